Context: an optimization exercise on an open-source flow, tuned for small area, a short achievable clock period and few clock cycles. The choices shown serve that exercise and are no tape-out recipe.
At most, simulation tests tie the RTL to the original design; equivalence was not proved.
Order is by start time. A run may have started before the one above it ended, and the first run may already hold edits.
Some runs may be left out. An edit can pass the tests and still lose a function that they never use.
Only the layout flow was run in runs 3 to 10, 12, 19, 23 to 26, 32 and 34; the RTL was not checked for function there.

## flow/design.v

```verilog
`timescale 1ns / 1ps
module KAG #(parameter m=3)(
    input clk,rstn,
    input [3:0]addr,  
    input [(m*m)-1:0] kernel,  
    output out
    );
    reg [(m*m)-1:0] k_mem;  
    always @(posedge clk)
     begin
        if(!rstn)
            k_mem <= 0;  
        else
            k_mem <= kernel;
     end
     assign out = k_mem[addr];  
endmodule
`timescale 1ns / 1ps
module IAG #(parameter w=220, h=220, m=3)(
    input clk,rstn,start,fetch,slide,
    input [3:0]pixel_count,
    output wire [15:0]img_addr,
    output reg [15:0]res_addr,
    output wire conv_complete
    );
    wire [15:0]base_addr;
    reg [15:0]offset;
    reg [9:0]col_offset, row_offset;
    reg [3:0]col_addr;
    assign base_addr = (w*row_offset)+col_offset;
    assign img_addr = base_addr+offset;
    assign conv_complete = (col_offset==w-m) && (row_offset==h-m);
    always @(posedge clk)
    begin
        if(!rstn || start)
         begin
            offset <= 0;
            col_offset <= 0;
            row_offset <= 0;
            col_addr <= 1;
          end
        else if(fetch)
            begin
            if(col_addr<m)
                 begin
                   offset <= offset+1;
                   col_addr <= col_addr+1;
                 end
            else
                 begin
                    offset <= offset+(w-m+1);
                    col_addr <= 1;
                 end
            if(pixel_count==(((m*m)-1)/2))res_addr <= img_addr;
            end
        else if(slide)
            begin
            offset <= 0;
            col_addr <= 1;
            if(col_offset<w-m)
                col_offset <= col_offset+1;
            else if(row_offset<h-m)
                begin
                col_offset <= 0;
                row_offset <= row_offset+1;
                end
            end
    end
endmodule
`timescale 1ns / 1ps
module Compute(
        input clk,rstn,
        input ker_val,res_rst,  
        input acc_en,           
        input [7:0]img_val,  
        output reg [15:0] temp_res
    );
    wire [15:0]product;
    assign product = ker_val*img_val;
    always @(posedge clk)
        begin
        if(!rstn || res_rst)temp_res <= 0;
        else if(acc_en)
        temp_res <= temp_res+product;
        end
endmodule
`timescale 1ns / 1ps
module control#(parameter m=3, w=220, h=220)(
    input rstn,clk,ready,
    input [(m*m)-1:0] kernel,
    output wire [15:0] img_addr,
    output wire img_rd,
    input [7:0] img_data,
    output wire res_valid,
    output wire [15:0] res_addr,
    output wire [7:0] out,
    output reg finish
    );
    reg [3:0]pixel_count;
    reg [3:0]ker_addr;
    reg acc_en;
    wire fetch,slide,start,res_rst;
    wire [15:0] res;
    wire [15:0] ker_res;
    wire ker_val;
    wire conv_complete;
    reg [2:0] state;
    parameter S0 = 3'b000, S1 = 3'b001, S2 = 3'b010, S3 = 3'b011;
    assign start = (state==S0) && ready;
    assign fetch = (state==S1);
    assign slide = (state==S3);
    assign res_rst = (state==S3);
    KAG #(m) ker(clk,rstn,ker_addr,kernel,ker_val);
    IAG #(w,h,m) img(clk,rstn,start,fetch,slide,pixel_count,img_addr,res_addr,conv_complete);
    Compute cmp(clk,rstn,ker_val,res_rst,acc_en,img_data,res);
    assign img_rd = fetch;
    assign ker_res = res/(m*m);
    assign out = ker_res[7:0];
    assign res_valid = (state==S3);
    always @ (posedge clk)
    begin
       if(!rstn)
         begin
           state <= S0;
           pixel_count <= 0;
           ker_addr <= 0;
           acc_en <= 0;
           finish <= 0;
         end
       else
         begin
           finish <= 0;
           acc_en <= fetch;
           ker_addr <= pixel_count;
           case(state)
             S0: if(ready)
                   begin
                     state <= S1;
                     pixel_count <= 0;
                   end
             S1: if(pixel_count>=(m*m-1))state <= S2;
                 else pixel_count <= pixel_count+1;
             S2: state <= S3;
             S3: begin
                   pixel_count <= 0;
                   if(conv_complete)
                     begin
                       state <= S0;
                       finish <= 1;
                     end
                   else state <= S1;
                 end
             default: state <= S0;
           endcase
         end
    end
endmodule
```

## flow/config.mk

```make
export PLATFORM = sky130hd
export DESIGN_NAME = control
export DESIGN_NICKNAME = control
export VERILOG_FILES = /design/flow/design.v
export SDC_FILE = /design/flow/constraint.sdc
export NUM_CORES = 4
export LEC_CHECK = 0
export CAP_MARGIN = 20
export CORE_MARGIN = 2
export CORE_UTILIZATION = 40
export SLEW_MARGIN = 20
```

## flow/run.sh

```bash
#!/bin/bash
# synth_recipe.tcl (not shown) runs the flow's synth.tcl, then flattens the netlist and writes it again
# the make line also repeats each setting of config.mk as NAME=value (left out here)
make -C /OpenROAD-flow-scripts/flow DESIGN_CONFIG=/design/flow/config.mk WORK_HOME=/design/flow/orfs CLKGATE_MAP_FILE= SYNTH_SCRIPT=/design/flow/synth_recipe.tcl finish
```

## flow/constraint.sdc

```tcl
create_clock -name core_clock -period 13.0 [get_ports {clk}]
set_input_delay 2.6000 -clock core_clock [delete_from_list [all_inputs] [get_ports {clk}]]
set_output_delay 2.6000 -clock core_clock [all_outputs]
set_load 0.01 [all_outputs]
```

==> flow_summary_export.csv, run 1 <==
group,metric,value,unit
outcome,status,"timing/DRC/antenna clean",
final_layout,multi_input_area,0.008243,mm^2
final_layout,drive_above_1_share,0.1203,
timing,fmax,79.97,MHz
cts,insertion_delay,0.35,ns
die,die_h,167.3,um
cts,htreeDepth,3,
global_routing,grt_pass1_wl,46060,um
critical_path,worst_path_largest_cell_delay,0.48,ns
cts,cts-root-buf,"clkbuf_16",
final_layout,diodes,0,
yosys,async_reset_ff_frac,0,
critical_path,r2r_slack,7.86,ns
route,routed_wl,28540,um
critical_path,r2r_end,"img.res_addr[15]",
placed_design,placed_cell_area,0.01174,mm^2
final_layout,layout_common_cells,"nor2_1, inv_1, nand2_1, ha_1, dfxtp_1",
min_path,worstHoldStart,"img.col_addr[2]",
final_layout,register_area,0.002022,mm^2
final_layout,fillers,2626,
placed_design,port_buffers,62,
critical_path,r2r_cells,22,
yosys,synth_seq_cells,93,
yosys,synth-warning-count,4,
yosys,synth_area_per_cell,7.866,um^2
global_routing,grt_max_degree,33,
critical_path,reg2reg_from,"img.row_offset[3]",
final_layout,fin_area,0.01244,mm^2
placed_design,dpl.hpwl,21940,um
final_layout,final_common_cell,"nor2_1",
min_path,hold_path_class,"register to register",
timing,finalMaxSlewViolations,0,
final_layout,area.growth.synth_to_final,16.60,%
yosys,synth_cell_types,107,
yosys,syn_inst,1356,
route,wl_per_cell,16.09,um
timing,min_period,12.50,ns
cts,cts_tree,"yes",
route,viasPerCell,5.680,
min_path,hold_end,"img.col_addr[2]",
route,route.antenna.remaining_nets,0,
critical_path,cp.arrival,9.90,ns
route,drc,0,
route,firstDrtPassIters,18,
global_routing,antenna_found_initial,0,
cts,cts_num_sinks,93,
yosys,syn_nets,1485,
yosys,yosys.area.top_type,"dfxtp_1",
yosys,synth_ff_type,"dfxtp_1",
yosys,seq_area_frac_synth,0.1896,
die,io_pins,63,
final_layout,nets,1563,
flow_run,max-cap-violations,0,
critical_path,crit_top_cell,"buf_4",
die,rows,59,
min_path,hold_depth,1,
die,core-area,0.02613,mm^2
yosys,synth_edf_count,16,
route,vias,10070,
yosys,netlist.area_leader.share,0.1445,
die,die_w,167.3,um
critical_path,start_kind,"register",
timing,max-slew-margin-rel,0.3507,
die,die-area,0.02799,mm^2
timing,fin_crit_sh,0.9619,
yosys,netlist_area,0.01067,mm^2
global_routing,grt_pass1_vias,9249,
critical_path,required,10.40,ns
timing,fin_skew,0.01174,ns
timing,hold_viol,0,
timing,worst_pin_slew,0.9728,ns
timing,final-setup-viol-count,0,
global_routing,globalRouteOverflowTotal,0,
critical_path,critPathKind,"register to primary output",
critical_path,worstSetupEndpointType,"primary output",
placed_design,place_congestion,0.8897,
route,initialDrtViolationCount,720,
critical_path,crit_slowest_cell,"clkdlybuf4s50_1",
die,initial_utilization,0.4082,
cts,numCtsBuffers,9,
critical_path,critPathMaxFanout,8,
critical_path,setup.worst_path.start,"cmp.temp_res[12]",
global_routing,grt_usage,0.1969,
yosys,synthTopCellsByArea,"dfxtp_1, ha_1, fa_1, xnor2_1, nor2_1",
cts,clk_path_buf_depth,2,
cts,clk_pin_slew,0.06,ns
==> per-layer routing <==
layer  vias to the layer above  wire length [um]  GRT usage  share of wire
li1                       5052                 -          -              -
met1                      4761             14080     0.2834           0.49
met2                       227             12810     0.3092           0.45
met3                        30              1204    0.03167          0.042
met4                         0               440    0.04575          0.015
met5                         -                 0          0              0
==> cell families (layout without fill, tap and decap cells) <==
| group | after synthesis | after routing | share of synthesized area |
|---|---|---|---|
| DFF | 93 | 93 | 0.1896 |
| xor gates and xnor gates | 79 | 79 | 0.06487 |
| muxes | 28 | 28 | 0.03015 |
| and+or+nand+nor | 491 | 491 | 0.2385 |
| adders and majority gates | 114 | 114 | 0.1551 |
| AOI/OAI and AO/OA | 381 | 382 | 0.2576 |
| buffers and inverters | 170 | 251 | 0.06428 |
==> what timing repair did <==
item,4_1_cts,5_1_grt
buffers inserted,2,14
gates resized for setup,3,49
setup endpoints to repair,1,2
hold buffers,0,0
pin swaps,1,9
gates cloned,0,1
==> cell type report <==
cell class	count	share of cell area
multi-input cells	1094	0.6628
flip-flops and latches	93	0.1626
repair buffers	110	0.07988
inverters	126	0.03803
well taps	335	0.03370
clock buffers	13	0.02173
clock inverters	2	0.001308
==> registers in the layout (all words and copies together), names as in the netlist <==
name and flops:
img.res_addr 16, finish 1, img.offset 16, state 2, pixel_count 4, img.col_offset 10
img.col_addr 4, cmp.temp_res 16, ker.k_mem 9, ker_addr 4, acc_en 1, img.row_offset 10
==> synth_stat cells, types with 9 or more instances <==
library cell	n
a211oi_1	23
xnor2_1	66
inv_1	119
o31ai_1	13
clkbuf_1	28
mux2i_1	17
o21ai_0	59
nand3_1	55
ha_1	77
a31oi_1	13
edfxtp_1	16
or3_1	9
o2111ai_1	9
o21a_1	13
a21o_1	23
nand2_1	92
and2_1	41
dfxtp_1	77
nand2b_1	13
o21bai_1	18
nand4_1	10
fa_1	32
nor2b_1	15
nor3_1	33
a21oi_1	79
xor2_1	13
or2_2	12
and3_1	27
o211a_1	10
o211ai_1	14
nor2_1	131
==> worst max-delay path by stage <==
stage,to,slack [ns],cells after the start
2_1_floorplan,out[0],1.48,42
3_3_place_gp,out[0],0.44,39
3_5_place_dp,out[0],0.27,41
4_1_cts,out[0],0.03,37
5_1_grt,out[0],-0.05,42
6_report,out[0],0.50,40
==> stage by stage <==
| stage | TNS (ns) | hold slack, ns | worst slack [ns] | utilization | std cells |
|---|---|---|---|---|---|
| 2_1_floorplan | 0 | 0.4692 | 1.483 | - | 1356 |
| 3_3_place_gp | 0 | 0.4794 | 0.4388 | 0.4491 | 1741 |
| 3_5_place_dp | 0 | 0.4865 | 0.2727 | 0.4491 | 1741 |
| 4_1_cts | 0 | 0.4957 | 0.02788 | 0.4614 | 1758 |
| 5_1_grt | -0.04905 | 0.5339 | -0.04905 | 0.4759 | 1773 |
| 6_report | 0 | 0.5051 | 0.4956 | 0.4759 | 1773 |
==> critical path, delay by kind of cell, from the launching register on <==
family	cells	cell delay, ns
mux	2	0.54
flops	1	0.32
simple gates	14	2.78
xor+xnor	1	0.15
buf+inv	6	1.19
fa+ha+maj	2	0.49
compound gates	15	4.07
Testbench counts, summed over its fixed seeds: cycles 3,136,596.
Power of run 1 is not shown: the default activity estimate is doubtful for this run.
==> run 2: changes to the inputs <==
==> flow/design.v (replaced) <==
`timescale 1ns / 1ps
module control#(parameter m=3, w=220, h=220)(
    input rstn,clk,ready,
    input [(m*m)-1:0] kernel,
    output wire [15:0] img_addr,
    output wire img_rd,
    input [7:0] img_data,
    output wire res_valid,
    output wire [15:0] res_addr,
    output wire [7:0] out,
    output wire finish
    );
    localparam K     = 6;
    localparam L     = K + 2;
    localparam NFULL = (h - 2) / K;
    localparam REM   = (h - 2) % K;
    localparam KL    = (REM == 0) ? K : REM;       
    localparam SKIP  = K - KL;                     
    localparam [15:0] ST_ROW   = w;
    localparam [15:0] ST_COL   = 16'd1 - w*(L-1);
    localparam [15:0] ST_STRIP = 16'd1 - 2*w;
    localparam [15:0] ST_LAST  = 16'd1 - 2*w - w*SKIP;
    localparam [15:0] A_PRELAST = w*((NFULL-1)*K + L - 1) + w - 1;
    localparam [15:0] RS_ROW   = w;
    localparam [15:0] RS_COL   = 16'd1 - w*(K-1);
    localparam [15:0] RS_COLL  = 16'd1 - w*(KL-1);
    localparam [15:0] RS_STRIP = 16'd3;
    reg        run;
    reg [15:0] ra;
    reg [2:0]  rc;           
    reg [7:0]  cc;           
    reg        last_strip;
    wire start   = ready & ~run;
    wire rc_end  = (rc == L-1);
    wire cc_end  = (cc == w-1);
    wire prelast = (ra == A_PRELAST) & (REM != 0);
    assign img_rd   = run;
    assign img_addr = ra;
    always @(posedge clk) begin
        if (!rstn) run <= 1'b0;
        else if (start) run <= 1'b1;
        else if (rc_end & cc_end & (last_strip | (REM == 0 & ra == w*h-1))) run <= 1'b0;
    end
    always @(posedge clk) begin
        if (start) begin
            ra <= 16'd0;
            rc <= 3'd0;
            cc <= 8'd0;
            last_strip <= 1'b0;
        end else begin
            rc <= rc + 3'd1;
            if (!rc_end) ra <= ra + ST_ROW;
            else if (!cc_end) ra <= ra + ST_COL;
            else if (prelast) ra <= ra + ST_LAST;
            else ra <= ra + ST_STRIP;
            if (rc_end) cc <= cc_end ? 8'd0 : cc + 8'd1;
            if (rc_end & cc_end & prelast) last_strip <= 1'b1;
        end
    end
    wire rv = run & (cc >= 2) & (last_strip ? (rc >= 2 + SKIP) : (rc >= 2));
    wire re = cc_end;
    reg [8:0] kr;
    always @(posedge clk) kr <= kernel;
    reg [7:0] sr [0:2*L+2];
    integer i;
    always @(posedge clk) begin
        sr[0] <= img_data;
        for (i = 1; i <= 2*L+2; i = i + 1) sr[i] <= sr[i-1];
    end
    function [7:0] tap(input integer r, input integer c);
        tap = sr[(2-c)*L + (2-r)] & {8{kr[3*r+c]}};
    endfunction
    wire [11:0] sum = tap(0,0) + tap(0,1) + tap(0,2)
                    + tap(1,0) + tap(1,1) + tap(1,2)
                    + tap(2,0) + tap(2,1) + tap(2,2);
    reg [11:0] s_r;
    always @(posedge clk) s_r <= sum;
    wire [19:0] prod = s_r * 20'd455 + 20'd256;
    reg [7:0] q_r;
    always @(posedge clk) q_r <= prod[19:12];
    assign out = q_r;
    localparam D = 4;
    reg [D-1:0] vp;
    reg [D-1:0] ep;
    reg [D-1:0] fp;
    wire rf = run & rc_end & cc_end & last_strip;
    always @(posedge clk) begin
        if (!rstn) begin vp <= 0; fp <= 0; end
        else begin vp <= {vp[D-2:0], rv}; fp <= {fp[D-2:0], rf}; end
        ep <= {ep[D-2:0], re};
    end
    assign res_valid = vp[D-1];
    wire col_last = vp[D-1] & ~vp[D-2];
    assign finish = fp[D-1];
    reg [15:0] rs;
    always @(posedge clk) begin
        if (start) rs <= w + 1;
        else if (res_valid) begin
            if (!col_last) rs <= rs + RS_ROW;
            else if (!ep[D-1]) rs <= rs + (last_strip ? RS_COLL : RS_COL);
            else rs <= rs + RS_STRIP;
        end
    end
    assign res_addr = rs;
endmodule
==> run 2 against run 1 <==
- still clean on timing, DRC and antenna
- core utilization grew 0.082 points
- global-route usage shrank 5.3 points
- critical path depth shrank 27
- fmax grew to 2.8 times the previous value
- flip-flop and latch count grew 145
- sequential share of layout area grew 21 points
- die area grew 2.8%
- non-clock buffer count shrank 45
- synthesized cell count shrank 24%
- clock-buffer cell count grew 18
- setup slack gained 8.1 ns
- critical path type is now register to register
- largest cell class unchanged
==> flow_summary_export.csv, run 2 <==
group,metric,value,unit
yosys,synthTopCellsByCount,"dfxtp_1, inv_1, ha_1",
cts,post-cts-setup-buffers,0,
timing,fin_crit_sh,0.3421,
timing,finalMaxSlewViolations,0,
cts,insertion_delay,0.52,ns
critical_path,crit_chain,"nand2_1 > fa_1 > inv_1 > fa_1 > fa_1 > fa_1 > ha_1 > fa_1 > a21o_1 > a21oi_1 > o21ai_0 > o41ai_1 > xnor2_1",
placed_design,port_buffers,62,
critical_path,required,13.45,ns
yosys,synth_edf_count,0,
final_layout,largest_reg_flops,152,
yosys,synthTopCellsByArea,"dfxtp_1, fa_1, ha_1, inv_1, nand2_1",
critical_path,path_delay_family,"adder cells",
global_routing,globalRouteOverflowTotal,0,
critical_path,critPathBufInv,1,
cts,htreeDepth,1,
timing,fmax,224.8,MHz
timing,rsz0062_at_grt,"no",
route,wl_per_cell,13.87,um
timing,fin_skew,0.01683,ns
min_path,hold_path_class,"register to register",
die,die_w,169.6,um
route,route.antenna.remaining_nets,0,
cts,cts-root-buf,"clkbuf_16",
flow_run,max-cap-violations,0,
route,drc,0,
route,viasPerCell,4.721,
critical_path,worst_path_largest_cell_delay,0.54,ns
cts,clk_path_buf_depth,3,
route,routed_wl,20270,um
route,firstDrtPassIters,5,
yosys,seq_area_frac_synth,0.4344,
yosys,synth_seq_cells,238,
timing,max-slew-margin-rel,0.3038,
die,die-area,0.02876,mm^2
yosys,async_reset_ff_frac,0,
die,core-area,0.02695,mm^2
global_routing,antenna_found_initial,0,
final_layout,reg_top3,"sr x152, ra x16, rs x16",
outcome,status,"timing/DRC/antenna clean",
yosys,synth_cell_types,64,
global_routing,grt_usage,0.1437,
final_layout,area.growth.synth_to_final,17.13,%
placed_design,dpl.hpwl,15390,um
global_routing,grt_max_degree,33,
timing,fin_setup_tns,0,ns
final_layout,layout_common_cells,"dfxtp_1, inv_1, ha_1, nand2_1, fa_1",
yosys,netlist.area_leader.share,0.4344,
final_layout,drive_above_1_share,0.04906,
yosys,syn_inst,1026,
route,vias,6902,
cts,numCtsBuffers,26,
cts,clk_pin_slew,0.06,ns
critical_path,start_kind,"register",
die,io_pins,63,
critical_path,critPathMaxFanout,8,
final_layout,fillers,2440,
yosys,syn_nets,1229,
final_layout,final_common_cell,"dfxtp_1",
global_routing,grt_pass1_vias,6886,
final_layout,largest-register,"sr",
route,initialDrtViolationCount,330,
final_layout,diodes,0,
timing,final-setup-viol-count,0,
final_layout,nets,1304,
critical_path,critPathKind,"register to register",
critical_path,cp.arrival,4.90,ns
critical_path,crit_slowest_cell,"fa_1",
die,initial_utilization,0.4070,
cts,cts_tree,"yes",
critical_path,crit_top_cell,"fa_1",
die,rows,60,
global_routing,grt_pass1_wl,33820,um
yosys,synth_area_per_cell,10.69,um^2
yosys,synth_ff_type,"dfxtp_1",
cts,cts_num_sinks,238,
die,die_h,169.6,um
cts,ctsHoldBuffers,0,
yosys,synth-warning-count,2,
yosys,netlist_area,0.01097,mm^2
yosys,yosys.area.top_type,"dfxtp_1",
timing,hold_viol,0,
cts,postCtsResizedCells,0,
critical_path,worstSetupEndpointType,"register",
yosys,synth.most_common_cell,"dfxtp_1",
timing,min_period,4.448,ns
timing,worst_pin_slew,1.042,ns
placed_design,place_congestion,0.8707,
run 2: final timing paths:
check | end | slack, ns | start | cells after the start
worst max-delay path | s_r[10] | 8.55 | kr[6] | 13
worst min-delay path | sr[16][6] | 0.31 | sr[15][6] | 0
worst max register to register | s_r[10] | 8.55 | kr[6] | 13
worst min register to register | sr[16][6] | 0.31 | sr[15][6] | 0
run 2: layout make-up:
cell class,count,area (um^2),area share
Clock buffer,31,689.4,0.05366
Clock inverter,17,187.7,0.01461
Inverter,131,491.7,0.03827
Multi-Input combinational cell,639,5645,0.4394
Sequential cell,238,4765,0.3708
Tap cell,341,426.7,0.03321
Timing Repair Buffer,65,643.1,0.05005
run 2: cells by family (layout without fill, tap and decap cells):
group,after synthesis,count (layout),synth area share
flip-flops,238,238,0.4344
XOR/XNOR,49,49,0.03912
AND/OR/NAND/NOR,263,263,0.1170
adder cells (fa/ha/maj),183,183,0.2642
AO/OA/AOI/OAI,141,141,0.09137
buffers and inverters,149,244,0.05121
multiplexers,3,3,0.002738
run 2: worst register-to-register path, delay by kind of cell, from the launching register on:
kind            cells  cell delay, ns
fa+ha+maj           6            2.66
compound gates      4            0.92
xor+xnor            1            0.16
buf+inv             1            0.05
flops               1            0.46
simple gates        1            0.13
run 2: layer usage:
| metal | GRT usage | wire [um] | up-vias |
|---|---|---|---|
| met5 | 0 | 0 | - |
| met4 | 0.03530 | 329 | 0 |
| met3 | 0.02705 | 904 | 28 |
| met2 | 0.2181 | 8575 | 109 |
| met1 | 0.2111 | 10460 | 3219 |
| li1 | - | - | 3546 |
run 2: through the flow:
| step | hold WS, ns | worst slack, ns | cell area (um^2) | util | instances |
|---|---|---|---|---|---|
| 2_1_floorplan | 0.3096 | 8.763 | 10970 | - | 1026 |
| 3_3_place_gp | 0.3096 | 8.643 | 11970 | 0.4442 | 1414 |
| 3_5_place_dp | 0.3121 | 8.594 | 11970 | 0.4442 | 1414 |
| 4_1_cts | 0.3198 | 8.550 | 12850 | 0.4767 | 1462 |
| 5_1_grt | 0.3266 | 8.274 | 12850 | 0.4767 | 1462 |
| 6_report | 0.3131 | 8.552 | 12850 | 0.4767 | 1462 |
Testbench counts for the RTL of run 2, summed over its fixed seeds: cycles 390,750.
Power of run 2 is not shown: the default activity estimate is doubtful for this run.
==> run 3: changes to the inputs <==
==> flow/design.v (replaced) <==
`timescale 1ns / 1ps
module control#(parameter m=3, w=220, h=220)(
    input rstn,clk,ready,
    input [(m*m)-1:0] kernel,
    output wire [15:0] img_addr,
    output wire img_rd,
    input [7:0] img_data,
    output wire res_valid,
    output wire [15:0] res_addr,
    output wire [7:0] out,
    output wire finish
    );
    localparam K     = 6;
    localparam L     = K + 2;                      
    localparam NFULL = (h - 2) / K;
    localparam REM   = (h - 2) % K;                
    localparam SKIP  = K - REM;                    
    localparam [15:0] ST_ROW   = w;
    localparam [15:0] ST_COL   = 16'd1 - w*(L-1);
    localparam [15:0] ST_STRIP = 16'd1 - 2*w;
    localparam [15:0] ST_LAST  = 16'd1 - 2*w - w*SKIP;
    localparam [15:0] A_PRELAST = w*((NFULL-1)*K + L - 1) + w - 1;
    localparam [15:0] RS_SAME  = -(3*w) - (w+1);           
    localparam [15:0] RS_PREV  = w*(L-3) - 1 - (w+1);      
    localparam [15:0] RS_STRIP = w*(L-3) - 1 - w*K + w - (w+1);        
    localparam [15:0] RS_LAST  = w*(L-3) - 1 - w*(K-SKIP) + w - (w+1);  
    reg        ready_r;
    reg        run;
    reg [15:0] ra;
    reg [2:0]  rc;           
    reg [7:0]  cc;           
    reg        c0;           
    reg        lsf;          
    reg        last_strip;
    wire start   = ready_r & ~run;
    wire rc_end  = (rc == L-1);
    wire cc_end  = (cc == w-1);
    wire prelast = (ra == A_PRELAST);
    assign img_rd   = run;
    assign img_addr = ra;
    always @(posedge clk) ready_r <= ready;
    always @(posedge clk) begin
        if (!rstn) run <= 1'b0;
        else if (start) run <= 1'b1;
        else if (rc_end & cc_end & last_strip) run <= 1'b0;
    end
    always @(posedge clk) begin
        if (start) begin
            ra <= 16'd0;
            rc <= 3'd0;
            cc <= 8'd0;
            c0 <= 1'b1;
            lsf <= 1'b0;
            last_strip <= 1'b0;
        end else begin
            rc <= rc + 3'd1;
            if (!rc_end) ra <= ra + ST_ROW;
            else if (!cc_end) ra <= ra + ST_COL;
            else if (prelast) ra <= ra + ST_LAST;
            else ra <= ra + ST_STRIP;
            if (rc_end) begin
                cc <= cc_end ? 8'd0 : cc + 8'd1;
                c0 <= cc_end;
                lsf <= cc_end & prelast;
            end
            if (rc_end & cc_end & prelast) last_strip <= 1'b1;
        end
    end
    reg [15:0] rs;
    wire same_col = rc[2] | (rc[1] & rc[0]);           
    always @(posedge clk) begin
        if (same_col) rs <= ra + RS_SAME;
        else if (!c0) rs <= ra + RS_PREV;
        else if (lsf) rs <= ra + RS_LAST;
        else rs <= ra + RS_STRIP;
    end
    assign res_addr = rs;
    wire rv = run & (cc >= 2) & (last_strip ? (rc >= 2 + SKIP) : (rc >= 2));
    wire rf = run & rc_end & cc_end & last_strip;
    reg [8:0] kr;
    always @(posedge clk) kr <= kernel;
    reg [7:0] sr [0:2*L];
    integer i;
    always @(posedge clk) begin
        sr[0] <= img_data;
        for (i = 1; i <= 2*L; i = i + 1) sr[i] <= sr[i-1];
    end
    wire [7:0] p2 = sr[0];
    wire [7:0] p1 = sr[L];
    wire [7:0] p0 = sr[2*L];
    wire [9:0] r0 = (p0 & {8{kr[0]}}) + (p1 & {8{kr[1]}}) + (p2 & {8{kr[2]}});
    wire [9:0] r1 = (p0 & {8{kr[3]}}) + (p1 & {8{kr[4]}}) + (p2 & {8{kr[5]}});
    wire [9:0] r2 = (p0 & {8{kr[6]}}) + (p1 & {8{kr[7]}}) + (p2 & {8{kr[8]}});
    reg [9:0]  a0;
    reg [10:0] a1;
    reg [11:0] ws;
    always @(posedge clk) begin
        a0 <= r0;
        a1 <= a0 + r1;
        ws <= a1 + r2;
    end
    wire [5:0] dh = ws[11:6];
    wire [6:0] hl = dh + ws[5:0];
    reg  [3:0] f;
    always @* begin
        case (hl)
            7'd0: f = 4'd0;
            7'd1: f = 4'd0;
            7'd2: f = 4'd0;
            7'd3: f = 4'd0;
            7'd4: f = 4'd0;
            7'd5: f = 4'd0;
            7'd6: f = 4'd0;
            7'd7: f = 4'd0;
            7'd8: f = 4'd0;
            7'd9: f = 4'd1;
            7'd10: f = 4'd1;
            7'd11: f = 4'd1;
            7'd12: f = 4'd1;
            7'd13: f = 4'd1;
            7'd14: f = 4'd1;
            7'd15: f = 4'd1;
            7'd16: f = 4'd1;
            7'd17: f = 4'd1;
            7'd18: f = 4'd2;
            7'd19: f = 4'd2;
            7'd20: f = 4'd2;
            7'd21: f = 4'd2;
            7'd22: f = 4'd2;
            7'd23: f = 4'd2;
            7'd24: f = 4'd2;
            7'd25: f = 4'd2;
            7'd26: f = 4'd2;
            7'd27: f = 4'd3;
            7'd28: f = 4'd3;
            7'd29: f = 4'd3;
            7'd30: f = 4'd3;
            7'd31: f = 4'd3;
            7'd32: f = 4'd3;
            7'd33: f = 4'd3;
            7'd34: f = 4'd3;
            7'd35: f = 4'd3;
            7'd36: f = 4'd4;
            7'd37: f = 4'd4;
            7'd38: f = 4'd4;
            7'd39: f = 4'd4;
            7'd40: f = 4'd4;
            7'd41: f = 4'd4;
            7'd42: f = 4'd4;
            7'd43: f = 4'd4;
            7'd44: f = 4'd4;
            7'd45: f = 4'd5;
            7'd46: f = 4'd5;
            7'd47: f = 4'd5;
            7'd48: f = 4'd5;
            7'd49: f = 4'd5;
            7'd50: f = 4'd5;
            7'd51: f = 4'd5;
            7'd52: f = 4'd5;
            7'd53: f = 4'd5;
            7'd54: f = 4'd6;
            7'd55: f = 4'd6;
            7'd56: f = 4'd6;
            7'd57: f = 4'd6;
            7'd58: f = 4'd6;
            7'd59: f = 4'd6;
            7'd60: f = 4'd6;
            7'd61: f = 4'd6;
            7'd62: f = 4'd6;
            7'd63: f = 4'd7;
            7'd64: f = 4'd7;
            7'd65: f = 4'd7;
            7'd66: f = 4'd7;
            7'd67: f = 4'd7;
            7'd68: f = 4'd7;
            7'd69: f = 4'd7;
            7'd70: f = 4'd7;
            7'd71: f = 4'd7;
            7'd72: f = 4'd8;
            7'd73: f = 4'd8;
            7'd74: f = 4'd8;
            7'd75: f = 4'd8;
            7'd76: f = 4'd8;
            7'd77: f = 4'd8;
            7'd78: f = 4'd8;
            7'd79: f = 4'd8;
            7'd80: f = 4'd8;
            7'd81: f = 4'd9;
            7'd82: f = 4'd9;
            7'd83: f = 4'd9;
            7'd84: f = 4'd9;
            7'd85: f = 4'd9;
            7'd86: f = 4'd9;
            7'd87: f = 4'd9;
            7'd88: f = 4'd9;
            7'd89: f = 4'd9;
            7'd90: f = 4'd10;
            7'd91: f = 4'd10;
            7'd92: f = 4'd10;
            7'd93: f = 4'd10;
            7'd94: f = 4'd10;
            7'd95: f = 4'd10;
            7'd96: f = 4'd10;
            7'd97: f = 4'd10;
            7'd98: f = 4'd10;
            7'd99: f = 4'd11;
            7'd100: f = 4'd11;
            7'd101: f = 4'd11;
            7'd102: f = 4'd11;
            7'd103: f = 4'd11;
            7'd104: f = 4'd11;
            7'd105: f = 4'd11;
            7'd106: f = 4'd11;
            7'd107: f = 4'd11;
            7'd108: f = 4'd12;
            7'd109: f = 4'd12;
            7'd110: f = 4'd12;
            7'd111: f = 4'd12;
            7'd112: f = 4'd12;
            7'd113: f = 4'd12;
            7'd114: f = 4'd12;
            7'd115: f = 4'd12;
            7'd116: f = 4'd12;
            7'd117: f = 4'd13;
            7'd118: f = 4'd13;
            7'd119: f = 4'd13;
            7'd120: f = 4'd13;
            7'd121: f = 4'd13;
            7'd122: f = 4'd13;
            7'd123: f = 4'd13;
            7'd124: f = 4'd13;
            7'd125: f = 4'd13;
            7'd126: f = 4'd14;
            7'd127: f = 4'd14;
            default: f = 4'd0;
        endcase
    end
    reg [7:0] q_r;
    always @(posedge clk) q_r <= {dh, 3'b0} - dh + f;
    assign out = q_r;
    localparam D = 4;
    reg [D-1:0] vp;
    reg [D-1:0] fp;
    always @(posedge clk) begin
        if (!rstn) begin vp <= 0; fp <= 0; end
        else begin vp <= {vp[D-2:0], rv}; fp <= {fp[D-2:0], rf}; end
    end
    assign res_valid = vp[D-1];
    assign finish = fp[D-1];
endmodule
==> run 3 against run 2 <==
- worst hold slack gained 0.0027 ns
- flip-flop and latch count grew 4
- non-clock buffer count shrank 1
- sequential share of layout area grew 2.8 points
- die area shrank 6.1%
- final area shrank 5.4%
- largest cell class unchanged
- setup slack gained 0.037 ns
- register-to-register slack gained 0.50 ns
- clock skew shrank 0.0014 ns
- synthesized area shrank 6.3%
- cell count shrank 4.7%
==> flow_summary_export.csv, run 3 <==
group,metric,value,unit
flow_run,max-cap-violations,0,
final_layout,drive_above_1_share,0.07432,
timing,fmax,226.7,MHz
cts,ctsHoldBuffers,0,
yosys,synth.most_common_cell,"dfxtp_1",
yosys,netlist.area_leader.share,0.4713,
die,rows,58,
route,drc,0,
route,routed_wl,18290,um
final_layout,final_common_cell,"dfxtp_1",
min_path,hold_path_class,"register to register",
critical_path,start_kind,"register",
cts,clk_pin_slew,0.06,ns
global_routing,grt_max_degree,32,
critical_path,path_delay_family,"flip-flops",
yosys,synth_cell_types,75,
final_layout,largest_reg_flops,136,
final_layout,register_area,0.004845,mm^2
yosys,synth-warning-count,2,
route,wl_per_cell,13.13,um
global_routing,grt_pass1_wl,30630,um
cts,cts-root-buf,"clkbuf_16",
critical_path,critPathMaxFanout,11,
die,initial_utilization,0.4082,
cts,numCtsBuffers,26,
timing,fin_setup_tns,0,ns
yosys,syn_nets,1114,
route,route.antenna.remaining_nets,0,
cts,htreeDepth,1,
global_routing,antenna_found_initial,0,
cts,postCtsResizedCells,0,
global_routing,grt_pass1_vias,6309,
yosys,seq_area_frac_synth,0.4713,
outcome,status,"timing/DRC/antenna clean",
placed_design,dpl.hpwl,13820,um
timing,max-slew-margin-rel,0.5738,
placed_design,place_congestion,0.8123,
cts,cts_num_sinks,242,
global_routing,grt_usage,0.1397,
final_layout,nets,1187,
route,initialDrtViolationCount,267,
timing,final-setup-viol-count,0,
timing,worst_pin_slew,0.6340,ns
timing,finalMaxSlewViolations,0,
yosys,synth_seq_cells,242,
final_layout,reg_top3,"sr x136, ra x16, rs x16",
critical_path,cp.arrival,1.81,ns
critical_path,crit_chain,"clkdlybuf4s50_1",
timing,fin_skew,0.01540,ns
die,die_h,164.3,um
yosys,syn_inst,975,
route,firstDrtPassIters,4,
final_layout,diodes,0,
placed_design,port_buffers,62,
final_layout,area.growth.synth_to_final,18.23,%
cts,clk_path_buf_depth,3,
timing,min_period,4.411,ns
critical_path,crit_slowest_cell,"dfxtp_1",
timing,fin_crit_sh,0.3393,
critical_path,required,10.40,ns
yosys,synth_edf_count,0,
timing,rsz0062_at_grt,"no",
route,vias,6635,
critical_path,worstSetupEndpointType,"primary output",
cts,cts_tree,"yes",
die,core-area,0.02518,mm^2
yosys,async_reset_ff_frac,0,
yosys,netlist_area,0.01028,mm^2
cts,post-cts-setup-buffers,0,
critical_path,worst_path_largest_cell_delay,0.64,ns
yosys,synthTopCellsByArea,"dfxtp_1, ha_1, fa_1, xnor2_1, a21oi_1",
timing,hold_viol,0,
yosys,synth_ff_type,"dfxtp_1",
route,viasPerCell,4.763,
final_layout,layout_common_cells,"dfxtp_1, nand2_1, inv_1, ha_1, a21oi_1",
yosys,yosys.area.top_type,"dfxtp_1",
critical_path,critPathBufInv,1,
yosys,synth_area_per_cell,10.54,um^2
die,die-area,0.02700,mm^2
final_layout,multi_input_area,0.005032,mm^2
yosys,synthTopCellsByCount,"dfxtp_1, nand2_1, inv_1",
global_routing,globalRouteOverflowTotal,0,
critical_path,critPathKind,"register to primary output",
die,io_pins,63,
final_layout,largest-register,"sr",
cts,insertion_delay,0.53,ns
final_layout,fillers,2329,
die,die_w,164.3,um
[run 3: changes by cell type after synthesis, moves of 6 or more]
cell,previous run,this run
inv_1,131,81
a21oi_1,28,64
fa_1,81,45
ha_1,102,74
xnor2_1,27,44
xor2_1,22,31
o21bai_1,2,10
nand2_1,92,85
a21oi_2,0,6
nor2_1,50,56
o211ai_1,9,3
[run 3: cells by family after synthesis]
logic type	synth area share
and+or+nand+nor	0.1357
AOI/OAI and AO/OA	0.1039
muxes	0.004869
adders and majority gates	0.1777
buffers and inverters	0.03943
DFF	0.4713
xor gates and xnor gates	0.06706
[run 3: per-layer routing]
layer,vias up,part of all wire,track usage,wire [um]
li1,3375,-,-,-
met1,3105,0.50,0.1957,9089
met2,127,0.44,0.2208,7995
met3,28,0.049,0.02677,892
met4,0,0.017,0.03748,309
met5,-,0,0,0
[run 3: path summary, 6_finish.rpt]
path	from	to	slack [ns]	depth (start not counted)
max reg2reg	ws[6]	q_r[7]	9.05	20
min	sr[13][2]	sr[14][2]	0.32	0
max	ra[10]	img_addr[10]	8.59	1
min reg2reg	sr[13][2]	sr[14][2]	0.32	0
[run 3: layout make-up]
class / count / share of cell area
clock buffer: 29 / 0.05693
multi-input combinational: 632 / 0.4140
sequential: 242 / 0.3986
tap: 330 / 0.03397
clock inverter: 14 / 0.01884
timing repair buffer: 64 / 0.05230
inverter: 82 / 0.02532
[run 3: stage by stage]
step	hold WS (ns)	setup WS, ns	area, um^2	instances	util
after global placement	0.3098	9.146	11230	1350	0.4460
after floorplan	0.3096	9.422	10280	975	-
after CTS	0.3158	8.564	12150	1393	0.4826
after global routing	0.3235	8.506	12150	1393	0.4827
after detailed placement	0.3121	9.074	11230	1350	0.4460
final	0.3158	8.589	12150	1393	0.4827
Power of run 3 is not shown: the default activity estimate is doubtful for this run.
==> run 4: changes to the inputs <==
--- a/flow/config.mk
+++ b/flow/config.mk
@@ -10,2 +10,5 @@
 export CORE_UTILIZATION = 40
+export CTS_BUF_LIST = sky130_fd_sc_hd__clkbuf_8
+export CTS_CLUSTER_DIAMETER = 50
+export CTS_CLUSTER_SIZE = 25
 export SLEW_MARGIN = 20
==> run 4 against run 3 <==
- wire length decreased by 0.36%
- largest cell class unchanged
- setup slack improved by 0.0044 ns
- clock skew increased by 0.033 ns
- highest routed layer unchanged
- die area unchanged
- via count decreased by 1.0%
- final area decreased by 1.9%
- global-route usage decreased by 0.066 points
- critical path type unchanged
- non-clock buffer count unchanged
- fmax about the same
- still clean on timing, DRC and antenna
- worst hold slack got worse by 0.016 ns
==> flow_summary_export.csv, run 4 <==
group,metric,value,unit
outcome,status,"timing/DRC/antenna clean",
cts,numCtsBuffers,27,
critical_path,crit_chain,"clkdlybuf4s50_1",
yosys,synth-warning-count,2,
timing,min_period,4.407,ns
route,routed_wl,18220,um
critical_path,start_kind,"register",
yosys,yosys.area.top_type,"dfxtp_1",
min_path,hold_path_class,"register to register",
yosys,syn_inst,975,
final_layout,area.growth.synth_to_final,15.97,%
critical_path,path_delay_family,"buffers and inverters",
critical_path,worst_path_largest_cell_delay,0.64,ns
yosys,synth_edf_count,0,
final_layout,final_common_cell,"dfxtp_1",
yosys,syn_nets,1114,
final_layout,drive_above_1_share,0.07764,
die,io_pins,63,
route,drc,0,
cts,cts-root-buf,"clkbuf_8",
yosys,netlist.area_leader.share,0.4713,
yosys,async_reset_ff_frac,0,
cts,postCtsResizedCells,0,
yosys,synth.most_common_cell,"dfxtp_1",
yosys,synth_seq_cells,242,
yosys,synth_cell_types,75,
cts,cts_num_sinks,242,
cts,ctsHoldBuffers,0,
critical_path,crit_slowest_cell,"clkdlybuf4s50_1",
cts,insertion_delay,0.58,ns
die,core-area,0.02518,mm^2
critical_path,cp.arrival,1.81,ns
timing,final-setup-viol-count,0,
die,initial_utilization,0.4082,
die,die-area,0.02700,mm^2
timing,worst_pin_slew,0.6310,ns
placed_design,place_congestion,0.8123,
critical_path,required,10.40,ns
route,vias,6568,
final_layout,reg_top3,"sr x136, ra x16, rs x16",
critical_path,critPathBufInv,1,
die,rows,58,
cts,post-cts-setup-buffers,0,
timing,hold_viol,0,
timing,finalMaxSlewViolations,0,
die,die_h,164.3,um
cts,clk_pin_slew,0.12,ns
timing,fmax,226.9,MHz
final_layout,diodes,0,
cts,clk_path_buf_depth,3,
critical_path,r2r_slack,9.03,ns
cts,htreeDepth,1,
yosys,seq_area_frac_synth,0.4713,
route,wl_per_cell,13.02,um
yosys,synthTopCellsByCount,"dfxtp_1, nand2_1, inv_1",
placed_design,port_buffers,62,
yosys,synthTopCellsByArea,"dfxtp_1, ha_1, fa_1, xnor2_1, a21oi_1",
route,route.antenna.remaining_nets,0,
global_routing,grt_max_degree,32,
route,viasPerCell,4.695,
final_layout,layout_common_cells,"dfxtp_1, nand2_1, inv_1, ha_1, a21oi_1",
global_routing,grt_pass1_wl,30600,um
flow_run,max-cap-violations,0,
yosys,synth_ff_type,"dfxtp_1",
timing,max-slew-margin-rel,0.5758,
die,die_w,164.3,um
global_routing,globalRouteOverflowTotal,0,
global_routing,antenna_found_initial,0,
timing,fin_setup_tns,0,ns
timing,fin_crit_sh,0.3390,
yosys,netlist_area,0.01028,mm^2
cts,cts_tree,"yes",
timing,rsz0062_at_grt,"no",
global_routing,grt_pass1_vias,6289,
timing,fin_skew,0.04884,ns
route,firstDrtPassIters,5,
yosys,synth_area_per_cell,10.54,um^2
final_layout,largest-register,"sr",
critical_path,critPathKind,"register to primary output",
critical_path,worstSetupEndpointType,"primary output",
placed_design,dpl.hpwl,13820,um
final_layout,largest_reg_flops,136,
final_layout,nets,1188,
critical_path,critPathMaxFanout,11,
route,initialDrtViolationCount,240,
global_routing,grt_usage,0.1391,
## run 4: cell types whose count changed in the layout (fill, tap and decap cells not counted)
cell,change
clkinv_2,-2
inv_8,+7
bufinv_16,-4
clkbuf_16,-26
clkbuf_8,+24
clkinv_8,+2
inv_6,-1
inv_12,+2
inv_16,+3
clkinv_16,+1
inv_1,+2
clkinvlp_4,-2
## run 4: through the flow
step	hold slack, ns	instance area (um^2)	util	cells	setup WS [ns]
detailed placement	0.3121	11230	0.4460	1350	9.074
global route	0.3093	11920	0.4734	1399	8.469
CTS	0.3083	11920	0.4733	1399	8.530
global placement	0.3098	11230	0.4460	1350	9.146
finish	0.2995	11920	0.4734	1399	8.593
floorplan	0.3096	10280	-	975	9.422
## run 4: cells by family after synthesis
group | after synthesis | synth area share
buffers and inverters | 101 | 0.03943
multiplexers | 5 | 0.004869
adder cells (fa/ha/maj) | 119 | 0.1777
AND/OR/NAND/NOR | 267 | 0.1357
AO/OA/AOI/OAI | 164 | 0.1039
XOR/XNOR | 77 | 0.06706
flip-flops | 242 | 0.4713
## run 4: area by class of cell
type,count,area (um^2)
sequential,242,4845
inverter,82,307.8
clock buffer,27,371.6
tap,330,412.9
timing repair buffer,64,635.6
clock inverter,22,316.6
multi-input combinational,632,5032
fill,2357,13260
## run 4: path summary, 6_finish.rpt
check,cells past startpoint,endpoint,from
min,0,sr[14][5],sr[13][5]
max reg2reg,20,q_r[7],ws[6]
max,1,img_addr[10],ra[10]
min reg2reg,0,sr[14][5],sr[13][5]
## run 4: per-layer routing
layer / wire [um] / global-route usage
met1: 9154 / 0.1963
met2: 7914 / 0.2189
met4: 306 / 0.03748
met3: 845 / 0.02525
met5: 0 / 0
Power of run 4 is not shown: the default activity estimate is doubtful for this run.
==> run 5: changes to the inputs <==
--- a/flow/config.mk
+++ b/flow/config.mk
@@ -10,5 +10,4 @@
 export CORE_UTILIZATION = 40
-export CTS_BUF_LIST = sky130_fd_sc_hd__clkbuf_8
-export CTS_CLUSTER_DIAMETER = 50
-export CTS_CLUSTER_SIZE = 25
+export CTS_BUF_LIST = sky130_fd_sc_hd__clkbuf_4 sky130_fd_sc_hd__clkbuf_8 sky130_fd_sc_hd__clkbuf_16
+export CTS_CLUSTER_SIZE = 20
 export SLEW_MARGIN = 20
==> run 5 against run 4 <==
- critical path type unchanged
- synthesized area unchanged
- non-clock buffer count unchanged
- synthesized cell count unchanged
- largest cell class unchanged
- clock skew down 0.033 ns
==> flow_summary_export.csv, run 5 <==
group,metric,value,unit
outcome,status,"timing/DRC/antenna clean",
yosys,synth_ff_type,"dfxtp_1",
critical_path,start_kind,"register",
cts,clk_path_buf_depth,3,
die,die_w,164.3,um
global_routing,grt_max_degree,32,
min_path,hold_path_class,"register to register",
cts,postCtsResizedCells,0,
final_layout,area.growth.synth_to_final,18.23,%
route,initialDrtViolationCount,267,
yosys,synth_seq_cells,242,
timing,hold_viol,0,
yosys,synth_edf_count,0,
yosys,synthTopCellsByArea,"dfxtp_1, ha_1, fa_1, xnor2_1, a21oi_1",
global_routing,grt_pass1_wl,30630,um
yosys,async_reset_ff_frac,0,
final_layout,fillers,2329,
timing,final-setup-viol-count,0,
placed_design,dpl.hpwl,13820,um
route,vias,6635,
yosys,netlist_area,0.01028,mm^2
critical_path,crit_slowest_cell,"dfxtp_1",
yosys,synth_cell_types,75,
timing,rsz0062_at_grt,"no",
cts,ctsHoldBuffers,0,
critical_path,critPathMaxFanout,11,
global_routing,grt_usage,0.1397,
cts,post-cts-setup-buffers,0,
yosys,yosys.area.top_type,"dfxtp_1",
cts,cts-root-buf,"clkbuf_16",
global_routing,grt_pass1_vias,6309,
final_layout,final_common_cell,"dfxtp_1",
timing,min_period,4.411,ns
timing,fin_crit_sh,0.3393,
yosys,synth.most_common_cell,"dfxtp_1",
critical_path,worstSetupEndpointType,"primary output",
global_routing,grt_use_met3,0.02677,
placed_design,port_buffers,62,
timing,max-slew-margin-rel,0.5738,
yosys,synth_area_per_cell,10.54,um^2
timing,fin_setup_tns,0,ns
yosys,netlist.area_leader.share,0.4713,
die,rows,58,
final_layout,largest_reg_flops,136,
route,wl_per_cell,13.13,um
timing,fmax,226.7,MHz
final_layout,nets,1187,
cts,clk_pin_slew,0.06,ns
critical_path,cp.arrival,1.81,ns
cts,cts_tree,"yes",
yosys,syn_nets,1114,
route,route.antenna.remaining_nets,0,
yosys,syn_inst,975,
timing,holdWs,0.3158,ns
timing,fin_skew,0.01540,ns
global_routing,met1_usage,0.1957,
route,viasPerCell,4.763,
route,routed_wl,18290,um
critical_path,worst_path_largest_cell_delay,0.64,ns
final_layout,diodes,0,
timing,worst_pin_slew,0.6340,ns
global_routing,antenna_found_initial,0,
global_routing,met2_usage,0.2208,
critical_path,crit_chain,"clkdlybuf4s50_1",
flow_run,max-cap-violations,0,
yosys,seq_area_frac_synth,0.4713,
global_routing,globalRouteOverflowTotal,0,
cts,htreeDepth,1,
cts,cts_num_sinks,242,
die,core-area,0.02518,mm^2
critical_path,path_delay_family,"flip-flops",
die,die-area,0.02700,mm^2
final_layout,drive_above_1_share,0.07432,
route,drc,0,
final_layout,largest-register,"sr",
cts,numCtsBuffers,26,
die,io_pins,63,
die,die_h,164.3,um
final_layout,layout_common_cells,"dfxtp_1, nand2_1, inv_1, ha_1, a21oi_1",
yosys,synthTopCellsByCount,"dfxtp_1, nand2_1, inv_1",
critical_path,critPathKind,"register to primary output",
critical_path,required,10.40,ns
cts,insertion_delay,0.53,ns
yosys,synth-warning-count,2,
critical_path,critPathBufInv,1,
final_layout,reg_top3,"sr x136, ra x16, rs x16",
die,initial_utilization,0.4082,
route,firstDrtPassIters,4,
timing,finalMaxSlewViolations,0,
global_routing,busiest_layer,"met2",
placed_design,place_congestion,0.8123,
-- run 5: final timing paths --
check | from | end | slack, ns | depth (start not counted)
setup / recovery | ra[10] | img_addr[10] | 8.59 | 1
hold / removal | sr[13][2] | sr[14][2] | 0.32 | 0
setup reg to reg | ws[6] | q_r[7] | 9.05 | 20
hold reg to reg | sr[13][2] | sr[14][2] | 0.32 | 0
-- run 5: layer usage --
layer / part of all wire / vias to the layer above
li1: - / 3375
met1: 0.50 / 3105
met2: 0.44 / 127
met3: 0.049 / 28
met4: 0.017 / 0
met5: 0 / -
-- run 5: layout make-up --
type | instances | area [um^2] | share of cell area
well taps | 330 | 412.9 | 0.03397
flip-flops and latches | 242 | 4845 | 0.3986
inverters | 82 | 307.8 | 0.02532
multi-input cells | 632 | 5032 | 0.4140
clock inverters | 14 | 229.0 | 0.01884
clock buffers | 29 | 691.9 | 0.05693
repair buffers | 64 | 635.6 | 0.05230
-- run 5: worst reg2reg max path: cells and delay by family, from the launching register on --
family	cells	cell delay [ns]
compound gates	8	1.00
xor+xnor	2	0.51
fa+ha+maj	5	1.39
buf+inv	3	0.18
flops	1	0.35
simple gates	2	0.42
-- run 5: cell families (layout without fill, tap and decap cells) --
group / Yosys count / count (layout) / share of synthesized area
buffers and inverters: 101 / 189 / 0.03943
xor gates and xnor gates: 77 / 77 / 0.06706
DFF: 242 / 242 / 0.4713
muxes: 5 / 5 / 0.004869
AOI/OAI and AO/OA: 164 / 164 / 0.1039
adders and majority gates: 119 / 119 / 0.1777
and+or+nand+nor: 267 / 267 / 0.1357
-- run 5: through the flow --
stage	instance area, um^2	utilization	instances	setup WS (ns)
global route	12150	0.4827	1393	8.506
detailed placement	11230	0.4460	1350	9.074
finish	12150	0.4827	1393	8.589
floorplan	10280	-	975	9.422
global placement	11230	0.4460	1350	9.146
CTS	12150	0.4826	1393	8.564
Power of run 5 is not shown: the default activity estimate is doubtful for this run.
==> run 6: changes to the inputs <==
--- a/flow/design.v
+++ b/flow/design.v
@@ -12,18 +12,10 @@
     );
-    localparam K     = 6;
-    localparam L     = K + 2;                      
-    localparam NFULL = (h - 2) / K;
-    localparam REM   = (h - 2) % K;                
-    localparam SKIP  = K - REM;                    
-    localparam [15:0] ST_ROW   = w;
-    localparam [15:0] ST_COL   = 16'd1 - w*(L-1);
-    localparam [15:0] ST_STRIP = 16'd1 - 2*w;
-    localparam [15:0] ST_LAST  = 16'd1 - 2*w - w*SKIP;
-    localparam [15:0] A_PRELAST = w*((NFULL-1)*K + L - 1) + w - 1;
-    localparam [15:0] RS_SAME  = -(3*w) - (w+1);           
-    localparam [15:0] RS_PREV  = w*(L-3) - 1 - (w+1);      
-    localparam [15:0] RS_STRIP = w*(L-3) - 1 - w*K + w - (w+1);        
-    localparam [15:0] RS_LAST  = w*(L-3) - 1 - w*(K-SKIP) + w - (w+1);  
+    localparam [15:0] ST_ROW   = 16'd220;               
+    localparam [15:0] ST_COL   = 16'd1 - 16'd1540;      
+    localparam [15:0] ST_STRIP = -16'd440;              
+    localparam [15:0] RS_SAME  = -16'd660 - 16'd221;    
+    localparam [15:0] RS_PREV  = 16'd1099 - 16'd221;    
     reg        ready_r;
     reg        run;
+    reg        rd;
     reg [15:0] ra;
@@ -31,10 +23,12 @@
     reg [7:0]  cc;           
-    reg        c0;           
-    reg        lsf;          
     reg        last_strip;
-    wire start   = ready_r & ~run;
-    wire rc_end  = (rc == L-1);
-    wire cc_end  = (cc == w-1);
-    wire prelast = (ra == A_PRELAST);
-    assign img_rd   = run;
+    wire start    = ready_r & ~run;
+    wire rc_end   = (rc == 3'd7);
+    wire cc_end   = (cc == 8'd220);
+    wire strip_end = rc_end & cc_end;
+    wire prelast  = ra[15] & ra[11] & ~ra[5];
+    wire run_end  = last_strip & (cc == 8'd219) & (rc == 3'd3);
+    wire [2:0] rc_nx = rc + 3'd1;
+    wire last_nx  = last_strip | (strip_end & prelast);
+    assign img_rd   = rd;
     assign img_addr = ra;
@@ -42,5 +36,12 @@
     always @(posedge clk) begin
-        if (!rstn) run <= 1'b0;
-        else if (start) run <= 1'b1;
-        else if (rc_end & cc_end & last_strip) run <= 1'b0;
+        if (!rstn) begin
+            run <= 1'b0;
+            rd  <= 1'b0;
+        end else if (start) begin
+            run <= 1'b1;
+            rd  <= 1'b1;
+        end else begin
+            if (run_end) run <= 1'b0;
+            rd <= run & ~run_end & ~(last_nx & rc_nx[2]);
+        end
     end
@@ -51,17 +52,8 @@
             cc <= 8'd0;
-            c0 <= 1'b1;
-            lsf <= 1'b0;
             last_strip <= 1'b0;
         end else begin
-            rc <= rc + 3'd1;
-            if (!rc_end) ra <= ra + ST_ROW;
-            else if (!cc_end) ra <= ra + ST_COL;
-            else if (prelast) ra <= ra + ST_LAST;
-            else ra <= ra + ST_STRIP;
-            if (rc_end) begin
-                cc <= cc_end ? 8'd0 : cc + 8'd1;
-                c0 <= cc_end;
-                lsf <= cc_end & prelast;
-            end
-            if (rc_end & cc_end & prelast) last_strip <= 1'b1;
+            rc <= rc_nx;
+            ra <= ra + (!rc_end ? ST_ROW : !cc_end ? ST_COL : ST_STRIP);
+            if (rc_end) cc <= cc_end ? 8'd0 : cc + 8'd1;
+            last_strip <= last_nx;
         end
@@ -70,14 +62,8 @@
     wire same_col = rc[2] | (rc[1] & rc[0]);           
-    always @(posedge clk) begin
-        if (same_col) rs <= ra + RS_SAME;
-        else if (!c0) rs <= ra + RS_PREV;
-        else if (lsf) rs <= ra + RS_LAST;
-        else rs <= ra + RS_STRIP;
-    end
+    always @(posedge clk) rs <= ra + (same_col ? RS_SAME : RS_PREV);
     assign res_addr = rs;
-    wire rv = run & (cc >= 2) & (last_strip ? (rc >= 2 + SKIP) : (rc >= 2));
-    wire rf = run & rc_end & cc_end & last_strip;
+    wire rv = run & (rc >= 3'd2) & (cc >= 8'd2) & ~cc_end & ~(last_strip & rc[2]);
     reg [8:0] kr;
     always @(posedge clk) kr <= kernel;
-    reg [7:0] sr [0:2*L];
+    reg [7:0] sr [0:16];
     integer i;
@@ -85,7 +71,7 @@
         sr[0] <= img_data;
-        for (i = 1; i <= 2*L; i = i + 1) sr[i] <= sr[i-1];
+        for (i = 1; i <= 16; i = i + 1) sr[i] <= sr[i-1];
     end
     wire [7:0] p2 = sr[0];
-    wire [7:0] p1 = sr[L];
-    wire [7:0] p0 = sr[2*L];
+    wire [7:0] p1 = sr[8];
+    wire [7:0] p0 = sr[16];
     wire [9:0] r0 = (p0 & {8{kr[0]}}) + (p1 & {8{kr[1]}}) + (p2 & {8{kr[2]}});
@@ -205,31 +191,2 @@
             7'd98: f = 4'd10;
-            7'd99: f = 4'd11;
-            7'd100: f = 4'd11;
-            7'd101: f = 4'd11;
-            7'd102: f = 4'd11;
-            7'd103: f = 4'd11;
-            7'd104: f = 4'd11;
-            7'd105: f = 4'd11;
-            7'd106: f = 4'd11;
-            7'd107: f = 4'd11;
-            7'd108: f = 4'd12;
-            7'd109: f = 4'd12;
-            7'd110: f = 4'd12;
-            7'd111: f = 4'd12;
-            7'd112: f = 4'd12;
-            7'd113: f = 4'd12;
-            7'd114: f = 4'd12;
-            7'd115: f = 4'd12;
-            7'd116: f = 4'd12;
-            7'd117: f = 4'd13;
-            7'd118: f = 4'd13;
-            7'd119: f = 4'd13;
-            7'd120: f = 4'd13;
-            7'd121: f = 4'd13;
-            7'd122: f = 4'd13;
-            7'd123: f = 4'd13;
-            7'd124: f = 4'd13;
-            7'd125: f = 4'd13;
-            7'd126: f = 4'd14;
-            7'd127: f = 4'd14;
             default: f = 4'd0;
@@ -240,11 +197,10 @@
     assign out = q_r;
-    localparam D = 4;
-    reg [D-1:0] vp;
-    reg [D-1:0] fp;
+    reg [3:0] vp;
+    reg [3:0] fp;
     always @(posedge clk) begin
         if (!rstn) begin vp <= 0; fp <= 0; end
-        else begin vp <= {vp[D-2:0], rv}; fp <= {fp[D-2:0], rf}; end
-    end
-    assign res_valid = vp[D-1];
-    assign finish = fp[D-1];
+        else begin vp <= {vp[2:0], rv}; fp <= {fp[2:0], run_end}; end
+    end
+    assign res_valid = vp[3];
+    assign finish = fp[3];
 endmodule
--- a/flow/config.mk
+++ b/flow/config.mk
@@ -10,4 +10,2 @@
 export CORE_UTILIZATION = 40
-export CTS_BUF_LIST = sky130_fd_sc_hd__clkbuf_4 sky130_fd_sc_hd__clkbuf_8 sky130_fd_sc_hd__clkbuf_16
-export CTS_CLUSTER_SIZE = 20
 export SLEW_MARGIN = 20
==> run 6 against run 5 <==
- still clean
- synthesized area is 7.7% lower
- fmax rose by 5.4%
- non-clock buffer count fell by 1
- via count shrank 12%
==> flow_summary_export.csv, run 6 <==
group,metric,value,unit
outcome,status,"timing/DRC/antenna clean",
placed_design,place_congestion,0.8058,
timing,fin_setup_tns,0,ns
die,die-area,0.02497,mm^2
route,top_layer_used,"met4",
final_layout,area.growth.synth_to_final,19.76,%
yosys,synthTopCellsByCount,"dfxtp_1, ha_1, inv_1",
yosys,syn_nets,984,
timing,finalMaxSlewViolations,0,
final_layout,reg_top3,"sr x136, ra x16, rs x16",
die,rows,56,
timing,fmax,238.8,MHz
timing,worst_pin_slew,0.6836,ns
timing,rsz0062_at_grt,"no",
route,initialDrtViolationCount,207,
final_layout,drive_above_1_share,0.06667,
min_path,hold_path_class,"register to register",
route,route.met2.wl,7065,um
critical_path,r2r_slack,9.07,ns
die,initial_utilization,0.4055,
global_routing,antenna_found_initial,0,
critical_path,crit_slowest_cell,"clkdlybuf4s50_1",
critical_path,worstSetupEndpointType,"primary output",
yosys,synth_area_per_cell,11.28,um^2
yosys,synth_cell_types,59,
final_layout,nets,1071,
route,met1_length,8415,um
yosys,synth.most_common_cell,"dfxtp_1",
final_layout,fin_area,0.01136,mm^2
timing,min_period,4.187,ns
route,viasPerCell,4.617,
cts,post-cts-setup-buffers,0,
cts,htreeDepth,1,
cts,clk_path_buf_depth,3,
global_routing,grt_pass1_vias,5575,
final_layout,layout_common_cells,"dfxtp_1, ha_1, inv_1, nand2_1, clkdlybuf4s50_1",
critical_path,critPathKind,"register to primary output",
yosys,synth-warning-count,2,
final_layout,diodes,0,
yosys,async_reset_ff_frac,0,
yosys,yosys.area.top_type,"dfxtp_1",
timing,fin_crit_sh,0.3221,
cts,postCtsResizedCells,0,
yosys,synth_ff_type,"dfxtp_1",
critical_path,start_kind,"register",
route,routed_wl,16420,um
timing,hold_viol,0,
timing,holdWs,0.3194,ns
global_routing,grt_usage,0.1330,
yosys,synth_seq_cells,241,
placed_design,port_buffers,62,
flow_run,max-cap-violations,0,
cts,insertion_delay,0.52,ns
route,vias,5836,
yosys,syn_inst,841,
critical_path,crit_chain,"clkdlybuf4s50_1",
critical_path,critPathMaxFanout,7,
final_layout,largest_reg_flops,136,
critical_path,path_delay_family,"buffers and inverters",
die,core-area,0.02340,mm^2
timing,final-setup-viol-count,0,
global_routing,globalRouteOverflowTotal,0,
cts,cts-root-buf,"clkbuf_16",
cts,cts_num_sinks,241,
cts,cts_tree,"yes",
cts,ctsHoldBuffers,0,
route,route.antenna.remaining_nets,0,
die,io_pins,63,
global_routing,grt_max_degree,18,
route,drc,0,
placed_design,placed_cell_area,0.01051,mm^2
route,wl_met3,654,um
yosys,netlist.area_leader.share,0.5084,
yosys,netlist_area,0.009489,mm^2
yosys,synth_edf_count,0,
critical_path,worst_path_largest_cell_delay,0.60,ns
cts,numCtsBuffers,25,
die,die_w,158.0,um
yosys,seq_area_frac_synth,0.5084,
timing,fin_skew,0.01806,ns
yosys,synthTopCellsByArea,"dfxtp_1, ha_1, fa_1, xnor2_1, and2_1",
placed_design,dpl.hpwl,12190,um
die,die_h,158.0,um
global_routing,grt_pass1_wl,26610,um
critical_path,critPathBufInv,1,
critical_path,cp.arrival,1.59,ns
timing,max-slew-margin-rel,0.5427,
final_layout,final_common_cell,"dfxtp_1",
route,wl_per_cell,12.99,um
final_layout,largest-register,"sr",
critical_path,required,10.40,ns
cts,clk_pin_slew,0.06,ns
route,firstDrtPassIters,4,
run 6: changes by cell type in the layout (fill, tap and decap cells not counted), moves of 8 or more:
cell     delta
a21oi_1    -29
nand2_1    -18
nor2_1     -17
o21ai_0    -12
inv_1      -10
nand3_1     -8
xnor2_1     -8
xor2_1      -8
run 6: cell type report:
cell class                 instances  area, um^2
timing repair buffer              63       628.1
clock inverter                    13       181.4
tap                              319       399.1
fill                            2161       12040
clock buffer                      31       678.2
inverter                          71       266.5
multi-input combinational        526        4387
sequential                       241        4825
run 6: worst paths after layout:
kind | startpoint | endpoint | cells past startpoint
worst max-delay path | ra[6] | img_addr[6] | 1
worst min-delay path | sr[6][4] | sr[7][4] | 0
worst max register to register | ws[6] | q_r[7] | 16
worst min register to register | sr[6][4] | sr[7][4] | 0
run 6: kinds of logic after synthesis:
| family | after synthesis | share of synthesized area |
|---|---|---|
| AO/OA/AOI/OAI | 120 | 0.08597 |
| XOR/XNOR | 60 | 0.05736 |
| flip-flops | 241 | 0.5084 |
| multiplexers | 1 | 0.001055 |
| adder cells (fa/ha/maj) | 125 | 0.1994 |
| AND/OR/NAND/NOR | 220 | 0.1185 |
| buffers and inverters | 74 | 0.02927 |
run 6: stage by stage:
| step | worst slack, ns | cells | util |
|---|---|---|---|
| floorplan | 9.350 | 841 | - |
| global placement | 9.162 | 1220 | 0.4489 |
| detailed placement | 9.079 | 1220 | 0.4489 |
| CTS | 8.794 | 1264 | 0.4856 |
| global route | 8.767 | 1264 | 0.4856 |
| finish | 8.813 | 1264 | 0.4856 |
run 6: metal layers:
layer,track usage,vias up
met5,0,-
met1,0.1871,2752
met2,0.2075,83
met3,0.02655,27
met4,0.03861,0
li1,-,2974
Power of run 6 is not shown: the default activity estimate is doubtful for this run.
==> run 7: changes to the inputs <==
==> flow/flow/run.sh (new file) <==
#!/bin/bash
# Standard ORFS layout (standard.sh, unchanged synthesis), with the
# port buffers made from buf_2 cells instead of the default buffer cell.
set -euo pipefail
export BUFFER_PORTS_ARGS="-buffer_cell sky130_fd_sc_hd__buf_2"
bash standard.sh > standard.log 2>&1
==> flow/standard.sh (new file) <==
#!/bin/bash
# synth_recipe.tcl (not shown) runs the flow's synth.tcl, then flattens the netlist and writes it again
# the make line also repeats each setting of config.mk as NAME=value (left out here)
make -C /OpenROAD-flow-scripts/flow DESIGN_CONFIG=/design/flow/config.mk WORK_HOME=/design/flow/orfs CLKGATE_MAP_FILE= SYNTH_SCRIPT=/design/flow/synth_recipe.tcl "${@:-finish}"
removed: flow/run.sh
==> run 7 against run 6 <==
- register-to-register slack lost 0.04 ns
- global-route usage rose by 0.34 points
- non-clock buffer count is the same
- clock-buffer cell count grew 6
- fmax grew 5.6%
- sequential share of layout area is 1.2 points higher
- clock skew down 0.0057 ns
- die area unchanged
- via count up 0.81%
- cell count barely moved
- flip-flop and latch count is the same
==> flow_summary_export.csv, run 7 <==
group,metric,value,unit
yosys,synthTopCellsByCount,"dfxtp_1, ha_1, inv_1",
yosys,synth.most_common_cell,"dfxtp_1",
final_layout,fin_area,0.01106,mm^2
timing,hold_viol,0,
critical_path,worstSetupEndpointType,"register",
yosys,seq_area_frac_synth,0.5084,
yosys,synth_edf_count,0,
outcome,status,"timing/DRC/antenna clean",
route,vias,5883,
final_layout,largest_reg_flops,136,
cts,clk_pin_slew,0.06,ns
final_layout,layout_common_cells,"dfxtp_1, ha_1, inv_1, nand2_1, buf_2",
route,route.antenna.remaining_nets,0,
cts,post-cts-setup-buffers,0,
timing,fin_crit_sh,0.3050,
final_layout,nets,1071,
min_path,hold_path_class,"register to register",
die,io_pins,63,
yosys,synth-warning-count,2,
route,routed_wl,16250,um
route,firstDrtPassIters,4,
yosys,syn_nets,984,
global_routing,grt_pass1_vias,5664,
yosys,synth_cell_types,59,
global_routing,grt_pass1_wl,27600,um
critical_path,cp.arrival,4.40,ns
critical_path,r2r_slack,9.03,ns
die,die-area,0.02497,mm^2
yosys,synth_ff_type,"dfxtp_1",
critical_path,required,13.43,ns
yosys,synth_seq_cells,241,
yosys,netlist.area_leader.share,0.5084,
timing,worst_slack,9.035,ns
timing,worst_pin_slew,0.6732,ns
final_layout,final_common_cell,"dfxtp_1",
placed_design,dpl.hpwl,12160,um
cts,cts-root-buf,"clkbuf_16",
timing,fin_skew,0.01237,ns
cts,postCtsResizedCells,0,
route,drc,0,
critical_path,critPathKind,"register to register",
cts,cts_num_sinks,241,
final_layout,largest-register,"sr",
die,core-area,0.02340,mm^2
die,initial_utilization,0.4055,
die,die_w,158.0,um
yosys,yosys.area.top_type,"dfxtp_1",
final_layout,diodes,0,
global_routing,grt_max_degree,17,
timing,rsz0062_at_grt,"no",
placed_design,port_buffers,62,
critical_path,start_kind,"register",
yosys,async_reset_ff_frac,0,
route,wl_per_cell,12.85,um
yosys,netlist_area,0.009489,mm^2
global_routing,antenna_found_initial,0,
final_layout,reg_top3,"sr x136, ra x16, rs x16",
route,viasPerCell,4.651,
timing,max-slew-margin-rel,0.5497,
placed_design,place_congestion,0.8230,
placed_design,dpl_worst_slack,9.082,ns
placed_design,placed_cell_area,0.01019,mm^2
yosys,syn_inst,841,
timing,fin_setup_tns,0,ns
cts,cts_tree,"yes",
cts,htreeDepth,1,
timing,final-setup-viol-count,0,
global_routing,globalRouteOverflowTotal,0,
die,die_h,158.0,um
final_layout,drive_above_1_share,0.1279,
cts,clk_path_buf_depth,3,
flow_run,max-cap-violations,0,
timing,finalMaxSlewViolations,0,
global_routing,grt_usage,0.1364,
timing,min_period,3.965,ns
cts,ctsHoldBuffers,0,
cts,numCtsBuffers,25,
yosys,synthTopCellsByArea,"dfxtp_1, ha_1, fa_1, xnor2_1, and2_1",
yosys,synth_area_per_cell,11.28,um^2
final_layout,area.growth.synth_to_final,16.53,%
route,initialDrtViolationCount,239,
critical_path,critPathMaxFanout,4,
cts,insertion_delay,0.51,ns
die,rows,56,
timing,fmax,252.2,MHz
[run 7: cell counts after synthesis]
No cell type changed its count.
[run 7: cells by family (layout without fill, tap and decap cells)]
family | Yosys count | after routing | synth area share
DFF | 241 | 241 | 0.5084
muxes | 1 | 1 | 0.001055
and+or+nand+nor | 220 | 220 | 0.1185
buffers and inverters | 74 | 179 | 0.02927
xor gates and xnor gates | 60 | 60 | 0.05736
adders and majority gates | 125 | 125 | 0.1994
AOI/OAI and AO/OA | 120 | 120 | 0.08597
[run 7: layout make-up]
cell class,instances,area [um^2]
inverter,71,266.5
multi-input combinational,526,4387
sequential,241,4825
timing repair buffer,63,317.8
clock buffer,37,710.7
clock inverter,8,152.6
fill,2190,12340
tap,319,399.1
[run 7: metal layers]
metal | GRT usage | vias to the layer above | share of wire | wire length [um]
li1 | - | 2987 | - | -
met1 | 0.1974 | 2763 | 0.49 | 8027
met2 | 0.2093 | 109 | 0.44 | 7082
met3 | 0.02683 | 24 | 0.054 | 882
met4 | 0.03432 | 0 | 0.016 | 261
met5 | 0 | - | 0 | 0
[run 7: stage by stage]
stage                     cells  utilization  hold WS, ns
after global routing       1265       0.4725       0.3291
after CTS                  1265       0.4725       0.3229
after global placement     1220       0.4356       0.3098
after floorplan             841            -       0.3096
final                      1265       0.4725       0.3227
after detailed placement   1220       0.4356       0.3121
[run 7: critical path: stages, from the launching register on]
cell and delay, ns:
dfxtp_1 0.44, ha_1 0.29, a21o_2 0.19, a21oi_1 0.23, xor2_1 0.37, nand2_1 0.18
a211oi_1 0.37, o32a_1 0.22, ha_1 0.23, ha_1 0.23, fa_1 0.41, a21oi_1 0.14
nor2_1 0.05, nor2_1 0.15, o21bai_1 0.08, a21oi_1 0.17, xnor2_1 0.14
[run 7: worst paths after layout]
check	startpoint	endpoint	cells after the start
hold reg to reg	sr[11][6]	sr[12][6]	0
hold / removal	sr[11][6]	sr[12][6]	0
setup reg to reg	ws[7]	q_r[7]	16
setup / recovery	ws[7]	q_r[7]	16
Power of run 7 is not shown: the default activity estimate is doubtful for this run.
==> run 8: changes to the inputs <==
--- a/flow/config.mk
+++ b/flow/config.mk
@@ -7,2 +7,3 @@
 export LEC_CHECK = 0
+export ABC_CLOCK_PERIOD_IN_PS = 3600
 export CAP_MARGIN = 20
==> run 8 against run 7 <==
- register-to-register slack about the same
- flip-flop and latch count did not move
- sequential share of layout area stayed put
- critical path type unchanged
- largest cell class unchanged
- highest routed layer unchanged
==> flow_summary_export.csv, run 8 <==
group,metric,value,unit
final_layout,register_area,0.004825,mm^2
route,initialDrtViolationCount,239,
yosys,synth_cell_types,59,
final_layout,area.growth.synth_to_final,16.53,%
cts,htreeDepth,1,
critical_path,start_kind,"register",
final_layout,largest-register,"sr",
cts,ctsHoldBuffers,0,
final_layout,fillers,2190,
flow_run,max-cap-violations,0,
die,io_pins,63,
timing,hold_viol,0,
timing,rsz0062_at_grt,"no",
min_path,hold_path_class,"register to register",
min_path,worstHoldStart,"sr[11][6]",
final_layout,largest_reg_flops,136,
cts,clk_pin_slew,0.06,ns
route,route.antenna.remaining_nets,0,
yosys,synthTopCellsByArea,"dfxtp_1, ha_1, fa_1, xnor2_1, and2_1",
yosys,synth_seq_cells,241,
yosys,syn_nets,984,
final_layout,final_common_cell,"dfxtp_1",
placed_design,place_inst,1220,
yosys,netlist_area,0.009489,mm^2
die,core-area,0.02340,mm^2
route,drc,0,
die,initial_utilization,0.4055,
timing,max-slew-margin-rel,0.5497,
critical_path,worstSetupEndpointType,"register",
global_routing,antenna_found_initial,0,
final_layout,reg_top3,"sr x136, ra x16, rs x16",
route,routed_wl,16250,um
yosys,synthTopCellsByCount,"dfxtp_1, ha_1, inv_1",
outcome,status,"timing/DRC/antenna clean",
min_path,hold_end,"sr[12][6]",
final_layout,fin_util,0.4725,
final_layout,multi_input_area,0.004387,mm^2
cts,numCtsBuffers,25,
yosys,async_reset_ff_frac,0,
die,rows,56,
final_layout,layout_common_cells,"dfxtp_1, ha_1, inv_1, nand2_1, buf_2",
timing,fin_skew,0.01237,ns
timing,worst_slack,9.035,ns
critical_path,critPathMaxFanout,4,
route,firstDrtPassIters,4,
die,die_h,158.0,um
placed_design,dpl.hpwl,12160,um
route,vias,5883,
timing,finalMaxSlewViolations,0,
die,die_w,158.0,um
timing,min_period,3.965,ns
yosys,yosys.area.top_type,"dfxtp_1",
critical_path,setup.worst_path.start,"ws[7]",
timing,fmax,252.2,MHz
yosys,synth_edf_count,0,
yosys,seq_area_frac_synth,0.5084,
route,viasPerCell,4.651,
global_routing,grt_usage,0.1364,
final_layout,drive_above_1_share,0.1279,
global_routing,grt_pass1_wl,27600,um
yosys,synth_ff_type,"dfxtp_1",
cts,postCtsResizedCells,0,
global_routing,globalRouteOverflowTotal,0,
placed_design,place_congestion,0.8230,
timing,worst_pin_slew,0.6732,ns
timing,fin_setup_tns,0,ns
final_layout,nets,1071,
yosys,synth_area_per_cell,11.28,um^2
min_path,hold_depth,0,
cts,insertion_delay,0.51,ns
critical_path,cp.arrival,4.40,ns
cts,cts_num_sinks,241,
cts,clk_path_buf_depth,3,
die,die-area,0.02497,mm^2
final_layout,diodes,0,
critical_path,r2r_end,"q_r[7]",
critical_path,r2r_slack,9.03,ns
placed_design,port_buffers,62,
cts,cts-root-buf,"clkbuf_16",
yosys,netlist.area_leader.share,0.5084,
critical_path,required,13.43,ns
global_routing,grt_max_degree,17,
yosys,syn_inst,841,
timing,fin_crit_sh,0.3050,
critical_path,reg2reg_from,"ws[7]",
global_routing,grt_pass1_vias,5664,
placed_design,dpl_worst_slack,9.082,ns
critical_path,r2r_cells,16,
yosys,synth.most_common_cell,"dfxtp_1",
cts,cts_tree,"yes",
yosys,synth-warning-count,2,
cts,post-cts-setup-buffers,0,
critical_path,critPathKind,"register to register",
route,wl_per_cell,12.85,um
final_layout,fin_cells,1265,
timing,final-setup-viol-count,0,
run 8: cell counts after synthesis:
Identical to the previous run, type by type.
run 8: cell type report:
class | instances | share of cell area
inverter | 71 | 0.02410
multi-input combinational | 526 | 0.3967
timing repair buffer | 63 | 0.02874
clock buffer | 37 | 0.06427
tap | 319 | 0.03609
clock inverter | 8 | 0.01380
sequential | 241 | 0.4363
run 8: layer usage:
metal | wire [um] | track usage | up-vias | share of wire
li1 | - | - | 2987 | -
met1 | 8027 | 0.1974 | 2763 | 0.49
met2 | 7082 | 0.2093 | 109 | 0.44
met3 | 882 | 0.02683 | 24 | 0.054
met4 | 261 | 0.03432 | 0 | 0.016
met5 | 0 | 0 | - | 0
run 8: metrics by stage:
stage	hold WS (ns)	instance area, um^2
finish	0.3227	11060
detailed placement	0.3121	10190
global route	0.3291	11060
global placement	0.3098	10190
CTS	0.3229	11060
floorplan	0.3096	9489
run 8: worst max path at each step:
| stage | endpoint | slack [ns] | depth (start not counted) |
|---|---|---|---|
| 6_report | q_r[7] | 9.03 | 16 |
| 5_1_grt | q_r[7] | 8.68 | 16 |
| 4_1_cts | q_r[7] | 9.07 | 18 |
| 3_5_place_dp | q_r[7] | 9.08 | 16 |
| 3_3_place_gp | q_r[7] | 9.16 | 18 |
| 2_1_floorplan | q_r[7] | 9.35 | 18 |
run 8: critical path: stages, from the launching register on:
cell      delay, ns
dfxtp_1        0.44
ha_1           0.29
a21o_2         0.19
a21oi_1        0.23
xor2_1         0.37
nand2_1        0.18
a211oi_1       0.37
o32a_1         0.22
ha_1           0.23
ha_1           0.23
fa_1           0.41
a21oi_1        0.14
nor2_1         0.05
nor2_1         0.15
o21bai_1       0.08
a21oi_1        0.17
xnor2_1        0.14
run 8: cell families after synthesis:
group / share of synthesized area
fa+ha+maj: 0.1994
compound gates: 0.08597
xor+xnor: 0.05736
mux: 0.001055
simple gates: 0.1185
flops: 0.5084
buf+inv: 0.02927
Power of run 8 is not shown: the default activity estimate is doubtful for this run.
==> run 9: changes to the inputs <==
--- a/flow/config.mk
+++ b/flow/config.mk
@@ -7,3 +7,3 @@
 export LEC_CHECK = 0
-export ABC_CLOCK_PERIOD_IN_PS = 3600
+export ABC_CLOCK_PERIOD_IN_PS = 3000
 export CAP_MARGIN = 20
==> run 9 against run 8 <==
- sequential share of layout area did not move
- non-clock buffer count did not move
- final area did not move
- still clean on timing, DRC and antenna
==> flow_summary_export.csv, run 9 <==
group,metric,value,unit
die,core-area,0.02340,mm^2
critical_path,r2r_cells,16,
route,routed_wl,16250,um
final_layout,largest-register,"sr",
die,die_h,158.0,um
die,die_w,158.0,um
timing,fin_crit_sh,0.3050,
route,viasPerCell,4.651,
cts,clk_pin_slew,0.06,ns
final_layout,diodes,0,
critical_path,worst_path_largest_cell_delay,0.44,ns
yosys,synth-warning-count,2,
route,drc,0,
placed_design,port_buffers,62,
critical_path,crit_chain,"ha_1 > a21o_2 > a21oi_1 > xor2_1 > nand2_1 > a211oi_1 > o32a_1 > ha_1 > ha_1 > fa_1 > a21oi_1 > nor2_1 > nor2_1 > o21bai_1 > a21oi_1 > xnor2_1",
cts,post-cts-setup-buffers,0,
cts,numCtsBuffers,25,
final_layout,reg_top3,"sr x136, ra x16, rs x16",
global_routing,grt_pass1_wl,27600,um
route,wl_per_cell,12.85,um
yosys,netlist_area,0.009489,mm^2
min_path,worstHoldStart,"sr[11][6]",
cts,ctsHoldBuffers,0,
timing,hold_viol,0,
yosys,async_reset_ff_frac,0,
critical_path,critPathBufInv,0,
timing,fin_skew,0.01237,ns
min_path,hold_path_class,"register to register",
cts,clk_path_buf_depth,3,
yosys,synth_seq_cells,241,
outcome,status,"timing/DRC/antenna clean",
cts,htreeDepth,1,
timing,min_period,3.965,ns
die,initial_utilization,0.4055,
timing,max-slew-margin-rel,0.5497,
global_routing,grt_usage,0.1364,
global_routing,antenna_found_initial,0,
critical_path,required,13.43,ns
critical_path,worstSetupEndpointType,"register",
yosys,syn_nets,984,
final_layout,layout_common_cells,"dfxtp_1, ha_1, inv_1, nand2_1, buf_2",
yosys,synth_cell_types,59,
cts,cts_tree,"yes",
critical_path,critPathMaxFanout,4,
critical_path,critPathKind,"register to register",
yosys,synth_edf_count,0,
critical_path,crit_slowest_cell,"dfxtp_1",
route,route.antenna.remaining_nets,0,
die,io_pins,63,
timing,final-setup-viol-count,0,
critical_path,r2r_end,"q_r[7]",
yosys,seq_area_frac_synth,0.5084,
timing,finalMaxSlewViolations,0,
critical_path,start_kind,"register",
placed_design,place_congestion,0.8230,
yosys,synthTopCellsByCount,"dfxtp_1, ha_1, inv_1",
die,die-area,0.02497,mm^2
global_routing,grt_pass1_vias,5664,
yosys,synth.most_common_cell,"dfxtp_1",
yosys,syn_inst,841,
die,rows,56,
critical_path,r2r_slack,9.03,ns
route,firstDrtPassIters,4,
final_layout,nets,1071,
yosys,synthTopCellsByArea,"dfxtp_1, ha_1, fa_1, xnor2_1, and2_1",
flow_run,max-cap-violations,0,
cts,cts_num_sinks,241,
critical_path,path_depth,16,
yosys,netlist.area_leader.share,0.5084,
timing,fin_setup_tns,0,ns
critical_path,reg2reg_from,"ws[7]",
critical_path,path_delay_family,"compound AO/OA/AOI/OAI gates",
min_path,hold_depth,0,
min_path,hold_end,"sr[12][6]",
timing,rsz0062_at_grt,"no",
global_routing,globalRouteOverflowTotal,0,
placed_design,dpl.hpwl,12160,um
cts,cts-root-buf,"clkbuf_16",
final_layout,area.growth.synth_to_final,16.53,%
yosys,synth_area_per_cell,11.28,um^2
critical_path,cp.arrival,4.40,ns
cts,postCtsResizedCells,0,
yosys,synth_ff_type,"dfxtp_1",
yosys,yosys.area.top_type,"dfxtp_1",
timing,fmax,252.2,MHz
cts,insertion_delay,0.51,ns
final_layout,final_common_cell,"dfxtp_1",
global_routing,grt_max_degree,17,
timing,worst_pin_slew,0.6732,ns
route,initialDrtViolationCount,239,
final_layout,drive_above_1_share,0.1279,
final_layout,fillers,2190,
final_layout,largest_reg_flops,136,
route,vias,5883,
[run 9: metal layers]
metal	part of all wire	global-route usage	vias up
met1	0.49	0.1974	2763
met5	0	0	-
met3	0.054	0.02683	24
li1	-	-	2987
met2	0.44	0.2093	109
met4	0.016	0.03432	0
[run 9: worst register-to-register path: cells and delay by family (launching register included)]
| family | cells | cell delay (ns) |
|---|---|---|
| and+or+nand+nor | 3 | 0.38 |
| DFF | 1 | 0.44 |
| AOI/OAI and AO/OA | 7 | 1.40 |
| adders and majority gates | 4 | 1.16 |
| xor gates and xnor gates | 2 | 0.51 |
[run 9: cell type report]
| cell class | instances | area [um^2] | share of cell area |
|---|---|---|---|
| flip-flops and latches | 241 | 4825 | 0.4363 |
| multi-input cells | 526 | 4387 | 0.3967 |
| clock buffers | 37 | 710.7 | 0.06427 |
| well taps | 319 | 399.1 | 0.03609 |
| repair buffers | 63 | 317.8 | 0.02874 |
| inverters | 71 | 266.5 | 0.02410 |
| clock inverters | 8 | 152.6 | 0.01380 |
[run 9: logic make-up (layout without fill, tap and decap cells)]
family	after synthesis	in the layout	share of synthesized area
flip-flops	241	241	0.5084
multiplexers	1	1	0.001055
buffers and inverters	74	179	0.02927
XOR/XNOR	60	60	0.05736
AND/OR/NAND/NOR	220	220	0.1185
adder cells (fa/ha/maj)	125	125	0.1994
AO/OA/AOI/OAI	120	120	0.08597
[run 9: worst max-delay path by stage]
stage	startpoint	slack [ns]	to
3_3_place_gp	ws[6]	9.16	q_r[7]
3_5_place_dp	ws[7]	9.08	q_r[7]
5_1_grt	ws[7]	8.68	q_r[7]
4_1_cts	ws[6]	9.07	q_r[7]
2_1_floorplan	ws[6]	9.35	q_r[7]
6_report	ws[7]	9.03	q_r[7]
[run 9: through the flow]
stage	instance area, um^2	utilization	std cells	hold WS, ns	setup WS, ns
after floorplan	9489	-	841	0.3096	9.350
after CTS	11060	0.4725	1265	0.3229	9.072
after global placement	10190	0.4356	1220	0.3098	9.157
after detailed placement	10190	0.4356	1220	0.3121	9.082
final	11060	0.4725	1265	0.3227	9.035
after global routing	11060	0.4725	1265	0.3291	8.676
Power of run 9 is not shown: the default activity estimate is doubtful for this run.
==> run 10: changes to the inputs <==
==> flow/flow/run.sh (replaced) <==
#!/bin/bash
# Standard ORFS layout (standard.sh, unchanged synthesis), with
# buf_2 port buffers and a smaller clock tree.
set -euo pipefail
export BUFFER_PORTS_ARGS="-buffer_cell sky130_fd_sc_hd__buf_2"
export CTS_ARGS="-sink_clustering_enable -repair_clock_nets -buf_list {sky130_fd_sc_hd__clkbuf_4 sky130_fd_sc_hd__clkbuf_8} -sink_clustering_size 20 -sink_clustering_max_diameter 50 -dont_use_dummy_load"
bash standard.sh > standard.log 2>&1
--- a/flow/config.mk
+++ b/flow/config.mk
@@ -7,3 +7,2 @@
 export LEC_CHECK = 0
-export ABC_CLOCK_PERIOD_IN_PS = 3000
 export CAP_MARGIN = 20
==> run 10 against run 9 <==
- synthesized area unchanged
- core utilization decreased by 2.3 points
- global-route usage decreased by 0.26 points
- register-to-register slack about the same
- critical endpoint unchanged
- highest routed layer unchanged
==> flow_summary_export.csv, run 10 <==
group,metric,value,unit
flow_run,max-cap-violations,0,
route,route.antenna.remaining_nets,0,
yosys,synth_seq_cells,241,
timing,fin_skew,0.06137,ns
timing,rsz0062_at_grt,"no",
final_layout,final_common_cell,"dfxtp_1",
global_routing,globalRouteOverflowTotal,0,
cts,cts_num_sinks,241,
yosys,synth_edf_count,0,
timing,hold_viol,0,
die,io_pins,63,
yosys,async_reset_ff_frac,0,
yosys,yosys.area.top_type,"dfxtp_1",
cts,post-cts-setup-buffers,0,
critical_path,worstSetupEndpointType,"register",
yosys,synth.most_common_cell,"dfxtp_1",
cts,ctsHoldBuffers,0,
cts,htreeDepth,1,
cts,clk_pin_slew,0.10,ns
timing,worst_slack,9.020,ns
die,die_w,158.0,um
timing,final-setup-viol-count,0,
die,die-area,0.02497,mm^2
yosys,synthTopCellsByArea,"dfxtp_1, ha_1, fa_1, xnor2_1, and2_1",
placed_design,place_congestion,0.8230,
final_layout,nets,1069,
final_layout,drive_above_1_share,0.1158,
outcome,status,"timing/DRC/antenna clean",
yosys,synth-warning-count,2,
yosys,netlist.area_leader.share,0.5084,
cts,insertion_delay,0.54,ns
cts,postCtsResizedCells,0,
final_layout,largest_reg_flops,136,
final_layout,reg_top3,"sr x136, ra x16, rs x16",
timing,worst_pin_slew,0.6821,ns
die,core-area,0.02340,mm^2
yosys,synth_cell_types,59,
global_routing,antenna_found_initial,0,
final_layout,layout_common_cells,"dfxtp_1, ha_1, inv_1, nand2_1, buf_2",
critical_path,cp.arrival,4.42,ns
placed_design,dpl.hpwl,12160,um
global_routing,grt_max_degree,21,
min_path,hold_path_class,"register to register",
yosys,synth_area_per_cell,11.28,um^2
yosys,syn_inst,841,
timing,fmax,251.3,MHz
global_routing,grt_usage,0.1338,
final_layout,diodes,0,
route,viasPerCell,4.652,
timing,fin_setup_tns,0,ns
yosys,synth_ff_type,"dfxtp_1",
die,rows,56,
final_layout,area.growth.synth_to_final,10.77,%
placed_design,dpl_worst_slack,9.082,ns
global_routing,grt_pass1_wl,27000,um
placed_design,port_buffers,62,
die,die_h,158.0,um
final_layout,largest-register,"sr",
critical_path,required,13.44,ns
yosys,syn_nets,984,
die,initial_utilization,0.4055,
yosys,seq_area_frac_synth,0.5084,
global_routing,grt_pass1_vias,5591,
cts,cts_tree,"yes",
final_layout,fillers,2232,
timing,min_period,3.980,ns
timing,finalMaxSlewViolations,0,
cts,clk_path_buf_depth,3,
critical_path,critPathKind,"register to register",
route,wl_per_cell,12.90,um
route,firstDrtPassIters,4,
yosys,synthTopCellsByCount,"dfxtp_1, ha_1, inv_1",
timing,holdWs,0.2821,ns
route,vias,5783,
critical_path,r2r_slack,9.02,ns
critical_path,start_kind,"register",
critical_path,critPathMaxFanout,10,
timing,fin_crit_sh,0.3061,
cts,numCtsBuffers,23,
timing,max-slew-margin-rel,0.5437,
route,initialDrtViolationCount,244,
cts,cts-root-buf,"clkbuf_8",
route,drc,0,
yosys,netlist_area,0.009489,mm^2
route,routed_wl,16040,um
-- run 10: area by class of cell --
cell class	instances	area, um^2	share of cell area
sequential	241	4825	0.4590
tap	319	399.1	0.03797
clock buffer	23	316.6	0.03012
multi-input combinational	526	4387	0.4173
timing repair buffer	63	317.8	0.03023
inverter	71	266.5	0.02535
-- run 10: path summary, 6_finish.rpt --
check             cells past startpoint        end       from
hold reg to reg                       0  sr[15][6]  sr[14][6]
setup reg to reg                     16     q_r[7]      ws[6]
hold / removal                        0  sr[15][6]  sr[14][6]
setup / recovery                     16     q_r[7]      ws[6]
-- run 10: kinds of logic (layout without fill, tap and decap cells) --
group                    after synthesis  after routing  synth area share
AND/OR/NAND/NOR                      220            220            0.1185
AO/OA/AOI/OAI                        120            120           0.08597
buffers and inverters                 74            157           0.02927
flip-flops                           241            241            0.5084
adder cells (fa/ha/maj)              125            125            0.1994
XOR/XNOR                              60             60           0.05736
multiplexers                           1              1          0.001055
-- run 10: metal layers --
metal / track usage / wire length, um / vias up
met5: 0 / 0 / -
met4: 0.03990 / 340 / 0
met3: 0.02245 / 532 / 26
met2: 0.2041 / 6848 / 83
met1: 0.1946 / 8318 / 2717
li1: - / - / 2957
-- run 10: critical path, cell delays in order, from the launching register on --
cell      delay, ns
dfxtp_1        0.36
ha_1           0.23
fa_1           0.40
xor2_1         0.57
nor2_1         0.06
or3_1          0.33
a21oi_1        0.17
o32a_1         0.16
ha_1           0.23
ha_1           0.23
fa_1           0.41
a21oi_1        0.14
nor2_1         0.05
nor2_1         0.15
o21bai_1       0.08
a21oi_1        0.17
xnor2_1        0.14
-- run 10: metrics by stage --
| stage | cells | utilization | area, um^2 |
|---|---|---|---|
| floorplan | 841 | - | 9489 |
| global placement | 1220 | 0.4356 | 10190 |
| detailed placement | 1220 | 0.4356 | 10190 |
| CTS | 1243 | 0.4492 | 10510 |
| global route | 1243 | 0.4492 | 10510 |
| finish | 1243 | 0.4492 | 10510 |
Power of run 10 is not shown: the default activity estimate is doubtful for this run.
==> run 11: changes to the inputs <==
--- a/flow/design.v
+++ b/flow/design.v
@@ -15,4 +15,4 @@
     localparam [15:0] ST_STRIP = -16'd440;              
-    localparam [15:0] RS_SAME  = -16'd660 - 16'd221;    
-    localparam [15:0] RS_PREV  = 16'd1099 - 16'd221;    
+    localparam [15:0] RS_SAME  = -16'd880 - 16'd221;    
+    localparam [15:0] RS_PREV  = 16'd879 - 16'd221;     
     reg        ready_r;
@@ -61,4 +61,3 @@
     reg [15:0] rs;
-    wire same_col = rc[2] | (rc[1] & rc[0]);           
-    always @(posedge clk) rs <= ra + (same_col ? RS_SAME : RS_PREV);
+    always @(posedge clk) rs <= ra + (rc[2] ? RS_SAME : RS_PREV);
     assign res_addr = rs;
@@ -87,4 +86,8 @@
     end
-    wire [5:0] dh = ws[11:6];
-    wire [6:0] hl = dh + ws[5:0];
+    reg  [6:0] hl;
+    reg  [8:0] h7;
+    always @(posedge clk) begin
+        hl <= ws[11:6] + ws[5:0];
+        h7 <= {ws[11:6], 3'b0} - ws[11:6];
+    end
     reg  [3:0] f;
@@ -195,12 +198,12 @@
     reg [7:0] q_r;
-    always @(posedge clk) q_r <= {dh, 3'b0} - dh + f;
+    always @(posedge clk) q_r <= h7 + f;
     assign out = q_r;
-    reg [3:0] vp;
-    reg [3:0] fp;
+    reg [4:0] vp;
+    reg [4:0] fp;
     always @(posedge clk) begin
         if (!rstn) begin vp <= 0; fp <= 0; end
-        else begin vp <= {vp[2:0], rv}; fp <= {fp[2:0], run_end}; end
-    end
-    assign res_valid = vp[3];
-    assign finish = fp[3];
+        else begin vp <= {vp[3:0], rv}; fp <= {fp[3:0], run_end}; end
+    end
+    assign res_valid = vp[4];
+    assign finish = fp[4];
 endmodule
==> run 11 against run 10 <==
- worst hold slack worse by 0.023 ns
- cell count up 3.5%
- clock-buffer cell count up 3
- core utilization down 0.11 points
- still clean
- non-clock buffer count unchanged
- largest cell class unchanged
- sequential share of layout area up 1.4 points
- setup slack better by 0.17 ns
==> flow_summary_export.csv, run 11 <==
group,metric,value,unit
yosys,seq_area_frac_synth,0.5236,
global_routing,grt_pass1_wl,26540,um
cts,htreeDepth,1,
yosys,synth_area_per_cell,11.07,um^2
final_layout,multi_input_area,0.004292,mm^2
critical_path,cp.arrival,1.21,ns
flow_run,max-cap-violations,0,
final_layout,fin_util,0.4480,
die,initial_utilization,0.4044,
critical_path,crit_chain,"buf_2",
critical_path,required,10.40,ns
critical_path,critPathMaxFanout,9,
cts,ctsHoldBuffers,0,
timing,fin_crit_sh,0.2927,
yosys,yosys.area.top_type,"dfxtp_1",
route,drc,0,
critical_path,worstSetupEndpointType,"primary output",
final_layout,register_area,0.005105,mm^2
yosys,netlist.area_leader.share,0.5236,
critical_path,start_kind,"register",
min_path,hold_depth,0,
critical_path,path_depth,1,
timing,worst_slack,9.194,ns
yosys,synthTopCellsByArea,"dfxtp_1, ha_1, fa_1, xnor2_1, inv_1",
timing,finalMaxSlewViolations,0,
yosys,synthTopCellsByCount,"dfxtp_1, inv_1, ha_1, nand2_1, nor2_1",
cts,postCtsResizedCells,0,
global_routing,grt_max_degree,21,
final_layout,drive_above_1_share,0.1029,
critical_path,crit_slowest_cell,"dfxtp_1",
timing,fin_setup_tns,0,ns
final_layout,reg_top3,"sr x136, ra x16, rs x16",
cts,clk_path_buf_depth,3,
global_routing,antenna_found_initial,0,
outcome,status,"timing/DRC/antenna clean",
cts,post-cts-setup-buffers,0,
timing,final-setup-viol-count,0,
cts,cts-root-buf,"clkbuf_8",
final_layout,area.growth.synth_to_final,10.78,%
critical_path,r2r_end,"a1[9]",
yosys,synth.most_common_cell,"dfxtp_1",
global_routing,globalRouteOverflowTotal,0,
min_path,hold_end,"sr[5][6]",
placed_design,dpl_worst_slack,9.445,ns
timing,rsz0062_at_grt,"no",
die,rows,57,
global_routing,grt_usage,0.1238,
placed_design,place_congestion,0.8249,
yosys,synth_seq_cells,255,
yosys,syn_nets,1014,
critical_path,critPathBufInv,1,
critical_path,r2r_cells,12,
cts,numCtsBuffers,26,
placed_design,port_buffers,62,
global_routing,grt_pass1_vias,5799,
final_layout,fillers,2315,
critical_path,path_delay_family,"flip-flops",
critical_path,r2r_slack,9.52,ns
route,vias,5907,
critical_path,critPathKind,"register to primary output",
die,die_w,160.1,um
final_layout,final_common_cell,"dfxtp_1",
timing,max-slew-margin-rel,0.6180,
yosys,netlist_area,0.009749,mm^2
min_path,hold_path_class,"register to register",
critical_path,reg2reg_from,"kr[3]",
yosys,syn_inst,881,
route,initialDrtViolationCount,229,
final_layout,largest-register,"sr",
final_layout,diodes,0,
timing,min_period,3.806,ns
die,io_pins,63,
cts,insertion_delay,0.58,ns
cts,cts_num_sinks,255,
critical_path,worst_path_largest_cell_delay,0.50,ns
min_path,worstHoldStart,"sr[4][6]",
final_layout,layout_common_cells,"dfxtp_1, inv_1, nand2_1, ha_1, buf_2",
route,routed_wl,15620,um
yosys,async_reset_ff_frac,0,
route,firstDrtPassIters,4,
final_layout,largest_reg_flops,136,
yosys,synth_ff_type,"dfxtp_1",
route,viasPerCell,4.593,
route,route.antenna.remaining_nets,0,
timing,fin_skew,0.08911,ns
die,core-area,0.02411,mm^2
timing,hold_viol,0,
placed_design,dpl.hpwl,11820,um
final_layout,nets,1097,
cts,cts_tree,"yes",
die,die-area,0.02564,mm^2
die,die_h,160.1,um
cts,clk_pin_slew,0.10,ns
yosys,synth_edf_count,0,
yosys,synth-warning-count,2,
timing,worst_pin_slew,0.5731,ns
yosys,synth_cell_types,58,
route,wl_per_cell,12.15,um
timing,fmax,262.8,MHz
[run 11: cell families after synthesis]
group                      share of synthesized area
DFF                                           0.5236
and+or+nand+nor                               0.1159
AOI/OAI and AO/OA                            0.08663
adders and majority gates                     0.1793
buffers and inverters                        0.03619
xor gates and xnor gates                     0.05737
muxes                                       0.001027
[run 11: final cells by class]
| class | instances | share of cell area |
|---|---|---|
| Inverter | 86 | 0.02989 |
| Clock buffer | 26 | 0.03313 |
| Sequential cell | 255 | 0.4727 |
| Multi-Input combinational cell | 532 | 0.3974 |
| Timing Repair Buffer | 63 | 0.02943 |
| Tap cell | 324 | 0.03753 |
[run 11: how the worst max path moves through the flow]
stage | end | slack (ns) | from
2_1_floorplan | a1[9] | 9.57 | kr[3]
3_3_place_gp | a1[9] | 9.51 | kr[3]
3_5_place_dp | a1[9] | 9.45 | kr[3]
4_1_cts | img_addr[10] | 9.16 | ra[10]
5_1_grt | img_addr[6] | 9.14 | ra[6]
6_report | img_addr[6] | 9.19 | ra[6]
[run 11: per-stage QoR]
stage               std cells  cell area, um^2  hold WS [ns]
finish                   1286            10800        0.2589
global route             1286            10800        0.2619
CTS                      1286            10800        0.2576
detailed placement       1260            10440        0.3121
global placement         1260            10440        0.3096
floorplan                 881             9749        0.3096
[run 11: metal layers]
layer	track usage	wire length, um	vias up
met3	0.02416	708	27
met2	0.2050	6987	102
li1	-	-	3063
met5	0	0	-
met4	0.03890	399	0
met1	0.1639	7527	2715
Testbench counts for the RTL of run 11, summed over its fixed seeds: cycles 392,466.
Power of run 11 is not shown: the default activity estimate is doubtful for this run.
==> run 12: changes to the inputs <==
--- a/flow/design.v
+++ b/flow/design.v
@@ -15,4 +15,4 @@
     localparam [15:0] ST_STRIP = -16'd440;              
-    localparam [15:0] RS_SAME  = -16'd880 - 16'd221;    
-    localparam [15:0] RS_PREV  = 16'd879 - 16'd221;     
+    localparam [15:0] RS_SAME  = -16'd660 - 16'd221;    
+    localparam [15:0] RS_PREV  = 16'd1099 - 16'd221;    
     reg        ready_r;
@@ -61,3 +61,4 @@
     reg [15:0] rs;
-    always @(posedge clk) rs <= ra + (rc[2] ? RS_SAME : RS_PREV);
+    wire same_col = rc[2] | (rc[1] & rc[0]);           
+    always @(posedge clk) rs <= ra + (same_col ? RS_SAME : RS_PREV);
     assign res_addr = rs;
@@ -86,8 +87,4 @@
     end
-    reg  [6:0] hl;
-    reg  [8:0] h7;
-    always @(posedge clk) begin
-        hl <= ws[11:6] + ws[5:0];
-        h7 <= {ws[11:6], 3'b0} - ws[11:6];
-    end
+    wire [5:0] dh = ws[11:6];
+    wire [6:0] hl = dh + ws[5:0];
     reg  [3:0] f;
@@ -198,12 +195,12 @@
     reg [7:0] q_r;
-    always @(posedge clk) q_r <= h7 + f;
+    always @(posedge clk) q_r <= {dh, 3'b0} - dh + f;
     assign out = q_r;
-    reg [4:0] vp;
-    reg [4:0] fp;
+    reg [3:0] vp;
+    reg [3:0] fp;
     always @(posedge clk) begin
         if (!rstn) begin vp <= 0; fp <= 0; end
-        else begin vp <= {vp[3:0], rv}; fp <= {fp[3:0], run_end}; end
-    end
-    assign res_valid = vp[4];
-    assign finish = fp[4];
+        else begin vp <= {vp[2:0], rv}; fp <= {fp[2:0], run_end}; end
+    end
+    assign res_valid = vp[3];
+    assign finish = fp[3];
 endmodule
==> flow/flow/run.sh (replaced) <==
#!/bin/bash
# Standard ORFS layout (standard.sh, unchanged synthesis), with
# buf_2 port buffers and a smaller clock tree.
set -euo pipefail
export BUFFER_PORTS_ARGS="-buffer_cell sky130_fd_sc_hd__buf_2"
export CTS_ARGS="-sink_clustering_enable -repair_clock_nets -buf_list sky130_fd_sc_hd__clkbuf_16 -sink_clustering_size 30 -sink_clustering_max_diameter 60 -dont_use_dummy_load"
bash standard.sh > standard.log 2>&1
==> run 12 against run 11 <==
- wire length is 3.2% higher
- final area is 1.2% lower
- critical path type is now register to register
- first-iteration DRC count is 9.6% lower
- critical endpoint is now q_r[7]
- still clean on timing, DRC and antenna
- fmax is 4.1% lower
==> flow_summary_export.csv, run 12 <==
group,metric,value,unit
route,wl_per_cell,13.02,um
cts,ctsHoldBuffers,0,
route,routed_wl,16130,um
die,initial_utilization,0.4055,
yosys,netlist.area_leader.share,0.5084,
timing,fin_setup_tns,0,ns
yosys,seq_area_frac_synth,0.5084,
global_routing,grt_usage,0.1347,
route,route.met2.wl,6953,um
yosys,syn_nets,984,
flow_run,max-cap-violations,0,
timing,rsz0062_at_grt,"no",
route,vias,5774,
cts,postCtsResizedCells,0,
route,initialDrtViolationCount,207,
critical_path,worstSetupEndpointType,"register",
route,viasPerCell,4.660,
timing,fmax,252.1,MHz
global_routing,globalRouteOverflowTotal,0,
die,die_w,158.0,um
route,met1_length,8263,um
cts,clk_pin_slew,0.10,ns
yosys,synth_cell_types,59,
yosys,synth_seq_cells,241,
die,die_h,158.0,um
cts,clk_path_buf_depth,3,
yosys,synthTopCellsByCount,"dfxtp_1, ha_1, inv_1",
critical_path,required,13.39,ns
cts,post-cts-setup-buffers,0,
placed_design,port_buffers,62,
yosys,async_reset_ff_frac,0,
timing,min_period,3.967,ns
critical_path,start_kind,"register",
critical_path,cp.arrival,4.36,ns
global_routing,grt_pass1_wl,27060,um
final_layout,drive_above_1_share,0.1120,
final_layout,reg_top3,"sr x136, ra x16, rs x16",
final_layout,final_common_cell,"dfxtp_1",
critical_path,critPathKind,"register to register",
die,rows,56,
critical_path,r2r_slack,9.03,ns
timing,max-slew-margin-rel,0.5470,
min_path,hold_path_class,"register to register",
yosys,yosys.area.top_type,"dfxtp_1",
outcome,status,"timing/DRC/antenna clean",
cts,cts_tree,"yes",
timing,finalMaxSlewViolations,0,
timing,fin_crit_sh,0.3052,
yosys,synth_ff_type,"dfxtp_1",
route,firstDrtPassIters,4,
route,wl_met3,673,um
final_layout,largest_reg_flops,136,
yosys,synth_edf_count,0,
placed_design,place_congestion,0.8230,
yosys,synth-warning-count,2,
placed_design,dpl.hpwl,12160,um
yosys,synth_area_per_cell,11.28,um^2
final_layout,fillers,2225,
route,drc,0,
die,core-area,0.02340,mm^2
die,die-area,0.02497,mm^2
timing,hold_viol,0,
final_layout,layout_common_cells,"dfxtp_1, ha_1, inv_1, nand2_1, buf_2",
global_routing,antenna_found_initial,0,
final_layout,diodes,0,
critical_path,critPathMaxFanout,10,
route,top_layer_used,"met4",
cts,htreeDepth,1,
final_layout,nets,1065,
global_routing,grt_max_degree,31,
yosys,syn_inst,841,
yosys,netlist_area,0.009489,mm^2
cts,cts_num_sinks,241,
final_layout,area.growth.synth_to_final,12.45,%
final_layout,largest-register,"sr",
cts,cts-root-buf,"clkbuf_16",
cts,insertion_delay,0.51,ns
global_routing,grt_pass1_vias,5556,
yosys,synthTopCellsByArea,"dfxtp_1, ha_1, fa_1, xnor2_1, and2_1",
timing,final-setup-viol-count,0,
yosys,synth.most_common_cell,"dfxtp_1",
die,io_pins,63,
route,route.antenna.remaining_nets,0,
timing,fin_skew,0.04269,ns
cts,numCtsBuffers,19,
timing,worst_pin_slew,0.6772,ns
-- run 12: changes by cell type after synthesis, moves of 4 or more --
cell / change
a21oi_1: +4
xnor2_1: -6
dfxtp_1: -14
o21ai_0: -6
clkbuf_1: -4
nor2_1: -6
inv_1: -15
or2_2: +4
and2_1: +8
ha_1: +9
-- run 12: final timing paths --
kind / cells past startpoint / startpoint / end
setup / recovery: 16 / ws[6] / q_r[7]
hold reg to reg: 0 / sr[6][3] / sr[7][3]
hold / removal: 0 / sr[6][3] / sr[7][3]
setup reg to reg: 16 / ws[6] / q_r[7]
-- run 12: cells by family (layout without fill, tap and decap cells) --
| logic type | count (synthesis) | after routing | synth area share |
|---|---|---|---|
| fa+ha+maj | 125 | 125 | 0.1994 |
| simple gates | 220 | 220 | 0.1185 |
| buf+inv | 74 | 153 | 0.02927 |
| flops | 241 | 241 | 0.5084 |
| xor+xnor | 60 | 60 | 0.05736 |
| mux | 1 | 1 | 0.001055 |
| compound gates | 120 | 120 | 0.08597 |
-- run 12: metrics by stage --
| stage | hold WS [ns] | cells | utilization | setup WS (ns) | area, um^2 |
|---|---|---|---|---|---|
| after CTS | 0.3027 | 1239 | 0.4559 | 9.043 | 10670 |
| after detailed placement | 0.3121 | 1220 | 0.4356 | 9.082 | 10190 |
| after global routing | 0.3055 | 1239 | 0.4559 | 8.672 | 10670 |
| final | 0.3009 | 1239 | 0.4559 | 9.033 | 10670 |
| after floorplan | 0.3096 | 841 | - | 9.350 | 9489 |
| after global placement | 0.3098 | 1220 | 0.4356 | 9.157 | 10190 |
-- run 12: final cells by class --
cell class	instances	area, um^2	share of cell area
Sequential cell	241	4825	0.4522
Multi-Input combinational cell	526	4387	0.4111
Clock buffer	19	475.5	0.04456
Tap cell	319	399.1	0.03741
Timing Repair Buffer	63	317.8	0.02978
Inverter	71	266.5	0.02498
-- run 12: critical path, cell delays in order (launching register included) --
cell and delay (ns):
dfxtp_1 0.35, ha_1 0.23, fa_1 0.40, xor2_1 0.56
nor2_1 0.06, or3_1 0.33, a21oi_1 0.17, o32a_1 0.16
ha_1 0.23, ha_1 0.23, fa_1 0.41, a21oi_1 0.14
nor2_1 0.05, nor2_1 0.15, o21bai_1 0.08, a21oi_1 0.17
xnor2_1 0.14
-- run 12: metal layers --
metal,vias to the layer above,track usage
li1,2950,-
met1,2722,0.1969
met2,83,0.2041
met3,19,0.02628
met4,0,0.03518
met5,-,0
Power of run 12 is not shown: the default activity estimate is doubtful for this run.
==> run 13: changes to the inputs <==
--- a/flow/design.v
+++ b/flow/design.v
@@ -15,4 +15,4 @@
     localparam [15:0] ST_STRIP = -16'd440;              
-    localparam [15:0] RS_SAME  = -16'd660 - 16'd221;    
-    localparam [15:0] RS_PREV  = 16'd1099 - 16'd221;    
+    localparam [15:0] RS_SAME  = -16'd880 - 16'd221;    
+    localparam [15:0] RS_PREV  = 16'd879 - 16'd221;     
     reg        ready_r;
@@ -61,4 +61,3 @@
     reg [15:0] rs;
-    wire same_col = rc[2] | (rc[1] & rc[0]);           
-    always @(posedge clk) rs <= ra + (same_col ? RS_SAME : RS_PREV);
+    always @(posedge clk) rs <= ra + (rc[2] ? RS_SAME : RS_PREV);
     assign res_addr = rs;
@@ -87,4 +86,8 @@
     end
-    wire [5:0] dh = ws[11:6];
-    wire [6:0] hl = dh + ws[5:0];
+    reg  [6:0] hl;
+    reg  [8:0] h7;
+    always @(posedge clk) begin
+        hl <= ws[11:6] + ws[5:0];
+        h7 <= {ws[11:6], 3'b0} - ws[11:6];
+    end
     reg  [3:0] f;
@@ -195,12 +198,12 @@
     reg [7:0] q_r;
-    always @(posedge clk) q_r <= {dh, 3'b0} - dh + f;
+    always @(posedge clk) q_r <= h7 + f;
     assign out = q_r;
-    reg [3:0] vp;
-    reg [3:0] fp;
+    reg [4:0] vp;
+    reg [4:0] fp;
     always @(posedge clk) begin
         if (!rstn) begin vp <= 0; fp <= 0; end
-        else begin vp <= {vp[2:0], rv}; fp <= {fp[2:0], run_end}; end
-    end
-    assign res_valid = vp[3];
-    assign finish = fp[3];
+        else begin vp <= {vp[3:0], rv}; fp <= {fp[3:0], run_end}; end
+    end
+    assign res_valid = vp[4];
+    assign finish = fp[4];
 endmodule
==> flow/flow/run.sh (replaced) <==
#!/bin/bash
# Standard ORFS layout (standard.sh, unchanged synthesis), with
# buf_2 port buffers and a smaller clock tree.
set -euo pipefail
export BUFFER_PORTS_ARGS="-buffer_cell sky130_fd_sc_hd__buf_2"
export CTS_ARGS="-sink_clustering_enable -repair_clock_nets -buf_list {sky130_fd_sc_hd__clkbuf_4 sky130_fd_sc_hd__clkbuf_8} -sink_clustering_size 20 -sink_clustering_max_diameter 50 -dont_use_dummy_load"
export SETUP_SLACK_MARGIN=9.6
bash standard.sh > standard.log 2>&1
==> run 13 against run 12 <==
- first-iteration DRC count increased by 20%
- largest cell class unchanged
- worst hold slack got worse by 0.040 ns
- critical path type is now register to primary output
- register-to-register slack gained 0.71 ns
- synthesized cell count is 4.8% higher
==> flow_summary_export.csv, run 13 <==
group,metric,value,unit
yosys,async_reset_ff_frac,0,
critical_path,r2r_slack,9.74,ns
route,routed_wl,16120,um
placed_design,place_congestion,0.8243,
yosys,synthTopCellsByArea,"dfxtp_1, ha_1, fa_1, xnor2_1, inv_1",
cts,numCtsBuffers,25,
critical_path,worst_path_largest_cell_delay,0.36,ns
critical_path,crit_chain,"buf_6",
die,initial_utilization,0.4044,
route,top_layer_used,"met4",
placed_design,port_buffers,62,
yosys,syn_nets,1014,
final_layout,largest-register,"sr",
global_routing,grt_pass1_wl,27410,um
min_path,hold_path_class,"register to register",
critical_path,critPathBufInv,1,
timing,fin_setup_tns,0,ns
yosys,synth_area_per_cell,11.07,um^2
final_layout,largest_reg_flops,136,
die,rows,57,
critical_path,start_kind,"register",
die,die_h,160.1,um
die,die_w,160.1,um
final_layout,nets,1118,
timing,min_period,3.602,ns
route,firstDrtPassIters,4,
placed_design,dpl.hpwl,11830,um
timing,hold_viol,0,
route,met1_length,7769,um
critical_path,path_delay_family,"flip-flops",
yosys,synth_ff_type,"dfxtp_1",
timing,fmax,277.6,MHz
die,io_pins,63,
die,core-area,0.02411,mm^2
cts,clk_path_buf_depth,3,
yosys,netlist.area_leader.share,0.5236,
route,route.met2.wl,7332,um
route,viasPerCell,4.604,
route,initialDrtViolationCount,248,
yosys,synth_cell_types,58,
route,wl_per_cell,12.34,um
critical_path,crit_slowest_cell,"dfxtp_4",
final_layout,layout_common_cells,"dfxtp_1, inv_1, nand2_1, ha_1, nor2_1",
global_routing,grt_max_degree,21,
critical_path,cp.arrival,1.00,ns
die,die-area,0.02564,mm^2
flow_run,max-cap-violations,0,
timing,fin_skew,0.05932,ns
yosys,synth-warning-count,2,
route,route.antenna.remaining_nets,0,
yosys,yosys.area.top_type,"dfxtp_1",
cts,htreeDepth,1,
yosys,synth_edf_count,0,
final_layout,register_area,0.005177,mm^2
critical_path,critPathMaxFanout,2,
final_layout,area.growth.synth_to_final,14.84,%
cts,cts-root-buf,"clkbuf_8",
timing,finalMaxSlewViolations,0,
critical_path,critPathKind,"register to primary output",
final_layout,final_common_cell,"dfxtp_1",
global_routing,grt_pass1_vias,5937,
final_layout,drive_above_1_share,0.1607,
yosys,syn_inst,881,
global_routing,grt_usage,0.1280,
critical_path,worstSetupEndpointType,"primary output",
timing,max-slew-margin-rel,0.5867,
timing,worst_pin_slew,0.6200,ns
timing,holdWs,0.2609,ns
final_layout,fillers,2306,
route,wl_met3,713,um
cts,clk_pin_slew,0.11,ns
critical_path,required,10.40,ns
yosys,synth_seq_cells,255,
final_layout,diodes,0,
final_layout,reg_top3,"sr x136, ra x16, rs x16",
yosys,synth.most_common_cell,"dfxtp_1",
timing,fin_crit_sh,0.2771,
global_routing,antenna_found_initial,0,
timing,rsz0062_at_grt,"yes",
timing,final-setup-viol-count,0,
outcome,status,"timing/DRC/antenna clean",
yosys,seq_area_frac_synth,0.5236,
global_routing,globalRouteOverflowTotal,0,
yosys,synthTopCellsByCount,"dfxtp_1, inv_1, ha_1, nand2_1, nor2_1",
route,vias,6018,
route,drc,0,
final_layout,multi_input_area,0.004325,mm^2
cts,cts_tree,"yes",
yosys,netlist_area,0.009749,mm^2
cts,insertion_delay,0.57,ns
cts,cts_num_sinks,255,
run 13: cell types whose count changed after synthesis, sizes merged, moves of 6 or more:
cell / previous run / this run
xnor2: 37 / 43
inv: 71 / 86
nor2: 39 / 45
o21ai: 20 / 26
and2: 45 / 36
dfxtp: 241 / 255
ha: 79 / 70
run 13: path summary, 6_finish.rpt:
path	startpoint	endpoint	depth (start not counted)
max reg2reg	kr[3]	a1[9]	12
max	ra[11]	img_addr[11]	1
min reg2reg	sr[6][2]	sr[7][2]	0
min	sr[6][2]	sr[7][2]	0
run 13: cell type report:
cell class,count,area share
clock buffers,25,0.03073
well taps,324,0.03621
multi-input cells,532,0.3863
flip-flops and latches,255,0.4625
repair buffers,85,0.05543
inverters,86,0.02883
run 13: worst reg2reg max path: cells and delay by family (launching register included):
family          cells  cell delay (ns)
buf+inv             2             0.18
compound gates      4             0.84
xor+xnor            1             0.15
simple gates        2             0.12
fa+ha+maj           3             1.41
flops               1             0.37
run 13: per-layer routing:
layer  global-route usage  vias up
met2               0.2190       94
li1                     -     3117
met4              0.03604        0
met3              0.02234       29
met1               0.1671     2778
met5                    0        -
run 13: what timing repair did:
action                     CTS  global route
setup endpoints to repair   47            56
setup buffers               22             0
hold buffers                 0             0
pin swaps                    0             3
gates resized for setup     52            23
gates cloned                 0             0
run 13: stage by stage:
step	cells	utilization	cell area, um^2	setup WS, ns
floorplan	881	-	9751	9.603
global placement	1260	0.4332	10440	9.517
detailed placement	1260	0.4332	10440	9.455
CTS	1307	0.4611	11110	9.355
global route	1307	0.4644	11200	9.355
finish	1307	0.4644	11200	9.398
run 13: logic make-up (layout without fill, tap and decap cells):
group | after synthesis | after routing | share of synthesized area
mux | 1 | 1 | 0.001027
compound gates | 126 | 126 | 0.08663
flops | 255 | 255 | 0.5236
buf+inv | 94 | 196 | 0.03619
xor+xnor | 63 | 63 | 0.05737
fa+ha+maj | 114 | 114 | 0.1793
simple gates | 228 | 228 | 0.1159
Testbench counts for the RTL of run 13, summed over its fixed seeds: cycles 392,466.
Power of run 13 is not shown: the default activity estimate is doubtful for this run.
==> run 14: changes to the inputs <==
--- a/flow/flow/run.sh
+++ b/flow/flow/run.sh
@@ -6,3 +6,3 @@
 export CTS_ARGS="-sink_clustering_enable -repair_clock_nets -buf_list {sky130_fd_sc_hd__clkbuf_4 sky130_fd_sc_hd__clkbuf_8} -sink_clustering_size 20 -sink_clustering_max_diameter 50 -dont_use_dummy_load"
-export SETUP_SLACK_MARGIN=9.6
+export SETUP_SLACK_MARGIN=9.3
 bash standard.sh > standard.log 2>&1
==> run 14 against run 13 <==
- still clean on timing, DRC and antenna
- clock-buffer cell count grew 1
- core utilization shrank 1.4 points
- first-iteration DRC count shrank 13%
- via count shrank 1.7%
- non-clock buffer count shrank 18
- fmax shrank 1.3%
- synthesized area is the same
- setup slack lost 0.048 ns
- cell count shrank 1.3%
- clock skew grew 0.029 ns
- critical endpoint is now img_addr[7]
==> flow_summary_export.csv, run 14 <==
group,metric,value,unit
outcome,status,"timing/DRC/antenna clean",
cts,clk_path_buf_depth,3,
die,die-area,0.02564,mm^2
critical_path,crit_slowest_cell,"dfxtp_2",
route,vias,5913,
critical_path,worstSetupEndpointType,"primary output",
final_layout,reg_top3,"sr x136, ra x16, rs x16",
global_routing,grt_pass1_vias,5804,
yosys,synth.most_common_cell,"dfxtp_1",
route,drc,0,
cts,insertion_delay,0.58,ns
final_layout,largest-register,"sr",
yosys,synthTopCellsByArea,"dfxtp_1, ha_1, fa_1, xnor2_1, inv_1",
flow_run,max-cap-violations,0,
yosys,netlist_area,0.009749,mm^2
min_path,hold_path_class,"register to register",
yosys,synth_cell_types,58,
die,io_pins,63,
placed_design,port_buffers,62,
timing,worst_slack,9.350,ns
yosys,yosys.area.top_type,"dfxtp_1",
global_routing,antenna_found_initial,0,
cts,cts_num_sinks,255,
yosys,synth_ff_type,"dfxtp_1",
cts,clk_pin_slew,0.10,ns
die,rows,57,
timing,hold_viol,0,
critical_path,required,10.40,ns
critical_path,critPathBufInv,1,
critical_path,start_kind,"register",
critical_path,crit_chain,"buf_2",
global_routing,grt_max_degree,21,
timing,max-slew-margin-rel,0.6180,
die,core-area,0.02411,mm^2
placed_design,place_congestion,0.8249,
global_routing,grt_pass1_wl,26570,um
yosys,netlist.area_leader.share,0.5236,
placed_design,dpl.hpwl,11820,um
final_layout,layout_common_cells,"dfxtp_1, inv_1, nand2_1, ha_1, buf_2",
timing,final-setup-viol-count,0,
route,firstDrtPassIters,4,
critical_path,critPathKind,"register to primary output",
die,die_h,160.1,um
yosys,synth_edf_count,0,
timing,finalMaxSlewViolations,0,
route,route.antenna.remaining_nets,0,
yosys,syn_nets,1014,
cts,cts-root-buf,"clkbuf_8",
final_layout,drive_above_1_share,0.1211,
global_routing,globalRouteOverflowTotal,0,
critical_path,r2r_slack,9.52,ns
timing,worst_pin_slew,0.5731,ns
timing,fmax,274.0,MHz
final_layout,register_area,0.005139,mm^2
critical_path,cp.arrival,1.05,ns
timing,rsz0062_at_grt,"no",
die,die_w,160.1,um
yosys,synth_area_per_cell,11.07,um^2
yosys,syn_inst,881,
final_layout,largest_reg_flops,136,
final_layout,area.growth.synth_to_final,11.46,%
final_layout,fillers,2308,
die,initial_utilization,0.4044,
cts,htreeDepth,1,
yosys,seq_area_frac_synth,0.5236,
critical_path,critPathMaxFanout,5,
timing,min_period,3.650,ns
route,initialDrtViolationCount,215,
cts,cts_tree,"yes",
critical_path,path_delay_family,"flip-flops",
yosys,synth-warning-count,2,
cts,numCtsBuffers,26,
final_layout,final_common_cell,"dfxtp_1",
critical_path,worst_path_largest_cell_delay,0.39,ns
final_layout,diodes,0,
final_layout,nets,1101,
timing,fin_skew,0.08880,ns
route,routed_wl,15660,um
placed_design,dpl_worst_slack,9.445,ns
yosys,synth_seq_cells,255,
route,wl_per_cell,12.14,um
timing,holdWs,0.2589,ns
yosys,async_reset_ff_frac,0,
final_layout,multi_input_area,0.004294,mm^2
yosys,synthTopCellsByCount,"dfxtp_1, inv_1, ha_1, nand2_1, nor2_1",
route,viasPerCell,4.584,
timing,fin_crit_sh,0.2808,
timing,fin_setup_tns,0,ns
global_routing,grt_usage,0.1239,
==> run 14: layer usage <==
metal / share of wire / global-route usage / wire, um / vias up
met3: 0.042 / 0.02416 / 657 / 27
li1: - / - / - / 3073
met5: 0 / 0 / 0 / -
met2: 0.45 / 0.2054 / 7038 / 95
met4: 0.025 / 0.03890 / 399 / 0
met1: 0.48 / 0.1639 / 7566 / 2718
==> run 14: logic make-up after synthesis <==
family	count (synthesis)	synth area share
muxes	1	0.001027
and+or+nand+nor	228	0.1159
AOI/OAI and AO/OA	126	0.08663
xor gates and xnor gates	63	0.05737
adders and majority gates	114	0.1793
buffers and inverters	94	0.03619
DFF	255	0.5236
==> run 14: final timing paths <==
path / cells past startpoint / endpoint / startpoint
worst max-delay path: 1 / img_addr[7] / ra[7]
worst min-delay path: 0 / sr[5][6] / sr[4][6]
worst max register to register: 12 / a1[9] / kr[3]
worst min register to register: 0 / sr[5][6] / sr[4][6]
==> run 14: final cells by class <==
class	instances	share of cell area
Sequential cell	255	0.4729
Multi-Input combinational cell	532	0.3952
Tap cell	324	0.03731
Clock buffer	26	0.03293
Timing Repair Buffer	67	0.03201
Inverter	86	0.02971
==> run 14: repair_timing <==
| item | CTS | global route |
|---|---|---|
| hold buffers | 0 | 0 |
| endpoints found under the setup margin | 13 | 7 |
| hold endpoints to repair | 0 | 0 |
| setup buffers | 0 | 4 |
| gates resized for setup | 19 | 2 |
==> run 14: stage by stage <==
stage | utilization | area [um^2] | cells
4_1_cts | 0.4493 | 10830 | 1286
5_1_grt | 0.4508 | 10870 | 1290
3_5_place_dp | 0.4332 | 10440 | 1260
3_3_place_gp | 0.4332 | 10440 | 1260
2_1_floorplan | - | 9749 | 881
6_report | 0.4508 | 10870 | 1290
Power of run 14 is not shown: the default activity estimate is doubtful for this run.
==> run 15: changes to the inputs <==
==> flow/flow/run.sh (replaced) <==
#!/bin/bash
# Standard ORFS layout (standard.sh, unchanged synthesis), with
# buf_2 port buffers and a smaller clock tree.
set -euo pipefail
export BUFFER_PORTS_ARGS="-buffer_cell sky130_fd_sc_hd__buf_2"
export CTS_ARGS="-sink_clustering_enable -repair_clock_nets -root_buf sky130_fd_sc_hd__clkbuf_16 -buf_list {sky130_fd_sc_hd__clkbuf_4 sky130_fd_sc_hd__clkbuf_8} -sink_clustering_size 20 -sink_clustering_max_diameter 50 -sink_clustering_levels 1 -dont_use_dummy_load"
export SETUP_SLACK_MARGIN=9.3
bash standard.sh > standard.log 2>&1
==> run 15 against run 14 <==
- highest routed layer unchanged
- clock-buffer cell count unchanged
- still clean on timing, DRC and antenna
- wire length decreased by 0.23%
- worst hold slack about the same
- critical path type unchanged
- register-to-register slack about the same
- critical path depth unchanged
- first-iteration DRC count decreased by 2.3%
==> flow_summary_export.csv, run 15 <==
group,metric,value,unit
die,core-area,0.02411,mm^2
yosys,yosys.area.top_type,"dfxtp_1",
critical_path,worst_path_largest_cell_delay,0.42,ns
route,drc,0,
critical_path,worstSetupEndpointType,"primary output",
critical_path,critPathMaxFanout,9,
yosys,synth_area_per_cell,11.07,um^2
critical_path,crit_slowest_cell,"dfxtp_2",
flow_run,max-cap-violations,0,
critical_path,r2r_cells,12,
yosys,synthTopCellsByArea,"dfxtp_1, ha_1, fa_1, xnor2_1, inv_1",
timing,min_period,3.637,ns
route,wl_per_cell,12.15,um
critical_path,path_delay_family,"flip-flops",
yosys,synthTopCellsByCount,"dfxtp_1, inv_1, ha_1, nand2_1, nor2_1",
final_layout,fillers,2311,
route,route.antenna.remaining_nets,0,
timing,finalMaxSlewViolations,0,
die,die-area,0.02564,mm^2
final_layout,largest-register,"sr",
global_routing,grt_pass1_vias,5790,
final_layout,drive_above_1_share,0.1133,
final_layout,largest_reg_flops,136,
die,die_h,160.1,um
final_layout,final_common_cell,"dfxtp_1",
critical_path,path_depth,1,
yosys,syn_inst,881,
cts,cts_num_sinks,255,
route,vias,5896,
cts,clk_pin_slew,0.10,ns
cts,numCtsBuffers,26,
yosys,synth-warning-count,2,
placed_design,port_buffers,62,
final_layout,diodes,0,
critical_path,start_kind,"register",
timing,fin_crit_sh,0.2797,
route,initialDrtViolationCount,210,
timing,hold_viol,0,
min_path,hold_depth,0,
timing,final-setup-viol-count,0,
timing,worst_pin_slew,0.5731,ns
yosys,synth.most_common_cell,"dfxtp_1",
cts,clk_path_buf_depth,3,
min_path,hold_path_class,"register to register",
yosys,syn_nets,1014,
cts,cts_tree,"yes",
critical_path,crit_chain,"buf_2",
placed_design,dpl.hpwl,11820,um
global_routing,antenna_found_initial,0,
global_routing,grt_max_degree,21,
global_routing,grt_usage,0.1243,
critical_path,cp.arrival,1.04,ns
cts,insertion_delay,0.52,ns
route,firstDrtPassIters,4,
critical_path,critPathKind,"register to primary output",
yosys,netlist.area_leader.share,0.5236,
die,die_w,160.1,um
outcome,status,"timing/DRC/antenna clean",
yosys,synth_seq_cells,255,
yosys,netlist_area,0.009749,mm^2
yosys,synth_ff_type,"dfxtp_1",
critical_path,critPathBufInv,1,
cts,htreeDepth,1,
yosys,synth_edf_count,0,
final_layout,area.growth.synth_to_final,11.27,%
timing,fin_skew,0.07954,ns
critical_path,required,10.40,ns
die,rows,57,
global_routing,globalRouteOverflowTotal,0,
placed_design,place_congestion,0.8249,
die,io_pins,63,
timing,fmax,275.0,MHz
timing,fin_setup_tns,0,ns
route,viasPerCell,4.585,
die,initial_utilization,0.4044,
yosys,async_reset_ff_frac,0,
route,routed_wl,15630,um
timing,max-slew-margin-rel,0.6180,
final_layout,reg_top3,"sr x136, ra x16, rs x16",
final_layout,nets,1097,
timing,rsz0062_at_grt,"no",
final_layout,layout_common_cells,"dfxtp_1, inv_1, nand2_1, ha_1, buf_2",
global_routing,grt_pass1_wl,26520,um
yosys,seq_area_frac_synth,0.5236,
cts,cts-root-buf,"clkbuf_16",
yosys,synth_cell_types,58,
==> run 15: repair_timing <==
action,4_1_cts,5_1_grt
setup endpoints to repair,8,4
gates resized for setup,8,2
hold buffers,0,0
setup buffers,0,0
endpoints found under the hold margin,0,0
==> run 15: worst paths after layout <==
kind                  to  startpoint  slack, ns
max          img_addr[6]       ra[6]       9.36
min reg2reg     sr[5][6]    sr[4][6]       0.26
max reg2reg        a1[9]       kr[3]       9.52
min             sr[5][6]    sr[4][6]       0.26
==> run 15: layer usage <==
layer | GRT usage | vias up | part of all wire | wire length (um)
met5 | 0 | - | 0 | 0
met4 | 0.04300 | 0 | 0.027 | 427
li1 | - | 3063 | - | -
met3 | 0.02416 | 31 | 0.047 | 734
met1 | 0.1636 | 2707 | 0.48 | 7516
met2 | 0.2052 | 95 | 0.44 | 6946
==> run 15: cell families after synthesis <==
family	after synthesis	share of synthesized area
flops	255	0.5236
simple gates	228	0.1159
compound gates	126	0.08663
fa+ha+maj	114	0.1793
buf+inv	94	0.03619
xor+xnor	63	0.05737
mux	1	0.001027
==> run 15: area by class of cell <==
type	instances	area (um^2)	share of cell area
flip-flops and latches	255	5116	0.4716
multi-input cells	532	4294	0.3958
well taps	324	405.4	0.03737
clock buffers	26	391.6	0.03610
inverters	86	322.8	0.02976
repair buffers	63	317.8	0.02930
==> run 15: through the flow <==
stage	cells	worst slack [ns]	utilization	cell area (um^2)	hold WS (ns)
after floorplan	881	9.569	-	9749	0.3096
after global placement	1260	9.511	0.4332	10440	0.3096
after detailed placement	1260	9.445	0.4332	10440	0.3121
after CTS	1286	9.319	0.4499	10840	0.2576
after global routing	1286	9.307	0.4500	10850	0.2618
final	1286	9.363	0.4500	10850	0.2588
Power of run 15 is not shown: the default activity estimate is doubtful for this run.
==> run 16: changes to the inputs <==
==> flow/flow/run.sh (replaced) <==
#!/bin/bash
# Standard ORFS layout (standard.sh, unchanged synthesis), with
# buf_2 port buffers and a smaller clock tree.
set -euo pipefail
export BUFFER_PORTS_ARGS="-buffer_cell sky130_fd_sc_hd__buf_2"
export CTS_ARGS="-sink_clustering_enable -repair_clock_nets -root_buf sky130_fd_sc_hd__clkbuf_16 -buf_list {sky130_fd_sc_hd__clkbuf_8 sky130_fd_sc_hd__clkbuf_16} -sink_clustering_size 30 -sink_clustering_max_diameter 100 -dont_use_dummy_load"
export SETUP_SLACK_MARGIN=9.3
bash standard.sh > standard.log 2>&1
==> run 16 against run 15 <==
- still clean on timing, DRC and antenna
- worst hold slack improved by 0.041 ns
- critical path depth unchanged
- non-clock buffer count unchanged
- critical endpoint is now img_addr[7]
- highest routed layer unchanged
==> flow_summary_export.csv, run 16 <==
group,metric,value,unit
placed_design,dpl_worst_slack,9.445,ns
critical_path,crit_chain,"buf_2",
yosys,async_reset_ff_frac,0,
final_layout,largest_reg_flops,136,
final_layout,nets,1084,
global_routing,grt_pass1_vias,5705,
critical_path,cp.arrival,1.04,ns
yosys,synth_cell_types,58,
yosys,seq_area_frac_synth,0.5236,
yosys,synth_ff_type,"dfxtp_1",
cts,clk_path_buf_depth,3,
yosys,synth.most_common_cell,"dfxtp_1",
timing,final-setup-viol-count,0,
global_routing,grt_max_degree,31,
min_path,hold_path_class,"register to register",
critical_path,path_delay_family,"flip-flops",
final_layout,largest-register,"sr",
critical_path,required,10.40,ns
critical_path,worstSetupEndpointType,"primary output",
critical_path,r2r_cells,12,
die,rows,57,
yosys,netlist.area_leader.share,0.5236,
global_routing,globalRouteOverflowTotal,0,
yosys,synth_area_per_cell,11.07,um^2
timing,fin_setup_tns,0,ns
critical_path,worst_path_largest_cell_delay,0.41,ns
cts,cts_tree,"yes",
yosys,synthTopCellsByCount,"dfxtp_1, inv_1, ha_1, nand2_1, nor2_1",
timing,fin_crit_sh,0.2802,
critical_path,critPathKind,"register to primary output",
cts,clk_pin_slew,0.11,ns
cts,insertion_delay,0.49,ns
global_routing,grt_pass1_wl,26190,um
placed_design,port_buffers,62,
die,die_h,160.1,um
yosys,synthTopCellsByArea,"dfxtp_1, ha_1, fa_1, xnor2_1, inv_1",
cts,ctsHoldBuffers,0,
timing,max-slew-margin-rel,0.6075,
placed_design,dpl.hpwl,11820,um
placed_design,place_congestion,0.8249,
final_layout,reg_top3,"sr x136, ra x16, rs x16",
timing,rsz0062_at_grt,"no",
final_layout,final_common_cell,"dfxtp_1",
die,die-area,0.02564,mm^2
cts,numCtsBuffers,13,
timing,min_period,3.643,ns
critical_path,start_kind,"register",
final_layout,area.growth.synth_to_final,10.69,%
yosys,synth-warning-count,2,
critical_path,crit_slowest_cell,"dfxtp_2",
final_layout,layout_common_cells,"dfxtp_1, inv_1, nand2_1, ha_1, buf_2",
route,firstDrtPassIters,4,
timing,worst_slack,9.358,ns
final_layout,diodes,0,
timing,holdWs,0.2993,ns
route,initialDrtViolationCount,247,
global_routing,grt_usage,0.1221,
yosys,yosys.area.top_type,"dfxtp_1",
timing,finalMaxSlewViolations,0,
timing,hold_viol,0,
route,wl_per_cell,12.15,um
die,die_w,160.1,um
final_layout,fillers,2314,
critical_path,path_depth,1,
route,vias,5837,
global_routing,antenna_found_initial,0,
timing,fmax,274.5,MHz
yosys,synth_seq_cells,255,
route,routed_wl,15470,um
cts,cts-root-buf,"clkbuf_16",
die,core-area,0.02411,mm^2
route,route.antenna.remaining_nets,0,
outcome,status,"timing/DRC/antenna clean",
die,io_pins,63,
yosys,synth_edf_count,0,
yosys,netlist_area,0.009749,mm^2
route,drc,0,
critical_path,critPathBufInv,1,
die,initial_utilization,0.4044,
timing,worst_pin_slew,0.5887,ns
yosys,syn_nets,1014,
critical_path,critPathMaxFanout,5,
timing,fin_skew,0.04550,ns
final_layout,drive_above_1_share,0.1033,
cts,cts_num_sinks,255,
flow_run,max-cap-violations,0,
yosys,syn_inst,881,
min_path,hold_depth,0,
route,viasPerCell,4.585,
cts,htreeDepth,1,
-- run 16: cell counts after synthesis --
Identical to the previous run, type by type.
-- run 16: what timing repair did --
item / 4_1_cts / 5_1_grt
buffers inserted: 0 / 0
setup endpoints to repair: 8 / 9
resized for setup: 8 / 7
-- run 16: path summary, 6_finish.rpt --
path | from | end | slack [ns]
max | ra[7] | img_addr[7] | 9.36
max reg2reg | kr[3] | a1[9] | 9.50
min | sr[10][6] | sr[11][6] | 0.30
min reg2reg | sr[10][6] | sr[11][6] | 0.30
-- run 16: cell families after synthesis --
logic type | Yosys count | share of synthesized area
AOI/OAI and AO/OA | 126 | 0.08663
xor gates and xnor gates | 63 | 0.05737
adders and majority gates | 114 | 0.1793
buffers and inverters | 94 | 0.03619
DFF | 255 | 0.5236
muxes | 1 | 0.001027
and+or+nand+nor | 228 | 0.1159
-- run 16: metrics by stage --
step / instance area (um^2) / util / std cells
detailed placement: 10440 / 0.4332 / 1260
floorplan: 9749 / - / 881
finish: 10790 / 0.4477 / 1273
global placement: 10440 / 0.4332 / 1260
CTS: 10780 / 0.4471 / 1273
global route: 10790 / 0.4477 / 1273
-- run 16: final cells by class --
class / count / area [um^2] / area share
multi-input cells: 532 / 4294 / 0.3979
well taps: 324 / 405.4 / 0.03757
clock buffers: 13 / 325.3 / 0.03014
flip-flops and latches: 255 / 5126 / 0.4750
inverters: 86 / 322.8 / 0.02991
repair buffers: 63 / 317.8 / 0.02945
-- run 16: layer usage --
layer	GRT usage	vias up	wire (um)
li1	-	3035	-
met1	0.1647	2707	7642
met2	0.2041	78	6955
met3	0.02104	17	625
met4	0.03153	0	246
met5	0	-	0
Power of run 16 is not shown: the default activity estimate is doubtful for this run.
==> run 17: changes to the inputs <==
--- a/flow/design.v
+++ b/flow/design.v
@@ -86,8 +86,3 @@
     end
-    reg  [6:0] hl;
-    reg  [8:0] h7;
-    always @(posedge clk) begin
-        hl <= ws[11:6] + ws[5:0];
-        h7 <= {ws[11:6], 3'b0} - ws[11:6];
-    end
+    wire [6:0] hl = ws[11:6] + ws[5:0];
     reg  [3:0] f;
@@ -197,13 +192,19 @@
     end
+    reg  [3:0] f_r;
+    reg  [5:0] h_r;
+    always @(posedge clk) begin
+        f_r <= f;
+        h_r <= ws[11:6];
+    end
     reg [7:0] q_r;
-    always @(posedge clk) q_r <= h7 + f;
+    always @(posedge clk) q_r <= {h_r, 3'b0} - h_r + f_r;
     assign out = q_r;
     reg [4:0] vp;
-    reg [4:0] fp;
-    always @(posedge clk) begin
-        if (!rstn) begin vp <= 0; fp <= 0; end
-        else begin vp <= {vp[3:0], rv}; fp <= {fp[3:0], run_end}; end
+    reg       fin;
+    always @(posedge clk) begin
+        if (!rstn) begin vp <= 0; fin <= 1'b0; end
+        else begin vp <= {vp[3:0], rv}; fin <= vp[3] & ~vp[2] & ~run; end
     end
     assign res_valid = vp[4];
-    assign finish = fp[4];
+    assign finish = fin;
 endmodule
==> flow/flow/run.sh (replaced) <==
#!/bin/bash
# Standard ORFS layout (standard.sh, unchanged synthesis), with
# buf_2 port buffers and a smaller clock tree.
set -euo pipefail
export BUFFER_PORTS_ARGS="-buffer_cell sky130_fd_sc_hd__buf_2"
export CTS_ARGS="-repair_clock_nets -root_buf sky130_fd_sc_hd__clkbuf_16 -buf_list {sky130_fd_sc_hd__clkbuf_8 sky130_fd_sc_hd__clkbuf_16} -dont_use_dummy_load"
export SETUP_SLACK_MARGIN=9.3
bash standard.sh > standard.log 2>&1
==> run 17 against run 16 <==
- still clean
- non-clock buffer count increased by 3
- register-to-register slack improved by 0.07 ns
- cell count up 2.4%
- die area decreased by 1.1%
- final area grew 7.5%
- flip-flop and latch count is 6 lower
- first-iteration DRC count shrank 4.9%
- synthesized cell count decreased by 0.23%
- via count grew 3.5%
- clock skew down 0.019 ns
- highest routed layer unchanged
==> flow_summary_export.csv, run 17 <==
group,metric,value,unit
route,initialDrtViolationCount,235,
yosys,synth_area_per_cell,10.96,um^2
cts,htreeDepth,5,
timing,fin_skew,0.02626,ns
die,die_w,159.2,um
global_routing,globalRouteOverflowTotal,0,
critical_path,path_delay_family,"flip-flops",
die,die-area,0.02535,mm^2
critical_path,path_depth,1,
yosys,synth.most_common_cell,"dfxtp_1",
timing,min_period,3.648,ns
critical_path,reg2reg_from,"kr[6]",
cts,clk_path_buf_depth,3,
critical_path,critPathBufInv,1,
route,wl_per_cell,12.66,um
critical_path,cp.arrival,1.05,ns
cts,clk_pin_slew,0.05,ns
yosys,synthTopCellsByCount,"dfxtp_1, inv_1, ha_1",
timing,max-slew-margin-rel,0.6826,
final_layout,fin_cells,1304,
die,rows,56,
cts,cts_tree,"yes",
placed_design,dpl.hpwl,11860,um
timing,finalMaxSlewViolations,0,
critical_path,required,10.40,ns
timing,fin_crit_sh,0.2806,
critical_path,crit_chain,"buf_2",
critical_path,start_kind,"register",
cts,cts-root-buf,"clkbuf_16",
timing,hold_viol,0,
yosys,netlist.area_leader.share,0.5173,
critical_path,worst_path_largest_cell_delay,0.39,ns
timing,worst_pin_slew,0.4640,ns
critical_path,critPathMaxFanout,9,
yosys,synth-warning-count,2,
global_routing,grt_pass1_wl,27920,um
final_layout,largest_reg_flops,136,
timing,final-setup-viol-count,0,
yosys,netlist_area,0.009637,mm^2
final_layout,layout_common_cells,"dfxtp_1, inv_1, nand2_1, ha_1, buf_2",
critical_path,crit_slowest_cell,"dfxtp_4",
final_layout,fin_util,0.4928,
final_layout,largest-register,"sr",
placed_design,place_congestion,0.8255,
critical_path,worstSetupEndpointType,"primary output",
yosys,synthTopCellsByArea,"dfxtp_1, ha_1, fa_1, inv_1, xnor2_1",
yosys,async_reset_ff_frac,0,
placed_design,place_inst,1252,
die,initial_utilization,0.4093,
cts,insertion_delay,0.54,ns
critical_path,r2r_end,"ws[10]",
die,io_pins,63,
die,core-area,0.02354,mm^2
yosys,seq_area_frac_synth,0.5173,
global_routing,antenna_found_initial,0,
route,viasPerCell,4.633,
yosys,synth_seq_cells,249,
critical_path,endpoint,"img_addr[6]",
critical_path,r2r_cells,11,
global_routing,grt_usage,0.1358,
yosys,syn_inst,879,
outcome,status,"timing/DRC/antenna clean",
placed_design,port_buffers,62,
timing,fin_setup_tns,0,ns
final_layout,reg_top3,"sr x136, ra x16, rs x16",
cts,numCtsBuffers,49,
min_path,hold_path_class,"register to register",
final_layout,diodes,0,
route,drc,0,
critical_path,critPathKind,"register to primary output",
route,vias,6041,
yosys,yosys.area.top_type,"dfxtp_1",
yosys,synth_ff_type,"dfxtp_1",
flow_run,max-cap-violations,0,
yosys,syn_nets,1016,
route,routed_wl,16510,um
die,die_h,159.2,um
global_routing,grt_pass1_vias,6101,
critical_path,r2r_slack,9.57,ns
route,route.antenna.remaining_nets,0,
final_layout,nets,1124,
yosys,synth_edf_count,0,
timing,fmax,274.2,MHz
timing,rsz0062_at_grt,"yes",
global_routing,grt_max_degree,24,
final_layout,area.growth.synth_to_final,20.40,%
final_layout,final_common_cell,"dfxtp_1",
cts,cts_num_sinks,249,
yosys,synth_cell_types,59,
route,firstDrtPassIters,4,
final_layout,drive_above_1_share,0.1472,
critical_path,setup.worst_path.start,"ra[6]",
[run 17: how the worst min path moves through the flow]
| stage | depth (start not counted) | to | slack, ns | from |
|---|---|---|---|---|
| final | 0 | sr[12][0] | 0.31 | sr[11][0] |
| after global routing | 0 | sr[12][0] | 0.31 | sr[11][0] |
| after CTS | 0 | sr[12][3] | 0.31 | sr[11][3] |
| after detailed placement | 0 | sr[11][2] | 0.31 | sr[10][2] |
| after global placement | 0 | sr[13][5] | 0.31 | sr[12][5] |
| after floorplan | 0 | sr[10][0] | 0.31 | sr[9][0] |
[run 17: layout make-up]
class	instances	area [um^2]
Clock buffer	49	1226
Timing Repair Buffer	66	340.3
Multi-Input combinational cell	527	4268
Tap cell	319	399.1
Inverter	94	352.8
Fill cell	2135	11940
Sequential cell	249	5016
[run 17: logic make-up (layout without fill, tap and decap cells)]
group,after synthesis,after routing,share of synthesized area
AOI/OAI and AO/OA,119,119,0.08154
xor gates and xnor gates,57,57,0.05258
adders and majority gates,118,118,0.1872
buffers and inverters,103,209,0.04012
and+or+nand+nor,232,232,0.1202
muxes,1,1,0.001039
DFF,249,249,0.5173
[run 17: stage by stage]
step / setup WS (ns) / cell area (um^2) / hold slack [ns]
3_5_place_dp: 9.553 / 10320 / 0.3121
2_1_floorplan: 9.813 / 9637 / 0.3096
3_3_place_gp: 9.630 / 10320 / 0.3098
4_1_cts: 9.282 / 11560 / 0.3130
5_1_grt: 9.297 / 11600 / 0.3108
6_report: 9.352 / 11600 / 0.3083
[run 17: worst register-to-register path: cells and delay by family (launching register included)]
family / cells / cell delay (ns)
AND/OR/NAND/NOR: 3 / 0.64
adder cells (fa/ha/maj): 3 / 1.39
flip-flops: 1 / 0.45
buffers and inverters: 1 / 0.06
AO/OA/AOI/OAI: 4 / 0.82
[run 17: what timing repair did]
item                                    CTS  global route
resized for setup                        12            10
endpoints found under the setup margin   10            11
hold buffers                              0             0
buffers inserted                          0             3
[run 17: layer usage]
layer / global-route usage / wire length [um] / vias up
li1: - / - / 3103
met1: 0.1735 / 7839 / 2794
met2: 0.2150 / 7669 / 112
met3: 0.03985 / 652 / 32
met4: 0.05785 / 346 / 0
met5: 0 / 0 / -
Testbench counts for the RTL of run 17, summed over its fixed seeds: cycles 392,466.
Power of run 17 is not shown: the default activity estimate is doubtful for this run.
==> run 18: changes to the inputs <==
==> flow/flow/run.sh (replaced) <==
#!/bin/bash
# Standard ORFS layout (standard.sh, unchanged synthesis), with
# buf_2 port buffers and a smaller clock tree.
set -euo pipefail
export BUFFER_PORTS_ARGS="-buffer_cell sky130_fd_sc_hd__buf_2"
export CTS_ARGS="-sink_clustering_enable -repair_clock_nets -root_buf sky130_fd_sc_hd__clkbuf_16 -buf_list {sky130_fd_sc_hd__clkbuf_8 sky130_fd_sc_hd__clkbuf_16} -sink_clustering_size 30 -sink_clustering_max_diameter 100 -dont_use_dummy_load"
export SETUP_SLACK_MARGIN=9.3
bash standard.sh > standard.log 2>&1
==> run 18 against run 17 <==
- synthesized cell count unchanged
- final area decreased by 8.3%
- first-iteration DRC count shrank 16%
- wire length fell by 5.6%
- global-route usage fell by 1.2 points
- synthesized area stayed put
- clock-buffer cell count down 37
- non-clock buffer count shrank 3
- fmax rose by 0.17%
- die area unchanged
- largest cell class unchanged
- highest routed layer unchanged
==> flow_summary_export.csv, run 18 <==
group,metric,value,unit
timing,fin_skew,0.04186,ns
timing,max-slew-margin-rel,0.6825,
die,initial_utilization,0.4093,
yosys,seq_area_frac_synth,0.5173,
final_layout,nets,1084,
yosys,synth_area_per_cell,10.96,um^2
die,die_h,159.2,um
cts,post-cts-setup-buffers,0,
final_layout,reg_top3,"sr x136, ra x16, rs x16",
timing,finalMaxSlewViolations,0,
critical_path,worstSetupEndpointType,"primary output",
timing,worst_slack,9.359,ns
timing,fin_setup_tns,0,ns
yosys,netlist.area_leader.share,0.5173,
min_path,hold_path_class,"register to register",
route,routed_wl,15580,um
cts,htreeDepth,1,
timing,fin_crit_sh,0.2801,
route,initialDrtViolationCount,197,
placed_design,dpl.hpwl,11860,um
route,wl_per_cell,12.33,um
critical_path,critPathKind,"register to primary output",
yosys,synth_cell_types,59,
critical_path,worst_path_largest_cell_delay,0.41,ns
placed_design,dpl_worst_slack,9.553,ns
global_routing,grt_pass1_wl,26340,um
die,die-area,0.02535,mm^2
cts,numCtsBuffers,12,
route,vias,5823,
timing,final-setup-viol-count,0,
flow_run,max-cap-violations,0,
placed_design,port_buffers,62,
cts,cts-root-buf,"clkbuf_16",
route,route.antenna.remaining_nets,0,
yosys,syn_inst,879,
timing,min_period,3.641,ns
yosys,synth_edf_count,0,
cts,clk_path_buf_depth,3,
global_routing,grt_pass1_vias,5652,
timing,worst_pin_slew,0.4762,ns
yosys,synth.most_common_cell,"dfxtp_1",
critical_path,cp.arrival,1.04,ns
route,drc,0,
final_layout,fillers,2240,
yosys,synth_seq_cells,249,
placed_design,place_congestion,0.8255,
yosys,synthTopCellsByCount,"dfxtp_1, inv_1, ha_1",
final_layout,drive_above_1_share,0.1069,
die,io_pins,63,
global_routing,antenna_found_initial,0,
cts,clk_pin_slew,0.11,ns
yosys,synthTopCellsByArea,"dfxtp_1, ha_1, fa_1, inv_1, xnor2_1",
die,die_w,159.2,um
timing,fmax,274.6,MHz
yosys,synth_ff_type,"dfxtp_1",
yosys,syn_nets,1016,
timing,holdWs,0.3222,ns
final_layout,largest_reg_flops,136,
critical_path,path_delay_family,"flip-flops",
critical_path,required,10.40,ns
critical_path,crit_chain,"buf_2",
timing,rsz0062_at_grt,"no",
route,firstDrtPassIters,4,
timing,hold_viol,0,
cts,cts_tree,"yes",
cts,cts_num_sinks,249,
die,core-area,0.02354,mm^2
cts,ctsHoldBuffers,0,
final_layout,area.growth.synth_to_final,10.45,%
die,rows,56,
cts,postCtsResizedCells,8,
global_routing,globalRouteOverflowTotal,0,
final_layout,layout_common_cells,"dfxtp_1, inv_1, nand2_1, ha_1, buf_2",
critical_path,start_kind,"register",
final_layout,final_common_cell,"dfxtp_1",
yosys,yosys.area.top_type,"dfxtp_1",
global_routing,grt_usage,0.1242,
cts,insertion_delay,0.48,ns
final_layout,largest-register,"sr",
outcome,status,"timing/DRC/antenna clean",
critical_path,critPathMaxFanout,7,
global_routing,grt_max_degree,31,
yosys,async_reset_ff_frac,0,
yosys,netlist_area,0.009637,mm^2
critical_path,critPathBufInv,1,
final_layout,diodes,0,
yosys,synth-warning-count,2,
route,viasPerCell,4.607,
critical_path,crit_slowest_cell,"dfxtp_2",
[run 18: cell counts after synthesis]
No cell type changed its count.
[run 18: metrics by stage]
step           area, um^2  cells  utilization
3_3_place_gp        10320   1252       0.4384
6_report            10640   1264       0.4521
3_5_place_dp        10320   1252       0.4384
5_1_grt             10640   1264       0.4521
4_1_cts             10630   1264       0.4515
2_1_floorplan        9637    879            -
[run 18: cells by family after synthesis]
family | count (synthesis) | synth area share
AND/OR/NAND/NOR | 232 | 0.1202
buffers and inverters | 103 | 0.04012
adder cells (fa/ha/maj) | 118 | 0.1872
multiplexers | 1 | 0.001039
flip-flops | 249 | 0.5173
AO/OA/AOI/OAI | 119 | 0.08154
XOR/XNOR | 57 | 0.05258
[run 18: path summary, 6_finish.rpt]
path | depth (start not counted) | startpoint | slack (ns) | endpoint
setup / recovery | 1 | ra[1] | 9.36 | img_addr[1]
setup reg to reg | 13 | sr[8][1] | 9.60 | ws[11]
hold reg to reg | 0 | sr[7][2] | 0.32 | sr[8][2]
hold / removal | 0 | sr[7][2] | 0.32 | sr[8][2]
[run 18: layout make-up]
| cell class | count | area [um^2] | area share |
|---|---|---|---|
| Inverter | 94 | 352.8 | 0.03315 |
| Timing Repair Buffer | 63 | 317.8 | 0.02986 |
| Sequential cell | 249 | 5006 | 0.4703 |
| Tap cell | 319 | 399.1 | 0.03750 |
| Clock buffer | 12 | 300.3 | 0.02821 |
| Multi-Input combinational cell | 527 | 4268 | 0.4010 |
[run 18: metal layers]
metal  GRT usage  routed length (um)
met5           0                   0
met3     0.02006                 557
met4     0.02810                 295
met2      0.2061                7019
met1      0.1712                7707
Power of run 18 is not shown: the default activity estimate is doubtful for this run.
==> run 19: changes to the inputs <==
--- a/flow/design.v
+++ b/flow/design.v
@@ -21,2 +21,3 @@
     reg [15:0] ra;
+    reg [15:0] ra_o;         
     reg [2:0]  rc;           
@@ -31,6 +32,11 @@
     wire [2:0] rc_nx = rc + 3'd1;
+    wire [15:0] ra_nx = ra + (!rc_end ? ST_ROW : !cc_end ? ST_COL : ST_STRIP);
     wire last_nx  = last_strip | (strip_end & prelast);
     assign img_rd   = rd;
-    assign img_addr = ra;
+    assign img_addr = ra_o;
     always @(posedge clk) ready_r <= ready;
+    always @(posedge clk) begin
+        if (!rstn || start) ra_o <= 16'd0;
+        else ra_o <= ra_nx;
+    end
     always @(posedge clk) begin
@@ -55,3 +61,3 @@
             rc <= rc_nx;
-            ra <= ra + (!rc_end ? ST_ROW : !cc_end ? ST_COL : ST_STRIP);
+            ra <= ra_nx;
             if (rc_end) cc <= cc_end ? 8'd0 : cc + 8'd1;
==> run 19 against run 18 <==
- critical path type unchanged
- critical endpoint is now img_addr[14]
- global-route usage is 0.18 points higher
- register-to-register slack worse by 0.13 ns
- synthesized cell count is 5.3% higher
- setup slack better by 0.016 ns
- clock skew is 0.0061 ns higher
- critical path depth stayed put
==> flow_summary_export.csv, run 19 <==
group,metric,value,unit
cts,cts_tree,"yes",
yosys,synth.most_common_cell,"dfxtp_1",
timing,fin_setup_tns,0,ns
yosys,synth_seq_cells,265,
min_path,hold_path_class,"register to register",
final_layout,final_common_cell,"dfxtp_1",
cts,cts_num_sinks,265,
global_routing,globalRouteOverflowTotal,0,
yosys,async_reset_ff_frac,0,
yosys,syn_inst,926,
die,io_pins,63,
min_path,hold_depth,0,
global_routing,grt_pass1_wl,27430,um
timing,final-setup-viol-count,0,
critical_path,worstSetupEndpointType,"primary output",
die,initial_utilization,0.4057,
final_layout,nets,1131,
final_layout,largest_reg_flops,136,
final_layout,area.growth.synth_to_final,10.06,%
yosys,synth_cell_types,66,
route,wl_per_cell,12.33,um
cts,cts-root-buf,"clkbuf_16",
final_layout,layout_common_cells,"dfxtp_1, nand2_1, inv_1, ha_1, nor2_1",
timing,finalMaxSlewViolations,0,
critical_path,critPathBufInv,1,
timing,max-slew-margin-rel,0.5863,
final_layout,diodes,0,
yosys,synth_edf_count,0,
yosys,synth_area_per_cell,10.97,um^2
critical_path,critPathMaxFanout,1,
critical_path,r2r_cells,11,
placed_design,dpl.hpwl,12420,um
global_routing,antenna_found_initial,0,
timing,rsz0062_at_grt,"no",
yosys,yosys.area.top_type,"dfxtp_1",
timing,worst_pin_slew,0.6205,ns
cts,clk_pin_slew,0.10,ns
final_layout,fin_area,0.01118,mm^2
route,viasPerCell,4.594,
cts,insertion_delay,0.50,ns
route,vias,6073,
die,core-area,0.02504,mm^2
global_routing,grt_max_degree,31,
cts,htreeDepth,1,
route,drc,0,
cts,clk_path_buf_depth,3,
final_layout,largest-register,"sr",
die,die-area,0.02669,mm^2
global_routing,grt_pass1_vias,5783,
yosys,netlist_area,0.01016,mm^2
placed_design,place_congestion,0.7933,
global_routing,grt_usage,0.1260,
critical_path,crit_chain,"buf_2",
placed_design,placed_cell_area,0.01085,mm^2
critical_path,required,10.40,ns
die,rows,58,
route,route.antenna.remaining_nets,0,
critical_path,path_depth,1,
critical_path,cp.arrival,1.03,ns
placed_design,port_buffers,62,
die,die_w,163.4,um
yosys,seq_area_frac_synth,0.5222,
critical_path,start_kind,"register",
yosys,syn_nets,1063,
timing,hold_viol,0,
yosys,netlist.area_leader.share,0.5222,
yosys,synth-warning-count,2,
timing,fin_skew,0.04795,ns
yosys,synth_ff_type,"dfxtp_1",
timing,fmax,275.9,MHz
route,firstDrtPassIters,4,
outcome,status,"timing/DRC/antenna clean",
final_layout,register_area,0.005309,mm^2
yosys,synthTopCellsByCount,"dfxtp_1, nand2_1, inv_1",
yosys,synthTopCellsByArea,"dfxtp_1, ha_1, fa_1, nand2_1, inv_1",
timing,fin_crit_sh,0.2788,
critical_path,worst_path_largest_cell_delay,0.38,ns
critical_path,path_delay_family,"flip-flops",
die,die_h,163.4,um
route,initialDrtViolationCount,234,
final_layout,drive_above_1_share,0.09677,
critical_path,critPathKind,"register to primary output",
final_layout,multi_input_area,0.004478,mm^2
final_layout,fillers,2412,
route,routed_wl,16300,um
flow_run,max-cap-violations,0,
critical_path,crit_slowest_cell,"dfxtp_1",
timing,min_period,3.625,ns
cts,numCtsBuffers,13,
==> run 19: timing repair <==
item                                    CTS  global route
hold buffers                              0             0
endpoints found under the hold margin     0             0
buffers inserted                          0             0
gates resized for setup                   1             3
endpoints found under the setup margin    1             2
==> run 19: cells by family (layout without fill, tap and decap cells) <==
logic type,count (synthesis),count (layout),share of synthesized area
AOI/OAI and AO/OA,115,115,0.08216
adders and majority gates,118,118,0.1776
DFF,265,265,0.5222
buffers and inverters,100,166,0.03720
muxes,3,3,0.003079
xor gates and xnor gates,58,58,0.05075
and+or+nand+nor,267,267,0.1270
==> run 19: path summary, 6_finish.rpt <==
path / startpoint / end / slack, ns
worst min-delay path: sr[2][0] / sr[3][0] / 0.28
worst max register to register: sr[8][2] / ws[10] / 9.47
worst min register to register: sr[2][0] / sr[3][0] / 0.28
worst max-delay path: ra_o[14] / img_addr[14] / 9.37
==> run 19: area by class of cell <==
cell class / instances / area share
flip-flops and latches: 265 / 0.4748
multi-input cells: 561 / 0.4005
well taps: 330 / 0.03693
inverters: 90 / 0.03021
clock buffers: 13 / 0.02910
repair buffers: 63 / 0.02842
==> run 19: layer usage <==
| layer | vias to the layer above | track usage | share of wire |
|---|---|---|---|
| li1 | 3141 | - | - |
| met1 | 2842 | 0.1801 | 0.51 |
| met2 | 70 | 0.1968 | 0.43 |
| met3 | 20 | 0.02158 | 0.042 |
| met4 | 0 | 0.03459 | 0.017 |
| met5 | - | 0 | 0 |
==> run 19: through the flow <==
step / setup slack (ns) / std cells / util / hold WS [ns]
final: 9.375 / 1322 / 0.4466 / 0.2826
after global routing: 9.317 / 1322 / 0.4466 / 0.2763
after floorplan: 9.617 / 926 / - / 0.3096
after global placement: 9.165 / 1309 / 0.4333 / 0.3098
after detailed placement: 9.135 / 1309 / 0.4333 / 0.3121
after CTS: 9.346 / 1322 / 0.4464 / 0.2810
Power of run 19 is not shown: the default activity estimate is doubtful for this run.
==> run 20: changes to the inputs <==
--- a/flow/design.v
+++ b/flow/design.v
@@ -17,2 +17,53 @@
     localparam [15:0] RS_PREV  = 16'd879 - 16'd221;     
+    function [15:0] bk16(input [15:0] x, input [15:0] y);
+        reg [15:0] g, p, G, P; integer i, d;
+        begin
+            g = x & y; p = x ^ y; G = g; P = p;
+            for (d = 1; d < 16; d = d * 2)
+                for (i = 2*d - 1; i < 16; i = i + 2*d) begin
+                    G[i] = G[i] | (P[i] & G[i-d]); P[i] = P[i] & P[i-d];
+                end
+            for (d = 4; d >= 1; d = d / 2)
+                for (i = 3*d - 1; i < 16; i = i + 2*d) begin
+                    G[i] = G[i] | (P[i] & G[i-d]); P[i] = P[i] & P[i-d];
+                end
+            bk16 = p ^ {G[14:0], 1'b0};
+        end
+    endfunction
+    function [11:0] bk12(input [11:0] x, input [11:0] y);
+        reg [11:0] g, p, G, P; integer i, d;
+        begin
+            g = x & y; p = x ^ y; G = g; P = p;
+            for (d = 1; d < 12; d = d * 2)
+                for (i = 2*d - 1; i < 12; i = i + 2*d) begin
+                    G[i] = G[i] | (P[i] & G[i-d]); P[i] = P[i] & P[i-d];
+                end
+            for (d = 4; d >= 1; d = d / 2)
+                for (i = 3*d - 1; i < 12; i = i + 2*d) begin
+                    G[i] = G[i] | (P[i] & G[i-d]); P[i] = P[i] & P[i-d];
+                end
+            bk12 = p ^ {G[10:0], 1'b0};
+        end
+    endfunction
+    function [23:0] csa(input [11:0] x, input [11:0] y, input [11:0] z);
+        begin
+            csa[11:0]  = x ^ y ^ z;
+            csa[23:12] = ((x & y) | (x & z) | (y & z)) << 1;
+        end
+    endfunction
+    function [11:0] add3(input [11:0] x, input [11:0] y, input [11:0] z);
+        reg [23:0] c;
+        begin
+            c = csa(x, y, z);
+            add3 = bk12(c[11:0], c[23:12]);
+        end
+    endfunction
+    function [11:0] add4(input [11:0] w, input [11:0] x, input [11:0] y, input [11:0] z);
+        reg [23:0] c, d;
+        begin
+            c = csa(w, x, y);
+            d = csa(c[11:0], c[23:12], z);
+            add4 = bk12(d[11:0], d[23:12]);
+        end
+    endfunction
     reg        ready_r;
@@ -21,3 +72,2 @@
     reg [15:0] ra;
-    reg [15:0] ra_o;         
     reg [2:0]  rc;           
@@ -26,4 +76,4 @@
     wire start    = ready_r & ~run;
-    wire rc_end   = (rc == 3'd7);
-    wire cc_end   = (cc == 8'd220);
+    reg        rc_end;       
+    reg        cc_end;       
     wire strip_end = rc_end & cc_end;
@@ -32,11 +82,6 @@
     wire [2:0] rc_nx = rc + 3'd1;
-    wire [15:0] ra_nx = ra + (!rc_end ? ST_ROW : !cc_end ? ST_COL : ST_STRIP);
     wire last_nx  = last_strip | (strip_end & prelast);
     assign img_rd   = rd;
-    assign img_addr = ra_o;
+    assign img_addr = ra;
     always @(posedge clk) ready_r <= ready;
-    always @(posedge clk) begin
-        if (!rstn || start) ra_o <= 16'd0;
-        else ra_o <= ra_nx;
-    end
     always @(posedge clk) begin
@@ -58,2 +103,4 @@
             cc <= 8'd0;
+            rc_end <= 1'b0;
+            cc_end <= 1'b0;
             last_strip <= 1'b0;
@@ -61,3 +108,5 @@
             rc <= rc_nx;
-            ra <= ra_nx;
+            rc_end <= (rc == 3'd6);
+            if (rc_end) cc_end <= (cc == 8'd219);
+            ra <= bk16(ra, !rc_end ? ST_ROW : !cc_end ? ST_COL : ST_STRIP);
             if (rc_end) cc <= cc_end ? 8'd0 : cc + 8'd1;
@@ -67,3 +116,3 @@
     reg [15:0] rs;
-    always @(posedge clk) rs <= ra + (rc[2] ? RS_SAME : RS_PREV);
+    always @(posedge clk) rs <= bk16(ra, rc[2] ? RS_SAME : RS_PREV);
     assign res_addr = rs;
@@ -81,5 +130,8 @@
     wire [7:0] p0 = sr[16];
-    wire [9:0] r0 = (p0 & {8{kr[0]}}) + (p1 & {8{kr[1]}}) + (p2 & {8{kr[2]}});
-    wire [9:0] r1 = (p0 & {8{kr[3]}}) + (p1 & {8{kr[4]}}) + (p2 & {8{kr[5]}});
-    wire [9:0] r2 = (p0 & {8{kr[6]}}) + (p1 & {8{kr[7]}}) + (p2 & {8{kr[8]}});
+    wire [7:0] m0 = p0 & {8{kr[0]}}, m1 = p1 & {8{kr[1]}}, m2 = p2 & {8{kr[2]}};
+    wire [7:0] m3 = p0 & {8{kr[3]}}, m4 = p1 & {8{kr[4]}}, m5 = p2 & {8{kr[5]}};
+    wire [7:0] m6 = p0 & {8{kr[6]}}, m7 = p1 & {8{kr[7]}}, m8 = p2 & {8{kr[8]}};
+    wire [11:0] s0 = add3(m0, m1, m2);
+    wire [11:0] s1 = add4(a0, m3, m4, m5);
+    wire [11:0] s2 = add4(a1, m6, m7, m8);
     reg [9:0]  a0;
@@ -88,5 +140,5 @@
     always @(posedge clk) begin
-        a0 <= r0;
-        a1 <= a0 + r1;
-        ws <= a1 + r2;
+        a0 <= s0[9:0];
+        a1 <= s1[10:0];
+        ws <= s2;
     end
--- a/flow/config.mk
+++ b/flow/config.mk
@@ -9,3 +9,3 @@
 export CORE_MARGIN = 2
-export CORE_UTILIZATION = 40
+export CORE_UTILIZATION = 60
 export SLEW_MARGIN = 20
==> run 20 against run 19 <==
- fmax is 1.2% lower
- sequential share of layout area increased by 1.8 points
- setup slack worse by 0.045 ns
- final area down 8.3%
- critical path type unchanged
- largest cell class unchanged
- cell count down 21%
==> flow_summary_export.csv, run 20 <==
group,metric,value,unit
outcome,status,"timing/DRC/antenna clean",
yosys,synthTopCellsByArea,"dfxtp_1, fa_1, ha_1, inv_1, and2_1",
yosys,synthTopCellsByCount,"dfxtp_1, inv_1, ha_1",
critical_path,path_delay_family,"flip-flops",
critical_path,cp.arrival,1.07,ns
yosys,async_reset_ff_frac,0,
timing,fin_setup_tns,0,ns
timing,worst_pin_slew,0.6004,ns
min_path,worstHoldStart,"sr[9][2]",
placed_design,placed_cell_area,0.009899,mm^2
cts,insertion_delay,0.49,ns
final_layout,largest-register,"sr",
yosys,synth_top_family_by_area,"adder cells",
timing,rsz0062_at_grt,"yes",
critical_path,critPathBufInv,1,
placed_design,place_congestion,0.8650,
timing,max-slew-margin-rel,0.5992,
placed_design,port_buffers,62,
final_layout,fillers,1143,
critical_path,r2r_end,"ws[9]",
critical_path,reg2reg_from,"kr[7]",
yosys,synth-warning-count,2,
critical_path,r2r_slack,9.51,ns
cts,numCtsBuffers,12,
final_layout,largest_reg_flops,136,
yosys,synth-xor-area-share,0.03741,
final_layout,reg_top3,"sr x136, ra x16, rs x16",
timing,fmax,272.5,MHz
route,drc,0,
yosys,yosys.area.top_type,"dfxtp_1",
final_layout,final_common_cell,"dfxtp_1",
cts,cts-root-buf,"clkbuf_16",
global_routing,grt_usage,0.1884,
yosys,synth.most_common_cell,"dfxtp_1",
die,rows,45,
yosys,netlist.area_leader.share,0.5365,
global_routing,grt_pass1_vias,5530,
flow_run,max-cap-violations,0,
global_routing,grt_max_degree,31,
critical_path,r2r_cells,12,
global_routing,grt_pass1_wl,25430,um
global_routing,antenna_found_initial,0,
min_path,hold_depth,0,
cts,clk_pin_slew,0.10,ns
route,firstDrtPassIters,5,
yosys,synth_seq_cells,251,
global_routing,globalRouteOverflowTotal,0,
timing,finalMaxSlewViolations,0,
critical_path,crit_slowest_cell,"dfxtp_2",
yosys,synth_ff_type,"dfxtp_1",
timing,fin_crit_sh,0.2823,
cts,clk_path_buf_depth,3,
cts,cts_tree,"yes",
timing,hold_viol,0,
yosys,syn_inst,781,
critical_path,worstSetupEndpointType,"primary output",
die,initial_utilization,0.6160,
yosys,synth_compound_area_frac,0.05972,
yosys,syn_nets,939,
critical_path,critPathKind,"register to primary output",
critical_path,start_kind,"register",
min_path,hold_path_class,"register to register",
cts,htreeDepth,1,
critical_path,worst_path_largest_cell_delay,0.43,ns
placed_design,dpl.hpwl,11190,um
yosys,synth_cell_types,48,
die,die_w,128.9,um
route,initialDrtViolationCount,189,
critical_path,path_depth,1,
route,route.antenna.remaining_nets,0,
yosys,synth-simple-area-share,0.08671,
final_layout,fin_area,0.01025,mm^2
die,die-area,0.01662,mm^2
placed_design,place_inst,1027,
die,die_h,128.9,um
timing,min_period,3.670,ns
final_layout,drive_above_1_share,0.1234,
final_layout,diodes,0,
critical_path,required,10.40,ns
die,io_pins,63,
timing,fin_skew,0.05244,ns
final_layout,area.growth.synth_to_final,9.419,%
yosys,synthAdderAreaFrac,0.2354,
route,viasPerCell,5.075,
final_layout,fin_cells,1039,
route,wl_per_cell,14.13,um
timing,holdWs,0.2910,ns
yosys,seq_area_frac_synth,0.5365,
die,core-area,0.01520,mm^2
min_path,hold_end,"sr[10][2]",
critical_path,critPathMaxFanout,5,
final_layout,layout_common_cells,"dfxtp_1, inv_1, ha_1, buf_2, fa_1",
route,vias,5273,
yosys,netlist_area,0.009365,mm^2
yosys,synth_edf_count,0,
route,routed_wl,14680,um
cts,cts_num_sinks,251,
final_layout,nets,1011,
yosys,synth_area_per_cell,11.99,um^2
critical_path,crit_chain,"buf_2",
yosys,muxShareOfSynthArea,0.002138,
timing,final-setup-viol-count,0,
cts,post-cts-setup-buffers,0,
-- run 20: changes by cell type after synthesis, sizes merged, moves of 9 or more --
cell and delta:
nand2 -37, dfxtp -14, nor2 -27, nor3 -9
inv +10, fa +17, o21ai -12, xnor2 -15
-- run 20: routing by layer --
layer,track usage,share of wire,vias to the layer above
li1,-,-,2617
met1,0.2476,0.46,2564
met2,0.3374,0.50,78
met3,0.02287,0.030,14
met4,0.04028,0.012,0
met5,0,0,-
-- run 20: cell type report --
cell class,count,area (um^2),area share
multi-input cells,425,3966,0.3871
well taps,188,235.2,0.02295
repair buffers,63,317.8,0.03101
flip-flops and latches,251,5052,0.4930
inverters,100,375.4,0.03663
clock buffers,12,300.3,0.02930
-- run 20: stage by stage --
| step | worst slack [ns] | utilization |
|---|---|---|
| 2_1_floorplan | 9.485 | - |
| 3_3_place_gp | 9.376 | 0.6512 |
| 3_5_place_dp | 9.182 | 0.6512 |
| 4_1_cts | 9.303 | 0.6717 |
| 5_1_grt | 9.240 | 0.6741 |
| 6_report | 9.330 | 0.6741 |
-- run 20: logic make-up (layout without fill, tap and decap cells) --
| logic type | count (synthesis) | in the layout |
|---|---|---|
| AOI/OAI and AO/OA | 77 | 77 |
| muxes | 2 | 2 |
| xor gates and xnor gates | 40 | 40 |
| and+or+nand+nor | 166 | 166 |
| DFF | 251 | 251 |
| adders and majority gates | 140 | 140 |
| buffers and inverters | 105 | 175 |
-- run 20: how the worst max path moves through the flow --
stage	start	endpoint
after detailed placement	rc_end	ra[15]
after global routing	cc_end	ra[15]
final	ra[3]	img_addr[3]
after global placement	rc_end	ra[15]
after CTS	rc_end	ra[15]
after floorplan	rc_end	ra[15]
-- run 20: timing repair --
item	CTS	global route
pin swaps	0	1
hold buffers	0	0
setup endpoints to repair	9	11
gates resized for setup	9	14
Testbench counts for the RTL of run 20, summed over its fixed seeds: cycles 392,466.
Power of run 20 is not shown: the default activity estimate is doubtful for this run.
==> run 21: changes to the inputs <==
--- a/flow/config.mk
+++ b/flow/config.mk
@@ -9,3 +9,3 @@
 export CORE_MARGIN = 2
-export CORE_UTILIZATION = 60
+export CORE_UTILIZATION = 25
 export SLEW_MARGIN = 20
==> run 21 against run 20 <==
- global-route usage decreased by 11 points
- still clean on timing, DRC and antenna
- first-iteration DRC count fell by 8.5%
- setup slack better by 0.029 ns
- fmax grew 0.79%
- clock skew is 0.0098 ns higher
- core utilization shrank 38 points
- critical path depth stayed put
- synthesized cell count is the same
- register-to-register slack gained 0.02 ns
- synthesized area did not move
- final area grew 3.9%
- cell count grew 27%
==> flow_summary_export.csv, run 21 <==
group,metric,value,unit
yosys,synth-simple-area-share,0.08671,
timing,final-setup-viol-count,0,
route,routed_wl,15150,um
global_routing,globalRouteOverflowTotal,0,
final_layout,fillers,3805,
final_layout,fin_cells,1321,
yosys,synth-warning-count,2,
die,io_pins,63,
yosys,synth_edf_count,0,
yosys,syn_inst,781,
global_routing,grt_pass1_wl,25570,um
cts,clk_path_buf_depth,3,
yosys,synth_ff_type,"dfxtp_1",
route,firstDrtPassIters,4,
yosys,synth_cell_types,48,
timing,hold_viol,0,
flow_run,max-cap-violations,0,
die,rows,70,
global_routing,grt_pass1_vias,5205,
route,initialDrtViolationCount,173,
critical_path,worst_path_largest_cell_delay,0.40,ns
die,die_w,197.6,um
final_layout,layout_common_cells,"dfxtp_1, inv_1, ha_1, buf_2, fa_1",
timing,finalMaxSlewViolations,0,
yosys,synthTopCellsByCount,"dfxtp_1, inv_1, ha_1",
yosys,netlist_area,0.009365,mm^2
cts,cts-root-buf,"clkbuf_16",
timing,rsz0062_at_grt,"yes",
timing,max-slew-margin-rel,0.6087,
final_layout,reg_top3,"sr x136, ra x16, rs x16",
placed_design,place_congestion,0.7755,
critical_path,critPathMaxFanout,5,
placed_design,place_inst,1307,
critical_path,path_delay_family,"flip-flops",
final_layout,drive_above_1_share,0.1266,
cts,clk_pin_slew,0.11,ns
route,wl_per_cell,11.47,um
yosys,netlist.area_leader.share,0.5365,
cts,insertion_delay,0.49,ns
yosys,synth_seq_cells,251,
timing,worst_pin_slew,0.5862,ns
yosys,synth-xor-area-share,0.03741,
final_layout,multi_input_area,0.003954,mm^2
yosys,syn_nets,939,
global_routing,grt_max_degree,31,
route,vias,5265,
yosys,seq_area_frac_synth,0.5365,
route,drc,0,
placed_design,dpl.hpwl,11710,um
placed_design,port_buffers,62,
timing,fin_setup_tns,0,ns
die,die_h,197.6,um
critical_path,cp.arrival,1.04,ns
critical_path,worstSetupEndpointType,"primary output",
outcome,status,"timing/DRC/antenna clean",
critical_path,crit_chain,"buf_2",
global_routing,antenna_found_initial,0,
timing,fin_crit_sh,0.2801,
timing,fmax,274.6,MHz
min_path,hold_path_class,"register to register",
final_layout,largest-register,"sr",
final_layout,area.growth.synth_to_final,13.69,%
die,core-area,0.03679,mm^2
die,die-area,0.03903,mm^2
critical_path,start_kind,"register",
yosys,synthTopCellsByArea,"dfxtp_1, fa_1, ha_1, inv_1, and2_1",
critical_path,critPathBufInv,1,
yosys,yosys.area.top_type,"dfxtp_1",
final_layout,nets,1013,
yosys,async_reset_ff_frac,0,
route,viasPerCell,3.986,
yosys,synth.most_common_cell,"dfxtp_1",
yosys,synthAdderAreaFrac,0.2354,
final_layout,register_area,0.005065,mm^2
die,initial_utilization,0.2546,
timing,fin_skew,0.06227,ns
final_layout,largest_reg_flops,136,
critical_path,crit_slowest_cell,"dfxtp_2",
timing,min_period,3.641,ns
final_layout,final_common_cell,"dfxtp_1",
final_layout,diodes,0,
yosys,synth_top_family_by_area,"adder cells",
global_routing,grt_usage,0.08059,
yosys,muxShareOfSynthArea,0.002138,
critical_path,required,10.40,ns
critical_path,critPathKind,"register to primary output",
route,route.antenna.remaining_nets,0,
yosys,synth_area_per_cell,11.99,um^2
yosys,synth_compound_area_frac,0.05972,
cts,cts_num_sinks,251,
cts,numCtsBuffers,14,
cts,cts_tree,"yes",
cts,htreeDepth,1,
==> run 21: through the flow <==
stage	worst slack (ns)	util	instance area (um^2)	hold WS [ns]
after floorplan	9.485	-	9365	0.3096
after global placement	9.296	0.2786	10250	0.3099
after detailed placement	9.209	0.2786	10250	0.3121
after CTS	9.300	0.2888	10620	0.2833
after global routing	9.267	0.2895	10650	0.2908
final	9.359	0.2895	10650	0.2838
==> run 21: repair_timing <==
item,4_1_cts,5_1_grt
setup buffers,0,0
pin swaps,0,0
hold buffers,0,0
endpoints found under the setup margin,13,16
gates resized for setup,16,13
==> run 21: per-layer routing <==
layer	routed length, um	share of wire	vias to the layer above	global-route usage
met5	0	0	-	0
met4	355	0.023	0	0.02896
met3	511	0.034	21	0.01366
met2	7028	0.46	57	0.1329
met1	7250	0.48	2564	0.1063
li1	-	-	2623	-
==> run 21: path summary, 6_finish.rpt <==
kind / start / endpoint / slack [ns] / depth (start not counted)
setup / recovery: ra[9] / img_addr[9] / 9.36 / 1
setup reg to reg: cc_end / ra[15] / 9.53 / 14
hold / removal: sr[11][7] / sr[12][7] / 0.28 / 0
hold reg to reg: sr[11][7] / sr[12][7] / 0.28 / 0
==> run 21: kinds of logic (layout without fill, tap and decap cells) <==
| logic type | count (synthesis) | count (layout) |
|---|---|---|
| and+or+nand+nor | 166 | 166 |
| buffers and inverters | 105 | 177 |
| muxes | 2 | 2 |
| xor gates and xnor gates | 40 | 40 |
| DFF | 251 | 251 |
| adders and majority gates | 140 | 140 |
| AOI/OAI and AO/OA | 77 | 77 |
==> run 21: cell type report <==
cell class	instances	share of cell area
clock buffers	14	0.03290
flip-flops and latches	251	0.4757
multi-input cells	425	0.3713
repair buffers	63	0.02985
well taps	468	0.05499
inverters	100	0.03525
Power of run 21 is not shown: the default activity estimate is doubtful for this run.
==> run 22: changes to the inputs <==
--- a/flow/config.mk
+++ b/flow/config.mk
@@ -9,3 +9,3 @@
 export CORE_MARGIN = 2
-export CORE_UTILIZATION = 25
+export CORE_UTILIZATION = 40
 export SLEW_MARGIN = 20
==> run 22 against run 21 <==
- flip-flop and latch count unchanged
- synthesized cell count unchanged
- wire length decreased by 4.4%
- sequential share of layout area increased by 1.0 points
- non-clock buffer count unchanged
- global-route usage increased by 4.4 points
- die area decreased by 37%
- worst hold slack improved by 0.014 ns
==> flow_summary_export.csv, run 22 <==
group,metric,value,unit
critical_path,critPathKind,"register to primary output",
die,core-area,0.02278,mm^2
timing,finalMaxSlewViolations,0,
yosys,synth_cell_types,48,
cts,numCtsBuffers,12,
final_layout,register_area,0.005049,mm^2
die,die_w,157.0,um
route,route.antenna.remaining_nets,0,
yosys,synth_edf_count,0,
yosys,synth-simple-area-share,0.08671,
critical_path,worstSetupEndpointType,"primary output",
yosys,netlist_area,0.009365,mm^2
yosys,synth_compound_area_frac,0.05972,
final_layout,multi_input_area,0.003954,mm^2
timing,rsz0062_at_grt,"yes",
critical_path,critPathBufInv,1,
timing,final-setup-viol-count,0,
yosys,syn_nets,939,
min_path,hold_path_class,"register to register",
final_layout,area.growth.synth_to_final,10.92,%
global_routing,globalRouteOverflowTotal,0,
placed_design,port_buffers,62,
flow_run,max-cap-violations,0,
die,io_pins,63,
final_layout,largest_reg_flops,136,
critical_path,cp.arrival,1.03,ns
timing,min_period,3.630,ns
yosys,synth_area_per_cell,11.99,um^2
yosys,seq_area_frac_synth,0.5365,
yosys,synth_ff_type,"dfxtp_1",
route,firstDrtPassIters,4,
timing,fin_crit_sh,0.2792,
yosys,yosys.area.top_type,"dfxtp_1",
die,die-area,0.02465,mm^2
route,initialDrtViolationCount,136,
global_routing,grt_pass1_vias,5138,
cts,clk_pin_slew,0.11,ns
global_routing,grt_max_degree,31,
timing,fmax,275.5,MHz
yosys,synthAdderAreaFrac,0.2354,
timing,hold_viol,0,
cts,post-cts-setup-buffers,0,
yosys,async_reset_ff_frac,0,
yosys,synth_seq_cells,251,
critical_path,crit_slowest_cell,"dfxtp_2",
route,drc,0,
die,die_h,157.0,um
cts,insertion_delay,0.49,ns
cts,htreeDepth,1,
die,initial_utilization,0.4112,
yosys,muxShareOfSynthArea,0.002138,
timing,fin_skew,0.04060,ns
final_layout,nets,1011,
final_layout,fin_util,0.4560,
final_layout,layout_common_cells,"dfxtp_1, inv_1, ha_1, buf_2, fa_1",
yosys,synth.most_common_cell,"dfxtp_1",
final_layout,diodes,0,
global_routing,grt_pass1_wl,24880,um
timing,holdWs,0.2982,ns
yosys,synth_top_family_by_area,"adder cells",
route,routed_wl,14480,um
route,vias,5093,
final_layout,fillers,2137,
yosys,netlist.area_leader.share,0.5365,
yosys,synth-xor-area-share,0.03741,
final_layout,drive_above_1_share,0.1234,
cts,cts-root-buf,"clkbuf_16",
final_layout,reg_top3,"sr x136, ra x16, rs x16",
outcome,status,"timing/DRC/antenna clean",
yosys,synth-warning-count,2,
cts,cts_tree,"yes",
critical_path,path_delay_family,"flip-flops",
yosys,syn_inst,781,
cts,clk_path_buf_depth,3,
critical_path,crit_chain,"buf_2",
critical_path,required,10.40,ns
cts,ctsHoldBuffers,0,
yosys,synthTopCellsByCount,"dfxtp_1, inv_1, ha_1",
route,viasPerCell,4.375,
global_routing,antenna_found_initial,0,
timing,fin_setup_tns,0,ns
placed_design,dpl.hpwl,10850,um
final_layout,final_common_cell,"dfxtp_1",
yosys,synthTopCellsByArea,"dfxtp_1, fa_1, ha_1, inv_1, and2_1",
die,rows,55,
cts,cts_num_sinks,251,
global_routing,grt_usage,0.1245,
timing,max-slew-margin-rel,0.5810,
route,wl_per_cell,12.44,um
final_layout,largest-register,"sr",
critical_path,critPathMaxFanout,5,
timing,worst_pin_slew,0.6277,ns
placed_design,place_congestion,0.7635,
critical_path,start_kind,"register",
critical_path,worst_path_largest_cell_delay,0.41,ns
[run 22: cell families (layout without fill, tap and decap cells)]
family	count (synthesis)	count (layout)
multiplexers	2	2
adder cells (fa/ha/maj)	140	140
AO/OA/AOI/OAI	77	77
buffers and inverters	105	175
flip-flops	251	251
XOR/XNOR	40	40
AND/OR/NAND/NOR	166	166
[run 22: worst paths after layout]
kind	from	endpoint	slack, ns	cells past startpoint
max reg2reg	cc_end	ra[15]	9.51	14
max	ra[8]	img_addr[8]	9.37	1
min reg2reg	sr[12][4]	sr[13][4]	0.30	0
min	sr[12][4]	sr[13][4]	0.30	0
[run 22: timing repair]
action                     CTS  global route
resized for setup            6            15
pin swaps                    0             1
setup endpoints to repair    6            17
[run 22: area by class of cell]
class / instances / area share
timing repair buffer: 63 / 0.03059
inverter: 100 / 0.03614
tap: 313 / 0.03770
sequential: 251 / 0.4860
multi-input combinational: 425 / 0.3806
clock buffer: 12 / 0.02891
[run 22: per-stage QoR]
| step | worst slack [ns] | cells | cell area, um^2 |
|---|---|---|---|
| 2_1_floorplan | 9.485 | 781 | 9365 |
| 3_3_place_gp | 9.362 | 1152 | 10060 |
| 3_5_place_dp | 9.251 | 1152 | 10060 |
| 4_1_cts | 9.301 | 1164 | 10360 |
| 5_1_grt | 9.231 | 1164 | 10390 |
| 6_report | 9.370 | 1164 | 10390 |
[run 22: routing by layer]
layer	share of wire	track usage
met2	0.44	0.2057
met5	0	0
met1	0.50	0.1714
met3	0.035	0.01872
met4	0.023	0.03290
Power of run 22 is not shown: the default activity estimate is doubtful for this run.
==> run 23: changes to the inputs <==
--- a/flow/design.v
+++ b/flow/design.v
@@ -14,3 +14,2 @@
     localparam [15:0] ST_COL   = 16'd1 - 16'd1540;      
-    localparam [15:0] ST_STRIP = -16'd440;              
     localparam [15:0] RS_SAME  = -16'd880 - 16'd221;    
@@ -74,11 +73,11 @@
     reg [7:0]  cc;           
+    reg        re;           
+    reg        dum;          
     reg        last_strip;
-    wire start    = ready_r & ~run;
-    reg        rc_end;       
-    reg        cc_end;       
-    wire strip_end = rc_end & cc_end;
-    wire prelast  = ra[15] & ra[11] & ~ra[5];
-    wire run_end  = last_strip & (cc == 8'd219) & (rc == 3'd3);
-    wire [2:0] rc_nx = rc + 3'd1;
-    wire last_nx  = last_strip | (strip_end & prelast);
+    wire start     = ready_r & ~run;
+    wire strip_end = dum & (rc == 3'd4);
+    wire prelast   = ra[15] & ra[6] & ~ra[4] & ~ra[3];
+    wire run_end   = last_strip & (cc == 8'd219) & (rc == 3'd3);
+    wire [2:0] rc_nx = strip_end ? 3'd0 : rc + 3'd1;
+    wire last_nx   = last_strip | (strip_end & prelast);
     assign img_rd   = rd;
@@ -103,4 +102,4 @@
             cc <= 8'd0;
-            rc_end <= 1'b0;
-            cc_end <= 1'b0;
+            re <= 1'b0;
+            dum <= 1'b0;
             last_strip <= 1'b0;
@@ -108,6 +107,11 @@
             rc <= rc_nx;
-            rc_end <= (rc == 3'd6);
-            if (rc_end) cc_end <= (cc == 8'd219);
-            ra <= bk16(ra, !rc_end ? ST_ROW : !cc_end ? ST_COL : ST_STRIP);
-            if (rc_end) cc <= cc_end ? 8'd0 : cc + 8'd1;
+            re <= (rc == 3'd6);
+            ra <= bk16(ra, re ? ST_COL : ST_ROW);
+            if (re) begin
+                cc <= cc + 8'd1;
+                dum <= (cc == 8'd219);
+            end else if (strip_end) begin
+                cc <= 8'd0;
+                dum <= 1'b0;
+            end
             last_strip <= last_nx;
@@ -118,3 +122,3 @@
     assign res_addr = rs;
-    wire rv = run & (rc >= 3'd2) & (cc >= 8'd2) & ~cc_end & ~(last_strip & rc[2]);
+    wire rv = run & (rc >= 3'd2) & (cc >= 8'd2) & ~dum & ~(last_strip & rc[2]);
     reg [8:0] kr;
==> run 23 against run 22 <==
- still clean
- flip-flop and latch count unchanged
- synthesized area down 0.63%
- wire length fell by 2.1%
- via count increased by 0.29%
- critical path depth unchanged
- sequential share of layout area is 0.45 points higher
- fmax shrank 0.29%
- die area decreased by 0.62%
- cell count is 2.7% lower
- critical path type unchanged
- critical endpoint is now img_addr[3]
- largest cell class unchanged
- highest routed layer unchanged
==> flow_summary_export.csv, run 23 <==
group,metric,value,unit
outcome,status,"timing/DRC/antenna clean",
timing,rsz0062_at_grt,"yes",
cts,clk_path_buf_depth,3,
min_path,hold_path_class,"register to register",
route,firstDrtPassIters,5,
die,die_w,156.5,um
yosys,synth-xor-area-share,0.03388,
timing,max-slew-margin-rel,0.6413,
global_routing,globalRouteOverflowTotal,0,
yosys,synthTopCellsByCount,"dfxtp_1, inv_1, ha_1",
die,initial_utilization,0.4098,
global_routing,grt_usage,0.1242,
global_routing,antenna_found_initial,0,
route,route.antenna.remaining_nets,0,
critical_path,path_delay_family,"flip-flops",
critical_path,r2r_slack,9.53,ns
timing,fmax,274.7,MHz
timing,fin_crit_sh,0.2801,
die,core-area,0.02271,mm^2
yosys,synthAdderAreaFrac,0.2291,
yosys,syn_inst,778,
timing,fin_skew,0.06576,ns
yosys,synth-simple-area-share,0.08887,
cts,cts_tree,"yes",
route,vias,5108,
critical_path,cp.arrival,1.04,ns
yosys,synth_compound_area_frac,0.06211,
critical_path,crit_slowest_cell,"dfxtp_4",
critical_path,start_kind,"register",
yosys,synth_cell_types,51,
placed_design,port_buffers,62,
final_layout,area.growth.synth_to_final,10.46,%
cts,cts_num_sinks,251,
yosys,synth_top_family_by_area,"adder cells",
global_routing,grt_max_degree,31,
critical_path,worstSetupEndpointType,"primary output",
cts,insertion_delay,0.50,ns
timing,final-setup-viol-count,0,
critical_path,critPathKind,"register to primary output",
final_layout,drive_above_1_share,0.1216,
critical_path,worst_path_largest_cell_delay,0.41,ns
route,drc,0,
final_layout,largest_reg_flops,136,
final_layout,nets,1003,
yosys,muxShareOfSynthArea,0.003361,
yosys,syn_nets,932,
yosys,netlist_area,0.009306,mm^2
timing,worst_pin_slew,0.5381,ns
final_layout,layout_common_cells,"dfxtp_1, inv_1, ha_1, buf_2, fa_1",
critical_path,critPathMaxFanout,7,
yosys,synth.most_common_cell,"dfxtp_1",
yosys,synthTopCellsByArea,"dfxtp_1, fa_1, ha_1, inv_1, and2_1",
route,viasPerCell,4.512,
cts,post-cts-setup-buffers,0,
route,routed_wl,14170,um
cts,ctsHoldBuffers,0,
global_routing,grt_pass1_vias,5056,
route,initialDrtViolationCount,219,
final_layout,largest-register,"sr",
die,die_h,156.5,um
placed_design,dpl.hpwl,10550,um
final_layout,diodes,0,
yosys,synth_ff_type,"dfxtp_1",
yosys,seq_area_frac_synth,0.5399,
cts,numCtsBuffers,12,
global_routing,grt_pass1_wl,24540,um
timing,min_period,3.641,ns
timing,finalMaxSlewViolations,0,
critical_path,required,10.40,ns
yosys,synth-warning-count,2,
yosys,yosys.area.top_type,"dfxtp_1",
yosys,synth_edf_count,0,
yosys,synth_seq_cells,251,
die,rows,55,
critical_path,crit_chain,"buf_2",
final_layout,reg_top3,"sr x136, ra x16, rs x16",
route,wl_per_cell,12.52,um
yosys,synth_area_per_cell,11.96,um^2
die,die-area,0.02450,mm^2
yosys,async_reset_ff_frac,0,
placed_design,place_congestion,0.7591,
cts,clk_pin_slew,0.10,ns
die,io_pins,63,
flow_run,max-cap-violations,0,
cts,htreeDepth,1,
yosys,netlist.area_leader.share,0.5399,
timing,hold_viol,0,
final_layout,final_common_cell,"dfxtp_1",
cts,postCtsResizedCells,6,
timing,fin_setup_tns,0,ns
cts,cts-root-buf,"clkbuf_16",
critical_path,critPathBufInv,1,
==> run 23: changes by cell type after synthesis, sizes merged, moves of 3 or more <==
cell / delta
a21oi: +6
fa: -3
nor2: -8
o21ai: -3
or2: +3
xor2: -5
==> run 23: cells by family after synthesis <==
group,Yosys count
buffers and inverters,106
and+or+nand+nor,165
AOI/OAI and AO/OA,81
xor gates and xnor gates,36
adders and majority gates,136
muxes,3
DFF,251
==> run 23: area by class of cell <==
cell class | count | area (um^2)
Fill cell | 2150 | 12430
Sequential cell | 251 | 5042
Multi-Input combinational cell | 421 | 3884
Inverter | 99 | 371.6
Tap cell | 285 | 356.6
Timing Repair Buffer | 64 | 325.3
Clock buffer | 12 | 300.3
==> run 23: final timing paths <==
check	startpoint	endpoint	cells past startpoint
setup reg to reg	kr[6]	ws[10]	12
setup / recovery	ra[3]	img_addr[3]	1
hold / removal	sr[12][2]	sr[13][2]	0
hold reg to reg	sr[12][2]	sr[13][2]	0
==> run 23: through the flow <==
step	instances	hold slack (ns)	setup slack [ns]	cell area, um^2	util
2_1_floorplan	778	0.3096	9.799	9306	-
3_3_place_gp	1120	0.3097	9.589	9962	0.4387
3_5_place_dp	1120	0.3121	9.478	9962	0.4387
4_1_cts	1132	0.2978	9.290	10270	0.4522
5_1_grt	1132	0.3146	9.244	10280	0.4527
6_report	1132	0.2990	9.359	10280	0.4527
==> run 23: per-layer routing <==
layer  GRT usage  share of wire
met1      0.1751           0.50
met2      0.2018           0.45
met3     0.01772          0.030
met4     0.03102          0.022
met5           0              0
Power of run 23 is not shown: the default activity estimate is doubtful for this run.
==> run 24: changes to the inputs <==
--- a/flow/flow/run.sh
+++ b/flow/flow/run.sh
@@ -6,3 +6,3 @@
 export CTS_ARGS="-sink_clustering_enable -repair_clock_nets -root_buf sky130_fd_sc_hd__clkbuf_16 -buf_list {sky130_fd_sc_hd__clkbuf_8 sky130_fd_sc_hd__clkbuf_16} -sink_clustering_size 30 -sink_clustering_max_diameter 100 -dont_use_dummy_load"
-export SETUP_SLACK_MARGIN=9.3
+export SETUP_SLACK_MARGIN=9.45
 bash standard.sh > standard.log 2>&1
==> run 24 against run 23 <==
- final area rose by 2.6%
- fmax increased by 2.3%
- clock-buffer cell count did not move
- cell count increased by 1.4%
- sequential share of layout area down 0.88 points
- register-to-register slack improved by 0.19 ns
- die area stayed put
- first-iteration DRC count decreased by 4.6%
- flip-flop and latch count did not move
- worst hold slack improved by 0.0081 ns
- global-route usage up 0.30 points
- core utilization rose by 1.2 points
==> flow_summary_export.csv, run 24 <==
group,metric,value,unit
final_layout,diodes,0,
yosys,synth_edf_count,0,
final_layout,final_common_cell,"dfxtp_1",
cts,clk_pin_slew,0.10,ns
die,die_w,156.5,um
flow_run,max-cap-violations,0,
cts,cts-root-buf,"clkbuf_16",
final_layout,largest-register,"sr",
cts,ctsHoldBuffers,0,
outcome,status,"timing/DRC/antenna clean",
yosys,async_reset_ff_frac,0,
yosys,synthTopCellsByArea,"dfxtp_1, fa_1, ha_1, inv_1, and2_1",
yosys,seq_area_frac_synth,0.5399,
route,viasPerCell,4.517,
cts,insertion_delay,0.50,ns
timing,hold_viol,0,
yosys,syn_nets,932,
final_layout,area.growth.synth_to_final,13.35,%
yosys,synth_cell_types,51,
die,io_pins,63,
final_layout,drive_above_1_share,0.1541,
critical_path,critPathMaxFanout,2,
timing,fmax,281.1,MHz
timing,worst_slack,9.443,ns
timing,fin_setup_tns,0,ns
route,drc,0,
critical_path,cp.arrival,0.96,ns
timing,max-slew-margin-rel,0.6413,
yosys,netlist.area_leader.share,0.5399,
final_layout,largest_reg_flops,136,
critical_path,critPathBufInv,1,
global_routing,grt_usage,0.1271,
yosys,synth_area_per_cell,11.96,um^2
global_routing,antenna_found_initial,0,
critical_path,start_kind,"register",
placed_design,dpl.hpwl,10550,um
cts,clk_path_buf_depth,3,
critical_path,required,10.40,ns
cts,cts_num_sinks,251,
timing,fin_crit_sh,0.2736,
die,rows,55,
route,wl_per_cell,12.73,um
yosys,synth_ff_type,"dfxtp_1",
timing,worst_pin_slew,0.5381,ns
timing,rsz0062_at_grt,"yes",
global_routing,grt_pass1_wl,25040,um
route,routed_wl,14610,um
yosys,yosys.area.top_type,"dfxtp_1",
timing,min_period,3.557,ns
final_layout,layout_common_cells,"dfxtp_1, inv_1, ha_1, fa_1, nand2_1",
die,core-area,0.02271,mm^2
placed_design,dpl_worst_slack,9.478,ns
die,initial_utilization,0.4098,
cts,numCtsBuffers,12,
timing,holdWs,0.3070,ns
yosys,synth-warning-count,2,
critical_path,crit_slowest_cell,"dfxtp_4",
die,die_h,156.5,um
critical_path,worstSetupEndpointType,"primary output",
die,die-area,0.02450,mm^2
yosys,synthTopCellsByCount,"dfxtp_1, inv_1, ha_1",
critical_path,path_delay_family,"flip-flops",
yosys,syn_inst,778,
final_layout,reg_top3,"sr x136, ra x16, rs x16",
route,firstDrtPassIters,5,
final_layout,nets,1019,
critical_path,worst_path_largest_cell_delay,0.36,ns
yosys,netlist_area,0.009306,mm^2
placed_design,place_congestion,0.7591,
yosys,synth.most_common_cell,"dfxtp_1",
route,initialDrtViolationCount,209,
yosys,synth_seq_cells,251,
min_path,hold_path_class,"register to register",
timing,finalMaxSlewViolations,0,
cts,cts_tree,"yes",
critical_path,critPathKind,"register to primary output",
timing,fin_skew,0.06162,ns
placed_design,port_buffers,62,
global_routing,globalRouteOverflowTotal,0,
route,route.antenna.remaining_nets,0,
critical_path,crit_chain,"buf_6",
cts,htreeDepth,1,
route,vias,5185,
timing,final-setup-viol-count,0,
global_routing,grt_pass1_vias,5124,
global_routing,grt_max_degree,31,
==> run 24: cell counts after synthesis <==
Identical to the previous run, type by type.
==> run 24: what timing repair did <==
action | in CTS | in global routing
pin swaps | 0 | 1
setup endpoints to repair | 18 | 27
buffers inserted | 15 | 1
resized for setup | 37 | 18
==> run 24: cell type report <==
| cell class | count | area [um^2] |
|---|---|---|
| clock buffer | 12 | 300.3 |
| fill | 2110 | 12160 |
| inverter | 99 | 371.6 |
| multi-input combinational | 421 | 3887 |
| sequential | 251 | 5081 |
| tap | 285 | 356.6 |
| timing repair buffer | 80 | 551.8 |
==> run 24: final timing paths <==
| check | start | slack (ns) | cells after the start | endpoint |
|---|---|---|---|---|
| hold / removal | sr[12][2] | 0.31 | 0 | sr[13][2] |
| setup / recovery | ra[3] | 9.44 | 1 | img_addr[3] |
| hold reg to reg | sr[12][2] | 0.31 | 0 | sr[13][2] |
| setup reg to reg | kr[3] | 9.72 | 12 | a1[9] |
==> run 24: logic make-up after synthesis <==
family          share of synthesized area
compound gates                    0.06211
flops                              0.5399
buf+inv                           0.04275
xor+xnor                          0.03388
mux                              0.003361
simple gates                      0.08887
fa+ha+maj                          0.2291
==> run 24: per-stage QoR <==
stage | area, um^2 | util | instances
after global placement | 9962 | 0.4387 | 1120
after floorplan | 9306 | - | 778
after global routing | 10550 | 0.4645 | 1148
after detailed placement | 9962 | 0.4387 | 1120
final | 10550 | 0.4645 | 1148
after CTS | 10470 | 0.4612 | 1147
==> run 24: per-layer routing <==
| metal | share of wire | vias up | track usage |
|---|---|---|---|
| met2 | 0.46 | 56 | 0.2098 |
| met1 | 0.50 | 2465 | 0.1771 |
| li1 | - | 2647 | - |
| met3 | 0.025 | 17 | 0.01772 |
| met4 | 0.021 | 0 | 0.03102 |
| met5 | 0 | - | 0 |
Power of run 24 is not shown: the default activity estimate is doubtful for this run.
==> run 25: changes to the inputs <==
--- a/flow/flow/run.sh
+++ b/flow/flow/run.sh
@@ -6,3 +6,3 @@
 export CTS_ARGS="-sink_clustering_enable -repair_clock_nets -root_buf sky130_fd_sc_hd__clkbuf_16 -buf_list {sky130_fd_sc_hd__clkbuf_8 sky130_fd_sc_hd__clkbuf_16} -sink_clustering_size 30 -sink_clustering_max_diameter 100 -dont_use_dummy_load"
-export SETUP_SLACK_MARGIN=9.45
+export SETUP_SLACK_MARGIN=9.0
 bash standard.sh > standard.log 2>&1
==> run 25 against run 24 <==
- cell count is 1.4% lower
- final area fell by 2.7%
- sequential share of layout area up 0.80 points
- synthesized cell count stayed put
- largest cell class unchanged
==> flow_summary_export.csv, run 25 <==
group,metric,value,unit
outcome,status,"timing/DRC/antenna clean",
global_routing,antenna_found_initial,0,
die,die_w,156.5,um
cts,numCtsBuffers,12,
final_layout,nets,1003,
die,io_pins,63,
final_layout,largest_reg_flops,136,
critical_path,path_delay_family,"flip-flops",
final_layout,diodes,0,
placed_design,dpl.hpwl,10550,um
yosys,synth_seq_cells,251,
critical_path,crit_chain,"buf_2",
cts,ctsHoldBuffers,0,
final_layout,reg_top3,"sr x136, ra x16, rs x16",
min_path,hold_path_class,"register to register",
placed_design,port_buffers,62,
timing,fin_skew,0.06607,ns
cts,insertion_delay,0.50,ns
cts,cts_tree,"yes",
global_routing,grt_pass1_wl,24540,um
timing,hold_viol,0,
route,firstDrtPassIters,5,
timing,fmax,262.4,MHz
die,die_h,156.5,um
route,route.antenna.remaining_nets,0,
yosys,synth_cell_types,51,
route,initialDrtViolationCount,203,
global_routing,grt_usage,0.1242,
yosys,synthTopCellsByArea,"dfxtp_1, fa_1, ha_1, inv_1, and2_1",
cts,postCtsResizedCells,0,
critical_path,start_kind,"register",
route,drc,0,
yosys,synth.most_common_cell,"dfxtp_1",
yosys,async_reset_ff_frac,0,
cts,cts-root-buf,"clkbuf_16",
min_path,worstHoldStart,"sr[12][2]",
critical_path,worst_path_largest_cell_delay,0.52,ns
critical_path,critPathMaxFanout,7,
critical_path,critPathKind,"register to primary output",
yosys,yosys.area.top_type,"dfxtp_1",
die,core-area,0.02271,mm^2
yosys,netlist_area,0.009306,mm^2
global_routing,grt_max_degree,31,
yosys,synth_area_per_cell,11.96,um^2
critical_path,required,10.40,ns
critical_path,critPathBufInv,1,
critical_path,cp.arrival,1.21,ns
yosys,synthTopCellsByCount,"dfxtp_1, inv_1, ha_1",
final_layout,layout_common_cells,"dfxtp_1, inv_1, ha_1, buf_2, fa_1",
cts,cts_num_sinks,251,
yosys,synth_edf_count,0,
timing,rsz0062_at_grt,"no",
timing,fin_setup_tns,0,ns
die,die-area,0.02450,mm^2
yosys,syn_nets,932,
die,initial_utilization,0.4098,
yosys,syn_inst,778,
cts,htreeDepth,1,
final_layout,fillers,2149,
global_routing,globalRouteOverflowTotal,0,
placed_design,placed_cell_area,0.009962,mm^2
timing,min_period,3.812,ns
final_layout,drive_above_1_share,0.1074,
route,viasPerCell,4.508,
placed_design,place_congestion,0.7591,
timing,finalMaxSlewViolations,0,
final_layout,fin_area,0.01026,mm^2
global_routing,grt_pass1_vias,5053,
route,vias,5103,
cts,post-cts-setup-buffers,0,
timing,fin_crit_sh,0.2932,
timing,worst_pin_slew,0.9324,ns
final_layout,final_common_cell,"dfxtp_1",
route,routed_wl,14180,um
route,wl_per_cell,12.53,um
cts,clk_pin_slew,0.10,ns
final_layout,largest-register,"sr",
die,rows,55,
critical_path,worstSetupEndpointType,"primary output",
critical_path,crit_slowest_cell,"dfxtp_1",
critical_path,setup.worst_path.start,"ra[3]",
yosys,synth_ff_type,"dfxtp_1",
timing,final-setup-viol-count,0,
critical_path,reg2reg_from,"kr[6]",
yosys,synth-warning-count,2,
final_layout,area.growth.synth_to_final,10.27,%
yosys,netlist.area_leader.share,0.5399,
flow_run,max-cap-violations,0,
yosys,seq_area_frac_synth,0.5399,
timing,max-slew-margin-rel,0.3775,
cts,clk_path_buf_depth,3,
[run 25: cell types whose count changed in the layout (fill, tap and decap cells not counted), sizes merged]
cell  before  now
buf       80   64
[run 25: logic make-up after synthesis]
| family | synth area share |
|---|---|
| xor+xnor | 0.03388 |
| compound gates | 0.06211 |
| buf+inv | 0.04275 |
| flops | 0.5399 |
| simple gates | 0.08887 |
| mux | 0.003361 |
| fa+ha+maj | 0.2291 |
[run 25: metrics by stage]
| stage | setup WS [ns] | util | cells | hold slack (ns) |
|---|---|---|---|---|
| floorplan | 9.799 | - | 778 | 0.3096 |
| global placement | 9.589 | 0.4387 | 1120 | 0.3097 |
| detailed placement | 9.478 | 0.4387 | 1120 | 0.3121 |
| CTS | 9.170 | 0.4519 | 1132 | 0.2978 |
| global route | 9.135 | 0.4519 | 1132 | 0.3146 |
| finish | 9.188 | 0.4519 | 1132 | 0.2995 |
[run 25: worst paths after layout]
kind	end	slack, ns	cells after the start
worst min register to register	sr[13][2]	0.30	0
worst min-delay path	sr[13][2]	0.30	0
worst max register to register	ws[10]	9.44	12
worst max-delay path	img_addr[3]	9.19	1
[run 25: cell type report]
class	instances	area, um^2	share of cell area
Sequential cell	251	5025	0.4896
Multi-Input combinational cell	421	3884	0.3784
Inverter	99	371.6	0.03621
Tap cell	285	356.6	0.03475
Timing Repair Buffer	64	325.3	0.03170
Clock buffer	12	300.3	0.02926
[run 25: per-layer routing]
layer	wire length, um	track usage	up-vias	share of wire
met5	0	0	-	0
met1	7135	0.1752	2415	0.50
li1	-	-	2615	-
met3	400	0.01772	17	0.028
met2	6339	0.2016	56	0.45
met4	308	0.03102	0	0.022
Power of run 25 is not shown: the default activity estimate is doubtful for this run.
==> run 26: changes to the inputs <==
--- a/flow/design.v
+++ b/flow/design.v
@@ -14,4 +14,4 @@
     localparam [15:0] ST_COL   = 16'd1 - 16'd1540;      
-    localparam [15:0] RS_SAME  = -16'd880 - 16'd221;    
-    localparam [15:0] RS_PREV  = 16'd879 - 16'd221;     
+    localparam [15:0] RS_SAME  = -16'd660 - 16'd221;    
+    localparam [15:0] RS_PREV  = 16'd1099 - 16'd221;    
     function [15:0] bk16(input [15:0] x, input [15:0] y);
@@ -120,3 +120,3 @@
     reg [15:0] rs;
-    always @(posedge clk) rs <= bk16(ra, rc[2] ? RS_SAME : RS_PREV);
+    always @(posedge clk) rs <= bk16(ra, (rc[2] | (rc[1] & rc[0])) ? RS_SAME : RS_PREV);
     assign res_addr = rs;
@@ -254,12 +254,6 @@
     end
-    reg  [3:0] f_r;
-    reg  [5:0] h_r;
-    always @(posedge clk) begin
-        f_r <= f;
-        h_r <= ws[11:6];
-    end
     reg [7:0] q_r;
-    always @(posedge clk) q_r <= {h_r, 3'b0} - h_r + f_r;
+    always @(posedge clk) q_r <= {ws[11:6], 3'b0} - ws[11:6] + f;
     assign out = q_r;
-    reg [4:0] vp;
+    reg [3:0] vp;
     reg       fin;
@@ -267,5 +261,5 @@
         if (!rstn) begin vp <= 0; fin <= 1'b0; end
-        else begin vp <= {vp[3:0], rv}; fin <= vp[3] & ~vp[2] & ~run; end
-    end
-    assign res_valid = vp[4];
+        else begin vp <= {vp[2:0], rv}; fin <= vp[2] & ~vp[1] & ~run; end
+    end
+    assign res_valid = vp[3];
     assign finish = fin;
--- a/flow/flow/run.sh
+++ b/flow/flow/run.sh
@@ -6,3 +6,3 @@
 export CTS_ARGS="-sink_clustering_enable -repair_clock_nets -root_buf sky130_fd_sc_hd__clkbuf_16 -buf_list {sky130_fd_sc_hd__clkbuf_8 sky130_fd_sc_hd__clkbuf_16} -sink_clustering_size 30 -sink_clustering_max_diameter 100 -dont_use_dummy_load"
-export SETUP_SLACK_MARGIN=9.0
+export SETUP_SLACK_MARGIN=9.3
 bash standard.sh > standard.log 2>&1
==> run 26 against run 25 <==
- still clean on timing, DRC and antenna
- largest cell class unchanged
- synthesized area is 1.5% lower
- core utilization rose by 1.1 points
- critical endpoint is now q_r[7]
- setup slack improved by 0.12 ns
- highest routed layer unchanged
- global-route usage grew 0.36 points
==> flow_summary_export.csv, run 26 <==
group,metric,value,unit
global_routing,grt_pass1_vias,5103,
global_routing,antenna_found_initial,0,
timing,finalMaxSlewViolations,0,
timing,rsz0062_at_grt,"yes",
yosys,yosys.area.top_type,"dfxtp_1",
cts,numCtsBuffers,12,
timing,fin_crit_sh,0.2839,
final_layout,largest_reg_flops,136,
yosys,synth-warning-count,2,
cts,clk_path_buf_depth,3,
timing,fmax,271.0,MHz
route,drc,0,
global_routing,globalRouteOverflowTotal,0,
die,core-area,0.02257,mm^2
timing,fin_setup_tns,0,ns
route,routed_wl,15220,um
route,route.antenna.remaining_nets,0,
route,initialDrtViolationCount,186,
yosys,synth_ff_type,"dfxtp_1",
final_layout,largest-register,"sr",
die,die_h,155.4,um
yosys,syn_nets,930,
timing,final-setup-viol-count,0,
die,initial_utilization,0.4063,
flow_run,max-cap-violations,0,
die,io_pins,63,
route,vias,5239,
die,die-area,0.02416,mm^2
final_layout,area.growth.synth_to_final,14.00,%
cts,htreeDepth,1,
critical_path,critPathMaxFanout,7,
timing,worst_pin_slew,0.9335,ns
final_layout,nets,1018,
global_routing,grt_pass1_wl,25120,um
yosys,syn_inst,771,
cts,clk_pin_slew,0.11,ns
yosys,synthTopCellsByArea,"dfxtp_1, fa_1, ha_1, inv_1, and2_1",
yosys,seq_area_frac_synth,0.5239,
final_layout,register_area,0.004836,mm^2
final_layout,diodes,0,
route,wl_per_cell,13.33,um
yosys,synth_edf_count,0,
final_layout,final_common_cell,"dfxtp_1",
critical_path,critPathKind,"register to register",
yosys,synthTopCellsByCount,"dfxtp_1, inv_1, ha_1",
critical_path,required,13.41,ns
global_routing,grt_usage,0.1277,
cts,insertion_delay,0.49,ns
yosys,synth_area_per_cell,11.90,um^2
yosys,async_reset_ff_frac,0,
critical_path,worstSetupEndpointType,"register",
min_path,hold_path_class,"register to register",
critical_path,cp.arrival,4.10,ns
outcome,status,"timing/DRC/antenna clean",
die,die_w,155.4,um
final_layout,layout_common_cells,"dfxtp_1, inv_1, ha_1, buf_2, fa_1",
route,viasPerCell,4.588,
final_layout,reg_top3,"sr x136, ra x16, rs x16",
cts,cts-root-buf,"clkbuf_16",
critical_path,r2r_slack,9.31,ns
final_layout,fillers,2038,
yosys,netlist.area_leader.share,0.5239,
critical_path,start_kind,"register",
cts,cts_num_sinks,240,
timing,max-slew-margin-rel,0.3749,
yosys,synth_seq_cells,240,
final_layout,multi_input_area,0.004172,mm^2
final_layout,fin_util,0.4632,
placed_design,place_congestion,0.7984,
placed_design,dpl.hpwl,11300,um
cts,cts_tree,"yes",
placed_design,port_buffers,62,
yosys,synth.most_common_cell,"dfxtp_1",
global_routing,grt_max_degree,31,
die,rows,55,
yosys,synth_cell_types,56,
timing,min_period,3.690,ns
timing,hold_viol,0,
timing,fin_skew,0.07217,ns
final_layout,drive_above_1_share,0.1657,
yosys,netlist_area,0.009171,mm^2
route,firstDrtPassIters,4,
## run 26: changes by cell type in the layout (fill, tap and decap cells not counted), sizes merged, moves of 3 or more
cell	delta
nand2	-15
buf	+14
dfxtp	-11
and2	+8
a21o	-5
inv	-5
nand3	+5
nor3	+4
a211o	-3
and3	+3
ha	+3
## run 26: timing repair
item | in CTS | in global routing
pin swaps | 4 | 1
endpoints found under the setup margin | 17 | 14
setup buffers | 1 | 14
hold endpoints to repair | 0 | 0
hold buffers | 0 | 0
resized for setup | 27 | 15
## run 26: cell families (layout without fill, tap and decap cells)
kind of cell,count (synthesis),in the layout,synth area share
AOI/OAI and AO/OA,77,77,0.05716
buffers and inverters,99,185,0.04065
xor gates and xnor gates,38,38,0.03629
DFF,240,240,0.5239
adders and majority gates,140,140,0.2398
muxes,1,1,0.001228
and+or+nand+nor,176,176,0.1010
## run 26: final timing paths
kind / startpoint / to / cells past startpoint
setup reg to reg: ws[6] / q_r[7] / 17
hold / removal: sr[13][4] / sr[14][4] / 0
hold reg to reg: sr[13][4] / sr[14][4] / 0
setup / recovery: ws[6] / q_r[7] / 17
## run 26: worst max-delay path, cell delays in order, from the launching register on
cell and delay (ns):
dfxtp_4 0.38, ha_4 0.13, inv_1 0.04, fa_2 0.38, nand2b_4 0.17, a21oi_4 0.20
xor2_4 0.24, or2_4 0.19, nor3_1 0.06, o32a_1 0.34, ha_1 0.28, ha_2 0.20
fa_2 0.34, a21o_1 0.19, a21oi_2 0.15, o21bai_1 0.07, a21oi_1 0.15, xnor2_1 0.12
## run 26: routing by layer
metal	track usage	part of all wire	up-vias
li1	-	-	2640
met1	0.1728	0.48	2523
met2	0.2139	0.46	57
met3	0.01894	0.026	19
met4	0.03626	0.025	0
met5	0	0	-
## run 26: area by class of cell
cell class,instances,share of cell area
inverter,95,0.03447
timing repair buffer,78,0.04117
clock buffer,12,0.02872
multi-input combinational,432,0.3990
tap,285,0.03411
sequential,240,0.4625
## run 26: per-stage QoR
stage / hold WS [ns] / setup WS [ns] / cells / instance area [um^2]
2_1_floorplan: 0.3096 / 9.303 / 771 / 9223
3_3_place_gp: 0.3100 / 9.171 / 1115 / 9883
3_5_place_dp: 0.3121 / 9.077 / 1115 / 9883
4_1_cts: 0.3275 / 9.308 / 1128 / 10300
5_1_grt: 0.3352 / 9.106 / 1142 / 10460
6_report: 0.3303 / 9.310 / 1142 / 10460
Power of run 26 is not shown: the default activity estimate is doubtful for this run.
==> run 27: changes to the inputs <==
--- a/flow/design.v
+++ b/flow/design.v
@@ -14,4 +14,4 @@
     localparam [15:0] ST_COL   = 16'd1 - 16'd1540;      
-    localparam [15:0] RS_SAME  = -16'd660 - 16'd221;    
-    localparam [15:0] RS_PREV  = 16'd1099 - 16'd221;    
+    localparam [15:0] RS_SAME  = -16'd880 - 16'd221;    
+    localparam [15:0] RS_PREV  = 16'd879 - 16'd221;     
     function [15:0] bk16(input [15:0] x, input [15:0] y);
@@ -67,3 +67,2 @@
     endfunction
-    reg        ready_r;
     reg        run;
@@ -76,3 +75,3 @@
     reg        last_strip;
-    wire start     = ready_r & ~run;
+    wire start     = ready & ~run;
     wire strip_end = dum & (rc == 3'd4);
@@ -84,3 +83,2 @@
     assign img_addr = ra;
-    always @(posedge clk) ready_r <= ready;
     always @(posedge clk) begin
@@ -120,3 +118,3 @@
     reg [15:0] rs;
-    always @(posedge clk) rs <= bk16(ra, (rc[2] | (rc[1] & rc[0])) ? RS_SAME : RS_PREV);
+    always @(posedge clk) rs <= bk16(ra, rc[2] ? RS_SAME : RS_PREV);
     assign res_addr = rs;
@@ -254,6 +252,12 @@
     end
+    reg  [3:0] f_r;
+    reg  [5:0] h_r;
+    always @(posedge clk) begin
+        f_r <= f;
+        h_r <= ws[11:6];
+    end
     reg [7:0] q_r;
-    always @(posedge clk) q_r <= {ws[11:6], 3'b0} - ws[11:6] + f;
+    always @(posedge clk) q_r <= {h_r, 3'b0} - h_r + f_r;
     assign out = q_r;
-    reg [3:0] vp;
+    reg [4:0] vp;
     reg       fin;
@@ -261,5 +265,5 @@
         if (!rstn) begin vp <= 0; fin <= 1'b0; end
-        else begin vp <= {vp[2:0], rv}; fin <= vp[2] & ~vp[1] & ~run; end
-    end
-    assign res_valid = vp[3];
+        else begin vp <= {vp[3:0], rv}; fin <= vp[3] & ~vp[2] & ~run; end
+    end
+    assign res_valid = vp[4];
     assign finish = fin;
==> run 27 against run 26 <==
- setup slack better by 0.066 ns
- critical endpoint is now img_addr[2]
- critical path type is now register to primary output
- clock skew decreased by 0.026 ns
- still clean
- global-route usage decreased by 0.57 points
- highest routed layer unchanged
- non-clock buffer count fell by 13
- final area shrank 1.8%
- synthesized cell count grew 0.78%
- worst hold slack got worse by 0.052 ns
- register-to-register slack better by 0.26 ns
- clock-buffer cell count unchanged
- largest cell class unchanged
==> flow_summary_export.csv, run 27 <==
group,metric,value,unit
cts,post-cts-setup-buffers,0,
critical_path,required,10.40,ns
route,viasPerCell,4.460,
timing,worst_pin_slew,0.5405,ns
yosys,netlist_area,0.009286,mm^2
timing,hold_viol,0,
global_routing,grt_max_degree,31,
timing,min_period,3.624,ns
yosys,synth_top_family_by_area,"adder cells",
critical_path,worst_path_largest_cell_delay,0.39,ns
yosys,async_reset_ff_frac,0,
placed_design,place_inst,1120,
critical_path,r2r_slack,9.57,ns
final_layout,register_area,0.005026,mm^2
critical_path,path_depth,1,
final_layout,layout_common_cells,"dfxtp_1, inv_1, ha_1, buf_2, fa_1",
route,route.antenna.remaining_nets,0,
yosys,synth.most_common_cell,"dfxtp_1",
global_routing,globalRouteOverflowTotal,0,
final_layout,diodes,0,
yosys,synth_area_per_cell,11.95,um^2
critical_path,crit_slowest_cell,"dfxtp_2",
final_layout,largest_reg_flops,136,
yosys,muxShareOfSynthArea,0.003368,
yosys,synth_seq_cells,250,
die,core-area,0.02271,mm^2
timing,rsz0062_at_grt,"no",
yosys,syn_nets,931,
die,io_pins,63,
timing,fmax,275.9,MHz
timing,final-setup-viol-count,0,
route,vias,5049,
critical_path,setup.worst_path.start,"ra[2]",
critical_path,r2r_end,"ws[10]",
placed_design,place_congestion,0.7924,
timing,max-slew-margin-rel,0.6397,
timing,worst_slack,9.376,ns
route,routed_wl,13860,um
cts,insertion_delay,0.49,ns
critical_path,path_delay_family,"flip-flops",
final_layout,area.growth.synth_to_final,10.60,%
die,rows,55,
yosys,yosys.area.top_type,"dfxtp_1",
yosys,synthTopCellsByCount,"dfxtp_1, inv_1, ha_1",
route,drc,0,
yosys,synthTopCellsByArea,"dfxtp_1, fa_1, ha_1, inv_1, and2_1",
die,die_w,156.4,um
yosys,synthAdderAreaFrac,0.2296,
critical_path,crit_chain,"buf_2",
cts,cts-root-buf,"clkbuf_16",
placed_design,port_buffers,62,
placed_design,dpl_worst_slack,9.489,ns
outcome,status,"timing/DRC/antenna clean",
route,wl_per_cell,12.24,um
cts,cts_tree,"yes",
flow_run,max-cap-violations,0,
global_routing,grt_usage,0.1220,
critical_path,critPathMaxFanout,6,
cts,clk_path_buf_depth,3,
yosys,seq_area_frac_synth,0.5389,
final_layout,fillers,2118,
timing,finalMaxSlewViolations,0,
die,die_h,156.4,um
final_layout,largest-register,"sr",
critical_path,critPathBufInv,1,
timing,holdWs,0.2783,ns
yosys,synth_ff_type,"dfxtp_1",
yosys,synth_edf_count,0,
critical_path,critPathKind,"register to primary output",
cts,clk_pin_slew,0.11,ns
global_routing,grt_pass1_vias,5170,
final_layout,final_common_cell,"dfxtp_1",
final_layout,nets,1003,
final_layout,drive_above_1_share,0.1263,
timing,fin_skew,0.04582,ns
yosys,syn_inst,777,
yosys,synth-simple-area-share,0.08906,
critical_path,endpoint,"img_addr[2]",
yosys,netlist.area_leader.share,0.5389,
cts,cts_num_sinks,250,
route,initialDrtViolationCount,148,
min_path,hold_path_class,"register to register",
placed_design,dpl.hpwl,10510,um
global_routing,antenna_found_initial,0,
yosys,synth-warning-count,2,
critical_path,start_kind,"register",
critical_path,reg2reg_from,"sr[8][2]",
critical_path,worstSetupEndpointType,"primary output",
critical_path,cp.arrival,1.02,ns
timing,fin_setup_tns,0,ns
yosys,synth_compound_area_frac,0.06225,
route,firstDrtPassIters,4,
cts,htreeDepth,1,
die,initial_utilization,0.4089,
yosys,synth_cell_types,51,
final_layout,multi_input_area,0.003884,mm^2
yosys,synth-xor-area-share,0.03395,
critical_path,r2r_cells,12,
die,die-area,0.02445,mm^2
cts,numCtsBuffers,12,
final_layout,fin_cells,1132,
timing,fin_crit_sh,0.2788,
global_routing,grt_pass1_wl,24180,um
final_layout,reg_top3,"sr x136, ra x16, rs x16",
-- run 27: repair_timing --
item                                    in CTS  in global routing
endpoints found under the setup margin       8                  8
hold buffers                                 0                  0
gates resized for setup                      8                  8
gates cloned                                 0                  0
pin swaps                                    0                  0
-- run 27: area by class of cell --
cell class	count	share of cell area
Tap cell	285	0.03472
Multi-Input combinational cell	421	0.3781
Timing Repair Buffer	65	0.03240
Inverter	99	0.03618
Clock buffer	12	0.02924
Sequential cell	250	0.4893
-- run 27: metal layers --
layer	up-vias	GRT usage	routed length, um
li1	2613	-	-
met3	17	0.01966	450
met2	58	0.1984	6105
met5	-	0	0
met1	2361	0.1695	7036
met4	0	0.03277	266
-- run 27: kinds of logic (layout without fill, tap and decap cells) --
logic type                 count (synthesis)  in the layout
DFF                                      250            250
muxes                                      3              3
xor gates and xnor gates                  36             36
AOI/OAI and AO/OA                         81             81
and+or+nand+nor                          165            165
buffers and inverters                    106            176
adders and majority gates                136            136
-- run 27: how the worst min path moves through the flow --
stage / startpoint / endpoint / slack, ns / cells after the start
finish: sr[7][2] / sr[8][2] / 0.28 / 0
CTS: sr[15][3] / sr[16][3] / 0.28 / 0
detailed placement: sr[2][7] / sr[3][7] / 0.31 / 0
floorplan: sr[9][0] / sr[10][0] / 0.31 / 0
global placement: sr[10][6] / sr[11][6] / 0.31 / 0
global route: sr[15][3] / sr[16][3] / 0.28 / 0
-- run 27: metrics by stage --
step,utilization,instance area [um^2]
2_1_floorplan,-,9286
4_1_cts,0.4518,10260
3_5_place_dp,0.4381,9950
5_1_grt,0.4523,10270
3_3_place_gp,0.4381,9950
6_report,0.4523,10270
Testbench counts for the RTL of run 27, summed over its fixed seeds: cycles 391,812.
Power of run 27 is not shown: the default activity estimate is doubtful for this run.
==> run 28: changes to the inputs <==
--- a/flow/flow/run.sh
+++ b/flow/flow/run.sh
@@ -6,3 +6,3 @@
 export CTS_ARGS="-sink_clustering_enable -repair_clock_nets -root_buf sky130_fd_sc_hd__clkbuf_16 -buf_list {sky130_fd_sc_hd__clkbuf_8 sky130_fd_sc_hd__clkbuf_16} -sink_clustering_size 30 -sink_clustering_max_diameter 100 -dont_use_dummy_load"
-export SETUP_SLACK_MARGIN=9.3
+export SETUP_SLACK_MARGIN=9.38
 bash standard.sh > standard.log 2>&1
==> run 28 against run 27 <==
- still clean on timing, DRC and antenna
- synthesized area did not move
- core utilization is 0.54 points higher
- register-to-register slack improved by 0.08 ns
- wire length rose by 1.1%
- die area unchanged
- sequential share of layout area shrank 0.30 points
- flip-flop and latch count unchanged
- clock skew about the same
- critical path type unchanged
==> flow_summary_export.csv, run 28 <==
group,metric,value,unit
final_layout,nets,1013,
yosys,synthTopCellsByCount,"dfxtp_1, inv_1, ha_1",
critical_path,worst_path_largest_cell_delay,0.39,ns
critical_path,crit_slowest_cell,"dfxtp_4",
global_routing,globalRouteOverflowTotal,0,
die,io_pins,63,
min_path,hold_depth,0,
timing,fin_crit_sh,0.2753,
final_layout,final_common_cell,"dfxtp_1",
yosys,synth_ff_type,"dfxtp_1",
cts,clk_pin_slew,0.11,ns
route,viasPerCell,4.447,
timing,fin_skew,0.04551,ns
final_layout,area.growth.synth_to_final,11.92,%
final_layout,diodes,0,
timing,worst_pin_slew,0.5405,ns
final_layout,fillers,2111,
yosys,netlist.area_leader.share,0.5389,
critical_path,required,10.40,ns
timing,max-slew-margin-rel,0.6397,
cts,numCtsBuffers,12,
route,drc,0,
final_layout,drive_above_1_share,0.1424,
timing,finalMaxSlewViolations,0,
yosys,synth_seq_cells,250,
critical_path,start_kind,"register",
timing,final-setup-viol-count,0,
die,initial_utilization,0.4089,
yosys,synthTopCellsByArea,"dfxtp_1, fa_1, ha_1, inv_1, and2_1",
cts,htreeDepth,1,
timing,hold_viol,0,
die,die-area,0.02445,mm^2
global_routing,antenna_found_initial,0,
route,vias,5079,
yosys,synth-warning-count,2,
min_path,hold_path_class,"register to register",
flow_run,max-cap-violations,0,
critical_path,crit_chain,"buf_2",
cts,insertion_delay,0.49,ns
timing,rsz0062_at_grt,"no",
critical_path,cp.arrival,0.98,ns
final_layout,layout_common_cells,"dfxtp_1, inv_1, ha_1, buf_2, fa_1",
global_routing,grt_usage,0.1231,
placed_design,dpl.hpwl,10510,um
route,route.antenna.remaining_nets,0,
cts,cts_tree,"yes",
cts,clk_path_buf_depth,3,
yosys,seq_area_frac_synth,0.5389,
die,die_w,156.4,um
critical_path,critPathBufInv,1,
global_routing,grt_pass1_vias,5215,
route,firstDrtPassIters,4,
final_layout,largest-register,"sr",
timing,fmax,279.4,MHz
yosys,syn_inst,777,
yosys,async_reset_ff_frac,0,
yosys,synth_cell_types,51,
critical_path,r2r_cells,12,
global_routing,grt_max_degree,31,
critical_path,path_depth,1,
yosys,synth_area_per_cell,11.95,um^2
critical_path,critPathKind,"register to primary output",
route,routed_wl,14010,um
critical_path,critPathMaxFanout,5,
placed_design,place_congestion,0.7924,
cts,cts-root-buf,"clkbuf_16",
yosys,yosys.area.top_type,"dfxtp_1",
die,core-area,0.02271,mm^2
final_layout,reg_top3,"sr x136, ra x16, rs x16",
outcome,status,"timing/DRC/antenna clean",
yosys,synth_edf_count,0,
global_routing,grt_pass1_wl,24360,um
yosys,synth.most_common_cell,"dfxtp_1",
yosys,syn_nets,931,
cts,cts_num_sinks,250,
route,wl_per_cell,12.26,um
timing,fin_setup_tns,0,ns
critical_path,worstSetupEndpointType,"primary output",
placed_design,port_buffers,62,
route,initialDrtViolationCount,190,
die,die_h,156.4,um
yosys,netlist_area,0.009286,mm^2
final_layout,largest_reg_flops,136,
die,rows,55,
critical_path,path_delay_family,"flip-flops",
timing,min_period,3.579,ns
==> run 28: changes by cell type in the layout (fill, tap and decap cells not counted) <==
cell	before	now
buf_4	3	13
dfxtp_4	1	10
dfxtp_1	235	230
dfxtp_2	14	10
buf_2	62	59
buf_6	0	3
o21ai_0	7	5
o21ai_1	0	2
==> run 28: repair_timing <==
action	in CTS	in global routing
setup endpoints to repair	13	18
setup buffers	3	7
gates resized for setup	20	15
hold buffers	0	0
==> run 28: cells by family after synthesis <==
family	synth area share
and+or+nand+nor	0.08906
xor gates and xnor gates	0.03395
AOI/OAI and AO/OA	0.06225
adders and majority gates	0.2296
DFF	0.5389
muxes	0.003368
buffers and inverters	0.04285
==> run 28: area by class of cell <==
cell class	instances	area, um^2	share of cell area
multi-input combinational	421	3884	0.3737
clock buffer	12	300.3	0.02889
timing repair buffer	75	426.7	0.04105
sequential	250	5055	0.4863
tap	285	356.6	0.03431
inverter	99	371.6	0.03575
==> run 28: worst paths after layout <==
path | endpoint | startpoint | slack [ns]
min | sr[8][2] | sr[7][2] | 0.28
max reg2reg | ws[10] | sr[8][2] | 9.65
max | img_addr[7] | ra[7] | 9.42
min reg2reg | sr[8][2] | sr[7][2] | 0.28
==> run 28: stage by stage <==
stage | worst slack (ns) | utilization | instance area, um^2 | hold WS [ns] | cells
after floorplan | 9.540 | - | 9286 | 0.3096 | 777
after global placement | 9.564 | 0.4381 | 9950 | 0.3102 | 1120
after detailed placement | 9.489 | 0.4381 | 9950 | 0.3121 | 1120
after CTS | 9.322 | 0.4538 | 10310 | 0.2777 | 1135
after global routing | 9.377 | 0.4577 | 10390 | 0.2835 | 1142
final | 9.421 | 0.4577 | 10390 | 0.2789 | 1142
==> run 28: metal layers <==
metal / track usage / wire [um]
met5: 0 / 0
met4: 0.03277 / 266
met3: 0.01966 / 404
met2: 0.2010 / 6194
met1: 0.1705 / 7139
Power of run 28 is not shown: the default activity estimate is doubtful for this run.
==> run 29: changes to the inputs <==
--- a/flow/design.v
+++ b/flow/design.v
@@ -50,2 +50,12 @@
             csa[23:12] = ((x & y) | (x & z) | (y & z)) << 1;
+        end
+    endfunction
+    function [11:0] rca(input [11:0] x, input [11:0] y, input cin);
+        integer i; reg c;
+        begin
+            c = cin;
+            for (i = 0; i < 12; i = i + 1) begin
+                rca[i] = x[i] ^ y[i] ^ c;
+                c = (x[i] & y[i]) | (x[i] & c) | (y[i] & c);
+            end
         end
@@ -146,3 +156,4 @@
     end
-    wire [6:0] hl = ws[11:6] + ws[5:0];
+    wire [11:0] hl12 = rca({6'd0, ws[11:6]}, {6'd0, ws[5:0]}, 1'b0);
+    wire [6:0] hl = hl12[6:0];
     reg  [3:0] f;
@@ -259,3 +270,5 @@
     reg [7:0] q_r;
-    always @(posedge clk) q_r <= {h_r, 3'b0} - h_r + f_r;
+    wire [11:0] h7 = rca({1'b0, h_r, 3'b0}, {2'b11, ~h_r}, 1'b1);
+    wire [11:0] q  = rca(h7, {8'd0, f_r}, 1'b0);
+    always @(posedge clk) q_r <= q[7:0];
     assign out = q_r;
--- a/flow/flow/run.sh
+++ b/flow/flow/run.sh
@@ -6,3 +6,3 @@
 export CTS_ARGS="-sink_clustering_enable -repair_clock_nets -root_buf sky130_fd_sc_hd__clkbuf_16 -buf_list {sky130_fd_sc_hd__clkbuf_8 sky130_fd_sc_hd__clkbuf_16} -sink_clustering_size 30 -sink_clustering_max_diameter 100 -dont_use_dummy_load"
-export SETUP_SLACK_MARGIN=9.38
+export SETUP_SLACK_MARGIN=9.3
 bash standard.sh > standard.log 2>&1
==> run 29 against run 28 <==
- critical endpoint is now img_addr[4]
- critical path type unchanged
- die area down 1.5%
- synthesized area down 1.5%
- wire length down 2.3%
- still clean on timing, DRC and antenna
==> flow_summary_export.csv, run 29 <==
group,metric,value,unit
route,route.antenna.remaining_nets,0,
timing,final-setup-viol-count,0,
die,die_h,155.2,um
final_layout,largest_reg_flops,136,
global_routing,grt_pass1_wl,23050,um
critical_path,critPathMaxFanout,5,
yosys,syn_nets,911,
placed_design,place_congestion,0.7389,
placed_design,port_buffers,62,
yosys,synth_top_family_by_area,"adder cells",
critical_path,r2r_slack,9.48,ns
critical_path,critPathKind,"register to primary output",
critical_path,setup.worst_path.start,"ra[4]",
yosys,synthAdderAreaFrac,0.2361,
route,drc,0,
yosys,synth_seq_cells,250,
critical_path,required,10.40,ns
die,rows,55,
route,firstDrtPassIters,4,
timing,max-slew-margin-rel,0.7241,
cts,clk_path_buf_depth,3,
timing,rsz0062_at_grt,"yes",
timing,worst_pin_slew,0.4138,ns
critical_path,crit_chain,"buf_2",
timing,fin_setup_tns,0,ns
final_layout,fin_area,0.01016,mm^2
cts,post-cts-setup-buffers,0,
yosys,synth_compound_area_frac,0.04870,
critical_path,worst_path_largest_cell_delay,0.41,ns
cts,cts-root-buf,"clkbuf_16",
yosys,yosys.area.top_type,"dfxtp_1",
critical_path,start_kind,"register",
final_layout,reg_top3,"sr x136, ra x16, rs x16",
route,routed_wl,13690,um
die,io_pins,63,
timing,fin_crit_sh,0.2799,
min_path,worstHoldStart,"sr[5][2]",
cts,numCtsBuffers,13,
critical_path,worstSetupEndpointType,"primary output",
yosys,async_reset_ff_frac,0,
yosys,netlist_area,0.009146,mm^2
yosys,netlist.area_leader.share,0.5472,
min_path,hold_path_class,"register to register",
yosys,muxShareOfSynthArea,0.002326,
global_routing,antenna_found_initial,0,
timing,fmax,274.8,MHz
final_layout,largest-register,"sr",
timing,finalMaxSlewViolations,0,
yosys,synth.most_common_cell,"dfxtp_1",
final_layout,diodes,0,
outcome,status,"timing/DRC/antenna clean",
yosys,synthTopCellsByArea,"dfxtp_1, fa_1, ha_1, inv_1, and2_1",
die,die_w,155.2,um
placed_design,placed_cell_area,0.009813,mm^2
critical_path,cp.arrival,1.04,ns
placed_design,dpl.hpwl,10190,um
timing,holdWs,0.3051,ns
route,initialDrtViolationCount,212,
final_layout,nets,985,
yosys,synth_edf_count,0,
yosys,syn_inst,758,
timing,fin_skew,0.02680,ns
flow_run,max-cap-violations,0,
die,die-area,0.02409,mm^2
yosys,synth_area_per_cell,12.07,um^2
cts,cts_num_sinks,250,
yosys,synth_cell_types,44,
yosys,synth-simple-area-share,0.08769,
die,initial_utilization,0.4052,
yosys,synth_ff_type,"dfxtp_1",
timing,min_period,3.639,ns
critical_path,critPathBufInv,1,
cts,htreeDepth,1,
final_layout,area.growth.synth_to_final,11.04,%
timing,hold_viol,0,
route,vias,4897,
cts,ctsHoldBuffers,0,
yosys,synth-warning-count,2,
yosys,synth-xor-area-share,0.02873,
route,wl_per_cell,12.28,um
route,viasPerCell,4.392,
critical_path,crit_slowest_cell,"dfxtp_1",
global_routing,grt_pass1_vias,4804,
cts,insertion_delay,0.48,ns
cts,cts_tree,"yes",
final_layout,final_common_cell,"dfxtp_1",
critical_path,reg2reg_from,"kr[3]",
cts,postCtsResizedCells,6,
critical_path,path_delay_family,"flip-flops",
final_layout,drive_above_1_share,0.1169,
global_routing,grt_usage,0.1181,
global_routing,grt_max_degree,31,
die,core-area,0.02257,mm^2
global_routing,globalRouteOverflowTotal,0,
yosys,synthTopCellsByCount,"dfxtp_1, inv_1, ha_1",
final_layout,layout_common_cells,"dfxtp_1, inv_1, ha_1, fa_1, buf_2",
cts,clk_pin_slew,0.11,ns
yosys,seq_area_frac_synth,0.5472,
## run 29: kinds of logic (layout without fill, tap and decap cells)
group	after synthesis	after routing
AOI/OAI and AO/OA	66	66
xor gates and xnor gates	30	30
adders and majority gates	133	133
buffers and inverters	120	192
DFF	250	250
muxes	2	2
and+or+nand+nor	157	157
## run 29: final cells by class
cell class | instances | area (um^2)
inverter | 114 | 427.9
sequential | 250 | 5020
fill | 2111 | 12420
clock buffer | 13 | 325.3
tap | 285 | 356.6
timing repair buffer | 65 | 332.8
multi-input combinational | 388 | 3694
## run 29: routing by layer
metal | wire length, um | GRT usage
met1 | 6952 | 0.1642
met3 | 474 | 0.01894
met2 | 6036 | 0.1932
met4 | 224 | 0.03145
met5 | 0 | 0
## run 29: path summary, 6_finish.rpt
check | to | depth (start not counted)
worst min-delay path | sr[6][2] | 0
worst max-delay path | img_addr[4] | 1
worst min register to register | sr[6][2] | 0
worst max register to register | a1[9] | 12
## run 29: per-stage QoR
step | util | std cells | setup slack (ns)
final | 0.4499 | 1115 | 9.361
after detailed placement | 0.4348 | 1102 | 9.448
after floorplan | - | 758 | 9.540
after global placement | 0.4348 | 1102 | 9.507
after global routing | 0.4499 | 1115 | 9.286
after CTS | 0.4495 | 1115 | 9.300
Testbench counts for the RTL of run 29, summed over its fixed seeds: cycles 391,812.
Power of run 29 is not shown: the default activity estimate is doubtful for this run.
==> run 30: changes to the inputs <==
--- a/flow/config.mk
+++ b/flow/config.mk
@@ -10,2 +10,3 @@
 export CORE_UTILIZATION = 40
+export PLACE_DENSITY = 0.75
 export SLEW_MARGIN = 20
==> run 30 against run 29 <==
- via count rose by 0.67%
- non-clock buffer count fell by 2
- first-iteration DRC count rose by 0.94%
- clock skew rose by 0.055 ns
- sequential share of layout area barely moved
- global-route usage fell by 0.12 points
- synthesized cell count did not move
- synthesized area did not move
- highest routed layer unchanged
- core utilization barely moved
- register-to-register slack got worse by 0.05 ns
- setup slack got worse by 0.0071 ns
- worst hold slack got worse by 0.064 ns
==> flow_summary_export.csv, run 30 <==
group,metric,value,unit
outcome,status,"timing/DRC/antenna clean",
yosys,yosys.area.top_type,"dfxtp_1",
route,routed_wl,13680,um
placed_design,placed_cell_area,0.009798,mm^2
final_layout,fin_area,0.01015,mm^2
die,die_h,155.2,um
timing,fin_crit_sh,0.2805,
placed_design,place_congestion,0.7856,
critical_path,critPathMaxFanout,5,
yosys,syn_nets,911,
critical_path,crit_chain,"buf_2",
critical_path,worst_path_largest_cell_delay,0.43,ns
die,rows,55,
cts,cts-root-buf,"clkbuf_16",
yosys,synthTopCellsByCount,"dfxtp_1, inv_1, ha_1",
global_routing,grt_pass1_wl,22940,um
timing,fin_skew,0.08182,ns
timing,min_period,3.646,ns
min_path,hold_path_class,"register to register",
yosys,synth_seq_cells,250,
final_layout,nets,983,
final_layout,area.growth.synth_to_final,10.97,%
timing,hold_viol,0,
yosys,synth_area_per_cell,12.07,um^2
route,route.antenna.remaining_nets,0,
placed_design,port_buffers,62,
yosys,netlist.area_leader.share,0.5472,
cts,clk_path_buf_depth,3,
die,die-area,0.02409,mm^2
cts,cts_tree,"yes",
yosys,seq_area_frac_synth,0.5472,
final_layout,reg_top3,"sr x136, ra x16, rs x16",
final_layout,multi_input_area,0.003704,mm^2
final_layout,drive_above_1_share,0.1196,
cts,numCtsBuffers,13,
route,vias,4930,
cts,ctsHoldBuffers,0,
critical_path,required,10.40,ns
yosys,synth_cell_types,44,
timing,final-setup-viol-count,0,
global_routing,globalRouteOverflowTotal,0,
yosys,async_reset_ff_frac,0,
timing,finalMaxSlewViolations,0,
critical_path,worstSetupEndpointType,"primary output",
final_layout,largest_reg_flops,136,
flow_run,max-cap-violations,0,
final_layout,final_common_cell,"dfxtp_1",
route,initialDrtViolationCount,214,
cts,htreeDepth,1,
timing,max-slew-margin-rel,0.5066,
die,die_w,155.2,um
cts,cts_num_sinks,250,
yosys,synth-warning-count,2,
global_routing,grt_usage,0.1170,
route,wl_per_cell,12.29,um
final_layout,register_area,0.005019,mm^2
cts,clk_pin_slew,0.11,ns
cts,postCtsResizedCells,9,
yosys,netlist_area,0.009146,mm^2
yosys,synth.most_common_cell,"dfxtp_1",
die,initial_utilization,0.4052,
placed_design,dpl.hpwl,10350,um
final_layout,largest-register,"sr",
timing,fmax,274.3,MHz
yosys,synth_ff_type,"dfxtp_1",
final_layout,fin_util,0.4497,
die,core-area,0.02257,mm^2
yosys,synth_edf_count,0,
global_routing,antenna_found_initial,0,
timing,rsz0062_at_grt,"yes",
route,firstDrtPassIters,4,
yosys,synthTopCellsByArea,"dfxtp_1, fa_1, ha_1, inv_1, and2_1",
critical_path,start_kind,"register",
timing,worst_pin_slew,0.7391,ns
critical_path,r2r_slack,9.43,ns
cts,post-cts-setup-buffers,0,
critical_path,crit_slowest_cell,"dfxtp_2",
global_routing,grt_max_degree,31,
critical_path,critPathBufInv,1,
die,io_pins,63,
route,drc,0,
final_layout,layout_common_cells,"dfxtp_1, inv_1, ha_1, fa_1, buf_2",
critical_path,critPathKind,"register to primary output",
timing,fin_setup_tns,0,ns
yosys,syn_inst,758,
critical_path,cp.arrival,1.05,ns
final_layout,diodes,0,
cts,insertion_delay,0.49,ns
critical_path,path_delay_family,"flip-flops",
route,viasPerCell,4.429,
global_routing,grt_pass1_vias,4939,
final_layout,fillers,2077,
[run 30: through the flow]
step | setup slack (ns) | hold slack, ns | std cells
4_1_cts | 9.312 | 0.2459 | 1113
6_report | 9.354 | 0.2408 | 1113
3_3_place_gp | 9.453 | 0.3099 | 1100
5_1_grt | 9.224 | 0.2377 | 1113
2_1_floorplan | 9.540 | 0.3096 | 758
3_5_place_dp | 9.378 | 0.3121 | 1100
[run 30: final timing paths]
path / from / end / depth (start not counted)
max: ra[8] / img_addr[8] / 1
min: sr[2][6] / sr[3][6] / 0
max reg2reg: kr[3] / a1[9] / 12
min reg2reg: sr[2][6] / sr[3][6] / 0
[run 30: kinds of logic after synthesis]
kind of cell | share of synthesized area
AOI/OAI and AO/OA | 0.04870
xor gates and xnor gates | 0.02873
adders and majority gates | 0.2361
buffers and inverters | 0.04925
DFF | 0.5472
muxes | 0.002326
and+or+nand+nor | 0.08769
[run 30: per-layer routing]
layer / global-route usage / part of all wire / vias up
met5: 0 / 0 / -
met4: 0.03582 / 0.017 / 0
met3: 0.01838 / 0.031 / 18
met2: 0.1941 / 0.46 / 62
met1: 0.1586 / 0.49 / 2346
li1: - / - / 2504
[run 30: area by class of cell]
class | instances | area share
Clock buffer | 13 | 0.03205
Inverter | 114 | 0.04216
Multi-Input combinational cell | 388 | 0.3649
Sequential cell | 250 | 0.4945
Tap cell | 285 | 0.03513
Timing Repair Buffer | 63 | 0.03131
Power of run 30 is not shown: the default activity estimate is doubtful for this run.
==> run 31: changes to the inputs <==
--- a/flow/config.mk
+++ b/flow/config.mk
@@ -10,3 +10,3 @@
 export CORE_UTILIZATION = 40
-export PLACE_DENSITY = 0.75
+export GPL_TIMING_DRIVEN = 1
 export SLEW_MARGIN = 20
==> run 31 against run 30 <==
- wire length hardly changed
- core utilization hardly changed
- synthesized cell count stayed put
- first-iteration DRC count is 0.93% lower
- critical path depth stayed put
- flip-flop and latch count stayed put
- clock-buffer cell count stayed put
- sequential share of layout area hardly changed
- clock skew is 0.055 ns lower
- register-to-register slack better by 0.05 ns
- setup slack better by 0.0071 ns
- critical endpoint is now img_addr[4]
==> flow_summary_export.csv, run 31 <==
group,metric,value,unit
global_routing,grt_pass1_wl,23050,um
global_routing,grt_max_degree,31,
route,firstDrtPassIters,4,
yosys,synth_seq_cells,250,
final_layout,nets,985,
critical_path,path_delay_family,"flip-flops",
final_layout,fin_cells,1115,
route,vias,4897,
critical_path,start_kind,"register",
placed_design,dpl.hpwl,10190,um
final_layout,largest_reg_flops,136,
global_routing,antenna_found_initial,0,
route,viasPerCell,4.392,
critical_path,cp.arrival,1.04,ns
yosys,seq_area_frac_synth,0.5472,
yosys,synthTopCellsByCount,"dfxtp_1, inv_1, ha_1",
die,die_w,155.2,um
final_layout,fin_area,0.01016,mm^2
die,core-area,0.02257,mm^2
yosys,synth_ff_type,"dfxtp_1",
die,die-area,0.02409,mm^2
final_layout,fillers,2111,
yosys,netlist_area,0.009146,mm^2
timing,hold_viol,0,
global_routing,globalRouteOverflowTotal,0,
final_layout,fin_util,0.4499,
cts,clk_pin_slew,0.11,ns
global_routing,grt_usage,0.1181,
timing,fin_skew,0.02680,ns
cts,htreeDepth,1,
timing,final-setup-viol-count,0,
timing,rsz0062_at_grt,"yes",
critical_path,worst_path_largest_cell_delay,0.41,ns
yosys,async_reset_ff_frac,0,
yosys,yosys.area.top_type,"dfxtp_1",
timing,finalMaxSlewViolations,0,
final_layout,diodes,0,
yosys,synthTopCellsByArea,"dfxtp_1, fa_1, ha_1, inv_1, and2_1",
yosys,syn_nets,911,
placed_design,port_buffers,62,
critical_path,critPathKind,"register to primary output",
global_routing,grt_pass1_vias,4804,
global_routing,busiest_layer,"met2",
timing,fin_crit_sh,0.2799,
cts,cts_num_sinks,250,
die,rows,55,
route,route.antenna.remaining_nets,0,
route,wl_per_cell,12.28,um
route,drc,0,
global_routing,met1_usage,0.1642,
yosys,synth_area_per_cell,12.07,um^2
cts,insertion_delay,0.48,ns
critical_path,required,10.40,ns
yosys,syn_inst,758,
final_layout,largest-register,"sr",
flow_run,max-cap-violations,0,
route,routed_wl,13690,um
yosys,synth-warning-count,2,
critical_path,worstSetupEndpointType,"primary output",
die,io_pins,63,
yosys,synth_cell_types,44,
route,initialDrtViolationCount,212,
global_routing,grt_use_met3,0.01894,
cts,cts-root-buf,"clkbuf_16",
timing,fin_setup_tns,0,ns
timing,worst_pin_slew,0.4138,ns
cts,clk_path_buf_depth,3,
min_path,hold_path_class,"register to register",
cts,numCtsBuffers,13,
final_layout,area.growth.synth_to_final,11.04,%
final_layout,drive_above_1_share,0.1169,
yosys,netlist.area_leader.share,0.5472,
cts,cts_tree,"yes",
critical_path,critPathMaxFanout,5,
global_routing,met2_usage,0.1932,
final_layout,final_common_cell,"dfxtp_1",
cts,post-cts-setup-buffers,0,
timing,fmax,274.8,MHz
timing,max-slew-margin-rel,0.7241,
yosys,synth.most_common_cell,"dfxtp_1",
critical_path,crit_slowest_cell,"dfxtp_1",
final_layout,reg_top3,"sr x136, ra x16, rs x16",
placed_design,place_inst,1102,
critical_path,crit_chain,"buf_2",
critical_path,critPathBufInv,1,
timing,min_period,3.639,ns
yosys,synth_edf_count,0,
final_layout,layout_common_cells,"dfxtp_1, inv_1, ha_1, fa_1, buf_2",
placed_design,placed_cell_area,0.009813,mm^2
die,die_h,155.2,um
die,initial_utilization,0.4052,
outcome,status,"timing/DRC/antenna clean",
placed_design,place_congestion,0.7389,
[run 31: worst reg2reg max path, delay by kind of cell, from the launching register on]
kind            cells  cell delay [ns]
buf+inv             2             0.11
compound gates      4             0.75
xor+xnor            1             0.17
fa+ha+maj           4             1.81
flops               1             0.39
simple gates        1             0.18
[run 31: metal layers]
layer  up-vias  wire, um
met5         -         0
met4         0       224
met3        19       474
met2        56      6036
met1      2312      6952
li1       2510         -
[run 31: final cells by class]
type	count	area (um^2)	area share
sequential	250	5020	0.4943
timing repair buffer	65	332.8	0.03277
multi-input combinational	388	3694	0.3637
inverter	114	427.9	0.04213
tap	285	356.6	0.03511
clock buffer	13	325.3	0.03203
[run 31: kinds of logic (layout without fill, tap and decap cells)]
| group | count (synthesis) | count (layout) | synth area share |
|---|---|---|---|
| DFF | 250 | 250 | 0.5472 |
| AOI/OAI and AO/OA | 66 | 66 | 0.04870 |
| muxes | 2 | 2 | 0.002326 |
| adders and majority gates | 133 | 133 | 0.2361 |
| xor gates and xnor gates | 30 | 30 | 0.02873 |
| and+or+nand+nor | 157 | 157 | 0.08769 |
| buffers and inverters | 120 | 192 | 0.04925 |
[run 31: final timing paths]
path,startpoint,end,slack (ns),cells after the start
max,ra[4],img_addr[4],9.36,1
min reg2reg,sr[5][2],sr[6][2],0.31,0
max reg2reg,kr[3],a1[9],9.48,12
min,sr[5][2],sr[6][2],0.31,0
[run 31: repair_timing]
item / in CTS / in global routing
setup endpoints to repair: 6 / 7
hold buffers: 0 / 0
resized for setup: 6 / 7
[run 31: metrics by stage]
stage,setup slack [ns],hold slack [ns]
floorplan,9.540,0.3096
global placement,9.507,0.3101
detailed placement,9.448,0.3121
CTS,9.300,0.2997
global route,9.286,0.3102
finish,9.361,0.3051
Power of run 31 is not shown: the default activity estimate is doubtful for this run.
==> run 32: changes to the inputs <==
--- a/flow/design.v
+++ b/flow/design.v
@@ -47,5 +47,10 @@
     function [23:0] csa(input [11:0] x, input [11:0] y, input [11:0] z);
-        begin
-            csa[11:0]  = x ^ y ^ z;
-            csa[23:12] = ((x & y) | (x & z) | (y & z)) << 1;
+        integer i; reg [1:0] t;
+        begin
+            csa[23:12] = 12'd0;
+            for (i = 0; i < 12; i = i + 1) begin
+                t = x[i] + y[i] + z[i];
+                csa[i] = t[0];
+                if (i < 11) csa[13+i] = t[1];
+            end
         end
--- a/flow/config.mk
+++ b/flow/config.mk
@@ -10,3 +10,2 @@
 export CORE_UTILIZATION = 40
-export GPL_TIMING_DRIVEN = 1
 export SLEW_MARGIN = 20
==> run 32 against run 31 <==
- clock-buffer cell count shrank 1
- via count down 1.7%
- non-clock buffer count shrank 1
- still clean
- critical path type unchanged
- final area decreased by 0.81%
- fmax up 0.15%
- wire length shrank 2.5%
- worst hold slack got worse by 0.023 ns
- cell count shrank 2.2%
- critical endpoint is now img_addr[3]
- first-iteration DRC count down 31%
- synthesized area decreased by 0.57%
- core utilization is 0.23 points lower
- sequential share of layout area grew 0.42 points
==> flow_summary_export.csv, run 32 <==
group,metric,value,unit
outcome,status,"timing/DRC/antenna clean",
yosys,synth_area_per_cell,12.37,um^2
placed_design,place_congestion,0.7600,
timing,max-slew-margin-rel,0.4714,
cts,insertion_delay,0.47,ns
critical_path,crit_chain,"buf_2",
final_layout,largest-register,"sr",
yosys,seq_area_frac_synth,0.5504,
die,die-area,0.02396,mm^2
min_path,hold_end,"sr[16][7]",
yosys,synth_cell_types,46,
timing,fmax,275.2,MHz
global_routing,antenna_found_initial,0,
timing,fin_crit_sh,0.2795,
route,wl_per_cell,12.23,um
global_routing,grt_max_degree,31,
yosys,synth.most_common_cell,"dfxtp_1",
global_routing,grt_pass1_wl,22570,um
yosys,syn_nets,888,
route,initialDrtViolationCount,146,
global_routing,globalRouteOverflowTotal,0,
critical_path,cp.arrival,1.03,ns
flow_run,max-cap-violations,0,
min_path,hold_depth,0,
route,routed_wl,13340,um
timing,holdWs,0.2826,ns
cts,post-cts-setup-buffers,0,
cts,clk_pin_slew,0.11,ns
die,die_w,154.8,um
route,viasPerCell,4.414,
timing,fin_skew,0.04201,ns
critical_path,path_delay_family,"flip-flops",
final_layout,diodes,0,
cts,htreeDepth,1,
critical_path,worstSetupEndpointType,"primary output",
yosys,synth_ff_type,"dfxtp_1",
route,firstDrtPassIters,4,
yosys,synth_edf_count,0,
yosys,synth-warning-count,2,
timing,finalMaxSlewViolations,0,
final_layout,area.growth.synth_to_final,10.77,%
final_layout,layout_common_cells,"dfxtp_1, inv_1, ha_1, fa_1, and2_1",
placed_design,port_buffers,62,
yosys,syn_inst,735,
min_path,hold_path_class,"register to register",
cts,cts_tree,"yes",
final_layout,nets,961,
timing,min_period,3.634,ns
critical_path,reg2reg_from,"ws[6]",
die,io_pins,63,
critical_path,critPathKind,"register to primary output",
final_layout,reg_top3,"sr x136, ra x16, rs x16",
timing,rsz0062_at_grt,"no",
critical_path,required,10.40,ns
timing,fin_setup_tns,0,ns
yosys,yosys.area.top_type,"dfxtp_1",
yosys,synth_seq_cells,250,
route,route.antenna.remaining_nets,0,
yosys,netlist.area_leader.share,0.5504,
timing,hold_viol,0,
die,die_h,154.8,um
cts,cts-root-buf,"clkbuf_16",
final_layout,drive_above_1_share,0.1166,
yosys,synthTopCellsByCount,"dfxtp_1, inv_1, ha_1",
die,rows,55,
route,vias,4816,
cts,clk_path_buf_depth,3,
cts,cts_num_sinks,250,
global_routing,grt_pass1_vias,4631,
yosys,async_reset_ff_frac,0,
timing,worst_pin_slew,0.7919,ns
critical_path,r2r_slack,9.50,ns
placed_design,dpl.hpwl,10080,um
die,initial_utilization,0.4041,
cts,numCtsBuffers,12,
final_layout,largest_reg_flops,136,
critical_path,critPathMaxFanout,7,
critical_path,r2r_end,"f_r[1]",
timing,final-setup-viol-count,0,
critical_path,worst_path_largest_cell_delay,0.41,ns
min_path,worstHoldStart,"sr[15][7]",
critical_path,crit_slowest_cell,"dfxtp_2",
yosys,synthTopCellsByArea,"dfxtp_1, fa_1, ha_1, and2_1, inv_1",
die,core-area,0.02250,mm^2
critical_path,r2r_cells,12,
timing,worst_slack,9.366,ns
final_layout,final_common_cell,"dfxtp_1",
yosys,netlist_area,0.009094,mm^2
placed_design,dpl_worst_slack,9.503,ns
route,drc,0,
global_routing,grt_usage,0.1154,
critical_path,critPathBufInv,1,
cts,ctsHoldBuffers,0,
critical_path,start_kind,"register",
==> run 32: cell types whose count changed after synthesis, moves of 3 or more <==
cell | previous run | this run
inv_1 | 114 | 91
and2_1 | 54 | 65
nand2_1 | 44 | 35
nor2_1 | 27 | 23
a21oi_1 | 19 | 22
nand3_1 | 8 | 5
o21ai_0 | 9 | 6
==> run 32: worst max path at each step <==
stage          startpoint  depth (start not counted)           to  slack, ns
2_1_floorplan       ready                          4        cc[0]       9.54
3_5_place_dp        kr[4]                         13        a1[9]       9.50
6_report            ra[3]                          1  img_addr[3]       9.37
3_3_place_gp        kr[4]                         13        a1[9]       9.53
4_1_cts             ra[2]                          1  img_addr[2]       9.30
5_1_grt             ra[3]                          1  img_addr[3]       9.30
==> run 32: cell type report <==
cell class	count	area [um^2]
Clock buffer	12	300.3
Inverter	91	341.6
Multi-Input combinational cell	389	3729
Tap cell	285	356.6
Sequential cell	250	5021
Fill cell	2058	12430
Timing Repair Buffer	64	325.3
==> run 32: layer usage <==
layer	track usage	part of all wire	vias to the layer above
met1	0.1705	0.52	2275
met3	0.01961	0.035	17
met4	0.03175	0.022	0
met5	0	0	-
li1	-	-	2466
met2	0.1752	0.43	58
==> run 32: timing repair <==
action,in CTS,in global routing
endpoints found under the setup margin,9,4
gates resized for setup,9,4
pin swaps,0,0
hold endpoints to repair,0,0
==> run 32: logic make-up after synthesis <==
family / count (synthesis) / share of synthesized area
AO/OA/AOI/OAI: 65 / 0.04733
flip-flops: 250 / 0.5504
XOR/XNOR: 30 / 0.02889
adder cells (fa/ha/maj): 133 / 0.2375
AND/OR/NAND/NOR: 159 / 0.09397
buffers and inverters: 96 / 0.03963
multiplexers: 2 / 0.002339
==> run 32: per-stage QoR <==
step | util | cells | instance area [um^2]
after CTS | 0.4474 | 1091 | 10070
after detailed placement | 0.4336 | 1079 | 9757
final | 0.4477 | 1091 | 10070
after floorplan | - | 735 | 9094
after global placement | 0.4336 | 1079 | 9757
after global routing | 0.4477 | 1091 | 10070
Power of run 32 is not shown: the default activity estimate is doubtful for this run.
==> run 33: changes to the inputs <==
--- a/flow/design.v
+++ b/flow/design.v
@@ -58,8 +58,8 @@
     function [11:0] rca(input [11:0] x, input [11:0] y, input cin);
-        integer i; reg c;
-        begin
-            c = cin;
+        integer i; reg [1:0] t;
+        begin
+            t[1] = cin;
             for (i = 0; i < 12; i = i + 1) begin
-                rca[i] = x[i] ^ y[i] ^ c;
-                c = (x[i] & y[i]) | (x[i] & c) | (y[i] & c);
+                t = x[i] + y[i] + t[1];
+                rca[i] = t[0];
             end
==> run 33 against run 32 <==
- still clean on timing, DRC and antenna
- via count is 0.12% lower
- first-iteration DRC count increased by 15%
- clock skew increased by 0.0011 ns
- synthesized area is 0.15% lower
- global-route usage about the same
- clock-buffer cell count unchanged
- largest cell class unchanged
==> flow_summary_export.csv, run 33 <==
group,metric,value,unit
outcome,status,"timing/DRC/antenna clean",
cts,insertion_delay,0.48,ns
timing,fin_crit_sh,0.2790,
final_layout,fin_area,0.01005,mm^2
route,route.antenna.remaining_nets,0,
placed_design,dpl.hpwl,9903,um
final_layout,fillers,2091,
global_routing,grt_pass1_wl,22510,um
placed_design,place_congestion,0.7436,
yosys,synthTopCellsByCount,"dfxtp_1, inv_1, ha_1",
yosys,synth_cell_types,47,
cts,cts_tree,"yes",
final_layout,diodes,0,
die,rows,55,
yosys,synth_edf_count,0,
global_routing,grt_pass1_vias,4712,
final_layout,final_common_cell,"dfxtp_1",
route,met1_length,6724,um
placed_design,placed_cell_area,0.009736,mm^2
yosys,synthTopCellsByArea,"dfxtp_1, fa_1, ha_1, and2_1, inv_1",
cts,clk_path_buf_depth,3,
route,firstDrtPassIters,4,
die,io_pins,63,
cts,htreeDepth,1,
route,top_layer_used,"met4",
route,wl_met3,480,um
final_layout,largest_reg_flops,136,
yosys,synth-warning-count,2,
final_layout,reg_top3,"sr x136, ra x16, rs x16",
final_layout,nets,955,
route,wl_per_cell,12.03,um
route,vias,4810,
cts,numCtsBuffers,12,
cts,ctsHoldBuffers,0,
timing,max-slew-margin-rel,0.4882,
critical_path,critPathMaxFanout,7,
timing,min_period,3.627,ns
global_routing,antenna_found_initial,0,
route,routed_wl,13050,um
critical_path,path_delay_family,"flip-flops",
die,initial_utilization,0.4047,
critical_path,start_kind,"register",
critical_path,critPathBufInv,1,
route,initialDrtViolationCount,168,
timing,finalMaxSlewViolations,0,
timing,final-setup-viol-count,0,
die,die_h,154.7,um
cts,cts-root-buf,"clkbuf_16",
placed_design,place_inst,1073,
final_layout,largest-register,"sr",
route,drc,0,
die,core-area,0.02243,mm^2
cts,cts_num_sinks,250,
yosys,synth.most_common_cell,"dfxtp_1",
global_routing,grt_max_degree,31,
critical_path,cp.arrival,1.03,ns
yosys,syn_inst,731,
critical_path,worstSetupEndpointType,"primary output",
timing,fmax,275.7,MHz
critical_path,required,10.40,ns
min_path,hold_path_class,"register to register",
final_layout,fin_cells,1085,
final_layout,layout_common_cells,"dfxtp_1, inv_1, ha_1, fa_1, and2_1",
placed_design,port_buffers,62,
global_routing,globalRouteOverflowTotal,0,
global_routing,grt_usage,0.1155,
yosys,seq_area_frac_synth,0.5512,
timing,hold_viol,0,
yosys,netlist_area,0.009080,mm^2
yosys,netlist.area_leader.share,0.5512,
route,route.met2.wl,5587,um
cts,post-cts-setup-buffers,0,
timing,fin_setup_tns,0,ns
yosys,async_reset_ff_frac,0,
final_layout,multi_input_area,0.003734,mm^2
yosys,synth_area_per_cell,12.42,um^2
timing,fin_skew,0.04314,ns
yosys,synth_seq_cells,250,
cts,clk_pin_slew,0.11,ns
flow_run,max-cap-violations,0,
critical_path,crit_slowest_cell,"dfxtp_2",
yosys,syn_nets,884,
final_layout,drive_above_1_share,0.1188,
die,die_w,154.7,um
final_layout,register_area,0.005024,mm^2
timing,rsz0062_at_grt,"no",
timing,worst_pin_slew,0.7666,ns
yosys,synth_ff_type,"dfxtp_1",
critical_path,crit_chain,"buf_2",
final_layout,area.growth.synth_to_final,10.73,%
die,die-area,0.02392,mm^2
critical_path,worst_path_largest_cell_delay,0.41,ns
yosys,yosys.area.top_type,"dfxtp_1",
route,viasPerCell,4.433,
critical_path,critPathKind,"register to primary output",
run 33: worst paths after layout:
check	slack [ns]	start	end	cells past startpoint
hold / removal	0.28	sr[4][7]	sr[5][7]	0
setup reg to reg	9.53	kr[4]	a1[9]	13
setup / recovery	9.37	ra[9]	img_addr[9]	1
hold reg to reg	0.28	sr[4][7]	sr[5][7]	0
run 33: kinds of logic after synthesis:
family,synth area share
compound gates,0.04975
xor+xnor,0.02797
fa+ha+maj,0.2378
buf+inv,0.03762
flops,0.5512
mux,0.003583
simple gates,0.09205
run 33: final cells by class:
cell class | count | share of cell area
sequential | 250 | 0.4996
multi-input combinational | 390 | 0.3713
tap | 285 | 0.03547
timing repair buffer | 64 | 0.03235
inverter | 84 | 0.03136
clock buffer | 12 | 0.02987
run 33: metrics by stage:
step / setup slack [ns] / hold WS (ns) / util
finish: 9.373 / 0.2823 / 0.4482
detailed placement: 9.462 / 0.3121 / 0.4340
global route: 9.313 / 0.2934 / 0.4482
floorplan: 9.564 / 0.3096 / -
global placement: 9.518 / 0.3098 / 0.4340
CTS: 9.304 / 0.2877 / 0.4479
run 33: timing repair:
| item | in CTS | in global routing |
|---|---|---|
| pin swaps | 0 | 1 |
| endpoints found under the hold margin | 0 | 0 |
| resized for setup | 9 | 5 |
| endpoints found under the setup margin | 9 | 6 |
run 33: metal layers:
layer	track usage	vias to the layer above
met5	0	-
met4	0.02778	0
met3	0.02017	17
met2	0.1798	75
met1	0.1682	2264
li1	-	2454
Testbench counts for the RTL of run 33, summed over its fixed seeds: cycles 391,812.
Power of run 33 is not shown: the default activity estimate is doubtful for this run.
==> run 34: changes to the inputs <==
--- a/flow/design.v
+++ b/flow/design.v
@@ -17,5 +17,9 @@
     function [15:0] bk16(input [15:0] x, input [15:0] y);
-        reg [15:0] g, p, G, P; integer i, d;
-        begin
-            g = x & y; p = x ^ y; G = g; P = p;
+        reg [15:0] g, p, G, P; integer i, d; reg [1:0] t;
+        begin
+            for (i = 0; i < 16; i = i + 1) begin
+                t = x[i] + y[i];
+                g[i] = t[1]; p[i] = t[0];
+            end
+            G = g; P = p;
             for (d = 1; d < 16; d = d * 2)
@@ -32,5 +36,9 @@
     function [11:0] bk12(input [11:0] x, input [11:0] y);
-        reg [11:0] g, p, G, P; integer i, d;
-        begin
-            g = x & y; p = x ^ y; G = g; P = p;
+        reg [11:0] g, p, G, P; integer i, d; reg [1:0] t;
+        begin
+            for (i = 0; i < 12; i = i + 1) begin
+                t = x[i] + y[i];
+                g[i] = t[1]; p[i] = t[0];
+            end
+            G = g; P = p;
             for (d = 1; d < 12; d = d * 2)
==> run 34 against run 33 <==
- still clean
- fmax hardly changed
- highest routed layer unchanged
- clock-buffer cell count stayed put
- core utilization is 0.13 points higher
- largest cell class unchanged
- critical endpoint is now img_addr[3]
==> flow_summary_export.csv, run 34 <==
group,metric,value,unit
cts,numCtsBuffers,12,
timing,hold_viol,0,
critical_path,critPathKind,"register to primary output",
critical_path,worstSetupEndpointType,"primary output",
route,firstDrtPassIters,4,
yosys,synthTopCellsByCount,"dfxtp_1, inv_1, ha_1",
cts,post-cts-setup-buffers,0,
route,route.antenna.remaining_nets,0,
cts,cts_num_sinks,250,
die,rows,55,
outcome,status,"timing/DRC/antenna clean",
die,core-area,0.02271,mm^2
yosys,async_reset_ff_frac,0,
final_layout,largest_reg_flops,136,
critical_path,reg2reg_from,"ws[6]",
timing,max-slew-margin-rel,0.4820,
global_routing,globalRouteOverflowTotal,0,
global_routing,grt_pass1_vias,5089,
final_layout,area.growth.synth_to_final,10.21,%
route,routed_wl,14200,um
final_layout,final_common_cell,"dfxtp_1",
yosys,synth_ff_type,"dfxtp_1",
final_layout,reg_top3,"sr x136, ra x16, rs x16",
final_layout,nets,987,
global_routing,grt_usage,0.1232,
die,die-area,0.02439,mm^2
timing,worst_pin_slew,0.7759,ns
timing,fin_setup_tns,0,ns
critical_path,crit_slowest_cell,"dfxtp_4",
timing,finalMaxSlewViolations,0,
timing,fin_crit_sh,0.2790,
timing,fin_skew,0.05404,ns
global_routing,grt_pass1_wl,24430,um
global_routing,antenna_found_initial,0,
cts,ctsHoldBuffers,0,
critical_path,critPathBufInv,1,
yosys,synth_edf_count,0,
yosys,syn_inst,768,
route,wl_per_cell,12.71,um
cts,cts-root-buf,"clkbuf_16",
route,drc,0,
timing,final-setup-viol-count,0,
critical_path,required,10.40,ns
cts,htreeDepth,1,
yosys,yosys.area.top_type,"dfxtp_1",
route,vias,5069,
die,io_pins,63,
yosys,netlist.area_leader.share,0.5404,
die,initial_utilization,0.4078,
route,initialDrtViolationCount,176,
placed_design,dpl.hpwl,10640,um
cts,clk_pin_slew,0.12,ns
die,die_h,156.2,um
cts,clk_path_buf_depth,3,
yosys,synth_seq_cells,250,
cts,cts_tree,"yes",
final_layout,diodes,0,
yosys,synth-warning-count,2,
yosys,synth_cell_types,46,
yosys,syn_nets,921,
placed_design,place_congestion,0.7606,
timing,min_period,3.626,ns
yosys,synthTopCellsByArea,"dfxtp_1, fa_1, ha_1, and2_1, inv_1",
critical_path,r2r_cells,11,
critical_path,path_delay_family,"flip-flops",
critical_path,start_kind,"register",
flow_run,max-cap-violations,0,
yosys,synth.most_common_cell,"dfxtp_1",
die,die_w,156.2,um
yosys,seq_area_frac_synth,0.5404,
min_path,hold_depth,0,
min_path,hold_end,"sr[8][2]",
yosys,synth_area_per_cell,12.06,um^2
critical_path,cp.arrival,1.03,ns
critical_path,r2r_slack,9.71,ns
placed_design,port_buffers,62,
final_layout,drive_above_1_share,0.1118,
yosys,netlist_area,0.009261,mm^2
timing,fmax,275.8,MHz
cts,insertion_delay,0.50,ns
global_routing,grt_max_degree,31,
critical_path,r2r_end,"f_r[0]",
critical_path,crit_chain,"buf_2",
timing,rsz0062_at_grt,"no",
critical_path,critPathMaxFanout,8,
route,viasPerCell,4.538,
final_layout,layout_common_cells,"dfxtp_1, inv_1, ha_1, fa_1, and2_1",
min_path,worstHoldStart,"sr[7][2]",
cts,postCtsResizedCells,10,
min_path,hold_path_class,"register to register",
critical_path,worst_path_largest_cell_delay,0.43,ns
final_layout,largest-register,"sr",
## run 34: cell types whose count changed in the layout (fill, tap and decap cells not counted), moves of 2 or more
cell,change
nor2b_1,+5
a21o_1,-5
inv_1,+5
nand4_1,+2
or3_1,+2
a21oi_1,+6
nor3_1,+2
a31o_2,-2
nand2_1,+9
o221ai_1,+2
nor2_1,+5
and2_1,-2
nand3_1,+5
o211ai_1,+2
## run 34: cells by family after synthesis
logic type	synth area share
simple gates	0.1029
compound gates	0.05026
fa+ha+maj	0.2332
flops	0.5404
xor+xnor	0.02742
buf+inv	0.04229
mux	0.003512
## run 34: area by class of cell
type | instances | area (um^2)
Multi-Input combinational cell | 417 | 3865
Tap cell | 285 | 356.6
Inverter | 89 | 334.1
Timing Repair Buffer | 64 | 325.3
Clock buffer | 12 | 300.3
Fill cell | 2145 | 12500
Sequential cell | 250 | 5026
## run 34: metrics by stage
step	hold slack [ns]	util	area (um^2)	instances	setup slack, ns
floorplan	0.3096	-	9261	768	9.799
global placement	0.3097	0.4353	9886	1105	9.533
detailed placement	0.3121	0.4353	9886	1105	9.508
CTS	0.2956	0.4491	10200	1117	9.306
global route	0.2952	0.4495	10210	1117	9.310
finish	0.2938	0.4495	10210	1117	9.374
## run 34: routing by layer
layer / vias to the layer above / track usage / wire [um]
met5: - / 0 / 0
met3: 20 / 0.01944 / 429
met2: 66 / 0.2065 / 6437
met1: 2426 / 0.1679 / 7063
li1: 2557 / - / -
met4: 0 / 0.02883 / 272
## run 34: how the worst max path moves through the flow
stage                     startpoint           end  slack [ns]  cells past startpoint
after floorplan                ready         cc[1]        9.80                      3
after global placement         ready            rd        9.53                      5
after detailed placement       ready            rd        9.51                      5
after CTS                      ra[3]   img_addr[3]        9.31                      1
after global routing          ra[12]  img_addr[12]        9.31                      1
final                          ra[3]   img_addr[3]        9.37                      1
Power of run 34 is not shown: the default activity estimate is doubtful for this run.
==> run 35: changes to the inputs <==
--- a/flow/design.v
+++ b/flow/design.v
@@ -17,9 +17,5 @@
     function [15:0] bk16(input [15:0] x, input [15:0] y);
-        reg [15:0] g, p, G, P; integer i, d; reg [1:0] t;
-        begin
-            for (i = 0; i < 16; i = i + 1) begin
-                t = x[i] + y[i];
-                g[i] = t[1]; p[i] = t[0];
-            end
-            G = g; P = p;
+        reg [15:0] g, p, G, P; integer i, d;
+        begin
+            g = x & y; p = x ^ y; G = g; P = p;
             for (d = 1; d < 16; d = d * 2)
@@ -36,9 +32,5 @@
     function [11:0] bk12(input [11:0] x, input [11:0] y);
-        reg [11:0] g, p, G, P; integer i, d; reg [1:0] t;
-        begin
-            for (i = 0; i < 12; i = i + 1) begin
-                t = x[i] + y[i];
-                g[i] = t[1]; p[i] = t[0];
-            end
-            G = g; P = p;
+        reg [11:0] g, p, G, P; integer i, d;
+        begin
+            g = x & y; p = x ^ y; G = g; P = p;
             for (d = 1; d < 12; d = d * 2)
--- a/flow/flow/run.sh
+++ b/flow/flow/run.sh
@@ -1,4 +1,7 @@
 #!/bin/bash
-# Standard ORFS layout (standard.sh, unchanged synthesis), with
-# buf_2 port buffers and a smaller clock tree.
+# The standard layout (standard.sh: unchanged synthesis, floorplan, power
+# grid, placement, CTS and routing), run with three settings of its own:
+#  - port buffers made from buf_2 cells instead of the default buffer cell;
+#  - a clock tree of clkbuf_8/clkbuf_16 cells in clusters of up to 30 sinks,
+#    without dummy loads;
 set -euo pipefail
==> run 35 against run 34 <==
- die area down 1.9%
- flip-flop and latch count stayed put
- final area down 1.5%
- non-clock buffer count unchanged
- core utilization shrank 0.13 points
- worst hold slack worse by 0.011 ns
- fmax is essentially flat
- sequential share of layout area up 0.72 points
- setup slack is essentially flat
==> flow_summary_export.csv, run 35 <==
group,metric,value,unit
critical_path,critPathKind,"register to primary output",
die,rows,55,
yosys,syn_inst,731,
route,initialDrtViolationCount,168,
yosys,syn_nets,884,
timing,worst_slack,9.373,ns
yosys,synthTopCellsByArea,"dfxtp_1, fa_1, ha_1, and2_1, inv_1",
final_layout,diodes,0,
critical_path,cp.arrival,1.03,ns
timing,worst_pin_slew,0.7666,ns
critical_path,path_depth,1,
timing,hold_viol,0,
final_layout,layout_common_cells,"dfxtp_1, inv_1, ha_1, fa_1, and2_1",
timing,rsz0062_at_grt,"no",
cts,insertion_delay,0.48,ns
yosys,async_reset_ff_frac,0,
placed_design,place_congestion,0.7436,
yosys,netlist.area_leader.share,0.5512,
final_layout,largest_reg_flops,136,
route,routed_wl,13050,um
yosys,synth_cell_types,47,
yosys,synth_seq_cells,250,
yosys,synthTopCellsByCount,"dfxtp_1, inv_1, ha_1",
critical_path,r2r_end,"a1[9]",
outcome,status,"timing/DRC/antenna clean",
critical_path,required,10.40,ns
global_routing,grt_max_degree,31,
final_layout,drive_above_1_share,0.1188,
placed_design,port_buffers,62,
route,firstDrtPassIters,4,
critical_path,reg2reg_from,"kr[4]",
global_routing,grt_pass1_vias,4712,
yosys,synth-warning-count,2,
timing,max-slew-margin-rel,0.4882,
route,vias,4810,
critical_path,worst_path_largest_cell_delay,0.41,ns
final_layout,final_common_cell,"dfxtp_1",
critical_path,critPathMaxFanout,7,
yosys,netlist_area,0.009080,mm^2
critical_path,crit_slowest_cell,"dfxtp_2",
critical_path,crit_chain,"buf_2",
timing,fin_crit_sh,0.2790,
critical_path,critPathBufInv,1,
yosys,synth_area_per_cell,12.42,um^2
placed_design,dpl.hpwl,9903,um
critical_path,r2r_cells,13,
yosys,synth_ff_type,"dfxtp_1",
cts,cts_tree,"yes",
die,core-area,0.02243,mm^2
route,wl_per_cell,12.03,um
global_routing,antenna_found_initial,0,
flow_run,max-cap-violations,0,
route,drc,0,
route,viasPerCell,4.433,
min_path,hold_depth,0,
die,die_h,154.7,um
die,die_w,154.7,um
critical_path,start_kind,"register",
timing,fin_skew,0.04314,ns
final_layout,largest-register,"sr",
timing,final-setup-viol-count,0,
cts,htreeDepth,1,
cts,cts-root-buf,"clkbuf_16",
die,die-area,0.02392,mm^2
cts,clk_pin_slew,0.11,ns
timing,min_period,3.627,ns
timing,fmax,275.7,MHz
timing,finalMaxSlewViolations,0,
yosys,seq_area_frac_synth,0.5512,
route,route.antenna.remaining_nets,0,
timing,fin_setup_tns,0,ns
cts,numCtsBuffers,12,
cts,clk_path_buf_depth,3,
global_routing,grt_usage,0.1155,
die,io_pins,63,
cts,cts_num_sinks,250,
placed_design,dpl_worst_slack,9.462,ns
min_path,hold_path_class,"register to register",
global_routing,globalRouteOverflowTotal,0,
die,initial_utilization,0.4047,
min_path,worstHoldStart,"sr[4][7]",
yosys,synth.most_common_cell,"dfxtp_1",
yosys,yosys.area.top_type,"dfxtp_1",
final_layout,area.growth.synth_to_final,10.73,%
final_layout,nets,955,
final_layout,reg_top3,"sr x136, ra x16, rs x16",
critical_path,r2r_slack,9.53,ns
global_routing,grt_pass1_wl,22510,um
critical_path,path_delay_family,"flip-flops",
critical_path,worstSetupEndpointType,"primary output",
yosys,synth_edf_count,0,
min_path,hold_end,"sr[5][7]",
[run 35: repair_timing]
action / in CTS / in global routing
buffers inserted: 0 / 0
resized for setup: 9 / 5
hold buffers: 0 / 0
pin swaps: 0 / 1
endpoints found under the setup margin: 9 / 6
[run 35: worst max path at each step]
stage	slack [ns]	endpoint	startpoint
2_1_floorplan	9.56	cc[0]	ready
3_3_place_gp	9.52	a1[9]	kr[4]
3_5_place_dp	9.46	a1[9]	kr[4]
4_1_cts	9.30	img_addr[2]	ra[2]
5_1_grt	9.31	img_addr[9]	ra[9]
6_report	9.37	img_addr[9]	ra[9]
[run 35: final cells by class]
cell class,instances,area [um^2]
sequential,250,5024
tap,285,356.6
inverter,84,315.3
timing repair buffer,64,325.3
multi-input combinational,390,3734
clock buffer,12,300.3
fill,2091,12380
[run 35: layer usage]
metal  vias up  track usage  part of all wire
met3        17      0.02017             0.037
met1      2264       0.1682              0.52
met4         0      0.02778             0.020
met5         -            0                 0
li1       2454            -                 -
met2        75       0.1798              0.43
[run 35: per-stage QoR]
step                        util  cell area, um^2  hold WS (ns)  std cells
after floorplan                -             9080        0.3096        731
after global placement    0.4340             9736        0.3098       1073
after detailed placement  0.4340             9736        0.3121       1073
after CTS                 0.4479            10050        0.2877       1085
after global routing      0.4482            10050        0.2934       1085
final                     0.4482            10050        0.2823       1085
[run 35: kinds of logic after synthesis]
family	Yosys count	share of synthesized area
AND/OR/NAND/NOR	156	0.09205
flip-flops	250	0.5512
XOR/XNOR	29	0.02797
buffers and inverters	91	0.03762
adder cells (fa/ha/maj)	133	0.2378
multiplexers	3	0.003583
AO/OA/AOI/OAI	69	0.04975
Testbench counts for the RTL of run 35, summed over its fixed seeds: cycles 391,812.
Power of run 35 is not shown: the default activity estimate is doubtful for this run.
==> run 36: changes to the inputs <==
--- a/flow/flow/run.sh
+++ b/flow/flow/run.sh
@@ -7,3 +7,3 @@
 set -euo pipefail
-export BUFFER_PORTS_ARGS="-buffer_cell sky130_fd_sc_hd__buf_2"
+export BUFFER_PORTS_ARGS="-buffer_cell sky130_fd_sc_hd__buf_1"
 export CTS_ARGS="-sink_clustering_enable -repair_clock_nets -root_buf sky130_fd_sc_hd__clkbuf_16 -buf_list {sky130_fd_sc_hd__clkbuf_8 sky130_fd_sc_hd__clkbuf_16} -sink_clustering_size 30 -sink_clustering_max_diameter 100 -dont_use_dummy_load"
==> run 36 against run 35 <==
- clock skew hardly changed
- synthesized area stayed put
- setup slack worse by 0.0087 ns
- still clean on timing, DRC and antenna
- worst hold slack worse by 0.0083 ns
- sequential share of layout area is 0.41 points higher
==> flow_summary_export.csv, run 36 <==
group,metric,value,unit
critical_path,worstSetupEndpointType,"primary output",
global_routing,grt_pass1_vias,4653,
cts,htreeDepth,1,
outcome,status,"timing/DRC/antenna clean",
placed_design,place_congestion,0.7396,
yosys,synthTopCellsByCount,"dfxtp_1, inv_1, ha_1",
final_layout,layout_common_cells,"dfxtp_1, inv_1, ha_1, fa_1, and2_1",
critical_path,r2r_cells,12,
yosys,synth.most_common_cell,"dfxtp_1",
die,die-area,0.02392,mm^2
timing,min_period,3.636,ns
timing,worst_pin_slew,0.7550,ns
cts,clk_path_buf_depth,3,
global_routing,globalRouteOverflowTotal,0,
timing,rsz0062_at_grt,"no",
yosys,yosys.area.top_type,"dfxtp_1",
route,routed_wl,13160,um
die,io_pins,63,
timing,finalMaxSlewViolations,0,
route,initialDrtViolationCount,133,
critical_path,path_delay_family,"flip-flops",
yosys,syn_inst,731,
critical_path,cp.arrival,1.04,ns
min_path,hold_path_class,"register to register",
yosys,synth_seq_cells,250,
yosys,synth_edf_count,0,
cts,insertion_delay,0.48,ns
cts,post-cts-setup-buffers,0,
die,rows,55,
global_routing,antenna_found_initial,0,
critical_path,r2r_slack,9.54,ns
timing,final-setup-viol-count,0,
critical_path,crit_slowest_cell,"dfxtp_1",
die,die_h,154.7,um
yosys,seq_area_frac_synth,0.5512,
timing,fin_setup_tns,0,ns
placed_design,dpl_worst_slack,9.441,ns
critical_path,crit_chain,"buf_1",
global_routing,grt_usage,0.1130,
final_layout,nets,955,
yosys,async_reset_ff_frac,0,
final_layout,final_common_cell,"dfxtp_1",
die,die_w,154.7,um
yosys,synth_cell_types,47,
cts,numCtsBuffers,12,
route,wl_per_cell,12.13,um
min_path,hold_depth,0,
critical_path,critPathKind,"register to primary output",
route,firstDrtPassIters,4,
critical_path,setup.worst_path.start,"ra[0]",
final_layout,largest-register,"sr",
die,initial_utilization,0.4047,
final_layout,diodes,0,
min_path,hold_end,"sr[7][7]",
critical_path,critPathMaxFanout,3,
global_routing,grt_max_degree,31,
critical_path,start_kind,"register",
cts,ctsHoldBuffers,0,
final_layout,reg_top3,"sr x136, ra x16, rs x16",
global_routing,grt_pass1_wl,22100,um
route,drc,0,
critical_path,worst_path_largest_cell_delay,0.40,ns
yosys,netlist_area,0.009080,mm^2
final_layout,area.growth.synth_to_final,9.949,%
yosys,synthTopCellsByArea,"dfxtp_1, fa_1, ha_1, and2_1, inv_1",
final_layout,drive_above_1_share,0.04250,
flow_run,max-cap-violations,0,
placed_design,port_buffers,62,
route,vias,4798,
timing,worst_slack,9.364,ns
timing,fmax,275.1,MHz
die,core-area,0.02243,mm^2
critical_path,r2r_end,"ra[15]",
placed_design,dpl.hpwl,9959,um
critical_path,critPathBufInv,1,
final_layout,fin_util,0.4450,
timing,fin_skew,0.04353,ns
cts,cts_num_sinks,250,
cts,cts_tree,"yes",
timing,max-slew-margin-rel,0.4960,
yosys,netlist.area_leader.share,0.5512,
route,route.antenna.remaining_nets,0,
cts,clk_pin_slew,0.11,ns
min_path,worstHoldStart,"sr[6][7]",
yosys,synth-warning-count,2,
critical_path,required,10.40,ns
yosys,syn_nets,884,
yosys,synth_area_per_cell,12.42,um^2
timing,hold_viol,0,
timing,fin_crit_sh,0.2797,
yosys,synth_ff_type,"dfxtp_1",
final_layout,largest_reg_flops,136,
route,viasPerCell,4.422,
critical_path,reg2reg_from,"re",
cts,cts-root-buf,"clkbuf_16",
[run 36: per-layer routing]
layer	up-vias	share of wire	global-route usage
li1	2454	-	-
met1	2262	0.52	0.1603
met2	64	0.43	0.1788
met3	18	0.034	0.02101
met4	0	0.022	0.02954
met5	-	0	0
[run 36: per-stage QoR]
step / area [um^2] / instances / hold slack [ns]
2_1_floorplan: 9080 / 731 / 0.3096
3_3_place_gp: 9658 / 1073 / 0.3099
3_5_place_dp: 9658 / 1073 / 0.3121
4_1_cts: 9971 / 1085 / 0.2728
5_1_grt: 9983 / 1085 / 0.2683
6_report: 9983 / 1085 / 0.2740
[run 36: logic make-up (layout without fill, tap and decap cells)]
logic type / count (synthesis) / count (layout) / synth area share
AO/OA/AOI/OAI: 69 / 69 / 0.04975
XOR/XNOR: 29 / 29 / 0.02797
adder cells (fa/ha/maj): 133 / 133 / 0.2378
buffers and inverters: 91 / 160 / 0.03762
flip-flops: 250 / 250 / 0.5512
multiplexers: 3 / 3 / 0.003583
AND/OR/NAND/NOR: 156 / 156 / 0.09205
[run 36: timing repair]
item	in CTS	in global routing
resized for setup	10	8
pin swaps	0	1
setup endpoints to repair	10	9
[run 36: how the worst max path moves through the flow]
stage | cells past startpoint | slack [ns] | to
6_report | 1 | 9.36 | img_addr[0]
5_1_grt | 1 | 9.30 | img_addr[0]
4_1_cts | 1 | 9.32 | img_addr[9]
3_5_place_dp | 13 | 9.44 | a1[9]
3_3_place_gp | 13 | 9.51 | a1[9]
2_1_floorplan | 4 | 9.56 | cc[0]
[run 36: area by class of cell]
type                            instances  area, um^2
Fill cell                            2104       12450
Sequential cell                       250        5029
Multi-Input combinational cell        390        3734
Tap cell                              285       356.6
Inverter                               84       315.3
Clock buffer                           12       300.3
Timing Repair Buffer                   64       249.0
Power of run 36 is not shown: the default activity estimate is doubtful for this run.
==> run 37: changes to the inputs <==
--- a/flow/flow/run.sh
+++ b/flow/flow/run.sh
@@ -3,3 +3,3 @@
 # grid, placement, CTS and routing), run with three settings of its own:
-#  - port buffers made from buf_2 cells instead of the default buffer cell;
+#  - port buffers made from buf_1 cells instead of the default buffer cell;
 #  - a clock tree of clkbuf_8/clkbuf_16 cells in clusters of up to 30 sinks,
==> run 37 against run 36 <==
- core utilization unchanged
- wire length unchanged
- cell count unchanged
- worst hold slack unchanged
- fmax did not move
- register-to-register slack is essentially flat
- critical path depth did not move
- flip-flop and latch count is the same
- via count is the same
- synthesized area is the same
- global-route usage unchanged
- critical path type unchanged
==> flow_summary_export.csv, run 37 <==
group,metric,value,unit
yosys,synth_area_per_cell,12.42,um^2
placed_design,dpl_worst_slack,9.441,ns
timing,worst_pin_slew,0.7550,ns
final_layout,largest_reg_flops,136,
placed_design,port_buffers,62,
die,initial_utilization,0.4047,
yosys,synth.most_common_cell,"dfxtp_1",
timing,worst_slack,9.364,ns
die,core-area,0.02243,mm^2
route,drc,0,
critical_path,required,10.40,ns
timing,fin_crit_sh,0.2797,
yosys,syn_inst,731,
global_routing,globalRouteOverflowTotal,0,
cts,insertion_delay,0.48,ns
critical_path,critPathKind,"register to primary output",
flow_run,max-cap-violations,0,
final_layout,area.growth.synth_to_final,9.949,%
final_layout,largest-register,"sr",
yosys,netlist_area,0.009080,mm^2
cts,cts_num_sinks,250,
yosys,synth_ff_type,"dfxtp_1",
timing,rsz0062_at_grt,"no",
global_routing,grt_pass1_wl,22100,um
cts,htreeDepth,1,
route,route.antenna.remaining_nets,0,
route,firstDrtPassIters,4,
yosys,seq_area_frac_synth,0.5512,
global_routing,antenna_found_initial,0,
route,viasPerCell,4.422,
outcome,status,"timing/DRC/antenna clean",
global_routing,grt_usage,0.1130,
yosys,synth_edf_count,0,
critical_path,critPathBufInv,1,
placed_design,dpl.hpwl,9959,um
cts,clk_pin_slew,0.11,ns
route,routed_wl,13160,um
route,initialDrtViolationCount,133,
min_path,hold_path_class,"register to register",
final_layout,diodes,0,
final_layout,fillers,2104,
timing,finalMaxSlewViolations,0,
die,die-area,0.02392,mm^2
cts,post-cts-setup-buffers,0,
yosys,synthTopCellsByCount,"dfxtp_1, inv_1, ha_1",
critical_path,path_delay_family,"flip-flops",
timing,max-slew-margin-rel,0.4960,
yosys,synthTopCellsByArea,"dfxtp_1, fa_1, ha_1, and2_1, inv_1",
final_layout,final_common_cell,"dfxtp_1",
critical_path,setup.worst_path.start,"ra[0]",
yosys,yosys.area.top_type,"dfxtp_1",
final_layout,reg_top3,"sr x136, ra x16, rs x16",
yosys,synth_seq_cells,250,
placed_design,place_congestion,0.7396,
min_path,worstHoldStart,"sr[6][7]",
timing,fmax,275.1,MHz
yosys,synth-warning-count,2,
die,die_w,154.7,um
die,die_h,154.7,um
timing,min_period,3.636,ns
critical_path,crit_slowest_cell,"dfxtp_1",
die,rows,55,
yosys,synth_cell_types,47,
final_layout,layout_common_cells,"dfxtp_1, inv_1, ha_1, fa_1, and2_1",
route,vias,4798,
critical_path,cp.arrival,1.04,ns
global_routing,grt_pass1_vias,4653,
critical_path,worst_path_largest_cell_delay,0.40,ns
cts,clk_path_buf_depth,3,
yosys,netlist.area_leader.share,0.5512,
critical_path,critPathMaxFanout,3,
cts,numCtsBuffers,12,
timing,fin_setup_tns,0,ns
critical_path,start_kind,"register",
timing,hold_viol,0,
die,io_pins,63,
cts,cts-root-buf,"clkbuf_16",
yosys,syn_nets,884,
yosys,async_reset_ff_frac,0,
final_layout,nets,955,
final_layout,drive_above_1_share,0.04250,
timing,fin_skew,0.04353,ns
global_routing,grt_max_degree,31,
route,wl_per_cell,12.13,um
cts,cts_tree,"yes",
critical_path,worstSetupEndpointType,"primary output",
critical_path,reg2reg_from,"re",
critical_path,crit_chain,"buf_1",
timing,final-setup-viol-count,0,
run 37: cell counts in the layout (fill, tap and decap cells not counted):
Identical to the previous run, type by type.
run 37: logic make-up after synthesis:
kind of cell    synth area share
simple gates             0.09205
flops                     0.5512
fa+ha+maj                 0.2378
buf+inv                  0.03762
mux                     0.003583
compound gates           0.04975
xor+xnor                 0.02797
run 37: metal layers:
| layer | vias up | routed length (um) | global-route usage |
|---|---|---|---|
| met5 | - | 0 | 0 |
| met4 | 0 | 291 | 0.02954 |
| met3 | 18 | 444 | 0.02101 |
| met2 | 64 | 5633 | 0.1788 |
| met1 | 2262 | 6795 | 0.1603 |
| li1 | 2454 | - | - |
run 37: area by class of cell:
class | count | area (um^2) | area share
inverter | 84 | 315.3 | 0.03158
timing repair buffer | 64 | 249.0 | 0.02494
sequential | 250 | 5029 | 0.5037
clock buffer | 12 | 300.3 | 0.03008
tap | 285 | 356.6 | 0.03572
multi-input combinational | 390 | 3734 | 0.3740
run 37: worst paths after layout:
path | endpoint | slack (ns) | depth (start not counted)
worst max-delay path | img_addr[0] | 9.36 | 1
worst min-delay path | sr[7][7] | 0.27 | 0
worst max register to register | ra[15] | 9.54 | 12
worst min register to register | sr[7][7] | 0.27 | 0
run 37: stage by stage:
stage	hold WS, ns	area [um^2]	instances	util
after global routing	0.2683	9983	1085	0.4450
final	0.2740	9983	1085	0.4450
after floorplan	0.3096	9080	731	-
after global placement	0.3099	9658	1073	0.4305
after detailed placement	0.3121	9658	1073	0.4305
after CTS	0.2728	9971	1085	0.4445
run 37: repair_timing:
action | in CTS | in global routing
endpoints found under the setup margin | 10 | 9
hold buffers | 0 | 0
gates resized for setup | 10 | 8
pin swaps | 0 | 1
Power of run 37 is not shown: the default activity estimate is doubtful for this run.
==> run 38: changes to the inputs <==
--- a/flow/config.mk
+++ b/flow/config.mk
@@ -7,2 +7,3 @@
 export LEC_CHECK = 0
+export ABC_AREA = 1
 export CAP_MARGIN = 20
==> run 38 against run 37 <==
- clock skew down 0.012 ns
- flip-flop and latch count stayed put
- die area increased by 3.3%
- critical path depth unchanged
- synthesized cell count up 21%
- synthesized area rose by 3.4%
- cell count grew 16%
- register-to-register slack better by 0.32 ns
- setup slack lost 0.00068 ns
- non-clock buffer count shrank 2
- core utilization is 0.30 points lower
- final area is 3.0% higher
==> flow_summary_export.csv, run 38 <==
group,metric,value,unit
final_layout,layout_common_cells,"dfxtp_1, inv_1, nand2_1, ha_1, fa_1",
global_routing,globalRouteOverflowTotal,0,
route,vias,5304,
critical_path,worst_path_largest_cell_delay,0.41,ns
yosys,async_reset_ff_frac,0,
yosys,synthTopCellsByCount,"dfxtp_1, inv_1, nand2_1",
timing,hold_viol,0,
global_routing,grt_pass1_vias,5280,
placed_design,port_buffers,62,
critical_path,r2r_end,"a1[9]",
min_path,hold_depth,0,
cts,cts_tree,"yes",
final_layout,largest-register,"sr",
critical_path,crit_slowest_cell,"dfxtp_4",
critical_path,start_kind,"register",
final_layout,largest_reg_flops,136,
placed_design,place_congestion,0.7647,
global_routing,grt_max_degree,31,
critical_path,path_delay_family,"flip-flops",
global_routing,grt_usage,0.1226,
final_layout,register_area,0.005034,mm^2
yosys,netlist_area,0.009389,mm^2
critical_path,r2r_cells,12,
placed_design,place_inst,1252,
route,route.antenna.remaining_nets,0,
global_routing,antenna_found_initial,0,
timing,max-slew-margin-rel,0.4227,
timing,fmax,275.0,MHz
min_path,worstHoldStart,"sr[13][3]",
placed_design,dpl.hpwl,10840,um
yosys,synth.most_common_cell,"dfxtp_1",
cts,post-cts-setup-buffers,0,
timing,fin_setup_tns,0,ns
critical_path,critPathKind,"register to primary output",
yosys,synth_ff_type,"dfxtp_1",
yosys,synth_seq_cells,250,
final_layout,drive_above_1_share,0.03598,
yosys,synth_edf_count,0,
min_path,hold_path_class,"register to register",
final_layout,nets,1100,
route,viasPerCell,4.196,
route,wl_per_cell,11.18,um
die,die_h,157.2,um
timing,finalMaxSlewViolations,0,
final_layout,fin_cells,1264,
timing,rsz0062_at_grt,"no",
route,drc,0,
die,io_pins,63,
yosys,netlist.area_leader.share,0.5330,
final_layout,diodes,0,
yosys,seq_area_frac_synth,0.5330,
yosys,synth_area_per_cell,10.60,um^2
critical_path,critPathBufInv,1,
yosys,syn_nets,1039,
yosys,synth-warning-count,2,
critical_path,cp.arrival,1.04,ns
final_layout,final_common_cell,"dfxtp_1",
critical_path,crit_chain,"buf_1",
yosys,yosys.area.top_type,"dfxtp_1",
yosys,synthTopCellsByArea,"dfxtp_1, fa_1, ha_1, inv_1, nand2_1",
route,initialDrtViolationCount,218,
outcome,status,"timing/DRC/antenna clean",
timing,worst_pin_slew,0.8647,ns
die,initial_utilization,0.4036,
cts,cts_num_sinks,250,
yosys,synth_cell_types,34,
min_path,hold_end,"sr[14][3]",
critical_path,worstSetupEndpointType,"primary output",
route,routed_wl,14130,um
timing,final-setup-viol-count,0,
final_layout,reg_top3,"sr x136, ra x16, rs x16",
yosys,syn_inst,886,
die,die_w,157.2,um
critical_path,required,10.40,ns
final_layout,area.growth.synth_to_final,9.501,%
timing,fin_crit_sh,0.2797,
critical_path,reg2reg_from,"kr[4]",
die,die-area,0.02471,mm^2
die,rows,56,
cts,insertion_delay,0.48,ns
cts,numCtsBuffers,12,
cts,clk_path_buf_depth,3,
final_layout,multi_input_area,0.003631,mm^2
timing,fin_skew,0.03181,ns
die,core-area,0.02326,mm^2
cts,htreeDepth,1,
timing,min_period,3.636,ns
global_routing,grt_pass1_wl,24630,um
critical_path,r2r_slack,9.86,ns
cts,cts-root-buf,"clkbuf_16",
cts,clk_pin_slew,0.11,ns
flow_run,max-cap-violations,0,
critical_path,critPathMaxFanout,8,
final_layout,fillers,2244,
route,firstDrtPassIters,4,
-- run 38: layout make-up --
type | instances | area share
sequential | 250 | 0.4896
multi-input combinational | 439 | 0.3532
inverter | 182 | 0.06645
tap | 319 | 0.03882
clock buffer | 12 | 0.02921
timing repair buffer | 62 | 0.02276
-- run 38: routing by layer --
metal	vias to the layer above	share of wire	GRT usage
met2	59	0.46	0.2073
met1	2470	0.49	0.1652
met4	0	0.019	0.02641
li1	2760	-	-
met3	15	0.032	0.02120
met5	-	0	0
-- run 38: kinds of logic after synthesis --
family	count (synthesis)	synth area share
flip-flops	250	0.5330
buffers and inverters	197	0.08022
XOR/XNOR	27	0.02519
adder cells (fa/ha/maj)	133	0.2300
AO/OA/AOI/OAI	52	0.03118
AND/OR/NAND/NOR	227	0.1003
-- run 38: repair_timing --
item / in CTS / in global routing
hold buffers: 0 / 0
gates resized for setup: 10 / 8
setup endpoints to repair: 10 / 8
-- run 38: how the worst max path moves through the flow --
stage	from	end	slack, ns	cells past startpoint
4_1_cts	ra[9]	img_addr[9]	9.31	1
2_1_floorplan	ready	last_strip	9.86	4
5_1_grt	ra[3]	img_addr[3]	9.31	1
3_3_place_gp	ready	last_strip	9.46	4
6_report	ra[9]	img_addr[9]	9.36	1
3_5_place_dp	ready	ra[9]	9.44	4
-- run 38: through the flow --
| stage | setup WS [ns] | hold WS (ns) | cell area [um^2] | util |
|---|---|---|---|---|
| CTS | 9.308 | 0.3059 | 10260 | 0.4412 |
| detailed placement | 9.439 | 0.3121 | 9951 | 0.4278 |
| floorplan | 9.862 | 0.3096 | 9389 | - |
| finish | 9.364 | 0.3024 | 10280 | 0.4420 |
| global route | 9.306 | 0.3169 | 10280 | 0.4420 |
| global placement | 9.462 | 0.3100 | 9951 | 0.4278 |
Power of run 38 is not shown: the default activity estimate is doubtful for this run.
==> run 39: changes to the inputs <==
--- a/flow/flow/run.sh
+++ b/flow/flow/run.sh
@@ -9,3 +9,3 @@
 export CTS_ARGS="-sink_clustering_enable -repair_clock_nets -root_buf sky130_fd_sc_hd__clkbuf_16 -buf_list {sky130_fd_sc_hd__clkbuf_8 sky130_fd_sc_hd__clkbuf_16} -sink_clustering_size 30 -sink_clustering_max_diameter 100 -dont_use_dummy_load"
-export SETUP_SLACK_MARGIN=9.3
+export SETUP_SLACK_MARGIN=9.2
 bash standard.sh > standard.log 2>&1
--- a/flow/config.mk
+++ b/flow/config.mk
@@ -7,3 +7,2 @@
 export LEC_CHECK = 0
-export ABC_AREA = 1
 export CAP_MARGIN = 20
==> run 39 against run 38 <==
- still clean on timing, DRC and antenna
- clock skew increased by 0.012 ns
- core utilization rose by 0.22 points
- global-route usage down 0.97 points
- critical path type unchanged
- largest cell class unchanged
==> flow_summary_export.csv, run 39 <==
group,metric,value,unit
outcome,status,"timing/DRC/antenna clean",
critical_path,setup.worst_path.start,"ra[15]",
timing,finalMaxSlewViolations,0,
critical_path,path_delay_family,"flip-flops",
timing,fin_setup_tns,0,ns
cts,cts-root-buf,"clkbuf_16",
die,initial_utilization,0.4047,
global_routing,antenna_found_initial,0,
route,viasPerCell,4.422,
global_routing,met1_usage,0.1603,
critical_path,endpoint,"img_addr[15]",
route,route.antenna.remaining_nets,0,
critical_path,critPathMaxFanout,4,
timing,fin_crit_sh,0.2850,
route,vias,4798,
yosys,netlist.area_leader.share,0.5512,
cts,htreeDepth,1,
global_routing,met2_usage,0.1784,
die,die_w,154.7,um
cts,numCtsBuffers,12,
timing,worst_pin_slew,0.7575,ns
route,drc,0,
timing,rsz0062_at_grt,"no",
yosys,yosys.area.top_type,"dfxtp_1",
critical_path,crit_chain,"buf_1",
global_routing,globalRouteOverflowTotal,0,
final_layout,largest-register,"sr",
critical_path,critPathBufInv,1,
final_layout,diodes,0,
critical_path,worstSetupEndpointType,"primary output",
route,routed_wl,13160,um
final_layout,fin_cells,1085,
final_layout,area.growth.synth_to_final,9.729,%
timing,fmax,269.9,MHz
timing,final-setup-viol-count,0,
global_routing,grt_usage,0.1129,
yosys,synthTopCellsByArea,"dfxtp_1, fa_1, ha_1, and2_1, inv_1",
critical_path,critPathKind,"register to primary output",
global_routing,grt_max_degree,31,
die,die_h,154.7,um
critical_path,reg2reg_from,"re",
route,initialDrtViolationCount,134,
final_layout,drive_above_1_share,0.03250,
critical_path,start_kind,"register",
yosys,syn_nets,884,
placed_design,place_inst,1073,
critical_path,r2r_end,"ra[15]",
final_layout,reg_top3,"sr x136, ra x16, rs x16",
yosys,synth_area_per_cell,12.42,um^2
placed_design,place_congestion,0.7396,
critical_path,path_depth,1,
critical_path,crit_slowest_cell,"dfxtp_1",
route,wl_per_cell,12.13,um
die,core-area,0.02243,mm^2
timing,hold_viol,0,
yosys,synth_cell_types,47,
placed_design,dpl.hpwl,9959,um
yosys,syn_inst,731,
die,io_pins,63,
timing,worst_slack,9.295,ns
yosys,synth_ff_type,"dfxtp_1",
die,die-area,0.02392,mm^2
critical_path,cp.arrival,1.10,ns
critical_path,r2r_cells,12,
placed_design,port_buffers,62,
critical_path,required,10.40,ns
timing,min_period,3.705,ns
cts,clk_path_buf_depth,3,
final_layout,fin_util,0.4441,
yosys,netlist_area,0.009080,mm^2
global_routing,grt_pass1_wl,22080,um
cts,insertion_delay,0.48,ns
route,firstDrtPassIters,4,
yosys,seq_area_frac_synth,0.5512,
final_layout,largest_reg_flops,136,
cts,clk_pin_slew,0.11,ns
critical_path,r2r_slack,9.50,ns
yosys,synth.most_common_cell,"dfxtp_1",
yosys,synth_edf_count,0,
yosys,async_reset_ff_frac,0,
yosys,synth-warning-count,2,
yosys,synth_seq_cells,250,
min_path,hold_path_class,"register to register",
final_layout,layout_common_cells,"dfxtp_1, inv_1, ha_1, fa_1, and2_1",
critical_path,worst_path_largest_cell_delay,0.46,ns
global_routing,grt_pass1_vias,4650,
placed_design,dpl_worst_slack,9.441,ns
cts,cts_tree,"yes",
die,rows,55,
final_layout,final_common_cell,"dfxtp_1",
cts,cts_num_sinks,250,
timing,max-slew-margin-rel,0.4943,
yosys,synthTopCellsByCount,"dfxtp_1, inv_1, ha_1",
global_routing,grt_use_met3,0.02101,
timing,fin_skew,0.04365,ns
final_layout,nets,955,
flow_run,max-cap-violations,0,
global_routing,busiest_layer,"met2",
## run 39: cell count changes after synthesis, sizes merged, moves of 7 or more
cell,delta
inv,-98
nand2,-112
and2,+65
nor2,-14
nand3,-23
a21o,+7
## run 39: worst min path at each step
stage	from	end	slack (ns)	cells after the start
3_3_place_gp	sr[11][1]	sr[12][1]	0.31	0
5_1_grt	sr[6][7]	sr[7][7]	0.27	0
3_5_place_dp	sr[2][5]	sr[3][5]	0.31	0
6_report	sr[6][7]	sr[7][7]	0.27	0
2_1_floorplan	sr[9][0]	sr[10][0]	0.31	0
4_1_cts	sr[6][7]	sr[7][7]	0.27	0
## run 39: cell families (layout without fill, tap and decap cells)
kind of cell               count (synthesis)  in the layout  share of synthesized area
DFF                                      250            250                     0.5512
AOI/OAI and AO/OA                         69             69                    0.04975
xor gates and xnor gates                  29             29                    0.02797
and+or+nand+nor                          156            156                    0.09205
muxes                                      3              3                   0.003583
buffers and inverters                     91            160                    0.03762
adders and majority gates                133            133                     0.2378
## run 39: repair_timing
action	in CTS	in global routing
hold endpoints to repair	0	0
hold buffers	0	0
setup buffers	0	0
resized for setup	0	5
setup endpoints to repair	0	5
## run 39: area by class of cell
type	instances	area, um^2
clock buffers	12	300.3
fillers	2110	12470
inverters	84	315.3
well taps	285	356.6
repair buffers	64	247.7
multi-input cells	390	3734
flip-flops and latches	250	5010
## run 39: stage by stage
step | hold slack (ns) | area (um^2)
after floorplan | 0.3096 | 9080
after global placement | 0.3099 | 9658
after detailed placement | 0.3121 | 9658
after CTS | 0.2728 | 9958
after global routing | 0.2683 | 9963
final | 0.2739 | 9963
## run 39: metal layers
metal	vias to the layer above	share of wire	wire length (um)
li1	2456	-	-
met1	2260	0.52	6788
met2	64	0.43	5636
met3	18	0.034	448
met4	0	0.022	291
met5	-	0	0
Power of run 39 is not shown: the default activity estimate is doubtful for this run.
==> run 40: changes to the inputs <==
--- a/flow/flow/run.sh
+++ b/flow/flow/run.sh
@@ -9,3 +9,3 @@
 export CTS_ARGS="-sink_clustering_enable -repair_clock_nets -root_buf sky130_fd_sc_hd__clkbuf_16 -buf_list {sky130_fd_sc_hd__clkbuf_8 sky130_fd_sc_hd__clkbuf_16} -sink_clustering_size 30 -sink_clustering_max_diameter 100 -dont_use_dummy_load"
-export SETUP_SLACK_MARGIN=9.2
+export SETUP_SLACK_MARGIN=9.4
 bash standard.sh > standard.log 2>&1
==> run 40 against run 39 <==
- still clean
- global-route usage up 0.21 points
- die area unchanged
- final area up 2.4%
- first-iteration DRC count down 9.7%
- clock-buffer cell count unchanged
- critical path type unchanged
- largest cell class unchanged
- highest routed layer unchanged
==> flow_summary_export.csv, run 40 <==
group,metric,value,unit
outcome,status,"timing/DRC/antenna clean",
final_layout,final_common_cell,"dfxtp_1",
yosys,synth_ff_type,"dfxtp_1",
critical_path,worstSetupEndpointType,"primary output",
timing,min_period,3.553,ns
die,io_pins,63,
route,vias,4887,
cts,clk_path_buf_depth,3,
yosys,synth-xor-area-share,0.02797,
yosys,synthAdderAreaFrac,0.2378,
route,viasPerCell,4.427,
route,wl_per_cell,12.15,um
yosys,seq_area_frac_synth,0.5512,
die,initial_utilization,0.4047,
critical_path,path_delay_family,"flip-flops",
timing,final-setup-viol-count,0,
yosys,synth_compound_area_frac,0.04975,
die,die_h,154.7,um
final_layout,layout_common_cells,"dfxtp_1, inv_1, ha_1, and2_1, fa_1",
yosys,async_reset_ff_frac,0,
cts,cts_num_sinks,250,
yosys,synth-warning-count,2,
yosys,synth_area_per_cell,12.42,um^2
critical_path,endpoint,"img_addr[5]",
cts,insertion_delay,0.48,ns
global_routing,grt_max_degree,31,
critical_path,crit_chain,"buf_2",
placed_design,place_inst,1073,
critical_path,worst_path_largest_cell_delay,0.36,ns
critical_path,cp.arrival,0.95,ns
die,core-area,0.02243,mm^2
route,routed_wl,13410,um
yosys,synthTopCellsByCount,"dfxtp_1, inv_1, ha_1",
timing,fin_skew,0.04441,ns
global_routing,grt_usage,0.1150,
placed_design,port_buffers,62,
cts,htreeDepth,1,
critical_path,start_kind,"register",
die,die-area,0.02392,mm^2
route,drc,0,
die,rows,55,
critical_path,setup.worst_path.start,"ra[5]",
route,initialDrtViolationCount,121,
cts,numCtsBuffers,12,
timing,fin_setup_tns,0,ns
timing,worst_slack,9.447,ns
yosys,yosys.area.top_type,"dfxtp_1",
cts,ctsHoldBuffers,0,
yosys,synth_seq_cells,250,
critical_path,critPathBufInv,1,
yosys,synth-simple-area-share,0.09205,
final_layout,largest_reg_flops,136,
placed_design,dpl_worst_slack,9.441,ns
timing,holdWs,0.2724,ns
yosys,synthTopCellsByArea,"dfxtp_1, fa_1, ha_1, and2_1, inv_1",
timing,rsz0062_at_grt,"yes",
critical_path,r2r_slack,9.57,ns
yosys,syn_inst,731,
critical_path,critPathKind,"register to primary output",
timing,worst_pin_slew,0.7536,ns
yosys,synth.most_common_cell,"dfxtp_1",
global_routing,antenna_found_initial,0,
critical_path,reg2reg_from,"kr[4]",
critical_path,r2r_cells,13,
final_layout,diodes,0,
global_routing,grt_pass1_vias,4738,
yosys,synth_top_family_by_area,"adder cells",
yosys,netlist_area,0.009080,mm^2
flow_run,max-cap-violations,0,
yosys,syn_nets,884,
yosys,netlist.area_leader.share,0.5512,
final_layout,nets,974,
critical_path,required,10.40,ns
final_layout,fillers,2080,
final_layout,fin_cells,1104,
critical_path,path_depth,1,
final_layout,drive_above_1_share,0.09402,
timing,max-slew-margin-rel,0.4969,
cts,clk_pin_slew,0.11,ns
critical_path,crit_slowest_cell,"dfxtp_2",
critical_path,r2r_end,"a1[9]",
global_routing,globalRouteOverflowTotal,0,
placed_design,dpl.hpwl,9959,um
timing,finalMaxSlewViolations,0,
final_layout,largest-register,"sr",
yosys,synth_edf_count,0,
cts,cts_tree,"yes",
timing,fin_crit_sh,0.2733,
global_routing,grt_pass1_wl,22490,um
cts,cts-root-buf,"clkbuf_16",
yosys,muxShareOfSynthArea,0.003583,
final_layout,area.growth.synth_to_final,12.37,%
yosys,synth_cell_types,47,
final_layout,reg_top3,"sr x136, ra x16, rs x16",
route,route.antenna.remaining_nets,0,
timing,fmax,281.5,MHz
placed_design,place_congestion,0.7396,
route,firstDrtPassIters,6,
die,die_w,154.7,um
critical_path,critPathMaxFanout,3,
min_path,hold_path_class,"register to register",
timing,hold_viol,0,
-- run 40: cell types whose count changed in the layout (fill, tap and decap cells not counted), sizes merged --
| cell | change |
|---|---|
| clkbuf | +2 |
| buf | +17 |
-- run 40: cell families after synthesis --
kind of cell	after synthesis
AO/OA/AOI/OAI	69
XOR/XNOR	29
adder cells (fa/ha/maj)	133
buffers and inverters	91
flip-flops	250
multiplexers	3
AND/OR/NAND/NOR	156
-- run 40: area by class of cell --
| cell class | instances | area, um^2 | share of cell area |
|---|---|---|---|
| Clock buffer | 12 | 300.3 | 0.02943 |
| Sequential cell | 250 | 5050 | 0.4949 |
| Tap cell | 285 | 356.6 | 0.03495 |
| Multi-Input combinational cell | 390 | 3740 | 0.3665 |
| Timing Repair Buffer | 83 | 441.7 | 0.04329 |
| Inverter | 84 | 315.3 | 0.03090 |
-- run 40: routing by layer --
| layer | global-route usage | vias up | share of wire |
|---|---|---|---|
| li1 | - | 2495 | - |
| met1 | 0.1626 | 2307 | 0.51 |
| met2 | 0.1830 | 67 | 0.44 |
| met5 | 0 | - | 0 |
| met4 | 0.02954 | 0 | 0.022 |
| met3 | 0.02101 | 18 | 0.035 |
-- run 40: repair_timing --
item | in CTS | in global routing
pin swaps | 0 | 3
setup buffers | 10 | 9
resized for setup | 41 | 13
endpoints found under the setup margin | 16 | 15
-- run 40: worst min-delay path by stage --
stage,start,end,slack [ns],depth (start not counted)
after floorplan,sr[9][0],sr[10][0],0.31,0
after global routing,sr[6][7],sr[7][7],0.27,0
after detailed placement,sr[2][5],sr[3][5],0.31,0
after CTS,sr[6][7],sr[7][7],0.27,0
after global placement,sr[11][1],sr[12][1],0.31,0
final,sr[6][7],sr[7][7],0.27,0
-- run 40: per-stage QoR --
step	utilization	instance area [um^2]
3_5_place_dp	0.4305	9658
2_1_floorplan	-	9080
3_3_place_gp	0.4305	9658
6_report	0.4548	10200
5_1_grt	0.4548	10200
4_1_cts	0.4501	10100
Power of run 40 is not shown: the default activity estimate is doubtful for this run.
==> run 41: changes to the inputs <==
--- a/flow/design.v
+++ b/flow/design.v
@@ -138,11 +138,7 @@
     always @(posedge clk) kr <= kernel;
-    reg [7:0] sr [0:16];
-    integer i;
-    always @(posedge clk) begin
-        sr[0] <= img_data;
-        for (i = 1; i <= 16; i = i + 1) sr[i] <= sr[i-1];
-    end
-    wire [7:0] p2 = sr[0];
-    wire [7:0] p1 = sr[8];
-    wire [7:0] p0 = sr[16];
+    reg [8*17-1:0] sr;
+    always @(posedge clk) sr <= {sr[8*16-1:0], img_data};
+    wire [7:0] p2 = sr[7:0];
+    wire [7:0] p1 = sr[8*8 +: 8];
+    wire [7:0] p0 = sr[8*16 +: 8];
     wire [7:0] m0 = p0 & {8{kr[0]}}, m1 = p1 & {8{kr[1]}}, m2 = p2 & {8{kr[2]}};
--- a/flow/flow/run.sh
+++ b/flow/flow/run.sh
@@ -9,3 +9,3 @@
 export CTS_ARGS="-sink_clustering_enable -repair_clock_nets -root_buf sky130_fd_sc_hd__clkbuf_16 -buf_list {sky130_fd_sc_hd__clkbuf_8 sky130_fd_sc_hd__clkbuf_16} -sink_clustering_size 30 -sink_clustering_max_diameter 100 -dont_use_dummy_load"
-export SETUP_SLACK_MARGIN=9.4
+export SETUP_SLACK_MARGIN=9.3
 bash standard.sh > standard.log 2>&1
==> run 41 against run 40 <==
- cell count barely moved
- wire length rose by 2.7%
- setup slack got worse by 0.10 ns
- clock skew fell by 0.011 ns
==> flow_summary_export.csv, run 41 <==
group,metric,value,unit
timing,worst_slack,9.343,ns
yosys,seq_area_frac_synth,0.5447,
critical_path,critPathKind,"register to primary output",
final_layout,layout_common_cells,"dfxtp_1, inv_1, ha_1, fa_1, and2_1",
die,die-area,0.02420,mm^2
final_layout,area.growth.synth_to_final,9.914,%
route,drc,0,
timing,fmax,273.4,MHz
cts,cts_num_sinks,250,
placed_design,dpl.hpwl,10270,um
placed_design,port_buffers,62,
die,initial_utilization,0.4070,
timing,finalMaxSlewViolations,0,
timing,fin_setup_tns,0,ns
yosys,synthTopCellsByCount,"dfxtp_1, inv_1, ha_1",
global_routing,grt_pass1_wl,22870,um
route,initialDrtViolationCount,157,
yosys,synth_edf_count,0,
critical_path,path_delay_family,"flip-flops",
yosys,synthAdderAreaFrac,0.2383,
die,core-area,0.02257,mm^2
yosys,synth_compound_area_frac,0.04753,
critical_path,required,10.40,ns
route,routed_wl,13770,um
flow_run,max-cap-violations,0,
route,vias,4980,
global_routing,globalRouteOverflowTotal,0,
yosys,netlist_area,0.009188,mm^2
global_routing,grt_usage,0.1161,
die,die_h,155.6,um
final_layout,diodes,0,
timing,fin_crit_sh,0.2813,
timing,fin_skew,0.03377,ns
min_path,hold_path_class,"register to register",
cts,clk_path_buf_depth,3,
global_routing,antenna_found_initial,0,
route,viasPerCell,4.515,
die,io_pins,63,
cts,cts-root-buf,"clkbuf_16",
placed_design,placed_cell_area,0.009766,mm^2
cts,cts_tree,"yes",
global_routing,grt_pass1_vias,4716,
cts,insertion_delay,0.47,ns
yosys,synth-simple-area-share,0.09710,
critical_path,start_kind,"register",
final_layout,nets,973,
critical_path,critPathMaxFanout,10,
yosys,synth.most_common_cell,"dfxtp_1",
route,firstDrtPassIters,4,
yosys,netlist.area_leader.share,0.5447,
yosys,synth_area_per_cell,12.28,um^2
yosys,muxShareOfSynthArea,0.004630,
yosys,async_reset_ff_frac,0,
global_routing,grt_max_degree,31,
yosys,synth_seq_cells,250,
yosys,synth_top_family_by_area,"adder cells",
critical_path,cp.arrival,1.06,ns
cts,post-cts-setup-buffers,0,
yosys,synth-warning-count,1,
timing,hold_viol,0,
critical_path,crit_chain,"buf_1",
timing,min_period,3.657,ns
cts,clk_pin_slew,0.11,ns
final_layout,final_common_cell,"dfxtp_1",
yosys,syn_inst,748,
critical_path,crit_slowest_cell,"dfxtp_4",
final_layout,largest_reg_flops,136,
cts,numCtsBuffers,12,
outcome,status,"timing/DRC/antenna clean",
critical_path,worstSetupEndpointType,"primary output",
yosys,yosys.area.top_type,"dfxtp_1",
final_layout,fillers,2143,
timing,max-slew-margin-rel,0.5220,
final_layout,reg_top3,"sr x136, ra x16, rs x16",
route,wl_per_cell,12.49,um
timing,worst_pin_slew,0.6990,ns
yosys,synth_cell_types,50,
timing,rsz0062_at_grt,"yes",
die,rows,55,
yosys,syn_nets,901,
final_layout,largest-register,"sr",
cts,htreeDepth,1,
critical_path,worst_path_largest_cell_delay,0.43,ns
yosys,synthTopCellsByArea,"dfxtp_1, fa_1, ha_1, and2_1, inv_1",
yosys,synth-xor-area-share,0.02765,
yosys,synth_ff_type,"dfxtp_1",
final_layout,fin_area,0.01010,mm^2
placed_design,place_congestion,0.7614,
final_layout,drive_above_1_share,0.04645,
critical_path,critPathBufInv,1,
timing,final-setup-viol-count,0,
die,die_w,155.6,um
route,route.antenna.remaining_nets,0,
critical_path,r2r_slack,9.70,ns
placed_design,dpl_worst_slack,9.545,ns
## run 41: cell types whose count changed in the layout (fill, tap and decap cells not counted), sizes merged, moves of 3 or more
cell / change
and2: -3
maj3: +3
nand2: +6
buf: -16
a21o: -6
nor2: +4
inv: +5
## run 41: repair_timing
item / CTS / global route
setup endpoints to repair: 11 / 8
hold buffers: 0 / 0
resized for setup: 11 / 8
## run 41: logic make-up after synthesis
kind of cell | after synthesis
and+or+nand+nor | 168
buffers and inverters | 96
muxes | 4
adders and majority gates | 136
DFF | 250
AOI/OAI and AO/OA | 65
xor gates and xnor gates | 29
## run 41: routing by layer
metal  track usage  wire length (um)  vias up
met4       0.02883               289        0
met2        0.1842              5998       62
li1              -                 -     2523
met3       0.01722               376       16
met1        0.1678              7109     2379
met5             0                 0        -
## run 41: per-stage QoR
step,hold WS [ns],util,std cells
4_1_cts,0.3020,0.4466,1103
5_1_grt,0.2979,0.4474,1103
6_report,0.2996,0.4474,1103
2_1_floorplan,0.3096,-,748
3_3_place_gp,0.3101,0.4327,1091
3_5_place_dp,0.3121,0.4327,1091
## run 41: worst paths after layout
kind,start,endpoint,cells past startpoint
max reg2reg,kr[4],a1[9],11
min reg2reg,sr[55],sr[63],0
min,sr[55],sr[63],0
max,ra[9],img_addr[9],1
## run 41: final cells by class
class | instances | area, um^2 | area share
clock buffer | 12 | 300.3 | 0.02974
inverter | 89 | 334.1 | 0.03308
tap | 285 | 356.6 | 0.03531
sequential | 250 | 5037 | 0.4988
timing repair buffer | 65 | 255.2 | 0.02528
multi-input combinational | 402 | 3815 | 0.3778
Testbench counts for the RTL of run 41, summed over its fixed seeds: cycles 391,812.
Power of run 41 is not shown: the default activity estimate is doubtful for this run.

[port drivers added, routing unchanged]
Ports are ideal in the flow. The routed layouts listed here were re-timed in OpenROAD.
Step 1: set_driving_cell puts a clkbuf_16 on clk and a buf_2 on each other input, an assumption about the parent block.
Step 2 also shifts input and output timing later by t, the mid clock arrival at the registers, as if the neighbouring blocks saw the same clock.
a / b / c = ideal ports / drivers / drivers and shift; a / b = the first two.
run	t (ns)	setup slack, ns	worst setup path at the end
run 1	0.389	0.496 / 0.454 / 0.843	register to output
run 2	0.561	8.552 / 8.552 / 8.552	register to register
run 3	0.571	8.589 / 8.544 / 9.052	register to register
run 4	0.601	8.593 / 8.550 / 9.032	register to register
run 5	0.571	8.589 / 8.544 / 9.052	register to register
run 6	0.557	8.813 / 8.764 / 9.072	register to register
run 7	0.548	9.035 / 9.035 / 9.035	register to register
run 8	0.548	9.035 / 9.035 / 9.035	register to register
run 9	0.548	9.035 / 9.035 / 9.035	register to register
run 10	0.550	9.020 / 9.020 / 9.020	register to register
run 11	0.573	9.194 / 9.154 / 9.520	register to register
run 12	0.532	9.033 / 9.033 / 9.033	register to register
run 13	0.572	9.398 / 9.357 / 9.741	register to register
run 14	0.573	9.350 / 9.310 / 9.520	register to register
run 15	0.523	9.363 / 9.316 / 9.522	register to register
run 16	0.514	9.358 / 9.314 / 9.504	register to register
run 17	0.574	9.352 / 9.306 / 9.571	register to register
run 18	0.506	9.359 / 9.314 / 9.602	register to register
run 19	0.522	9.375 / 9.329 / 9.127	input to register
run 20	0.499	9.330 / 9.292 / 9.507	register to register
run 21	0.503	9.359 / 9.312 / 9.530	register to register
run 22	0.514	9.370 / 9.325 / 9.512	register to register
run 23	0.510	9.359 / 9.315 / 9.527	register to register
run 24	0.508	9.443 / 9.398 / 9.697	input to register
run 25	0.510	9.188 / 9.144 / 9.443	register to register
run 26	0.494	9.310 / 9.285 / 9.310	register to register
run 27	0.518	9.376 / 9.329 / 9.537	input to register
run 28	0.518	9.421 / 9.373 / 9.527	input to register
run 29	0.505	9.361 / 9.318 / 9.480	input to register
run 30	0.494	9.354 / 9.309 / 9.434	register to register
run 31	0.505	9.361 / 9.318 / 9.480	input to register
run 32	0.497	9.366 / 9.322 / 9.498	register to register
run 33	0.497	9.373 / 9.330 / 9.528	register to register
run 34	0.514	9.374 / 9.328 / 9.534	input to register
run 35	0.497	9.373 / 9.330 / 9.528	register to register
run 36	0.508	9.364 / 9.321 / 9.539	register to register
run 37	0.508	9.364 / 9.321 / 9.539	register to register
run 38	0.505	9.364 / 9.320 / 9.499	input to register
run 39	0.508	9.295 / 9.252 / 9.495	register to register
run 40	0.507	9.447 / 9.404 / 9.547	input to register
run 41	0.498	9.343 / 9.297 / 9.549	input to register
After both steps every run listed still meets setup and hold. The setup slack of run 19, which loses most, moves by -0.046 ns with the drivers and by -0.248 ns with both steps.
